What follows belongs to an exercise in optimizing a design on an open flow for small area, a short achievable clock period and few clock cycles per item; a production flow would make more cautious choices. RTL that was checked went through simulation tests only; none was proved equivalent to the original. Runs are listed by start time; runs that overlapped did not see each other's results, and the first one shown may already differ from the original design. Not every run is shown, and edits may drop behaviour that the tests do not exercise. No functional check of the RTL was part of runs 3 to 10, 20, 24 to 26, 30 and 34 to 36.

==> design.v <==
module simple_generic_matrix_mult #(
    parameter integer M = 3,
    parameter integer N = 3,
    parameter integer P = 3,
    parameter integer DATA_WIDTH = 8
)(
    input  wire clk,
    input  wire rst,
    input  wire start,
    input  wire signed [DATA_WIDTH-1:0] a_in,
    input  wire [$clog2(M*N)-1:0] a_addr,
    input  wire a_wen,
    input  wire signed [DATA_WIDTH-1:0] b_in,
    input  wire [$clog2(N*P)-1:0] b_addr,
    input  wire b_wen,
    output reg [2*DATA_WIDTH-1:0] c_out,
    output reg c_valid,
    output reg done
);
    reg signed [DATA_WIDTH-1:0] A [0:M*N-1];
    reg signed [DATA_WIDTH-1:0] B [0:N*P-1];
    reg [$clog2(M):0] row;
    reg [$clog2(P):0] col;
    reg [$clog2(N):0] k_count;
    reg signed [2*DATA_WIDTH + $clog2(N):0] accumulator;
    localparam IDLE     = 0;
    localparam COMPUTE  = 1;
    localparam ACC_FINAL= 2;
    localparam OUTPUT   = 3;
    localparam DONE_ST  = 4;
    reg [2:0] state;
    wire signed [2*DATA_WIDTH-1:0] product;
    assign product = $signed(A[row*N + k_count]) * $signed(B[k_count*P + col]);
    always @(posedge clk) begin
        if (a_wen) A[a_addr] <= a_in;
        if (b_wen) B[b_addr] <= b_in;
    end
    always @(posedge clk or posedge rst) begin
        if (rst) begin
            state <= IDLE;
            row <= 0;
            col <= 0;
            k_count <= 0;
            accumulator <= 0;
            c_valid <= 0;
            done <= 0;
            c_out <= 0;
        end else begin
            c_valid <= 0;
            case (state)
                IDLE: begin
                    done <= 0;
                    if (start) begin
                        row <= 0;
                        col <= 0;
                        k_count <= 0;
                        accumulator <= 0;
                        state <= COMPUTE;
                    end
                end
                COMPUTE: begin
                    accumulator <= accumulator + product;
                    if (k_count == N-1) state <= ACC_FINAL;
                    else k_count <= k_count + 1;
                end
                ACC_FINAL: state <= OUTPUT;
                OUTPUT: begin
                    c_out <= accumulator[2*DATA_WIDTH-1:0];
                    c_valid <= 1;
                    accumulator <= 0;
                    k_count <= 0;
                    if (col == P-1) begin
                        col <= 0;
                        if (row == M-1) state <= DONE_ST;
                        else begin
                            row <= row + 1;
                            state <= COMPUTE;
                        end
                    end else begin
                        col <= col + 1;
                        state <= COMPUTE;
                    end
                end
                DONE_ST: begin
                    done <= 1;
                    if (!start) state <= IDLE;
                end
                default: state <= IDLE;
            endcase
        end
    end
endmodule
==> run.sh <==
#!/bin/bash
# synth_recipe.tcl (not shown) runs the flow's synth.tcl, then flattens the netlist and writes it again
# the make line also repeats each setting of config.mk as NAME=value (left out here)
make -C /OpenROAD-flow-scripts/flow DESIGN_CONFIG=/design/flow/config.mk WORK_HOME=/design/flow/orfs CLKGATE_MAP_FILE= SYNTH_SCRIPT=/design/flow/synth_recipe.tcl finish
==> config.mk <==
export PLATFORM = sky130hd
export DESIGN_NAME = simple_generic_matrix_mult
export DESIGN_NICKNAME = simple_generic_matrix_mult
export VERILOG_FILES = /design/flow/design.v
export SDC_FILE = /design/flow/constraint.sdc
export NUM_CORES = 4
export LEC_CHECK = 0
export CAP_MARGIN = 20
export CORE_MARGIN = 2
export CORE_UTILIZATION = 40
export SLEW_MARGIN = 20
==> constraint.sdc <==
create_clock -name core_clock -period 10.0 [get_ports {clk}]
set_input_delay 2.0000 -clock core_clock [delete_from_list [all_inputs] [get_ports {clk}]]
set_output_delay 2.0000 -clock core_clock [all_outputs]
set_load 0.01 [all_outputs]
==> impl_metrics.toml, run 1 <==
[synth]
syn_inst = 792
ys_seq_area_share_pct = 50.8
syn_area_um2 = 10800
async_flop_share_pct = 24.2
ys_seq_elements = 190
syn_avg_cell_area_um2 = 13.6
syn_nets = 943
yosysWarnings = 1
synth_ff_type = "edfxtp_1"
synth-edff-count = 144
synthDistinctLibCells = 51

[global_route]
grt_pass1_vias = 6160
grt_use_total_pct = 15.5
antenna_found_initial = 0
grt_max_degree = 47
grt_pass1_wl_um = 33600
grt.overflow.total = 0

[finish]
final_area_um2 = 12100
final_nets = 993
layout_commonest_cell = "edfxtp_1"
n_antenna_cell = 0
area_growth_pct = 12.8
layout-drive-gt1-share_pct = 9.84
final_cell_mix = "edfxtp_1, inv_1, fa_1"

[clocking]
cts_buffers = 17
cts.sinks = 190
ctsResizeCount = 0
insertion_delay_ns = 0.44
root_buffer = "clkbuf_16"
clockBufferDepth = 2
postCtsSetupRepairBufs = 0
cts_tree = "done"
h-tree-depth = 4
postCtsHoldBufs = 0
clk_transition_reported_paths_ns = 0.08

[floorplanning]
num_rows = 60
coreArea_um2 = 26700
die_h_um = 168
die-area_um2 = 28200
start_util_pct = 40.3
fp.dieW_um = 168
io_pins = 47

[job]
max-cap-violations = 0

[worst_setup_path]
worst-setup-path-type = "flop to flop"
worstPathArrival_ns = 7.77
crit_path_max_fanout = 8
reg2reg_depth = 26
end_kind = "flop"
critPathRequiredTime_ns = 10.35
start_kind = "flop"

[detailed_routing]
vias = 5969
routed_wl_um = 20500
via_per_inst = 4.99
ant_nets = 0
drc = 0
first_iter_violations = 461
wl_per_cell_um = 17.1
firstDrtPassIters = 4

[timing]
fmaxAchievable_ghz = 0.135
finalHoldViolCount = 0
tns_ns = 0
worst_pin_slew_ns = 1.01
period_share_pct = 74.2
skew_ns = 0.0144
setup_viol = 0
rsz0062_at_grt = "no"
slew_viol_final = 0
relSlewSlack_pct = 32.3
period_needed_ns = 7.42

[placement]
dp_hpwl_um = 14700
globalplace.congestion = 0.780
io_buffer_count = 46
place_area_um2 = 11600

[status]
status = "timing/DRC/antenna clean"

[worst_hold_path]
min_path_type = "flop to flop"
holdPathStages = 2
-- layout make-up --
type	instances	area [um^2]
Tap cell	341	427
Multi-Input combinational cell	480	4800
Fill cell	2386	14600
Clock buffer	17	425
Sequential cell	190	5480
Clock inverter	14	129
Inverter	102	383
Timing Repair Buffer	51	510
-- cell usage after synthesis, types with 12 or more instances --
master,count,area (um^2)
dfrtp_1,46,1150
edfxtp_1,144,4320
fa_1,78,1560
ha_1,44,551
inv_1,99,372
mux2i_1,16,160
mux4_2,23,518
nand2_1,74,278
nand2b_1,19,119
nor2_1,71,267
o21ai_0,28,140
xnor2_1,12,105
-- registers in the layout, indices dropped and copies added, names as in the netlist --
signal       cells
B               72
c_valid          1
c_out           16
k_count          3
A               72
done             1
col              3
accumulator     16
state            3
row              3
-- routing by layer --
layer  share of wire (%)  global-route usage [%]
met1                  50                    22.7
met2                  46                    24.5
met3                 3.3                    2.44
met4                 1.1                    4.05
met5                   0                       0
-- worst max-delay path, cell delays in order (launching register included) --
cell,delay [ns]
dfrtp_1,0.47
inv_1,0.11
fa_1,0.46
inv_1,0.07
ha_1,0.13
inv_1,0.05
fa_1,0.92
mux2i_1,0.40
nor2_1,0.12
a21oi_4,0.28
inv_2,0.06
nand2_1,0.07
fa_1,0.44
fa_1,0.55
inv_1,0.05
fa_1,0.50
fa_1,0.54
inv_1,0.05
fa_1,0.52
inv_1,0.04
ha_1,0.34
a21oi_1,0.17
o22ai_1,0.13
o21ai_0,0.36
a31oi_1,0.16
xnor2_1,0.15
o21ai_0,0.15
-- final timing paths --
check                                        from                           to  slack, ns
min in group asynchronous                     rst           col[0]$_DFFE_PP0P_       1.82
hold reg to reg              c_out[9]$_DFFE_PP0P_         c_out[9]$_DFFE_PP0P_       0.48
hold / removal               c_out[9]$_DFFE_PP0P_         c_out[9]$_DFFE_PP0P_       0.48
setup / recovery           k_count[0]$_DFFE_PP0P_  accumulator[15]$_DFFE_PP0P_       2.58
max in group asynchronous                     rst  accumulator[11]$_DFFE_PP0P_       7.70
setup reg to reg           k_count[0]$_DFFE_PP0P_  accumulator[15]$_DFFE_PP0P_       2.58
-- kinds of logic (layout without fill, tap and decap cells) --
family | Yosys count | count (layout) | synth area share, %
compound gates | 80 | 80 | 5.29
xor+xnor | 21 | 21 | 2.02
fa+ha+maj | 122 | 122 | 19.6
buf+inv | 122 | 184 | 4.88
flops | 190 | 190 | 50.8
mux | 49 | 49 | 8.60
simple gates | 208 | 208 | 8.75
-- through the flow --
step / hold WS [ns] / std cells / utilization (%) / setup WS [ns]
CTS: 0.486 / 1194 / 45.3 / 2.43
finish: 0.479 / 1195 / 45.4 / 2.58
global route: 0.526 / 1195 / 45.4 / 2.03
detailed placement: 0.466 / 1163 / 43.2 / 2.48
global placement: 0.457 / 1163 / 43.2 / 2.56
floorplan: 0.468 / 792 / - / 3.27
Testbench counts, summed over its fixed seeds: cycles 89,600, items 14,400.
Power of run 1 is not shown: default switching activity piles up to over one toggle a cycle in this logic, so the estimate is an artifact.
==> inputs of run 2 (changes only) <==
==> design.v (replaced) <==
module simple_generic_matrix_mult #(
    parameter integer M = 3,
    parameter integer N = 3,
    parameter integer P = 3,
    parameter integer DATA_WIDTH = 8
)(
    input  wire clk,
    input  wire rst,
    input  wire start,
    input  wire signed [DATA_WIDTH-1:0] a_in,
    input  wire [$clog2(M*N)-1:0] a_addr,
    input  wire a_wen,
    input  wire signed [DATA_WIDTH-1:0] b_in,
    input  wire [$clog2(N*P)-1:0] b_addr,
    input  wire b_wen,
    output reg [2*DATA_WIDTH-1:0] c_out,
    output reg c_valid,
    output reg done
);
    reg [7:0] A [0:8];
    reg [7:0] B [0:8];
    always @(posedge clk) begin
        if (a_wen) A[a_addr] <= a_in;
        if (b_wen) B[b_addr] <= b_in;
    end
    reg [3:0] t;
    reg [2:0] row, col;    
    wire adv = start | (t != 0);
    always @(posedge clk or posedge rst) begin
        if (rst) begin
            t <= 0;
            row <= 3'b001;
            col <= 3'b001;
            c_valid <= 0;
            done <= 0;
        end else begin
            c_valid <= adv;
            done <= (t == 8);
            t <= (t == 8) ? 4'd0 : adv ? t + 4'd1 : 4'd0;
            if (adv) begin
                col <= {col[1:0], col[2]};
                if (col[2]) row <= {row[1:0], row[2]};
            end
        end
    end
    wire [7:0] a0 = ({8{row[0]}} & A[0]) | ({8{row[1]}} & A[3]) | ({8{row[2]}} & A[6]);
    wire [7:0] a1 = ({8{row[0]}} & A[1]) | ({8{row[1]}} & A[4]) | ({8{row[2]}} & A[7]);
    wire [7:0] a2 = ({8{row[0]}} & A[2]) | ({8{row[1]}} & A[5]) | ({8{row[2]}} & A[8]);
    wire [7:0] b0 = ({8{col[0]}} & B[0]) | ({8{col[1]}} & B[1]) | ({8{col[2]}} & B[2]);
    wire [7:0] b1 = ({8{col[0]}} & B[3]) | ({8{col[1]}} & B[4]) | ({8{col[2]}} & B[5]);
    wire [7:0] b2 = ({8{col[0]}} & B[6]) | ({8{col[1]}} & B[7]) | ({8{col[2]}} & B[8]);
    wire signed [15:0] p0 = $signed(a0) * $signed(b0);
    wire signed [15:0] p1 = $signed(a1) * $signed(b1);
    wire signed [15:0] p2 = $signed(a2) * $signed(b2);
    always @(posedge clk) c_out <= p0 + p1 + p2;
endmodule
==> run 2 against run 1 <==
  * Die area grew 25%
  * Worst setup slack worse by 0.051 ns
  * Clock skew fell by 0.0019 ns
  * Final area rose by 26%
  * Still clean
  * Area after synthesis grew 25%
  * Clock-buffer cell count did not move
  * Global-route usage increased by 2.9 points
  * Critical endpoint is now c_out[15]$_DFF_P_
  * Register-to-register slack got worse by 0.05 ns
  * Critical path type unchanged
==> impl_metrics.toml, run 2 <==
[finish]
final_nets = 1550
final_area_um2 = 15300
layout_commonest_cell = "inv_1"
layout-drive-gt1-share_pct = 6.50
final_cell_mix = "inv_1, fa_1, edfxtp_1"
area_growth_pct = 13.4
largestRegisters = "A (72), B (72), c_out (16)"
n_antenna_cell = 0

[clocking]
clk_transition_reported_paths_ns = 0.07
cts.sinks = 172
cts_buffers = 17
cts_tree = "done"
postCtsHoldBufs = 0
insertion_delay_ns = 0.43
clockBufferDepth = 2
ctsResizeCount = 0
root_buffer = "clkbuf_16"
postCtsSetupRepairBufs = 0
h-tree-depth = 4

[global_route]
grt_max_degree = 27
grtUsageMet3_pct = 2.83
grt.overflow.total = 0
grt_use_met2_pct = 31.3
grt_use_met1_pct = 24.7
grt_pass1_vias = 9067
top_usage_layer = "met2"
antenna_found_initial = 0
grt_pass1_wl_um = 49400
grt_use_total_pct = 18.4

[timing]
slew_viol_final = 0
setup_ws_ns = 2.53
relSlewSlack_pct = 37.5
fmaxAchievable_ghz = 0.134
setup_viol = 0
rsz0062_at_grt = "no"
period_needed_ns = 7.47
tns_ns = 0
period_share_pct = 74.7
finalHoldViolCount = 0
skew_ns = 0.0125
worst_pin_slew_ns = 0.934

[worst_setup_path]
start_kind = "flop"
crit_top_cell = "fa_1"
critPathSlowestCell = "dfrtp_1"
critPathRequiredTime_ns = 10.30
ff2ff_setup_slack_ns = 2.53
max_stage_delay_ns = 0.95
path_depth = 21
crit_chain = "a222oi_1 -> buf_4 -> nor2_1 -> inv_1 -> fa_1 -> fa_1 -> inv_1 -> fa_1 -> fa_1 -> fa_1 -> fa_1 -> inv_1 -> fa_1 -> inv_1 -> ha_1 -> o21a_1 -> o31a_1 -> o41a_1 -> or3_1 -> a31oi_1 -> xnor2_1"
crit_path_max_fanout = 26
worstPathArrival_ns = 7.78
worst-setup-path-type = "flop to flop"
reg2reg_depth = 21
critPathBufInv = 5
end_kind = "flop"
path_delay_family = "adder cells"

[synth]
async_flop_share_pct = 6.98
synth_commonest_cells = "inv_1, fa_1, edfxtp_1"
yosys.area.top_type_share_pct = 32.1
synth_ff_type = "edfxtp_1"
syn_area_um2 = 13500
synth-edff-count = 144
yosysTopAreaCell = "edfxtp_1"
ys_top_cells_by_area = "edfxtp_1, fa_1, inv_1"
syn_inst = 1150
ys_seq_elements = 172
syn_nets = 1467
ys_seq_area_share_pct = 36.7
synth_most_common_cell = "inv_1"
yosysWarnings = 1
synthDistinctLibCells = 39
syn_avg_cell_area_um2 = 11.7

[floorplanning]
start_util_pct = 40.4
die-area_um2 = 35200
coreArea_um2 = 33400
fp.dieW_um = 188
io_pins = 47
die_h_um = 188
num_rows = 67

[detailed_routing]
ant_nets = 0
vias = 8219
wl_per_cell_um = 17.8
routed_wl_um = 30200
firstDrtPassIters = 6
via_per_inst = 4.85
first_iter_violations = 579
drc = 0

[worst_hold_path]
min_path_type = "flop to flop"
holdPathStages = 1

[placement]
place_ws_ns = 2.47
io_buffer_count = 46
globalplace.congestion = 0.883
place_area_um2 = 14700
dp_hpwl_um = 24400

[job]
max-cap-violations = 0

[status]
status = "timing/DRC/antenna clean"
==> run 2: cell types whose count changed after synthesis, sizes merged, moves of 15 or more <==
| cell | delta |
|---|---|
| a222oi | +31 |
| a22oi | +17 |
| dfrtp | -36 |
| dfxtp | +16 |
| fa | +135 |
| ha | +31 |
| inv | +158 |
| mux2i | -15 |
| mux4 | -32 |
| nand2 | +20 |
| nor2 | +40 |
| o21ai | -31 |
| or2 | +19 |
| xnor2 | +16 |
==> run 2: through the flow <==
step | util [%] | hold WS [ns] | cells
6_report | 45.8 | 0.497 | 1694
3_3_place_gp | 44.0 | 0.475 | 1657
5_1_grt | 45.8 | 0.506 | 1694
3_5_place_dp | 44.1 | 0.482 | 1659
2_1_floorplan | - | 0.448 | 1150
4_1_cts | 45.8 | 0.497 | 1691
==> run 2: worst register-to-register path, delay by kind of cell (launching register included) <==
family                     cells  cell delay [ns]
xor gates and xnor gates       1             0.09
AOI/OAI and AO/OA              5             1.04
DFF                            1             0.95
buffers and inverters          5             0.50
and+or+nand+nor                2             1.04
adders and majority gates      8             3.75
==> run 2: cell type report <==
type / instances / area (um^2)
Fill cell: 3127 / 18100
Timing Repair Buffer: 84 / 738
Tap cell: 448 / 561
Clock inverter: 15 / 145
Multi-Input combinational cell: 698 / 7500
Inverter: 260 / 976
Clock buffer: 17 / 425
Sequential cell: 172 / 4950
==> run 2: metal layers <==
metal	vias up	share of wire, %
met5	-	0
met4	0	1.8
met3	36	5.0
met2	223	49
met1	4158	44
li1	3802	-
==> run 2: kinds of logic after synthesis <==
logic type      Yosys count  share of synthesized area (%)
mux                       4                          0.325
buf+inv                 280                           7.79
xor+xnor                 33                           2.14
simple gates            299                           10.0
fa+ha+maj               288                           38.6
compound gates           74                           4.46
flops                   172                           36.7
==> run 2: path summary, 6_finish.rpt <==
| kind | from | to |
|---|---|---|
| hold / removal | t[0]$_DFF_PP0_ | t[0]$_DFF_PP0_ |
| min in group asynchronous | rst | c_valid$_DFF_PP0_ |
| setup / recovery | row[1]$_DFFE_PP0P_ | c_out[15]$_DFF_P_ |
| setup reg to reg | row[1]$_DFFE_PP0P_ | c_out[15]$_DFF_P_ |
| hold reg to reg | t[0]$_DFF_PP0_ | t[0]$_DFF_PP0_ |
| max in group asynchronous | rst | row[0]$_DFFE_PP1P_ |
Testbench counts for the RTL of run 2, summed over its fixed seeds: cycles 28,800, items 14,400.
Power of run 2 is not shown: the default activity estimate is doubtful for this run.
==> inputs of run 3 (changes only) <==
--- a/design.v
+++ b/design.v
@@ -17,6 +17,7 @@
     output reg c_valid,
     output reg done
 );
+    localparam integer E = 1;    
     reg [7:0] A [0:8];
     reg [7:0] B [0:8];
     always @(posedge clk) begin
@@ -34,10 +35,10 @@
             c_valid <= 0;
             done <= 0;
         end else begin
-            c_valid <= adv;
-            done <= (t == 8);
-            t <= (t == 8) ? 4'd0 : adv ? t + 4'd1 : 4'd0;
-            if (adv) begin
+            c_valid <= adv && (t >= E) && (t <= E + 8);
+            done <= (t == E + 8);
+            t <= (t == E + 8) ? 4'd0 : adv ? t + 4'd1 : 4'd0;
+            if (adv && t <= 8) begin
                 col <= {col[1:0], col[2]};
                 if (col[2]) row <= {row[1:0], row[2]};
             end
@@ -49,8 +50,417 @@
     wire [7:0] b0 = ({8{col[0]}} & B[0]) | ({8{col[1]}} & B[1]) | ({8{col[2]}} & B[2]);
     wire [7:0] b1 = ({8{col[0]}} & B[3]) | ({8{col[1]}} & B[4]) | ({8{col[2]}} & B[5]);
     wire [7:0] b2 = ({8{col[0]}} & B[6]) | ({8{col[1]}} & B[7]) | ({8{col[2]}} & B[8]);
-    wire signed [15:0] p0 = $signed(a0) * $signed(b0);
-    wire signed [15:0] p1 = $signed(a1) * $signed(b1);
-    wire signed [15:0] p2 = $signed(a2) * $signed(b2);
-    always @(posedge clk) c_out <= p0 + p1 + p2;
+    wire pp0_0_0, pp0_0_1, pp0_0_2, pp0_0_3, pp0_0_4, pp0_0_5, pp0_0_6, pp0_0_7, pp0_1_0, pp0_1_1, pp0_1_2, pp0_1_3, pp0_1_4, pp0_1_5, pp0_1_6, pp0_1_7, pp0_2_0, pp0_2_1, pp0_2_2, pp0_2_3, pp0_2_4, pp0_2_5, pp0_2_6, pp0_2_7, pp0_3_0, pp0_3_1, pp0_3_2, pp0_3_3, pp0_3_4, pp0_3_5, pp0_3_6, pp0_3_7, pp0_4_0, pp0_4_1, pp0_4_2, pp0_4_3, pp0_4_4, pp0_4_5, pp0_4_6, pp0_4_7, pp0_5_0, pp0_5_1, pp0_5_2, pp0_5_3, pp0_5_4, pp0_5_5, pp0_5_6, pp0_5_7, pp0_6_0, pp0_6_1, pp0_6_2, pp0_6_3, pp0_6_4, pp0_6_5, pp0_6_6, pp0_6_7, pp0_7_0, pp0_7_1, pp0_7_2, pp0_7_3, pp0_7_4, pp0_7_5, pp0_7_6, pp0_7_7, pp1_0_0, pp1_0_1, pp1_0_2, pp1_0_3, pp1_0_4, pp1_0_5, pp1_0_6, pp1_0_7, pp1_1_0, pp1_1_1, pp1_1_2, pp1_1_3, pp1_1_4, pp1_1_5, pp1_1_6, pp1_1_7, pp1_2_0, pp1_2_1, pp1_2_2, pp1_2_3, pp1_2_4, pp1_2_5, pp1_2_6, pp1_2_7, pp1_3_0, pp1_3_1, pp1_3_2, pp1_3_3, pp1_3_4, pp1_3_5, pp1_3_6, pp1_3_7, pp1_4_0, pp1_4_1, pp1_4_2, pp1_4_3, pp1_4_4, pp1_4_5, pp1_4_6, pp1_4_7, pp1_5_0, pp1_5_1, pp1_5_2, pp1_5_3, pp1_5_4, pp1_5_5, pp1_5_6, pp1_5_7, pp1_6_0, pp1_6_1, pp1_6_2, pp1_6_3, pp1_6_4, pp1_6_5, pp1_6_6, pp1_6_7, pp1_7_0, pp1_7_1, pp1_7_2, pp1_7_3, pp1_7_4, pp1_7_5, pp1_7_6, pp1_7_7, pp2_0_0, pp2_0_1, pp2_0_2, pp2_0_3, pp2_0_4, pp2_0_5, pp2_0_6, pp2_0_7, pp2_1_0, pp2_1_1, pp2_1_2, pp2_1_3, pp2_1_4, pp2_1_5, pp2_1_6, pp2_1_7, pp2_2_0, pp2_2_1, pp2_2_2, pp2_2_3, pp2_2_4, pp2_2_5, pp2_2_6, pp2_2_7, pp2_3_0, pp2_3_1, pp2_3_2, pp2_3_3, pp2_3_4, pp2_3_5, pp2_3_6, pp2_3_7, pp2_4_0, pp2_4_1, pp2_4_2, pp2_4_3, pp2_4_4, pp2_4_5, pp2_4_6, pp2_4_7, pp2_5_0, pp2_5_1, pp2_5_2, pp2_5_3, pp2_5_4, pp2_5_5, pp2_5_6, pp2_5_7, pp2_6_0, pp2_6_1, pp2_6_2, pp2_6_3, pp2_6_4, pp2_6_5, pp2_6_6, pp2_6_7, pp2_7_0, pp2_7_1, pp2_7_2, pp2_7_3, pp2_7_4, pp2_7_5, pp2_7_6, pp2_7_7, s1, c2, s3, c4, s5, c6, s7, c8, s9, c10, s11, c12, s13, c14, s15, c16, s17, c18, s19, c20, s21, c22, s23, c24, s25, c26, s27, c28, s29, c30, s31, c32, s33, c34, s35, c36, s37, c38, s39, c40, s41, c42, s43, c44, s45, c46, s47, c48, s49, c50, s51, c52, s53, c54, s55, c56, s57, c58, s59, c60, s61, c62, s63, c64, s65, c66, s67, c68, s69, c70, s71, c72, s73, c74, s75, c76, s77, c78, s79, c80, s81, c82, s83, c84, s85, c86, s87, c88, s89, c90, s91, c92, s93, c94, s95, c96, s97, c98, s99, c100, s101, c102, s103, c104, s105, c106, s107, c108, s109, c110, s111, c112, s113, c114, s115, c116, s117, c118, s119, c120, s121, c122, s123, c124, s125, c126, s127, c128, s129, c130, s131, c132, s133, c134, s135, c136, s137, c138, s139, c140, s141, c142, s143, c144, s145, c146, s147, c148, s149, c150, s151, c152, s153, c154, s155, c156, s157, c158, s159, c160, s161, c162, s163, c164, s165, c166, s167, c168, s169, c170, s171, c172, s173, c174, s175, c176, s177, c178, s179, c180, s181, c182, s183, c184, s185, c186, s187, c188, s189, c190, s191, c192, s193, c194, s195, c196, s197, c198, s199, c200, s201, c202, s203, c204, s205, c206, s207, c208, s209, c210, s211, c212, s213, c214, s215, c216, s217, c218, s219, c220, s221, c222, s223, c224, s225, c226, s227, c228, s229, c230, s231, c232, s233, c234, s235, c236, s237, c238, s239, c240, s241, c242, s243, c244, s245, c246, s247, c248, s249, c250, s251, c252, s253, c254, s255, c256, s257, c258, s259, c260, s261, c262, s263, c264, s265, c266, s267, c268, s269, c270, s271, c272, s273, c274, s275, c276, s277, c278, s279, c280, s281, c282, s283, c284, s285, c286, s287, c288, s289, c290, s291, c292, s293, c294, s295, c296, s297, c298, s299, c300, s301, c302, s303, c304, s305, c306, s307, c308, s309, c310, s311, s312, c313, s314, c315, s316, c317, s318, c319, s320, c321, s322, c323, s324, c325, s326, c327, s328, c329, s330, c331, s332, c333, s334, c335, s336, c337, s338, c339, s340, c341, s342;
+    assign pp0_0_0 = a0[0] & b0[0];
+    assign pp0_0_1 = a0[0] & b0[1];
+    assign pp0_0_2 = a0[0] & b0[2];
+    assign pp0_0_3 = a0[0] & b0[3];
+    assign pp0_0_4 = a0[0] & b0[4];
+    assign pp0_0_5 = a0[0] & b0[5];
+    assign pp0_0_6 = a0[0] & b0[6];
+    assign pp0_0_7 = ~(a0[0] & b0[7]);
+    assign pp0_1_0 = a0[1] & b0[0];
+    assign pp0_1_1 = a0[1] & b0[1];
+    assign pp0_1_2 = a0[1] & b0[2];
+    assign pp0_1_3 = a0[1] & b0[3];
+    assign pp0_1_4 = a0[1] & b0[4];
+    assign pp0_1_5 = a0[1] & b0[5];
+    assign pp0_1_6 = a0[1] & b0[6];
+    assign pp0_1_7 = ~(a0[1] & b0[7]);
+    assign pp0_2_0 = a0[2] & b0[0];
+    assign pp0_2_1 = a0[2] & b0[1];
+    assign pp0_2_2 = a0[2] & b0[2];
+    assign pp0_2_3 = a0[2] & b0[3];
+    assign pp0_2_4 = a0[2] & b0[4];
+    assign pp0_2_5 = a0[2] & b0[5];
+    assign pp0_2_6 = a0[2] & b0[6];
+    assign pp0_2_7 = ~(a0[2] & b0[7]);
+    assign pp0_3_0 = a0[3] & b0[0];
+    assign pp0_3_1 = a0[3] & b0[1];
+    assign pp0_3_2 = a0[3] & b0[2];
+    assign pp0_3_3 = a0[3] & b0[3];
+    assign pp0_3_4 = a0[3] & b0[4];
+    assign pp0_3_5 = a0[3] & b0[5];
+    assign pp0_3_6 = a0[3] & b0[6];
+    assign pp0_3_7 = ~(a0[3] & b0[7]);
+    assign pp0_4_0 = a0[4] & b0[0];
+    assign pp0_4_1 = a0[4] & b0[1];
+    assign pp0_4_2 = a0[4] & b0[2];
+    assign pp0_4_3 = a0[4] & b0[3];
+    assign pp0_4_4 = a0[4] & b0[4];
+    assign pp0_4_5 = a0[4] & b0[5];
+    assign pp0_4_6 = a0[4] & b0[6];
+    assign pp0_4_7 = ~(a0[4] & b0[7]);
+    assign pp0_5_0 = a0[5] & b0[0];
+    assign pp0_5_1 = a0[5] & b0[1];
+    assign pp0_5_2 = a0[5] & b0[2];
+    assign pp0_5_3 = a0[5] & b0[3];
+    assign pp0_5_4 = a0[5] & b0[4];
+    assign pp0_5_5 = a0[5] & b0[5];
+    assign pp0_5_6 = a0[5] & b0[6];
+    assign pp0_5_7 = ~(a0[5] & b0[7]);
+    assign pp0_6_0 = a0[6] & b0[0];
+    assign pp0_6_1 = a0[6] & b0[1];
+    assign pp0_6_2 = a0[6] & b0[2];
+    assign pp0_6_3 = a0[6] & b0[3];
+    assign pp0_6_4 = a0[6] & b0[4];
+    assign pp0_6_5 = a0[6] & b0[5];
+    assign pp0_6_6 = a0[6] & b0[6];
+    assign pp0_6_7 = ~(a0[6] & b0[7]);
+    assign pp0_7_0 = ~(a0[7] & b0[0]);
+    assign pp0_7_1 = ~(a0[7] & b0[1]);
+    assign pp0_7_2 = ~(a0[7] & b0[2]);
+    assign pp0_7_3 = ~(a0[7] & b0[3]);
+    assign pp0_7_4 = ~(a0[7] & b0[4]);
+    assign pp0_7_5 = ~(a0[7] & b0[5]);
+    assign pp0_7_6 = ~(a0[7] & b0[6]);
+    assign pp0_7_7 = a0[7] & b0[7];
+    assign pp1_0_0 = a1[0] & b1[0];
+    assign pp1_0_1 = a1[0] & b1[1];
+    assign pp1_0_2 = a1[0] & b1[2];
+    assign pp1_0_3 = a1[0] & b1[3];
+    assign pp1_0_4 = a1[0] & b1[4];
+    assign pp1_0_5 = a1[0] & b1[5];
+    assign pp1_0_6 = a1[0] & b1[6];
+    assign pp1_0_7 = ~(a1[0] & b1[7]);
+    assign pp1_1_0 = a1[1] & b1[0];
+    assign pp1_1_1 = a1[1] & b1[1];
+    assign pp1_1_2 = a1[1] & b1[2];
+    assign pp1_1_3 = a1[1] & b1[3];
+    assign pp1_1_4 = a1[1] & b1[4];
+    assign pp1_1_5 = a1[1] & b1[5];
+    assign pp1_1_6 = a1[1] & b1[6];
+    assign pp1_1_7 = ~(a1[1] & b1[7]);
+    assign pp1_2_0 = a1[2] & b1[0];
+    assign pp1_2_1 = a1[2] & b1[1];
+    assign pp1_2_2 = a1[2] & b1[2];
+    assign pp1_2_3 = a1[2] & b1[3];
+    assign pp1_2_4 = a1[2] & b1[4];
+    assign pp1_2_5 = a1[2] & b1[5];
+    assign pp1_2_6 = a1[2] & b1[6];
+    assign pp1_2_7 = ~(a1[2] & b1[7]);
+    assign pp1_3_0 = a1[3] & b1[0];
+    assign pp1_3_1 = a1[3] & b1[1];
+    assign pp1_3_2 = a1[3] & b1[2];
+    assign pp1_3_3 = a1[3] & b1[3];
+    assign pp1_3_4 = a1[3] & b1[4];
+    assign pp1_3_5 = a1[3] & b1[5];
+    assign pp1_3_6 = a1[3] & b1[6];
+    assign pp1_3_7 = ~(a1[3] & b1[7]);
+    assign pp1_4_0 = a1[4] & b1[0];
+    assign pp1_4_1 = a1[4] & b1[1];
+    assign pp1_4_2 = a1[4] & b1[2];
+    assign pp1_4_3 = a1[4] & b1[3];
+    assign pp1_4_4 = a1[4] & b1[4];
+    assign pp1_4_5 = a1[4] & b1[5];
+    assign pp1_4_6 = a1[4] & b1[6];
+    assign pp1_4_7 = ~(a1[4] & b1[7]);
+    assign pp1_5_0 = a1[5] & b1[0];
+    assign pp1_5_1 = a1[5] & b1[1];
+    assign pp1_5_2 = a1[5] & b1[2];
+    assign pp1_5_3 = a1[5] & b1[3];
+    assign pp1_5_4 = a1[5] & b1[4];
+    assign pp1_5_5 = a1[5] & b1[5];
+    assign pp1_5_6 = a1[5] & b1[6];
+    assign pp1_5_7 = ~(a1[5] & b1[7]);
+    assign pp1_6_0 = a1[6] & b1[0];
+    assign pp1_6_1 = a1[6] & b1[1];
+    assign pp1_6_2 = a1[6] & b1[2];
+    assign pp1_6_3 = a1[6] & b1[3];
+    assign pp1_6_4 = a1[6] & b1[4];
+    assign pp1_6_5 = a1[6] & b1[5];
+    assign pp1_6_6 = a1[6] & b1[6];
+    assign pp1_6_7 = ~(a1[6] & b1[7]);
+    assign pp1_7_0 = ~(a1[7] & b1[0]);
+    assign pp1_7_1 = ~(a1[7] & b1[1]);
+    assign pp1_7_2 = ~(a1[7] & b1[2]);
+    assign pp1_7_3 = ~(a1[7] & b1[3]);
+    assign pp1_7_4 = ~(a1[7] & b1[4]);
+    assign pp1_7_5 = ~(a1[7] & b1[5]);
+    assign pp1_7_6 = ~(a1[7] & b1[6]);
+    assign pp1_7_7 = a1[7] & b1[7];
+    assign pp2_0_0 = a2[0] & b2[0];
+    assign pp2_0_1 = a2[0] & b2[1];
+    assign pp2_0_2 = a2[0] & b2[2];
+    assign pp2_0_3 = a2[0] & b2[3];
+    assign pp2_0_4 = a2[0] & b2[4];
+    assign pp2_0_5 = a2[0] & b2[5];
+    assign pp2_0_6 = a2[0] & b2[6];
+    assign pp2_0_7 = ~(a2[0] & b2[7]);
+    assign pp2_1_0 = a2[1] & b2[0];
+    assign pp2_1_1 = a2[1] & b2[1];
+    assign pp2_1_2 = a2[1] & b2[2];
+    assign pp2_1_3 = a2[1] & b2[3];
+    assign pp2_1_4 = a2[1] & b2[4];
+    assign pp2_1_5 = a2[1] & b2[5];
+    assign pp2_1_6 = a2[1] & b2[6];
+    assign pp2_1_7 = ~(a2[1] & b2[7]);
+    assign pp2_2_0 = a2[2] & b2[0];
+    assign pp2_2_1 = a2[2] & b2[1];
+    assign pp2_2_2 = a2[2] & b2[2];
+    assign pp2_2_3 = a2[2] & b2[3];
+    assign pp2_2_4 = a2[2] & b2[4];
+    assign pp2_2_5 = a2[2] & b2[5];
+    assign pp2_2_6 = a2[2] & b2[6];
+    assign pp2_2_7 = ~(a2[2] & b2[7]);
+    assign pp2_3_0 = a2[3] & b2[0];
+    assign pp2_3_1 = a2[3] & b2[1];
+    assign pp2_3_2 = a2[3] & b2[2];
+    assign pp2_3_3 = a2[3] & b2[3];
+    assign pp2_3_4 = a2[3] & b2[4];
+    assign pp2_3_5 = a2[3] & b2[5];
+    assign pp2_3_6 = a2[3] & b2[6];
+    assign pp2_3_7 = ~(a2[3] & b2[7]);
+    assign pp2_4_0 = a2[4] & b2[0];
+    assign pp2_4_1 = a2[4] & b2[1];
+    assign pp2_4_2 = a2[4] & b2[2];
+    assign pp2_4_3 = a2[4] & b2[3];
+    assign pp2_4_4 = a2[4] & b2[4];
+    assign pp2_4_5 = a2[4] & b2[5];
+    assign pp2_4_6 = a2[4] & b2[6];
+    assign pp2_4_7 = ~(a2[4] & b2[7]);
+    assign pp2_5_0 = a2[5] & b2[0];
+    assign pp2_5_1 = a2[5] & b2[1];
+    assign pp2_5_2 = a2[5] & b2[2];
+    assign pp2_5_3 = a2[5] & b2[3];
+    assign pp2_5_4 = a2[5] & b2[4];
+    assign pp2_5_5 = a2[5] & b2[5];
+    assign pp2_5_6 = a2[5] & b2[6];
+    assign pp2_5_7 = ~(a2[5] & b2[7]);
+    assign pp2_6_0 = a2[6] & b2[0];
+    assign pp2_6_1 = a2[6] & b2[1];
+    assign pp2_6_2 = a2[6] & b2[2];
+    assign pp2_6_3 = a2[6] & b2[3];
+    assign pp2_6_4 = a2[6] & b2[4];
+    assign pp2_6_5 = a2[6] & b2[5];
+    assign pp2_6_6 = a2[6] & b2[6];
+    assign pp2_6_7 = ~(a2[6] & b2[7]);
+    assign pp2_7_0 = ~(a2[7] & b2[0]);
+    assign pp2_7_1 = ~(a2[7] & b2[1]);
+    assign pp2_7_2 = ~(a2[7] & b2[2]);
+    assign pp2_7_3 = ~(a2[7] & b2[3]);
+    assign pp2_7_4 = ~(a2[7] & b2[4]);
+    assign pp2_7_5 = ~(a2[7] & b2[5]);
+    assign pp2_7_6 = ~(a2[7] & b2[6]);
+    assign pp2_7_7 = a2[7] & b2[7];
+    mm_fa u_s1 (.a(pp0_0_6), .b(pp0_1_5), .c(pp0_2_4), .s(s1), .co(c2));
+    mm_fa u_s3 (.a(pp0_0_7), .b(pp0_1_6), .c(pp0_2_5), .s(s3), .co(c4));
+    mm_fa u_s5 (.a(pp0_3_4), .b(pp0_4_3), .c(pp0_5_2), .s(s5), .co(c6));
+    mm_fa u_s7 (.a(pp0_6_1), .b(pp0_7_0), .c(pp1_0_7), .s(s7), .co(c8));
+    mm_fa u_s9 (.a(pp0_1_7), .b(pp0_2_6), .c(pp0_3_5), .s(s9), .co(c10));
+    mm_fa u_s11 (.a(pp0_4_4), .b(pp0_5_3), .c(pp0_6_2), .s(s11), .co(c12));
+    mm_fa u_s13 (.a(pp0_7_1), .b(pp1_1_7), .c(pp1_2_6), .s(s13), .co(c14));
+    mm_fa u_s15 (.a(pp0_2_7), .b(pp0_3_6), .c(pp0_4_5), .s(s15), .co(c16));
+    mm_ha u_s17 (.a(pp0_5_4), .b(pp0_6_3), .s(s17), .co(c18));
+    mm_fa u_s19 (.a(pp0_0_4), .b(pp0_1_3), .c(pp0_2_2), .s(s19), .co(c20));
+    mm_fa u_s21 (.a(pp0_0_5), .b(pp0_1_4), .c(pp0_2_3), .s(s21), .co(c22));
+    mm_fa u_s23 (.a(pp0_3_2), .b(pp0_4_1), .c(pp0_5_0), .s(s23), .co(c24));
+    mm_fa u_s25 (.a(pp1_0_5), .b(pp1_1_4), .c(pp1_2_3), .s(s25), .co(c26));
+    mm_fa u_s27 (.a(s1), .b(pp0_3_3), .c(pp0_4_2), .s(s27), .co(c28));
+    mm_fa u_s29 (.a(pp0_5_1), .b(pp0_6_0), .c(pp1_0_6), .s(s29), .co(c30));
+    mm_fa u_s31 (.a(pp1_1_5), .b(pp1_2_4), .c(pp1_3_3), .s(s31), .co(c32));
+    mm_fa u_s33 (.a(pp1_4_2), .b(pp1_5_1), .c(pp1_6_0), .s(s33), .co(c34));
+    mm_ha u_s35 (.a(pp2_0_6), .b(pp2_1_5), .s(s35), .co(c36));
+    mm_fa u_s37 (.a(c2), .b(s3), .c(s5), .s(s37), .co(c38));
+    mm_fa u_s39 (.a(s7), .b(pp1_1_6), .c(pp1_2_5), .s(s39), .co(c40));
+    mm_fa u_s41 (.a(pp1_3_4), .b(pp1_4_3), .c(pp1_5_2), .s(s41), .co(c42));
+    mm_fa u_s43 (.a(pp1_6_1), .b(pp1_7_0), .c(pp2_0_7), .s(s43), .co(c44));
+    mm_fa u_s45 (.a(pp2_1_6), .b(pp2_2_5), .c(pp2_3_4), .s(s45), .co(c46));
+    mm_ha u_s47 (.a(pp2_4_3), .b(pp2_5_2), .s(s47), .co(c48));
+    mm_fa u_s49 (.a(c4), .b(c6), .c(c8), .s(s49), .co(c50));
+    mm_fa u_s51 (.a(s9), .b(s11), .c(s13), .s(s51), .co(c52));
+    mm_fa u_s53 (.a(pp1_3_5), .b(pp1_4_4), .c(pp1_5_3), .s(s53), .co(c54));
+    mm_fa u_s55 (.a(pp1_6_2), .b(pp1_7_1), .c(pp2_1_7), .s(s55), .co(c56));
+    mm_fa u_s57 (.a(pp2_2_6), .b(pp2_3_5), .c(pp2_4_4), .s(s57), .co(c58));
+    mm_fa u_s59 (.a(pp2_5_3), .b(pp2_6_2), .c(pp2_7_1), .s(s59), .co(c60));
+    mm_fa u_s61 (.a(c10), .b(c12), .c(c14), .s(s61), .co(c62));
+    mm_fa u_s63 (.a(s15), .b(s17), .c(pp0_7_2), .s(s63), .co(c64));
+    mm_fa u_s65 (.a(pp1_2_7), .b(pp1_3_6), .c(pp1_4_5), .s(s65), .co(c66));
+    mm_fa u_s67 (.a(pp1_5_4), .b(pp1_6_3), .c(pp1_7_2), .s(s67), .co(c68));
+    mm_fa u_s69 (.a(pp2_2_7), .b(pp2_3_6), .c(pp2_4_5), .s(s69), .co(c70));
+    mm_fa u_s71 (.a(pp2_5_4), .b(pp2_6_3), .c(pp2_7_2), .s(s71), .co(c72));
+    mm_fa u_s73 (.a(c16), .b(c18), .c(pp0_3_7), .s(s73), .co(c74));
+    mm_fa u_s75 (.a(pp0_4_6), .b(pp0_5_5), .c(pp0_6_4), .s(s75), .co(c76));
+    mm_fa u_s77 (.a(pp0_7_3), .b(pp1_3_7), .c(pp1_4_6), .s(s77), .co(c78));
+    mm_fa u_s79 (.a(pp1_5_5), .b(pp1_6_4), .c(pp1_7_3), .s(s79), .co(c80));
+    mm_fa u_s81 (.a(pp2_3_7), .b(pp2_4_6), .c(pp2_5_5), .s(s81), .co(c82));
+    mm_fa u_s83 (.a(pp0_4_7), .b(pp0_5_6), .c(pp0_6_5), .s(s83), .co(c84));
+    mm_fa u_s85 (.a(pp0_7_4), .b(pp1_4_7), .c(pp1_5_6), .s(s85), .co(c86));
+    mm_fa u_s87 (.a(pp0_0_3), .b(pp0_1_2), .c(pp0_2_1), .s(s87), .co(c88));
+    mm_ha u_s89 (.a(pp0_3_0), .b(pp1_0_3), .s(s89), .co(c90));
+    mm_fa u_s91 (.a(s19), .b(pp0_3_1), .c(pp0_4_0), .s(s91), .co(c92));
+    mm_fa u_s93 (.a(pp1_0_4), .b(pp1_1_3), .c(pp1_2_2), .s(s93), .co(c94));
+    mm_fa u_s95 (.a(pp1_3_1), .b(pp1_4_0), .c(pp2_0_4), .s(s95), .co(c96));
+    mm_fa u_s97 (.a(c20), .b(s21), .c(s23), .s(s97), .co(c98));
+    mm_fa u_s99 (.a(s25), .b(pp1_3_2), .c(pp1_4_1), .s(s99), .co(c100));
+    mm_fa u_s101 (.a(pp1_5_0), .b(pp2_0_5), .c(pp2_1_4), .s(s101), .co(c102));
+    mm_ha u_s103 (.a(pp2_2_3), .b(pp2_3_2), .s(s103), .co(c104));
+    mm_fa u_s105 (.a(c22), .b(c24), .c(c26), .s(s105), .co(c106));
+    mm_fa u_s107 (.a(s27), .b(s29), .c(s31), .s(s107), .co(c108));
+    mm_fa u_s109 (.a(s33), .b(s35), .c(pp2_2_4), .s(s109), .co(c110));
+    mm_fa u_s111 (.a(pp2_3_3), .b(pp2_4_2), .c(pp2_5_1), .s(s111), .co(c112));
+    mm_fa u_s113 (.a(c28), .b(c30), .c(c32), .s(s113), .co(c114));
+    mm_fa u_s115 (.a(c34), .b(c36), .c(s37), .s(s115), .co(c116));
+    mm_fa u_s117 (.a(s39), .b(s41), .c(s43), .s(s117), .co(c118));
+    mm_fa u_s119 (.a(s45), .b(s47), .c(pp2_6_1), .s(s119), .co(c120));
+    mm_fa u_s121 (.a(c38), .b(c40), .c(c42), .s(s121), .co(c122));
+    mm_fa u_s123 (.a(c44), .b(c46), .c(c48), .s(s123), .co(c124));
+    mm_fa u_s125 (.a(s49), .b(s51), .c(s53), .s(s125), .co(c126));
+    mm_fa u_s127 (.a(s55), .b(s57), .c(s59), .s(s127), .co(c128));
+    mm_fa u_s129 (.a(c50), .b(c52), .c(c54), .s(s129), .co(c130));
+    mm_fa u_s131 (.a(c56), .b(c58), .c(c60), .s(s131), .co(c132));
+    mm_fa u_s133 (.a(s61), .b(s63), .c(s65), .s(s133), .co(c134));
+    mm_fa u_s135 (.a(s67), .b(s69), .c(s71), .s(s135), .co(c136));
+    mm_fa u_s137 (.a(c62), .b(c64), .c(c66), .s(s137), .co(c138));
+    mm_fa u_s139 (.a(c68), .b(c70), .c(c72), .s(s139), .co(c140));
+    mm_fa u_s141 (.a(s73), .b(s75), .c(s77), .s(s141), .co(c142));
+    mm_fa u_s143 (.a(s79), .b(s81), .c(pp2_6_4), .s(s143), .co(c144));
+    mm_fa u_s145 (.a(c74), .b(c76), .c(c78), .s(s145), .co(c146));
+    mm_fa u_s147 (.a(c80), .b(c82), .c(s83), .s(s147), .co(c148));
+    mm_fa u_s149 (.a(s85), .b(pp1_6_5), .c(pp1_7_4), .s(s149), .co(c150));
+    mm_fa u_s151 (.a(pp2_4_7), .b(pp2_5_6), .c(pp2_6_5), .s(s151), .co(c152));
+    mm_fa u_s153 (.a(c84), .b(c86), .c(pp0_5_7), .s(s153), .co(c154));
+    mm_fa u_s155 (.a(pp0_6_6), .b(pp0_7_5), .c(pp1_5_7), .s(s155), .co(c156));
+    mm_fa u_s157 (.a(pp1_6_6), .b(pp1_7_5), .c(pp2_5_7), .s(s157), .co(c158));
+    mm_fa u_s159 (.a(pp0_0_2), .b(pp0_1_1), .c(pp0_2_0), .s(s159), .co(c160));
+    mm_ha u_s161 (.a(pp1_0_2), .b(pp1_1_1), .s(s161), .co(c162));
+    mm_fa u_s163 (.a(s87), .b(s89), .c(pp1_1_2), .s(s163), .co(c164));
+    mm_fa u_s165 (.a(pp1_2_1), .b(pp1_3_0), .c(pp2_0_3), .s(s165), .co(c166));
+    mm_ha u_s167 (.a(pp2_1_2), .b(pp2_2_1), .s(s167), .co(c168));
+    mm_fa u_s169 (.a(c88), .b(c90), .c(s91), .s(s169), .co(c170));
+    mm_fa u_s171 (.a(s93), .b(s95), .c(pp2_1_3), .s(s171), .co(c172));
+    mm_fa u_s173 (.a(pp2_2_2), .b(pp2_3_1), .c(pp2_4_0), .s(s173), .co(c174));
+    mm_fa u_s175 (.a(c92), .b(c94), .c(c96), .s(s175), .co(c176));
+    mm_fa u_s177 (.a(s97), .b(s99), .c(s101), .s(s177), .co(c178));
+    mm_fa u_s179 (.a(s103), .b(pp2_4_1), .c(pp2_5_0), .s(s179), .co(c180));
+    mm_fa u_s181 (.a(c98), .b(c100), .c(c102), .s(s181), .co(c182));
+    mm_fa u_s183 (.a(c104), .b(s105), .c(s107), .s(s183), .co(c184));
+    mm_fa u_s185 (.a(s109), .b(s111), .c(pp2_6_0), .s(s185), .co(c186));
+    mm_fa u_s187 (.a(c106), .b(c108), .c(c110), .s(s187), .co(c188));
+    mm_fa u_s189 (.a(c112), .b(s113), .c(s115), .s(s189), .co(c190));
+    mm_fa u_s191 (.a(s117), .b(s119), .c(pp2_7_0), .s(s191), .co(c192));
+    mm_fa u_s193 (.a(c114), .b(c116), .c(c118), .s(s193), .co(c194));
+    mm_fa u_s195 (.a(c120), .b(s121), .c(s123), .s(s195), .co(c196));
+    assign s197 = ~(s125 ^ s127);
+    assign c198 = s125 | s127;
+    mm_fa u_s199 (.a(c122), .b(c124), .c(c126), .s(s199), .co(c200));
+    mm_fa u_s201 (.a(c128), .b(s129), .c(s131), .s(s201), .co(c202));
+    assign s203 = ~(s133 ^ s135);
+    assign c204 = s133 | s135;
+    mm_fa u_s205 (.a(c130), .b(c132), .c(c134), .s(s205), .co(c206));
+    mm_fa u_s207 (.a(c136), .b(s137), .c(s139), .s(s207), .co(c208));
+    mm_fa u_s209 (.a(s141), .b(s143), .c(pp2_7_3), .s(s209), .co(c210));
+    mm_fa u_s211 (.a(c138), .b(c140), .c(c142), .s(s211), .co(c212));
+    mm_fa u_s213 (.a(c144), .b(s145), .c(s147), .s(s213), .co(c214));
+    mm_fa u_s215 (.a(s149), .b(s151), .c(pp2_7_4), .s(s215), .co(c216));
+    mm_fa u_s217 (.a(c146), .b(c148), .c(c150), .s(s217), .co(c218));
+    mm_fa u_s219 (.a(c152), .b(s153), .c(s155), .s(s219), .co(c220));
+    mm_fa u_s221 (.a(s157), .b(pp2_6_6), .c(pp2_7_5), .s(s221), .co(c222));
+    mm_fa u_s223 (.a(c154), .b(c156), .c(c158), .s(s223), .co(c224));
+    mm_fa u_s225 (.a(pp0_6_7), .b(pp0_7_6), .c(pp1_6_7), .s(s225), .co(c226));
+    mm_fa u_s227 (.a(pp1_7_6), .b(pp2_6_7), .c(pp2_7_6), .s(s227), .co(c228));
+    mm_fa u_s229 (.a(pp0_0_1), .b(pp0_1_0), .c(pp1_0_1), .s(s229), .co(c230));
+    mm_fa u_s231 (.a(s159), .b(s161), .c(pp1_2_0), .s(s231), .co(c232));
+    mm_ha u_s233 (.a(pp2_0_2), .b(pp2_1_1), .s(s233), .co(c234));
+    mm_fa u_s235 (.a(c160), .b(c162), .c(s163), .s(s235), .co(c236));
+    mm_fa u_s237 (.a(s165), .b(s167), .c(pp2_3_0), .s(s237), .co(c238));
+    mm_fa u_s239 (.a(c164), .b(c166), .c(c168), .s(s239), .co(c240));
+    mm_fa u_s241 (.a(s169), .b(s171), .c(s173), .s(s241), .co(c242));
+    mm_fa u_s243 (.a(c170), .b(c172), .c(c174), .s(s243), .co(c244));
+    mm_fa u_s245 (.a(s175), .b(s177), .c(s179), .s(s245), .co(c246));
+    mm_fa u_s247 (.a(c176), .b(c178), .c(c180), .s(s247), .co(c248));
+    mm_fa u_s249 (.a(s181), .b(s183), .c(s185), .s(s249), .co(c250));
+    mm_fa u_s251 (.a(c182), .b(c184), .c(c186), .s(s251), .co(c252));
+    mm_fa u_s253 (.a(s187), .b(s189), .c(s191), .s(s253), .co(c254));
+    mm_fa u_s255 (.a(c188), .b(c190), .c(c192), .s(s255), .co(c256));
+    mm_fa u_s257 (.a(s193), .b(s195), .c(s197), .s(s257), .co(c258));
+    mm_fa u_s259 (.a(c194), .b(c196), .c(c198), .s(s259), .co(c260));
+    mm_fa u_s261 (.a(s199), .b(s201), .c(s203), .s(s261), .co(c262));
+    mm_fa u_s263 (.a(c200), .b(c202), .c(c204), .s(s263), .co(c264));
+    mm_fa u_s265 (.a(s205), .b(s207), .c(s209), .s(s265), .co(c266));
+    mm_fa u_s267 (.a(c206), .b(c208), .c(c210), .s(s267), .co(c268));
+    mm_fa u_s269 (.a(s211), .b(s213), .c(s215), .s(s269), .co(c270));
+    mm_fa u_s271 (.a(c212), .b(c214), .c(c216), .s(s271), .co(c272));
+    mm_fa u_s273 (.a(s217), .b(s219), .c(s221), .s(s273), .co(c274));
+    mm_fa u_s275 (.a(c218), .b(c220), .c(c222), .s(s275), .co(c276));
+    mm_fa u_s277 (.a(s223), .b(s225), .c(s227), .s(s277), .co(c278));
+    mm_fa u_s279 (.a(c224), .b(c226), .c(c228), .s(s279), .co(c280));
+    mm_fa u_s281 (.a(pp0_7_7), .b(pp1_7_7), .c(pp2_7_7), .s(s281), .co(c282));
+    mm_ha u_s283 (.a(s229), .b(pp1_1_0), .s(s283), .co(c284));
+    mm_fa u_s285 (.a(c230), .b(s231), .c(s233), .s(s285), .co(c286));
+    mm_fa u_s287 (.a(c232), .b(c234), .c(s235), .s(s287), .co(c288));
+    mm_fa u_s289 (.a(c236), .b(c238), .c(s239), .s(s289), .co(c290));
+    mm_fa u_s291 (.a(c240), .b(c242), .c(s243), .s(s291), .co(c292));
+    mm_fa u_s293 (.a(c244), .b(c246), .c(s247), .s(s293), .co(c294));
+    mm_fa u_s295 (.a(c248), .b(c250), .c(s251), .s(s295), .co(c296));
+    mm_fa u_s297 (.a(c252), .b(c254), .c(s255), .s(s297), .co(c298));
+    mm_fa u_s299 (.a(c256), .b(c258), .c(s259), .s(s299), .co(c300));
+    mm_fa u_s301 (.a(c260), .b(c262), .c(s263), .s(s301), .co(c302));
+    mm_fa u_s303 (.a(c264), .b(c266), .c(s267), .s(s303), .co(c304));
+    mm_fa u_s305 (.a(c268), .b(c270), .c(s271), .s(s305), .co(c306));
+    mm_fa u_s307 (.a(c272), .b(c274), .c(s275), .s(s307), .co(c308));
+    mm_fa u_s309 (.a(c276), .b(c278), .c(s279), .s(s309), .co(c310));
+    assign s311 = c280 ^ c282;
+    mm_ha u_s312 (.a(pp0_0_0), .b(pp1_0_0), .s(s312), .co(c313));
+    mm_fa u_s314 (.a(s283), .b(pp2_0_1), .c(pp2_1_0), .s(s314), .co(c315));
+    mm_fa u_s316 (.a(c284), .b(s285), .c(pp2_2_0), .s(s316), .co(c317));
+    mm_fa u_s318 (.a(c286), .b(s287), .c(s237), .s(s318), .co(c319));
+    mm_fa u_s320 (.a(c288), .b(s289), .c(s241), .s(s320), .co(c321));
+    mm_fa u_s322 (.a(c290), .b(s291), .c(s245), .s(s322), .co(c323));
+    mm_fa u_s324 (.a(c292), .b(s293), .c(s249), .s(s324), .co(c325));
+    mm_fa u_s326 (.a(c294), .b(s295), .c(s253), .s(s326), .co(c327));
+    mm_fa u_s328 (.a(c296), .b(s297), .c(s257), .s(s328), .co(c329));
+    mm_fa u_s330 (.a(c298), .b(s299), .c(s261), .s(s330), .co(c331));
+    mm_fa u_s332 (.a(c300), .b(s301), .c(s265), .s(s332), .co(c333));
+    mm_fa u_s334 (.a(c302), .b(s303), .c(s269), .s(s334), .co(c335));
+    mm_fa u_s336 (.a(c304), .b(s305), .c(s273), .s(s336), .co(c337));
+    mm_fa u_s338 (.a(c306), .b(s307), .c(s277), .s(s338), .co(c339));
+    mm_fa u_s340 (.a(c308), .b(s309), .c(s281), .s(s340), .co(c341));
+    assign s342 = c310 ^ s311 ^ 1'b1;
+    reg ra_s312, ra_pp2_0_0, ra_c313, ra_s314, ra_c315, ra_s316, ra_c317, ra_s318, ra_c319, ra_s320, ra_c321, ra_s322, ra_c323, ra_s324, ra_c325, ra_s326, ra_c327, ra_s328, ra_c329, ra_s330, ra_c331, ra_s332, ra_c333, ra_s334, ra_c335, ra_s336, ra_c337, ra_s338, ra_c339, ra_s340, ra_c341, ra_s342;
+    always @(posedge clk) begin
+        ra_s312 <= s312;
+        ra_pp2_0_0 <= pp2_0_0;
+        ra_c313 <= c313;
+        ra_s314 <= s314;
+        ra_c315 <= c315;
+        ra_s316 <= s316;
+        ra_c317 <= c317;
+        ra_s318 <= s318;
+        ra_c319 <= c319;
+        ra_s320 <= s320;
+        ra_c321 <= c321;
+        ra_s322 <= s322;
+        ra_c323 <= c323;
+        ra_s324 <= s324;
+        ra_c325 <= c325;
+        ra_s326 <= s326;
+        ra_c327 <= c327;
+        ra_s328 <= s328;
+        ra_c329 <= c329;
+        ra_s330 <= s330;
+        ra_c331 <= c331;
+        ra_s332 <= s332;
+        ra_c333 <= c333;
+        ra_s334 <= s334;
+        ra_c335 <= c335;
+        ra_s336 <= s336;
+        ra_c337 <= c337;
+        ra_s338 <= s338;
+        ra_c339 <= c339;
+        ra_s340 <= s340;
+        ra_c341 <= c341;
+        ra_s342 <= s342;
+    end
+    wire [15:0] row1 = {ra_c341, ra_c339, ra_c337, ra_c335, ra_c333, ra_c331, ra_c329, ra_c327, ra_c325, ra_c323, ra_c321, ra_c319, ra_c317, ra_c315, ra_c313, ra_s312};
+    wire [15:0] row2 = {ra_s342, ra_s340, ra_s338, ra_s336, ra_s334, ra_s332, ra_s330, ra_s328, ra_s326, ra_s324, ra_s322, ra_s320, ra_s318, ra_s316, ra_s314, ra_pp2_0_0};
+    always @(posedge clk) c_out <= row1 + row2;
 endmodule
+module mm_fa (input wire a, input wire b, input wire c, output wire s, output wire co);
+    assign s = a ^ b ^ c;
+    assign co = (a & b) | (a & c) | (b & c);
+endmodule
+module mm_ha (input wire a, input wire b, output wire s, output wire co);
+    assign s = a ^ b;
+    assign co = a & b;
+endmodule
--- a/config.mk
+++ b/config.mk
@@ -9,3 +9,5 @@
 export CORE_MARGIN = 2
 export CORE_UTILIZATION = 40
 export SLEW_MARGIN = 20
+export SYNTH_HIERARCHICAL = 1
+export SYNTH_MINIMUM_KEEP_SIZE = 0
==> run 3 against run 2 <==
  * Still clean
  * Clock skew increased by 0.0032 ns
  * Fmax up 35%
  * Critical path depth shrank 12
  * Sequential share of layout area up 9.3 points
  * First-iteration DRC count up 24%
  * Register-to-register slack improved by 1.9 ns
  * Worst setup slack gained 1.9 ns
  * Synthesized cell count down 28%
  * Core utilization up 1.0 points
  * Non-clock buffer count up 9
  * Clock-buffer cell count increased by 14
  * Worst hold slack got worse by 0.060 ns
==> impl_metrics.toml, run 3 <==
[status]
status = "timing/DRC/antenna clean"

[synth]
ys_seq_area_share_pct = 48.1
yosys.area.top_type_share_pct = 37.2
synthXorXnorAreaFrac_pct = 0.980
yosysWarnings = 7
ys_seq_elements = 204
synth_commonest_cells = "nor2_1, fa_1, edfxtp_1"
synth-edff-count = 144
synth_top_family_by_area = "adder cells"
synthMuxAreaShare_pct = 0.754
yosysTopAreaCell = "edfxtp_1"
synth_most_common_cell = "nor2_1"
syn_avg_cell_area_um2 = 14.1
synthDistinctLibCells = 50
synth_ff_type = "edfxtp_1"
yosys.area_share.simple_pct = 10.5
yosys.area_share.adder_pct = 30.7
synth_compound_area_share_pct = 6.66
syn_area_um2 = 11600
async_flop_share_pct = 5.88
syn_nets = 1042
ys_top_cells_by_area = "edfxtp_1, fa_1, dfxtp_1"
syn_inst = 823

[finish]
largestRegisters = "A (72), B (72), c_out (16)"
n_antenna_cell = 0
layoutNonFillerInstCount = 1318
layout-drive-gt1-share_pct = 9.96
area_growth_pct = 15.5
final_nets = 1138
final_cell_mix = "nor2_1, fa_1, edfxtp_1"
nFillCells = 2521
layout_commonest_cell = "nor2_1"
final_area_um2 = 13400

[clocking]
postCtsSetupRepairBufs = 0
postCtsHoldBufs = 0
cts_buffers = 22
h-tree-depth = 1
root_buffer = "clkbuf_16"
insertion_delay_ns = 0.53
cts_tree = "done"
clk_transition_reported_paths_ns = 0.06
ctsResizeCount = 0
clockBufferDepth = 3
cts.sinks = 204

[timing]
period_share_pct = 55.3
rsz0062_at_grt = "no"
tns_ns = 0
relSlewSlack_pct = 25.2
period_needed_ns = 5.53
skew_ns = 0.0158
slew_viol_final = 0
setup_viol = 0
fmaxAchievable_ghz = 0.181
finalHoldViolCount = 0
setup_ws_ns = 4.47
worst_pin_slew_ns = 1.12

[floorplanning]
fp.dieW_um = 174
io_pins = 47
coreArea_um2 = 28600
num_rows = 62
start_util_pct = 40.6
die_h_um = 174
die-area_um2 = 30400

[detailed_routing]
first_iter_violations = 716
via_per_inst = 5.30
wl_per_cell_um = 20.1
drc = 0
vias = 6982
routed_wl_um = 26500
firstDrtPassIters = 6
ant_nets = 0

[placement]
io_buffer_count = 46
globalplace.congestion = 0.879
place_inst = 1279
dp_hpwl_um = 19300
place_ws_ns = 4.47
place_area_um2 = 12700

[global_route]
grt.overflow.total = 0
grt_max_degree = 27
antenna_found_initial = 0
grt_pass1_wl_um = 42500
grt_use_total_pct = 18.0
grt_pass1_vias = 7552

[job]
max-cap-violations = 0

[worst_setup_path]
start_kind = "flop"
worst-setup-path-type = "flop to flop"
end_kind = "flop"
worstPathArrival_ns = 5.93
crit_path_max_fanout = 26
critPathRequiredTime_ns = 10.40

[worst_hold_path]
min_path_type = "flop to flop"
[run 3: changes by cell type after synthesis, sizes merged, moves of 22 or more]
cell / previous run / this run
inv: 260 / 21
nand2: 94 / 33
dfxtp: 16 / 48
fa: 213 / 159
ha: 75 / 31
xnor2: 30 / 8
nor2: 111 / 167
or2: 27 / 0
nand2b: 18 / 42
[run 3: cell type report]
| cell class | count | area [um^2] | share of cell area (%) |
|---|---|---|---|
| multi-input combinational | 577 | 5770 | 43.0 |
| inverter | 21 | 78.8 | 0.588 |
| timing repair buffer | 93 | 808 | 6.03 |
| clock inverter | 8 | 88.8 | 0.662 |
| clock buffer | 31 | 594 | 4.43 |
| tap | 384 | 480 | 3.58 |
| sequential | 204 | 5590 | 41.7 |
[run 3: metrics by stage]
step	utilization, %	hold slack, ns
final	46.8	0.437
after global routing	46.8	0.459
after CTS	46.8	0.446
after detailed placement	44.5	0.434
after global placement	44.4	0.433
after floorplan	-	0.420
[run 3: final timing paths]
check | endpoint | cells past startpoint | slack [ns] | from
worst max register to register | ra_s328$_DFF_P_ | 9 | 4.47 | col[1]$_DFFE_PP0N_
worst min register to register | c_out[0]$_DFF_P_ | 1 | 0.44 | ra_pp2_0_0$_DFF_P_
min in group asynchronous | c_valid$_DFF_PP0_ | 2 | 1.79 | rst
worst max-delay path | ra_s328$_DFF_P_ | 9 | 4.47 | col[1]$_DFFE_PP0N_
max in group asynchronous | row[0]$_DFFE_PP1P_ | 2 | 7.87 | rst
worst min-delay path | c_out[0]$_DFF_P_ | 1 | 0.44 | ra_pp2_0_0$_DFF_P_
[run 3: cell families (layout without fill, tap and decap cells)]
kind of cell | count (synthesis) | in the layout
compound gates | 93 | 93
xor+xnor | 13 | 13
fa+ha+maj | 190 | 190
buf+inv | 42 | 153
flops | 204 | 204
mux | 8 | 8
simple gates | 273 | 273
[run 3: Yosys stat by module, one instance, submodules excluded]
module	flops+latches	copies in the design
simple_generic_matrix_mult	204	1
mm_ha	0	10
mm_fa	0	158
[run 3: metal layers]
layer / wire length (um) / GRT usage [%] / vias to the layer above
li1: - / - / 3110
met1: 11500 / 24.8 / 3553
met2: 12400 / 29.4 / 271
met3: 1900 / 3.28 / 48
met4: 688 / 4.87 / 0
met5: 0 / 0 / -
[run 3: worst max-delay path, stage by stage (launching register included)]
cell,delay (ns)
dfrtp_1,0.72
a222oi_1,1.04
nor2_1,0.18
fa_1,0.55
fa_1,0.53
fa_1,0.54
fa_1,0.52
fa_1,0.40
fa_1,0.54
fa_1,0.41
Power of run 3 is not shown: the default activity estimate is doubtful for this run.
==> inputs of run 4 (changes only) <==
--- a/config.mk
+++ b/config.mk
@@ -5,9 +5,11 @@
 export SDC_FILE = /design/flow/constraint.sdc
 export NUM_CORES = 4
 export LEC_CHECK = 0
+export ABC_CLOCK_PERIOD_IN_PS = 3000
 export CAP_MARGIN = 20
 export CORE_MARGIN = 2
 export CORE_UTILIZATION = 40
+export SETUP_SLACK_MARGIN = 5
 export SLEW_MARGIN = 20
 export SYNTH_HIERARCHICAL = 1
 export SYNTH_MINIMUM_KEEP_SIZE = 0
==> run 4 against run 3 <==
  * Flip-flop and latch count stayed put
  * Synthesized cell count stayed put
  * Register-to-register slack better by 0.68 ns
  * Clock-buffer cell count stayed put
  * Worst setup slack better by 0.68 ns
  * First-iteration DRC count is 7.4% higher
  * Critical path type unchanged
  * Worst hold slack hardly changed
==> impl_metrics.toml, run 4 <==
[synth]
synth_commonest_cells = "nor2_1, fa_1, edfxtp_1"
syn_nets = 1042
synthMuxAreaShare_pct = 0.754
yosys.area_share.adder_pct = 30.7
yosys.area_share.simple_pct = 10.5
synthDistinctLibCells = 50
async_flop_share_pct = 5.88
ys_top_cells_by_area = "edfxtp_1, fa_1, dfxtp_1"
synth_most_common_cell = "nor2_1"
synthXorXnorAreaFrac_pct = 0.980
syn_avg_cell_area_um2 = 14.1
synth_ff_type = "edfxtp_1"
yosysWarnings = 7
syn_inst = 823
yosys.area.top_type_share_pct = 37.2
syn_area_um2 = 11600
synth-edff-count = 144
synth_top_family_by_area = "adder cells"
yosysTopAreaCell = "edfxtp_1"
synth_compound_area_share_pct = 6.66
ys_seq_area_share_pct = 48.1
ys_seq_elements = 204

[detailed_routing]
firstDrtPassIters = 7
via_per_inst = 5.26
first_iter_violations = 769
drc = 0
ant_nets = 0
routed_wl_um = 26900
wl_per_cell_um = 20.2
vias = 7027

[clocking]
h-tree-depth = 1
insertion_delay_ns = 0.53
clockBufferDepth = 3
cts_tree = "done"
root_buffer = "clkbuf_16"
cts.sinks = 204
cts_buffers = 22
clk_transition_reported_paths_ns = 0.06

[timing]
tns_ns = 0
fmaxAchievable_ghz = 0.206
setup_viol = 0
slew_viol_final = 0
skew_ns = 0.0152
relSlewSlack_pct = 35.5
period_share_pct = 48.4
rsz0062_at_grt = "no"
period_needed_ns = 4.84
finalHoldViolCount = 0
worst_pin_slew_ns = 0.965

[global_route]
grt_pass1_wl_um = 42600
grt_pass1_vias = 7592
grt.overflow.total = 0
antenna_found_initial = 0
grt_max_degree = 27
grt_use_total_pct = 18.0

[worst_setup_path]
crit_path_max_fanout = 23
critPathRequiredTime_ns = 10.40
max_stage_delay_ns = 0.56
worstPathArrival_ns = 5.25
crit_chain = "buf_6 -> a222oi_1 -> buf_4 -> nor2_1 -> fa_1 -> fa_1 -> fa_1 -> fa_1 -> fa_1 -> fa_1 -> fa_1"
crit_top_cell = "fa_1"
critPathSlowestCell = "fa_1"
worst-setup-path-type = "flop to flop"
start_kind = "flop"
end_kind = "flop"

[floorplanning]
fp.dieW_um = 174
io_pins = 47
start_util_pct = 40.6
coreArea_um2 = 28600
num_rows = 62
die-area_um2 = 30400
die_h_um = 174

[finish]
n_antenna_cell = 0
largestRegisters = "A (72), B (72), c_out (16)"
area_growth_pct = 16.9
nFillCells = 2515
layout-drive-gt1-share_pct = 12.1
final_cell_mix = "nor2_1, fa_1, edfxtp_1"
final_nets = 1155
layout_commonest_cell = "nor2_1"

[placement]
io_buffer_count = 46
globalplace.congestion = 0.879
dp_hpwl_um = 19300

[status]
status = "timing/DRC/antenna clean"

[job]
max-cap-violations = 0

[worst_hold_path]
min_path_type = "flop to flop"
-- run 4: cell types whose count changed in the layout (fill, tap and decap cells not counted) --
cell | previous run | this run
buf_4 | 45 | 58
buf_6 | 0 | 4
nand2_1 | 33 | 30
nand2_2 | 0 | 3
dfrtp_1 | 10 | 8
dfstp_2 | 2 | 0
dfstp_4 | 0 | 2
dfrtp_2 | 0 | 1
dfrtp_4 | 0 | 1
-- run 4: timing repair --
| item | in CTS | in global routing |
|---|---|---|
| hold buffers | 0 | 0 |
| pin swaps | 4 | 4 |
| hold endpoints to repair | 0 | 0 |
| setup endpoints to repair | 20 | 13 |
| buffers inserted | 6 | 11 |
| resized for setup | 4 | 5 |
-- run 4: area by class of cell --
cell class	count	area (um^2)	share of cell area, %
well taps	384	480	3.54
clock inverters	8	88.8	0.654
clock buffers	31	594	4.38
repair buffers	110	951	7.01
inverters	21	78.8	0.581
multi-input cells	577	5780	42.6
flip-flops and latches	204	5600	41.3
-- run 4: worst paths after layout --
kind	start	end	slack, ns	cells past startpoint
max	row[1]$_DFFE_PP0P_	ra_s330$_DFF_P_	5.16	11
min	ra_pp2_0_0$_DFF_P_	c_out[0]$_DFF_P_	0.44	1
max reg2reg	row[1]$_DFFE_PP0P_	ra_s330$_DFF_P_	5.16	11
min reg2reg	ra_pp2_0_0$_DFF_P_	c_out[0]$_DFF_P_	0.44	1
max in group asynchronous	rst	col[1]$_DFFE_PP0N_	7.87	2
min in group asynchronous	rst	c_valid$_DFF_PP0_	1.78	2
-- run 4: per-stage QoR --
stage / worst slack, ns / cell area, um^2 / hold WS (ns) / instances / util (%)
6_report: 5.16 / 13600 / 0.437 / 1335 / 47.4
5_1_grt: 5.01 / 13600 / 0.459 / 1335 / 47.4
3_5_place_dp: 4.47 / 12700 / 0.434 / 1279 / 44.5
2_1_floorplan: 5.03 / 11600 / 0.420 / 823 / -
4_1_cts: 5.04 / 13500 / 0.446 / 1324 / 47.0
3_3_place_gp: 4.52 / 12700 / 0.433 / 1277 / 44.4
-- run 4: kinds of logic after synthesis --
family                   count (synthesis)
adder cells (fa/ha/maj)                190
AO/OA/AOI/OAI                           93
buffers and inverters                   42
AND/OR/NAND/NOR                        273
XOR/XNOR                                13
flip-flops                             204
multiplexers                             8
-- run 4: routing by layer --
layer / part of all wire, % / global-route usage [%]
met1: 43 / 24.9
met2: 47 / 29.5
met3: 6.8 / 3.35
met4: 2.5 / 4.90
met5: 0 / 0
-- run 4: critical path, delay by kind of cell (launching register included) --
family	cells	cell delay [ns]
AOI/OAI and AO/OA	1	0.33
buffers and inverters	2	0.44
adders and majority gates	7	3.46
DFF	1	0.42
and+or+nand+nor	1	0.07
-- run 4: per-module statistics from Yosys, one instance, submodules excluded --
| module | cells | area (um^2) |
|---|---|---|
| mm_fa | 1 | 20.0 |
| simple_generic_matrix_mult | 655 | 8330 |
| mm_ha | 1 | 12.5 |
Power of run 4 is not shown: the default activity estimate is doubtful for this run.
--- run 5: outline of the changes from run 4 ---
design.v: 466 -> 472 lines; modules unchanged: 2
  simple_generic_matrix_mult: edited, 458 -> 464 lines, shown in part
==> module simple_generic_matrix_mult as of run 5, first 51 of 464 lines <==
module simple_generic_matrix_mult #(
    parameter integer M = 3,
    parameter integer N = 3,
    parameter integer P = 3,
    parameter integer DATA_WIDTH = 8
)(
    input  wire clk,
    input  wire rst,
    input  wire start,
    input  wire signed [DATA_WIDTH-1:0] a_in,
    input  wire [$clog2(M*N)-1:0] a_addr,
    input  wire a_wen,
    input  wire signed [DATA_WIDTH-1:0] b_in,
    input  wire [$clog2(N*P)-1:0] b_addr,
    input  wire b_wen,
    output reg [2*DATA_WIDTH-1:0] c_out,
    output reg c_valid,
    output reg done
);
    localparam integer E = 1;    
    reg [7:0] A [0:8];
    reg [7:0] B [0:8];
    always @(posedge clk) begin
        if (a_wen) A[a_addr] <= a_in;
        if (b_wen) B[b_addr] <= b_in;
    end
    reg [3:0] t;
    reg [2:0] row, col;    
    wire adv = start | (t != 0);
    always @(posedge clk or posedge rst) begin
        if (rst) begin
            t <= 0;
            row <= 3'b001;
            col <= 3'b001;
            c_valid <= 0;
            done <= 0;
        end else begin
            c_valid <= adv && (t >= E) && (t <= E + 8);
            done <= (t == E + 8);
            t <= (t == E + 8) ? 4'd0 : adv ? t + 4'd1 : 4'd0;
            if (adv && t <= 8) begin
                col <= {col[1:0], col[2]};
                if (col[2]) row <= {row[1:0], row[2]};
            end
        end
    end
    wire [7:0] ma0 = ({8{row[0]}} & A[0]) | ({8{row[1]}} & A[3]) | ({8{row[2]}} & A[6]);
    wire [7:0] ma1 = ({8{row[0]}} & A[1]) | ({8{row[1]}} & A[4]) | ({8{row[2]}} & A[7]);
    wire [7:0] ma2 = ({8{row[0]}} & A[2]) | ({8{row[1]}} & A[5]) | ({8{row[2]}} & A[8]);
    wire [7:0] mb0 = ({8{col[0]}} & B[0]) | ({8{col[1]}} & B[1]) | ({8{col[2]}} & B[2]);
    wire [7:0] mb1 = ({8{col[0]}} & B[3]) | ({8{col[1]}} & B[4]) | ({8{col[2]}} & B[5]);
==> run 5 against run 4 <==
  * Worst hold slack lost 0.11 ns
  * Sequential share of layout area up 1.2 points
  * Die area shrank 0.62%
  * Highest routed layer unchanged
==> impl_metrics.toml, run 5 <==
[floorplanning]
coreArea_um2 = 28500
io_pins = 47
fp.dieW_um = 174
num_rows = 62
die_h_um = 174
die-area_um2 = 30200
start_util_pct = 40.4

[worst_setup_path]
end_kind = "flop"
crit_path_max_fanout = 14
worst-setup-path-type = "flop to flop"
start_kind = "flop"
critPathSlowestCell = "a222oi_1"
critPathBufInv = 1
worstPathArrival_ns = 5.06
path_delay_family = "adder cells"
crit_top_cell = "fa_1"
crit_chain = "buf_4 -> a222oi_1 -> nor2_1 -> fa_1 -> fa_1 -> fa_1 -> fa_1 -> fa_1"
max_stage_delay_ns = 0.96
critPathRequiredTime_ns = 10.40

[clocking]
root_buffer = "clkbuf_16"
postCtsSetupRepairBufs = 0
ctsResizeCount = 0
h-tree-depth = 1
clk_transition_reported_paths_ns = 0.06
insertion_delay_ns = 0.53
postCtsHoldBufs = 0
clockBufferDepth = 3
cts_tree = "done"
cts.sinks = 211
cts_buffers = 24

[timing]
setup_viol = 0
worst_pin_slew_ns = 1.12
fmaxAchievable_ghz = 0.215
finalHoldViolCount = 0
relSlewSlack_pct = 25.2
period_share_pct = 46.6
skew_ns = 0.0188
rsz0062_at_grt = "no"
period_needed_ns = 4.66
slew_viol_final = 0
tns_ns = 0
hold_ws_ns = 0.326

[global_route]
grt_pass1_vias = 7448
antenna_found_initial = 0
grt.overflow.total = 0
grt_pass1_wl_um = 41100
grt_use_total_pct = 17.5
grt_max_degree = 27

[finish]
final_cell_mix = "nor2_1, fa_1, edfxtp_1"
layout-drive-gt1-share_pct = 11.0
final_nets = 1111
seq_area_um2 = 5730
layout_commonest_cell = "nor2_1"
nFillCells = 2543
largestRegisters = "A (72), B (72), c_out (16)"
layoutNonFillerInstCount = 1300
area_growth_pct = 16.9
final_util_pct = 47.2
n_antenna_cell = 0
multi_input_area_um2 = 5580

[detailed_routing]
vias = 6744
first_iter_violations = 566
drc = 0
route.met3.wl_um = 1260
ant_nets = 0
firstDrtPassIters = 6
wl_per_cell_um = 19.5
wl_met1_um = 11100
top_layer_used = "met4"
via_per_inst = 5.19
routed_wl_um = 25400
wl_met2_um = 12300

[synth]
yosysTopAreaCell = "edfxtp_1"
ys_top_cells_by_area = "edfxtp_1, fa_1, dfxtp_1"
synth-edff-count = 144
yosys.area.top_type_share_pct = 37.5
syn_avg_cell_area_um2 = 14.4
ys_seq_area_share_pct = 49.6
syn_nets = 1014
ys_seq_elements = 211
yosysWarnings = 7
synth_commonest_cells = "nor2_1, fa_1, edfxtp_1"
synth_ff_type = "edfxtp_1"
async_flop_share_pct = 5.69
synth_most_common_cell = "nor2_1"
syn_inst = 801
syn_area_um2 = 11500
synthDistinctLibCells = 40

[status]
status = "timing/DRC/antenna clean"

[job]
max-cap-violations = 0

[placement]
dp_hpwl_um = 18800
globalplace.congestion = 0.870
io_buffer_count = 46
place_inst = 1253

[worst_hold_path]
min_path_type = "flop to flop"
run 5: routing by layer:
layer  up-vias  GRT usage (%)
met5         -              0
met1      3504           23.7
met4         0           4.76
met2       183           29.4
li1       3015              -
met3        42           2.74
run 5: path summary, 6_finish.rpt:
kind                            slack (ns)               start                 end  depth (start not counted)
worst min register to register        0.33       ra_s1$_DFF_P_    c_out[0]$_DFF_P_                          0
worst max-delay path                  5.34  col[1]$_DFFE_PP0P_     ra_s290$_DFF_P_                          8
min in group asynchronous             1.78                 rst  row[1]$_DFFE_PP0P_                          2
worst max register to register        5.34  col[1]$_DFFE_PP0P_     ra_s290$_DFF_P_                          8
worst min-delay path                  0.33       ra_s1$_DFF_P_    c_out[0]$_DFF_P_                          0
max in group asynchronous             7.87                 rst  col[0]$_DFFE_PP1P_                          2
run 5: final cells by class:
type	instances	share of cell area [%]
clock inverters	15	1.57
inverters	19	0.529
clock buffers	29	4.67
repair buffers	90	5.81
flip-flops and latches	211	42.5
well taps	384	3.56
multi-input cells	552	41.4
run 5: Yosys stat by module (local to each module, per instance):
module | cell area [um^2] | times used | flops+latches | cells inside
mm_ha | 12.5 | 4 | 0 | 1
simple_generic_matrix_mult | 8250 | 1 | 211 | 635
mm_fa | 20.0 | 162 | 0 | 1
run 5: cells by family after synthesis:
group / synth area share [%]
DFF: 49.6
AOI/OAI and AO/OA: 5.75
and+or+nand+nor: 10.3
adders and majority gates: 30.5
muxes: 0.770
buffers and inverters: 2.06
xor gates and xnor gates: 0.987
run 5: worst reg2reg max path: stages, from the launching register on:
cell and delay [ns]:
dfrtp_1 0.55, buf_4 0.28, a222oi_1 0.96, nor2_1 0.18
fa_1 0.55, fa_1 0.59, fa_1 0.46, fa_1 0.57
fa_1 0.40
run 5: metrics by stage:
stage                     cell area [um^2]  setup WS (ns)
after CTS                            13500           5.28
after floorplan                      11500           5.95
after detailed placement             12600           5.29
after global routing                 13500           5.14
final                                13500           5.34
after global placement               12600           5.20
Power of run 5 is not shown: the default activity estimate is doubtful for this run.
==> inputs of run 6 (changes only) <==
--- a/design.v
+++ b/design.v
@@ -387,79 +387,89 @@
     mm_fa u_s280 (.a(c244), .b(c246), .c(s247), .s(s280), .co(c281));
     mm_fa u_s282 (.a(c248), .b(c250), .c(s251), .s(s282), .co(c283));
     mm_fa u_s284 (.a(c252), .b(c202), .c(s203), .s(s284), .co(c285));
-    mm_fa u_s286 (.a(c255), .b(s256), .c(s141), .s(s286), .co(c287));
-    mm_fa u_s288 (.a(c257), .b(s258), .c(s39), .s(s288), .co(c289));
-    mm_fa u_s290 (.a(c259), .b(s260), .c(s262), .s(s290), .co(c291));
-    mm_fa u_s292 (.a(c261), .b(c263), .c(s264), .s(s292), .co(c293));
-    mm_fa u_s294 (.a(c265), .b(s266), .c(s268), .s(s294), .co(c295));
-    mm_fa u_s296 (.a(c267), .b(c269), .c(s270), .s(s296), .co(c297));
-    assign s298 = ~(s272 ^ s97);
-    assign c299 = s272 | s97;
-    mm_fa u_s300 (.a(c271), .b(c273), .c(s274), .s(s300), .co(c301));
-    mm_fa u_s302 (.a(c275), .b(c277), .c(s278), .s(s302), .co(c303));
-    mm_fa u_s304 (.a(c279), .b(s280), .c(s249), .s(s304), .co(c305));
-    mm_fa u_s306 (.a(c281), .b(s282), .c(s123), .s(s306), .co(c307));
-    mm_ha u_s308 (.a(ra_c291), .b(ra_s292), .s(s308), .co(c309));
-    mm_fa u_s310 (.a(ra_c293), .b(ra_s294), .c(ra_s175), .s(s310), .co(c311));
-    mm_ha u_s312 (.a(ra_c295), .b(ra_s296), .s(s312), .co(c313));
-    mm_fa u_s314 (.a(ra_c297), .b(ra_c299), .c(ra_s300), .s(s314), .co(c315));
-    mm_fa u_s316 (.a(ra_c301), .b(ra_s302), .c(ra_s243), .s(s316), .co(c317));
-    mm_ha u_s318 (.a(ra_c287), .b(ra_s288), .s(s318), .co(c319));
-    mm_ha u_s320 (.a(ra_c289), .b(ra_s290), .s(s320), .co(c321));
-    mm_fa u_s322 (.a(s308), .b(ra_s221), .c(ra_s223), .s(s322), .co(c323));
-    assign s324 = ~(c309 ^ s310);
-    assign c325 = c309 | s310;
-    mm_fa u_s326 (.a(c311), .b(s312), .c(ra_s298), .s(s326), .co(c327));
-    mm_fa u_s328 (.a(c313), .b(s314), .c(ra_s276), .s(s328), .co(c329));
-    mm_fa u_s330 (.a(c315), .b(s316), .c(ra_s245), .s(s330), .co(c331));
-    mm_fa u_s332 (.a(c317), .b(ra_c303), .c(ra_s304), .s(s332), .co(c333));
-    mm_fa u_s334 (.a(ra_c305), .b(ra_s306), .c(ra_s125), .s(s334), .co(c335));
-    mm_fa u_s336 (.a(ra_c307), .b(ra_c283), .c(ra_s284), .s(s336), .co(c337));
+    mm_ha u_s286 (.a(ra_c261), .b(ra_c263), .s(s286), .co(c287));
+    mm_fa u_s288 (.a(ra_c265), .b(ra_s266), .c(ra_s268), .s(s288), .co(c289));
+    mm_fa u_s290 (.a(ra_c267), .b(ra_c269), .c(ra_s270), .s(s290), .co(c291));
+    mm_ha u_s292 (.a(ra_s272), .b(ra_s97), .s(s292), .co(c293));
+    mm_fa u_s294 (.a(ra_c271), .b(ra_c273), .c(ra_s274), .s(s294), .co(c295));
+    mm_fa u_s296 (.a(ra_c275), .b(ra_c277), .c(ra_s278), .s(s296), .co(c297));
+    mm_ha u_s298 (.a(ra_c257), .b(ra_s258), .s(s298), .co(c299));
+    mm_ha u_s300 (.a(ra_c259), .b(ra_s260), .s(s300), .co(c301));
+    mm_fa u_s302 (.a(s286), .b(ra_s264), .c(ra_s221), .s(s302), .co(c303));
+    mm_fa u_s304 (.a(c287), .b(s288), .c(ra_s175), .s(s304), .co(c305));
+    mm_fa u_s306 (.a(c289), .b(s290), .c(s292), .s(s306), .co(c307));
+    mm_fa u_s308 (.a(c291), .b(c293), .c(s294), .s(s308), .co(c309));
+    mm_fa u_s310 (.a(c295), .b(s296), .c(ra_s243), .s(s310), .co(c311));
+    mm_fa u_s312 (.a(c297), .b(ra_c279), .c(ra_s280), .s(s312), .co(c313));
+    mm_fa u_s314 (.a(ra_c281), .b(ra_s282), .c(ra_s123), .s(s314), .co(c315));
+    mm_ha u_s316 (.a(ra_c255), .b(ra_s256), .s(s316), .co(c317));
+    mm_fa u_s318 (.a(s298), .b(ra_s39), .c(ra_s41), .s(s318), .co(c319));
+    mm_fa u_s320 (.a(c299), .b(s300), .c(ra_s262), .s(s320), .co(c321));
+    mm_fa u_s322 (.a(c301), .b(s302), .c(ra_s223), .s(s322), .co(c323));
+    assign s324 = ~(c303 ^ s304);
+    assign c325 = c303 | s304;
+    assign s326 = ~(c305 ^ s306);
+    assign c327 = c305 | s306;
+    mm_fa u_s328 (.a(c307), .b(s308), .c(ra_s276), .s(s328), .co(c329));
+    mm_fa u_s330 (.a(c309), .b(s310), .c(ra_s245), .s(s330), .co(c331));
+    mm_fa u_s332 (.a(c311), .b(s312), .c(ra_s249), .s(s332), .co(c333));
+    mm_fa u_s334 (.a(c313), .b(s314), .c(ra_s125), .s(s334), .co(c335));
+    mm_fa u_s336 (.a(c315), .b(ra_c283), .c(ra_s284), .s(s336), .co(c337));
     assign s338 = ra_c285 ^ ra_s253;
-    reg ra_s1, ra_s129, ra_s205, ra_s11, ra_s254, ra_s286, ra_c287, ra_s288, ra_s41, ra_c289, ra_s290, ra_c291, ra_s292, ra_s221, ra_s223, ra_c293, ra_s294, ra_s175, ra_c295, ra_s296, ra_s298, ra_c297, ra_c299, ra_s300, ra_s276, ra_c301, ra_s302, ra_s243, ra_s245, ra_c303, ra_s304, ra_c305, ra_s306, ra_s125, ra_c307, ra_c283, ra_s284, ra_c285, ra_s253;
+    reg ra_s1, ra_s129, ra_s205, ra_s11, ra_s254, ra_c255, ra_s256, ra_s141, ra_c257, ra_s258, ra_s39, ra_s41, ra_c259, ra_s260, ra_s262, ra_c261, ra_c263, ra_s264, ra_s221, ra_s223, ra_c265, ra_s266, ra_s268, ra_s175, ra_c267, ra_c269, ra_s270, ra_s272, ra_s97, ra_c271, ra_c273, ra_s274, ra_s276, ra_c275, ra_c277, ra_s278, ra_s243, ra_s245, ra_c279, ra_s280, ra_s249, ra_c281, ra_s282, ra_s123, ra_s125, ra_c283, ra_s284, ra_c285, ra_s253;
     always @(posedge clk) begin
         ra_s1 <= s1;
         ra_s129 <= s129;
         ra_s205 <= s205;
         ra_s11 <= s11;
         ra_s254 <= s254;
-        ra_s286 <= s286;
-        ra_c287 <= c287;
-        ra_s288 <= s288;
+        ra_c255 <= c255;
+        ra_s256 <= s256;
+        ra_s141 <= s141;
+        ra_c257 <= c257;
+        ra_s258 <= s258;
+        ra_s39 <= s39;
         ra_s41 <= s41;
-        ra_c289 <= c289;
-        ra_s290 <= s290;
-        ra_c291 <= c291;
-        ra_s292 <= s292;
+        ra_c259 <= c259;
+        ra_s260 <= s260;
+        ra_s262 <= s262;
+        ra_c261 <= c261;
+        ra_c263 <= c263;
+        ra_s264 <= s264;
         ra_s221 <= s221;
         ra_s223 <= s223;
-        ra_c293 <= c293;
-        ra_s294 <= s294;
+        ra_c265 <= c265;
+        ra_s266 <= s266;
+        ra_s268 <= s268;
         ra_s175 <= s175;
-        ra_c295 <= c295;
-        ra_s296 <= s296;
-        ra_s298 <= s298;
-        ra_c297 <= c297;
-        ra_c299 <= c299;
-        ra_s300 <= s300;
+        ra_c267 <= c267;
+        ra_c269 <= c269;
+        ra_s270 <= s270;
+        ra_s272 <= s272;
+        ra_s97 <= s97;
+        ra_c271 <= c271;
+        ra_c273 <= c273;
+        ra_s274 <= s274;
         ra_s276 <= s276;
-        ra_c301 <= c301;
-        ra_s302 <= s302;
+        ra_c275 <= c275;
+        ra_c277 <= c277;
+        ra_s278 <= s278;
         ra_s243 <= s243;
         ra_s245 <= s245;
-        ra_c303 <= c303;
-        ra_s304 <= s304;
-        ra_c305 <= c305;
-        ra_s306 <= s306;
+        ra_c279 <= c279;
+        ra_s280 <= s280;
+        ra_s249 <= s249;
+        ra_c281 <= c281;
+        ra_s282 <= s282;
+        ra_s123 <= s123;
         ra_s125 <= s125;
-        ra_c307 <= c307;
         ra_c283 <= c283;
         ra_s284 <= s284;
         ra_c285 <= c285;
         ra_s253 <= s253;
     end
-    wire [15:0] row1 = {c337, c335, c333, c331, c329, c327, c325, c323, c321, c319, s318, ra_s286, ra_s254, ra_s205, ra_s129, ra_s1};
-    wire [15:0] row2 = {s338, s336, s334, s332, s330, s328, s326, s324, s322, s320, ra_s41, 1'b0, 1'b0, ra_s11, 1'b0, 1'b0};
+    wire [15:0] row1 = {c337, c335, c333, c331, c329, c327, c325, c323, c321, c319, c317, s316, ra_s254, ra_s205, ra_s129, ra_s1};
+    wire [15:0] row2 = {s338, s336, s334, s332, s330, s328, s326, s324, s322, s320, s318, ra_s141, 1'b0, ra_s11, 1'b0, 1'b0};
     always @(posedge clk) c_out <= row1 + row2;
 endmodule
 module mm_fa (input wire a, input wire b, input wire c, output wire s, output wire co);
==> run 6 against run 5 <==
  * Still clean
  * Register-to-register slack improved by 0.64 ns
  * Clock skew decreased by 0.0063 ns
  * Synthesized cell count is 1.9% higher
  * Critical path type unchanged
  * Highest routed layer unchanged
==> impl_metrics.toml, run 6 <==
[timing]
setup_viol = 0
slew_viol_final = 0
relSlewSlack_pct = 36.4
rsz0062_at_grt = "no"
skew_ns = 0.0125
finalHoldViolCount = 0
tns_ns = 0
worst_pin_slew_ns = 0.951
period_share_pct = 40.2
fmaxAchievable_ghz = 0.249
period_needed_ns = 4.02

[worst_setup_path]
ff2ff_setup_slack_ns = 5.98
worst-setup-path-type = "flop to flop"
crit_path_max_fanout = 26
worstPathArrival_ns = 4.43
start_kind = "flop"
end_kind = "flop"
reg2reg_depth = 7
critPathRequiredTime_ns = 10.41
r2r_end = "ra_s276$_DFF_P_"
r2r-start = "row[1]$_DFFE_PP0P_"

[floorplanning]
die_h_um = 175
start_util_pct = 40.8
die-area_um2 = 30800
coreArea_um2 = 28800
io_pins = 47
num_rows = 62
fp.dieW_um = 175

[worst_hold_path]
min_from = "ra_s1$_DFF_P_"
min_path_type = "flop to flop"
holdPathStages = 0
whs_endpoint = "c_out[0]$_DFF_P_"

[synth]
yosysTopAreaCell = "edfxtp_1"
synth_ff_type = "edfxtp_1"
syn_nets = 1030
synth-edff-count = 144
ys_seq_area_share_pct = 50.4
syn_avg_cell_area_um2 = 14.4
yosys.area.top_type_share_pct = 36.8
synthDistinctLibCells = 40
ys_top_cells_by_area = "edfxtp_1, fa_1, dfxtp_1"
synth_most_common_cell = "nor2_1"
ys_seq_elements = 221
syn_inst = 816
async_flop_share_pct = 5.43
yosysWarnings = 7
synth_commonest_cells = "nor2_1, fa_1, edfxtp_1"
syn_area_um2 = 11800

[job]
max-cap-violations = 0

[clocking]
insertion_delay_ns = 0.55
cts.sinks = 221
clk_transition_reported_paths_ns = 0.06
ctsResizeCount = 0
postCtsHoldBufs = 0
cts_buffers = 25
root_buffer = "clkbuf_16"
h-tree-depth = 1
clockBufferDepth = 3
postCtsSetupRepairBufs = 0
cts_tree = "done"

[finish]
n_antenna_cell = 0
layout_commonest_cell = "nor2_1"
layout-drive-gt1-share_pct = 11.2
area_growth_pct = 17.1
final_cell_mix = "nor2_1, fa_1, edfxtp_1"
nFillCells = 2513
final_nets = 1132
largestRegisters = "A (72), B (72), c_out (16)"

[global_route]
antenna_found_initial = 0
grt_pass1_wl_um = 41600
grt.overflow.total = 0
grt_use_total_pct = 17.5
grt_max_degree = 27
grt_pass1_vias = 7478

[detailed_routing]
vias = 6881
first_iter_violations = 615
wl_per_cell_um = 19.6
ant_nets = 0
via_per_inst = 5.21
firstDrtPassIters = 7
routed_wl_um = 25900
drc = 0

[placement]
io_buffer_count = 46
globalplace.congestion = 0.833
dp_hpwl_um = 18900

[status]
status = "timing/DRC/antenna clean"
## run 6: kinds of logic (layout without fill, tap and decap cells)
group / count (synthesis) / in the layout / share of synthesized area [%]
XOR/XNOR: 14 / 14 / 1.04
adder cells (fa/ha/maj): 185 / 185 / 30.0
buffers and inverters: 41 / 161 / 2.12
AO/OA/AOI/OAI: 83 / 83 / 5.79
AND/OR/NAND/NOR: 266 / 266 / 10.1
flip-flops: 221 / 221 / 50.4
multiplexers: 6 / 6 / 0.575
## run 6: modules after synthesis, one instance, submodules excluded
module / area, um^2 / cells / copies in the design
simple_generic_matrix_mult: 8470 / 650 / 1
mm_fa: 20.0 / 1 / 161
mm_ha: 12.5 / 1 / 5
## run 6: how the worst max path moves through the flow
stage / from / endpoint / slack [ns] / cells after the start
floorplan: row[1]$_DFFE_PP0P_ / ra_s262$_DFF_P_ / 6.44 / 8
global placement: b_wen / B[0][7]$_DFFE_PP_ / 5.71 / 3
detailed placement: a_wen / A[0][0]$_DFFE_PP_ / 5.66 / 3
CTS: row[1]$_DFFE_PP0P_ / ra_s262$_DFF_P_ / 5.79 / 6
global route: row[1]$_DFFE_PP0P_ / ra_s276$_DFF_P_ / 5.80 / 7
finish: row[1]$_DFFE_PP0P_ / ra_s276$_DFF_P_ / 5.98 / 7
## run 6: layer usage
layer | part of all wire (%) | global-route usage [%]
met1 | 44 | 24.3
met2 | 48 | 28.7
met3 | 6.2 | 2.97
met4 | 2.5 | 4.92
met5 | 0 | 0
## run 6: layout make-up
cell class,instances,area (um^2),area share (%)
clock inverters,17,236,1.72
well taps,384,480,3.49
clock buffers,28,637,4.63
inverters,22,82.6,0.600
flip-flops and latches,221,5930,43.1
multi-input cells,554,5590,40.6
repair buffers,94,808,5.87
## run 6: stage by stage
step | instances | hold slack, ns | cell area [um^2] | utilization, % | worst slack [ns]
final | 1320 | 0.331 | 13800 | 47.8 | 5.98
after global routing | 1320 | 0.349 | 13800 | 47.8 | 5.80
after CTS | 1318 | 0.332 | 13700 | 47.8 | 5.79
after detailed placement | 1273 | 0.318 | 12900 | 44.7 | 5.66
after global placement | 1265 | 0.314 | 12800 | 44.6 | 5.71
after floorplan | 816 | 0.310 | 11800 | - | 6.44
## run 6: critical path, stage by stage (launching register included)
cell             delay [ns]
dfrtp_1                0.70
a222oi_1               0.73
clkdlybuf4s18_2        0.37
nor2_1                 0.07
fa_1                   0.49
fa_1                   0.53
fa_1                   0.57
fa_1                   0.42
Power of run 6 is not shown: the default activity estimate is doubtful for this run.
==> inputs of run 7 (changes only) <==
==> flow/run.sh (new file) <==
#!/bin/bash
set -euo pipefail
bash standard.sh SETUP_SLACK_MARGIN=7 finish > standard_flow.log 2>&1
==> standard.sh (new file) <==
#!/bin/bash
# synth_recipe.tcl (not shown) runs the flow's synth.tcl, then flattens the netlist and writes it again
# the make line also repeats each setting of config.mk as NAME=value (left out here)
make -C /OpenROAD-flow-scripts/flow DESIGN_CONFIG=/design/flow/config.mk WORK_HOME=/design/flow/orfs CLKGATE_MAP_FILE= SYNTH_SCRIPT=/design/flow/synth_recipe.tcl "${@:-finish}"
--- a/config.mk
+++ b/config.mk
@@ -9,7 +9,6 @@
 export CAP_MARGIN = 20
 export CORE_MARGIN = 2
 export CORE_UTILIZATION = 40
-export SETUP_SLACK_MARGIN = 5
 export SLEW_MARGIN = 20
 export SYNTH_HIERARCHICAL = 1
 export SYNTH_MINIMUM_KEEP_SIZE = 0
removed: run.sh
==> run 7 against run 6 <==
  * Synthesized cell count is the same
  * Critical path depth grew 1
  * Non-clock buffer count grew 71
  * Clock skew grew 0.0043 ns
  * Still clean on timing, DRC and antenna
  * First-iteration DRC count shrank 10%
  * Via count grew 5.8%
  * Flip-flop and latch count is the same
  * Core utilization grew 4.6 points
  * Die area is the same
  * Routed wire length grew 8.2%
  * Clock-buffer cell count grew 6
  * Register-to-register slack gained 0.45 ns
==> impl_metrics.toml, run 7 <==
[timing]
period_needed_ns = 3.57
relSlewSlack_pct = 66.6
fmaxAchievable_ghz = 0.280
finalHoldViolCount = 0
skew_ns = 0.0168
tns_ns = 0
worst_pin_slew_ns = 0.499
setup_viol = 0
slew_viol_final = 0
rsz0062_at_grt = "yes"
period_share_pct = 35.7

[floorplanning]
num_rows = 62
die-area_um2 = 30800
fp.dieW_um = 175
io_pins = 47
start_util_pct = 40.8
die_h_um = 175
coreArea_um2 = 28800

[clocking]
cts_buffers = 25
insertion_delay_ns = 0.54
clockBufferDepth = 3
root_buffer = "clkbuf_16"
cts.sinks = 221
h-tree-depth = 1
postCtsHoldBufs = 0
clk_transition_reported_paths_ns = 0.06
cts_tree = "done"

[worst_setup_path]
ff2ff_setup_slack_ns = 6.43
crit_path_max_fanout = 12
r2r_end = "ra_s254$_DFF_P_"
worst-setup-path-type = "flop to flop"
worstPathArrival_ns = 3.98
start_kind = "flop"
end_kind = "flop"
reg2reg_depth = 8
r2r-start = "row[0]$_DFFE_PP1P_"
critPathRequiredTime_ns = 10.42

[synth]
syn_area_um2 = 11800
syn_inst = 816
async_flop_share_pct = 5.43
ys_seq_area_share_pct = 50.4
synth_ff_type = "edfxtp_1"
synth_commonest_cells = "nor2_1, fa_1, edfxtp_1"
ys_top_cells_by_area = "edfxtp_1, fa_1, dfxtp_1"
ys_seq_elements = 221
yosysTopAreaCell = "edfxtp_1"
synthDistinctLibCells = 40
synth_most_common_cell = "nor2_1"
synth-edff-count = 144
yosys.area.top_type_share_pct = 36.8
syn_avg_cell_area_um2 = 14.4
syn_nets = 1030
yosysWarnings = 7

[detailed_routing]
routed_wl_um = 28000
vias = 7279
drc = 0
wl_per_cell_um = 20.1
wl_met2_um = 14000
route.met3.wl_um = 1650
wl_met1_um = 11800
ant_nets = 0
top_layer_used = "met4"
firstDrtPassIters = 5
first_iter_violations = 552
via_per_inst = 5.23

[job]
max-cap-violations = 0

[placement]
dp_hpwl_um = 19200
io_buffer_count = 46
globalplace.congestion = 0.837

[global_route]
grt.overflow.total = 0
grt_max_degree = 27
grt_pass1_vias = 7839
grt_pass1_wl_um = 44300
grt_use_total_pct = 18.8
antenna_found_initial = 0

[status]
status = "timing/DRC/antenna clean"

[finish]
multi_input_area_um2 = 6140
nFillCells = 2390
area_growth_pct = 28.3
final_cell_mix = "nor2_1, edfxtp_1, fa_2"
final_nets = 1203
layout-drive-gt1-share_pct = 34.0
largestRegisters = "A (72), B (72), c_out (16)"
layout_commonest_cell = "nor2_1"
seq_area_um2 = 5950
n_antenna_cell = 0

[worst_hold_path]
min_from = "ra_s129$_DFF_P_"
holdPathStages = 0
min_path_type = "flop to flop"
whs_endpoint = "c_out[1]$_DFF_P_"
-- run 7: area by class of cell --
| cell class | instances | area share (%) |
|---|---|---|
| multi-input combinational | 554 | 40.7 |
| sequential | 221 | 39.5 |
| timing repair buffer | 165 | 10.6 |
| clock buffer | 34 | 4.64 |
| tap | 384 | 3.19 |
| clock inverter | 12 | 0.813 |
| inverter | 22 | 0.548 |
-- run 7: logic make-up (layout without fill, tap and decap cells) --
logic type / count (synthesis) / count (layout) / synth area share, %
simple gates: 266 / 266 / 10.1
compound gates: 83 / 83 / 5.79
mux: 6 / 6 / 0.575
xor+xnor: 14 / 14 / 1.04
fa+ha+maj: 185 / 185 / 30.0
buf+inv: 41 / 233 / 2.12
flops: 221 / 221 / 50.4
-- run 7: what timing repair did --
item,in CTS,in global routing
cloned,1,0
setup endpoints to repair,207,179
pin swaps,70,52
gates resized for setup,182,71
buffers inserted,67,11
-- run 7: worst max-delay path: stages (launching register included) --
cell      delay (ns)
dfstp_4         0.51
buf_12          0.16
a222oi_1        0.44
buf_2           0.26
nor2_1          0.09
fa_2            0.56
fa_2            0.45
fa_2            0.55
fa_2            0.43
-- run 7: modules after synthesis (local to each module, per instance) --
module                      area, um^2  cells  copies in the design  flops+latches
mm_fa                             20.0      1                   161              0
mm_ha                             12.5      1                     5              0
simple_generic_matrix_mult        8470    650                     1            221
-- run 7: stage by stage --
step	util (%)	hold slack (ns)	setup slack, ns	cells	area, um^2
after floorplan	-	0.310	6.48	816	11900
final	52.4	0.327	6.43	1392	15100
after detailed placement	45.0	0.315	5.81	1267	13000
after CTS	51.1	0.329	6.53	1381	14700
after global routing	52.4	0.339	6.37	1392	15100
after global placement	44.8	0.311	5.62	1255	12900
-- run 7: worst max-delay path by stage --
stage | start | slack, ns | to | depth (start not counted)
3_5_place_dp | col[1]$_DFFE_PP0P_ | 5.81 | ra_s272$_DFF_P_ | 6
4_1_cts | row[1]$_DFFE_PP0P_ | 6.53 | ra_s254$_DFF_P_ | 8
3_3_place_gp | row[1]$_DFFE_PP0P_ | 5.62 | ra_s276$_DFF_P_ | 6
2_1_floorplan | row[0]$_DFFE_PP1P_ | 6.48 | ra_s254$_DFF_P_ | 8
5_1_grt | row[0]$_DFFE_PP1P_ | 6.37 | ra_s254$_DFF_P_ | 8
6_report | row[0]$_DFFE_PP1P_ | 6.43 | ra_s254$_DFF_P_ | 8
-- run 7: layer usage --
metal,global-route usage [%],vias up
met5,0,-
met4,4.27,0
met3,3.01,35
met2,32.1,226
met1,25.4,3787
li1,-,3231
Power of run 7 is not shown: the default activity estimate is doubtful for this run.
==> inputs of run 8 (changes only) <==
==> flow/run.sh (replaced) <==
#!/bin/bash
set -euo pipefail
bash standard.sh SETUP_SLACK_MARGIN=6 finish > standard_flow.log 2>&1
==> run 8 against run 7 <==
  * Clock-buffer cell count is 6 lower
  * Final area is 8.6% lower
  * Synthesized cell count stayed put
  * Worst hold slack better by 0.0031 ns
  * Routed wire length is 7.6% lower
  * Critical path depth is 1 lower
  * Cell count is 5.1% lower
  * Clock skew is 0.0055 ns lower
  * Still clean on timing, DRC and antenna
  * Area after synthesis stayed put
  * Worst setup slack worse by 0.28 ns
==> impl_metrics.toml, run 8 <==
[worst_hold_path]
min_from = "ra_s1$_DFF_P_"
holdPathStages = 0
whs_endpoint = "c_out[0]$_DFF_P_"
min_path_type = "flop to flop"

[job]
max-cap-violations = 0

[timing]
rsz0062_at_grt = "no"
period_share_pct = 38.4
worst_pin_slew_ns = 0.944
skew_ns = 0.0113
period_needed_ns = 3.84
tns_ns = 0
finalHoldViolCount = 0
setup_viol = 0
relSlewSlack_pct = 36.8
fmaxAchievable_ghz = 0.260
slew_viol_final = 0

[placement]
dp_hpwl_um = 18900
io_buffer_count = 46
globalplace.congestion = 0.833

[synth]
yosys.area.top_type_share_pct = 36.8
ys_top_cells_by_area = "edfxtp_1, fa_1, dfxtp_1"
ys_seq_area_share_pct = 50.4
synth_most_common_cell = "nor2_1"
synthDistinctLibCells = 40
ys_seq_elements = 221
async_flop_share_pct = 5.43
syn_avg_cell_area_um2 = 14.4
syn_nets = 1030
yosysWarnings = 7
synth-edff-count = 144
yosysTopAreaCell = "edfxtp_1"
synth_commonest_cells = "nor2_1, fa_1, edfxtp_1"
syn_area_um2 = 11800
syn_inst = 816
synth_ff_type = "edfxtp_1"

[finish]
layout-drive-gt1-share_pct = 11.4
multi_input_area_um2 = 5590
final_nets = 1133
n_antenna_cell = 0
largestRegisters = "A (72), B (72), c_out (16)"
area_growth_pct = 17.2
final_cell_mix = "nor2_1, fa_1, edfxtp_1"
seq_area_um2 = 5930
nFillCells = 2512
layout_commonest_cell = "nor2_1"

[global_route]
grt.overflow.total = 0
grt_max_degree = 27
grt_pass1_wl_um = 41700
grt_pass1_vias = 7497
grt_use_total_pct = 17.6
antenna_found_initial = 0

[worst_setup_path]
start_kind = "flop"
r2r_end = "ra_s262$_DFF_P_"
r2r-start = "col[2]$_DFFE_PP0P_"
critPathRequiredTime_ns = 10.42
worst-setup-path-type = "flop to flop"
end_kind = "flop"
worstPathArrival_ns = 4.26
reg2reg_depth = 7
ff2ff_setup_slack_ns = 6.16
crit_path_max_fanout = 13

[clocking]
insertion_delay_ns = 0.55
cts_buffers = 25
root_buffer = "clkbuf_16"
clk_transition_reported_paths_ns = 0.06
h-tree-depth = 1
clockBufferDepth = 3
cts.sinks = 221
cts_tree = "done"

[floorplanning]
io_pins = 47
die-area_um2 = 30800
die_h_um = 175
fp.dieW_um = 175
start_util_pct = 40.8
num_rows = 62
coreArea_um2 = 28800

[detailed_routing]
ant_nets = 0
routed_wl_um = 25900
firstDrtPassIters = 7
first_iter_violations = 617
via_per_inst = 5.24
drc = 0
vias = 6921
wl_per_cell_um = 19.6

[status]
status = "timing/DRC/antenna clean"
-- run 8: worst max-delay path, cell delays in order (launching register included) --
cell      delay, ns
dfrtp_1        0.58
a222oi_1       0.77
buf_2          0.30
nor2_1         0.09
fa_1           0.43
fa_1           0.58
fa_1           0.48
fa_1           0.48
-- run 8: worst max-delay path by stage --
stage	slack, ns	from	cells after the start	endpoint
finish	6.16	col[2]$_DFFE_PP0P_	7	ra_s262$_DFF_P_
global route	6.02	col[2]$_DFFE_PP0P_	7	ra_s262$_DFF_P_
CTS	6.13	col[2]$_DFFE_PP0P_	7	ra_s262$_DFF_P_
detailed placement	5.66	a_wen	3	A[0][0]$_DFFE_PP_
global placement	5.71	b_wen	3	B[0][7]$_DFFE_PP_
floorplan	6.44	row[1]$_DFFE_PP0P_	8	ra_s262$_DFF_P_
-- run 8: metrics by stage --
| step | utilization (%) | instance area, um^2 | std cells | setup WS (ns) | hold WS (ns) |
|---|---|---|---|---|---|
| 2_1_floorplan | - | 11800 | 816 | 6.44 | 0.310 |
| 6_report | 47.9 | 13800 | 1321 | 6.16 | 0.330 |
| 5_1_grt | 47.9 | 13800 | 1321 | 6.02 | 0.349 |
| 3_5_place_dp | 44.7 | 12900 | 1273 | 5.66 | 0.318 |
| 4_1_cts | 47.8 | 13800 | 1321 | 6.13 | 0.332 |
| 3_3_place_gp | 44.6 | 12800 | 1265 | 5.71 | 0.314 |
-- run 8: cells by family (layout without fill, tap and decap cells) --
logic type,Yosys count,count (layout),share of synthesized area (%)
xor+xnor,14,14,1.04
buf+inv,41,162,2.12
fa+ha+maj,185,185,30.0
simple gates,266,266,10.1
compound gates,83,83,5.79
mux,6,6,0.575
flops,221,221,50.4
-- run 8: per-module statistics from Yosys (local to each module, per instance) --
module | cells inside | area (um^2) | flops+latches
mm_fa | 1 | 20.0 | 0
simple_generic_matrix_mult | 650 | 8470 | 221
mm_ha | 1 | 12.5 | 0
-- run 8: what timing repair did --
item / in CTS / in global routing
pin swaps: 3 / 1
hold endpoints to repair: 0 / 0
setup buffers: 3 / 0
hold buffers: 0 / 0
gates resized for setup: 0 / 1
endpoints found under the setup margin: 27 / 2
-- run 8: area by class of cell --
cell class	count	share of cell area (%)
timing repair buffer	95	5.96
clock buffer	28	4.62
tap	384	3.49
sequential	221	43.0
inverter	22	0.599
clock inverter	17	1.72
multi-input combinational	554	40.6
-- run 8: layer usage --
| layer | vias up | GRT usage (%) | part of all wire [%] |
|---|---|---|---|
| met3 | 41 | 2.92 | 6.6 |
| met5 | - | 0 | 0 |
| met4 | 0 | 5.13 | 2.4 |
| met2 | 239 | 28.7 | 47 |
| li1 | 3081 | - | - |
| met1 | 3560 | 24.4 | 44 |
Power of run 8 is not shown: the default activity estimate is doubtful for this run.
==> inputs of run 9 (changes only) <==
--- a/design.v
+++ b/design.v
@@ -18,38 +18,34 @@
     output reg done
 );
     localparam integer E = 1;    
-    reg [7:0] A [0:8];
-    reg [7:0] B [0:8];
-    always @(posedge clk) begin
-        if (a_wen) A[a_addr] <= a_in;
-        if (b_wen) B[b_addr] <= b_in;
-    end
     reg [3:0] t;
-    reg [2:0] row, col;    
-    wire adv = start | (t != 0);
+    wire rd = start | ((t != 0) & (t <= 8));           
+    wire rot_b = rd;                                    
+    wire rot_a = rd & ((t == 2) | (t == 5) | (t == 8));  
     always @(posedge clk or posedge rst) begin
         if (rst) begin
             t <= 0;
-            row <= 3'b001;
-            col <= 3'b001;
             c_valid <= 0;
             done <= 0;
         end else begin
-            c_valid <= adv && (t >= E) && (t <= E + 8);
+            c_valid <= (t >= E) && (t <= E + 8) && (t != 0 || start);
             done <= (t == E + 8);
-            t <= (t == E + 8) ? 4'd0 : adv ? t + 4'd1 : 4'd0;
-            if (adv && t <= 8) begin
-                col <= {col[1:0], col[2]};
-                if (col[2]) row <= {row[1:0], row[2]};
-            end
+            t <= (t == E + 8) ? 4'd0 : (start || t != 0) ? t + 4'd1 : 4'd0;
+        end
+    end
+    reg [7:0] A [0:8];
+    reg [7:0] B [0:8];
+    integer x;
+    always @(posedge clk) begin
+        for (x = 0; x < 9; x = x + 1) begin
+            if (rot_a) A[x] <= A[(x + 3) % 9];
+            else if (a_wen && a_addr == x) A[x] <= a_in;
+            if (rot_b) B[x] <= B[(x % 3 == 2) ? x - 2 : x + 1];
+            else if (b_wen && b_addr == x) B[x] <= b_in;
         end
     end
-    wire [7:0] ma0 = ({8{row[0]}} & A[0]) | ({8{row[1]}} & A[3]) | ({8{row[2]}} & A[6]);
-    wire [7:0] ma1 = ({8{row[0]}} & A[1]) | ({8{row[1]}} & A[4]) | ({8{row[2]}} & A[7]);
-    wire [7:0] ma2 = ({8{row[0]}} & A[2]) | ({8{row[1]}} & A[5]) | ({8{row[2]}} & A[8]);
-    wire [7:0] mb0 = ({8{col[0]}} & B[0]) | ({8{col[1]}} & B[1]) | ({8{col[2]}} & B[2]);
-    wire [7:0] mb1 = ({8{col[0]}} & B[3]) | ({8{col[1]}} & B[4]) | ({8{col[2]}} & B[5]);
-    wire [7:0] mb2 = ({8{col[0]}} & B[6]) | ({8{col[1]}} & B[7]) | ({8{col[2]}} & B[8]);
+    wire [7:0] ma0 = A[0], ma1 = A[1], ma2 = A[2];
+    wire [7:0] mb0 = B[0], mb1 = B[3], mb2 = B[6];
     wire [7:0] a0 = ma0, a1 = ma1, a2 = ma2, b0 = mb0, b1 = mb1, b2 = mb2;
     wire pp0_0_0, pp0_0_1, pp0_0_2, pp0_0_3, pp0_0_4, pp0_0_5, pp0_0_6, pp0_0_7, pp0_1_0, pp0_1_1, pp0_1_2, pp0_1_3, pp0_1_4, pp0_1_5, pp0_1_6, pp0_1_7, pp0_2_0, pp0_2_1, pp0_2_2, pp0_2_3, pp0_2_4, pp0_2_5, pp0_2_6, pp0_2_7, pp0_3_0, pp0_3_1, pp0_3_2, pp0_3_3, pp0_3_4, pp0_3_5, pp0_3_6, pp0_3_7, pp0_4_0, pp0_4_1, pp0_4_2, pp0_4_3, pp0_4_4, pp0_4_5, pp0_4_6, pp0_4_7, pp0_5_0, pp0_5_1, pp0_5_2, pp0_5_3, pp0_5_4, pp0_5_5, pp0_5_6, pp0_5_7, pp0_6_0, pp0_6_1, pp0_6_2, pp0_6_3, pp0_6_4, pp0_6_5, pp0_6_6, pp0_6_7, pp0_7_0, pp0_7_1, pp0_7_2, pp0_7_3, pp0_7_4, pp0_7_5, pp0_7_6, pp0_7_7, pp1_0_0, pp1_0_1, pp1_0_2, pp1_0_3, pp1_0_4, pp1_0_5, pp1_0_6, pp1_0_7, pp1_1_0, pp1_1_1, pp1_1_2, pp1_1_3, pp1_1_4, pp1_1_5, pp1_1_6, pp1_1_7, pp1_2_0, pp1_2_1, pp1_2_2, pp1_2_3, pp1_2_4, pp1_2_5, pp1_2_6, pp1_2_7, pp1_3_0, pp1_3_1, pp1_3_2, pp1_3_3, pp1_3_4, pp1_3_5, pp1_3_6, pp1_3_7, pp1_4_0, pp1_4_1, pp1_4_2, pp1_4_3, pp1_4_4, pp1_4_5, pp1_4_6, pp1_4_7, pp1_5_0, pp1_5_1, pp1_5_2, pp1_5_3, pp1_5_4, pp1_5_5, pp1_5_6, pp1_5_7, pp1_6_0, pp1_6_1, pp1_6_2, pp1_6_3, pp1_6_4, pp1_6_5, pp1_6_6, pp1_6_7, pp1_7_0, pp1_7_1, pp1_7_2, pp1_7_3, pp1_7_4, pp1_7_5, pp1_7_6, pp1_7_7, pp2_0_0, pp2_0_1, pp2_0_2, pp2_0_3, pp2_0_4, pp2_0_5, pp2_0_6, pp2_0_7, pp2_1_0, pp2_1_1, pp2_1_2, pp2_1_3, pp2_1_4, pp2_1_5, pp2_1_6, pp2_1_7, pp2_2_0, pp2_2_1, pp2_2_2, pp2_2_3, pp2_2_4, pp2_2_5, pp2_2_6, pp2_2_7, pp2_3_0, pp2_3_1, pp2_3_2, pp2_3_3, pp2_3_4, pp2_3_5, pp2_3_6, pp2_3_7, pp2_4_0, pp2_4_1, pp2_4_2, pp2_4_3, pp2_4_4, pp2_4_5, pp2_4_6, pp2_4_7, pp2_5_0, pp2_5_1, pp2_5_2, pp2_5_3, pp2_5_4, pp2_5_5, pp2_5_6, pp2_5_7, pp2_6_0, pp2_6_1, pp2_6_2, pp2_6_3, pp2_6_4, pp2_6_5, pp2_6_6, pp2_6_7, pp2_7_0, pp2_7_1, pp2_7_2, pp2_7_3, pp2_7_4, pp2_7_5, pp2_7_6, pp2_7_7, s1, c2, s3, c4, s5, c6, s7, c8, s9, c10, s11, c12, s13, c14, s15, c16, s17, c18, s19, c20, s21, c22, s23, c24, s25, c26, s27, c28, s29, c30, s31, c32, s33, c34, s35, c36, s37, c38, s39, c40, s41, c42, s43, c44, s45, c46, s47, c48, s49, c50, s51, c52, s53, c54, s55, c56, s57, c58, s59, c60, s61, c62, s63, c64, s65, c66, s67, c68, s69, c70, s71, c72, s73, c74, s75, c76, s77, c78, s79, c80, s81, c82, s83, c84, s85, c86, s87, c88, s89, c90, s91, c92, s93, c94, s95, c96, s97, c98, s99, c100, s101, c102, s103, c104, s105, c106, s107, c108, s109, c110, s111, c112, s113, c114, s115, c116, s117, c118, s119, c120, s121, c122, s123, c124, s125, c126, s127, c128, s129, c130, s131, c132, s133, c134, s135, c136, s137, c138, s139, c140, s141, c142, s143, c144, s145, c146, s147, c148, s149, c150, s151, c152, s153, c154, s155, c156, s157, c158, s159, c160, s161, c162, s163, c164, s165, c166, s167, c168, s169, c170, s171, c172, s173, c174, s175, c176, s177, c178, s179, c180, s181, c182, s183, c184, s185, c186, s187, c188, s189, c190, s191, c192, s193, c194, s195, c196, s197, c198, s199, c200, s201, c202, s203, c204, s205, c206, s207, c208, s209, c210, s211, c212, s213, c214, s215, c216, s217, c218, s219, c220, s221, c222, s223, c224, s225, c226, s227, c228, s229, c230, s231, c232, s233, c234, s235, c236, s237, c238, s239, c240, s241, c242, s243, c244, s245, c246, s247, c248, s249, c250, s251, c252, s253, s254, c255, s256, c257, s258, c259, s260, c261, s262, c263, s264, c265, s266, c267, s268, c269, s270, c271, s272, c273, s274, c275, s276, c277, s278, c279, s280, c281, s282, c283, s284, c285, s286, c287, s288, c289, s290, c291, s292, c293, s294, c295, s296, c297, s298, c299, s300, c301, s302, c303, s304, c305, s306, c307, s308, c309, s310, c311, s312, c313, s314, c315, s316, c317, s318, c319, s320, c321, s322, c323, s324, c325, s326, c327, s328, c329, s330, c331, s332, c333, s334, c335, s336, c337, s338;
     assign pp0_0_0 = a0[0] & b0[0];
@@ -387,89 +383,79 @@
     mm_fa u_s280 (.a(c244), .b(c246), .c(s247), .s(s280), .co(c281));
     mm_fa u_s282 (.a(c248), .b(c250), .c(s251), .s(s282), .co(c283));
     mm_fa u_s284 (.a(c252), .b(c202), .c(s203), .s(s284), .co(c285));
-    mm_ha u_s286 (.a(ra_c261), .b(ra_c263), .s(s286), .co(c287));
-    mm_fa u_s288 (.a(ra_c265), .b(ra_s266), .c(ra_s268), .s(s288), .co(c289));
-    mm_fa u_s290 (.a(ra_c267), .b(ra_c269), .c(ra_s270), .s(s290), .co(c291));
-    mm_ha u_s292 (.a(ra_s272), .b(ra_s97), .s(s292), .co(c293));
-    mm_fa u_s294 (.a(ra_c271), .b(ra_c273), .c(ra_s274), .s(s294), .co(c295));
-    mm_fa u_s296 (.a(ra_c275), .b(ra_c277), .c(ra_s278), .s(s296), .co(c297));
-    mm_ha u_s298 (.a(ra_c257), .b(ra_s258), .s(s298), .co(c299));
-    mm_ha u_s300 (.a(ra_c259), .b(ra_s260), .s(s300), .co(c301));
-    mm_fa u_s302 (.a(s286), .b(ra_s264), .c(ra_s221), .s(s302), .co(c303));
-    mm_fa u_s304 (.a(c287), .b(s288), .c(ra_s175), .s(s304), .co(c305));
-    mm_fa u_s306 (.a(c289), .b(s290), .c(s292), .s(s306), .co(c307));
-    mm_fa u_s308 (.a(c291), .b(c293), .c(s294), .s(s308), .co(c309));
-    mm_fa u_s310 (.a(c295), .b(s296), .c(ra_s243), .s(s310), .co(c311));
-    mm_fa u_s312 (.a(c297), .b(ra_c279), .c(ra_s280), .s(s312), .co(c313));
-    mm_fa u_s314 (.a(ra_c281), .b(ra_s282), .c(ra_s123), .s(s314), .co(c315));
-    mm_ha u_s316 (.a(ra_c255), .b(ra_s256), .s(s316), .co(c317));
-    mm_fa u_s318 (.a(s298), .b(ra_s39), .c(ra_s41), .s(s318), .co(c319));
-    mm_fa u_s320 (.a(c299), .b(s300), .c(ra_s262), .s(s320), .co(c321));
-    mm_fa u_s322 (.a(c301), .b(s302), .c(ra_s223), .s(s322), .co(c323));
-    assign s324 = ~(c303 ^ s304);
-    assign c325 = c303 | s304;
-    assign s326 = ~(c305 ^ s306);
-    assign c327 = c305 | s306;
-    mm_fa u_s328 (.a(c307), .b(s308), .c(ra_s276), .s(s328), .co(c329));
-    mm_fa u_s330 (.a(c309), .b(s310), .c(ra_s245), .s(s330), .co(c331));
-    mm_fa u_s332 (.a(c311), .b(s312), .c(ra_s249), .s(s332), .co(c333));
-    mm_fa u_s334 (.a(c313), .b(s314), .c(ra_s125), .s(s334), .co(c335));
-    mm_fa u_s336 (.a(c315), .b(ra_c283), .c(ra_s284), .s(s336), .co(c337));
+    mm_fa u_s286 (.a(c255), .b(s256), .c(s141), .s(s286), .co(c287));
+    mm_fa u_s288 (.a(c257), .b(s258), .c(s39), .s(s288), .co(c289));
+    mm_fa u_s290 (.a(c259), .b(s260), .c(s262), .s(s290), .co(c291));
+    mm_fa u_s292 (.a(c261), .b(c263), .c(s264), .s(s292), .co(c293));
+    mm_fa u_s294 (.a(c265), .b(s266), .c(s268), .s(s294), .co(c295));
+    mm_fa u_s296 (.a(c267), .b(c269), .c(s270), .s(s296), .co(c297));
+    assign s298 = ~(s272 ^ s97);
+    assign c299 = s272 | s97;
+    mm_fa u_s300 (.a(c271), .b(c273), .c(s274), .s(s300), .co(c301));
+    mm_fa u_s302 (.a(c275), .b(c277), .c(s278), .s(s302), .co(c303));
+    mm_fa u_s304 (.a(c279), .b(s280), .c(s249), .s(s304), .co(c305));
+    mm_fa u_s306 (.a(c281), .b(s282), .c(s123), .s(s306), .co(c307));
+    mm_ha u_s308 (.a(ra_c291), .b(ra_s292), .s(s308), .co(c309));
+    mm_fa u_s310 (.a(ra_c293), .b(ra_s294), .c(ra_s175), .s(s310), .co(c311));
+    mm_ha u_s312 (.a(ra_c295), .b(ra_s296), .s(s312), .co(c313));
+    mm_fa u_s314 (.a(ra_c297), .b(ra_c299), .c(ra_s300), .s(s314), .co(c315));
+    mm_fa u_s316 (.a(ra_c301), .b(ra_s302), .c(ra_s243), .s(s316), .co(c317));
+    mm_ha u_s318 (.a(ra_c287), .b(ra_s288), .s(s318), .co(c319));
+    mm_ha u_s320 (.a(ra_c289), .b(ra_s290), .s(s320), .co(c321));
+    mm_fa u_s322 (.a(s308), .b(ra_s221), .c(ra_s223), .s(s322), .co(c323));
+    assign s324 = ~(c309 ^ s310);
+    assign c325 = c309 | s310;
+    mm_fa u_s326 (.a(c311), .b(s312), .c(ra_s298), .s(s326), .co(c327));
+    mm_fa u_s328 (.a(c313), .b(s314), .c(ra_s276), .s(s328), .co(c329));
+    mm_fa u_s330 (.a(c315), .b(s316), .c(ra_s245), .s(s330), .co(c331));
+    mm_fa u_s332 (.a(c317), .b(ra_c303), .c(ra_s304), .s(s332), .co(c333));
+    mm_fa u_s334 (.a(ra_c305), .b(ra_s306), .c(ra_s125), .s(s334), .co(c335));
+    mm_fa u_s336 (.a(ra_c307), .b(ra_c283), .c(ra_s284), .s(s336), .co(c337));
     assign s338 = ra_c285 ^ ra_s253;
-    reg ra_s1, ra_s129, ra_s205, ra_s11, ra_s254, ra_c255, ra_s256, ra_s141, ra_c257, ra_s258, ra_s39, ra_s41, ra_c259, ra_s260, ra_s262, ra_c261, ra_c263, ra_s264, ra_s221, ra_s223, ra_c265, ra_s266, ra_s268, ra_s175, ra_c267, ra_c269, ra_s270, ra_s272, ra_s97, ra_c271, ra_c273, ra_s274, ra_s276, ra_c275, ra_c277, ra_s278, ra_s243, ra_s245, ra_c279, ra_s280, ra_s249, ra_c281, ra_s282, ra_s123, ra_s125, ra_c283, ra_s284, ra_c285, ra_s253;
+    reg ra_s1, ra_s129, ra_s205, ra_s11, ra_s254, ra_s286, ra_c287, ra_s288, ra_s41, ra_c289, ra_s290, ra_c291, ra_s292, ra_s221, ra_s223, ra_c293, ra_s294, ra_s175, ra_c295, ra_s296, ra_s298, ra_c297, ra_c299, ra_s300, ra_s276, ra_c301, ra_s302, ra_s243, ra_s245, ra_c303, ra_s304, ra_c305, ra_s306, ra_s125, ra_c307, ra_c283, ra_s284, ra_c285, ra_s253;
     always @(posedge clk) begin
         ra_s1 <= s1;
         ra_s129 <= s129;
         ra_s205 <= s205;
         ra_s11 <= s11;
         ra_s254 <= s254;
-        ra_c255 <= c255;
-        ra_s256 <= s256;
-        ra_s141 <= s141;
-        ra_c257 <= c257;
-        ra_s258 <= s258;
-        ra_s39 <= s39;
+        ra_s286 <= s286;
+        ra_c287 <= c287;
+        ra_s288 <= s288;
         ra_s41 <= s41;
-        ra_c259 <= c259;
-        ra_s260 <= s260;
-        ra_s262 <= s262;
-        ra_c261 <= c261;
-        ra_c263 <= c263;
-        ra_s264 <= s264;
+        ra_c289 <= c289;
+        ra_s290 <= s290;
+        ra_c291 <= c291;
+        ra_s292 <= s292;
         ra_s221 <= s221;
         ra_s223 <= s223;
-        ra_c265 <= c265;
-        ra_s266 <= s266;
-        ra_s268 <= s268;
+        ra_c293 <= c293;
+        ra_s294 <= s294;
         ra_s175 <= s175;
-        ra_c267 <= c267;
-        ra_c269 <= c269;
-        ra_s270 <= s270;
-        ra_s272 <= s272;
-        ra_s97 <= s97;
-        ra_c271 <= c271;
-        ra_c273 <= c273;
-        ra_s274 <= s274;
+        ra_c295 <= c295;
+        ra_s296 <= s296;
+        ra_s298 <= s298;
+        ra_c297 <= c297;
+        ra_c299 <= c299;
+        ra_s300 <= s300;
         ra_s276 <= s276;
-        ra_c275 <= c275;
-        ra_c277 <= c277;
-        ra_s278 <= s278;
+        ra_c301 <= c301;
+        ra_s302 <= s302;
         ra_s243 <= s243;
         ra_s245 <= s245;
-        ra_c279 <= c279;
-        ra_s280 <= s280;
-        ra_s249 <= s249;
-        ra_c281 <= c281;
-        ra_s282 <= s282;
-        ra_s123 <= s123;
+        ra_c303 <= c303;
+        ra_s304 <= s304;
+        ra_c305 <= c305;
+        ra_s306 <= s306;
         ra_s125 <= s125;
+        ra_c307 <= c307;
         ra_c283 <= c283;
         ra_s284 <= s284;
         ra_c285 <= c285;
         ra_s253 <= s253;
     end
-    wire [15:0] row1 = {c337, c335, c333, c331, c329, c327, c325, c323, c321, c319, c317, s316, ra_s254, ra_s205, ra_s129, ra_s1};
-    wire [15:0] row2 = {s338, s336, s334, s332, s330, s328, s326, s324, s322, s320, s318, ra_s141, 1'b0, ra_s11, 1'b0, 1'b0};
+    wire [15:0] row1 = {c337, c335, c333, c331, c329, c327, c325, c323, c321, c319, s318, ra_s286, ra_s254, ra_s205, ra_s129, ra_s1};
+    wire [15:0] row2 = {s338, s336, s334, s332, s330, s328, s326, s324, s322, s320, ra_s41, 1'b0, 1'b0, ra_s11, 1'b0, 1'b0};
     always @(posedge clk) c_out <= row1 + row2;
 endmodule
 module mm_fa (input wire a, input wire b, input wire c, output wire s, output wire co);
==> flow/run.sh (replaced) <==
#!/bin/bash
set -euo pipefail
bash standard.sh SETUP_SLACK_MARGIN=7 finish > standard_flow.log 2>&1
==> run 9 against run 8 <==
  * Via count rose by 14%
  * Global-route usage rose by 1.4 points
  * Worst setup slack improved by 0.48 ns
  * Still clean on timing, DRC and antenna
  * Worst hold slack got worse by 0.0041 ns
  * Clock skew rose by 0.0051 ns
  * Flip-flop and latch count fell by 16
  * Non-clock buffer count rose by 98
  * Largest cell class is now multi-input gates
  * Die area rose by 5.4%
  * Highest routed layer unchanged
==> impl_metrics.toml, run 9 <==
[clocking]
cts_tree = "done"
root_buffer = "clkbuf_16"
clk_transition_reported_paths_ns = 0.06
clockBufferDepth = 3
insertion_delay_ns = 0.53
cts_buffers = 24
h-tree-depth = 1
cts.sinks = 205
postCtsHoldBufs = 0

[detailed_routing]
routed_wl_um = 31000
wl_per_cell_um = 20.5
via_per_inst = 5.21
first_iter_violations = 665
firstDrtPassIters = 5
vias = 7869
drc = 0
ant_nets = 0

[timing]
relSlewSlack_pct = 52.5
slew_viol_final = 0
worst_pin_slew_ns = 0.712
skew_ns = 0.0164
fmaxAchievable_ghz = 0.298
tns_ns = 0
period_needed_ns = 3.36
period_share_pct = 33.6
rsz0062_at_grt = "yes"
setup_viol = 0
finalHoldViolCount = 0

[synth]
synth_most_common_cell = "and2_1"
synth_commonest_cells = "and2_1, fa_1, a21o_1"
synth_ff_type = "edfxtp_1"
syn_avg_cell_area_um2 = 13.5
syn_nets = 1130
synth-edff-count = 144
yosysWarnings = 9
synthDistinctLibCells = 42
yosysTopAreaCell = "edfxtp_1"
syn_inst = 916
ys_seq_area_share_pct = 45.0
yosys.area.top_type_share_pct = 34.9
syn_area_um2 = 12400
async_flop_share_pct = 2.93
ys_top_cells_by_area = "edfxtp_1, fa_1, dfxtp_1"
ys_seq_elements = 205

[placement]
io_buffer_count = 46
dp_hpwl_um = 19800
globalplace.congestion = 0.800
place_area_um2 = 13500

[worst_setup_path]
start_kind = "flop"
path_delay_family = "adder cells"
end_kind = "flop"
crit_path_max_fanout = 7
crit_chain = "and2_4 -> fa_2 -> fa_1 -> fa_2 -> fa_2 -> fa_1"
crit_top_cell = "fa_2"
max_stage_delay_ns = 0.58
ff2ff_setup_slack_ns = 6.64
worst-setup-path-type = "flop to flop"
critPathRequiredTime_ns = 10.41
critPathSlowestCell = "fa_2"
worstPathArrival_ns = 3.77
critPathBufInv = 0

[floorplanning]
die-area_um2 = 32400
die_h_um = 180
start_util_pct = 40.5
fp.dieW_um = 180
io_pins = 47
num_rows = 64
coreArea_um2 = 30600

[global_route]
grt_max_degree = 73
grt_pass1_wl_um = 47800
grt_use_total_pct = 19.0
grt_pass1_vias = 8367
antenna_found_initial = 0
grt.overflow.total = 0

[finish]
final_cell_mix = "a21o_1, edfxtp_1, and2_1"
area_growth_pct = 28.4
layout_commonest_cell = "a21o_1"
final_area_um2 = 15900
largestRegisters = "A (72), B (72), c_out (16)"
final_nets = 1312
layout-drive-gt1-share_pct = 32.2
n_antenna_cell = 0

[job]
max-cap-violations = 0

[status]
status = "timing/DRC/antenna clean"

[worst_hold_path]
min_path_type = "flop to flop"
[run 9: cell types whose count changed in the layout (fill, tap and decap cells not counted), moves of 16 or more]
cell | previous run | this run
buf_12 | 0 | 16
nand2b_1 | 42 | 4
and2_1 | 5 | 122
clkdlybuf4s50_1 | 46 | 17
nand2_1 | 24 | 51
a21o_1 | 1 | 145
nor2_1 | 167 | 8
buf_4 | 42 | 100
and2_4 | 0 | 45
fa_1 | 161 | 90
buf_6 | 0 | 23
a222oi_1 | 42 | 0
fa_2 | 0 | 72
[run 9: Yosys stat by module (local to each module, per instance)]
module | flip-flops and latches | cells
mm_fa | 0 | 1
mm_ha | 0 | 1
simple_generic_matrix_mult | 205 | 750
[run 9: metrics by stage]
step / cells / worst slack (ns) / utilization, % / hold slack, ns
after global routing: 1509 / 6.57 / 52.1 / 0.345
final: 1509 / 6.64 / 52.1 / 0.326
after detailed placement: 1320 / 5.85 / 44.0 / 0.312
after global placement: 1320 / 5.90 / 44.0 / 0.315
after CTS: 1477 / 6.63 / 50.4 / 0.326
after floorplan: 916 / 6.80 / - / 0.310
[run 9: metal layers]
metal	GRT usage [%]	part of all wire, %
met4	5.19	2.4
met2	31.5	49
met3	2.79	4.8
met1	26.2	44
met5	0	0
[run 9: cell families after synthesis]
kind of cell,synth area share (%)
compound gates,11.4
xor+xnor,0.908
fa+ha+maj,28.5
buf+inv,2.12
flops,45.0
simple gates,12.1
[run 9: timing repair]
action | in CTS | in global routing
resized for setup | 154 | 55
cloned | 2 | 14
buffers inserted | 114 | 18
endpoints found under the setup margin | 329 | 247
pin swaps | 33 | 13
[run 9: path summary, 6_finish.rpt]
check / cells after the start / from / to
max reg2reg: 6 / B[0][6]$_DFFE_PP_ / ra_s294$_DFF_P_
min in group asynchronous: 2 / rst / t[1]$_DFF_PP0_
min reg2reg: 0 / ra_s1$_DFF_P_ / c_out[0]$_DFF_P_
max in group asynchronous: 2 / rst / t[3]$_DFF_PP0_
min: 0 / ra_s1$_DFF_P_ / c_out[0]$_DFF_P_
max: 6 / B[0][6]$_DFFE_PP_ / ra_s294$_DFF_P_
[run 9: final cells by class]
class | count | area (um^2)
timing repair buffer | 193 | 1830
inverter | 14 | 52.6
multi-input combinational | 660 | 7180
clock buffer | 28 | 616
fill | 2609 | 14700
tap | 396 | 495
sequential | 205 | 5580
clock inverter | 13 | 178
[run 9: worst reg2reg max path, stage by stage (launching register included)]
cell and delay (ns):
edfxtp_1 0.54, and2_4 0.24, fa_2 0.58, fa_1 0.45, fa_2 0.57, fa_2 0.44
fa_1 0.42
Power of run 9 is not shown: default switching activity piles up to over one toggle a cycle in this logic, so the estimate is an artifact.
==> inputs of run 10 (changes only) <==
--- a/design.v
+++ b/design.v
@@ -383,79 +383,89 @@
     mm_fa u_s280 (.a(c244), .b(c246), .c(s247), .s(s280), .co(c281));
     mm_fa u_s282 (.a(c248), .b(c250), .c(s251), .s(s282), .co(c283));
     mm_fa u_s284 (.a(c252), .b(c202), .c(s203), .s(s284), .co(c285));
-    mm_fa u_s286 (.a(c255), .b(s256), .c(s141), .s(s286), .co(c287));
-    mm_fa u_s288 (.a(c257), .b(s258), .c(s39), .s(s288), .co(c289));
-    mm_fa u_s290 (.a(c259), .b(s260), .c(s262), .s(s290), .co(c291));
-    mm_fa u_s292 (.a(c261), .b(c263), .c(s264), .s(s292), .co(c293));
-    mm_fa u_s294 (.a(c265), .b(s266), .c(s268), .s(s294), .co(c295));
-    mm_fa u_s296 (.a(c267), .b(c269), .c(s270), .s(s296), .co(c297));
-    assign s298 = ~(s272 ^ s97);
-    assign c299 = s272 | s97;
-    mm_fa u_s300 (.a(c271), .b(c273), .c(s274), .s(s300), .co(c301));
-    mm_fa u_s302 (.a(c275), .b(c277), .c(s278), .s(s302), .co(c303));
-    mm_fa u_s304 (.a(c279), .b(s280), .c(s249), .s(s304), .co(c305));
-    mm_fa u_s306 (.a(c281), .b(s282), .c(s123), .s(s306), .co(c307));
-    mm_ha u_s308 (.a(ra_c291), .b(ra_s292), .s(s308), .co(c309));
-    mm_fa u_s310 (.a(ra_c293), .b(ra_s294), .c(ra_s175), .s(s310), .co(c311));
-    mm_ha u_s312 (.a(ra_c295), .b(ra_s296), .s(s312), .co(c313));
-    mm_fa u_s314 (.a(ra_c297), .b(ra_c299), .c(ra_s300), .s(s314), .co(c315));
-    mm_fa u_s316 (.a(ra_c301), .b(ra_s302), .c(ra_s243), .s(s316), .co(c317));
-    mm_ha u_s318 (.a(ra_c287), .b(ra_s288), .s(s318), .co(c319));
-    mm_ha u_s320 (.a(ra_c289), .b(ra_s290), .s(s320), .co(c321));
-    mm_fa u_s322 (.a(s308), .b(ra_s221), .c(ra_s223), .s(s322), .co(c323));
-    assign s324 = ~(c309 ^ s310);
-    assign c325 = c309 | s310;
-    mm_fa u_s326 (.a(c311), .b(s312), .c(ra_s298), .s(s326), .co(c327));
-    mm_fa u_s328 (.a(c313), .b(s314), .c(ra_s276), .s(s328), .co(c329));
-    mm_fa u_s330 (.a(c315), .b(s316), .c(ra_s245), .s(s330), .co(c331));
-    mm_fa u_s332 (.a(c317), .b(ra_c303), .c(ra_s304), .s(s332), .co(c333));
-    mm_fa u_s334 (.a(ra_c305), .b(ra_s306), .c(ra_s125), .s(s334), .co(c335));
-    mm_fa u_s336 (.a(ra_c307), .b(ra_c283), .c(ra_s284), .s(s336), .co(c337));
+    mm_ha u_s286 (.a(ra_c261), .b(ra_c263), .s(s286), .co(c287));
+    mm_fa u_s288 (.a(ra_c265), .b(ra_s266), .c(ra_s268), .s(s288), .co(c289));
+    mm_fa u_s290 (.a(ra_c267), .b(ra_c269), .c(ra_s270), .s(s290), .co(c291));
+    mm_ha u_s292 (.a(ra_s272), .b(ra_s97), .s(s292), .co(c293));
+    mm_fa u_s294 (.a(ra_c271), .b(ra_c273), .c(ra_s274), .s(s294), .co(c295));
+    mm_fa u_s296 (.a(ra_c275), .b(ra_c277), .c(ra_s278), .s(s296), .co(c297));
+    mm_ha u_s298 (.a(ra_c257), .b(ra_s258), .s(s298), .co(c299));
+    mm_ha u_s300 (.a(ra_c259), .b(ra_s260), .s(s300), .co(c301));
+    mm_fa u_s302 (.a(s286), .b(ra_s264), .c(ra_s221), .s(s302), .co(c303));
+    mm_fa u_s304 (.a(c287), .b(s288), .c(ra_s175), .s(s304), .co(c305));
+    mm_fa u_s306 (.a(c289), .b(s290), .c(s292), .s(s306), .co(c307));
+    mm_fa u_s308 (.a(c291), .b(c293), .c(s294), .s(s308), .co(c309));
+    mm_fa u_s310 (.a(c295), .b(s296), .c(ra_s243), .s(s310), .co(c311));
+    mm_fa u_s312 (.a(c297), .b(ra_c279), .c(ra_s280), .s(s312), .co(c313));
+    mm_fa u_s314 (.a(ra_c281), .b(ra_s282), .c(ra_s123), .s(s314), .co(c315));
+    mm_ha u_s316 (.a(ra_c255), .b(ra_s256), .s(s316), .co(c317));
+    mm_fa u_s318 (.a(s298), .b(ra_s39), .c(ra_s41), .s(s318), .co(c319));
+    mm_fa u_s320 (.a(c299), .b(s300), .c(ra_s262), .s(s320), .co(c321));
+    mm_fa u_s322 (.a(c301), .b(s302), .c(ra_s223), .s(s322), .co(c323));
+    assign s324 = ~(c303 ^ s304);
+    assign c325 = c303 | s304;
+    assign s326 = ~(c305 ^ s306);
+    assign c327 = c305 | s306;
+    mm_fa u_s328 (.a(c307), .b(s308), .c(ra_s276), .s(s328), .co(c329));
+    mm_fa u_s330 (.a(c309), .b(s310), .c(ra_s245), .s(s330), .co(c331));
+    mm_fa u_s332 (.a(c311), .b(s312), .c(ra_s249), .s(s332), .co(c333));
+    mm_fa u_s334 (.a(c313), .b(s314), .c(ra_s125), .s(s334), .co(c335));
+    mm_fa u_s336 (.a(c315), .b(ra_c283), .c(ra_s284), .s(s336), .co(c337));
     assign s338 = ra_c285 ^ ra_s253;
-    reg ra_s1, ra_s129, ra_s205, ra_s11, ra_s254, ra_s286, ra_c287, ra_s288, ra_s41, ra_c289, ra_s290, ra_c291, ra_s292, ra_s221, ra_s223, ra_c293, ra_s294, ra_s175, ra_c295, ra_s296, ra_s298, ra_c297, ra_c299, ra_s300, ra_s276, ra_c301, ra_s302, ra_s243, ra_s245, ra_c303, ra_s304, ra_c305, ra_s306, ra_s125, ra_c307, ra_c283, ra_s284, ra_c285, ra_s253;
+    reg ra_s1, ra_s129, ra_s205, ra_s11, ra_s254, ra_c255, ra_s256, ra_s141, ra_c257, ra_s258, ra_s39, ra_s41, ra_c259, ra_s260, ra_s262, ra_c261, ra_c263, ra_s264, ra_s221, ra_s223, ra_c265, ra_s266, ra_s268, ra_s175, ra_c267, ra_c269, ra_s270, ra_s272, ra_s97, ra_c271, ra_c273, ra_s274, ra_s276, ra_c275, ra_c277, ra_s278, ra_s243, ra_s245, ra_c279, ra_s280, ra_s249, ra_c281, ra_s282, ra_s123, ra_s125, ra_c283, ra_s284, ra_c285, ra_s253;
     always @(posedge clk) begin
         ra_s1 <= s1;
         ra_s129 <= s129;
         ra_s205 <= s205;
         ra_s11 <= s11;
         ra_s254 <= s254;
-        ra_s286 <= s286;
-        ra_c287 <= c287;
-        ra_s288 <= s288;
+        ra_c255 <= c255;
+        ra_s256 <= s256;
+        ra_s141 <= s141;
+        ra_c257 <= c257;
+        ra_s258 <= s258;
+        ra_s39 <= s39;
         ra_s41 <= s41;
-        ra_c289 <= c289;
-        ra_s290 <= s290;
-        ra_c291 <= c291;
-        ra_s292 <= s292;
+        ra_c259 <= c259;
+        ra_s260 <= s260;
+        ra_s262 <= s262;
+        ra_c261 <= c261;
+        ra_c263 <= c263;
+        ra_s264 <= s264;
         ra_s221 <= s221;
         ra_s223 <= s223;
-        ra_c293 <= c293;
-        ra_s294 <= s294;
+        ra_c265 <= c265;
+        ra_s266 <= s266;
+        ra_s268 <= s268;
         ra_s175 <= s175;
-        ra_c295 <= c295;
-        ra_s296 <= s296;
-        ra_s298 <= s298;
-        ra_c297 <= c297;
-        ra_c299 <= c299;
-        ra_s300 <= s300;
+        ra_c267 <= c267;
+        ra_c269 <= c269;
+        ra_s270 <= s270;
+        ra_s272 <= s272;
+        ra_s97 <= s97;
+        ra_c271 <= c271;
+        ra_c273 <= c273;
+        ra_s274 <= s274;
         ra_s276 <= s276;
-        ra_c301 <= c301;
-        ra_s302 <= s302;
+        ra_c275 <= c275;
+        ra_c277 <= c277;
+        ra_s278 <= s278;
         ra_s243 <= s243;
         ra_s245 <= s245;
-        ra_c303 <= c303;
-        ra_s304 <= s304;
-        ra_c305 <= c305;
-        ra_s306 <= s306;
+        ra_c279 <= c279;
+        ra_s280 <= s280;
+        ra_s249 <= s249;
+        ra_c281 <= c281;
+        ra_s282 <= s282;
+        ra_s123 <= s123;
         ra_s125 <= s125;
-        ra_c307 <= c307;
         ra_c283 <= c283;
         ra_s284 <= s284;
         ra_c285 <= c285;
         ra_s253 <= s253;
     end
-    wire [15:0] row1 = {c337, c335, c333, c331, c329, c327, c325, c323, c321, c319, s318, ra_s286, ra_s254, ra_s205, ra_s129, ra_s1};
-    wire [15:0] row2 = {s338, s336, s334, s332, s330, s328, s326, s324, s322, s320, ra_s41, 1'b0, 1'b0, ra_s11, 1'b0, 1'b0};
+    wire [15:0] row1 = {c337, c335, c333, c331, c329, c327, c325, c323, c321, c319, c317, s316, ra_s254, ra_s205, ra_s129, ra_s1};
+    wire [15:0] row2 = {s338, s336, s334, s332, s330, s328, s326, s324, s322, s320, s318, ra_s141, 1'b0, ra_s11, 1'b0, 1'b0};
     always @(posedge clk) c_out <= row1 + row2;
 endmodule
 module mm_fa (input wire a, input wire b, input wire c, output wire s, output wire co);
==> run 10 against run 9 <==
  * Still clean on timing, DRC and antenna
  * Global-route usage shrank 0.30 points
  * Core utilization shrank 1.6 points
  * Area after synthesis grew 2.2%
==> impl_metrics.toml, run 10 <==
[synth]
synth_compound_area_share_pct = 11.3
ys_seq_elements = 215
ys_top_cells_by_area = "edfxtp_1, fa_1, dfxtp_1"
syn_area_um2 = 12700
yosysTopAreaCell = "edfxtp_1"
yosysWarnings = 9
yosys.area_share.adder_pct = 27.9
synthMuxAreaShare_pct = 0.0889
synth_commonest_cells = "and2_1, fa_1, a21o_1"
synthDistinctLibCells = 48
async_flop_share_pct = 2.79
synth_ff_type = "edfxtp_1"
syn_avg_cell_area_um2 = 13.6
syn_nets = 1147
ys_seq_area_share_pct = 45.6
syn_inst = 932
synth_most_common_cell = "and2_1"
synth_top_family_by_area = "adder cells"
synth-edff-count = 144
yosys.area_share.simple_pct = 11.9
synthXorXnorAreaFrac_pct = 1.07
yosys.area.top_type_share_pct = 34.1

[timing]
setup_viol = 0
relSlewSlack_pct = 51.2
worst_pin_slew_ns = 0.732
skew_ns = 0.0167
period_needed_ns = 3.14
rsz0062_at_grt = "yes"
hold_ws_ns = 0.328
tns_ns = 0
fmaxAchievable_ghz = 0.318
slew_viol_final = 0
period_share_pct = 31.4
finalHoldViolCount = 0

[floorplanning]
die_h_um = 182
io_pins = 47
start_util_pct = 40.4
fp.dieW_um = 182
die-area_um2 = 33100
coreArea_um2 = 31400
num_rows = 65

[detailed_routing]
vias = 7916
routed_wl_um = 31000
firstDrtPassIters = 5
via_per_inst = 5.28
wl_per_cell_um = 20.7
drc = 0
first_iter_violations = 547
ant_nets = 0

[finish]
final_util_pct = 50.5
nFillCells = 2670
n_antenna_cell = 0
largestRegisters = "A (72), B (72), c_out (16)"
layout_commonest_cell = "fa_1"
final_nets = 1295
area_growth_pct = 25.0
final_cell_mix = "fa_1, and2_1, a21o_1"
layout-drive-gt1-share_pct = 21.5

[global_route]
grt.overflow.total = 0
grt_use_total_pct = 18.7
grt_pass1_wl_um = 47400
grt_max_degree = 73
grt_pass1_vias = 8186
antenna_found_initial = 0

[worst_setup_path]
end_kind = "flop"
crit_path_max_fanout = 6
worstPathArrival_ns = 3.60
critPathRequiredTime_ns = 10.46
start_kind = "flop"
worst-setup-path-type = "flop to flop"

[clocking]
clockBufferDepth = 3
postCtsHoldBufs = 0
insertion_delay_ns = 0.54
clk_transition_reported_paths_ns = 0.06
h-tree-depth = 1
cts_buffers = 23
root_buffer = "clkbuf_16"
cts_tree = "done"
cts.sinks = 215

[job]
max-cap-violations = 0

[placement]
globalplace.congestion = 0.776
io_buffer_count = 46
dp_hpwl_um = 20100

[status]
status = "timing/DRC/antenna clean"

[worst_hold_path]
min_path_type = "flop to flop"
run 10: cell count changes after synthesis, sizes merged, moves of 3 or more:
| cell | change |
|---|---|
| dfxtp | +10 |
| o21ai | -4 |
| a211oi | -3 |
| clkbuf | +3 |
| nor2b | +3 |
run 10: path summary, 6_finish.rpt:
| check | slack, ns | cells after the start | end | from |
|---|---|---|---|---|
| worst max-delay path | 6.86 | 9 | c_out[15]$_DFF_P_ | ra_c271$_DFF_P_ |
| worst min-delay path | 0.33 | 0 | c_out[1]$_DFF_P_ | ra_s129$_DFF_P_ |
| worst max register to register | 6.86 | 9 | c_out[15]$_DFF_P_ | ra_c271$_DFF_P_ |
| worst min register to register | 0.33 | 0 | c_out[1]$_DFF_P_ | ra_s129$_DFF_P_ |
| max in group asynchronous | 8.12 | 2 | done$_DFF_PP0_ | rst |
| min in group asynchronous | 1.67 | 2 | t[1]$_DFF_PP0_ | rst |
run 10: cells by family (layout without fill, tap and decap cells):
group,Yosys count,after routing
and+or+nand+nor,263,263
DFF,215,215
AOI/OAI and AO/OA,197,199
adders and majority gates,186,186
buffers and inverters,57,220
xor gates and xnor gates,13,13
muxes,1,1
run 10: metal layers:
metal	wire length, um	up-vias	global-route usage (%)
met5	0	-	0
met4	852	0	5.35
met3	1340	50	2.09
met2	15500	204	32.5
met1	13300	4161	24.9
li1	-	3501	-
run 10: timing repair:
| item | 4_1_cts | 5_1_grt |
|---|---|---|
| endpoints found under the hold margin | 0 | 0 |
| pin swaps | 20 | 24 |
| gates cloned | 6 | 8 |
| buffers inserted | 51 | 52 |
| setup endpoints to repair | 311 | 139 |
| resized for setup | 132 | 19 |
run 10: critical path, cell delays in order (launching register included):
cell	delay, ns
dfxtp_1	0.32
fa_2	0.57
fa_1	0.43
fa_1	0.49
ha_4	0.33
and4_4	0.25
nand4_1	0.12
a2bb2oi_2	0.17
mux2_1	0.32
o211ai_1	0.08
run 10: metrics by stage:
step	worst slack (ns)	area [um^2]	std cells
floorplan	6.80	12800	932
global placement	5.86	13600	1340
detailed placement	5.85	13600	1340
CTS	6.84	15200	1439
global route	6.74	15800	1499
finish	6.86	15800	1499
run 10: per-module statistics from Yosys (local to each module, per instance):
module                      cells  area [um^2]  flip-flops and latches
mm_fa                           1         20.0                       0
simple_generic_matrix_mult    766         9390                     215
mm_ha                           1         12.5                       0
run 10: layout make-up:
class                   count  area, um^2  area share, %
well taps                 402         503           3.18
flip-flops and latches    215        5780           36.5
multi-input cells         662        7020           44.3
clock buffers              29         629           3.97
inverters                  14        52.6          0.332
repair buffers            164        1660           10.5
clock inverters            13         189           1.19
Power of run 10 is left out for the same reason.
## Run 11: large edit since run 10, in outline
design.v: 478 -> 488 lines; modules unchanged: 2
  simple_generic_matrix_mult: edited, 470 -> 480 lines, shown in part
==> module simple_generic_matrix_mult as of run 11, first 49 of 480 lines <==
module simple_generic_matrix_mult #(
    parameter integer M = 3,
    parameter integer N = 3,
    parameter integer P = 3,
    parameter integer DATA_WIDTH = 8
)(
    input  wire clk,
    input  wire rst,
    input  wire start,
    input  wire signed [DATA_WIDTH-1:0] a_in,
    input  wire [$clog2(M*N)-1:0] a_addr,
    input  wire a_wen,
    input  wire signed [DATA_WIDTH-1:0] b_in,
    input  wire [$clog2(N*P)-1:0] b_addr,
    input  wire b_wen,
    output reg [2*DATA_WIDTH-1:0] c_out,
    output reg c_valid,
    output reg done
);
    localparam integer E = 1;    
    reg [3:0] t;
    wire rd = start | ((t != 0) & (t <= 8));           
    wire rot_b = rd;                                    
    wire rot_a = rd & ((t == 2) | (t == 5) | (t == 8));  
    always @(posedge clk or posedge rst) begin
        if (rst) begin
            t <= 0;
            c_valid <= 0;
            done <= 0;
        end else begin
            c_valid <= (t >= E) && (t <= E + 8) && (t != 0 || start);
            done <= (t == E + 8);
            t <= (t == E + 8) ? 4'd0 : (start || t != 0) ? t + 4'd1 : 4'd0;
        end
    end
    reg [7:0] A [0:8];
    reg [7:0] B [0:8];
    integer x;
    always @(posedge clk) begin
        for (x = 0; x < 9; x = x + 1) begin
            if (rot_a) A[x] <= A[(x + 3) % 9];
            else if (a_wen && a_addr == x) A[x] <= a_in;
            if (rot_b) B[x] <= B[(x % 3 == 2) ? x - 2 : x + 1];
            else if (b_wen && b_addr == x) B[x] <= b_in;
        end
    end
    wire [7:0] ma0 = A[0], ma1 = A[1], ma2 = A[2];
    wire [7:0] mb0 = B[0], mb1 = B[3], mb2 = B[6];
    wire [7:0] a0 = ma0, a1 = ma1, a2 = ma2, b0 = mb0, b1 = mb1, b2 = mb2;
--- a/config.mk
+++ b/config.mk
@@ -9,6 +9,7 @@
 export CAP_MARGIN = 20
 export CORE_MARGIN = 2
 export CORE_UTILIZATION = 40
+export CTS_BUF_LIST = sky130_fd_sc_hd__clkbuf_4
 export SLEW_MARGIN = 20
 export SYNTH_HIERARCHICAL = 1
 export SYNTH_MINIMUM_KEEP_SIZE = 0
==> run 11 against run 10 <==
  * Still clean on timing, DRC and antenna
  * Synthesized cell count up 4.3%
  * Clock-buffer cell count up 53
  * Final area down 4.4%
  * Die area down 0.91%
  * First-iteration DRC count up 2.9%
  * Flip-flop and latch count down 1
  * Non-clock buffer count down 20
  * Register-to-register slack better by 0.12 ns
  * Routed wire length down 7.6%
  * Clock skew up 0.067 ns
==> impl_metrics.toml, run 11 <==
[status]
status = "timing/DRC/antenna clean"

[detailed_routing]
vias = 7843
routed_wl_um = 28700
wl_per_cell_um = 18.6
firstDrtPassIters = 5
ant_nets = 0
drc = 0
via_per_inst = 5.09
first_iter_violations = 563

[clocking]
clockBufferDepth = 3
cts.sinks = 214
root_buffer = "clkbuf_4"
h-tree-depth = 2
clk_transition_reported_paths_ns = 0.07
insertion_delay_ns = 0.69
cts_buffers = 55
postCtsHoldBufs = 0
cts_tree = "done"

[timing]
period_share_pct = 31.9
finalHoldViolCount = 0
skew_ns = 0.0837
fmaxAchievable_ghz = 0.314
setup_ws_ns = 6.81
relSlewSlack_pct = 52.9
hold_ws_ns = 0.356
setup_viol = 0
slew_viol_final = 0
tns_ns = 0
worst_pin_slew_ns = 0.707
period_needed_ns = 3.19
rsz0062_at_grt = "yes"

[finish]
area_growth_pct = 20.7
final_nets = 1318
largestRegisters = "A (72), B (72), c_out (16)"
layout_commonest_cell = "fa_1"
final_cell_mix = "fa_1, nand2_1, a21o_1"
nFillCells = 2718
layout-drive-gt1-share_pct = 23.6

[worst_setup_path]
critPathRequiredTime_ns = 8.00
critPathBufInv = 1
path_delay_family = "flip-flops"
critPathSlowestCell = "dfrtp_1"
start_kind = "flop"
crit_path_max_fanout = 1
max_stage_delay_ns = 0.37
worstPathArrival_ns = 1.19
end_kind = "output pin"
worst-setup-path-type = "flop to output pin"
crit_chain = "buf_2"

[floorplanning]
fp.dieW_um = 181
die_h_um = 181
coreArea_um2 = 30700
start_util_pct = 40.8
io_pins = 47
die-area_um2 = 32800
num_rows = 64

[synth]
yosysWarnings = 9
synth-edff-count = 144
synth_most_common_cell = "fa_1"
yosysTopAreaCell = "edfxtp_1"
ys_top_cells_by_area = "edfxtp_1, fa_1, dfxtp_1"
syn_avg_cell_area_um2 = 12.9
ys_seq_elements = 214
synthDistinctLibCells = 41
synth_commonest_cells = "fa_1, nand2_1, a21o_1"
syn_nets = 1192
syn_area_um2 = 12600
async_flop_share_pct = 2.80
synth_ff_type = "edfxtp_1"
yosys.area.top_type_share_pct = 34.4
ys_seq_area_share_pct = 45.8
syn_inst = 972

[global_route]
grt_pass1_vias = 8156
antenna_found_initial = 1
grt_use_total_pct = 17.5
grt_max_degree = 73
grt.overflow.total = 0
grt_pass1_wl_um = 44600

[placement]
dp_hpwl_um = 19500
place_ws_ns = 5.82
io_buffer_count = 46
globalplace.congestion = 0.851

[job]
max-cap-violations = 0

[worst_hold_path]
min_path_type = "flop to flop"
-- run 11: cell count changes after synthesis, sizes merged, moves of 3 or more --
cell and delta:
nor3 -3, and2 -108, nand2 +105, nor2b -3, nand4 -3, clkbuf +33, nor2 -6, inv +27
ha +3
-- run 11: path summary, 6_finish.rpt --
| path | start | to | slack, ns | depth (start not counted) |
|---|---|---|---|---|
| max reg2reg | ra_s278$_DFF_P_ | c_out[13]$_DFF_P_ | 6.98 | 9 |
| min reg2reg | ra_s264$_DFF_P_ | c_out[3]$_DFF_P_ | 0.36 | 1 |
| min | ra_s264$_DFF_P_ | c_out[3]$_DFF_P_ | 0.36 | 1 |
| max in group asynchronous | rst | t[0]$_DFF_PP0_ | 8.27 | 2 |
| min in group asynchronous | rst | c_valid$_DFF_PP0_ | 1.52 | 2 |
| max | c_valid$_DFF_PP0_ | c_valid | 6.81 | 1 |
-- run 11: cell families after synthesis --
logic type | after synthesis | synth area share, %
flops | 214 | 45.8
xor+xnor | 14 | 1.04
simple gates | 247 | 9.22
fa+ha+maj | 191 | 28.8
buf+inv | 117 | 4.26
compound gates | 189 | 10.9
-- run 11: final cells by class --
class / count / area, um^2 / area share, %
clock inverter: 21 / 118 / 0.776
clock buffer: 82 / 616 / 4.06
antenna: 1 / 2.50 / 0.0165
tap: 396 / 495 / 3.27
inverter: 41 / 154 / 1.02
multi-input combinational: 642 / 6690 / 44.1
sequential: 214 / 5760 / 38.0
timing repair buffer: 144 / 1310 / 8.67
-- run 11: through the flow --
stage                     instances  area, um^2  util [%]
after global routing           1541       15200      49.3
after floorplan                 972       12700         -
final                          1541       15200      49.3
after global placement         1341       13300      43.2
after CTS                      1487       14500      47.2
after detailed placement       1341       13300      43.2
-- run 11: Yosys stat by module, one instance, submodules excluded --
module / cells / copies in the design / area [um^2] / flops+latches
simple_generic_matrix_mult: 805 / 1 / 9250 / 214
mm_fa: 1 / 162 / 20.0 / 0
mm_ha: 1 / 5 / 12.5 / 0
-- run 11: routing by layer --
layer,GRT usage (%),up-vias,part of all wire [%]
li1,-,3522,-
met1,24.2,4032,46
met2,27.8,244,47
met3,3.59,45,5.8
met4,5.30,0,1.7
met5,0,-,0
-- run 11: what timing repair did --
action	CTS	global route
gates cloned	1	0
endpoints found under the setup margin	315	158
setup buffers	42	53
resized for setup	106	38
pin swaps	14	23
Testbench counts for the RTL of run 11, summed over its fixed seeds: cycles 30,400, items 14,400.
Power of run 11 is left out for the same reason.
==> inputs of run 12 (changes only) <==
--- a/config.mk
+++ b/config.mk
@@ -9,7 +9,7 @@
 export CAP_MARGIN = 20
 export CORE_MARGIN = 2
 export CORE_UTILIZATION = 40
-export CTS_BUF_LIST = sky130_fd_sc_hd__clkbuf_4
+export CTS_BUF_LIST = sky130_fd_sc_hd__clkbuf_8
 export SLEW_MARGIN = 20
 export SYNTH_HIERARCHICAL = 1
 export SYNTH_MINIMUM_KEEP_SIZE = 0
==> run 12 against run 11 <==
  * Still clean on timing, DRC and antenna
  * First-iteration DRC count rose by 20%
  * Synthesized cell count is the same
  * Via count shrank 1.5%
  * Core utilization rose by 0.35 points
  * Non-clock buffer count decreased by 2
  * Clock-buffer cell count fell by 42
  * Critical path depth unchanged
  * Final area up 0.70%
  * Critical path type unchanged
  * Critical endpoint unchanged
  * Highest routed layer unchanged
==> impl_metrics.toml, run 12 <==
[timing]
tns_ns = 0
setup_viol = 0
slew_viol_final = 0
period_needed_ns = 3.06
skew_ns = 0.0375
fmaxAchievable_ghz = 0.327
worst_pin_slew_ns = 0.712
relSlewSlack_pct = 52.6
rsz0062_at_grt = "yes"
period_share_pct = 30.6
finalHoldViolCount = 0

[synth]
yosysTopAreaCell = "edfxtp_1"
syn_avg_cell_area_um2 = 12.9
synth_ff_type = "edfxtp_1"
ys_seq_elements = 214
syn_nets = 1192
synth_commonest_cells = "fa_1, nand2_1, a21o_1"
syn_area_um2 = 12600
synthDistinctLibCells = 41
async_flop_share_pct = 2.80
yosys.area.top_type_share_pct = 34.4
syn_inst = 972
synth-edff-count = 144
ys_top_cells_by_area = "edfxtp_1, fa_1, dfxtp_1"
yosysWarnings = 9
synth_most_common_cell = "fa_1"
ys_seq_area_share_pct = 45.8

[detailed_routing]
first_iter_violations = 676
drc = 0
via_per_inst = 5.15
vias = 7726
ant_nets = 0
firstDrtPassIters = 6
routed_wl_um = 29200
wl_per_cell_um = 19.4

[worst_setup_path]
crit_path_max_fanout = 1
path_delay_family = "flip-flops"
critPathSlowestCell = "dfrtp_1"
crit_chain = "buf_2"
critPathBufInv = 1
start_kind = "flop"
end_kind = "output pin"
worst-setup-path-type = "flop to output pin"
max_stage_delay_ns = 0.37
worstPathArrival_ns = 1.06
critPathRequiredTime_ns = 8.00

[clocking]
clk_transition_reported_paths_ns = 0.06
cts.sinks = 214
postCtsHoldBufs = 0
insertion_delay_ns = 0.57
cts_tree = "done"
h-tree-depth = 2
clockBufferDepth = 3
cts_buffers = 38
root_buffer = "clkbuf_8"

[global_route]
grt_pass1_wl_um = 44600
grt_pass1_vias = 7953
grt.overflow.total = 0
grt_use_total_pct = 17.6
grt_max_degree = 73
antenna_found_initial = 0

[finish]
nFillCells = 2657
n_antenna_cell = 0
layout-drive-gt1-share_pct = 20.2
area_growth_pct = 21.5
final_nets = 1301
layout_commonest_cell = "fa_1"
largestRegisters = "A (72), B (72), c_out (16)"
layoutNonFillerInstCount = 1501
final_cell_mix = "fa_1, nand2_1, a21o_1"

[placement]
place_inst = 1341
io_buffer_count = 46
globalplace.congestion = 0.851
dp_hpwl_um = 19500

[floorplanning]
fp.dieW_um = 181
io_pins = 47
die-area_um2 = 32800
die_h_um = 181
coreArea_um2 = 30700
start_util_pct = 40.8
num_rows = 64

[status]
status = "timing/DRC/antenna clean"

[worst_hold_path]
min_path_type = "flop to flop"

[job]
max-cap-violations = 0
==> run 12: cell types whose count changed in the layout (fill, tap and decap cells not counted), moves of 4 or more <==
| cell | change |
|---|---|
| inv_1 | +10 |
| clkbuf_4 | -82 |
| clkbuf_8 | +40 |
| buf_6 | +5 |
| buf_4 | -14 |
| clkinv_1 | -10 |
| dlygate4sd2_1 | +6 |
| clkdlybuf4s50_1 | -9 |
| and2_4 | -6 |
| clkbuf_16 | +4 |
| and2_1 | +5 |
==> run 12: cells by family (layout without fill, tap and decap cells) <==
family          Yosys count  in the layout  share of synthesized area [%]
simple gates            247            248                           9.22
flops                   214            214                           45.8
fa+ha+maj               191            191                           28.8
compound gates          189            191                           10.9
buf+inv                 117            247                           4.26
xor+xnor                 14             14                           1.04
==> run 12: repair_timing <==
action / in CTS / in global routing
resized for setup: 122 / 32
pin swaps: 29 / 15
endpoints found under the setup margin: 314 / 216
gates cloned: 3 / 4
setup buffers: 47 / 42
hold endpoints to repair: 0 / 0
==> run 12: area by class of cell <==
type / count / area, um^2 / area share (%)
clock buffer: 40 / 551 / 3.61
clock inverter: 24 / 205 / 1.34
inverter: 41 / 154 / 1.01
multi-input combinational: 644 / 6700 / 43.9
sequential: 214 / 5760 / 37.8
tap: 396 / 495 / 3.25
timing repair buffer: 142 / 1400 / 9.14
==> run 12: per-module statistics from Yosys (local to each module, per instance) <==
module / copies in the design / flip-flops and latches / area (um^2) / cells inside
mm_fa: 162 / 0 / 20.0 / 1
mm_ha: 5 / 0 / 12.5 / 1
simple_generic_matrix_mult: 1 / 214 / 9250 / 805
==> run 12: per-layer routing <==
| metal | vias to the layer above | global-route usage [%] | part of all wire, % |
|---|---|---|---|
| met4 | 0 | 5.27 | 2.7 |
| met2 | 240 | 28.2 | 46 |
| met5 | - | 0 | 0 |
| li1 | 3450 | - | - |
| met1 | 3976 | 24.7 | 46 |
| met3 | 60 | 3.25 | 5.7 |
==> run 12: through the flow <==
stage / util, % / hold slack [ns] / setup slack [ns] / instance area (um^2)
2_1_floorplan: - / 0.338 / 6.80 / 12700
3_3_place_gp: 43.2 / 0.347 / 5.87 / 13300
3_5_place_dp: 43.2 / 0.341 / 5.82 / 13300
4_1_cts: 47.6 / 0.354 / 6.83 / 14600
5_1_grt: 49.6 / 0.363 / 6.88 / 15300
6_report: 49.6 / 0.353 / 6.94 / 15300
==> run 12: worst reg2reg max path: stages (launching register included) <==
cell	delay (ns)
dfxtp_2	0.32
fa_1	0.54
fa_1	0.43
fa_1	0.49
ha_4	0.32
nand3_2	0.07
o211ai_1	0.27
nand2b_4	0.22
a41oi_2	0.12
xnor2_1	0.14
==> run 12: final timing paths <==
check	to	start	cells after the start	slack (ns)
worst min-delay path	c_out[3]$_DFF_P_	ra_s264$_DFF_P_	1	0.35
worst min register to register	c_out[3]$_DFF_P_	ra_s264$_DFF_P_	1	0.35
worst max register to register	c_out[15]$_DFF_P_	ra_s278$_DFF_P_	9	6.98
worst max-delay path	c_valid	c_valid$_DFF_PP0_	1	6.94
max in group asynchronous	t[3]$_DFF_PP0_	rst	2	8.15
min in group asynchronous	c_valid$_DFF_PP0_	rst	2	1.65
Power of run 12 is left out for the same reason.
==> inputs of run 13 (changes only) <==
--- a/config.mk
+++ b/config.mk
@@ -10,6 +10,8 @@
 export CORE_MARGIN = 2
 export CORE_UTILIZATION = 40
 export CTS_BUF_LIST = sky130_fd_sc_hd__clkbuf_8
+export CTS_CLUSTER_DIAMETER = 60
+export CTS_CLUSTER_SIZE = 14
 export SLEW_MARGIN = 20
 export SYNTH_HIERARCHICAL = 1
 export SYNTH_MINIMUM_KEEP_SIZE = 0
==> run 13 against run 12 <==
  * Die area unchanged
  * Clock-buffer cell count decreased by 19
  * First-iteration DRC count increased by 7.2%
  * Fmax about the same
  * Register-to-register slack improved by 0.02 ns
  * Cell count decreased by 3.4%
  * Worst setup slack improved by 0.0025 ns
  * Sequential share of layout area increased by 1.6 points
  * Non-clock buffer count decreased by 23
  * Synthesized cell count unchanged
  * Flip-flop and latch count unchanged
  * Critical endpoint unchanged
==> impl_metrics.toml, run 13 <==
[timing]
hold_ws_ns = 0.360
tns_ns = 0
fmaxAchievable_ghz = 0.327
skew_ns = 0.0221
worst_pin_slew_ns = 0.704
slew_viol_final = 0
period_share_pct = 30.6
period_needed_ns = 3.06
relSlewSlack_pct = 53.0
finalHoldViolCount = 0
rsz0062_at_grt = "yes"
setup_viol = 0

[worst_setup_path]
ff2ff_setup_slack_ns = 7.00
start_kind = "flop"
reg2reg_depth = 9
r2r_end = "c_out[15]$_DFF_P_"
crit_chain = "buf_2"
critPathSlowestCell = "dfrtp_1"
end_kind = "output pin"
critPathBufInv = 1
crit_path_max_fanout = 1
r2r-start = "ra_s278$_DFF_P_"
worst-setup-path-type = "flop to output pin"
max_stage_delay_ns = 0.38
path_delay_family = "flip-flops"
critPathRequiredTime_ns = 8.00
worstPathArrival_ns = 1.06

[clocking]
cts.sinks = 214
clockBufferDepth = 3
postCtsHoldBufs = 0
clk_transition_reported_paths_ns = 0.09
cts_tree = "done"
insertion_delay_ns = 0.56
cts_buffers = 21
root_buffer = "clkbuf_8"
h-tree-depth = 1

[finish]
final_cell_mix = "fa_1, nand2_1, a21o_1"
layout_commonest_cell = "fa_1"
n_antenna_cell = 0
layout-drive-gt1-share_pct = 16.8
largestRegisters = "A (72), B (72), c_out (16)"
multi_input_area_um2 = 6650
nFillCells = 2686
final_util_pct = 47.7
area_growth_pct = 16.7
final_nets = 1261
seq_area_um2 = 5760

[synth]
syn_area_um2 = 12600
synth_ff_type = "edfxtp_1"
syn_inst = 972
yosysTopAreaCell = "edfxtp_1"
synth_commonest_cells = "fa_1, nand2_1, a21o_1"
synth_most_common_cell = "fa_1"
syn_avg_cell_area_um2 = 12.9
ys_top_cells_by_area = "edfxtp_1, fa_1, dfxtp_1"
synth-edff-count = 144
ys_seq_area_share_pct = 45.8
yosys.area.top_type_share_pct = 34.4
synthDistinctLibCells = 41
ys_seq_elements = 214
syn_nets = 1192
yosysWarnings = 9
async_flop_share_pct = 2.80

[detailed_routing]
vias = 7466
firstDrtPassIters = 7
wl_per_cell_um = 19.4
routed_wl_um = 28100
drc = 0
via_per_inst = 5.15
ant_nets = 0
first_iter_violations = 725

[global_route]
grt_use_met1_pct = 24.4
grt_pass1_wl_um = 43700
grtUsageMet3_pct = 2.72
grt_max_degree = 73
grt_use_met2_pct = 27.6
grt.overflow.total = 0
antenna_found_initial = 0
grt_pass1_vias = 7756
top_usage_layer = "met2"
grt_use_total_pct = 17.1

[worst_hold_path]
min_path_type = "flop to flop"
holdPathStages = 1
whs_endpoint = "c_out[3]$_DFF_P_"
min_from = "ra_s264$_DFF_P_"

[floorplanning]
fp.dieW_um = 181
coreArea_um2 = 30700
start_util_pct = 40.8
die-area_um2 = 32800
io_pins = 47
num_rows = 64
die_h_um = 181

[placement]
globalplace.congestion = 0.851
dp_hpwl_um = 19500
io_buffer_count = 46

[status]
status = "timing/DRC/antenna clean"

[job]
max-cap-violations = 0
run 13: layout make-up:
type	instances	area share [%]
multi-input cells	644	45.4
clock buffers	21	1.97
inverters	41	1.05
flip-flops and latches	214	39.3
clock inverters	15	0.572
well taps	396	3.38
repair buffers	119	8.29
run 13: worst max path at each step:
stage	start	to	cells after the start
after global routing	c_valid$_DFF_PP0_	c_valid	1
after detailed placement	start	A[7][2]$_DFFE_PP_	5
after floorplan	start	A[5][0]$_DFFE_PP_	5
after global placement	start	A[7][6]$_DFFE_PP_	5
after CTS	done$_DFF_PP0_	done	1
final	c_valid$_DFF_PP0_	c_valid	1
run 13: metrics by stage:
stage	std cells	setup WS, ns	area (um^2)
after CTS	1414	6.90	14300
after global placement	1341	5.87	13300
final	1450	6.94	14700
after floorplan	972	6.80	12700
after global routing	1450	6.88	14700
after detailed placement	1341	5.82	13300
run 13: repair_timing:
action | in CTS | in global routing
cloned | 2 | 2
pin swaps | 31 | 10
setup endpoints to repair | 312 | 241
buffers inserted | 35 | 34
gates resized for setup | 124 | 20
run 13: worst register-to-register path, cell delays in order (launching register included):
cell,delay [ns]
dfxtp_2,0.33
fa_1,0.54
fa_1,0.43
fa_1,0.49
ha_4,0.31
nand3_2,0.07
o211ai_1,0.25
nand2b_4,0.21
a41oi_2,0.12
xnor2_1,0.14
run 13: modules after synthesis (local to each module, per instance):
module | cells inside | flops+latches
mm_ha | 1 | 0
simple_generic_matrix_mult | 805 | 214
mm_fa | 1 | 0
run 13: metal layers:
layer / wire, um / vias up
met5: 0 / -
met3: 1520 / 43
met2: 13000 / 220
li1: - / 3363
met4: 609 / 0
met1: 13000 / 3840
run 13: kinds of logic after synthesis:
logic type / Yosys count / share of synthesized area [%]
xor+xnor: 14 / 1.04
fa+ha+maj: 191 / 28.8
simple gates: 247 / 9.22
flops: 214 / 45.8
buf+inv: 117 / 4.26
compound gates: 189 / 10.9
Power of run 13 is left out for the same reason.
==> inputs of run 14 (changes only) <==
==> flow/run.sh (replaced) <==
#!/bin/bash
set -euo pipefail
bash standard.sh SETUP_SLACK_MARGIN=6.7 finish > standard_flow.log 2>&1
--- a/config.mk
+++ b/config.mk
@@ -10,8 +10,6 @@
 export CORE_MARGIN = 2
 export CORE_UTILIZATION = 40
 export CTS_BUF_LIST = sky130_fd_sc_hd__clkbuf_8
-export CTS_CLUSTER_DIAMETER = 60
-export CTS_CLUSTER_SIZE = 14
 export SLEW_MARGIN = 20
 export SYNTH_HIERARCHICAL = 1
 export SYNTH_MINIMUM_KEEP_SIZE = 0
==> run 14 against run 13 <==
  * Still clean on timing, DRC and antenna
  * Flip-flop and latch count unchanged
  * Worst setup slack got worse by 0.24 ns
  * Sequential share of layout area up 1.3 points
  * Worst hold slack got worse by 0.0055 ns
==> impl_metrics.toml, run 14 <==
[clocking]
insertion_delay_ns = 0.55
cts_tree = "done"
cts_buffers = 37
h-tree-depth = 2
root_buffer = "clkbuf_8"
clockBufferDepth = 3
postCtsHoldBufs = 0
clk_transition_reported_paths_ns = 0.06
cts.sinks = 214

[detailed_routing]
wl_per_cell_um = 19.2
first_iter_violations = 582
firstDrtPassIters = 5
via_per_inst = 5.16
vias = 7340
drc = 0
ant_nets = 0
routed_wl_um = 27300

[synth]
synthXorXnorAreaFrac_pct = 1.04
synth_top_family_by_area = "adder cells"
ys_seq_area_share_pct = 45.8
yosysWarnings = 9
synth_commonest_cells = "fa_1, nand2_1, a21o_1"
syn_area_um2 = 12600
yosys.area_share.simple_pct = 9.22
syn_inst = 972
synthMuxAreaShare_pct = 0
synth_compound_area_share_pct = 10.9
yosysTopAreaCell = "edfxtp_1"
synth-edff-count = 144
yosys.area_share.adder_pct = 28.8
yosys.area.top_type_share_pct = 34.4
syn_avg_cell_area_um2 = 12.9
ys_seq_elements = 214
synth_most_common_cell = "fa_1"
async_flop_share_pct = 2.80
syn_nets = 1192
synthDistinctLibCells = 41
ys_top_cells_by_area = "edfxtp_1, fa_1, dfxtp_1"
synth_ff_type = "edfxtp_1"

[timing]
fmaxAchievable_ghz = 0.303
period_share_pct = 33.0
skew_ns = 0.0243
worst_pin_slew_ns = 0.845
relSlewSlack_pct = 43.6
slew_viol_final = 0
finalHoldViolCount = 0
tns_ns = 0
rsz0062_at_grt = "yes"
period_needed_ns = 3.30
setup_viol = 0

[placement]
dp_hpwl_um = 19700
place_inst = 1345
globalplace.congestion = 0.841
io_buffer_count = 46

[worst_hold_path]
min_path_type = "flop to flop"

[finish]
area_growth_pct = 12.9
final_nets = 1217
layout-drive-gt1-share_pct = 9.84
layout_commonest_cell = "fa_1"
final_cell_mix = "fa_1, nand2_1, a21o_1"
n_antenna_cell = 0
layoutNonFillerInstCount = 1422
largestRegisters = "A (72), B (72), c_out (16)"

[worst_setup_path]
worst-setup-path-type = "input port to flop"
crit_path_max_fanout = 8
worstPathArrival_ns = 3.49
start_kind = "input port"
critPathRequiredTime_ns = 10.19
end_kind = "flop"

[global_route]
grt_pass1_vias = 7785
grt_max_degree = 73
antenna_found_initial = 0
grt_pass1_wl_um = 43400
grt.overflow.total = 0
grt_use_total_pct = 17.0

[floorplanning]
die_h_um = 181
coreArea_um2 = 30700
start_util_pct = 40.8
fp.dieW_um = 181
io_pins = 47
die-area_um2 = 32800
num_rows = 64

[status]
status = "timing/DRC/antenna clean"

[job]
max-cap-violations = 0
==> run 14: cell count changes in the layout (fill, tap and decap cells not counted), moves of 7 or more <==
cell | previous run | this run
buf_2 | 14 | 0
dfxtp_2 | 7 | 0
dfxtp_1 | 57 | 64
buf_4 | 50 | 13
clkdlybuf4s50_1 | 17 | 27
o21ai_4 | 12 | 5
buf_12 | 20 | 1
clkbuf_8 | 21 | 41
dlygate4sd2_1 | 7 | 18
==> run 14: critical path, cell delays in order <==
cell             delay (ns)
clkdlybuf4s50_1        0.49
or3b_2                 0.58
o21ai_2                0.41
==> run 14: cell families after synthesis <==
| logic type | Yosys count |
|---|---|
| DFF | 214 |
| AOI/OAI and AO/OA | 189 |
| adders and majority gates | 191 |
| and+or+nand+nor | 247 |
| buffers and inverters | 117 |
| xor gates and xnor gates | 14 |
==> run 14: what timing repair did <==
| item | in CTS | in global routing |
|---|---|---|
| setup endpoints to repair | 202 | 236 |
| resized for setup | 38 | 16 |
| buffers inserted | 7 | 1 |
| pin swaps | 1 | 4 |
| hold endpoints to repair | 0 | 0 |
| cloned | 0 | 1 |
==> run 14: per-layer routing <==
metal	share of wire, %	routed length, um	up-vias	GRT usage [%]
met5	0	0	-	0
met4	2.5	689	0	5.17
met3	5.6	1530	50	3.53
met2	48	13000	206	26.9
met1	44	12100	3794	23.8
li1	-	-	3290	-
==> run 14: layout make-up <==
class / count / area [um^2]
clock inverters: 27 / 160
repair buffers: 61 / 573
inverters: 41 / 154
fillers: 2836 / 16600
clock buffers: 41 / 564
multi-input cells: 642 / 6470
well taps: 396 / 495
flip-flops and latches: 214 / 5760
==> run 14: worst paths after layout <==
| path | startpoint | depth (start not counted) | slack (ns) | end |
|---|---|---|---|---|
| max in group asynchronous | rst | 2 | 8.13 | t[3]$_DFF_PP0_ |
| min in group asynchronous | rst | 2 | 1.67 | done$_DFF_PP0_ |
| worst max register to register | ra_c283$_DFF_P_ | 8 | 6.80 | c_out[12]$_DFF_P_ |
| worst min register to register | ra_s264$_DFF_P_ | 1 | 0.35 | c_out[3]$_DFF_P_ |
| worst min-delay path | ra_s264$_DFF_P_ | 1 | 0.35 | c_out[3]$_DFF_P_ |
| worst max-delay path | b_wen | 3 | 6.70 | B[1][5]$_DFFE_PP_ |
==> run 14: modules after synthesis (local to each module, per instance) <==
module / cell area (um^2) / cells inside / flops+latches
mm_ha: 12.5 / 1 / 0
simple_generic_matrix_mult: 9250 / 805 / 214
mm_fa: 20.0 / 1 / 0
==> run 14: through the flow <==
stage	hold WS (ns)	utilization [%]	instance area, um^2	setup slack, ns
after floorplan	0.338	-	12600	6.65
after global placement	0.343	43.0	13200	5.85
after detailed placement	0.343	43.0	13200	5.82
after CTS	0.356	45.8	14100	6.62
after global routing	0.369	46.1	14200	6.66
final	0.354	46.1	14200	6.70
Power of run 14 is left out for the same reason.
==> inputs of run 15 (changes only) <==
==> flow/run.sh (replaced) <==
#!/bin/bash
set -euo pipefail
bash standard.sh SETUP_SLACK_MARGIN=7 finish > standard_flow.log 2>&1
--- a/config.mk
+++ b/config.mk
@@ -10,6 +10,8 @@
 export CORE_MARGIN = 2
 export CORE_UTILIZATION = 40
 export CTS_BUF_LIST = sky130_fd_sc_hd__clkbuf_8
+export CTS_CLUSTER_DIAMETER = 60
+export CTS_CLUSTER_SIZE = 18
 export SLEW_MARGIN = 20
 export SYNTH_HIERARCHICAL = 1
 export SYNTH_MINIMUM_KEEP_SIZE = 0
==> run 15 against run 14 <==
  * Still clean on timing, DRC and antenna
  * Routed wire length increased by 2.9%
  * Non-clock buffer count grew 59
  * Core utilization increased by 1.8 points
  * Synthesized cell count is the same
  * Worst hold slack improved by 0.0034 ns
  * Critical path depth decreased by 2
  * Worst setup slack gained 0.24 ns
  * Clock-buffer cell count fell by 22
  * Area after synthesis is the same
  * Critical endpoint is now c_valid
  * Largest cell class unchanged
  * Highest routed layer unchanged
==> impl_metrics.toml, run 15 <==
[global_route]
grt_use_total_pct = 17.0
grt_pass1_wl_um = 43400
grt_max_degree = 73
grt_pass1_vias = 7685
grt.overflow.total = 0
antenna_found_initial = 0

[worst_setup_path]
critPathSlowestCell = "dfrtp_1"
ff2ff_setup_slack_ns = 7.01
critPathRequiredTime_ns = 8.00
worstPathArrival_ns = 1.05
r2r-start = "B[0][7]$_DFFE_PP_"
end_kind = "output pin"
reg2reg_depth = 5
crit_chain = "buf_2"
max_stage_delay_ns = 0.38
start_kind = "flop"
worst-setup-path-type = "flop to output pin"
path_delay_family = "flip-flops"
crit_path_max_fanout = 1
r2r_end = "ra_s288$_DFF_P_"
critPathBufInv = 1

[detailed_routing]
wl_met1_um = 13000
routed_wl_um = 28100
wl_per_cell_um = 19.4
ant_nets = 0
first_iter_violations = 694
via_per_inst = 5.20
vias = 7518
top_layer_used = "met4"
route.met3.wl_um = 1450
firstDrtPassIters = 5
drc = 0
wl_met2_um = 13000

[floorplanning]
num_rows = 64
io_pins = 47
start_util_pct = 40.8
die-area_um2 = 32800
coreArea_um2 = 30700
fp.dieW_um = 181
die_h_um = 181

[synth]
synth_ff_type = "edfxtp_1"
synthDistinctLibCells = 41
synth-edff-count = 144
synth_commonest_cells = "fa_1, nand2_1, a21o_1"
syn_avg_cell_area_um2 = 12.9
synth_most_common_cell = "fa_1"
syn_nets = 1192
yosysWarnings = 9
yosysTopAreaCell = "edfxtp_1"
syn_inst = 972
ys_seq_elements = 214
yosys.area.top_type_share_pct = 34.4
syn_area_um2 = 12600
ys_seq_area_share_pct = 45.8
ys_top_cells_by_area = "edfxtp_1, fa_1, dfxtp_1"
async_flop_share_pct = 2.80

[clocking]
h-tree-depth = 1
cts_buffers = 19
clockBufferDepth = 3
clk_transition_reported_paths_ns = 0.09
insertion_delay_ns = 0.56
cts.sinks = 214
root_buffer = "clkbuf_8"
cts_tree = "done"

[timing]
rsz0062_at_grt = "yes"
finalHoldViolCount = 0
relSlewSlack_pct = 53.2
skew_ns = 0.0270
tns_ns = 0
slew_viol_final = 0
period_needed_ns = 3.05
period_share_pct = 30.5
worst_pin_slew_ns = 0.702
fmaxAchievable_ghz = 0.328
setup_viol = 0

[finish]
final_cell_mix = "fa_1, nand2_1, a21o_1"
n_antenna_cell = 0
area_growth_pct = 17.3
final_util_pct = 47.9
layout_commonest_cell = "fa_1"
final_nets = 1258
largestRegisters = "A (72), B (72), c_out (16)"
layout-drive-gt1-share_pct = 17.1

[worst_hold_path]
holdPathStages = 1
whs_endpoint = "c_out[3]$_DFF_P_"
min_from = "ra_s264$_DFF_P_"
min_path_type = "flop to flop"

[status]
status = "timing/DRC/antenna clean"

[job]
max-cap-violations = 0

[placement]
dp_hpwl_um = 19500
io_buffer_count = 46
globalplace.congestion = 0.851
run 15: metal layers:
metal  vias up  track usage (%)
met5         -                0
met4         0             4.07
met3        41             2.58
li1       3353                -
met2       223             27.3
met1      3901             24.4
run 15: Yosys stat by module (local to each module, per instance):
| module | area [um^2] | copies in the design |
|---|---|---|
| mm_ha | 12.5 | 5 |
| mm_fa | 20.0 | 162 |
| simple_generic_matrix_mult | 9250 | 1 |
run 15: layout make-up:
class / count / area [um^2]
flip-flops and latches: 214 / 5760
clock buffers: 19 / 262
repair buffers: 120 / 1240
inverters: 41 / 154
clock inverters: 13 / 159
fillers: 2683 / 16000
well taps: 396 / 495
multi-input cells: 642 / 6650
run 15: worst max path at each step:
stage	from	endpoint	cells past startpoint
finish	c_valid$_DFF_PP0_	c_valid	1
global route	ra_c275$_DFF_P_	c_out[14]$_DFF_P_	8
CTS	b_addr[0]	B[7][5]$_DFFE_PP_	3
detailed placement	start	A[7][2]$_DFFE_PP_	5
global placement	start	A[7][6]$_DFFE_PP_	5
floorplan	start	A[5][0]$_DFFE_PP_	5
run 15: timing repair:
| action | 4_1_cts | 5_1_grt |
|---|---|---|
| pin swaps | 25 | 14 |
| gates resized for setup | 122 | 26 |
| cloned | 2 | 2 |
| hold buffers | 0 | 0 |
| endpoints found under the setup margin | 312 | 198 |
| setup buffers | 32 | 36 |
run 15: cells by family (layout without fill, tap and decap cells):
| group | count (synthesis) | in the layout | synth area share, % |
|---|---|---|---|
| buf+inv | 117 | 193 | 4.26 |
| simple gates | 247 | 247 | 9.22 |
| fa+ha+maj | 191 | 191 | 28.8 |
| compound gates | 189 | 190 | 10.9 |
| flops | 214 | 214 | 45.8 |
| xor+xnor | 14 | 14 | 1.04 |
run 15: through the flow:
stage / cell area, um^2 / worst slack, ns / hold WS, ns / cells
final: 14700 / 6.95 / 0.358 / 1445
after global routing: 14700 / 6.88 / 0.364 / 1445
after CTS: 14200 / 6.82 / 0.362 / 1407
after detailed placement: 13300 / 5.82 / 0.341 / 1341
after global placement: 13300 / 5.87 / 0.347 / 1341
after floorplan: 12700 / 6.80 / 0.338 / 972
Power of run 15 is left out for the same reason.
==> inputs of run 16 (changes only) <==
--- a/config.mk
+++ b/config.mk
@@ -9,9 +9,9 @@
 export CAP_MARGIN = 20
 export CORE_MARGIN = 2
 export CORE_UTILIZATION = 40
-export CTS_BUF_LIST = sky130_fd_sc_hd__clkbuf_8
-export CTS_CLUSTER_DIAMETER = 60
-export CTS_CLUSTER_SIZE = 18
+export CTS_BUF_LIST = sky130_fd_sc_hd__clkbuf_16
+export CTS_CLUSTER_DIAMETER = 80
+export CTS_CLUSTER_SIZE = 28
 export SLEW_MARGIN = 20
 export SYNTH_HIERARCHICAL = 1
 export SYNTH_MINIMUM_KEEP_SIZE = 0
==> run 16 against run 15 <==
  * Core utilization up 0.89 points
  * Still clean
  * Register-to-register slack lost 0.05 ns
  * Flip-flop and latch count did not move
  * Fmax up 0.36%
  * Clock-buffer cell count decreased by 6
  * Area after synthesis did not move
  * Critical endpoint is now c_out[13]$_DFF_P_
  * Via count increased by 1.8%
  * Critical path depth is 8 higher
  * Non-clock buffer count up 29
  * Routed wire length increased by 3.4%
  * Cell count is 1.3% higher
  * Worst setup slack better by 0.011 ns
==> impl_metrics.toml, run 16 <==
[synth]
syn_inst = 972
async_flop_share_pct = 2.80
yosysTopAreaCell = "edfxtp_1"
syn_avg_cell_area_um2 = 12.9
yosysWarnings = 9
syn_nets = 1192
synthDistinctLibCells = 41
synth_most_common_cell = "fa_1"
ys_seq_area_share_pct = 45.8
yosys.area.top_type_share_pct = 34.4
synth-edff-count = 144
synth_commonest_cells = "fa_1, nand2_1, a21o_1"
syn_area_um2 = 12600
ys_seq_elements = 214
synth_ff_type = "edfxtp_1"
ys_top_cells_by_area = "edfxtp_1, fa_1, dfxtp_1"

[placement]
globalplace.congestion = 0.851
dp_hpwl_um = 19500
io_buffer_count = 46

[status]
status = "timing/DRC/antenna clean"

[floorplanning]
fp.dieW_um = 181
die-area_um2 = 32800
num_rows = 64
die_h_um = 181
coreArea_um2 = 30700
io_pins = 47
start_util_pct = 40.8

[global_route]
grt_pass1_vias = 7708
grt_max_degree = 73
grt.overflow.total = 0
grt_pass1_wl_um = 44300
antenna_found_initial = 0
grt_use_total_pct = 17.4

[detailed_routing]
via_per_inst = 5.23
routed_wl_um = 29000
ant_nets = 0
first_iter_violations = 670
firstDrtPassIters = 5
drc = 0
wl_met1_um = 13000
top_layer_used = "met4"
route.met3.wl_um = 1890
wl_met2_um = 13600
vias = 7653
wl_per_cell_um = 19.8

[finish]
largestRegisters = "A (72), B (72), c_out (16)"
n_antenna_cell = 0
final_nets = 1281
nFillCells = 2657
multi_input_area_um2 = 6650
final_cell_mix = "fa_1, nand2_1, a21o_1"
layout-drive-gt1-share_pct = 18.4
area_growth_pct = 19.5
layout_commonest_cell = "fa_1"
seq_area_um2 = 5760

[worst_setup_path]
crit_top_cell = "fa_1"
start_kind = "flop"
crit_path_max_fanout = 4
end_kind = "flop"
crit_chain = "fa_1 -> fa_1 -> fa_1 -> ha_4 -> nand3_2 -> o211ai_1 -> nand2b_4 -> a41oi_2 -> xor2_1"
critPathRequiredTime_ns = 10.37
max_stage_delay_ns = 0.54
worstPathArrival_ns = 3.41
worst-setup-path-type = "flop to flop"
critPathSlowestCell = "fa_1"

[timing]
period_needed_ns = 3.04
worst_pin_slew_ns = 0.696
period_share_pct = 30.4
finalHoldViolCount = 0
slew_viol_final = 0
skew_ns = 0.0350
rsz0062_at_grt = "yes"
relSlewSlack_pct = 53.5
setup_viol = 0
tns_ns = 0
fmaxAchievable_ghz = 0.329

[clocking]
insertion_delay_ns = 0.51
cts_tree = "done"
root_buffer = "clkbuf_16"
clockBufferDepth = 3
cts.sinks = 214
cts_buffers = 13
postCtsHoldBufs = 0
h-tree-depth = 1
clk_transition_reported_paths_ns = 0.08

[job]
max-cap-violations = 0

[worst_hold_path]
min_path_type = "flop to flop"
[run 16: cell counts after synthesis]
Identical to the previous run, type by type.
[run 16: area by class of cell]
| class | instances | share of cell area (%) |
|---|---|---|
| clock inverters | 9 | 0.626 |
| well taps | 396 | 3.30 |
| flip-flops and latches | 214 | 38.4 |
| inverters | 41 | 1.03 |
| clock buffers | 13 | 2.17 |
| repair buffers | 149 | 10.1 |
| multi-input cells | 642 | 44.4 |
[run 16: what timing repair did]
action                                  4_1_cts  5_1_grt
resized for setup                           139       12
gates cloned                                  6        8
setup buffers                                44       43
pin swaps                                    22       46
endpoints found under the setup margin      314      101
[run 16: Yosys stat by module, one instance, submodules excluded]
module                      cells  flops+latches  area [um^2]
simple_generic_matrix_mult    805            214         9250
mm_ha                           1              0         12.5
mm_fa                           1              0         20.0
[run 16: metal layers]
metal  up-vias  track usage [%]
li1       3398                -
met1      3941             25.7
met2       279             27.9
met3        35             2.14
met4         0             3.35
met5         -                0
[run 16: through the flow]
step | hold slack (ns) | cell area (um^2) | util [%] | std cells | setup WS [ns]
final | 0.358 | 15000 | 48.8 | 1464 | 6.96
after global routing | 0.370 | 15000 | 48.8 | 1464 | 6.89
after CTS | 0.360 | 14400 | 46.8 | 1413 | 6.94
after detailed placement | 0.341 | 13300 | 43.2 | 1341 | 5.82
after global placement | 0.347 | 13300 | 43.2 | 1341 | 5.87
after floorplan | 0.338 | 12700 | - | 972 | 6.80
[run 16: worst paths after layout]
path | startpoint | end | slack [ns] | cells past startpoint
worst max-delay path | ra_s278$_DFF_P_ | c_out[13]$_DFF_P_ | 6.96 | 9
min in group asynchronous | rst | c_valid$_DFF_PP0_ | 1.70 | 2
worst max register to register | ra_s278$_DFF_P_ | c_out[13]$_DFF_P_ | 6.96 | 9
max in group asynchronous | rst | t[2]$_DFF_PP0_ | 8.10 | 2
worst min-delay path | ra_s264$_DFF_P_ | c_out[3]$_DFF_P_ | 0.36 | 1
worst min register to register | ra_s264$_DFF_P_ | c_out[3]$_DFF_P_ | 0.36 | 1
[run 16: logic make-up (layout without fill, tap and decap cells)]
group | count (synthesis) | after routing | share of synthesized area, %
and+or+nand+nor | 247 | 247 | 9.22
DFF | 214 | 214 | 45.8
adders and majority gates | 191 | 191 | 28.8
AOI/OAI and AO/OA | 189 | 190 | 10.9
buffers and inverters | 117 | 212 | 4.26
xor gates and xnor gates | 14 | 14 | 1.04
[run 16: worst max-delay path: cells and delay by family, from the launching register on]
family	cells	cell delay, ns
adders and majority gates	4	1.77
AOI/OAI and AO/OA	2	0.38
DFF	1	0.33
and+or+nand+nor	2	0.28
xor gates and xnor gates	1	0.16
Power of run 16 is left out for the same reason.
==> inputs of run 17 (changes only) <==
--- a/design.v
+++ b/design.v
@@ -33,19 +33,36 @@
             t <= (t == E + 8) ? 4'd0 : (start || t != 0) ? t + 4'd1 : 4'd0;
         end
     end
-    reg [7:0] A [0:8];
-    reg [7:0] B [0:8];
-    integer x;
-    always @(posedge clk) begin
-        for (x = 0; x < 9; x = x + 1) begin
-            if (rot_a) A[x] <= A[(x + 3) % 9];
-            else if (a_wen && a_addr == x) A[x] <= a_in;
-            if (rot_b) B[x] <= B[(x % 3 == 2) ? x - 2 : x + 1];
-            else if (b_wen && b_addr == x) B[x] <= b_in;
+    reg [71:0] Am, Bm;
+    genvar x;
+    generate
+        for (x = 0; x < 9; x = x + 1) begin : st
+            wire wa = a_wen & (a_addr == x);
+            wire wb = b_wen & (b_addr == x);
+            wire ha = ~(wa | rot_a);
+            wire hb = ~(wb | rot_b);
+            if (x < 3) begin : ao
+                always @(posedge clk)
+                    Am[8*x +: 8] <= ({8{wa}} & a_in) | ({8{rot_a}} & Am[8*((x + 3) % 9) +: 8])
+                                  | ({8{ha}} & Am[8*x +: 8]);
+            end else begin : ae
+                always @(posedge clk)
+                    if (rot_a) Am[8*x +: 8] <= Am[8*((x + 3) % 9) +: 8];
+                    else if (wa) Am[8*x +: 8] <= a_in;
+            end
+            if (x % 3 == 0) begin : bo
+                always @(posedge clk)
+                    Bm[8*x +: 8] <= ({8{wb}} & b_in) | ({8{rot_b}} & Bm[8*(x + 1) +: 8])
+                                  | ({8{hb}} & Bm[8*x +: 8]);
+            end else begin : be
+                always @(posedge clk)
+                    if (rot_b) Bm[8*x +: 8] <= Bm[8*((x % 3 == 2) ? x - 2 : x + 1) +: 8];
+                    else if (wb) Bm[8*x +: 8] <= b_in;
+            end
         end
-    end
-    wire [7:0] ma0 = A[0], ma1 = A[1], ma2 = A[2];
-    wire [7:0] mb0 = B[0], mb1 = B[3], mb2 = B[6];
+    endgenerate
+    wire [7:0] ma0 = Am[7:0], ma1 = Am[15:8], ma2 = Am[23:16];
+    wire [7:0] mb0 = Bm[7:0], mb1 = Bm[31:24], mb2 = Bm[55:48];
     wire [7:0] a0 = ma0, a1 = ma1, a2 = ma2, b0 = mb0, b1 = mb1, b2 = mb2;
     wire pp0_0_0, pp0_0_1, pp0_0_2, pp0_0_3, pp0_0_4, pp0_0_5, pp0_0_6, pp0_0_7, pp0_1_0, pp0_1_1, pp0_1_2, pp0_1_3, pp0_1_4, pp0_1_5, pp0_1_6, pp0_1_7, pp0_2_0, pp0_2_1, pp0_2_2, pp0_2_3, pp0_2_4, pp0_2_5, pp0_2_6, pp0_2_7, pp0_3_0, pp0_3_1, pp0_3_2, pp0_3_3, pp0_3_4, pp0_3_5, pp0_3_6, pp0_3_7, pp0_4_0, pp0_4_1, pp0_4_2, pp0_4_3, pp0_4_4, pp0_4_5, pp0_4_6, pp0_4_7, pp0_5_0, pp0_5_1, pp0_5_2, pp0_5_3, pp0_5_4, pp0_5_5, pp0_5_6, pp0_5_7, pp0_6_0, pp0_6_1, pp0_6_2, pp0_6_3, pp0_6_4, pp0_6_5, pp0_6_6, pp0_6_7, pp0_7_0, pp0_7_1, pp0_7_2, pp0_7_3, pp0_7_4, pp0_7_5, pp0_7_6, pp0_7_7, pp1_0_0, pp1_0_1, pp1_0_2, pp1_0_3, pp1_0_4, pp1_0_5, pp1_0_6, pp1_0_7, pp1_1_0, pp1_1_1, pp1_1_2, pp1_1_3, pp1_1_4, pp1_1_5, pp1_1_6, pp1_1_7, pp1_2_0, pp1_2_1, pp1_2_2, pp1_2_3, pp1_2_4, pp1_2_5, pp1_2_6, pp1_2_7, pp1_3_0, pp1_3_1, pp1_3_2, pp1_3_3, pp1_3_4, pp1_3_5, pp1_3_6, pp1_3_7, pp1_4_0, pp1_4_1, pp1_4_2, pp1_4_3, pp1_4_4, pp1_4_5, pp1_4_6, pp1_4_7, pp1_5_0, pp1_5_1, pp1_5_2, pp1_5_3, pp1_5_4, pp1_5_5, pp1_5_6, pp1_5_7, pp1_6_0, pp1_6_1, pp1_6_2, pp1_6_3, pp1_6_4, pp1_6_5, pp1_6_6, pp1_6_7, pp1_7_0, pp1_7_1, pp1_7_2, pp1_7_3, pp1_7_4, pp1_7_5, pp1_7_6, pp1_7_7, pp2_0_0, pp2_0_1, pp2_0_2, pp2_0_3, pp2_0_4, pp2_0_5, pp2_0_6, pp2_0_7, pp2_1_0, pp2_1_1, pp2_1_2, pp2_1_3, pp2_1_4, pp2_1_5, pp2_1_6, pp2_1_7, pp2_2_0, pp2_2_1, pp2_2_2, pp2_2_3, pp2_2_4, pp2_2_5, pp2_2_6, pp2_2_7, pp2_3_0, pp2_3_1, pp2_3_2, pp2_3_3, pp2_3_4, pp2_3_5, pp2_3_6, pp2_3_7, pp2_4_0, pp2_4_1, pp2_4_2, pp2_4_3, pp2_4_4, pp2_4_5, pp2_4_6, pp2_4_7, pp2_5_0, pp2_5_1, pp2_5_2, pp2_5_3, pp2_5_4, pp2_5_5, pp2_5_6, pp2_5_7, pp2_6_0, pp2_6_1, pp2_6_2, pp2_6_3, pp2_6_4, pp2_6_5, pp2_6_6, pp2_6_7, pp2_7_0, pp2_7_1, pp2_7_2, pp2_7_3, pp2_7_4, pp2_7_5, pp2_7_6, pp2_7_7, s1, c2, s3, c4, s5, c6, s7, c8, s9, c10, s11, c12, s13, c14, s15, c16, s17, c18, s19, c20, s21, c22, s23, c24, s25, c26, s27, c28, s29, c30, s31, c32, s33, c34, s35, c36, s37, c38, s39, c40, s41, c42, s43, c44, s45, c46, s47, c48, s49, c50, s51, c52, s53, c54, s55, c56, s57, c58, s59, c60, s61, c62, s63, c64, s65, c66, s67, c68, s69, c70, s71, c72, s73, c74, s75, c76, s77, c78, s79, c80, s81, c82, s83, c84, s85, c86, s87, c88, s89, c90, s91, c92, s93, c94, s95, c96, s97, c98, s99, c100, s101, c102, s103, c104, s105, c106, s107, c108, s109, c110, s111, c112, s113, c114, s115, c116, s117, c118, s119, c120, s121, c122, s123, c124, s125, c126, s127, c128, s129, c130, s131, c132, s133, c134, s135, c136, s137, c138, s139, c140, s141, c142, s143, c144, s145, c146, s147, c148, s149, c150, s151, c152, s153, c154, s155, c156, s157, c158, s159, c160, s161, c162, s163, c164, s165, c166, s167, c168, s169, c170, s171, c172, s173, c174, s175, c176, s177, c178, s179, c180, s181, c182, s183, c184, s185, c186, s187, c188, s189, c190, s191, c192, s193, c194, s195, c196, s197, c198, s199, c200, s201, c202, s203, c204, s205, c206, s207, c208, s209, c210, s211, c212, s213, c214, s215, c216, s217, c218, s219, c220, s221, c222, s223, c224, s225, c226, s227, c228, s229, c230, s231, c232, s233, c234, s235, c236, s237, c238, s239, c240, s241, c242, s243, c244, s245, c246, s247, c248, s249, c250, s251, c252, s253, c254, s255, c256, s257, c258, s259, c260, s261, c262, s263, s264, c265, s266, c267, s268, c269, s270, c271, s272, c273, s274, c275, s276, c277, s278, c279, s280, c281, s282, c283, s284, c285, s286, c287, s288, c289, s290, c291, s292, c293, s294, c295, s296, c297, s298, c299, s300, c301, s302, c303, s304, c305, s306, c307, s308, c309, s310, c311, s312, c313, s314, c315, s316, c317, s318, c319, s320, c321, s322, c323, s324, c325, s326, c327, s328, c329, s330, c331, s332, c333, s334, c335, s336, c337, s338, c339, s340, c341, s342, c343, s344, c345, s346, c347, s348, c349, s350;
     assign pp0_0_0 = ~(a0[0] & b0[0]);
--- a/config.mk
+++ b/config.mk
@@ -9,9 +9,9 @@
 export CAP_MARGIN = 20
 export CORE_MARGIN = 2
 export CORE_UTILIZATION = 40
-export CTS_BUF_LIST = sky130_fd_sc_hd__clkbuf_16
-export CTS_CLUSTER_DIAMETER = 80
-export CTS_CLUSTER_SIZE = 28
+export CTS_BUF_LIST = sky130_fd_sc_hd__clkbuf_8
+export CTS_CLUSTER_DIAMETER = 60
+export CTS_CLUSTER_SIZE = 14
 export SLEW_MARGIN = 20
 export SYNTH_HIERARCHICAL = 1
 export SYNTH_MINIMUM_KEEP_SIZE = 0
==> run 17 against run 16 <==
  * Sequential share of layout area is 1.1 points lower
  * Routed wire length is 0.88% higher
  * Die area fell by 0.78%
  * Largest cell class unchanged
==> impl_metrics.toml, run 17 <==
[clocking]
root_buffer = "clkbuf_8"
clk_transition_reported_paths_ns = 0.08
cts_tree = "done"
clockBufferDepth = 3
cts.sinks = 214
postCtsHoldBufs = 0
cts_buffers = 23
h-tree-depth = 1
insertion_delay_ns = 0.57

[timing]
relSlewSlack_pct = 52.6
finalHoldViolCount = 0
period_needed_ns = 3.17
slew_viol_final = 0
rsz0062_at_grt = "yes"
worst_pin_slew_ns = 0.711
fmaxAchievable_ghz = 0.316
tns_ns = 0
skew_ns = 0.0395
period_share_pct = 31.7
setup_viol = 0

[synth]
yosysTopAreaCell = "fa_1"
syn_avg_cell_area_um2 = 10.9
syn_area_um2 = 12500
syn_inst = 1140
async_flop_share_pct = 2.80
ys_seq_elements = 214
synthDistinctLibCells = 49
ys_seq_area_share_pct = 42.4
syn_nets = 1360
synth_ff_type = "dfxtp_1"
synth_commonest_cells = "nand2_1, fa_1, dfxtp_1"
synth_most_common_cell = "nand2_1"
yosysWarnings = 7
ys_top_cells_by_area = "fa_1, edfxtp_1, dfxtp_1"
yosys.area.top_type_share_pct = 26.2
synth-edff-count = 96

[worst_setup_path]
max_stage_delay_ns = 0.54
crit_path_max_fanout = 5
path_delay_family = "adder cells"
crit_chain = "fa_1 -> fa_1 -> fa_1 -> ha_4 -> and3_4 -> a2111oi_4 -> a21oi_2 -> a41oi_2 -> xnor2_1"
worst-setup-path-type = "flop to flop"
critPathSlowestCell = "fa_1"
end_kind = "flop"
critPathBufInv = 0
worstPathArrival_ns = 3.61
start_kind = "flop"
crit_top_cell = "fa_1"
critPathRequiredTime_ns = 10.44
ff2ff_setup_slack_ns = 6.83

[detailed_routing]
first_iter_violations = 496
vias = 8171
routed_wl_um = 29300
firstDrtPassIters = 7
wl_per_cell_um = 18.4
ant_nets = 0
drc = 0
via_per_inst = 5.14

[global_route]
grt_pass1_vias = 8747
antenna_found_initial = 2
grt.overflow.total = 0
grt_max_degree = 76
grt_use_total_pct = 18.7
grt_pass1_wl_um = 47900

[finish]
final_nets = 1397
layout-drive-gt1-share_pct = 14.3
area_growth_pct = 14.5
layout_commonest_cell = "nand2_1"
n_antenna_cell = 0
final_cell_mix = "nand2_1, fa_1, edfxtp_1"
largestRegisters = "Am (72), Bm (72), c_out (16)"

[status]
status = "timing/DRC/antenna clean"

[job]
max-cap-violations = 0

[floorplanning]
start_util_pct = 40.7
io_pins = 47
fp.dieW_um = 180
num_rows = 64
coreArea_um2 = 30600
die_h_um = 180
die-area_um2 = 32600

[worst_hold_path]
min_path_type = "flop to flop"

[placement]
globalplace.congestion = 0.805
dp_hpwl_um = 21200
io_buffer_count = 46
[run 17: cell count changes after synthesis, sizes merged, moves of 10 or more]
cell / delta
buf: -10
and2: -15
a22o: +24
nand2: +255
a22oi: +25
edfxtp: -48
dfxtp: +48
a21o: -119
[run 17: final timing paths]
kind / from / end / cells past startpoint
setup reg to reg: ra_s278$_DFF_P_ / c_out[15]$_DFF_P_ / 9
hold reg to reg: ra_s1$_DFF_P_ / c_out[0]$_DFF_P_ / 1
setup / recovery: ra_s278$_DFF_P_ / c_out[15]$_DFF_P_ / 9
hold / removal: ra_s1$_DFF_P_ / c_out[0]$_DFF_P_ / 1
min in group asynchronous: rst / t[2]$_DFF_PP0_ / 2
max in group asynchronous: rst / t[1]$_DFF_PP0_ / 2
[run 17: cells by family after synthesis]
| kind of cell | share of synthesized area (%) |
|---|---|
| AO/OA/AOI/OAI | 6.90 |
| XOR/XNOR | 1.12 |
| adder cells (fa/ha/maj) | 29.0 |
| buffers and inverters | 3.57 |
| flip-flops | 42.4 |
| AND/OR/NAND/NOR | 17.0 |
[run 17: worst register-to-register path, delay by kind of cell, from the launching register on]
| family | cells | cell delay [ns] |
|---|---|---|
| DFF | 1 | 0.33 |
| and+or+nand+nor | 1 | 0.17 |
| AOI/OAI and AO/OA | 3 | 0.75 |
| adders and majority gates | 4 | 1.73 |
| xor gates and xnor gates | 1 | 0.09 |
[run 17: final cells by class]
cell class / count / area, um^2
Clock buffer: 24 / 330
Clock inverter: 18 / 140
Fill cell: 2860 / 16300
Inverter: 38 / 143
Multi-Input combinational cell: 822 / 7090
Sequential cell: 214 / 5320
Tap cell: 396 / 495
Timing Repair Buffer: 78 / 743
[run 17: modules after synthesis (local to each module, per instance)]
module	area, um^2	copies in the design	flops+latches	cells
mm_fa	20.0	162	0	1
mm_ha	12.5	5	0	1
simple_generic_matrix_mult	9150	1	214	973
[run 17: stage by stage]
| step | hold WS, ns | cells | setup slack, ns | util (%) | cell area (um^2) |
|---|---|---|---|---|---|
| floorplan | 0.338 | 1140 | 6.85 | - | 12700 |
| global placement | 0.341 | 1518 | 5.60 | 43.7 | 13400 |
| detailed placement | 0.344 | 1518 | 5.55 | 43.7 | 13400 |
| CTS | 0.364 | 1586 | 6.81 | 46.2 | 14100 |
| global route | 0.382 | 1590 | 6.63 | 46.6 | 14300 |
| finish | 0.360 | 1590 | 6.83 | 46.6 | 14300 |
[run 17: layer usage]
metal | track usage, % | up-vias | wire length, um | part of all wire [%]
met1 | 24.2 | 4082 | 12200 | 42
li1 | - | 3775 | - | -
met4 | 5.42 | 0 | 883 | 3.0
met3 | 3.11 | 57 | 1660 | 5.7
met5 | 0 | - | 0 | 0
met2 | 32.5 | 257 | 14500 | 50
[run 17: timing repair]
action,in CTS,in global routing
gates cloned,1,0
pin swaps,20,7
gates resized for setup,112,48
endpoints found under the setup margin,272,128
setup buffers,25,4
Testbench counts for the RTL of run 17, summed over its fixed seeds: cycles 30,400, items 14,400.
Power of run 17 is left out for the same reason.
==> inputs of run 18 (changes only) <==
--- a/config.mk
+++ b/config.mk
@@ -8,7 +8,7 @@
 export ABC_CLOCK_PERIOD_IN_PS = 3000
 export CAP_MARGIN = 20
 export CORE_MARGIN = 2
-export CORE_UTILIZATION = 40
+export CORE_UTILIZATION = 60
 export CTS_BUF_LIST = sky130_fd_sc_hd__clkbuf_8
 export CTS_CLUSTER_DIAMETER = 60
 export CTS_CLUSTER_SIZE = 14
==> run 18 against run 17 <==
  * Clock-buffer cell count decreased by 1
  * Global-route usage increased by 7.9 points
  * Critical path type unchanged
  * Synthesized cell count unchanged
  * Via count decreased by 0.97%
  * Still clean
  * Core utilization increased by 23 points
  * Sequential share of layout area increased by 0.43 points
  * Clock skew decreased by 0.012 ns
  * Register-to-register slack improved by 0.07 ns
  * First-iteration DRC count increased by 12%
  * Non-clock buffer count unchanged
  * Worst hold slack got worse by 0.0015 ns
  * Largest cell class unchanged
  * Routed wire length decreased by 4.8%
  * Highest routed layer unchanged
==> impl_metrics.toml, run 18 <==
[finish]
final_cell_mix = "nand2_1, fa_1, dfxtp_1, edfxtp_1, inv_1"
n_antenna_cell = 0
layout-drive-gt1-share_pct = 12.6
nFillCells = 1577
multi_input_area_um2 = 7120
final_nets = 1394
seq_area_um2 = 5300
layoutNonFillerInstCount = 1457
area_growth_pct = 12.7
layout_commonest_cell = "nand2_1"
largestRegisters = "Am (72), Bm (72), c_out (16)"

[clocking]
cts_buffers = 20
h-tree-depth = 1
postCtsHoldBufs = 0
clk_transition_reported_paths_ns = 0.09
clockBufferDepth = 3
insertion_delay_ns = 0.54
cts_tree = "done"
root_buffer = "clkbuf_8"
cts.sinks = 214

[synth]
synth_most_common_cell = "nand2_1"
ys_seq_elements = 214
synth_ff_type = "dfxtp_1"
yosysTopAreaCell = "fa_1"
synth-edff-count = 96
async_flop_share_pct = 2.80
synth_commonest_cells = "nand2_1, fa_1, dfxtp_1"
syn_inst = 1140
synthDistinctLibCells = 49
yosysWarnings = 7
ys_seq_area_share_pct = 42.4
syn_area_um2 = 12500
syn_nets = 1360
syn_avg_cell_area_um2 = 10.9
ys_top_cells_by_area = "fa_1, edfxtp_1, dfxtp_1"
yosys.area.top_type_share_pct = 26.2

[floorplanning]
io_pins = 47
start_util_pct = 61.4
fp.dieW_um = 148
coreArea_um2 = 20300
num_rows = 52
die_h_um = 148
die-area_um2 = 21900

[timing]
slew_viol_final = 0
rsz0062_at_grt = "yes"
finalHoldViolCount = 0
worst_pin_slew_ns = 0.568
fmaxAchievable_ghz = 0.323
hold_ws_ns = 0.359
period_needed_ns = 3.10
setup_viol = 0
setup_ws_ns = 6.90
skew_ns = 0.0272
relSlewSlack_pct = 61.9
period_share_pct = 31.0
tns_ns = 0

[job]
max-cap-violations = 0

[worst_hold_path]
min_path_type = "flop to flop"
min_from = "ra_s1$_DFF_P_"

[detailed_routing]
first_iter_violations = 556
firstDrtPassIters = 6
ant_nets = 0
drc = 0
routed_wl_um = 27900
vias = 8092
wl_per_cell_um = 19.1
via_per_inst = 5.55

[worst_setup_path]
worstPathArrival_ns = 3.56
cp-startpoint = "ra_s278$_DFF_P_"
r2r-start = "ra_s278$_DFF_P_"
start_kind = "flop"
max_stage_delay_ns = 0.54
end_kind = "flop"
critPathSlowestCell = "fa_1"
critPathRequiredTime_ns = 10.46
crit_top_cell = "fa_1"
worst-setup-path-type = "flop to flop"
crit_chain = "fa_1 -> fa_1 -> fa_1 -> ha_4 -> and3_4 -> a2111oi_4 -> a21oi_2 -> a41oi_2 -> xnor2_1"
crit_path_max_fanout = 5

[global_route]
grt_max_degree = 76
grt_pass1_wl_um = 45400
grt_use_total_pct = 26.7
antenna_found_initial = 0
grt_pass1_vias = 8529
grt.overflow.total = 0

[placement]
io_buffer_count = 46
globalplace.congestion = 0.875
place_ws_ns = 5.57
place_inst = 1393
dp_hpwl_um = 20900

[status]
status = "timing/DRC/antenna clean"
## run 18: cell families (layout without fill, tap and decap cells)
logic type,count (synthesis),count (layout),share of synthesized area [%]
xor+xnor,15,15,1.12
compound gates,115,116,6.90
simple gates,500,500,17.0
fa+ha+maj,191,191,29.0
buf+inv,105,151,3.57
flops,214,214,42.4
## run 18: repair_timing
| item | CTS | global route |
|---|---|---|
| endpoints found under the setup margin | 263 | 163 |
| resized for setup | 122 | 20 |
| gates cloned | 2 | 0 |
| pin swaps | 36 | 10 |
| buffers inserted | 23 | 4 |
## run 18: cell type report
cell class | instances | share of cell area [%]
Multi-Input combinational cell | 822 | 50.7
Clock inverter | 12 | 0.606
Inverter | 38 | 1.02
Clock buffer | 23 | 2.26
Sequential cell | 214 | 37.7
Timing Repair Buffer | 78 | 5.30
Tap cell | 270 | 2.41
## run 18: modules after synthesis, one instance, submodules excluded
module                      cell area [um^2]  cells  flip-flops and latches
simple_generic_matrix_mult              9150    973                     214
mm_fa                                   20.0      1                       0
mm_ha                                   12.5      1                       0
## run 18: final timing paths
path,slack (ns),cells after the start,to
hold / removal,0.36,1,c_out[0]$_DFF_P_
setup / recovery,6.90,9,c_out[15]$_DFF_P_
min in group asynchronous,1.67,2,t[1]$_DFF_PP0_
setup reg to reg,6.90,9,c_out[15]$_DFF_P_
max in group asynchronous,8.14,2,t[3]$_DFF_PP0_
hold reg to reg,0.36,1,c_out[0]$_DFF_P_
## run 18: worst max-delay path: cells and delay by family (launching register included)
family	cells	cell delay (ns)
AND/OR/NAND/NOR	1	0.17
flip-flops	1	0.33
AO/OA/AOI/OAI	3	0.68
XOR/XNOR	1	0.14
adder cells (fa/ha/maj)	4	1.71
## run 18: routing by layer
metal,global-route usage [%],vias up,share of wire (%)
li1,-,3745,-
met1,37.1,4032,43
met2,45.3,276,49
met3,4.17,39,6.5
met4,5.38,0,1.5
met5,0,-,0
## run 18: metrics by stage
| step | area [um^2] | utilization, % |
|---|---|---|
| 2_1_floorplan | 12700 | - |
| 3_3_place_gp | 13200 | 65.0 |
| 3_5_place_dp | 13200 | 65.0 |
| 4_1_cts | 14000 | 68.9 |
| 5_1_grt | 14000 | 69.2 |
| 6_report | 14000 | 69.2 |
Power of run 18 is left out for the same reason.
==> inputs of run 19 (changes only) <==
--- a/config.mk
+++ b/config.mk
@@ -5,10 +5,10 @@
 export SDC_FILE = /design/flow/constraint.sdc
 export NUM_CORES = 4
 export LEC_CHECK = 0
-export ABC_CLOCK_PERIOD_IN_PS = 3000
+export ABC_CLOCK_PERIOD_IN_PS = 1500
 export CAP_MARGIN = 20
 export CORE_MARGIN = 2
-export CORE_UTILIZATION = 60
+export CORE_UTILIZATION = 40
 export CTS_BUF_LIST = sky130_fd_sc_hd__clkbuf_8
 export CTS_CLUSTER_DIAMETER = 60
 export CTS_CLUSTER_SIZE = 14
==> run 19 against run 18 <==
  * Critical path depth unchanged
  * Global-route usage down 7.9 points
  * Clock skew is 0.012 ns higher
  * Routed wire length rose by 5.0%
  * Critical endpoint unchanged
  * Area after synthesis stayed put
==> impl_metrics.toml, run 19 <==
[status]
status = "timing/DRC/antenna clean"

[synth]
synthDistinctLibCells = 49
ys_seq_area_share_pct = 42.4
synth_most_common_cell = "nand2_1"
synth-edff-count = 96
syn_area_um2 = 12500
async_flop_share_pct = 2.80
syn_inst = 1140
syn_avg_cell_area_um2 = 10.9
ys_seq_elements = 214
ys_top_cells_by_area = "fa_1, edfxtp_1, dfxtp_1"
yosysWarnings = 7
yosys.area.top_type_share_pct = 26.2
syn_nets = 1360
yosysTopAreaCell = "fa_1"
synth_ff_type = "dfxtp_1"
synth_commonest_cells = "nand2_1, fa_1, dfxtp_1"

[timing]
fmaxAchievable_ghz = 0.316
relSlewSlack_pct = 52.6
worst_pin_slew_ns = 0.711
slew_viol_final = 0
skew_ns = 0.0395
hold_ws_ns = 0.360
period_needed_ns = 3.17
tns_ns = 0
finalHoldViolCount = 0
setup_viol = 0
rsz0062_at_grt = "yes"
period_share_pct = 31.7

[floorplanning]
num_rows = 64
io_pins = 47
fp.dieW_um = 180
start_util_pct = 40.7
coreArea_um2 = 30600
die_h_um = 180
die-area_um2 = 32600

[placement]
io_buffer_count = 46
dp_hpwl_um = 21200
globalplace.congestion = 0.805

[global_route]
grt_pass1_wl_um = 47900
grt.overflow.total = 0
grt_pass1_vias = 8747
grt_max_degree = 76
antenna_found_initial = 2
grt_use_total_pct = 18.7

[worst_setup_path]
ff2ff_setup_slack_ns = 6.83
end_kind = "flop"
start_kind = "flop"
worstPathArrival_ns = 3.61
r2r_end = "c_out[15]$_DFF_P_"
r2r-start = "ra_s278$_DFF_P_"
worst-setup-path-type = "flop to flop"
critPathRequiredTime_ns = 10.44
crit_path_max_fanout = 5
reg2reg_depth = 9

[worst_hold_path]
whs_endpoint = "c_out[0]$_DFF_P_"
min_path_type = "flop to flop"
min_from = "ra_s1$_DFF_P_"
holdPathStages = 1

[detailed_routing]
first_iter_violations = 496
routed_wl_um = 29300
via_per_inst = 5.14
vias = 8171
ant_nets = 0
drc = 0
firstDrtPassIters = 7
wl_per_cell_um = 18.4

[finish]
final_cell_mix = "nand2_1, fa_1, edfxtp_1"
layout_commonest_cell = "nand2_1"
layout-drive-gt1-share_pct = 14.3
n_antenna_cell = 0
largestRegisters = "Am (72), Bm (72), c_out (16)"
area_growth_pct = 14.5
final_nets = 1397

[clocking]
h-tree-depth = 1
cts_buffers = 23
insertion_delay_ns = 0.57
cts.sinks = 214
postCtsHoldBufs = 0
root_buffer = "clkbuf_8"
clockBufferDepth = 3
clk_transition_reported_paths_ns = 0.08
cts_tree = "done"

[job]
max-cap-violations = 0
==> run 19: layout make-up <==
cell class / instances / area [um^2]
flip-flops and latches: 214 / 5320
multi-input cells: 822 / 7090
clock buffers: 24 / 330
repair buffers: 78 / 743
fillers: 2860 / 16300
well taps: 396 / 495
inverters: 38 / 143
clock inverters: 18 / 140
==> run 19: cells by family (layout without fill, tap and decap cells) <==
family / after synthesis / count (layout) / synth area share (%)
buf+inv: 105 / 158 / 3.57
xor+xnor: 15 / 15 / 1.12
simple gates: 500 / 500 / 17.0
compound gates: 115 / 116 / 6.90
fa+ha+maj: 191 / 191 / 29.0
flops: 214 / 214 / 42.4
==> run 19: metal layers <==
| layer | wire, um | vias to the layer above | global-route usage, % |
|---|---|---|---|
| met5 | 0 | - | 0 |
| li1 | - | 3775 | - |
| met1 | 12200 | 4082 | 24.2 |
| met3 | 1660 | 57 | 3.11 |
| met2 | 14500 | 257 | 32.5 |
| met4 | 883 | 0 | 5.42 |
==> run 19: how the worst max path moves through the flow <==
stage	start	to	slack (ns)	cells past startpoint
2_1_floorplan	start	Am[24]$_DFFE_PP_	6.85	8
3_3_place_gp	start	Am[32]$_DFFE_PP_	5.60	5
3_5_place_dp	start	Am[34]$_DFFE_PP_	5.55	5
4_1_cts	ra_s278$_DFF_P_	c_out[15]$_DFF_P_	6.81	9
5_1_grt	ra_s278$_DFF_P_	c_out[15]$_DFF_P_	6.63	9
6_report	ra_s278$_DFF_P_	c_out[15]$_DFF_P_	6.83	9
==> run 19: through the flow <==
stage / cell area (um^2) / std cells / setup WS (ns) / utilization [%]
final: 14300 / 1590 / 6.83 / 46.6
after global routing: 14300 / 1590 / 6.63 / 46.6
after CTS: 14100 / 1586 / 6.81 / 46.2
after detailed placement: 13400 / 1518 / 5.55 / 43.7
after global placement: 13400 / 1518 / 5.60 / 43.7
after floorplan: 12700 / 1140 / 6.85 / -
==> run 19: critical path, cell delays in order, from the launching register on <==
cell and delay [ns]:
dfxtp_2 0.33, fa_1 0.54, fa_1 0.43, fa_1 0.54, ha_4 0.22, and3_4 0.17
a2111oi_4 0.40, a21oi_2 0.16, a41oi_2 0.19, xnor2_1 0.09
==> run 19: modules after synthesis (local to each module, per instance) <==
module,flip-flops and latches,cells inside,cell area (um^2),copies in the design
mm_fa,0,1,20.0,162
mm_ha,0,1,12.5,5
simple_generic_matrix_mult,214,973,9150,1
==> run 19: what timing repair did <==
action,CTS,global route
buffers inserted,25,4
resized for setup,112,48
pin swaps,20,7
setup endpoints to repair,272,128
gates cloned,1,0
Power of run 19 is left out for the same reason.
--- run 20: outline of the changes from run 19 ---
design.v: 505 -> 365 lines; modules unchanged: 2
  simple_generic_matrix_mult: edited, 497 -> 350 lines, shown in part
  mm_be: new, 4 lines
  mm_bs: new, 3 lines
==> module simple_generic_matrix_mult as of run 20, first 50 of 350 lines <==
module simple_generic_matrix_mult #(
    parameter integer M = 3,
    parameter integer N = 3,
    parameter integer P = 3,
    parameter integer DATA_WIDTH = 8
)(
    input  wire clk,
    input  wire rst,
    input  wire start,
    input  wire signed [DATA_WIDTH-1:0] a_in,
    input  wire [$clog2(M*N)-1:0] a_addr,
    input  wire a_wen,
    input  wire signed [DATA_WIDTH-1:0] b_in,
    input  wire [$clog2(N*P)-1:0] b_addr,
    input  wire b_wen,
    output reg [2*DATA_WIDTH-1:0] c_out,
    output reg c_valid,
    output reg done
);
    localparam integer E = 1;    
    reg [3:0] t;
    wire rd = start | ((t != 0) & (t <= 8));           
    wire rot_b = rd;                                    
    wire rot_a = rd & ((t == 2) | (t == 5) | (t == 8));  
    always @(posedge clk or posedge rst) begin
        if (rst) begin
            t <= 0;
            c_valid <= 0;
            done <= 0;
        end else begin
            c_valid <= (t >= E) && (t <= E + 8) && (t != 0 || start);
            done <= (t == E + 8);
            t <= (t == E + 8) ? 4'd0 : (start || t != 0) ? t + 4'd1 : 4'd0;
        end
    end
    reg [71:0] Am, Bm;
    genvar x;
    generate
        for (x = 0; x < 9; x = x + 1) begin : st
            wire wa = a_wen & (a_addr == x);
            wire wb = b_wen & (b_addr == x);
            wire ha = ~(wa | rot_a);
            wire hb = ~(wb | rot_b);
            if (x < 3) begin : ao
                always @(posedge clk)
                    Am[8*x +: 8] <= ({8{wa}} & a_in) | ({8{rot_a}} & Am[8*((x + 3) % 9) +: 8])
                                  | ({8{ha}} & Am[8*x +: 8]);
            end else begin : ae
                always @(posedge clk)
                    if (rot_a) Am[8*x +: 8] <= Am[8*((x + 3) % 9) +: 8];
==> module mm_be as of run 20 <==
module mm_be (input wire b2, input wire b1, input wire b0, output wire one, output wire two);
    assign one = b1 ^ b0;
    assign two = (b2 ^ b1) & ~(b1 ^ b0);
endmodule
==> module mm_bs as of run 20 <==
module mm_bs (input wire one, input wire two, input wire neg, input wire x, input wire y, output wire p);
    assign p = ((one & x) | (two & y)) ^ neg;
endmodule
--- a/config.mk
+++ b/config.mk
@@ -5,10 +5,10 @@
 export SDC_FILE = /design/flow/constraint.sdc
 export NUM_CORES = 4
 export LEC_CHECK = 0
-export ABC_CLOCK_PERIOD_IN_PS = 1500
+export ABC_CLOCK_PERIOD_IN_PS = 3000
 export CAP_MARGIN = 20
 export CORE_MARGIN = 2
-export CORE_UTILIZATION = 40
+export CORE_UTILIZATION = 60
 export CTS_BUF_LIST = sky130_fd_sc_hd__clkbuf_8
 export CTS_CLUSTER_DIAMETER = 60
 export CTS_CLUSTER_SIZE = 14
==> run 20 against run 19 <==
  * Still clean
  * Final area rose by 2.9%
  * Clock skew down 0.016 ns
  * Synthesized cell count decreased by 9.5%
  * Global-route usage is 9.3 points higher
  * Routed wire length is 0.63% higher
  * Register-to-register slack improved by 0.25 ns
  * Worst setup slack better by 0.10 ns
  * Via count rose by 3.0%
  * Non-clock buffer count is 37 higher
  * Clock-buffer cell count increased by 1
  * Die area down 33%
  * Flip-flop and latch count fell by 4
  * Largest cell class unchanged
  * Critical path type is now flop to output pin
==> impl_metrics.toml, run 20 <==
[finish]
layout_commonest_cell = "nand2_1"
n_antenna_cell = 0
final_cell_mix = "nand2_1, xnor2_1, edfxtp_1"
layoutNonFillerInstCount = 1426
largestRegisters = "Am (72), Bm (72), c_out (16)"
area_growth_pct = 19.0
final_nets = 1285
final_area_um2 = 14700
layout-drive-gt1-share_pct = 25.3
nFillCells = 1426

[timing]
skew_ns = 0.0237
period_needed_ns = 3.06
slew_viol_final = 0
setup_viol = 0
tns_ns = 0
fmaxAchievable_ghz = 0.326
period_share_pct = 30.6
worst_pin_slew_ns = 0.751
relSlewSlack_pct = 49.9
rsz0062_at_grt = "yes"
finalHoldViolCount = 0

[floorplanning]
die-area_um2 = 21700
coreArea_um2 = 20200
fp.dieW_um = 147
io_pins = 47
start_util_pct = 61.1
num_rows = 52
die_h_um = 147

[synth]
syn_nets = 1176
syn_area_um2 = 12300
synth-edff-count = 96
yosysTopAreaCell = "edfxtp_1"
syn_avg_cell_area_um2 = 11.9
yosys.area.top_type_share_pct = 23.4
synth_ff_type = "dfxtp_1"
yosysWarnings = 7
synth_commonest_cells = "nand2_1, xnor2_1, dfxtp_1"
synthDistinctLibCells = 54
ys_top_cells_by_area = "edfxtp_1, dfxtp_1, fa_1"
synth_most_common_cell = "nand2_1"
syn_inst = 1032
ys_seq_elements = 210
async_flop_share_pct = 2.86
ys_seq_area_share_pct = 42.2

[clocking]
clk_transition_reported_paths_ns = 0.09
insertion_delay_ns = 0.56
cts_tree = "done"
root_buffer = "clkbuf_8"
cts.sinks = 210
h-tree-depth = 1
cts_buffers = 22
clockBufferDepth = 3

[detailed_routing]
routed_wl_um = 29500
firstDrtPassIters = 4
vias = 8417
wl_per_cell_um = 20.7
drc = 0
ant_nets = 0
first_iter_violations = 588
via_per_inst = 5.90

[worst_setup_path]
critPathSlowestCell = "dfrtp_1"
crit_chain = "buf_2"
worstPathArrival_ns = 1.06
path_delay_family = "flip-flops"
r2r-start = "Bm[30]$_DFF_P_"
end_kind = "output pin"
worst-setup-path-type = "flop to output pin"
cp-startpoint = "c_valid$_DFF_PP0_"
start_kind = "flop"
max_stage_delay_ns = 0.37
critPathBufInv = 1
crit_path_max_fanout = 1
critPathRequiredTime_ns = 8.00

[global_route]
grt_pass1_vias = 8317
grt_pass1_wl_um = 47300
grt.overflow.total = 0
grt_max_degree = 61
grt_use_total_pct = 28.0
antenna_found_initial = 0

[worst_hold_path]
min_path_type = "flop to flop"
min_from = "ra_s3$_DFF_P_"

[job]
max-cap-violations = 0

[status]
status = "timing/DRC/antenna clean"

[placement]
io_buffer_count = 46
place_area_um2 = 13200
globalplace.congestion = 0.824
place_inst = 1324
dp_hpwl_um = 20800
-- run 20: cell types whose count changed after synthesis, moves of 10 or more --
cell	previous run	this run
o21ai_2	0	10
and2_1	44	8
nand2_1	413	177
xnor2_1	6	111
inv_1	38	14
a22oi_2	0	84
o21ai_0	12	25
fa_1	163	90
clkbuf_1	49	6
a21o_1	27	72
xor2_1	8	19
-- run 20: cells by family (layout without fill, tap and decap cells) --
logic type	after synthesis	count (layout)	synth area share, %
compound gates	275	276	19.9
fa+ha+maj	115	115	17.2
mux	3	3	0.274
simple gates	254	254	9.40
flops	210	210	42.2
buf+inv	45	168	1.91
xor+xnor	130	130	9.24
-- run 20: area by class of cell --
cell class / instances / area (um^2) / area share, %
Multi-Input combinational cell: 778 / 7480 / 51.0
Sequential cell: 210 / 5240 / 35.7
Timing Repair Buffer: 115 / 1120 / 7.62
Clock buffer: 25 / 344 / 2.35
Tap cell: 270 / 338 / 2.30
Clock inverter: 14 / 92.6 / 0.631
Inverter: 14 / 52.6 / 0.358
-- run 20: per-stage QoR --
stage               hold slack (ns)  utilization, %  worst slack, ns
floorplan                     0.420               -             6.67
global placement              0.442            65.7             5.54
detailed placement            0.463            65.7             5.46
CTS                           0.480            70.9             6.91
global route                  0.496            72.7             6.90
finish                        0.470            72.7             6.94
-- run 20: Yosys stat by module, one instance, submodules excluded --
module,cells inside,copies in the design,cell area [um^2],flip-flops and latches
mm_fa,1,90,20.0,0
simple_generic_matrix_mult,733,1,8390,210
mm_ha,1,5,12.5,0
mm_bs,2,84,21.3,0
mm_be,4,9,31.3,0
-- run 20: final timing paths --
check	endpoint	slack (ns)	cells past startpoint
worst max-delay path	c_valid	6.94	1
worst min-delay path	c_out[0]$_DFF_P_	0.47	1
worst max register to register	ra_s135$_DFF_P_	7.08	6
worst min register to register	c_out[0]$_DFF_P_	0.47	1
max in group asynchronous	done$_DFF_PP0_	8.14	2
min in group asynchronous	t[0]$_DFF_PP0_	1.65	2
-- run 20: layer usage --
layer | global-route usage, % | routed length [um] | share of wire, %
met5 | 0 | 0 | 0
met4 | 7.84 | 795 | 2.7
met3 | 3.79 | 1620 | 5.5
met2 | 45.4 | 14000 | 48
met1 | 40.0 | 13000 | 44
-- run 20: what timing repair did --
action                                  4_1_cts  5_1_grt
hold buffers                                  0        0
pin swaps                                    24        9
resized for setup                           146       36
setup buffers                                29       31
cloned                                        3        0
endpoints found under the setup margin      285      145
Power of run 20 is left out for the same reason.
==> inputs of run 21 (changes only) <==
==> design.v: back to that of run 17 <==
--- a/config.mk
+++ b/config.mk
@@ -8,7 +8,7 @@
 export ABC_CLOCK_PERIOD_IN_PS = 3000
 export CAP_MARGIN = 20
 export CORE_MARGIN = 2
-export CORE_UTILIZATION = 60
+export CORE_UTILIZATION = 70
 export CTS_BUF_LIST = sky130_fd_sc_hd__clkbuf_8
 export CTS_CLUSTER_DIAMETER = 60
 export CTS_CLUSTER_SIZE = 14
==> run 21 against run 20 <==
  * Die area decreased by 13%
  * Non-clock buffer count decreased by 37
  * Flip-flop and latch count increased by 4
  * First-iteration DRC count increased by 30%
  * Fmax decreased by 0.82%
  * Via count decreased by 1.0%
  * Cell count decreased by 1.2%
  * Area after synthesis increased by 1.1%
  * Worst hold slack got worse by 0.10 ns
  * Synthesized cell count increased by 10%
  * Global-route usage increased by 3.1 points
  * Sequential share of layout area increased by 2.3 points
==> impl_metrics.toml, run 21 <==
[status]
status = "timing/DRC/antenna clean"

[detailed_routing]
firstDrtPassIters = 5
vias = 8331
via_per_inst = 5.91
routed_wl_um = 27400
first_iter_violations = 766
wl_per_cell_um = 19.5
ant_nets = 0
drc = 0

[worst_setup_path]
critPathSlowestCell = "fa_1"
crit_top_cell = "fa_1"
critPathRequiredTime_ns = 10.47
crit_path_max_fanout = 5
end_kind = "flop"
ff2ff_setup_slack_ns = 6.91
worstPathArrival_ns = 3.56
max_stage_delay_ns = 0.55
worst-setup-path-type = "flop to flop"
crit_chain = "fa_1 -> fa_1 -> fa_1 -> ha_4 -> and3_4 -> a2111oi_4 -> a21oi_2 -> a41oi_2 -> xnor2_1"
start_kind = "flop"

[clocking]
cts_tree = "done"
clockBufferDepth = 3
cts.sinks = 214
insertion_delay_ns = 0.54
cts_buffers = 19
h-tree-depth = 1
root_buffer = "clkbuf_8"
clk_transition_reported_paths_ns = 0.09

[synth]
synth_commonest_cells = "nand2_1, fa_1, dfxtp_1"
yosysTopAreaCell = "fa_1"
yosys.area_share.adder_pct = 29.0
synthXorXnorAreaFrac_pct = 1.12
synth_compound_area_share_pct = 6.90
async_flop_share_pct = 2.80
synth_top_family_by_area = "adder cells"
yosysWarnings = 7
synth_most_common_cell = "nand2_1"
synth-edff-count = 96
ys_seq_area_share_pct = 42.4
synthDistinctLibCells = 49
syn_area_um2 = 12500
syn_nets = 1360
yosys.area_share.simple_pct = 17.0
syn_inst = 1140
synth_ff_type = "dfxtp_1"
ys_top_cells_by_area = "fa_1, edfxtp_1, dfxtp_1"
syn_avg_cell_area_um2 = 10.9
synthMuxAreaShare_pct = 0
yosys.area.top_type_share_pct = 26.2
ys_seq_elements = 214

[timing]
hold_ws_ns = 0.366
period_share_pct = 30.9
worst_pin_slew_ns = 0.705
setup_viol = 0
fmaxAchievable_ghz = 0.324
period_needed_ns = 3.09
skew_ns = 0.0146
rsz0062_at_grt = "yes"
slew_viol_final = 0
relSlewSlack_pct = 53.0
finalHoldViolCount = 0
tns_ns = 0

[placement]
dp_hpwl_um = 20100
io_buffer_count = 46
place_area_um2 = 13100
globalplace.congestion = 0.910

[finish]
n_antenna_cell = 0
largestRegisters = "Am (72), Bm (72), c_out (16)"
final_util_pct = 80.3
final_cell_mix = "nand2_1, fa_1, edfxtp_1"
area_growth_pct = 12.0
layout-drive-gt1-share_pct = 12.1
layout_commonest_cell = "nand2_1"
final_nets = 1393
final_area_um2 = 13900

[floorplanning]
fp.dieW_um = 137
coreArea_um2 = 17400
io_pins = 47
die_h_um = 137
num_rows = 48
die-area_um2 = 18900
start_util_pct = 71.8

[global_route]
grt_use_total_pct = 31.1
grt_max_degree = 73
antenna_found_initial = 0
grt.overflow.total = 0
grt_pass1_vias = 8555
grt_pass1_wl_um = 44400

[job]
max-cap-violations = 0

[worst_hold_path]
min_path_type = "flop to flop"
==> run 21: cell count changes in the layout (fill, tap and decap cells not counted), moves of 41 or more <==
cell / previous run / this run
fa_1: 90 / 163
nand2_1: 176 / 413
a22oi_2: 84 / 1
xnor2_1: 109 / 6
a21o_1: 72 / 27
and2_1: 3 / 44
==> run 21: Yosys stat by module (local to each module, per instance) <==
| module | flops+latches | copies in the design | cells inside |
|---|---|---|---|
| mm_ha | 0 | 5 | 1 |
| mm_fa | 0 | 162 | 1 |
| simple_generic_matrix_mult | 214 | 1 | 973 |
==> run 21: cells by family after synthesis <==
kind of cell	Yosys count
simple gates	500
fa+ha+maj	191
xor+xnor	15
flops	214
buf+inv	105
compound gates	115
==> run 21: final timing paths <==
kind / startpoint / end / cells past startpoint
worst min register to register: ra_s129$_DFF_P_ / c_out[1]$_DFF_P_ / 1
min in group asynchronous: rst / t[3]$_DFF_PP0_ / 2
worst min-delay path: ra_s129$_DFF_P_ / c_out[1]$_DFF_P_ / 1
worst max-delay path: ra_s278$_DFF_P_ / c_out[15]$_DFF_P_ / 9
worst max register to register: ra_s278$_DFF_P_ / c_out[15]$_DFF_P_ / 9
max in group asynchronous: rst / done$_DFF_PP0_ / 2
==> run 21: metal layers <==
layer	vias to the layer above	wire length [um]	share of wire, %	track usage, %
li1	3749	-	-	-
met1	4149	11100	41	43.0
met2	359	13200	48	50.4
met3	74	2180	8.0	5.92
met4	0	894	3.3	10.5
met5	-	0	0	0
==> run 21: area by class of cell <==
cell class | count | area [um^2]
clock buffer | 21 | 289
clock inverter | 11 | 47.5
fill | 1044 | 3410
inverter | 38 | 143
multi-input combinational | 822 | 7070
sequential | 214 | 5300
tap | 225 | 282
timing repair buffer | 78 | 813
==> run 21: worst max-delay path: cells and delay by family, from the launching register on <==
family          cells  cell delay, ns
xor+xnor            1            0.13
compound gates      3            0.66
simple gates        1            0.18
fa+ha+maj           4            1.74
flops               1            0.33
==> run 21: what timing repair did <==
item                       4_1_cts  5_1_grt
pin swaps                       23        9
setup endpoints to repair      263       84
buffers inserted                22        4
gates cloned                     4        0
hold buffers                     0        0
gates resized for setup        110       39
==> run 21: metrics by stage <==
stage / setup WS (ns) / cells
2_1_floorplan: 6.85 / 1140
3_3_place_gp: 5.63 / 1347
3_5_place_dp: 5.57 / 1347
4_1_cts: 6.89 / 1405
5_1_grt: 6.78 / 1409
6_report: 6.91 / 1409
Testbench counts for the RTL of run 21, summed over its fixed seeds: cycles 30,400, items 14,400.
Power of run 21 is left out for the same reason.
==> inputs of run 22 (changes only) <==
==> flow/run.sh (replaced) <==
#!/bin/bash
set -euo pipefail
bash standard.sh SETUP_SLACK_MARGIN=7.15 finish > standard_flow.log 2>&1
==> run 22 against run 21 <==
  * Register-to-register slack hardly changed
  * Area after synthesis did not move
  * Critical path depth unchanged
  * Die area stayed put
  * Clock-buffer cell count decreased by 1
  * Core utilization up 2.3 points
  * Synthesized cell count is the same
  * Worst hold slack worse by 0.0054 ns
  * Cell count increased by 1.2%
  * Sequential share of layout area fell by 0.74 points
==> impl_metrics.toml, run 22 <==
[status]
status = "timing/DRC/antenna clean"

[placement]
dp_hpwl_um = 20400
globalplace.congestion = 0.909
io_buffer_count = 46
place_inst = 1347
place_ws_ns = 5.62

[finish]
largestRegisters = "Am (72), Bm (72), c_out (16)"
area_growth_pct = 15.2
layout-drive-gt1-share_pct = 17.9
layout_commonest_cell = "nand2_1"
final_cell_mix = "nand2_1, fa_1, edfxtp_1"
n_antenna_cell = 0
layoutNonFillerInstCount = 1426
nFillCells = 947
final_nets = 1409

[synth]
async_flop_share_pct = 2.80
synth_commonest_cells = "nand2_1, fa_1, dfxtp_1"
synth-edff-count = 96
syn_nets = 1360
ys_seq_area_share_pct = 42.4
syn_inst = 1140
syn_area_um2 = 12500
synth_most_common_cell = "nand2_1"
synthDistinctLibCells = 49
syn_avg_cell_area_um2 = 10.9
ys_seq_elements = 214
yosysTopAreaCell = "fa_1"
yosys.area.top_type_share_pct = 26.2
synth_ff_type = "dfxtp_1"
ys_top_cells_by_area = "fa_1, edfxtp_1, dfxtp_1"
yosysWarnings = 7

[timing]
period_needed_ns = 3.10
rsz0062_at_grt = "yes"
setup_viol = 0
slew_viol_final = 0
relSlewSlack_pct = 60.1
fmaxAchievable_ghz = 0.322
skew_ns = 0.0347
setup_ws_ns = 6.90
finalHoldViolCount = 0
worst_pin_slew_ns = 0.598
tns_ns = 0
hold_ws_ns = 0.360
period_share_pct = 31.0

[clocking]
h-tree-depth = 1
insertion_delay_ns = 0.55
cts_tree = "done"
cts.sinks = 214
root_buffer = "clkbuf_8"
clockBufferDepth = 3
cts_buffers = 19
clk_transition_reported_paths_ns = 0.08

[global_route]
grt_use_total_pct = 31.6
grt_max_degree = 73
grt_pass1_wl_um = 45200
antenna_found_initial = 0
grt_pass1_vias = 8684
grt.overflow.total = 0

[detailed_routing]
ant_nets = 0
vias = 8746
firstDrtPassIters = 5
drc = 0
first_iter_violations = 761
via_per_inst = 6.13
routed_wl_um = 30200
wl_per_cell_um = 21.1

[worst_setup_path]
critPathRequiredTime_ns = 10.45
start_kind = "flop"
crit_path_max_fanout = 4
worstPathArrival_ns = 3.56
crit_chain = "fa_1 -> fa_1 -> fa_1 -> ha_4 -> and3_4 -> a2111oi_4 -> a21oi_2 -> a41oi_2 -> xnor2_1"
critPathSlowestCell = "fa_1"
worst-setup-path-type = "flop to flop"
end_kind = "flop"
max_stage_delay_ns = 0.54
crit_top_cell = "fa_1"

[floorplanning]
die-area_um2 = 18900
die_h_um = 137
coreArea_um2 = 17400
start_util_pct = 71.8
fp.dieW_um = 137
io_pins = 47
num_rows = 48

[worst_hold_path]
min_path_type = "flop to flop"

[job]
max-cap-violations = 0
[run 22: per-module statistics from Yosys, one instance, submodules excluded]
module | copies in the design | cell area (um^2) | flops+latches
simple_generic_matrix_mult | 1 | 9150 | 214
mm_fa | 162 | 20.0 | 0
mm_ha | 5 | 12.5 | 0
[run 22: what timing repair did]
item                       in CTS  in global routing
gates resized for setup       145                 81
pin swaps                      24                 46
setup buffers                  21                 12
cloned                          3                 10
hold buffers                    0                  0
setup endpoints to repair     275                193
[run 22: metrics by stage]
step | util (%) | cell area (um^2)
after floorplan | - | 12800
after global placement | 76.0 | 13200
after global routing | 82.7 | 14300
after detailed placement | 76.0 | 13200
final | 82.7 | 14300
after CTS | 80.2 | 13900
[run 22: path summary, 6_finish.rpt]
check	start	end	slack (ns)	depth (start not counted)
setup / recovery	ra_c275$_DFF_P_	c_out[15]$_DFF_P_	6.90	9
max in group asynchronous	rst	done$_DFF_PP0_	8.15	2
hold reg to reg	ra_s209$_DFF_P_	c_out[2]$_DFF_P_	0.36	1
min in group asynchronous	rst	t[0]$_DFF_PP0_	1.66	2
setup reg to reg	ra_c275$_DFF_P_	c_out[15]$_DFF_P_	6.90	9
hold / removal	ra_s209$_DFF_P_	c_out[2]$_DFF_P_	0.36	1
[run 22: critical path: cells and delay by family (launching register included)]
| kind | cells | cell delay [ns] |
|---|---|---|
| XOR/XNOR | 1 | 0.13 |
| flip-flops | 1 | 0.33 |
| AO/OA/AOI/OAI | 3 | 0.67 |
| adder cells (fa/ha/maj) | 4 | 1.73 |
| AND/OR/NAND/NOR | 1 | 0.17 |
[run 22: per-layer routing]
layer / share of wire (%) / up-vias / track usage, %
li1: - / 3787 / -
met4: 3.8 / 0 / 7.50
met1: 37 / 4337 / 42.3
met3: 9.8 / 105 / 5.89
met2: 49 / 517 / 54.2
met5: 0 / - / 0
[run 22: cells by family (layout without fill, tap and decap cells)]
logic type                 Yosys count  after routing  synth area share, %
adders and majority gates          191            191                 29.0
xor gates and xnor gates            15             15                 1.12
AOI/OAI and AO/OA                  115            117                 6.90
DFF                                214            214                 42.4
and+or+nand+nor                    500            500                 17.0
buffers and inverters              105            164                 3.57
[run 22: final cells by class]
class / count / area, um^2 / area share (%)
clock inverters: 13 / 78.8 / 0.549
well taps: 225 / 282 / 1.96
clock buffers: 20 / 275 / 1.92
multi-input cells: 823 / 7180 / 50.1
flip-flops and latches: 214 / 5350 / 37.3
repair buffers: 93 / 1040 / 7.22
inverters: 38 / 143 / 0.994
Power of run 22 is left out for the same reason.
==> inputs of run 23 (changes only) <==
==> flow/run.sh (replaced) <==
#!/bin/bash
set -euo pipefail
bash standard.sh SETUP_SLACK_MARGIN=7 "BUFFER_PORTS_ARGS=-buffer_cell sky130_fd_sc_hd__buf_2" finish > standard_flow.log 2>&1
==> run 23 against run 22 <==
  * Still clean on timing, DRC and antenna
  * Non-clock buffer count fell by 38
  * Routed wire length fell by 9.4%
  * Fmax is 0.99% lower
  * Flip-flop and latch count did not move
  * First-iteration DRC count is 4.6% lower
  * Worst hold slack gained 0.0081 ns
  * Synthesized cell count unchanged
  * Register-to-register slack worse by 0.03 ns
  * Via count decreased by 8.0%
  * Sequential share of layout area is 1.8 points higher
  * Largest cell class unchanged
==> impl_metrics.toml, run 23 <==
[status]
status = "timing/DRC/antenna clean"

[floorplanning]
coreArea_um2 = 17400
fp.dieW_um = 137
io_pins = 47
num_rows = 48
die-area_um2 = 18900
start_util_pct = 71.8
die_h_um = 137

[timing]
skew_ns = 0.0179
fmaxAchievable_ghz = 0.319
period_share_pct = 31.3
slew_viol_final = 0
relSlewSlack_pct = 52.1
rsz0062_at_grt = "yes"
tns_ns = 0
finalHoldViolCount = 0
setup_viol = 0
worst_pin_slew_ns = 0.719
period_needed_ns = 3.13

[worst_setup_path]
path_depth = 9
critPathSlowestCell = "fa_1"
path_delay_family = "adder cells"
worst-setup-path-type = "flop to flop"
end_kind = "flop"
crit_top_cell = "fa_1"
critPathRequiredTime_ns = 10.41
reg2reg_depth = 9
worstPathArrival_ns = 3.55
crit_chain = "fa_1 -> fa_1 -> fa_1 -> ha_4 -> and2_1 -> a2111oi_4 -> a21oi_2 -> a41oi_2 -> xnor2_1"
r2r_end = "c_out[15]$_DFF_P_"
start_kind = "flop"
max_stage_delay_ns = 0.55
worstSetupEndpoint = "c_out[15]$_DFF_P_"
crit_path_max_fanout = 5
r2r-start = "ra_s278$_DFF_P_"
cp-startpoint = "ra_s278$_DFF_P_"
ff2ff_setup_slack_ns = 6.87
critPathBufInv = 0

[synth]
async_flop_share_pct = 2.80
yosysWarnings = 7
yosysTopAreaCell = "fa_1"
syn_inst = 1140
yosys.area.top_type_share_pct = 26.2
syn_nets = 1360
synth-edff-count = 96
synth_ff_type = "dfxtp_1"
ys_top_cells_by_area = "fa_1, edfxtp_1, dfxtp_1"
synth_commonest_cells = "nand2_1, fa_1, dfxtp_1"
ys_seq_elements = 214
synth_most_common_cell = "nand2_1"
ys_seq_area_share_pct = 42.4
syn_area_um2 = 12500
syn_avg_cell_area_um2 = 10.9
synthDistinctLibCells = 49

[clocking]
h-tree-depth = 1
postCtsHoldBufs = 0
clockBufferDepth = 3
cts_tree = "done"
clk_transition_reported_paths_ns = 0.09
cts.sinks = 214
root_buffer = "clkbuf_8"
cts_buffers = 19
insertion_delay_ns = 0.53

[detailed_routing]
ant_nets = 0
via_per_inst = 5.81
vias = 8044
drc = 0
first_iter_violations = 726
routed_wl_um = 27300
wl_per_cell_um = 19.7
firstDrtPassIters = 5

[finish]
seq_area_um2 = 5300
n_antenna_cell = 0
layout-drive-gt1-share_pct = 13.3
nFillCells = 1102
largestRegisters = "Am (72), Bm (72), c_out (16)"
multi_input_area_um2 = 7140
layout_commonest_cell = "nand2_1"
final_cell_mix = "nand2_1, fa_1, edfxtp_1"
area_growth_pct = 9.05
final_nets = 1369

[global_route]
grt_use_total_pct = 30.2
grt_pass1_vias = 8335
grt_pass1_wl_um = 43000
antenna_found_initial = 0
grt_max_degree = 76
grt.overflow.total = 0

[placement]
dp_hpwl_um = 20300
io_buffer_count = 46
globalplace.congestion = 0.905

[worst_hold_path]
min_path_type = "flop to flop"

[job]
max-cap-violations = 0
## run 23: cell types whose count changed in the layout (fill, tap and decap cells not counted), sizes merged
cell           before  now
clkdlybuf4s50      17    0
clkbuf             31   19
buf                63   55
clkdlybuf4s15       2    0
inv                48   46
clkinv              1    2
o21a                3    2
o21ai              14   13
## run 23: metal layers
layer  routed length, um  share of wire (%)  global-route usage (%)
met5                   0                  0                       0
met4                 463                1.7                    6.76
met2               13600                 50                    51.5
met3                2180                8.0                    6.44
met1               11100                 41                    40.5
## run 23: cell families after synthesis
kind of cell | count (synthesis) | synth area share [%]
AND/OR/NAND/NOR | 500 | 17.0
flip-flops | 214 | 42.4
adder cells (fa/ha/maj) | 191 | 29.0
AO/OA/AOI/OAI | 115 | 6.90
buffers and inverters | 105 | 3.57
XOR/XNOR | 15 | 1.12
## run 23: repair_timing
item | 4_1_cts | 5_1_grt
setup endpoints to repair | 152 | 81
setup buffers | 2 | 4
pin swaps | 5 | 17
gates resized for setup | 14 | 53
## run 23: worst min path at each step
stage / from / end / slack (ns) / depth (start not counted)
after floorplan: ra_s1$_DFF_P_ / c_out[0]$_DFF_P_ / 0.34 / 1
after global placement: ra_s264$_DFF_P_ / c_out[3]$_DFF_P_ / 0.34 / 1
after detailed placement: ra_s209$_DFF_P_ / c_out[2]$_DFF_P_ / 0.35 / 1
after CTS: ra_s209$_DFF_P_ / c_out[2]$_DFF_P_ / 0.37 / 1
after global routing: ra_s264$_DFF_P_ / c_out[3]$_DFF_P_ / 0.39 / 1
final: ra_s209$_DFF_P_ / c_out[2]$_DFF_P_ / 0.37 / 1
## run 23: stage by stage
step	setup slack (ns)	cells	instance area (um^2)	hold slack, ns	util, %
after detailed placement	6.10	1347	12900	0.348	74.4
final	6.87	1384	13600	0.369	78.3
after floorplan	6.85	1140	12700	0.338	-
after CTS	6.83	1380	13300	0.369	76.9
after global routing	6.77	1384	13600	0.386	78.3
after global placement	6.14	1347	12900	0.338	74.4
## run 23: cell type report
class	instances	share of cell area, %
flip-flops and latches	214	39.1
well taps	225	2.07
multi-input cells	821	52.5
repair buffers	55	2.79
inverters	38	1.05
clock inverters	12	0.571
clock buffers	19	1.93
## run 23: Yosys stat by module, one instance, submodules excluded
module	cells inside	cell area [um^2]
simple_generic_matrix_mult	973	9150
mm_ha	1	12.5
mm_fa	1	20.0
Power of run 23 is left out for the same reason.
--- run 24: outline of the changes from run 23 ---
design.v: 505 -> 500 lines; modules unchanged: 2
  simple_generic_matrix_mult: edited, 497 -> 492 lines, shown in part
==> module simple_generic_matrix_mult as of run 24, first 50 of 492 lines <==
module simple_generic_matrix_mult #(
    parameter integer M = 3,
    parameter integer N = 3,
    parameter integer P = 3,
    parameter integer DATA_WIDTH = 8
)(
    input  wire clk,
    input  wire rst,
    input  wire start,
    input  wire signed [DATA_WIDTH-1:0] a_in,
    input  wire [$clog2(M*N)-1:0] a_addr,
    input  wire a_wen,
    input  wire signed [DATA_WIDTH-1:0] b_in,
    input  wire [$clog2(N*P)-1:0] b_addr,
    input  wire b_wen,
    output reg [2*DATA_WIDTH-1:0] c_out,
    output reg c_valid,
    output reg done
);
    localparam integer E = 1;    
    reg [3:0] t;
    wire rd = start | ((t != 0) & (t <= 8));           
    wire rot_b = rd;                                    
    wire rot_a = rd & ((t == 2) | (t == 5) | (t == 8));  
    always @(posedge clk or posedge rst) begin
        if (rst) begin
            t <= 0;
            c_valid <= 0;
            done <= 0;
        end else begin
            c_valid <= (t >= E) && (t <= E + 8) && (t != 0 || start);
            done <= (t == E + 8);
            t <= (t == E + 8) ? 4'd0 : (start || t != 0) ? t + 4'd1 : 4'd0;
        end
    end
    reg [71:0] Am, Bm;
    genvar x;
    generate
        for (x = 0; x < 9; x = x + 1) begin : st
            wire wa = a_wen & (a_addr == x);
            wire wb = b_wen & (b_addr == x);
            wire ha = ~(wa | rot_a);
            wire hb = ~(wb | rot_b);
            if (x < 3) begin : ao
                always @(posedge clk)
                    Am[8*x +: 8] <= ({8{wa}} & a_in) | ({8{rot_a}} & Am[8*((x + 3) % 9) +: 8])
                                  | ({8{ha}} & Am[8*x +: 8]);
            end else begin : ae
                always @(posedge clk)
                    if (rot_a) Am[8*x +: 8] <= Am[8*((x + 3) % 9) +: 8];
==> run 24 against run 23 <==
  * Non-clock buffer count increased by 51
  * Flip-flop and latch count fell by 5
  * Worst hold slack worse by 0.0068 ns
  * Die area decreased by 1.4%
  * Register-to-register slack improved by 0.10 ns
  * Clock-buffer cell count did not move
  * Fmax increased by 3.0%
==> impl_metrics.toml, run 24 <==
[worst_setup_path]
critPathSlowestCell = "dfrtp_1"
max_stage_delay_ns = 0.37
r2r-start = "Bm[25]$_DFF_P_"
crit_path_max_fanout = 1
reg2reg_depth = 6
path_delay_family = "flip-flops"
r2r_end = "ra_s253$_DFF_P_"
path_depth = 1
critPathRequiredTime_ns = 8.00
crit_chain = "buf_2"
start_kind = "flop"
end_kind = "output pin"
worst-setup-path-type = "flop to output pin"
ff2ff_setup_slack_ns = 6.97
worstPathArrival_ns = 1.04
critPathBufInv = 1

[finish]
final_nets = 1257
nFillCells = 1014
multi_input_area_um2 = 6990
area_growth_pct = 13.1
layout_commonest_cell = "nand2_1"
layout-drive-gt1-share_pct = 25.3
n_antenna_cell = 0
largestRegisters = "Am (72), Bm (72), c_out (16)"
final_util_pct = 80.5
seq_area_um2 = 5360
final_cell_mix = "nand2_1, fa_1, a21o_1"

[synth]
syn_inst = 998
async_flop_share_pct = 2.87
synth_commonest_cells = "fa_1, nand2_1, a21o_1"
syn_area_um2 = 12300
yosysTopAreaCell = "fa_1"
ys_seq_area_share_pct = 42.1
synth_top_family_by_area = "adder cells"
synth_most_common_cell = "fa_1"
ys_seq_elements = 209
yosysWarnings = 7
ys_top_cells_by_area = "fa_1, edfxtp_1, dfxtp_1"
synthDistinctLibCells = 48
syn_nets = 1213
synthMuxAreaShare_pct = 0.173
syn_avg_cell_area_um2 = 12.3
yosys.area.top_type_share_pct = 27.2
synth_compound_area_share_pct = 12.7
yosys.area_share.adder_pct = 29.2
synth-edff-count = 96
synth_ff_type = "dfxtp_1"
yosys.area_share.simple_pct = 11.0
synthXorXnorAreaFrac_pct = 0.642

[timing]
slew_viol_final = 0
rsz0062_at_grt = "yes"
hold_ws_ns = 0.362
tns_ns = 0
period_share_pct = 30.4
setup_viol = 0
relSlewSlack_pct = 29.5
finalHoldViolCount = 0
period_needed_ns = 3.04
skew_ns = 0.0325
fmaxAchievable_ghz = 0.329
worst_pin_slew_ns = 1.05

[clocking]
insertion_delay_ns = 0.54
clockBufferDepth = 3
h-tree-depth = 1
root_buffer = "clkbuf_8"
cts_tree = "done"
clk_transition_reported_paths_ns = 0.09
postCtsHoldBufs = 0
cts_buffers = 19
cts.sinks = 209

[placement]
io_buffer_count = 46
dp_hpwl_um = 20600
globalplace.congestion = 0.945

[floorplanning]
fp.dieW_um = 136
start_util_pct = 71.2
die_h_um = 136
coreArea_um2 = 17200
num_rows = 48
die-area_um2 = 18600
io_pins = 47

[worst_hold_path]
min_from = "ra_s19$_DFF_P_"
holdPathStages = 1
min_path_type = "flop to flop"
whs_endpoint = "c_out[2]$_DFF_P_"

[global_route]
grt_pass1_wl_um = 44400
grt_max_degree = 76
grt_pass1_vias = 8383
antenna_found_initial = 1
grt_use_total_pct = 31.9
grt.overflow.total = 0

[status]
status = "timing/DRC/antenna clean"

[detailed_routing]
ant_nets = 0
drc = 0
vias = 8140
via_per_inst = 6.36
first_iter_violations = 745
wl_per_cell_um = 22.8
firstDrtPassIters = 6
routed_wl_um = 29200

[job]
max-cap-violations = 0
run 24: cell types whose count changed after synthesis, moves of 14 or more:
cell and change:
nor3_1 +14, a221o_1 +24, a22oi_1 -25, and2_1 +20
nand2_1 -269, a21o_1 +93
run 24: final cells by class:
type	instances	area share [%]
Sequential cell	209	38.6
Tap cell	225	2.03
Inverter	38	1.03
Clock buffer	19	1.88
Clock inverter	14	0.478
Multi-Input combinational cell	668	50.3
Timing Repair Buffer	106	5.67
run 24: cell families after synthesis:
| logic type | count (synthesis) |
|---|---|
| flops | 209 |
| xor+xnor | 9 |
| fa+ha+maj | 186 |
| mux | 2 |
| simple gates | 271 |
| compound gates | 200 |
| buf+inv | 121 |
run 24: what timing repair did:
item	CTS	global route
pin swaps	5	27
endpoints found under the setup margin	231	55
setup buffers	23	35
resized for setup	114	59
run 24: per-stage QoR:
stage / instance area (um^2) / std cells / worst slack, ns
global placement: 12700 / 1188 / 6.19
CTS: 13400 / 1244 / 6.95
finish: 13900 / 1279 / 6.96
floorplan: 12600 / 998 / 6.83
global route: 13900 / 1279 / 6.92
detailed placement: 12700 / 1188 / 6.09
run 24: worst reg2reg max path, stage by stage (launching register included):
cell and delay, ns:
dfxtp_4 0.44, and2_1 0.19, fa_2 0.49, fa_2 0.41, fa_1 0.44, fa_1 0.52
fa_1 0.40
run 24: per-module statistics from Yosys, one instance, submodules excluded:
| module | flops+latches | cells | times used |
|---|---|---|---|
| mm_fa | 0 | 1 | 167 |
| simple_generic_matrix_mult | 209 | 831 | 1 |
run 24: worst max-delay path by stage:
| stage | from | endpoint | slack [ns] |
|---|---|---|---|
| final | done$_DFF_PP0_ | done | 6.96 |
| after global routing | Bm[25]$_DFF_P_ | ra_s253$_DFF_P_ | 6.92 |
| after CTS | done$_DFF_PP0_ | done | 6.95 |
| after detailed placement | start | Am[60]$_DFFE_PP_ | 6.09 |
| after global placement | start | Am[40]$_DFFE_PP_ | 6.19 |
| after floorplan | b_addr[1] | Bm[16]$_DFFE_PP_ | 6.83 |
run 24: metal layers:
| metal | GRT usage (%) | share of wire (%) | vias to the layer above |
|---|---|---|---|
| met1 | 42.1 | 38 | 4080 |
| met2 | 51.6 | 48 | 495 |
| met5 | 0 | 0.055 | - |
| met3 | 8.02 | 10 | 103 |
| li1 | - | - | 3460 |
| met4 | 12.1 | 3.6 | 2 |
Power of run 24 is left out for the same reason.
==> inputs of run 25 (changes only) <==
--- a/design.v
+++ b/design.v
@@ -359,7 +359,7 @@
     mm_fa u_s187 (.a(s175), .b(s177), .c(s179), .s(s187), .co(c188));
     mm_fa u_s189 (.a(s181), .b(c148), .c(c150), .s(s189), .co(c190));
     mm_fa u_s191 (.a(c152), .b(s183), .c(s185), .s(s191), .co(c192));
-    mm_fa u_s193 (.a(s187), .b(c154), .c(c156), .s(s193), .co(c194));
+    mm_fa u_s193 (.a(s187), .b(c154), .c(s189), .s(s193), .co(c194));
     assign s195 = ~(pp0_2_7 ^ pp0_3_6);
     assign c196 = pp0_2_7 | pp0_3_6;
     mm_fa u_s197 (.a(pp0_4_5), .b(pp0_5_4), .c(pp0_6_3), .s(s197), .co(c198));
@@ -390,7 +390,7 @@
     mm_fa u_s247 (.a(s237), .b(s239), .c(s241), .s(s247), .co(c248));
     mm_fa u_s249 (.a(c216), .b(c218), .c(c220), .s(s249), .co(c250));
     mm_fa u_s251 (.a(s243), .b(s245), .c(s247), .s(s251), .co(c252));
-    mm_fa u_s253 (.a(c222), .b(c224), .c(s249), .s(s253), .co(c254));
+    mm_fa u_s253 (.a(c222), .b(s249), .c(c224), .s(s253), .co(c254));
     mm_fa u_s255 (.a(pp0_4_7), .b(pp0_5_6), .c(pp0_6_5), .s(s255), .co(c256));
     mm_fa u_s257 (.a(pp0_7_4), .b(pp1_4_7), .c(pp1_5_6), .s(s257), .co(c258));
     mm_fa u_s259 (.a(pp1_6_5), .b(pp1_7_4), .c(pp2_4_7), .s(s259), .co(c260));
@@ -415,32 +415,32 @@
     mm_fa u_s297 (.a(c278), .b(c280), .c(c282), .s(s297), .co(c298));
     mm_fa u_s299 (.a(s293), .b(s295), .c(c284), .s(s299), .co(c300));
     mm_fa u_s301 (.a(c286), .b(s297), .c(c288), .s(s301), .co(c302));
-    mm_fa u_s303 (.a(s299), .b(c290), .c(c292), .s(s303), .co(c304));
+    mm_fa u_s303 (.a(s299), .b(c290), .c(s301), .s(s303), .co(c304));
     mm_fa u_s305 (.a(pp0_7_7), .b(pp1_7_7), .c(pp2_7_7), .s(s305), .co(c306));
     mm_fa u_s307 (.a(c294), .b(c296), .c(s305), .s(s307), .co(c308));
     mm_fa u_s309 (.a(c298), .b(s307), .c(c300), .s(s309), .co(c310));
     assign s311 = 1'b1 ^ c306 ^ c308;
     mm_fa u_s312 (.a(ra_s57), .b(ra_c38), .c(ra_s59), .s(s312), .co(c313));
     mm_fa u_s314 (.a(ra_s85), .b(ra_s87), .c(c313), .s(s314), .co(c315));
-    mm_fa u_s316 (.a(ra_c86), .b(ra_s117), .c(ra_s119), .s(s316), .co(c317));
+    mm_fa u_s316 (.a(ra_s117), .b(ra_c86), .c(ra_s119), .s(s316), .co(c317));
     mm_fa u_s318 (.a(ra_c88), .b(s316), .c(c315), .s(s318), .co(c319));
     mm_fa u_s320 (.a(ra_c120), .b(ra_s155), .c(ra_s157), .s(s320), .co(c321));
     mm_fa u_s322 (.a(c317), .b(s320), .c(c319), .s(s322), .co(c323));
-    mm_fa u_s324 (.a(ra_s189), .b(ra_s191), .c(ra_c158), .s(s324), .co(c325));
+    mm_fa u_s324 (.a(ra_c156), .b(ra_s191), .c(ra_c158), .s(s324), .co(c325));
     mm_fa u_s326 (.a(ra_s193), .b(c321), .c(s324), .s(s326), .co(c327));
-    mm_fa u_s328 (.a(ra_c192), .b(ra_s221), .c(ra_s223), .s(s328), .co(c329));
+    mm_fa u_s328 (.a(ra_s221), .b(ra_c192), .c(ra_s223), .s(s328), .co(c329));
     mm_fa u_s330 (.a(ra_c194), .b(ra_s225), .c(c325), .s(s330), .co(c331));
     mm_fa u_s332 (.a(s328), .b(c327), .c(s330), .s(s332), .co(c333));
-    mm_fa u_s334 (.a(ra_s251), .b(ra_c226), .c(ra_s253), .s(s334), .co(c335));
+    mm_fa u_s334 (.a(ra_c226), .b(ra_s251), .c(ra_s253), .s(s334), .co(c335));
     mm_fa u_s336 (.a(c329), .b(s334), .c(c331), .s(s336), .co(c337));
-    mm_fa u_s338 (.a(ra_c252), .b(ra_s273), .c(ra_c254), .s(s338), .co(c339));
-    mm_fa u_s340 (.a(ra_s275), .b(c335), .c(s338), .s(s340), .co(c341));
+    mm_fa u_s338 (.a(ra_c252), .b(ra_s273), .c(ra_s275), .s(s338), .co(c339));
+    mm_fa u_s340 (.a(ra_c254), .b(c335), .c(s338), .s(s340), .co(c341));
     mm_fa u_s342 (.a(ra_s289), .b(ra_c274), .c(ra_s291), .s(s342), .co(c343));
     mm_fa u_s344 (.a(ra_c276), .b(c339), .c(s342), .s(s344), .co(c345));
-    mm_fa u_s346 (.a(ra_s301), .b(ra_s303), .c(c343), .s(s346), .co(c347));
+    mm_fa u_s346 (.a(ra_c292), .b(ra_s303), .c(c343), .s(s346), .co(c347));
     mm_fa u_s348 (.a(ra_c302), .b(ra_s309), .c(ra_c304), .s(s348), .co(c349));
     assign s350 = ra_s311 ^ ra_c310 ^ c349;
-    reg ra_s1, ra_s7, ra_s19, ra_s37, ra_s57, ra_c38, ra_s59, ra_s85, ra_s87, ra_c86, ra_s117, ra_s119, ra_c88, ra_c120, ra_s155, ra_s157, ra_s189, ra_s191, ra_c158, ra_s193, ra_c192, ra_s221, ra_s223, ra_c194, ra_s225, ra_s251, ra_c226, ra_s253, ra_c252, ra_s273, ra_c254, ra_s275, ra_s289, ra_c274, ra_s291, ra_c276, ra_s301, ra_s303, ra_c302, ra_s309, ra_c304, ra_s311, ra_c310;
+    reg ra_s1, ra_s7, ra_s19, ra_s37, ra_s57, ra_c38, ra_s59, ra_s85, ra_s87, ra_s117, ra_c86, ra_s119, ra_c88, ra_c120, ra_s155, ra_s157, ra_c156, ra_s191, ra_c158, ra_s193, ra_s221, ra_c192, ra_s223, ra_c194, ra_s225, ra_c226, ra_s251, ra_s253, ra_c252, ra_s273, ra_s275, ra_c254, ra_s289, ra_c274, ra_s291, ra_c276, ra_c292, ra_s303, ra_c302, ra_s309, ra_c304, ra_s311, ra_c310;
     always @(posedge clk) begin
         ra_s1 <= s1;
         ra_s7 <= s7;
@@ -451,34 +451,34 @@
         ra_s59 <= s59;
         ra_s85 <= s85;
         ra_s87 <= s87;
-        ra_c86 <= c86;
         ra_s117 <= s117;
+        ra_c86 <= c86;
         ra_s119 <= s119;
         ra_c88 <= c88;
         ra_c120 <= c120;
         ra_s155 <= s155;
         ra_s157 <= s157;
-        ra_s189 <= s189;
+        ra_c156 <= c156;
         ra_s191 <= s191;
         ra_c158 <= c158;
         ra_s193 <= s193;
-        ra_c192 <= c192;
         ra_s221 <= s221;
+        ra_c192 <= c192;
         ra_s223 <= s223;
         ra_c194 <= c194;
         ra_s225 <= s225;
-        ra_s251 <= s251;
         ra_c226 <= c226;
+        ra_s251 <= s251;
         ra_s253 <= s253;
         ra_c252 <= c252;
         ra_s273 <= s273;
-        ra_c254 <= c254;
         ra_s275 <= s275;
+        ra_c254 <= c254;
         ra_s289 <= s289;
         ra_c274 <= c274;
         ra_s291 <= s291;
         ra_c276 <= c276;
-        ra_s301 <= s301;
+        ra_c292 <= c292;
         ra_s303 <= s303;
         ra_c302 <= c302;
         ra_s309 <= s309;
==> run 25 against run 24 <==
  * Still clean on timing, DRC and antenna
  * Core utilization is 1.2 points lower
  * First-iteration DRC count increased by 15%
  * Clock skew down 0.0087 ns
  * Cell count fell by 1.5%
  * Fmax is 0.70% lower
  * Critical path depth up 5
  * Critical endpoint is now ra_s157$_DFF_P_
  * Largest cell class unchanged
==> impl_metrics.toml, run 25 <==
[floorplanning]
fp.dieW_um = 136
num_rows = 48
coreArea_um2 = 17200
io_pins = 47
start_util_pct = 71.2
die_h_um = 136
die-area_um2 = 18600

[timing]
worst_pin_slew_ns = 0.936
period_share_pct = 30.6
setup_viol = 0
finalHoldViolCount = 0
relSlewSlack_pct = 37.1
fmaxAchievable_ghz = 0.326
rsz0062_at_grt = "yes"
tns_ns = 0
slew_viol_final = 0
skew_ns = 0.0238
period_needed_ns = 3.06

[synth]
syn_avg_cell_area_um2 = 12.3
synth_ff_type = "dfxtp_1"
synthXorXnorAreaFrac_pct = 0.642
synth_commonest_cells = "fa_1, nand2_1, a21o_1"
yosysTopAreaCell = "fa_1"
synthMuxAreaShare_pct = 0.173
ys_seq_area_share_pct = 42.1
synth_top_family_by_area = "adder cells"
synth_compound_area_share_pct = 12.7
syn_area_um2 = 12300
yosys.area_share.simple_pct = 11.0
yosysWarnings = 7
syn_inst = 998
yosys.area_share.adder_pct = 29.2
ys_top_cells_by_area = "fa_1, edfxtp_1, dfxtp_1"
yosys.area.top_type_share_pct = 27.2
synthDistinctLibCells = 48
ys_seq_elements = 209
synth-edff-count = 96
syn_nets = 1213
synth_most_common_cell = "fa_1"
async_flop_share_pct = 2.87

[global_route]
grt_use_met1_pct = 44.3
antenna_found_initial = 0
grtUsageMet3_pct = 6.26
grt_pass1_vias = 8306
grt_max_degree = 76
top_usage_layer = "met2"
grt_use_total_pct = 32.4
grt_use_met2_pct = 51.9
grt.overflow.total = 0
grt_pass1_wl_um = 45000

[status]
status = "timing/DRC/antenna clean"

[placement]
globalplace.congestion = 0.923
dp_hpwl_um = 20700
io_buffer_count = 46

[detailed_routing]
first_iter_violations = 855
drc = 0
routed_wl_um = 29300
vias = 8031
via_per_inst = 6.37
ant_nets = 0
firstDrtPassIters = 7
wl_per_cell_um = 23.2

[worst_setup_path]
critPathBufInv = 0
crit_path_max_fanout = 10
critPathRequiredTime_ns = 10.39
crit_top_cell = "fa_1"
r2r-start = "Am[12]$_DFF_P_"
path_depth = 6
worstPathArrival_ns = 3.45
crit_chain = "nand2_1 -> fa_1 -> fa_1 -> fa_1 -> fa_1 -> fa_1"
reg2reg_depth = 6
worstSetupEndpoint = "ra_s157$_DFF_P_"
max_stage_delay_ns = 0.55
path_delay_family = "adder cells"
end_kind = "flop"
start_kind = "flop"
cp-startpoint = "Am[12]$_DFF_P_"
worst-setup-path-type = "flop to flop"
critPathSlowestCell = "fa_1"
ff2ff_setup_slack_ns = 6.94
r2r_end = "ra_s157$_DFF_P_"

[finish]
layout-drive-gt1-share_pct = 22.7
nFillCells = 1033
final_nets = 1238
n_antenna_cell = 0
layout_commonest_cell = "nand2_1"
final_cell_mix = "nand2_1, fa_1, a21o_1"
area_growth_pct = 11.4
largestRegisters = "Am (72), Bm (72), c_out (16)"

[clocking]
cts_buffers = 19
cts.sinks = 209
h-tree-depth = 1
cts_tree = "done"
insertion_delay_ns = 0.53
clk_transition_reported_paths_ns = 0.10
root_buffer = "clkbuf_8"
postCtsHoldBufs = 0
clockBufferDepth = 3

[worst_hold_path]
min_path_type = "flop to flop"

[job]
max-cap-violations = 0
-- run 25: cell types whose count changed in the layout (fill, tap and decap cells not counted), sizes merged --
cell    change
buf        -19
clkbuf      +1
clkinv      -1
-- run 25: worst register-to-register path: stages (launching register included) --
cell and delay [ns]:
dfxtp_4 0.45, nand2_1 0.10, fa_1 0.50, fa_1 0.47, fa_1 0.41, fa_1 0.55, fa_1 0.44
-- run 25: layout make-up --
| class | count | area (um^2) | share of cell area (%) |
|---|---|---|---|
| timing repair buffer | 87 | 597 | 4.36 |
| sequential | 209 | 5360 | 39.2 |
| inverter | 38 | 143 | 1.04 |
| tap | 225 | 282 | 2.06 |
| clock inverter | 13 | 57.6 | 0.421 |
| clock buffer | 20 | 275 | 2.01 |
| multi-input combinational | 668 | 6970 | 50.9 |
-- run 25: logic make-up (layout without fill, tap and decap cells) --
group                      count (synthesis)  count (layout)
muxes                                      2               2
AOI/OAI and AO/OA                        200             200
DFF                                      209             209
adders and majority gates                186             186
and+or+nand+nor                          271             271
xor gates and xnor gates                   9               9
buffers and inverters                    121             158
-- run 25: per-stage QoR --
stage | setup WS, ns | util, % | cells | cell area, um^2 | hold slack, ns
3_5_place_dp | 6.04 | 73.4 | 1187 | 12700 | 0.341
6_report | 6.94 | 79.4 | 1260 | 13700 | 0.359
3_3_place_gp | 6.12 | 73.4 | 1187 | 12700 | 0.337
2_1_floorplan | 6.83 | - | 998 | 12600 | 0.338
5_1_grt | 6.89 | 79.4 | 1260 | 13700 | 0.372
4_1_cts | 6.96 | 78.1 | 1248 | 13500 | 0.361
-- run 25: per-module statistics from Yosys (local to each module, per instance) --
| module | times used | cells inside | flops+latches | cell area, um^2 |
|---|---|---|---|---|
| mm_fa | 167 | 1 | 0 | 20.0 |
| simple_generic_matrix_mult | 1 | 831 | 209 | 8940 |
-- run 25: timing repair --
item                                    CTS  global route
setup buffers                            28            12
pin swaps                                10             9
endpoints found under the setup margin  243            42
resized for setup                       123            35
gates cloned                              0             0
hold endpoints to repair                  0             0
-- run 25: worst min path at each step --
stage	start	to	slack, ns	cells after the start
final	ra_s19$_DFF_P_	c_out[2]$_DFF_P_	0.36	1
after global routing	ra_s1$_DFF_P_	c_out[0]$_DFF_P_	0.37	1
after CTS	ra_s19$_DFF_P_	c_out[2]$_DFF_P_	0.36	1
after detailed placement	ra_s19$_DFF_P_	c_out[2]$_DFF_P_	0.34	1
after global placement	ra_s7$_DFF_P_	c_out[1]$_DFF_P_	0.34	1
after floorplan	ra_s1$_DFF_P_	c_out[0]$_DFF_P_	0.34	1
-- run 25: routing by layer --
layer,wire [um],vias up
li1,-,3429
met1,11500,4075
met2,14000,423
met3,2680,104
met4,1080,0
met5,0,-
Power of run 25 is left out for the same reason.
==> run 26: too many edits to list; what changed since run 25 <==
design.v: 500 -> 505 lines; modules unchanged: 2
  simple_generic_matrix_mult: edited, 492 -> 497 lines, shown in part
==> module simple_generic_matrix_mult as of run 26, first 50 of 497 lines <==
module simple_generic_matrix_mult #(
    parameter integer M = 3,
    parameter integer N = 3,
    parameter integer P = 3,
    parameter integer DATA_WIDTH = 8
)(
    input  wire clk,
    input  wire rst,
    input  wire start,
    input  wire signed [DATA_WIDTH-1:0] a_in,
    input  wire [$clog2(M*N)-1:0] a_addr,
    input  wire a_wen,
    input  wire signed [DATA_WIDTH-1:0] b_in,
    input  wire [$clog2(N*P)-1:0] b_addr,
    input  wire b_wen,
    output reg [2*DATA_WIDTH-1:0] c_out,
    output reg c_valid,
    output reg done
);
    localparam integer E = 1;    
    reg [3:0] t;
    wire rd = start | ((t != 0) & (t <= 8));           
    wire rot_b = rd;                                    
    wire rot_a = rd & ((t == 2) | (t == 5) | (t == 8));  
    always @(posedge clk or posedge rst) begin
        if (rst) begin
            t <= 0;
            c_valid <= 0;
            done <= 0;
        end else begin
            c_valid <= (t >= E) && (t <= E + 8) && (t != 0 || start);
            done <= (t == E + 8);
            t <= (t == E + 8) ? 4'd0 : (start || t != 0) ? t + 4'd1 : 4'd0;
        end
    end
    reg [71:0] Am, Bm;
    genvar x;
    generate
        for (x = 0; x < 9; x = x + 1) begin : st
            wire wa = a_wen & (a_addr == x);
            wire wb = b_wen & (b_addr == x);
            wire ha = ~(wa | rot_a);
            wire hb = ~(wb | rot_b);
            if (x < 3) begin : ao
                always @(posedge clk)
                    Am[8*x +: 8] <= ({8{wa}} & a_in) | ({8{rot_a}} & Am[8*((x + 3) % 9) +: 8])
                                  | ({8{ha}} & Am[8*x +: 8]);
            end else begin : ae
                always @(posedge clk)
                    if (rot_a) Am[8*x +: 8] <= Am[8*((x + 3) % 9) +: 8];
==> run 26 against run 25 <==
  * Still clean
  * Clock skew up 0.0073 ns
  * Clock-buffer cell count shrank 1
  * Worst hold slack better by 0.0049 ns
  * Worst setup slack better by 0.047 ns
  * Via count fell by 0.96%
  * Non-clock buffer count decreased by 17
  * Core utilization fell by 0.17 points
  * Critical path depth shrank 5
  * Flip-flop and latch count rose by 5
  * First-iteration DRC count is 17% lower
  * Critical endpoint is now c_valid
  * Largest cell class unchanged
  * Highest routed layer unchanged
==> impl_metrics.toml, run 26 <==
[synth]
ys_top_cells_by_area = "fa_1, edfxtp_1, dfxtp_1"
yosysTopAreaCell = "fa_1"
yosysWarnings = 7
synth-edff-count = 96
syn_avg_cell_area_um2 = 12.3
syn_inst = 1003
synthDistinctLibCells = 48
synth_most_common_cell = "fa_1"
ys_seq_area_share_pct = 42.6
yosys.area.top_type_share_pct = 27.0
synth_ff_type = "dfxtp_1"
async_flop_share_pct = 2.80
syn_area_um2 = 12400
synth_commonest_cells = "fa_1, nand2_1, a21o_1"
ys_seq_elements = 214
syn_nets = 1218

[timing]
finalHoldViolCount = 0
rsz0062_at_grt = "yes"
period_needed_ns = 3.02
fmaxAchievable_ghz = 0.332
relSlewSlack_pct = 34.4
setup_viol = 0
tns_ns = 0
skew_ns = 0.0312
slew_viol_final = 0
worst_pin_slew_ns = 0.976
period_share_pct = 30.2

[worst_setup_path]
crit_path_max_fanout = 1
critPathRequiredTime_ns = 8.00
crit_chain = "buf_2"
reg2reg_depth = 10
cp-startpoint = "c_valid$_DFF_PP0_"
path_depth = 1
worstPathArrival_ns = 1.02
start_kind = "flop"
end_kind = "output pin"
path_delay_family = "flip-flops"
worst-setup-path-type = "flop to output pin"
r2r_end = "c_out[14]$_DFF_P_"
critPathSlowestCell = "dfrtp_1"
worstSetupEndpoint = "c_valid"
ff2ff_setup_slack_ns = 6.99
critPathBufInv = 1
max_stage_delay_ns = 0.36
r2r-start = "ra_c86$_DFF_P_"

[placement]
io_buffer_count = 46
dp_hpwl_um = 21000
globalplace.congestion = 0.958
place_inst = 1192

[finish]
layout-drive-gt1-share_pct = 20.2
layout_commonest_cell = "fa_1"
final_nets = 1226
final_cell_mix = "fa_1, nand2_1, a21o_1"
layoutNonFillerInstCount = 1249
nFillCells = 1025
area_growth_pct = 10.6
largestRegisters = "Am (72), Bm (72), c_out (16)"

[floorplanning]
num_rows = 48
io_pins = 47
die-area_um2 = 18800
die_h_um = 137
start_util_pct = 71.6
coreArea_um2 = 17300
fp.dieW_um = 137

[detailed_routing]
route.met3.wl_um = 2640
routed_wl_um = 29000
wl_met1_um = 11200
via_per_inst = 6.37
wl_met2_um = 14200
drc = 0
firstDrtPassIters = 5
ant_nets = 0
top_layer_used = "met4"
wl_per_cell_um = 23.2
first_iter_violations = 706
vias = 7954

[clocking]
clockBufferDepth = 3
cts_buffers = 19
cts.sinks = 214
insertion_delay_ns = 0.53
root_buffer = "clkbuf_8"
h-tree-depth = 1
clk_transition_reported_paths_ns = 0.09
cts_tree = "done"

[global_route]
grt_use_total_pct = 31.7
grt.overflow.total = 0
antenna_found_initial = 0
grt_max_degree = 76
grt_pass1_vias = 8368
grt_pass1_wl_um = 44400

[worst_hold_path]
min_path_type = "flop to flop"
holdPathStages = 1

[job]
max-cap-violations = 0

[status]
status = "timing/DRC/antenna clean"
## run 26: cell count changes in the layout (fill, tap and decap cells not counted), moves of 2 or more
cell and delta:
dfxtp_2 +15, buf_4 -15, buf_2 -9, fa_2 -18, ha_2 -2, dfxtp_4 -9
ha_4 +3, fa_1 +18, buf_6 +7, diode_2 +2
## run 26: per-stage QoR
stage / util, % / setup slack [ns] / instance area (um^2) / hold WS (ns)
2_1_floorplan: - / 6.83 / 12700 / 0.338
3_3_place_gp: 73.8 / 6.19 / 12800 / 0.340
3_5_place_dp: 73.8 / 6.09 / 12800 / 0.346
4_1_cts: 77.4 / 6.90 / 13400 / 0.365
5_1_grt: 79.2 / 6.92 / 13700 / 0.373
6_report: 79.2 / 6.98 / 13700 / 0.364
## run 26: metal layers
metal	global-route usage [%]	vias to the layer above
met5	0	-
met4	11.3	0
met3	7.59	94
met2	51.5	446
met1	42.1	4009
li1	-	3405
## run 26: how the worst min path moves through the flow
stage             startpoint          endpoint
3_3_place_gp   ra_s7$_DFF_P_  c_out[1]$_DFF_P_
3_5_place_dp   ra_s1$_DFF_P_  c_out[0]$_DFF_P_
5_1_grt        ra_s1$_DFF_P_  c_out[0]$_DFF_P_
4_1_cts        ra_s1$_DFF_P_  c_out[0]$_DFF_P_
2_1_floorplan  ra_s1$_DFF_P_  c_out[0]$_DFF_P_
6_report       ra_s1$_DFF_P_  c_out[0]$_DFF_P_
## run 26: layout make-up
| type | instances | area (um^2) | share of cell area (%) |
|---|---|---|---|
| Antenna cell | 2 | 5.00 | 0.0365 |
| Clock buffer | 19 | 262 | 1.91 |
| Clock inverter | 13 | 60.1 | 0.438 |
| Inverter | 38 | 143 | 1.04 |
| Multi-Input combinational cell | 668 | 6990 | 51.0 |
| Sequential cell | 214 | 5440 | 39.7 |
| Tap cell | 225 | 282 | 2.06 |
| Timing Repair Buffer | 70 | 518 | 3.78 |
## run 26: cells by family (layout without fill, tap and decap cells)
group	Yosys count	in the layout	share of synthesized area, %
other	0	2	0
XOR/XNOR	9	9	0.637
buffers and inverters	121	140	4.13
AO/OA/AOI/OAI	200	200	12.6
flip-flops	214	214	42.6
AND/OR/NAND/NOR	271	271	10.9
adder cells (fa/ha/maj)	186	186	28.9
multiplexers	2	2	0.172
## run 26: per-module statistics from Yosys, one instance, submodules excluded
module                      copies in the design  flip-flops and latches
simple_generic_matrix_mult                     1                     214
mm_fa                                        167                       0
## run 26: timing repair
action	in CTS	in global routing
endpoints found under the setup margin	238	81
setup buffers	7	16
resized for setup	103	42
pin swaps	17	9
hold buffers	0	0
Power of run 26 is left out for the same reason.
==> inputs of run 27 (changes only) <==
--- a/design.v
+++ b/design.v
@@ -64,7 +64,7 @@
     wire [7:0] ma0 = Am[7:0], ma1 = Am[15:8], ma2 = Am[23:16];
     wire [7:0] mb0 = Bm[7:0], mb1 = Bm[31:24], mb2 = Bm[55:48];
     wire [7:0] a0 = ma0, a1 = ma1, a2 = ma2, b0 = mb0, b1 = mb1, b2 = mb2;
-    wire pp0_0_0, pp0_0_1, pp0_0_2, pp0_0_3, pp0_0_4, pp0_0_5, pp0_0_6, pp0_0_7, pp0_1_0, pp0_1_1, pp0_1_2, pp0_1_3, pp0_1_4, pp0_1_5, pp0_1_6, pp0_1_7, pp0_2_0, pp0_2_1, pp0_2_2, pp0_2_3, pp0_2_4, pp0_2_5, pp0_2_6, pp0_2_7, pp0_3_0, pp0_3_1, pp0_3_2, pp0_3_3, pp0_3_4, pp0_3_5, pp0_3_6, pp0_3_7, pp0_4_0, pp0_4_1, pp0_4_2, pp0_4_3, pp0_4_4, pp0_4_5, pp0_4_6, pp0_4_7, pp0_5_0, pp0_5_1, pp0_5_2, pp0_5_3, pp0_5_4, pp0_5_5, pp0_5_6, pp0_5_7, pp0_6_0, pp0_6_1, pp0_6_2, pp0_6_3, pp0_6_4, pp0_6_5, pp0_6_6, pp0_6_7, pp0_7_0, pp0_7_1, pp0_7_2, pp0_7_3, pp0_7_4, pp0_7_5, pp0_7_6, pp0_7_7, pp1_0_0, pp1_0_1, pp1_0_2, pp1_0_3, pp1_0_4, pp1_0_5, pp1_0_6, pp1_0_7, pp1_1_0, pp1_1_1, pp1_1_2, pp1_1_3, pp1_1_4, pp1_1_5, pp1_1_6, pp1_1_7, pp1_2_0, pp1_2_1, pp1_2_2, pp1_2_3, pp1_2_4, pp1_2_5, pp1_2_6, pp1_2_7, pp1_3_0, pp1_3_1, pp1_3_2, pp1_3_3, pp1_3_4, pp1_3_5, pp1_3_6, pp1_3_7, pp1_4_0, pp1_4_1, pp1_4_2, pp1_4_3, pp1_4_4, pp1_4_5, pp1_4_6, pp1_4_7, pp1_5_0, pp1_5_1, pp1_5_2, pp1_5_3, pp1_5_4, pp1_5_5, pp1_5_6, pp1_5_7, pp1_6_0, pp1_6_1, pp1_6_2, pp1_6_3, pp1_6_4, pp1_6_5, pp1_6_6, pp1_6_7, pp1_7_0, pp1_7_1, pp1_7_2, pp1_7_3, pp1_7_4, pp1_7_5, pp1_7_6, pp1_7_7, pp2_0_0, pp2_0_1, pp2_0_2, pp2_0_3, pp2_0_4, pp2_0_5, pp2_0_6, pp2_0_7, pp2_1_0, pp2_1_1, pp2_1_2, pp2_1_3, pp2_1_4, pp2_1_5, pp2_1_6, pp2_1_7, pp2_2_0, pp2_2_1, pp2_2_2, pp2_2_3, pp2_2_4, pp2_2_5, pp2_2_6, pp2_2_7, pp2_3_0, pp2_3_1, pp2_3_2, pp2_3_3, pp2_3_4, pp2_3_5, pp2_3_6, pp2_3_7, pp2_4_0, pp2_4_1, pp2_4_2, pp2_4_3, pp2_4_4, pp2_4_5, pp2_4_6, pp2_4_7, pp2_5_0, pp2_5_1, pp2_5_2, pp2_5_3, pp2_5_4, pp2_5_5, pp2_5_6, pp2_5_7, pp2_6_0, pp2_6_1, pp2_6_2, pp2_6_3, pp2_6_4, pp2_6_5, pp2_6_6, pp2_6_7, pp2_7_0, pp2_7_1, pp2_7_2, pp2_7_3, pp2_7_4, pp2_7_5, pp2_7_6, pp2_7_7, s1, c2, s3, c4, s5, c6, s7, c8, s9, c10, s11, c12, s13, c14, s15, c16, s17, c18, s19, c20, s21, c22, s23, c24, s25, c26, s27, c28, s29, c30, s31, c32, s33, c34, s35, c36, s37, c38, s39, c40, s41, c42, s43, c44, s45, c46, s47, c48, s49, c50, s51, c52, s53, c54, s55, c56, s57, c58, s59, c60, s61, c62, s63, c64, s65, c66, s67, c68, s69, c70, s71, c72, s73, c74, s75, c76, s77, c78, s79, c80, s81, c82, s83, c84, s85, c86, s87, c88, s89, c90, s91, c92, s93, c94, s95, c96, s97, c98, s99, c100, s101, c102, s103, c104, s105, c106, s107, c108, s109, c110, s111, c112, s113, c114, s115, c116, s117, c118, s119, c120, s121, c122, s123, c124, s125, c126, s127, c128, s129, c130, s131, c132, s133, c134, s135, c136, s137, c138, s139, c140, s141, c142, s143, c144, s145, c146, s147, c148, s149, c150, s151, c152, s153, c154, s155, c156, s157, c158, s159, c160, s161, c162, s163, c164, s165, c166, s167, c168, s169, c170, s171, c172, s173, c174, s175, c176, s177, c178, s179, c180, s181, c182, s183, c184, s185, c186, s187, c188, s189, c190, s191, c192, s193, c194, s195, c196, s197, c198, s199, c200, s201, c202, s203, c204, s205, c206, s207, c208, s209, c210, s211, c212, s213, c214, s215, c216, s217, c218, s219, c220, s221, c222, s223, c224, s225, c226, s227, c228, s229, c230, s231, c232, s233, c234, s235, c236, s237, c238, s239, c240, s241, c242, s243, c244, s245, c246, s247, c248, s249, c250, s251, c252, s253, c254, s255, c256, s257, c258, s259, c260, s261, c262, s263, c264, s265, c266, s267, c268, s269, c270, s271, c272, s273, c274, s275, c276, s277, c278, s279, c280, s281, c282, s283, c284, s285, c286, s287, c288, s289, c290, s291, c292, s293, c294, s295, c296, s297, c298, s299, c300, s301, s302, c303, s304, c305, s306, c307, s308, c309, s310, c311, s312, c313, s314, c315, s316, c317, s318, c319, s320, c321, s322, c323, s324, c325, s326, c327, s328, c329, s330, c331, s332, c333, s334, c335, s336, c337, s338, c339, s340, c341, s342, c343, s344, c345, s346, c347, s348, c349, s350;
+    wire pp0_0_0, pp0_0_1, pp0_0_2, pp0_0_3, pp0_0_4, pp0_0_5, pp0_0_6, pp0_0_7, pp0_1_0, pp0_1_1, pp0_1_2, pp0_1_3, pp0_1_4, pp0_1_5, pp0_1_6, pp0_1_7, pp0_2_0, pp0_2_1, pp0_2_2, pp0_2_3, pp0_2_4, pp0_2_5, pp0_2_6, pp0_2_7, pp0_3_0, pp0_3_1, pp0_3_2, pp0_3_3, pp0_3_4, pp0_3_5, pp0_3_6, pp0_3_7, pp0_4_0, pp0_4_1, pp0_4_2, pp0_4_3, pp0_4_4, pp0_4_5, pp0_4_6, pp0_4_7, pp0_5_0, pp0_5_1, pp0_5_2, pp0_5_3, pp0_5_4, pp0_5_5, pp0_5_6, pp0_5_7, pp0_6_0, pp0_6_1, pp0_6_2, pp0_6_3, pp0_6_4, pp0_6_5, pp0_6_6, pp0_6_7, pp0_7_0, pp0_7_1, pp0_7_2, pp0_7_3, pp0_7_4, pp0_7_5, pp0_7_6, pp0_7_7, pp1_0_0, pp1_0_1, pp1_0_2, pp1_0_3, pp1_0_4, pp1_0_5, pp1_0_6, pp1_0_7, pp1_1_0, pp1_1_1, pp1_1_2, pp1_1_3, pp1_1_4, pp1_1_5, pp1_1_6, pp1_1_7, pp1_2_0, pp1_2_1, pp1_2_2, pp1_2_3, pp1_2_4, pp1_2_5, pp1_2_6, pp1_2_7, pp1_3_0, pp1_3_1, pp1_3_2, pp1_3_3, pp1_3_4, pp1_3_5, pp1_3_6, pp1_3_7, pp1_4_0, pp1_4_1, pp1_4_2, pp1_4_3, pp1_4_4, pp1_4_5, pp1_4_6, pp1_4_7, pp1_5_0, pp1_5_1, pp1_5_2, pp1_5_3, pp1_5_4, pp1_5_5, pp1_5_6, pp1_5_7, pp1_6_0, pp1_6_1, pp1_6_2, pp1_6_3, pp1_6_4, pp1_6_5, pp1_6_6, pp1_6_7, pp1_7_0, pp1_7_1, pp1_7_2, pp1_7_3, pp1_7_4, pp1_7_5, pp1_7_6, pp1_7_7, pp2_0_0, pp2_0_1, pp2_0_2, pp2_0_3, pp2_0_4, pp2_0_5, pp2_0_6, pp2_0_7, pp2_1_0, pp2_1_1, pp2_1_2, pp2_1_3, pp2_1_4, pp2_1_5, pp2_1_6, pp2_1_7, pp2_2_0, pp2_2_1, pp2_2_2, pp2_2_3, pp2_2_4, pp2_2_5, pp2_2_6, pp2_2_7, pp2_3_0, pp2_3_1, pp2_3_2, pp2_3_3, pp2_3_4, pp2_3_5, pp2_3_6, pp2_3_7, pp2_4_0, pp2_4_1, pp2_4_2, pp2_4_3, pp2_4_4, pp2_4_5, pp2_4_6, pp2_4_7, pp2_5_0, pp2_5_1, pp2_5_2, pp2_5_3, pp2_5_4, pp2_5_5, pp2_5_6, pp2_5_7, pp2_6_0, pp2_6_1, pp2_6_2, pp2_6_3, pp2_6_4, pp2_6_5, pp2_6_6, pp2_6_7, pp2_7_0, pp2_7_1, pp2_7_2, pp2_7_3, pp2_7_4, pp2_7_5, pp2_7_6, pp2_7_7, s1, c2, s3, c4, s5, c6, s7, c8, s9, c10, s11, c12, s13, c14, s15, c16, s17, c18, s19, c20, s21, c22, s23, c24, s25, c26, s27, c28, s29, c30, s31, c32, s33, c34, s35, c36, s37, c38, s39, c40, s41, c42, s43, c44, s45, c46, s47, c48, s49, c50, s51, c52, s53, c54, s55, c56, s57, c58, s59, c60, s61, c62, s63, c64, s65, c66, s67, c68, s69, c70, s71, c72, s73, c74, s75, c76, s77, c78, s79, c80, s81, c82, s83, c84, s85, c86, s87, c88, s89, c90, s91, c92, s93, c94, s95, c96, s97, c98, s99, c100, s101, c102, s103, c104, s105, c106, s107, c108, s109, c110, s111, c112, s113, c114, s115, c116, s117, c118, s119, c120, s121, c122, s123, c124, s125, c126, s127, c128, s129, c130, s131, c132, s133, c134, s135, c136, s137, c138, s139, c140, s141, c142, s143, c144, s145, c146, s147, c148, s149, c150, s151, c152, s153, c154, s155, c156, s157, c158, s159, c160, s161, c162, s163, c164, s165, c166, s167, c168, s169, c170, s171, c172, s173, c174, s175, c176, s177, c178, s179, c180, s181, c182, s183, c184, s185, c186, s187, c188, s189, c190, s191, c192, s193, c194, s195, c196, s197, c198, s199, c200, s201, c202, s203, c204, s205, c206, s207, c208, s209, c210, s211, c212, s213, c214, s215, c216, s217, c218, s219, c220, s221, c222, s223, c224, s225, c226, s227, c228, s229, c230, s231, c232, s233, c234, s235, c236, s237, c238, s239, c240, s241, c242, s243, c244, s245, c246, s247, c248, s249, c250, s251, c252, s253, c254, s255, c256, s257, c258, s259, c260, s261, c262, s263, c264, s265, c266, s267, c268, s269, c270, s271, c272, s273, c274, s275, c276, s277, c278, s279, c280, s281, c282, s283, c284, s285, c286, s287, c288, s289, c290, s291, c292, s293, c294, s295, c296, s297, s298, c299, s300, c301, s302, c303, s304, c305, s306, c307, s308, c309, s310, c311, s312, c313, s314, c315, s316, c317, s318, c319, s320, c321, s322, c323, s324, c325, s326, c327, s328, c329, s330, c331, s332, c333, s334, c335, s336, c337, s338, c339, s340, c341, s342, c343, s344, c345, s346, c347, s348, c349, s350;
     assign pp0_0_0 = ~(a0[0] & b0[0]);
     assign pp0_0_1 = ~(a0[0] & b0[1]);
     assign pp0_0_2 = ~(a0[0] & b0[2]);
@@ -373,74 +373,74 @@
     mm_fa u_s213 (.a(c178), .b(s201), .c(s203), .s(s213), .co(c214));
     mm_fa u_s215 (.a(s205), .b(s207), .c(c180), .s(s215), .co(c216));
     mm_fa u_s217 (.a(c182), .b(s209), .c(c184), .s(s217), .co(c218));
-    mm_fa u_s219 (.a(s211), .b(s213), .c(c186), .s(s219), .co(c220));
-    mm_fa u_s221 (.a(pp0_3_7), .b(pp0_4_6), .c(pp0_5_5), .s(s221), .co(c222));
-    mm_fa u_s223 (.a(pp0_6_4), .b(pp0_7_3), .c(pp1_3_7), .s(s223), .co(c224));
-    mm_fa u_s225 (.a(pp1_4_6), .b(pp1_5_5), .c(pp1_6_4), .s(s225), .co(c226));
-    mm_fa u_s227 (.a(pp1_7_3), .b(pp2_3_7), .c(pp2_4_6), .s(s227), .co(c228));
-    mm_fa u_s229 (.a(pp2_5_5), .b(pp2_6_4), .c(pp2_7_3), .s(s229), .co(c230));
-    mm_fa u_s231 (.a(c190), .b(c192), .c(c194), .s(s231), .co(c232));
-    mm_fa u_s233 (.a(c196), .b(c198), .c(c200), .s(s233), .co(c234));
-    mm_fa u_s235 (.a(s221), .b(s223), .c(s225), .s(s235), .co(c236));
-    mm_fa u_s237 (.a(s227), .b(s229), .c(c202), .s(s237), .co(c238));
-    mm_fa u_s239 (.a(c204), .b(c206), .c(c208), .s(s239), .co(c240));
-    mm_fa u_s241 (.a(s231), .b(s233), .c(s235), .s(s241), .co(c242));
-    mm_fa u_s243 (.a(c210), .b(c212), .c(c214), .s(s243), .co(c244));
-    mm_fa u_s245 (.a(s237), .b(s239), .c(s241), .s(s245), .co(c246));
-    mm_fa u_s247 (.a(pp0_4_7), .b(pp0_5_6), .c(pp0_6_5), .s(s247), .co(c248));
-    mm_fa u_s249 (.a(pp0_7_4), .b(pp1_4_7), .c(pp1_5_6), .s(s249), .co(c250));
-    mm_fa u_s251 (.a(pp1_6_5), .b(pp1_7_4), .c(pp2_4_7), .s(s251), .co(c252));
-    mm_fa u_s253 (.a(pp2_5_6), .b(pp2_6_5), .c(pp2_7_4), .s(s253), .co(c254));
-    mm_fa u_s255 (.a(c222), .b(c224), .c(c226), .s(s255), .co(c256));
-    mm_fa u_s257 (.a(c228), .b(c230), .c(s247), .s(s257), .co(c258));
-    mm_fa u_s259 (.a(s249), .b(s251), .c(s253), .s(s259), .co(c260));
-    mm_fa u_s261 (.a(c232), .b(c234), .c(c236), .s(s261), .co(c262));
-    mm_fa u_s263 (.a(s255), .b(s257), .c(s259), .s(s263), .co(c264));
-    mm_fa u_s265 (.a(c238), .b(c240), .c(c242), .s(s265), .co(c266));
-    mm_fa u_s267 (.a(s261), .b(s263), .c(c244), .s(s267), .co(c268));
-    mm_fa u_s269 (.a(pp0_5_7), .b(pp0_6_6), .c(pp0_7_5), .s(s269), .co(c270));
-    mm_fa u_s271 (.a(pp1_5_7), .b(pp1_6_6), .c(pp1_7_5), .s(s271), .co(c272));
-    mm_fa u_s273 (.a(pp2_5_7), .b(pp2_6_6), .c(pp2_7_5), .s(s273), .co(c274));
-    mm_fa u_s275 (.a(c248), .b(c250), .c(c252), .s(s275), .co(c276));
-    mm_fa u_s277 (.a(c254), .b(s269), .c(s271), .s(s277), .co(c278));
-    mm_fa u_s279 (.a(s273), .b(c256), .c(c258), .s(s279), .co(c280));
-    mm_fa u_s281 (.a(c260), .b(s275), .c(s277), .s(s281), .co(c282));
-    mm_fa u_s283 (.a(c262), .b(c264), .c(s279), .s(s283), .co(c284));
-    mm_fa u_s285 (.a(pp0_6_7), .b(pp0_7_6), .c(pp1_6_7), .s(s285), .co(c286));
-    mm_fa u_s287 (.a(pp1_7_6), .b(pp2_6_7), .c(pp2_7_6), .s(s287), .co(c288));
-    mm_fa u_s289 (.a(c270), .b(c272), .c(c274), .s(s289), .co(c290));
-    mm_fa u_s291 (.a(s285), .b(s287), .c(c276), .s(s291), .co(c292));
-    mm_fa u_s293 (.a(c278), .b(s289), .c(c280), .s(s293), .co(c294));
-    mm_fa u_s295 (.a(pp0_7_7), .b(pp1_7_7), .c(pp2_7_7), .s(s295), .co(c296));
-    mm_fa u_s297 (.a(c286), .b(c288), .c(s295), .s(s297), .co(c298));
-    mm_fa u_s299 (.a(c290), .b(s297), .c(c292), .s(s299), .co(c300));
-    assign s301 = 1'b1 ^ c296 ^ c298;
-    mm_fa u_s302 (.a(ra_s57), .b(ra_c38), .c(ra_s59), .s(s302), .co(c303));
-    mm_fa u_s304 (.a(ra_s81), .b(ra_s83), .c(ra_c60), .s(s304), .co(c305));
-    mm_fa u_s306 (.a(ra_s85), .b(c303), .c(s304), .s(s306), .co(c307));
-    mm_fa u_s308 (.a(ra_c86), .b(ra_s115), .c(ra_s117), .s(s308), .co(c309));
-    mm_fa u_s310 (.a(c305), .b(s308), .c(c307), .s(s310), .co(c311));
-    mm_fa u_s312 (.a(ra_s149), .b(ra_c116), .c(ra_s151), .s(s312), .co(c313));
-    mm_fa u_s314 (.a(ra_c118), .b(ra_s153), .c(c309), .s(s314), .co(c315));
-    mm_fa u_s316 (.a(s312), .b(s314), .c(c311), .s(s316), .co(c317));
-    mm_fa u_s318 (.a(ra_s183), .b(ra_c152), .c(ra_c154), .s(s318), .co(c319));
-    mm_fa u_s320 (.a(ra_s185), .b(ra_s187), .c(c313), .s(s320), .co(c321));
-    mm_fa u_s322 (.a(s318), .b(c315), .c(s320), .s(s322), .co(c323));
-    mm_fa u_s324 (.a(ra_c188), .b(ra_s215), .c(ra_s217), .s(s324), .co(c325));
-    mm_fa u_s326 (.a(ra_s219), .b(c319), .c(s324), .s(s326), .co(c327));
-    mm_fa u_s328 (.a(c321), .b(s326), .c(c323), .s(s328), .co(c329));
-    mm_fa u_s330 (.a(ra_c216), .b(ra_c218), .c(ra_s243), .s(s330), .co(c331));
-    mm_fa u_s332 (.a(ra_s245), .b(ra_c220), .c(c325), .s(s332), .co(c333));
-    mm_fa u_s334 (.a(s330), .b(c327), .c(s332), .s(s334), .co(c335));
-    mm_fa u_s336 (.a(ra_c246), .b(ra_s265), .c(ra_s267), .s(s336), .co(c337));
-    mm_fa u_s338 (.a(c331), .b(s336), .c(c333), .s(s338), .co(c339));
-    mm_fa u_s340 (.a(ra_s281), .b(ra_c266), .c(ra_s283), .s(s340), .co(c341));
-    mm_fa u_s342 (.a(ra_c268), .b(c337), .c(s340), .s(s342), .co(c343));
-    mm_fa u_s344 (.a(ra_s291), .b(ra_c282), .c(ra_c284), .s(s344), .co(c345));
-    mm_fa u_s346 (.a(ra_s293), .b(c341), .c(s344), .s(s346), .co(c347));
-    mm_fa u_s348 (.a(ra_c294), .b(ra_s299), .c(c345), .s(s348), .co(c349));
-    assign s350 = ra_s301 ^ ra_c300 ^ c349;
-    reg ra_s1, ra_s7, ra_s19, ra_s37, ra_s57, ra_c38, ra_s59, ra_s81, ra_s83, ra_c60, ra_s85, ra_c86, ra_s115, ra_s117, ra_s149, ra_c116, ra_s151, ra_c118, ra_s153, ra_s183, ra_c152, ra_c154, ra_s185, ra_s187, ra_c188, ra_s215, ra_s217, ra_s219, ra_c216, ra_c218, ra_s243, ra_s245, ra_c220, ra_c246, ra_s265, ra_s267, ra_s281, ra_c266, ra_s283, ra_c268, ra_s291, ra_c282, ra_c284, ra_s293, ra_c294, ra_s299, ra_s301, ra_c300;
+    mm_fa u_s219 (.a(pp0_3_7), .b(pp0_4_6), .c(pp0_5_5), .s(s219), .co(c220));
+    mm_fa u_s221 (.a(pp0_6_4), .b(pp0_7_3), .c(pp1_3_7), .s(s221), .co(c222));
+    mm_fa u_s223 (.a(pp1_4_6), .b(pp1_5_5), .c(pp1_6_4), .s(s223), .co(c224));
+    mm_fa u_s225 (.a(pp1_7_3), .b(pp2_3_7), .c(pp2_4_6), .s(s225), .co(c226));
+    mm_fa u_s227 (.a(pp2_5_5), .b(pp2_6_4), .c(pp2_7_3), .s(s227), .co(c228));
+    mm_fa u_s229 (.a(c190), .b(c192), .c(c194), .s(s229), .co(c230));
+    mm_fa u_s231 (.a(c196), .b(c198), .c(c200), .s(s231), .co(c232));
+    mm_fa u_s233 (.a(s219), .b(s221), .c(s223), .s(s233), .co(c234));
+    mm_fa u_s235 (.a(s225), .b(s227), .c(c202), .s(s235), .co(c236));
+    mm_fa u_s237 (.a(c204), .b(c206), .c(c208), .s(s237), .co(c238));
+    mm_fa u_s239 (.a(s229), .b(s231), .c(s233), .s(s239), .co(c240));
+    mm_fa u_s241 (.a(c210), .b(c212), .c(c214), .s(s241), .co(c242));
+    mm_fa u_s243 (.a(s235), .b(s237), .c(s239), .s(s243), .co(c244));
+    mm_fa u_s245 (.a(pp0_4_7), .b(pp0_5_6), .c(pp0_6_5), .s(s245), .co(c246));
+    mm_fa u_s247 (.a(pp0_7_4), .b(pp1_4_7), .c(pp1_5_6), .s(s247), .co(c248));
+    mm_fa u_s249 (.a(pp1_6_5), .b(pp1_7_4), .c(pp2_4_7), .s(s249), .co(c250));
+    mm_fa u_s251 (.a(pp2_5_6), .b(pp2_6_5), .c(pp2_7_4), .s(s251), .co(c252));
+    mm_fa u_s253 (.a(c220), .b(c222), .c(c224), .s(s253), .co(c254));
+    mm_fa u_s255 (.a(c226), .b(c228), .c(s245), .s(s255), .co(c256));
+    mm_fa u_s257 (.a(s247), .b(s249), .c(s251), .s(s257), .co(c258));
+    mm_fa u_s259 (.a(c230), .b(c232), .c(c234), .s(s259), .co(c260));
+    mm_fa u_s261 (.a(s253), .b(s255), .c(s257), .s(s261), .co(c262));
+    mm_fa u_s263 (.a(c236), .b(c238), .c(c240), .s(s263), .co(c264));
+    mm_fa u_s265 (.a(pp0_5_7), .b(pp0_6_6), .c(pp0_7_5), .s(s265), .co(c266));
+    mm_fa u_s267 (.a(pp1_5_7), .b(pp1_6_6), .c(pp1_7_5), .s(s267), .co(c268));
+    mm_fa u_s269 (.a(pp2_5_7), .b(pp2_6_6), .c(pp2_7_5), .s(s269), .co(c270));
+    mm_fa u_s271 (.a(c246), .b(c248), .c(c250), .s(s271), .co(c272));
+    mm_fa u_s273 (.a(c252), .b(s265), .c(s267), .s(s273), .co(c274));
+    mm_fa u_s275 (.a(s269), .b(c254), .c(c256), .s(s275), .co(c276));
+    mm_fa u_s277 (.a(c258), .b(s271), .c(s273), .s(s277), .co(c278));
+    mm_fa u_s279 (.a(c260), .b(c262), .c(s275), .s(s279), .co(c280));
+    mm_fa u_s281 (.a(pp0_6_7), .b(pp0_7_6), .c(pp1_6_7), .s(s281), .co(c282));
+    mm_fa u_s283 (.a(pp1_7_6), .b(pp2_6_7), .c(pp2_7_6), .s(s283), .co(c284));
+    mm_fa u_s285 (.a(c266), .b(c268), .c(c270), .s(s285), .co(c286));
+    mm_fa u_s287 (.a(s281), .b(s283), .c(c272), .s(s287), .co(c288));
+    mm_fa u_s289 (.a(c274), .b(s285), .c(c276), .s(s289), .co(c290));
+    mm_fa u_s291 (.a(pp0_7_7), .b(pp1_7_7), .c(pp2_7_7), .s(s291), .co(c292));
+    mm_fa u_s293 (.a(c282), .b(c284), .c(s291), .s(s293), .co(c294));
+    mm_fa u_s295 (.a(c286), .b(s293), .c(c288), .s(s295), .co(c296));
+    assign s297 = 1'b1 ^ c292 ^ c294;
+    mm_fa u_s298 (.a(ra_s57), .b(ra_c38), .c(ra_s59), .s(s298), .co(c299));
+    mm_fa u_s300 (.a(ra_s81), .b(ra_s83), .c(ra_c60), .s(s300), .co(c301));
+    mm_fa u_s302 (.a(ra_s85), .b(c299), .c(s300), .s(s302), .co(c303));
+    mm_fa u_s304 (.a(ra_c86), .b(ra_s115), .c(ra_s117), .s(s304), .co(c305));
+    mm_fa u_s306 (.a(c301), .b(s304), .c(c303), .s(s306), .co(c307));
+    mm_fa u_s308 (.a(ra_s149), .b(ra_c116), .c(ra_s151), .s(s308), .co(c309));
+    mm_fa u_s310 (.a(ra_c118), .b(ra_s153), .c(c305), .s(s310), .co(c311));
+    mm_fa u_s312 (.a(s308), .b(s310), .c(c307), .s(s312), .co(c313));
+    mm_fa u_s314 (.a(ra_s183), .b(ra_c152), .c(ra_c154), .s(s314), .co(c315));
+    mm_fa u_s316 (.a(ra_s185), .b(ra_s187), .c(c309), .s(s316), .co(c317));
+    mm_fa u_s318 (.a(s314), .b(c311), .c(s316), .s(s318), .co(c319));
+    mm_fa u_s320 (.a(ra_s211), .b(ra_s213), .c(ra_c186), .s(s320), .co(c321));
+    mm_fa u_s322 (.a(ra_c188), .b(ra_s215), .c(ra_s217), .s(s322), .co(c323));
+    mm_fa u_s324 (.a(c315), .b(s320), .c(s322), .s(s324), .co(c325));
+    mm_fa u_s326 (.a(c317), .b(s324), .c(c319), .s(s326), .co(c327));
+    mm_fa u_s328 (.a(ra_c216), .b(ra_c218), .c(ra_s241), .s(s328), .co(c329));
+    mm_fa u_s330 (.a(ra_s243), .b(c321), .c(c323), .s(s330), .co(c331));
+    mm_fa u_s332 (.a(s328), .b(c325), .c(s330), .s(s332), .co(c333));
+    mm_fa u_s334 (.a(ra_s259), .b(ra_s261), .c(ra_c242), .s(s334), .co(c335));
+    mm_fa u_s336 (.a(ra_c244), .b(ra_s263), .c(c329), .s(s336), .co(c337));
+    mm_fa u_s338 (.a(s334), .b(c331), .c(s336), .s(s338), .co(c339));
+    mm_fa u_s340 (.a(ra_s277), .b(ra_c264), .c(ra_s279), .s(s340), .co(c341));
+    mm_fa u_s342 (.a(c335), .b(s340), .c(c337), .s(s342), .co(c343));
+    mm_fa u_s344 (.a(ra_s287), .b(ra_c278), .c(ra_c280), .s(s344), .co(c345));
+    mm_fa u_s346 (.a(ra_s289), .b(c341), .c(s344), .s(s346), .co(c347));
+    mm_fa u_s348 (.a(ra_c290), .b(ra_s295), .c(c345), .s(s348), .co(c349));
+    assign s350 = ra_s297 ^ ra_c296 ^ c349;
+    reg ra_s1, ra_s7, ra_s19, ra_s37, ra_s57, ra_c38, ra_s59, ra_s81, ra_s83, ra_c60, ra_s85, ra_c86, ra_s115, ra_s117, ra_s149, ra_c116, ra_s151, ra_c118, ra_s153, ra_s183, ra_c152, ra_c154, ra_s185, ra_s187, ra_s211, ra_s213, ra_c186, ra_c188, ra_s215, ra_s217, ra_c216, ra_c218, ra_s241, ra_s243, ra_s259, ra_s261, ra_c242, ra_c244, ra_s263, ra_s277, ra_c264, ra_s279, ra_s287, ra_c278, ra_c280, ra_s289, ra_c290, ra_s295, ra_s297, ra_c296;
     always @(posedge clk) begin
         ra_s1 <= s1;
         ra_s7 <= s7;
@@ -466,33 +466,35 @@
         ra_c154 <= c154;
         ra_s185 <= s185;
         ra_s187 <= s187;
+        ra_s211 <= s211;
+        ra_s213 <= s213;
+        ra_c186 <= c186;
         ra_c188 <= c188;
         ra_s215 <= s215;
         ra_s217 <= s217;
-        ra_s219 <= s219;
         ra_c216 <= c216;
         ra_c218 <= c218;
+        ra_s241 <= s241;
         ra_s243 <= s243;
-        ra_s245 <= s245;
-        ra_c220 <= c220;
-        ra_c246 <= c246;
-        ra_s265 <= s265;
-        ra_s267 <= s267;
-        ra_s281 <= s281;
-        ra_c266 <= c266;
-        ra_s283 <= s283;
-        ra_c268 <= c268;
-        ra_s291 <= s291;
-        ra_c282 <= c282;
-        ra_c284 <= c284;
-        ra_s293 <= s293;
-        ra_c294 <= c294;
-        ra_s299 <= s299;
-        ra_s301 <= s301;
-        ra_c300 <= c300;
+        ra_s259 <= s259;
+        ra_s261 <= s261;
+        ra_c242 <= c242;
+        ra_c244 <= c244;
+        ra_s263 <= s263;
+        ra_s277 <= s277;
+        ra_c264 <= c264;
+        ra_s279 <= s279;
+        ra_s287 <= s287;
+        ra_c278 <= c278;
+        ra_c280 <= c280;
+        ra_s289 <= s289;
+        ra_c290 <= c290;
+        ra_s295 <= s295;
+        ra_s297 <= s297;
+        ra_c296 <= c296;
     end
-    wire [15:0] row1 = {s350, c347, c343, s342, c335, s334, s328, s322, s316, s310, s306, s302, ra_s37, ra_s19, ra_s7, ra_s1};
-    wire [15:0] row2 = {1'b0, s348, s346, c339, s338, c329, 1'b0, c317, 1'b0, 1'b0, 1'b0, 1'b0, 1'b0, 1'b0, 1'b0, 1'b0};
+    wire [15:0] row1 = {s350, c347, s346, c339, c333, s332, s326, s318, s312, s306, s302, s298, ra_s37, ra_s19, ra_s7, ra_s1};
+    wire [15:0] row2 = {1'b0, s348, c343, s342, s338, c327, 1'b0, c313, 1'b0, 1'b0, 1'b0, 1'b0, 1'b0, 1'b0, 1'b0, 1'b0};
     always @(posedge clk) c_out <= ~(row1 + row2);
 endmodule
 module mm_fa (input wire a, input wire b, input wire c, output wire s, output wire co);
==> run 27 against run 26 <==
  * Still clean on timing, DRC and antenna
  * Final area down 1.0%
  * Worst hold slack worse by 0.0037 ns
  * Core utilization shrank 0.82 points
  * Routed wire length about the same
  * Flip-flop and latch count increased by 2
  * Clock-buffer cell count grew 2
  * Synthesized cell count increased by 0.20%
  * Die area increased by 0.31%
  * Critical endpoint unchanged
==> impl_metrics.toml, run 27 <==
[status]
status = "timing/DRC/antenna clean"

[global_route]
grt_pass1_wl_um = 44700
grt_max_degree = 76
grt.overflow.total = 0
grt_pass1_vias = 8445
antenna_found_initial = 1
grt_use_total_pct = 32.0

[worst_setup_path]
r2r-start = "ra_s151$_DFF_P_"
worst-setup-path-type = "flop to output pin"
start_kind = "flop"
cp-startpoint = "c_valid$_DFF_PP0_"
crit_path_max_fanout = 1
ff2ff_setup_slack_ns = 7.00
critPathRequiredTime_ns = 8.00
critPathSlowestCell = "dfrtp_1"
path_delay_family = "flip-flops"
worstSetupEndpoint = "c_valid"
max_stage_delay_ns = 0.36
r2r_end = "c_out[14]$_DFF_P_"
end_kind = "output pin"
crit_chain = "buf_2"
path_depth = 1
worstPathArrival_ns = 1.03
critPathBufInv = 1
reg2reg_depth = 10

[finish]
layout-drive-gt1-share_pct = 15.2
nFillCells = 1045
layout_commonest_cell = "fa_1"
seq_area_um2 = 5340
multi_input_area_um2 = 6970
final_nets = 1218
largestRegisters = "Am (72), Bm (72), c_out (16)"
area_growth_pct = 9.15
final_cell_mix = "fa_1, nand2_1, a21o_1"

[synth]
syn_nets = 1220
yosysWarnings = 7
synth_ff_type = "dfxtp_1"
ys_top_cells_by_area = "fa_1, edfxtp_1, dfxtp_1"
syn_avg_cell_area_um2 = 12.4
ys_seq_area_share_pct = 42.8
yosys.area.top_type_share_pct = 26.9
synth_most_common_cell = "fa_1"
syn_inst = 1005
synth-edff-count = 96
synth_commonest_cells = "fa_1, nand2_1, a21o_1"
async_flop_share_pct = 2.78
ys_seq_elements = 216
yosysTopAreaCell = "fa_1"
synthDistinctLibCells = 48
syn_area_um2 = 12400

[timing]
setup_viol = 0
tns_ns = 0
relSlewSlack_pct = 32.0
worst_pin_slew_ns = 1.01
fmaxAchievable_ghz = 0.330
skew_ns = 0.0203
period_needed_ns = 3.03
period_share_pct = 30.3
slew_viol_final = 0
finalHoldViolCount = 0
rsz0062_at_grt = "yes"

[detailed_routing]
routed_wl_um = 29000
wl_met1_um = 10800
vias = 8036
wl_met2_um = 14200
route.met3.wl_um = 2930
ant_nets = 0
via_per_inst = 6.47
drc = 0
first_iter_violations = 689
wl_per_cell_um = 23.4
top_layer_used = "met4"
firstDrtPassIters = 5

[clocking]
clockBufferDepth = 3
postCtsHoldBufs = 0
cts_tree = "done"
cts.sinks = 216
h-tree-depth = 1
clk_transition_reported_paths_ns = 0.09
root_buffer = "clkbuf_8"
cts_buffers = 20
insertion_delay_ns = 0.54

[placement]
globalplace.congestion = 0.936
dp_hpwl_um = 21300
io_buffer_count = 46

[worst_hold_path]
min_path_type = "flop to flop"

[floorplanning]
io_pins = 47
coreArea_um2 = 17300
fp.dieW_um = 137
num_rows = 48
die-area_um2 = 18800
start_util_pct = 71.8
die_h_um = 137

[job]
max-cap-violations = 0
==> run 27: cell count changes after synthesis, sizes merged <==
cell / previous run / this run
dfxtp: 112 / 114
==> run 27: worst min-delay path by stage <==
stage / to / from / slack [ns] / cells after the start
global route: c_out[3]$_DFF_P_ / ra_s37$_DFF_P_ / 0.37 / 1
global placement: c_out[0]$_DFF_P_ / ra_s1$_DFF_P_ / 0.34 / 1
detailed placement: c_out[1]$_DFF_P_ / ra_s7$_DFF_P_ / 0.34 / 1
CTS: c_out[1]$_DFF_P_ / ra_s7$_DFF_P_ / 0.36 / 1
floorplan: c_out[0]$_DFF_P_ / ra_s1$_DFF_P_ / 0.34 / 1
finish: c_out[3]$_DFF_P_ / ra_s37$_DFF_P_ / 0.36 / 1
==> run 27: per-layer routing <==
layer / up-vias / GRT usage (%)
met3: 89 / 7.28
li1: 3386 / -
met1: 4069 / 42.2
met5: - / 0
met4: 0 / 12.2
met2: 492 / 52.3
==> run 27: logic make-up (layout without fill, tap and decap cells) <==
logic type,count (synthesis),after routing,share of synthesized area (%)
other cells,0,1,0
xor+xnor,9,9,0.635
fa+ha+maj,186,186,28.8
flops,216,216,42.8
compound gates,200,200,12.6
buf+inv,121,132,4.12
mux,2,2,0.171
simple gates,271,271,10.9
==> run 27: area by class of cell <==
class | instances | share of cell area [%]
Tap cell | 225 | 2.08
Multi-Input combinational cell | 668 | 51.4
Clock inverter | 14 | 0.701
Inverter | 38 | 1.05
Sequential cell | 216 | 39.4
Antenna cell | 1 | 0.0185
Timing Repair Buffer | 59 | 3.23
Clock buffer | 21 | 2.13
==> run 27: timing repair <==
| item | 4_1_cts | 5_1_grt |
|---|---|---|
| pin swaps | 17 | 12 |
| gates resized for setup | 23 | 33 |
| endpoints found under the setup margin | 197 | 73 |
| setup buffers | 4 | 7 |
==> run 27: through the flow <==
| step | instances | hold slack [ns] | instance area (um^2) | worst slack, ns | utilization (%) |
|---|---|---|---|---|---|
| floorplan | 1005 | 0.338 | 12700 | 6.83 | - |
| global placement | 1194 | 0.340 | 12800 | 6.19 | 74.0 |
| detailed placement | 1195 | 0.341 | 12800 | 6.10 | 74.2 |
| CTS | 1234 | 0.360 | 13400 | 6.82 | 77.2 |
| global route | 1242 | 0.372 | 13600 | 6.89 | 78.4 |
| finish | 1242 | 0.360 | 13600 | 6.97 | 78.4 |
==> run 27: per-module statistics from Yosys (local to each module, per instance) <==
module | cells inside | cell area (um^2) | flops+latches
mm_fa | 1 | 20.0 | 0
simple_generic_matrix_mult | 838 | 9080 | 216
==> run 27: worst reg2reg max path: cells and delay by family (launching register included) <==
| family | cells | cell delay (ns) |
|---|---|---|
| buf+inv | 1 | 0.16 |
| fa+ha+maj | 5 | 1.85 |
| compound gates | 3 | 0.42 |
| flops | 1 | 0.34 |
| xor+xnor | 1 | 0.18 |
Testbench counts for the RTL of run 27, summed over its fixed seeds: cycles 30,400, items 14,400.
Power of run 27 is left out for the same reason.
==> inputs of run 28 (changes only) <==
--- a/design.v
+++ b/design.v
@@ -41,23 +41,11 @@
             wire wb = b_wen & (b_addr == x);
             wire ha = ~(wa | rot_a);
             wire hb = ~(wb | rot_b);
-            if (x < 3) begin : ao
-                always @(posedge clk)
-                    Am[8*x +: 8] <= ({8{wa}} & a_in) | ({8{rot_a}} & Am[8*((x + 3) % 9) +: 8])
-                                  | ({8{ha}} & Am[8*x +: 8]);
-            end else begin : ae
-                always @(posedge clk)
-                    if (rot_a) Am[8*x +: 8] <= Am[8*((x + 3) % 9) +: 8];
-                    else if (wa) Am[8*x +: 8] <= a_in;
-            end
-            if (x % 3 == 0) begin : bo
-                always @(posedge clk)
-                    Bm[8*x +: 8] <= ({8{wb}} & b_in) | ({8{rot_b}} & Bm[8*(x + 1) +: 8])
-                                  | ({8{hb}} & Bm[8*x +: 8]);
-            end else begin : be
-                always @(posedge clk)
-                    if (rot_b) Bm[8*x +: 8] <= Bm[8*((x % 3 == 2) ? x - 2 : x + 1) +: 8];
-                    else if (wb) Bm[8*x +: 8] <= b_in;
+            always @(posedge clk) begin
+                Am[8*x +: 8] <= ({8{wa}} & a_in) | ({8{rot_a}} & Am[8*((x + 3) % 9) +: 8])
+                              | ({8{ha}} & Am[8*x +: 8]);
+                Bm[8*x +: 8] <= ({8{wb}} & b_in) | ({8{rot_b}} & Bm[8*((x % 3 == 2) ? x - 2 : x + 1) +: 8])
+                              | ({8{hb}} & Bm[8*x +: 8]);
             end
         end
     endgenerate
==> run 28 against run 27 <==
  * Die area shrank 0.88%
  * Critical path depth stayed put
  * Via count is 5.8% higher
  * Clock skew is 0.0081 ns lower
  * Global-route usage down 0.86 points
  * Sequential share of layout area fell by 6.1 points
  * Non-clock buffer count is 9 lower
  * Flip-flop and latch count is the same
==> impl_metrics.toml, run 28 <==
[detailed_routing]
drc = 0
firstDrtPassIters = 6
routed_wl_um = 28900
ant_nets = 0
vias = 8506
first_iter_violations = 904
wl_per_cell_um = 22.0
via_per_inst = 6.47

[finish]
layoutNonFillerInstCount = 1315
layout-drive-gt1-share_pct = 13.3
area_growth_pct = 6.73
nFillCells = 1132
final_area_um2 = 13100
layout_commonest_cell = "dfxtp_1"
final_nets = 1303
largestRegisters = "Am (72), Bm (72), c_out (16)"
n_antenna_cell = 0
final_cell_mix = "dfxtp_1, fa_1, nand2_1"

[synth]
ys_top_cells_by_area = "dfxtp_1, fa_1, a221o_1"
synth_commonest_cells = "dfxtp_1, fa_1, nand2_1"
synth-edff-count = 0
yosys.area.top_type_share_pct = 34.2
syn_area_um2 = 12300
ys_seq_elements = 216
async_flop_share_pct = 2.78
synth_ff_type = "dfxtp_1"
yosysTopAreaCell = "dfxtp_1"
syn_nets = 1323
yosysWarnings = 7
synth_most_common_cell = "dfxtp_1"
ys_seq_area_share_pct = 35.4
syn_inst = 1108
synthDistinctLibCells = 46
syn_avg_cell_area_um2 = 11.1

[global_route]
grt_pass1_vias = 8409
grt_use_total_pct = 31.1
grt.overflow.total = 0
grt_max_degree = 82
antenna_found_initial = 0
grt_pass1_wl_um = 44800

[clocking]
clockBufferDepth = 3
root_buffer = "clkbuf_8"
clk_transition_reported_paths_ns = 0.09
cts_tree = "done"
postCtsSetupRepairBufs = 0
h-tree-depth = 1
insertion_delay_ns = 0.55
cts.sinks = 216
cts_buffers = 19

[timing]
period_share_pct = 30.4
slew_viol_final = 0
rsz0062_at_grt = "yes"
fmaxAchievable_ghz = 0.329
finalHoldViolCount = 0
worst_pin_slew_ns = 0.812
skew_ns = 0.0122
tns_ns = 0
setup_ws_ns = 6.96
setup_viol = 0
period_needed_ns = 3.04
relSlewSlack_pct = 45.7

[worst_setup_path]
reg2reg_depth = 10
end_kind = "output pin"
critPathSlowestCell = "dfrtp_1"
worst-setup-path-type = "flop to output pin"
path_delay_family = "flip-flops"
crit_path_max_fanout = 1
worstPathArrival_ns = 1.04
r2r-start = "ra_s81$_DFF_P_"
max_stage_delay_ns = 0.36
crit_chain = "buf_2"
worstSetupEndpoint = "done"
critPathBufInv = 1
r2r_end = "c_out[14]$_DFF_P_"
start_kind = "flop"
critPathRequiredTime_ns = 8.00
cp-startpoint = "done$_DFF_PP0_"
path_depth = 1
ff2ff_setup_slack_ns = 7.01

[status]
status = "timing/DRC/antenna clean"

[floorplanning]
start_util_pct = 71.4
num_rows = 48
fp.dieW_um = 137
die-area_um2 = 18700
die_h_um = 137
coreArea_um2 = 17200
io_pins = 47

[job]
max-cap-violations = 0

[placement]
place_ws_ns = 6.14
place_area_um2 = 12600
dp_hpwl_um = 20400
io_buffer_count = 46
place_inst = 1290
globalplace.congestion = 0.910

[worst_hold_path]
min_from = "ra_s1$_DFF_P_"
min_path_type = "flop to flop"
run 28: cell types whose count changed after synthesis, moves of 35 or more:
cell,previous run,this run
dfxtp_1,114,210
nor3_1,16,51
edfxtp_1,96,0
a221o_1,24,70
a21o_1,120,72
a22o_1,24,72
run 28: worst min-delay path by stage:
stage	end	cells past startpoint	slack, ns
2_1_floorplan	c_out[0]$_DFF_P_	1	0.34
3_3_place_gp	c_out[0]$_DFF_P_	1	0.34
3_5_place_dp	c_out[0]$_DFF_P_	1	0.35
4_1_cts	c_out[0]$_DFF_P_	1	0.37
5_1_grt	c_out[2]$_DFF_P_	1	0.38
6_report	c_out[0]$_DFF_P_	1	0.37
run 28: worst reg2reg max path, cell delays in order (launching register included):
cell and delay, ns:
dfxtp_1 0.32, fa_1 0.50, fa_2 0.36, fa_2 0.36, fa_2 0.38, ha_4 0.19
ha_2 0.19, a21oi_2 0.19, o211ai_1 0.12, a21oi_1 0.17, xor2_1 0.15
run 28: routing by layer:
metal / track usage (%) / wire [um] / vias to the layer above
met4: 8.56 / 790 / 0
met3: 4.74 / 2120 / 69
met1: 44.5 / 12300 / 4249
li1: - / - / 3778
met2: 49.9 / 13700 / 410
met5: 0 / 0 / -
run 28: what timing repair did:
item                                    4_1_cts  5_1_grt
hold buffers                                  0        0
endpoints found under the hold margin         0        0
pin swaps                                     2        5
gates resized for setup                      24       38
cloned                                        0        2
endpoints found under the setup margin      143      141
run 28: per-stage QoR:
stage               util [%]  hold WS, ns
global route            76.2        0.382
CTS                     75.3        0.366
finish                  76.2        0.369
detailed placement      72.8        0.345
floorplan                  -        0.338
global placement        72.8        0.338
run 28: per-module statistics from Yosys, one instance, submodules excluded:
module | times used | cells inside | flip-flops and latches | area, um^2
simple_generic_matrix_mult | 1 | 941 | 216 | 8960
mm_fa | 167 | 1 | 0 | 20.0
run 28: cells by family after synthesis:
| family | after synthesis | share of synthesized area (%) |
|---|---|---|
| AO/OA/AOI/OAI | 234 | 16.4 |
| XOR/XNOR | 10 | 0.864 |
| adder cells (fa/ha/maj) | 186 | 29.1 |
| buffers and inverters | 130 | 4.99 |
| flip-flops | 216 | 35.4 |
| multiplexers | 1 | 0.0813 |
| AND/OR/NAND/NOR | 331 | 13.2 |
run 28: area by class of cell:
class | instances | area, um^2 | share of cell area, %
Multi-Input combinational cell | 763 | 7670 | 58.4
Sequential cell | 216 | 4370 | 33.3
Timing Repair Buffer | 50 | 349 | 2.66
Clock buffer | 21 | 289 | 2.20
Tap cell | 225 | 282 | 2.14
Inverter | 38 | 143 | 1.09
Clock inverter | 2 | 37.5 | 0.286
Testbench counts for the RTL of run 28, summed over its fixed seeds: cycles 30,400, items 14,400.
Power of run 28 is not shown: the default activity estimate is doubtful for this run.
==> inputs of run 29 (changes only) <==
--- a/config.mk
+++ b/config.mk
@@ -8,7 +8,7 @@
 export ABC_CLOCK_PERIOD_IN_PS = 3000
 export CAP_MARGIN = 20
 export CORE_MARGIN = 2
-export CORE_UTILIZATION = 70
+export CORE_UTILIZATION = 80
 export CTS_BUF_LIST = sky130_fd_sc_hd__clkbuf_8
 export CTS_CLUSTER_DIAMETER = 60
 export CTS_CLUSTER_SIZE = 14
==> run 29 against run 28 <==
  * Cell count down 2.6%
  * Worst hold slack better by 0.0018 ns
  * Core utilization up 11 points
  * Routed wire length up 9.9%
  * Fmax down 3.9%
  * Die area down 12%
  * Via count up 7.3%
  * Critical path depth up 8
  * Clock-buffer cell count down 2
==> impl_metrics.toml, run 29 <==
[status]
status = "timing/DRC/antenna clean"

[finish]
final_cell_mix = "dfxtp_1, fa_1, nand2_1"
layout-drive-gt1-share_pct = 13.8
largestRegisters = "Am (72), Bm (72), c_out (16)"
final_nets = 1305
layout_commonest_cell = "dfxtp_1"
n_antenna_cell = 0
area_growth_pct = 6.61

[worst_setup_path]
worstPathArrival_ns = 3.61
crit_top_cell = "fa_2"
max_stage_delay_ns = 0.63
crit_chain = "fa_2 -> fa_1 -> fa_2 -> fa_2 -> ha_4 -> a21oi_4 -> o211ai_1 -> a21oi_2 -> xor2_1"
critPathSlowestCell = "fa_2"
reg2reg_depth = 9
crit_path_max_fanout = 3
start_kind = "flop"
ff2ff_setup_slack_ns = 6.84
worst-setup-path-type = "flop to flop"
r2r_end = "c_out[14]$_DFF_P_"
critPathRequiredTime_ns = 10.45
end_kind = "flop"
path_delay_family = "adder cells"
r2r-start = "ra_s151$_DFF_P_"
critPathBufInv = 0

[clocking]
h-tree-depth = 1
cts_tree = "done"
root_buffer = "clkbuf_8"
insertion_delay_ns = 0.56
postCtsHoldBufs = 0
cts.sinks = 216
cts_buffers = 19
clockBufferDepth = 3
clk_transition_reported_paths_ns = 0.09

[synth]
yosysWarnings = 7
synth-edff-count = 0
synthDistinctLibCells = 46
syn_area_um2 = 12300
yosys.area.top_type_share_pct = 34.2
syn_avg_cell_area_um2 = 11.1
syn_nets = 1323
ys_seq_area_share_pct = 35.4
synth_commonest_cells = "dfxtp_1, fa_1, nand2_1"
ys_seq_elements = 216
async_flop_share_pct = 2.78
synth_most_common_cell = "dfxtp_1"
synth_ff_type = "dfxtp_1"
syn_inst = 1108
yosysTopAreaCell = "dfxtp_1"
ys_top_cells_by_area = "dfxtp_1, fa_1, a221o_1"

[floorplanning]
start_util_pct = 81.6
die-area_um2 = 16400
die_h_um = 128
num_rows = 45
coreArea_um2 = 15100
io_pins = 47
fp.dieW_um = 128

[detailed_routing]
vias = 9129
firstDrtPassIters = 8
first_iter_violations = 1150
via_per_inst = 7.13
drc = 0
wl_per_cell_um = 24.8
routed_wl_um = 31800
ant_nets = 0

[worst_hold_path]
min_path_type = "flop to flop"
holdPathStages = 1
whs_endpoint = "c_out[3]$_DFF_P_"
min_from = "ra_s37$_DFF_P_"

[global_route]
grt_max_degree = 82
grt_use_total_pct = 37.5
grt_pass1_vias = 9234
antenna_found_initial = 0
grt.overflow.total = 0
grt_pass1_wl_um = 47400

[placement]
dp_hpwl_um = 21600
io_buffer_count = 46
globalplace.congestion = 0.936

[timing]
worst_pin_slew_ns = 0.728
finalHoldViolCount = 0
skew_ns = 0.0189
rsz0062_at_grt = "yes"
relSlewSlack_pct = 51.3
period_needed_ns = 3.16
period_share_pct = 31.6
tns_ns = 0
setup_viol = 0
fmaxAchievable_ghz = 0.316
slew_viol_final = 0

[job]
max-cap-violations = 0
-- run 29: changes by cell type in the layout (fill, tap and decap cells not counted), moves of 2 or more --
| cell | change |
|---|---|
| nor3_4 | +2 |
| inv_1 | +3 |
| dfxtp_2 | +5 |
| dfxtp_1 | -5 |
| nor3_2 | -3 |
| clkbuf_4 | -2 |
| clkbuf_8 | -2 |
| fa_1 | -2 |
| buf_6 | +4 |
| fa_2 | +2 |
| buf_4 | +3 |
-- run 29: layout make-up --
class | count | area (um^2)
multi-input combinational | 763 | 7720
sequential | 216 | 4380
fill | 748 | 1970
timing repair buffer | 52 | 357
clock buffer | 19 | 262
tap | 188 | 235
inverter | 38 | 143
clock inverter | 5 | 27.5
-- run 29: per-stage QoR --
step                      worst slack [ns]  hold WS [ns]  utilization (%)  area, um^2  std cells
final                                 6.84         0.371             86.9       13100       1281
after CTS                             6.82         0.376             85.6       12900       1277
after global routing                  6.72         0.385             86.9       13100       1281
after global placement                6.16         0.338             82.9       12500       1253
after floorplan                       6.77         0.338                -       12600       1108
after detailed placement              6.08         0.356             82.9       12500       1253
-- run 29: logic make-up (layout without fill, tap and decap cells) --
family / count (synthesis) / count (layout) / synth area share, %
AND/OR/NAND/NOR: 331 / 332 / 13.2
multiplexers: 1 / 1 / 0.0813
AO/OA/AOI/OAI: 234 / 234 / 16.4
XOR/XNOR: 10 / 10 / 0.864
adder cells (fa/ha/maj): 186 / 186 / 29.1
buffers and inverters: 130 / 114 / 4.99
flip-flops: 216 / 216 / 35.4
-- run 29: per-layer routing --
| layer | global-route usage, % | part of all wire, % |
|---|---|---|
| met5 | 0 | 0 |
| met4 | 19.0 | 6.1 |
| met3 | 7.35 | 10 |
| met2 | 60.7 | 47 |
| met1 | 48.7 | 36 |
-- run 29: worst max-delay path by stage --
stage | to | slack [ns] | from | depth (start not counted)
after detailed placement | Bm[26]$_DFF_P_ | 6.08 | b_addr[0] | 5
final | c_out[14]$_DFF_P_ | 6.84 | ra_s151$_DFF_P_ | 9
after global placement | Am[0]$_DFF_P_ | 6.16 | start | 6
after CTS | c_out[14]$_DFF_P_ | 6.82 | ra_s81$_DFF_P_ | 10
after floorplan | Bm[0]$_DFF_P_ | 6.77 | b_addr[3] | 5
after global routing | c_out[14]$_DFF_P_ | 6.72 | ra_s151$_DFF_P_ | 9
-- run 29: per-module statistics from Yosys (local to each module, per instance) --
module,cells inside,flops+latches
mm_fa,1,0
simple_generic_matrix_mult,941,216
-- run 29: what timing repair did --
action | in CTS | in global routing
gates resized for setup | 28 | 42
cloned | 0 | 1
hold endpoints to repair | 0 | 0
buffers inserted | 0 | 3
pin swaps | 2 | 14
endpoints found under the setup margin | 146 | 154
Power of run 29 is not shown: the default activity estimate is doubtful for this run.
==> run 30: too many edits to list; what changed since run 29 <==
design.v: 495 -> 488 lines; modules unchanged: 2
  simple_generic_matrix_mult: edited, 487 -> 480 lines, shown in part
==> module simple_generic_matrix_mult as of run 30, first 51 of 480 lines <==
module simple_generic_matrix_mult #(
    parameter integer M = 3,
    parameter integer N = 3,
    parameter integer P = 3,
    parameter integer DATA_WIDTH = 8
)(
    input  wire clk,
    input  wire rst,
    input  wire start,
    input  wire signed [DATA_WIDTH-1:0] a_in,
    input  wire [$clog2(M*N)-1:0] a_addr,
    input  wire a_wen,
    input  wire signed [DATA_WIDTH-1:0] b_in,
    input  wire [$clog2(N*P)-1:0] b_addr,
    input  wire b_wen,
    output reg [2*DATA_WIDTH-1:0] c_out,
    output reg c_valid,
    output reg done
);
    localparam integer E = 1;    
    reg [3:0] t;
    wire rd = start | ((t != 0) & (t <= 8));           
    wire rot_b = rd;                                    
    wire rot_a = rd & ((t == 2) | (t == 5) | (t == 8));  
    always @(posedge clk or posedge rst) begin
        if (rst) begin
            t <= 0;
            c_valid <= 0;
            done <= 0;
        end else begin
            c_valid <= (t >= E) && (t <= E + 8) && (t != 0 || start);
            done <= (t == E + 8);
            t <= (t == E + 8) ? 4'd0 : (start || t != 0) ? t + 4'd1 : 4'd0;
        end
    end
    reg [71:0] Am, Bm;
    genvar x;
    generate
        for (x = 0; x < 9; x = x + 1) begin : st
            wire wa = a_wen & (a_addr == x);
            wire wb = b_wen & (b_addr == x);
            wire ha = ~(wa | rot_a);
            wire hb = ~(wb | rot_b);
            always @(posedge clk) begin
                Am[8*x +: 8] <= ({8{wa}} & a_in) | ({8{rot_a}} & Am[8*((x + 3) % 9) +: 8])
                              | ({8{ha}} & Am[8*x +: 8]);
                Bm[8*x +: 8] <= ({8{wb}} & b_in) | ({8{rot_b}} & Bm[8*((x % 3 == 2) ? x - 2 : x + 1) +: 8])
                              | ({8{hb}} & Bm[8*x +: 8]);
            end
        end
    endgenerate
--- a/config.mk
+++ b/config.mk
@@ -8,7 +8,7 @@
 export ABC_CLOCK_PERIOD_IN_PS = 3000
 export CAP_MARGIN = 20
 export CORE_MARGIN = 2
-export CORE_UTILIZATION = 80
+export CORE_UTILIZATION = 70
 export CTS_BUF_LIST = sky130_fd_sc_hd__clkbuf_8
 export CTS_CLUSTER_DIAMETER = 60
 export CTS_CLUSTER_SIZE = 14
==> run 30 against run 29 <==
  * Highest routed layer unchanged
  * Area after synthesis shrank 1.1%
  * Routed wire length is 6.7% lower
  * Worst setup slack improved by 0.092 ns
  * Worst hold slack got worse by 0.011 ns
  * Non-clock buffer count grew 42
  * Global-route usage is 5.7 points lower
  * Core utilization is 8.0 points lower
  * Clock skew up 0.0075 ns
  * Cell count rose by 5.7%
  * Critical path type unchanged
  * Sequential share of layout area down 0.89 points
==> impl_metrics.toml, run 30 <==
[floorplanning]
die_h_um = 136
start_util_pct = 71.1
io_pins = 47
coreArea_um2 = 17100
die-area_um2 = 18500
num_rows = 48
fp.dieW_um = 136

[synth]
yosysTopAreaCell = "dfxtp_1"
yosysWarnings = 7
yosys.area.top_type_share_pct = 33.4
ys_seq_area_share_pct = 34.6
syn_avg_cell_area_um2 = 11.1
synth_most_common_cell = "dfxtp_1"
syn_nets = 1316
ys_top_cells_by_area = "dfxtp_1, fa_1, a221o_1"
synth-edff-count = 0
async_flop_share_pct = 2.87
ys_seq_elements = 209
synth_commonest_cells = "dfxtp_1, fa_1, nand2_1"
synth_ff_type = "dfxtp_1"
synthDistinctLibCells = 46
syn_inst = 1101
syn_area_um2 = 12200

[finish]
n_antenna_cell = 0
final_nets = 1340
largestRegisters = "Am (72), Bm (72), c_out (16)"
layout_commonest_cell = "dfxtp_1"
nFillCells = 1073
layout-drive-gt1-share_pct = 21.9
final_cell_mix = "dfxtp_1, nand2_1, fa_1"
area_growth_pct = 11.0

[timing]
tns_ns = 0
skew_ns = 0.0264
fmaxAchievable_ghz = 0.326
period_needed_ns = 3.07
worst_pin_slew_ns = 0.716
period_share_pct = 30.7
relSlewSlack_pct = 52.2
setup_viol = 0
rsz0062_at_grt = "yes"
slew_viol_final = 0
finalHoldViolCount = 0

[clocking]
postCtsHoldBufs = 0
clk_transition_reported_paths_ns = 0.09
insertion_delay_ns = 0.53
cts_tree = "done"
cts_buffers = 19
root_buffer = "clkbuf_8"
cts.sinks = 209
h-tree-depth = 1
clockBufferDepth = 3

[worst_setup_path]
critPathRequiredTime_ns = 10.38
r2r-start = "Bm[3]$_DFF_P_"
start_kind = "flop"
worst-setup-path-type = "flop to flop"
ff2ff_setup_slack_ns = 6.93
crit_path_max_fanout = 10
r2r_end = "ra_s157$_DFF_P_"
worstPathArrival_ns = 3.45
end_kind = "flop"
reg2reg_depth = 6

[global_route]
grt_use_met2_pct = 51.4
top_usage_layer = "met2"
grt_pass1_vias = 8607
grt_pass1_wl_um = 45400
antenna_found_initial = 0
grt_max_degree = 82
grt_use_met1_pct = 44.5
grt_use_total_pct = 31.8
grtUsageMet3_pct = 5.93
grt.overflow.total = 0

[detailed_routing]
first_iter_violations = 1073
via_per_inst = 6.51
routed_wl_um = 29700
ant_nets = 0
vias = 8817
wl_per_cell_um = 21.9
drc = 0
firstDrtPassIters = 6

[worst_hold_path]
min_path_type = "flop to flop"
min_from = "ra_s37$_DFF_P_"
whs_endpoint = "c_out[3]$_DFF_P_"
holdPathStages = 1

[placement]
dp_hpwl_um = 20500
globalplace.congestion = 0.888
io_buffer_count = 46

[status]
status = "timing/DRC/antenna clean"

[job]
max-cap-violations = 0
-- run 30: changes by cell type after synthesis, sizes merged --
cell,change
dfxtp,-7
-- run 30: cell type report --
type,count,area [um^2],share of cell area (%)
repair buffers,94,671,4.97
clock buffers,21,289,2.14
flip-flops and latches,209,4380,32.5
inverters,38,143,1.06
well taps,225,282,2.08
clock inverters,4,45.0,0.333
multi-input cells,763,7690,57.0
-- run 30: repair_timing --
item,in CTS,in global routing
setup endpoints to repair,152,129
buffers inserted,13,29
pin swaps,3,14
cloned,1,2
resized for setup,111,50
-- run 30: logic make-up (layout without fill, tap and decap cells) --
kind of cell	Yosys count	count (layout)	share of synthesized area, %
and+or+nand+nor	331	332	13.4
AOI/OAI and AO/OA	234	234	16.6
DFF	209	209	34.6
adders and majority gates	186	186	29.4
buffers and inverters	130	157	5.05
xor gates and xnor gates	10	10	0.874
muxes	1	1	0.0823
-- run 30: per-stage QoR --
stage          utilization [%]  instance area [um^2]  hold slack (ns)  instances  setup slack (ns)
4_1_cts                   76.6                 13100            0.362       1323              6.96
6_report                  78.9                 13500            0.360       1354              6.93
2_1_floorplan                -                 12500            0.338       1101              6.77
3_5_place_dp              72.5                 12400            0.343       1284              6.10
3_3_place_gp              72.5                 12400            0.338       1284              6.16
5_1_grt                   78.9                 13500            0.376       1354              6.90
-- run 30: per-module statistics from Yosys, one instance, submodules excluded --
module / cells / copies in the design
mm_fa: 1 / 167
simple_generic_matrix_mult: 934 / 1
-- run 30: per-layer routing --
| metal | up-vias | share of wire, % |
|---|---|---|
| li1 | 3856 | - |
| met1 | 4396 | 40 |
| met2 | 499 | 48 |
| met3 | 66 | 9.6 |
| met4 | 0 | 2.4 |
| met5 | - | 0 |
-- run 30: worst max path at each step --
stage,startpoint,end,slack (ns)
final,Bm[3]$_DFF_P_,ra_s157$_DFF_P_,6.93
after floorplan,b_addr[3],Bm[0]$_DFF_P_,6.77
after CTS,c_valid$_DFF_PP0_,c_valid,6.96
after global routing,Bm[3]$_DFF_P_,ra_s157$_DFF_P_,6.90
after global placement,start,Am[0]$_DFF_P_,6.16
after detailed placement,b_addr[0],Bm[28]$_DFF_P_,6.10
-- run 30: worst max-delay path, cell delays in order, from the launching register on --
cell and delay, ns:
dfxtp_4 0.43, nand2_1 0.10, fa_1 0.52, fa_1 0.48, fa_2 0.43, fa_1 0.54, fa_1 0.43
Power of run 30 is not shown: the default activity estimate is doubtful for this run.
==> inputs of run 31 (changes only) <==
==> design.v: back to that of run 28 <==
==> flow/run.sh (replaced) <==
#!/bin/bash
set -euo pipefail
bash standard.sh SETUP_SLACK_MARGIN=7.1 "BUFFER_PORTS_ARGS=-buffer_cell sky130_fd_sc_hd__buf_2" finish > standard_flow.log 2>&1
==> run 31 against run 30 <==
  * Register-to-register slack improved by 0.07 ns
  * Cell count fell by 2.0%
  * Clock-buffer cell count did not move
  * Still clean
  * Critical path depth fell by 5
  * Synthesized cell count rose by 0.64%
  * First-iteration DRC count fell by 20%
  * Core utilization fell by 1.5 points
  * Fmax rose by 0.86%
  * Final area fell by 1.2%
  * Non-clock buffer count fell by 35
  * Worst hold slack improved by 0.019 ns
==> impl_metrics.toml, run 31 <==
[clocking]
cts_buffers = 20
clockBufferDepth = 3
root_buffer = "clkbuf_8"
cts.sinks = 216
cts_tree = "done"
insertion_delay_ns = 0.53
postCtsHoldBufs = 0
h-tree-depth = 1
clk_transition_reported_paths_ns = 0.10

[floorplanning]
num_rows = 48
die-area_um2 = 18700
fp.dieW_um = 137
die_h_um = 137
coreArea_um2 = 17200
start_util_pct = 71.4
io_pins = 47

[placement]
dp_hpwl_um = 20500
io_buffer_count = 46
globalplace.congestion = 0.889

[worst_setup_path]
reg2reg_depth = 9
critPathBufInv = 1
path_delay_family = "flip-flops"
r2r_end = "c_out[15]$_DFF_P_"
crit_path_max_fanout = 1
worstPathArrival_ns = 1.04
critPathRequiredTime_ns = 8.00
start_kind = "flop"
critPathSlowestCell = "dfrtp_1"
end_kind = "output pin"
max_stage_delay_ns = 0.37
worst-setup-path-type = "flop to output pin"
r2r-start = "ra_s151$_DFF_P_"
crit_chain = "buf_2"
ff2ff_setup_slack_ns = 7.00

[synth]
async_flop_share_pct = 2.78
yosysTopAreaCell = "dfxtp_1"
synth_ff_type = "dfxtp_1"
yosysWarnings = 7
ys_top_cells_by_area = "dfxtp_1, fa_1, a221o_1"
synth_commonest_cells = "dfxtp_1, fa_1, nand2_1"
ys_seq_area_share_pct = 35.4
ys_seq_elements = 216
syn_inst = 1108
synthDistinctLibCells = 46
synth-edff-count = 0
synth_most_common_cell = "dfxtp_1"
syn_nets = 1323
yosys.area.top_type_share_pct = 34.2
syn_area_um2 = 12300
syn_avg_cell_area_um2 = 11.1

[timing]
relSlewSlack_pct = 52.1
finalHoldViolCount = 0
skew_ns = 0.0241
tns_ns = 0
period_share_pct = 30.4
period_needed_ns = 3.04
worst_pin_slew_ns = 0.718
fmaxAchievable_ghz = 0.329
rsz0062_at_grt = "yes"
slew_viol_final = 0
setup_viol = 0

[detailed_routing]
routed_wl_um = 29700
wl_per_cell_um = 22.4
ant_nets = 0
via_per_inst = 6.50
vias = 8631
firstDrtPassIters = 5
drc = 0
first_iter_violations = 862

[worst_hold_path]
min_from = "ra_s37$_DFF_P_"
holdPathStages = 1
whs_endpoint = "c_out[3]$_DFF_P_"
min_path_type = "flop to flop"

[global_route]
antenna_found_initial = 0
grt_use_total_pct = 32.2
grt_max_degree = 73
grt_pass1_wl_um = 46100
grt.overflow.total = 0
grt_pass1_vias = 8627

[finish]
largestRegisters = "Am (72), Bm (72), c_out (16)"
nFillCells = 1150
layout-drive-gt1-share_pct = 17.7
final_cell_mix = "dfxtp_1, fa_1, nand2_1"
layout_commonest_cell = "dfxtp_1"
n_antenna_cell = 0
final_nets = 1313
area_growth_pct = 8.45

[status]
status = "timing/DRC/antenna clean"

[job]
max-cap-violations = 0
run 31: cell types whose count changed in the layout (fill, tap and decap cells not counted), sizes merged:
cell / delta
dfxtp: +7
buf: -31
clkbuf: -5
clkinvlp: +1
bufbuf: +1
run 31: Yosys stat by module (local to each module, per instance):
module                      flip-flops and latches  times used
mm_fa                                            0         167
simple_generic_matrix_mult                     216           1
run 31: kinds of logic after synthesis:
| family | share of synthesized area (%) |
|---|---|
| fa+ha+maj | 29.1 |
| simple gates | 13.2 |
| buf+inv | 4.99 |
| compound gates | 16.4 |
| mux | 0.0813 |
| xor+xnor | 0.864 |
| flops | 35.4 |
run 31: worst max path at each step:
stage | from | end | slack [ns] | depth (start not counted)
3_3_place_gp | b_addr[0] | Bm[29]$_DFF_P_ | 6.14 | 5
4_1_cts | done$_DFF_PP0_ | done | 6.93 | 1
3_5_place_dp | b_addr[0] | Bm[27]$_DFF_P_ | 6.07 | 5
6_report | done$_DFF_PP0_ | done | 6.96 | 1
2_1_floorplan | b_addr[3] | Bm[0]$_DFF_P_ | 6.77 | 5
5_1_grt | ra_s151$_DFF_P_ | c_out[15]$_DFF_P_ | 6.85 | 9
run 31: what timing repair did:
item / CTS / global route
resized for setup: 42 / 56
setup buffers: 7 / 2
pin swaps: 10 / 4
cloned: 2 / 0
endpoints found under the setup margin: 168 / 120
run 31: final cells by class:
cell class | instances | area [um^2] | area share (%)
inverter | 38 | 143 | 1.07
timing repair buffer | 59 | 443 | 3.32
clock buffer | 21 | 289 | 2.17
sequential | 216 | 4410 | 33.1
clock inverter | 5 | 57.6 | 0.431
tap | 225 | 282 | 2.11
multi-input combinational | 763 | 7720 | 57.8
run 31: through the flow:
step	hold slack [ns]	cell area (um^2)	cells	worst slack [ns]	util [%]
final	0.379	13300	1327	6.96	77.4
after global routing	0.383	13300	1327	6.85	77.4
after CTS	0.365	13200	1325	6.93	76.5
after detailed placement	0.345	12600	1290	6.07	73.0
after global placement	0.338	12600	1290	6.14	73.0
after floorplan	0.338	12600	1108	6.77	-
run 31: layer usage:
metal  vias to the layer above  global-route usage (%)  part of all wire [%]
li1                       3801                       -                     -
met4                         0                    10.4                   2.8
met2                       432                    52.1                    48
met3                        85                    6.00                   7.7
met1                      4313                    44.2                    41
met5                         -                       0                     0
Testbench counts for the RTL of run 31, summed over its fixed seeds: cycles 30,400, items 14,400.
Power of run 31 is not shown: the default activity estimate is doubtful for this run.
==> inputs of run 32 (changes only) <==
==> flow/run.sh (replaced) <==
#!/bin/bash
set -euo pipefail
bash standard.sh SETUP_SLACK_MARGIN=7 "BUFFER_PORTS_ARGS=-buffer_cell sky130_fd_sc_hd__buf_2" finish > standard_flow.log 2>&1
--- a/config.mk
+++ b/config.mk
@@ -9,9 +9,9 @@
 export CAP_MARGIN = 20
 export CORE_MARGIN = 2
 export CORE_UTILIZATION = 70
-export CTS_BUF_LIST = sky130_fd_sc_hd__clkbuf_8
-export CTS_CLUSTER_DIAMETER = 60
-export CTS_CLUSTER_SIZE = 14
+export CTS_BUF_LIST = sky130_fd_sc_hd__clkbuf_16
+export CTS_CLUSTER_DIAMETER = 80
+export CTS_CLUSTER_SIZE = 24
 export SLEW_MARGIN = 20
 export SYNTH_HIERARCHICAL = 1
 export SYNTH_MINIMUM_KEEP_SIZE = 0
==> run 32 against run 31 <==
  * Worst hold slack worse by 0.015 ns
  * Clock-buffer cell count is 8 lower
  * Via count is 0.75% lower
  * Sequential share of layout area is 0.20 points lower
  * Critical path depth is 5 higher
  * Still clean
  * Register-to-register slack hardly changed
  * Area after synthesis stayed put
==> impl_metrics.toml, run 32 <==
[status]
status = "timing/DRC/antenna clean"

[finish]
layout-drive-gt1-share_pct = 13.2
layout_commonest_cell = "dfxtp_1"
nFillCells = 1109
final_nets = 1307
area_growth_pct = 7.85
largestRegisters = "Am (72), Bm (72), c_out (16)"
final_cell_mix = "dfxtp_1, fa_1, nand2_1"

[job]
max-cap-violations = 0

[detailed_routing]
wl_per_cell_um = 22.2
routed_wl_um = 29300
via_per_inst = 6.48
firstDrtPassIters = 7
first_iter_violations = 922
vias = 8566
drc = 0
ant_nets = 0

[global_route]
grt.overflow.total = 0
grt_pass1_wl_um = 45300
antenna_found_initial = 0
grt_use_total_pct = 31.7
grt_max_degree = 82
grt_pass1_vias = 8426

[timing]
period_needed_ns = 3.01
finalHoldViolCount = 0
period_share_pct = 30.1
fmaxAchievable_ghz = 0.332
worst_pin_slew_ns = 0.675
skew_ns = 0.0210
tns_ns = 0
relSlewSlack_pct = 54.7
setup_viol = 0
slew_viol_final = 0
rsz0062_at_grt = "yes"

[worst_setup_path]
worst-setup-path-type = "input port to flop"
start_kind = "input port"
path_delay_family = "simple AND/OR/NAND/NOR gates"
critPathRequiredTime_ns = 10.44
critPathBufInv = 2
end_kind = "flop"
worstPathArrival_ns = 3.45
max_stage_delay_ns = 0.45
critPathSlowestCell = "nor3_2"
crit_chain = "buf_2 -> nand3b_1 -> buf_4 -> nor2_1 -> nor3_2 -> a221o_1"
crit_path_max_fanout = 32

[synth]
syn_inst = 1108
synth_top_family_by_area = "adder cells"
ys_seq_area_share_pct = 35.4
synthXorXnorAreaFrac_pct = 0.864
synth_compound_area_share_pct = 16.4
yosysTopAreaCell = "dfxtp_1"
synth_most_common_cell = "dfxtp_1"
synth-edff-count = 0
ys_top_cells_by_area = "dfxtp_1, fa_1, a221o_1"
synthDistinctLibCells = 46
synthMuxAreaShare_pct = 0.0813
yosysWarnings = 7
syn_avg_cell_area_um2 = 11.1
yosys.area_share.simple_pct = 13.2
synth_ff_type = "dfxtp_1"
yosys.area_share.adder_pct = 29.1
ys_seq_elements = 216
synth_commonest_cells = "dfxtp_1, fa_1, nand2_1"
async_flop_share_pct = 2.78
yosys.area.top_type_share_pct = 34.2
syn_area_um2 = 12300
syn_nets = 1323

[floorplanning]
num_rows = 48
coreArea_um2 = 17200
io_pins = 47
fp.dieW_um = 137
die-area_um2 = 18700
start_util_pct = 71.4
die_h_um = 137

[placement]
globalplace.congestion = 0.910
io_buffer_count = 46
dp_hpwl_um = 20400

[clocking]
cts_buffers = 13
postCtsHoldBufs = 0
cts.sinks = 216
clk_transition_reported_paths_ns = 0.09
clockBufferDepth = 3
root_buffer = "clkbuf_16"
insertion_delay_ns = 0.50
cts_tree = "done"
h-tree-depth = 1

[worst_hold_path]
min_path_type = "flop to flop"
==> run 32: cell counts after synthesis <==
Identical to the previous run, type by type.
==> run 32: per-stage QoR <==
stage	hold WS (ns)	area, um^2	utilization [%]	std cells	setup WS (ns)
global placement	0.338	12600	72.8	1290	6.13
global route	0.375	13300	77.0	1320	6.92
detailed placement	0.345	12600	72.8	1290	6.14
finish	0.363	13300	77.0	1321	6.99
CTS	0.365	13100	75.9	1310	6.92
floorplan	0.338	12600	-	1108	6.77
==> run 32: timing repair <==
item,4_1_cts,5_1_grt
resized for setup,27,26
cloned,1,4
pin swaps,4,5
endpoints found under the setup margin,148,154
setup buffers,1,6
==> run 32: path summary, 6_finish.rpt <==
| check | slack [ns] | end | cells past startpoint | from |
|---|---|---|---|---|
| setup / recovery | 6.99 | Bm[56]$_DFF_P_ | 6 | b_addr[3] |
| hold / removal | 0.36 | c_out[0]$_DFF_P_ | 1 | ra_s1$_DFF_P_ |
| setup reg to reg | 7.00 | c_out[14]$_DFF_P_ | 10 | ra_s81$_DFF_P_ |
| hold reg to reg | 0.36 | c_out[0]$_DFF_P_ | 1 | ra_s1$_DFF_P_ |
| max in group asynchronous | 8.42 | c_valid$_DFF_PP0_ | 2 | rst |
| min in group asynchronous | 1.40 | t[2]$_DFF_PP0_ | 2 | rst |
==> run 32: per-module statistics from Yosys (local to each module, per instance) <==
module,cell area [um^2],flops+latches,cells
simple_generic_matrix_mult,8960,216,941
mm_fa,20.0,0,1
==> run 32: cell families (layout without fill, tap and decap cells) <==
| group | count (synthesis) | after routing |
|---|---|---|
| multiplexers | 1 | 1 |
| AO/OA/AOI/OAI | 234 | 234 |
| other | 0 | 1 |
| adder cells (fa/ha/maj) | 186 | 186 |
| buffers and inverters | 130 | 115 |
| flip-flops | 216 | 216 |
| XOR/XNOR | 10 | 10 |
| AND/OR/NAND/NOR | 331 | 333 |
==> run 32: cell type report <==
type                            instances  area, um^2  area share, %
Timing Repair Buffer                   59         388           2.92
Tap cell                              225         282           2.12
Clock buffer                           13         325           2.45
Clock inverter                          5        65.1          0.490
Sequential cell                       216        4360           32.9
Antenna cell                            1        2.50         0.0189
Inverter                               38         143           1.07
Multi-Input combinational cell        764        7710           58.1
==> run 32: routing by layer <==
metal  wire, um  global-route usage (%)
met4        715                    8.91
met2      14100                    51.9
met1      12300                    44.2
met3       2170                    5.11
met5          0                       0
==> run 32: worst reg2reg max path: stages, from the launching register on <==
cell,delay [ns]
dfxtp_1,0.33
fa_1,0.49
fa_2,0.36
fa_2,0.36
fa_2,0.37
ha_4,0.20
ha_2,0.21
a21oi_4,0.19
o211ai_1,0.12
a21oi_1,0.16
xor2_1,0.17
Power of run 32 is not shown: the default activity estimate is doubtful for this run.
==> inputs of run 33 (changes only) <==
--- a/config.mk
+++ b/config.mk
@@ -9,9 +9,9 @@
 export CAP_MARGIN = 20
 export CORE_MARGIN = 2
 export CORE_UTILIZATION = 70
-export CTS_BUF_LIST = sky130_fd_sc_hd__clkbuf_16
-export CTS_CLUSTER_DIAMETER = 80
-export CTS_CLUSTER_SIZE = 24
+export CTS_BUF_LIST = sky130_fd_sc_hd__clkbuf_8 sky130_fd_sc_hd__clkbuf_16
+export CTS_CLUSTER_DIAMETER = 60
+export CTS_CLUSTER_SIZE = 14
 export SLEW_MARGIN = 20
 export SYNTH_HIERARCHICAL = 1
 export SYNTH_MINIMUM_KEEP_SIZE = 0
==> run 33 against run 32 <==
  * Cell count about the same
  * First-iteration DRC count increased by 12%
  * Via count decreased by 0.69%
  * Die area unchanged
  * Sequential share of layout area decreased by 0.23 points
  * Register-to-register slack improved by 0.03 ns
  * Critical endpoint is now Am[0]$_DFF_P_
  * Clock skew decreased by 0.012 ns
  * Clock-buffer cell count increased by 8
  * Routed wire length decreased by 0.98%
  * Worst hold slack got worse by 0.0043 ns
  * Final area increased by 0.69%
==> impl_metrics.toml, run 33 <==
[floorplanning]
io_pins = 47
num_rows = 48
die-area_um2 = 18700
coreArea_um2 = 17200
start_util_pct = 71.4
die_h_um = 137
fp.dieW_um = 137

[detailed_routing]
wl_met1_um = 12300
wl_per_cell_um = 22.0
top_layer_used = "met4"
firstDrtPassIters = 6
routed_wl_um = 29000
drc = 0
route.met3.wl_um = 2150
via_per_inst = 6.44
wl_met2_um = 14100
ant_nets = 0
first_iter_violations = 1036
vias = 8507

[worst_hold_path]
whs_endpoint = "c_out[3]$_DFF_P_"
min_path_type = "flop to flop"
min_from = "ra_s37$_DFF_P_"
holdPathStages = 1

[clocking]
insertion_delay_ns = 0.50
cts.sinks = 216
h-tree-depth = 1
cts_buffers = 19
root_buffer = "clkbuf_16"
cts_tree = "done"
postCtsHoldBufs = 0
clk_transition_reported_paths_ns = 0.06
clockBufferDepth = 3

[synth]
yosys.area_share.simple_pct = 13.2
synthDistinctLibCells = 46
syn_inst = 1108
syn_nets = 1323
synthXorXnorAreaFrac_pct = 0.864
yosysTopAreaCell = "dfxtp_1"
synth_compound_area_share_pct = 16.4
synth_ff_type = "dfxtp_1"
yosys.area_share.adder_pct = 29.1
async_flop_share_pct = 2.78
yosysWarnings = 7
yosys.area.top_type_share_pct = 34.2
synthMuxAreaShare_pct = 0.0813
syn_avg_cell_area_um2 = 11.1
synth_most_common_cell = "dfxtp_1"
ys_top_cells_by_area = "dfxtp_1, fa_1, a221o_1"
synth_top_family_by_area = "adder cells"
synth-edff-count = 0
ys_seq_elements = 216
synth_commonest_cells = "dfxtp_1, fa_1, nand2_1"
ys_seq_area_share_pct = 35.4
syn_area_um2 = 12300

[placement]
dp_hpwl_um = 20400
globalplace.congestion = 0.910
place_ws_ns = 6.14
io_buffer_count = 46
place_area_um2 = 12600

[finish]
layout_commonest_cell = "dfxtp_1"
largestRegisters = "Am (72), Bm (72), c_out (16)"
layout-drive-gt1-share_pct = 13.2
final_cell_mix = "dfxtp_1, fa_1, nand2_1"
multi_input_area_um2 = 7700
seq_area_um2 = 4360
area_growth_pct = 8.59
nFillCells = 1114
final_nets = 1308
final_area_um2 = 13400
n_antenna_cell = 0

[global_route]
grt.overflow.total = 0
antenna_found_initial = 0
grt_use_total_pct = 32.0
grt_pass1_vias = 8555
grt_pass1_wl_um = 46100
grt_max_degree = 64

[worst_setup_path]
crit_path_max_fanout = 41
critPathSlowestCell = "o31ai_4"
reg2reg_depth = 9
start_kind = "input port"
worst-setup-path-type = "input port to flop"
r2r-start = "ra_s151$_DFF_P_"
max_stage_delay_ns = 0.36
crit_chain = "buf_4 -> nor3b_4 -> o31ai_4 -> buf_12 -> nor2_4 -> a21o_1"
ff2ff_setup_slack_ns = 7.03
path_delay_family = "compound AO/OA/AOI/OAI gates"
r2r_end = "c_out[15]$_DFF_P_"
end_kind = "flop"
critPathBufInv = 2
critPathRequiredTime_ns = 10.39
worstPathArrival_ns = 3.38

[timing]
rsz0062_at_grt = "yes"
slew_viol_final = 0
setup_ws_ns = 7.01
relSlewSlack_pct = 55.6
worst_pin_slew_ns = 0.663
finalHoldViolCount = 0
period_needed_ns = 2.99
tns_ns = 0
skew_ns = 0.00936
setup_viol = 0
period_share_pct = 29.9
fmaxAchievable_ghz = 0.334

[status]
status = "timing/DRC/antenna clean"

[job]
max-cap-violations = 0
## run 33: cell counts after synthesis
Identical to the previous run, type by type.
## run 33: per-module statistics from Yosys (local to each module, per instance)
| module | flops+latches | cells | times used |
|---|---|---|---|
| simple_generic_matrix_mult | 216 | 941 | 1 |
| mm_fa | 0 | 1 | 167 |
## run 33: worst max path at each step
stage | startpoint | to | slack [ns] | cells after the start
after global routing | ra_s81$_DFF_P_ | c_out[14]$_DFF_P_ | 6.96 | 10
final | start | Am[0]$_DFF_P_ | 7.01 | 6
after global placement | start | Am[0]$_DFF_P_ | 6.13 | 6
after detailed placement | b_addr[0] | Bm[19]$_DFF_P_ | 6.14 | 5
after floorplan | b_addr[3] | Bm[0]$_DFF_P_ | 6.77 | 5
after CTS | ra_s151$_DFF_P_ | c_out[14]$_DFF_P_ | 6.97 | 9
## run 33: cell families (layout without fill, tap and decap cells)
| family | count (synthesis) | in the layout |
|---|---|---|
| muxes | 1 | 1 |
| adders and majority gates | 186 | 186 |
| and+or+nand+nor | 331 | 333 |
| xor gates and xnor gates | 10 | 10 |
| DFF | 216 | 216 |
| buffers and inverters | 130 | 115 |
| AOI/OAI and AO/OA | 234 | 234 |
## run 33: worst register-to-register path, stage by stage (launching register included)
cell and delay [ns]:
dfxtp_2 0.32, fa_2 0.38, fa_1 0.46, fa_2 0.38
fa_2 0.39, ha_4 0.29, a31oi_4 0.17, o21bai_2 0.11
o41ai_2 0.24, xnor2_1 0.11
## run 33: area by class of cell
type / count / share of cell area, %
clock buffer: 21 / 3.76
sequential: 216 / 32.6
tap: 225 / 2.11
inverter: 38 / 1.07
clock inverter: 2 / 0.290
timing repair buffer: 54 / 2.54
multi-input combinational: 764 / 57.6
## run 33: repair_timing
| action | in CTS | in global routing |
|---|---|---|
| buffers inserted | 1 | 3 |
| setup endpoints to repair | 148 | 73 |
| cloned | 2 | 1 |
| gates resized for setup | 31 | 16 |
| pin swaps | 10 | 5 |
## run 33: metal layers
metal  vias up  track usage [%]
met3        64             4.85
met4         0             7.00
met2       399             52.5
met5         -                0
li1       3784                -
met1      4260             45.6
## run 33: through the flow
stage,utilization [%],hold WS (ns),instances
2_1_floorplan,-,0.338,1108
3_3_place_gp,72.8,0.338,1290
3_5_place_dp,72.8,0.345,1290
4_1_cts,77.0,0.360,1316
5_1_grt,77.5,0.377,1320
6_report,77.5,0.359,1320
Power of run 33 is not shown: the default activity estimate is doubtful for this run.
==> inputs of run 34 (changes only) <==
--- a/design.v
+++ b/design.v
@@ -264,7 +264,7 @@
     mm_fa u_s29 (.a(pp2_3_0), .b(c10), .c(c12), .s(s29), .co(c30));
     mm_fa u_s31 (.a(c14), .b(s21), .c(s23), .s(s31), .co(c32));
     mm_fa u_s33 (.a(s25), .b(s27), .c(c16), .s(s33), .co(c34));
-    mm_fa u_s35 (.a(c18), .b(s29), .c(s31), .s(s35), .co(c36));
+    mm_fa u_s35 (.a(s29), .b(c18), .c(s31), .s(s35), .co(c36));
     mm_fa u_s37 (.a(s33), .b(c20), .c(s35), .s(s37), .co(c38));
     assign s39 = ~(pp0_0_4 ^ pp0_1_3);
     assign c40 = pp0_0_4 | pp0_1_3;
@@ -289,9 +289,9 @@
     mm_fa u_s75 (.a(c44), .b(c46), .c(c48), .s(s75), .co(c76));
     mm_fa u_s77 (.a(s61), .b(s63), .c(s65), .s(s77), .co(c78));
     mm_fa u_s79 (.a(s67), .b(s69), .c(s71), .s(s79), .co(c80));
-    mm_fa u_s81 (.a(c50), .b(c52), .c(c54), .s(s81), .co(c82));
-    mm_fa u_s83 (.a(s73), .b(s75), .c(s77), .s(s83), .co(c84));
-    mm_fa u_s85 (.a(s79), .b(c56), .c(c58), .s(s85), .co(c86));
+    mm_fa u_s81 (.a(c50), .b(c52), .c(s73), .s(s81), .co(c82));
+    mm_fa u_s83 (.a(c54), .b(s75), .c(s77), .s(s83), .co(c84));
+    mm_fa u_s85 (.a(s79), .b(c56), .c(s81), .s(s85), .co(c86));
     assign s87 = ~(pp0_0_6 ^ pp0_1_5);
     assign c88 = pp0_0_6 | pp0_1_5;
     mm_fa u_s89 (.a(pp0_2_4), .b(pp0_3_3), .c(pp0_4_2), .s(s89), .co(c90));
@@ -305,8 +305,8 @@
     mm_fa u_s105 (.a(c72), .b(s87), .c(s89), .s(s105), .co(c106));
     mm_fa u_s107 (.a(s91), .b(s93), .c(s95), .s(s107), .co(c108));
     mm_fa u_s109 (.a(s97), .b(s99), .c(c74), .s(s109), .co(c110));
-    mm_fa u_s111 (.a(c76), .b(c78), .c(c80), .s(s111), .co(c112));
-    mm_fa u_s113 (.a(s101), .b(s103), .c(s105), .s(s113), .co(c114));
+    mm_fa u_s111 (.a(c76), .b(s101), .c(c78), .s(s111), .co(c112));
+    mm_fa u_s113 (.a(c80), .b(s103), .c(s105), .s(s113), .co(c114));
     mm_fa u_s115 (.a(s107), .b(c82), .c(s109), .s(s115), .co(c116));
     mm_fa u_s117 (.a(c84), .b(s111), .c(s113), .s(s117), .co(c118));
     assign s119 = ~(pp0_0_7 ^ pp0_1_6);
@@ -324,7 +324,7 @@
     mm_fa u_s141 (.a(s121), .b(s123), .c(s125), .s(s141), .co(c142));
     mm_fa u_s143 (.a(s127), .b(s129), .c(s131), .s(s143), .co(c144));
     mm_fa u_s145 (.a(s133), .b(c102), .c(c104), .s(s145), .co(c146));
-    mm_fa u_s147 (.a(c106), .b(c108), .c(s135), .s(s147), .co(c148));
+    mm_fa u_s147 (.a(c106), .b(s135), .c(c108), .s(s147), .co(c148));
     mm_fa u_s149 (.a(s137), .b(s139), .c(s141), .s(s149), .co(c150));
     mm_fa u_s151 (.a(s143), .b(c110), .c(c112), .s(s151), .co(c152));
     mm_fa u_s153 (.a(s145), .b(c114), .c(s147), .s(s153), .co(c154));
@@ -341,10 +341,10 @@
     mm_fa u_s175 (.a(s157), .b(s159), .c(s161), .s(s175), .co(c176));
     mm_fa u_s177 (.a(s163), .b(s165), .c(s167), .s(s177), .co(c178));
     mm_fa u_s179 (.a(c136), .b(c138), .c(c140), .s(s179), .co(c180));
-    mm_fa u_s181 (.a(c142), .b(c144), .c(s169), .s(s181), .co(c182));
+    mm_fa u_s181 (.a(s169), .b(c142), .c(c144), .s(s181), .co(c182));
     mm_fa u_s183 (.a(s171), .b(s173), .c(s175), .s(s183), .co(c184));
     mm_fa u_s185 (.a(s177), .b(c146), .c(c148), .s(s185), .co(c186));
-    mm_fa u_s187 (.a(c150), .b(s179), .c(s181), .s(s187), .co(c188));
+    mm_fa u_s187 (.a(s179), .b(c150), .c(s181), .s(s187), .co(c188));
     assign s189 = ~(pp0_2_7 ^ pp0_3_6);
     assign c190 = pp0_2_7 | pp0_3_6;
     mm_fa u_s191 (.a(pp0_4_5), .b(pp0_5_4), .c(pp0_6_3), .s(s191), .co(c192));
@@ -357,10 +357,10 @@
     mm_fa u_s205 (.a(c166), .b(c168), .c(s189), .s(s205), .co(c206));
     mm_fa u_s207 (.a(s191), .b(s193), .c(s195), .s(s207), .co(c208));
     mm_fa u_s209 (.a(s197), .b(s199), .c(c170), .s(s209), .co(c210));
-    mm_fa u_s211 (.a(c172), .b(c174), .c(c176), .s(s211), .co(c212));
-    mm_fa u_s213 (.a(c178), .b(s201), .c(s203), .s(s213), .co(c214));
+    mm_fa u_s211 (.a(c172), .b(c174), .c(s201), .s(s211), .co(c212));
+    mm_fa u_s213 (.a(c176), .b(c178), .c(s203), .s(s213), .co(c214));
     mm_fa u_s215 (.a(s205), .b(s207), .c(c180), .s(s215), .co(c216));
-    mm_fa u_s217 (.a(c182), .b(s209), .c(c184), .s(s217), .co(c218));
+    mm_fa u_s217 (.a(s209), .b(c182), .c(s211), .s(s217), .co(c218));
     mm_fa u_s219 (.a(pp0_3_7), .b(pp0_4_6), .c(pp0_5_5), .s(s219), .co(c220));
     mm_fa u_s221 (.a(pp0_6_4), .b(pp0_7_3), .c(pp1_3_7), .s(s221), .co(c222));
     mm_fa u_s223 (.a(pp1_4_6), .b(pp1_5_5), .c(pp1_6_4), .s(s223), .co(c224));
@@ -370,10 +370,10 @@
     mm_fa u_s231 (.a(c196), .b(c198), .c(c200), .s(s231), .co(c232));
     mm_fa u_s233 (.a(s219), .b(s221), .c(s223), .s(s233), .co(c234));
     mm_fa u_s235 (.a(s225), .b(s227), .c(c202), .s(s235), .co(c236));
-    mm_fa u_s237 (.a(c204), .b(c206), .c(c208), .s(s237), .co(c238));
-    mm_fa u_s239 (.a(s229), .b(s231), .c(s233), .s(s239), .co(c240));
-    mm_fa u_s241 (.a(c210), .b(c212), .c(c214), .s(s241), .co(c242));
-    mm_fa u_s243 (.a(s235), .b(s237), .c(s239), .s(s243), .co(c244));
+    mm_fa u_s237 (.a(c204), .b(c206), .c(s229), .s(s237), .co(c238));
+    mm_fa u_s239 (.a(c208), .b(s231), .c(s233), .s(s239), .co(c240));
+    mm_fa u_s241 (.a(c210), .b(c212), .c(s235), .s(s241), .co(c242));
+    mm_fa u_s243 (.a(c214), .b(s237), .c(s239), .s(s243), .co(c244));
     mm_fa u_s245 (.a(pp0_4_7), .b(pp0_5_6), .c(pp0_6_5), .s(s245), .co(c246));
     mm_fa u_s247 (.a(pp0_7_4), .b(pp1_4_7), .c(pp1_5_6), .s(s247), .co(c248));
     mm_fa u_s249 (.a(pp1_6_5), .b(pp1_7_4), .c(pp2_4_7), .s(s249), .co(c250));
@@ -391,7 +391,7 @@
     mm_fa u_s273 (.a(c252), .b(s265), .c(s267), .s(s273), .co(c274));
     mm_fa u_s275 (.a(s269), .b(c254), .c(c256), .s(s275), .co(c276));
     mm_fa u_s277 (.a(c258), .b(s271), .c(s273), .s(s277), .co(c278));
-    mm_fa u_s279 (.a(c260), .b(c262), .c(s275), .s(s279), .co(c280));
+    mm_fa u_s279 (.a(c260), .b(s275), .c(c262), .s(s279), .co(c280));
     mm_fa u_s281 (.a(pp0_6_7), .b(pp0_7_6), .c(pp1_6_7), .s(s281), .co(c282));
     mm_fa u_s283 (.a(pp1_7_6), .b(pp2_6_7), .c(pp2_7_6), .s(s283), .co(c284));
     mm_fa u_s285 (.a(c266), .b(c268), .c(c270), .s(s285), .co(c286));
@@ -402,7 +402,7 @@
     mm_fa u_s295 (.a(c286), .b(s293), .c(c288), .s(s295), .co(c296));
     assign s297 = 1'b1 ^ c292 ^ c294;
     mm_fa u_s298 (.a(ra_s57), .b(ra_c38), .c(ra_s59), .s(s298), .co(c299));
-    mm_fa u_s300 (.a(ra_s81), .b(ra_s83), .c(ra_c60), .s(s300), .co(c301));
+    mm_fa u_s300 (.a(ra_c58), .b(ra_s83), .c(ra_c60), .s(s300), .co(c301));
     mm_fa u_s302 (.a(ra_s85), .b(c299), .c(s300), .s(s302), .co(c303));
     mm_fa u_s304 (.a(ra_c86), .b(ra_s115), .c(ra_s117), .s(s304), .co(c305));
     mm_fa u_s306 (.a(c301), .b(s304), .c(c303), .s(s306), .co(c307));
@@ -412,8 +412,8 @@
     mm_fa u_s314 (.a(ra_s183), .b(ra_c152), .c(ra_c154), .s(s314), .co(c315));
     mm_fa u_s316 (.a(ra_s185), .b(ra_s187), .c(c309), .s(s316), .co(c317));
     mm_fa u_s318 (.a(s314), .b(c311), .c(s316), .s(s318), .co(c319));
-    mm_fa u_s320 (.a(ra_s211), .b(ra_s213), .c(ra_c186), .s(s320), .co(c321));
-    mm_fa u_s322 (.a(ra_c188), .b(ra_s215), .c(ra_s217), .s(s322), .co(c323));
+    mm_fa u_s320 (.a(ra_c184), .b(ra_s213), .c(ra_c186), .s(s320), .co(c321));
+    mm_fa u_s322 (.a(ra_s215), .b(ra_c188), .c(ra_s217), .s(s322), .co(c323));
     mm_fa u_s324 (.a(c315), .b(s320), .c(s322), .s(s324), .co(c325));
     mm_fa u_s326 (.a(c317), .b(s324), .c(c319), .s(s326), .co(c327));
     mm_fa u_s328 (.a(ra_c216), .b(ra_c218), .c(ra_s241), .s(s328), .co(c329));
@@ -424,11 +424,11 @@
     mm_fa u_s338 (.a(s334), .b(c331), .c(s336), .s(s338), .co(c339));
     mm_fa u_s340 (.a(ra_s277), .b(ra_c264), .c(ra_s279), .s(s340), .co(c341));
     mm_fa u_s342 (.a(c335), .b(s340), .c(c337), .s(s342), .co(c343));
-    mm_fa u_s344 (.a(ra_s287), .b(ra_c278), .c(ra_c280), .s(s344), .co(c345));
-    mm_fa u_s346 (.a(ra_s289), .b(c341), .c(s344), .s(s346), .co(c347));
+    mm_fa u_s344 (.a(ra_s287), .b(ra_c278), .c(ra_s289), .s(s344), .co(c345));
+    mm_fa u_s346 (.a(ra_c280), .b(c341), .c(s344), .s(s346), .co(c347));
     mm_fa u_s348 (.a(ra_c290), .b(ra_s295), .c(c345), .s(s348), .co(c349));
     assign s350 = ra_s297 ^ ra_c296 ^ c349;
-    reg ra_s1, ra_s7, ra_s19, ra_s37, ra_s57, ra_c38, ra_s59, ra_s81, ra_s83, ra_c60, ra_s85, ra_c86, ra_s115, ra_s117, ra_s149, ra_c116, ra_s151, ra_c118, ra_s153, ra_s183, ra_c152, ra_c154, ra_s185, ra_s187, ra_s211, ra_s213, ra_c186, ra_c188, ra_s215, ra_s217, ra_c216, ra_c218, ra_s241, ra_s243, ra_s259, ra_s261, ra_c242, ra_c244, ra_s263, ra_s277, ra_c264, ra_s279, ra_s287, ra_c278, ra_c280, ra_s289, ra_c290, ra_s295, ra_s297, ra_c296;
+    reg ra_s1, ra_s7, ra_s19, ra_s37, ra_s57, ra_c38, ra_s59, ra_c58, ra_s83, ra_c60, ra_s85, ra_c86, ra_s115, ra_s117, ra_s149, ra_c116, ra_s151, ra_c118, ra_s153, ra_s183, ra_c152, ra_c154, ra_s185, ra_s187, ra_c184, ra_s213, ra_c186, ra_s215, ra_c188, ra_s217, ra_c216, ra_c218, ra_s241, ra_s243, ra_s259, ra_s261, ra_c242, ra_c244, ra_s263, ra_s277, ra_c264, ra_s279, ra_s287, ra_c278, ra_s289, ra_c280, ra_c290, ra_s295, ra_s297, ra_c296;
     always @(posedge clk) begin
         ra_s1 <= s1;
         ra_s7 <= s7;
@@ -437,7 +437,7 @@
         ra_s57 <= s57;
         ra_c38 <= c38;
         ra_s59 <= s59;
-        ra_s81 <= s81;
+        ra_c58 <= c58;
         ra_s83 <= s83;
         ra_c60 <= c60;
         ra_s85 <= s85;
@@ -454,11 +454,11 @@
         ra_c154 <= c154;
         ra_s185 <= s185;
         ra_s187 <= s187;
-        ra_s211 <= s211;
+        ra_c184 <= c184;
         ra_s213 <= s213;
         ra_c186 <= c186;
-        ra_c188 <= c188;
         ra_s215 <= s215;
+        ra_c188 <= c188;
         ra_s217 <= s217;
         ra_c216 <= c216;
         ra_c218 <= c218;
@@ -474,8 +474,8 @@
         ra_s279 <= s279;
         ra_s287 <= s287;
         ra_c278 <= c278;
-        ra_c280 <= c280;
         ra_s289 <= s289;
+        ra_c280 <= c280;
         ra_c290 <= c290;
         ra_s295 <= s295;
         ra_s297 <= s297;
--- a/config.mk
+++ b/config.mk
@@ -9,7 +9,7 @@
 export CAP_MARGIN = 20
 export CORE_MARGIN = 2
 export CORE_UTILIZATION = 70
-export CTS_BUF_LIST = sky130_fd_sc_hd__clkbuf_8 sky130_fd_sc_hd__clkbuf_16
+export CTS_BUF_LIST = sky130_fd_sc_hd__clkbuf_8
 export CTS_CLUSTER_DIAMETER = 60
 export CTS_CLUSTER_SIZE = 14
 export SLEW_MARGIN = 20
==> run 34 against run 33 <==
  * Critical path depth decreased by 5
  * Highest routed layer unchanged
  * Clock skew increased by 0.023 ns
  * Via count decreased by 0.29%
  * Still clean
  * Global-route usage down 1.7 points
==> impl_metrics.toml, run 34 <==
[status]
status = "timing/DRC/antenna clean"

[timing]
relSlewSlack_pct = 44.0
finalHoldViolCount = 0
period_needed_ns = 3.02
rsz0062_at_grt = "yes"
slew_viol_final = 0
worst_pin_slew_ns = 0.836
tns_ns = 0
setup_viol = 0
period_share_pct = 30.2
fmaxAchievable_ghz = 0.331
skew_ns = 0.0321

[detailed_routing]
via_per_inst = 6.44
wl_per_cell_um = 21.6
ant_nets = 0
drc = 0
routed_wl_um = 28500
firstDrtPassIters = 5
vias = 8482
first_iter_violations = 730

[synth]
syn_nets = 1323
synthDistinctLibCells = 46
syn_inst = 1108
yosys.area.top_type_share_pct = 34.2
ys_top_cells_by_area = "dfxtp_1, fa_1, a221o_1"
async_flop_share_pct = 2.78
synth_most_common_cell = "dfxtp_1"
synth_ff_type = "dfxtp_1"
synth-edff-count = 0
ys_seq_elements = 216
syn_avg_cell_area_um2 = 11.1
synth_commonest_cells = "dfxtp_1, fa_1, nand2_1"
yosysWarnings = 7
ys_seq_area_share_pct = 35.4
yosysTopAreaCell = "dfxtp_1"
syn_area_um2 = 12300

[finish]
seq_area_um2 = 4370
final_cell_mix = "dfxtp_1, fa_1, nand2_1"
final_nets = 1306
layout_commonest_cell = "dfxtp_1"
area_growth_pct = 7.08
layout-drive-gt1-share_pct = 13.4
nFillCells = 1151
n_antenna_cell = 0
multi_input_area_um2 = 7690
largestRegisters = "Am (72), Bm (72), c_out (16)"

[global_route]
grt.overflow.total = 0
grt_max_degree = 82
antenna_found_initial = 0
grtUsageMet3_pct = 5.63
grt_use_total_pct = 30.3
top_usage_layer = "met2"
grt_pass1_vias = 8450
grt_use_met1_pct = 42.9
grt_pass1_wl_um = 43900
grt_use_met2_pct = 48.8

[clocking]
cts_buffers = 19
cts_tree = "done"
clockBufferDepth = 3
root_buffer = "clkbuf_8"
cts.sinks = 216
postCtsHoldBufs = 0
h-tree-depth = 1
insertion_delay_ns = 0.54
clk_transition_reported_paths_ns = 0.09

[floorplanning]
coreArea_um2 = 17200
fp.dieW_um = 137
io_pins = 47
start_util_pct = 71.4
num_rows = 48
die_h_um = 137
die-area_um2 = 18700

[worst_setup_path]
critPathSlowestCell = "dfrtp_1"
crit_path_max_fanout = 1
worst-setup-path-type = "flop to output pin"
end_kind = "output pin"
crit_chain = "buf_2"
worstPathArrival_ns = 1.02
path_delay_family = "flip-flops"
max_stage_delay_ns = 0.37
critPathRequiredTime_ns = 8.00
critPathBufInv = 1
start_kind = "flop"

[placement]
globalplace.congestion = 0.909
dp_hpwl_um = 20400
io_buffer_count = 46

[job]
max-cap-violations = 0

[worst_hold_path]
min_path_type = "flop to flop"
## run 34: cell counts after synthesis
Identical to the previous run, type by type.
## run 34: final cells by class
type | instances | area share (%)
inverter | 38 | 1.08
clock inverter | 2 | 0.285
multi-input combinational | 763 | 58.4
tap | 225 | 2.14
sequential | 216 | 33.1
clock buffer | 21 | 2.19
timing repair buffer | 53 | 2.79
## run 34: Yosys stat by module, one instance, submodules excluded
module,flip-flops and latches,copies in the design,cell area (um^2),cells inside
mm_fa,0,167,20.0,1
simple_generic_matrix_mult,216,1,8960,941
## run 34: logic make-up after synthesis
kind of cell	synth area share, %
multiplexers	0.0813
buffers and inverters	4.99
AO/OA/AOI/OAI	16.4
XOR/XNOR	0.864
adder cells (fa/ha/maj)	29.1
flip-flops	35.4
AND/OR/NAND/NOR	13.2
## run 34: what timing repair did
item	CTS	global route
setup endpoints to repair	133	159
setup buffers	0	2
gates cloned	0	2
endpoints found under the hold margin	0	0
resized for setup	23	39
pin swaps	4	10
## run 34: final timing paths
kind,start,to,slack [ns],cells past startpoint
worst max-delay path,done$_DFF_PP0_,done,6.98,1
worst min register to register,ra_s19$_DFF_P_,c_out[2]$_DFF_P_,0.36,1
worst min-delay path,ra_s19$_DFF_P_,c_out[2]$_DFF_P_,0.36,1
worst max register to register,ra_c58$_DFF_P_,c_out[14]$_DFF_P_,7.05,10
min in group asynchronous,rst,t[2]$_DFF_PP0_,1.37,2
max in group asynchronous,rst,t[3]$_DFF_PP0_,8.43,2
## run 34: layer usage
| metal | share of wire [%] | up-vias |
|---|---|---|
| met1 | 42 | 4265 |
| li1 | - | 3772 |
| met2 | 48 | 382 |
| met3 | 7.8 | 63 |
| met4 | 2.4 | 0 |
| met5 | 0 | - |
## run 34: stage by stage
step	instances	utilization, %	setup slack [ns]	area, um^2	hold WS, ns
final	1318	76.5	6.98	13200	0.363
after global routing	1318	76.5	6.91	13200	0.381
after CTS	1314	75.3	6.83	13000	0.369
after detailed placement	1291	72.9	6.16	12600	0.341
after global placement	1291	72.9	6.15	12600	0.338
after floorplan	1108	-	6.77	12600	0.338
Power of run 34 is not shown: the default activity estimate is doubtful for this run.
--- run 35: outline of the changes from run 34 ---
design.v: 495 -> 353 lines; modules unchanged: 2
  simple_generic_matrix_mult: edited, 487 -> 338 lines, shown in part
  mm_be: new, 4 lines
  mm_bs: new, 3 lines
==> module simple_generic_matrix_mult as of run 35, first 51 of 338 lines <==
module simple_generic_matrix_mult #(
    parameter integer M = 3,
    parameter integer N = 3,
    parameter integer P = 3,
    parameter integer DATA_WIDTH = 8
)(
    input  wire clk,
    input  wire rst,
    input  wire start,
    input  wire signed [DATA_WIDTH-1:0] a_in,
    input  wire [$clog2(M*N)-1:0] a_addr,
    input  wire a_wen,
    input  wire signed [DATA_WIDTH-1:0] b_in,
    input  wire [$clog2(N*P)-1:0] b_addr,
    input  wire b_wen,
    output reg [2*DATA_WIDTH-1:0] c_out,
    output reg c_valid,
    output reg done
);
    localparam integer E = 1;    
    reg [3:0] t;
    wire rd = start | ((t != 0) & (t <= 8));           
    wire rot_b = rd;                                    
    wire rot_a = rd & ((t == 2) | (t == 5) | (t == 8));  
    always @(posedge clk or posedge rst) begin
        if (rst) begin
            t <= 0;
            c_valid <= 0;
            done <= 0;
        end else begin
            c_valid <= (t >= E) && (t <= E + 8) && (t != 0 || start);
            done <= (t == E + 8);
            t <= (t == E + 8) ? 4'd0 : (start || t != 0) ? t + 4'd1 : 4'd0;
        end
    end
    reg [71:0] Am, Bm;
    genvar x;
    generate
        for (x = 0; x < 9; x = x + 1) begin : st
            wire wa = a_wen & (a_addr == x);
            wire wb = b_wen & (b_addr == x);
            wire ha = ~(wa | rot_a);
            wire hb = ~(wb | rot_b);
            always @(posedge clk) begin
                Am[8*x +: 8] <= ({8{wa}} & a_in) | ({8{rot_a}} & Am[8*((x + 3) % 9) +: 8])
                              | ({8{ha}} & Am[8*x +: 8]);
                Bm[8*x +: 8] <= ({8{wb}} & b_in) | ({8{rot_b}} & Bm[8*((x % 3 == 2) ? x - 2 : x + 1) +: 8])
                              | ({8{hb}} & Bm[8*x +: 8]);
            end
        end
    endgenerate
==> module mm_be as of run 35 <==
module mm_be (input wire b2, input wire b1, input wire b0, output wire one, output wire two);
    assign one = b1 ^ b0;
    assign two = (b2 ^ b1) & ~(b1 ^ b0);
endmodule
==> module mm_bs as of run 35 <==
module mm_bs (input wire one, input wire two, input wire neg, input wire x, input wire y, output wire p);
    assign p = ((one & x) | (two & y)) ^ neg;
endmodule
==> run 35 against run 34 <==
  * Die area fell by 1.1%
  * Via count increased by 7.2%
  * Core utilization grew 4.8 points
  * Register-to-register slack worse by 0.22 ns
  * Worst setup slack got worse by 0.14 ns
  * Routed wire length increased by 5.7%
  * Highest routed layer unchanged
  * Cell count increased by 3.3%
  * Largest cell class unchanged
  * Synthesized cell count decreased by 5.7%
  * First-iteration DRC count down 23%
  * Area after synthesis decreased by 1.1%
==> impl_metrics.toml, run 35 <==
[detailed_routing]
drc = 0
route.met3.wl_um = 1960
firstDrtPassIters = 7
vias = 9089
via_per_inst = 6.67
wl_met2_um = 14800
wl_per_cell_um = 22.1
top_layer_used = "met4"
first_iter_violations = 560
ant_nets = 0
wl_met1_um = 12500
routed_wl_um = 30100

[synth]
syn_inst = 1045
synth_ff_type = "dfxtp_1"
synthMuxAreaShare_pct = 0.452
synth-edff-count = 0
synthXorXnorAreaFrac_pct = 9.13
ys_seq_area_share_pct = 34.8
syn_avg_cell_area_um2 = 11.6
yosys.area_share.adder_pct = 17.2
synth_commonest_cells = "dfxtp_1, a221o_1, xnor2_1"
synth_compound_area_share_pct = 23.5
synth_top_family_by_area = "compound AO/OA/AOI/OAI gates"
yosysWarnings = 7
ys_seq_elements = 210
syn_area_um2 = 12200
ys_top_cells_by_area = "dfxtp_1, fa_1, a221o_1"
synthDistinctLibCells = 49
yosys.area.top_type_share_pct = 33.6
async_flop_share_pct = 2.86
yosysTopAreaCell = "dfxtp_1"
syn_nets = 1184
yosys.area_share.simple_pct = 12.4
synth_most_common_cell = "dfxtp_1"

[clocking]
postCtsHoldBufs = 0
cts.sinks = 210
clockBufferDepth = 3
clk_transition_reported_paths_ns = 0.09
root_buffer = "clkbuf_8"
cts_buffers = 19
insertion_delay_ns = 0.54
h-tree-depth = 1
cts_tree = "done"

[global_route]
grt_pass1_vias = 8602
grt_use_total_pct = 31.2
antenna_found_initial = 0
grt_pass1_wl_um = 45300
grt_max_degree = 73
grt.overflow.total = 0

[timing]
worst_pin_slew_ns = 0.981
setup_viol = 0
finalHoldViolCount = 0
period_share_pct = 31.7
tns_ns = 0
skew_ns = 0.0189
slew_viol_final = 0
relSlewSlack_pct = 34.5
rsz0062_at_grt = "yes"
fmaxAchievable_ghz = 0.316
period_needed_ns = 3.17

[floorplanning]
num_rows = 48
start_util_pct = 71.1
coreArea_um2 = 17100
fp.dieW_um = 136
die-area_um2 = 18500
io_pins = 47
die_h_um = 136

[placement]
dp_hpwl_um = 20000
globalplace.congestion = 0.874
io_buffer_count = 46

[worst_setup_path]
end_kind = "flop"
path_delay_family = "adder cells"
worst-setup-path-type = "flop to flop"
critPathRequiredTime_ns = 10.43
worstPathArrival_ns = 3.59
critPathSlowestCell = "fa_2"
critPathBufInv = 0
crit_chain = "fa_2 -> fa_2 -> fa_2 -> fa_2 -> fa_2 -> ha_4 -> nand4_1 -> o21bai_2 -> a2111o_1 -> nand3_1"
start_kind = "flop"
crit_path_max_fanout = 4
crit_top_cell = "fa_2"
max_stage_delay_ns = 0.39

[finish]
layout-drive-gt1-share_pct = 27.9
n_antenna_cell = 0
final_cell_mix = "dfxtp_1, a221o_1, xnor2_1"
area_growth_pct = 14.3
largestRegisters = "Am (72), Bm (72), c_out (16)"
final_nets = 1273
layout_commonest_cell = "dfxtp_1"

[status]
status = "timing/DRC/antenna clean"

[job]
max-cap-violations = 0

[worst_hold_path]
min_path_type = "flop to flop"
## run 35: logic make-up (layout without fill, tap and decap cells)
| logic type | after synthesis | after routing |
|---|---|---|
| xor gates and xnor gates | 126 | 126 |
| and+or+nand+nor | 257 | 261 |
| adders and majority gates | 110 | 110 |
| DFF | 210 | 210 |
| muxes | 5 | 5 |
| buffers and inverters | 52 | 140 |
| AOI/OAI and AO/OA | 285 | 285 |
## run 35: Yosys stat by module, one instance, submodules excluded
module / flops+latches / cells / copies in the design / cell area, um^2
simple_generic_matrix_mult: 210 / 746 / 1 / 8200
mm_fa: 0 / 1 / 95 / 20.0
mm_bs: 0 / 2 / 84 / 21.3
mm_be: 0 / 4 / 9 / 31.3
## run 35: cell type report
cell class | instances | area (um^2)
multi-input cells | 787 | 8210
flip-flops and latches | 210 | 4300
fillers | 958 | 3200
repair buffers | 99 | 774
well taps | 225 | 282
clock buffers | 19 | 262
inverters | 17 | 63.8
clock inverters | 5 | 30.0
## run 35: stage by stage
step	utilization [%]	worst slack, ns	std cells	area, um^2	hold WS, ns
floorplan	-	6.85	1045	12400	0.420
global placement	74.0	6.00	1283	12700	0.435
detailed placement	74.0	5.91	1283	12700	0.445
CTS	77.6	6.77	1314	13300	0.466
global route	81.3	6.73	1362	13900	0.483
finish	81.3	6.83	1362	13900	0.460
## run 35: layer usage
metal / up-vias / track usage (%)
met5: - / 0
met4: 0 / 9.90
met3: 69 / 4.77
met2: 375 / 51.5
met1: 4501 / 42.6
li1: 4144 / -
## run 35: worst paths after layout
| path | cells past startpoint | slack [ns] | end | startpoint |
|---|---|---|---|---|
| max | 10 | 6.83 | c_out[14]$_DFF_P_ | ra_s23$_DFF_P_ |
| min | 1 | 0.46 | c_out[0]$_DFF_P_ | ra_s3$_DFF_P_ |
| max reg2reg | 10 | 6.83 | c_out[14]$_DFF_P_ | ra_s23$_DFF_P_ |
| min reg2reg | 1 | 0.46 | c_out[0]$_DFF_P_ | ra_s3$_DFF_P_ |
| max in group asynchronous | 2 | 8.45 | t[3]$_DFF_PP0_ | rst |
| min in group asynchronous | 2 | 1.37 | done$_DFF_PP0_ | rst |
## run 35: timing repair
action                                  4_1_cts  5_1_grt
gates cloned                                  2        2
resized for setup                            58       44
setup buffers                                 5       46
endpoints found under the setup margin      182      152
pin swaps                                     5       16
## run 35: worst reg2reg max path, delay by kind of cell (launching register included)
| family | cells | cell delay [ns] |
|---|---|---|
| AOI/OAI and AO/OA | 2 | 0.42 |
| and+or+nand+nor | 2 | 0.19 |
| adders and majority gates | 6 | 2.11 |
| DFF | 1 | 0.34 |
Power of run 35 is not shown: the default activity estimate is doubtful for this run.
## Run 36: large edit since run 35, in outline
design.v: 353 -> 495 lines; modules unchanged: 2
  simple_generic_matrix_mult: edited, 338 -> 487 lines, shown in part
  removed: mm_be, mm_bs
==> module simple_generic_matrix_mult as of run 36, first 50 of 487 lines <==
module simple_generic_matrix_mult #(
    parameter integer M = 3,
    parameter integer N = 3,
    parameter integer P = 3,
    parameter integer DATA_WIDTH = 8
)(
    input  wire clk,
    input  wire rst,
    input  wire start,
    input  wire signed [DATA_WIDTH-1:0] a_in,
    input  wire [$clog2(M*N)-1:0] a_addr,
    input  wire a_wen,
    input  wire signed [DATA_WIDTH-1:0] b_in,
    input  wire [$clog2(N*P)-1:0] b_addr,
    input  wire b_wen,
    output reg [2*DATA_WIDTH-1:0] c_out,
    output reg c_valid,
    output reg done
);
    localparam integer E = 1;    
    reg [3:0] t;
    wire rd = start | ((t != 0) & (t <= 8));           
    wire rot_b = rd;                                    
    wire rot_a = (t == 2) | (t == 5) | (t == 8);         
    always @(posedge clk or posedge rst) begin
        if (rst) begin
            t <= 0;
            c_valid <= 0;
            done <= 0;
        end else begin
            c_valid <= (E == 0) ? ((t <= 8) && (t != 0 || start)) : ((t >= E) && (t <= E + 8));
            done <= (t == E + 8);
            t <= (t == E + 8) ? 4'd0 : (start || t != 0) ? t + 4'd1 : 4'd0;
        end
    end
    reg [71:0] Am, Bm;
    genvar x;
    generate
        for (x = 0; x < 9; x = x + 1) begin : st
            wire wa = a_wen & (a_addr == x);
            wire wb = b_wen & (b_addr == x);
            wire ha = ~(wa | rot_a);
            wire hb = ~(wb | rot_b);
            always @(posedge clk) begin
                Am[8*x +: 8] <= ({8{wa}} & a_in) | ({8{rot_a}} & Am[8*((x + 3) % 9) +: 8])
                              | ({8{ha}} & Am[8*x +: 8]);
                Bm[8*x +: 8] <= ({8{wb}} & b_in) | ({8{rot_b}} & Bm[8*((x % 3 == 2) ? x - 2 : x + 1) +: 8])
                              | ({8{hb}} & Bm[8*x +: 8]);
            end
        end
==> run 36 against run 35 <==
  * Via count down 4.7%
  * Sequential share of layout area up 2.4 points
  * Core utilization down 4.7 points
  * Worst setup slack better by 0.13 ns
  * Register-to-register slack better by 0.13 ns
  * Critical path depth down 9
  * Flip-flop and latch count up 6
  * Worst hold slack worse by 0.092 ns
  * Die area up 0.31%
  * Critical path type is now flop to output pin
  * Largest cell class unchanged
==> impl_metrics.toml, run 36 <==
[placement]
io_buffer_count = 46
dp_hpwl_um = 20900
place_area_um2 = 12500
place_inst = 1284
globalplace.congestion = 0.896

[clocking]
cts_buffers = 20
cts_tree = "done"
postCtsHoldBufs = 0
h-tree-depth = 1
clockBufferDepth = 3
insertion_delay_ns = 0.53
cts.sinks = 216
root_buffer = "clkbuf_8"
clk_transition_reported_paths_ns = 0.09

[finish]
area_growth_pct = 7.74
final_area_um2 = 13200
layoutNonFillerInstCount = 1317
largestRegisters = "Am (72), Bm (72), c_out (16)"
seq_area_um2 = 4370
layout_commonest_cell = "dfxtp_1"
final_util_pct = 76.6
multi_input_area_um2 = 7650
nFillCells = 1129
final_nets = 1302
layout-drive-gt1-share_pct = 13.8
final_cell_mix = "dfxtp_1, fa_1, nand2_1"

[detailed_routing]
via_per_inst = 6.58
firstDrtPassIters = 7
routed_wl_um = 29900
first_iter_violations = 978
drc = 0
wl_per_cell_um = 22.7
ant_nets = 0
vias = 8665

[timing]
relSlewSlack_pct = 38.0
worst_pin_slew_ns = 0.929
rsz0062_at_grt = "yes"
period_share_pct = 30.4
period_needed_ns = 3.04
tns_ns = 0
skew_ns = 0.0232
finalHoldViolCount = 0
setup_viol = 0
fmaxAchievable_ghz = 0.329
slew_viol_final = 0

[global_route]
grt_use_total_pct = 33.1
grt_max_degree = 82
antenna_found_initial = 0
grt_pass1_wl_um = 46700
grt_pass1_vias = 8700
grt.overflow.total = 0

[floorplanning]
coreArea_um2 = 17200
io_pins = 47
die_h_um = 136
fp.dieW_um = 136
die-area_um2 = 18500
start_util_pct = 71.1
num_rows = 48

[synth]
syn_area_um2 = 12200
syn_inst = 1105
ys_seq_area_share_pct = 35.7
synth_commonest_cells = "dfxtp_1, fa_1, nand2_1"
yosysTopAreaCell = "dfxtp_1"
synth-edff-count = 0
synthDistinctLibCells = 44
yosys.area.top_type_share_pct = 34.4
ys_seq_elements = 216
async_flop_share_pct = 2.78
ys_top_cells_by_area = "dfxtp_1, fa_1, a221o_1"
syn_avg_cell_area_um2 = 11.0
synth_most_common_cell = "dfxtp_1"
yosysWarnings = 7
synth_ff_type = "dfxtp_1"
syn_nets = 1319

[worst_setup_path]
critPathBufInv = 1
critPathSlowestCell = "dfrtp_1"
crit_path_max_fanout = 1
crit_chain = "buf_2"
worst-setup-path-type = "flop to output pin"
max_stage_delay_ns = 0.38
path_delay_family = "flip-flops"
end_kind = "output pin"
worstPathArrival_ns = 1.04
start_kind = "flop"
critPathRequiredTime_ns = 8.00

[job]
max-cap-violations = 0

[status]
status = "timing/DRC/antenna clean"

[worst_hold_path]
min_path_type = "flop to flop"
-- run 36: cell types whose count changed in the layout (fill, tap and decap cells not counted), sizes merged, moves of 17 or more --
cell,delta
nand2,+124
xnor2,-96
a22oi,-83
a21o,+73
a221o,-72
a22o,+72
fa,+72
buf,-45
o21ai,-24
and2,-23
xor2,-20
inv,+18
nor2,+17
-- run 36: modules after synthesis, one instance, submodules excluded --
module / cell area [um^2] / flip-flops and latches / times used / cells
mm_fa: 20.0 / 0 / 167 / 1
simple_generic_matrix_mult: 8860 / 216 / 1 / 938
-- run 36: logic make-up after synthesis --
group,after synthesis,synth area share (%)
buffers and inverters,130,4.63
and+or+nand+nor,330,13.2
AOI/OAI and AO/OA,232,16.3
muxes,2,0.174
xor gates and xnor gates,10,0.779
DFF,216,35.7
adders and majority gates,185,29.2
-- run 36: path summary, 6_finish.rpt --
path	startpoint	slack, ns	depth (start not counted)	end
worst max-delay path	done$_DFF_PP0_	6.96	1	done
worst min-delay path	ra_s7$_DFF_P_	0.37	1	c_out[1]$_DFF_P_
worst max register to register	ra_s149$_DFF_P_	6.96	9	c_out[13]$_DFF_P_
worst min register to register	ra_s7$_DFF_P_	0.37	1	c_out[1]$_DFF_P_
max in group asynchronous	rst	8.40	2	c_valid$_DFF_PP0_
min in group asynchronous	rst	1.39	2	t[2]$_DFF_PP0_
-- run 36: repair_timing --
action / 4_1_cts / 5_1_grt
resized for setup: 32 / 32
gates cloned: 1 / 0
endpoints found under the setup margin: 63 / 68
pin swaps: 14 / 8
setup buffers: 6 / 0
-- run 36: area by class of cell --
| class | count | share of cell area [%] |
|---|---|---|
| Multi-Input combinational cell | 760 | 58.2 |
| Sequential cell | 216 | 33.3 |
| Timing Repair Buffer | 54 | 2.61 |
| Clock buffer | 21 | 2.20 |
| Tap cell | 225 | 2.14 |
| Inverter | 36 | 1.03 |
| Clock inverter | 4 | 0.590 |
| Antenna cell | 1 | 0.0190 |
-- run 36: routing by layer --
metal | GRT usage (%) | up-vias | share of wire [%]
li1 | - | 3766 | -
met1 | 45.5 | 4270 | 40
met2 | 51.9 | 524 | 47
met3 | 6.64 | 105 | 9.0
met4 | 13.7 | 0 | 3.6
met5 | 0 | - | 0
-- run 36: per-stage QoR --
step,setup slack [ns],hold WS [ns]
after CTS,6.88,0.366
after global placement,5.96,0.338
after floorplan,6.82,0.338
after detailed placement,5.87,0.345
after global routing,6.89,0.377
final,6.96,0.368
Power of run 36 is not shown: the default activity estimate is doubtful for this run.
==> inputs of run 37 (changes only) <==
--- a/design.v
+++ b/design.v
@@ -21,14 +21,14 @@
     reg [3:0] t;
     wire rd = start | ((t != 0) & (t <= 8));           
     wire rot_b = rd;                                    
-    wire rot_a = (t == 2) | (t == 5) | (t == 8);         
+    wire rot_a = rd & ((t == 2) | (t == 5) | (t == 8));  
     always @(posedge clk or posedge rst) begin
         if (rst) begin
             t <= 0;
             c_valid <= 0;
             done <= 0;
         end else begin
-            c_valid <= (E == 0) ? ((t <= 8) && (t != 0 || start)) : ((t >= E) && (t <= E + 8));
+            c_valid <= (t >= E) && (t <= E + 8) && (t != 0 || start);
             done <= (t == E + 8);
             t <= (t == E + 8) ? 4'd0 : (start || t != 0) ? t + 4'd1 : 4'd0;
         end
==> flow/run.sh (replaced) <==
#!/bin/bash
set -euo pipefail
bash standard.sh SETUP_SLACK_MARGIN=6.9 "BUFFER_PORTS_ARGS=-buffer_cell sky130_fd_sc_hd__buf_2" finish > standard_flow.log 2>&1
==> run 37 against run 36 <==
  * Register-to-register slack better by 0.03 ns
  * Synthesized cell count rose by 0.27%
  * Sequential share of layout area up 0.22 points
  * Clock skew fell by 0.011 ns
  * Die area increased by 0.80%
  * Via count down 1.1%
  * Highest routed layer unchanged
==> impl_metrics.toml, run 37 <==
[status]
status = "timing/DRC/antenna clean"

[clocking]
cts_buffers = 19
clockBufferDepth = 3
h-tree-depth = 1
cts_tree = "done"
insertion_delay_ns = 0.53
clk_transition_reported_paths_ns = 0.09
root_buffer = "clkbuf_8"
cts.sinks = 216
postCtsHoldBufs = 0

[floorplanning]
die_h_um = 137
start_util_pct = 71.4
fp.dieW_um = 137
num_rows = 48
coreArea_um2 = 17200
die-area_um2 = 18700
io_pins = 47

[global_route]
grt.overflow.total = 0
grt_pass1_vias = 8618
top_usage_layer = "met2"
grt_use_total_pct = 31.2
grt_max_degree = 73
antenna_found_initial = 0
grtUsageMet3_pct = 4.78
grt_use_met1_pct = 43.8
grt_use_met2_pct = 50.3
grt_pass1_wl_um = 45000

[detailed_routing]
drc = 0
via_per_inst = 6.50
wl_per_cell_um = 21.4
ant_nets = 0
firstDrtPassIters = 6
routed_wl_um = 28300
vias = 8569
first_iter_violations = 974

[worst_setup_path]
critPathRequiredTime_ns = 10.47
critPathBufInv = 1
worstPathArrival_ns = 3.57
max_stage_delay_ns = 0.45
critPathSlowestCell = "nor3_2"
start_kind = "input port"
crit_path_max_fanout = 20
path_delay_family = "simple AND/OR/NAND/NOR gates"
crit_chain = "buf_2 -> nand2b_4 -> nor2_1 -> nor3_2 -> a221o_1"
worst-setup-path-type = "input port to flop"
end_kind = "flop"

[finish]
layout_commonest_cell = "dfxtp_1"
final_cell_mix = "dfxtp_1, fa_1, nand2_1"
final_util_pct = 75.5
n_antenna_cell = 0
final_area_um2 = 13000
nFillCells = 1208
multi_input_area_um2 = 7610
largestRegisters = "Am (72), Bm (72), c_out (16)"
layout-drive-gt1-share_pct = 12.2
seq_area_um2 = 4350
final_nets = 1306
area_growth_pct = 5.70

[timing]
finalHoldViolCount = 0
slew_viol_final = 0
worst_pin_slew_ns = 0.732
relSlewSlack_pct = 51.2
tns_ns = 0
period_needed_ns = 3.10
fmaxAchievable_ghz = 0.323
rsz0062_at_grt = "yes"
skew_ns = 0.0124
period_share_pct = 31.0
setup_viol = 0

[synth]
syn_area_um2 = 12300
synth_most_common_cell = "dfxtp_1"
ys_top_cells_by_area = "dfxtp_1, fa_1, a221o_1"
ys_seq_area_share_pct = 35.4
syn_avg_cell_area_um2 = 11.1
synthDistinctLibCells = 46
yosysWarnings = 7
syn_inst = 1108
ys_seq_elements = 216
synth-edff-count = 0
yosys.area.top_type_share_pct = 34.2
syn_nets = 1323
synth_ff_type = "dfxtp_1"
yosysTopAreaCell = "dfxtp_1"
async_flop_share_pct = 2.78
synth_commonest_cells = "dfxtp_1, fa_1, nand2_1"

[job]
max-cap-violations = 0

[placement]
io_buffer_count = 46
dp_hpwl_um = 20300
place_area_um2 = 12500
globalplace.congestion = 0.881

[worst_hold_path]
min_path_type = "flop to flop"
==> run 37: cell types whose count changed after synthesis, sizes merged, moves of 2 or more <==
cell	previous run	this run
a21oi	4	7
nor2	36	33
buf	25	39
inv	29	31
clkbuf	69	53
==> run 37: cell type report <==
class	count	share of cell area (%)
Clock inverter	4	0.164
Sequential cell	216	33.5
Timing Repair Buffer	53	2.48
Clock buffer	20	2.12
Multi-Input combinational cell	763	58.5
Inverter	38	1.10
Tap cell	225	2.16
==> run 37: stage by stage <==
step	hold WS (ns)	setup slack [ns]	cells
after global routing	0.374	6.84	1319
final	0.364	6.90	1319
after global placement	0.338	5.91	1289
after CTS	0.366	6.91	1319
after floorplan	0.338	6.81	1108
after detailed placement	0.345	5.85	1289
==> run 37: kinds of logic after synthesis <==
group	after synthesis	share of synthesized area, %
XOR/XNOR	10	0.864
flip-flops	216	35.4
buffers and inverters	130	4.99
multiplexers	1	0.0813
adder cells (fa/ha/maj)	186	29.1
AND/OR/NAND/NOR	331	13.2
AO/OA/AOI/OAI	234	16.4
==> run 37: what timing repair did <==
item	CTS	global route
endpoints found under the hold margin	0	0
pin swaps	4	3
endpoints found under the setup margin	123	50
gates resized for setup	23	2
gates cloned	2	0
setup buffers	4	0
==> run 37: worst paths after layout <==
path	startpoint	to	slack, ns	depth (start not counted)
min in group asynchronous	rst	t[2]$_DFF_PP0_	1.37	2
setup reg to reg	ra_s81$_DFF_P_	c_out[14]$_DFF_P_	6.99	10
hold / removal	ra_s37$_DFF_P_	c_out[3]$_DFF_P_	0.36	1
setup / recovery	b_addr[1]	Bm[46]$_DFF_P_	6.90	5
hold reg to reg	ra_s37$_DFF_P_	c_out[3]$_DFF_P_	0.36	1
max in group asynchronous	rst	t[1]$_DFF_PP0_	8.44	2
==> run 37: metal layers <==
metal | routed length [um] | up-vias
met5 | 0 | -
met1 | 12200 | 4353
met3 | 1920 | 70
met2 | 13300 | 372
li1 | - | 3774
met4 | 843 | 0
==> run 37: modules after synthesis, one instance, submodules excluded <==
module	cells inside	cell area [um^2]	flops+latches
mm_fa	1	20.0	0
simple_generic_matrix_mult	941	8960	216
Testbench counts for the RTL of run 37, summed over its fixed seeds: cycles 30,400, items 14,400.
Power of run 37 is not shown: the default activity estimate is doubtful for this run.
==> inputs of run 38 (changes only) <==
==> flow/run.sh (replaced) <==
#!/bin/bash
set -euo pipefail
bash standard.sh SETUP_SLACK_MARGIN=6.8 "BUFFER_PORTS_ARGS=-buffer_cell sky130_fd_sc_hd__buf_2" finish > standard_flow.log 2>&1
==> run 38 against run 37 <==
  * Still clean on timing, DRC and antenna
  * Worst setup slack lost 0.068 ns
  * Die area did not move
  * Clock skew grew 0.0073 ns
  * Critical path depth up 1
  * Core utilization fell by 0.62 points
  * Fmax fell by 2.1%
  * Flip-flop and latch count unchanged
  * Routed wire length decreased by 1.6%
  * Worst hold slack lost 0.0045 ns
  * Cell count is essentially flat
  * Area after synthesis unchanged
  * Critical endpoint is now Am[0]$_DFF_P_
==> impl_metrics.toml, run 38 <==
[status]
status = "timing/DRC/antenna clean"

[detailed_routing]
drc = 0
routed_wl_um = 27800
via_per_inst = 6.29
wl_per_cell_um = 21.1
firstDrtPassIters = 5
first_iter_violations = 882
vias = 8302
ant_nets = 0

[timing]
relSlewSlack_pct = 53.4
skew_ns = 0.0197
tns_ns = 0
setup_viol = 0
fmaxAchievable_ghz = 0.316
period_share_pct = 31.7
rsz0062_at_grt = "yes"
period_needed_ns = 3.17
finalHoldViolCount = 0
slew_viol_final = 0
worst_pin_slew_ns = 0.697

[synth]
synth-edff-count = 0
yosysWarnings = 7
syn_nets = 1323
syn_area_um2 = 12300
ys_top_cells_by_area = "dfxtp_1, fa_1, a221o_1"
async_flop_share_pct = 2.78
synth_most_common_cell = "dfxtp_1"
synthDistinctLibCells = 46
syn_inst = 1108
ys_seq_area_share_pct = 35.4
synth_commonest_cells = "dfxtp_1, fa_1, nand2_1"
syn_avg_cell_area_um2 = 11.1
yosysTopAreaCell = "dfxtp_1"
ys_seq_elements = 216
synth_ff_type = "dfxtp_1"
yosys.area.top_type_share_pct = 34.2

[worst_hold_path]
min_path_type = "flop to flop"
holdPathStages = 1
min_from = "ra_s19$_DFF_P_"
whs_endpoint = "c_out[2]$_DFF_P_"

[floorplanning]
coreArea_um2 = 17200
die_h_um = 137
die-area_um2 = 18700
start_util_pct = 71.4
fp.dieW_um = 137
io_pins = 47
num_rows = 48

[clocking]
clockBufferDepth = 3
h-tree-depth = 1
cts.sinks = 216
cts_tree = "done"
insertion_delay_ns = 0.53
cts_buffers = 20
root_buffer = "clkbuf_8"
clk_transition_reported_paths_ns = 0.08

[finish]
n_antenna_cell = 0
layout-drive-gt1-share_pct = 11.1
final_nets = 1305
layout_commonest_cell = "dfxtp_1"
final_cell_mix = "dfxtp_1, fa_1, nand2_1"
largestRegisters = "Am (72), Bm (72), c_out (16)"
area_growth_pct = 4.84

[global_route]
grt_max_degree = 82
grtUsageMet3_pct = 5.56
top_usage_layer = "met2"
antenna_found_initial = 0
grt_pass1_vias = 8549
grt_use_met1_pct = 43.3
grt_use_met2_pct = 48.8
grt_pass1_wl_um = 44300
grt_use_total_pct = 30.8
grt.overflow.total = 0

[worst_setup_path]
critPathRequiredTime_ns = 10.43
crit_path_max_fanout = 81
r2r_end = "c_out[15]$_DFF_P_"
ff2ff_setup_slack_ns = 6.92
end_kind = "flop"
worst-setup-path-type = "input port to flop"
start_kind = "input port"
critPathSlowestCell = "buf_2"
crit_chain = "buf_2 -> nor3b_2 -> o31ai_4 -> clkbuf_16 -> nor2_1 -> a21o_1"
max_stage_delay_ns = 0.36
reg2reg_depth = 9
worstPathArrival_ns = 3.59
r2r-start = "ra_s149$_DFF_P_"

[placement]
dp_hpwl_um = 20300
globalplace.congestion = 0.861
io_buffer_count = 46

[job]
max-cap-violations = 0
-- run 38: cell type report --
class	count	area, um^2
clock inverter	6	36.3
multi-input combinational	763	7510
inverter	38	143
sequential	216	4350
clock buffer	21	289
fill	1211	4330
timing repair buffer	51	285
tap	225	282
-- run 38: critical path, delay by kind of cell --
family | cells | cell delay, ns
buffers and inverters | 2 | 0.71
AOI/OAI and AO/OA | 2 | 0.49
and+or+nand+nor | 2 | 0.34
-- run 38: modules after synthesis, one instance, submodules excluded --
| module | flops+latches | cell area [um^2] | times used | cells inside |
|---|---|---|---|---|
| simple_generic_matrix_mult | 216 | 8960 | 1 | 941 |
| mm_fa | 0 | 20.0 | 167 | 1 |
-- run 38: cells by family (layout without fill, tap and decap cells) --
family          count (synthesis)  in the layout  synth area share (%)
buf+inv                       130            116                  4.99
xor+xnor                       10             10                 0.864
flops                         216            216                  35.4
compound gates                234            234                  16.4
simple gates                  331            332                  13.2
mux                             1              1                0.0813
fa+ha+maj                     186            186                  29.1
-- run 38: what timing repair did --
action / in CTS / in global routing
endpoints found under the hold margin: 0 / 0
hold buffers: 0 / 0
pin swaps: 2 / 3
setup endpoints to repair: 138 / 122
gates resized for setup: 14 / 18
cloned: 1 / 0
setup buffers: 0 / 2
-- run 38: how the worst max path moves through the flow --
stage / endpoint / from / cells after the start
after floorplan: Am[32]$_DFF_P_ / a_addr[0] / 5
after global placement: Bm[63]$_DFF_P_ / b_addr[2] / 5
after detailed placement: Bm[33]$_DFF_P_ / b_addr[2] / 5
after CTS: Bm[33]$_DFF_P_ / b_addr[3] / 5
after global routing: Am[1]$_DFF_P_ / start / 6
final: Am[0]$_DFF_P_ / start / 6
-- run 38: metrics by stage --
step | setup slack (ns) | std cells | util, % | hold slack, ns | cell area (um^2)
after floorplan | 6.66 | 1108 | - | 0.338 | 12400
after global placement | 5.93 | 1290 | 72.0 | 0.338 | 12400
after detailed placement | 5.82 | 1290 | 72.0 | 0.341 | 12400
after CTS | 6.69 | 1318 | 74.3 | 0.360 | 12800
after global routing | 6.77 | 1320 | 74.9 | 0.381 | 12900
final | 6.83 | 1320 | 74.9 | 0.360 | 12900
-- run 38: per-layer routing --
layer  wire length, um  vias up
met5                 0        -
met4               697        0
met3              1930       65
met2             13000      311
met1             12200     4151
li1                  -     3775
Power of run 38 is not shown: the default activity estimate is doubtful for this run.

-- separate check: timing with driven ports --
In the flow no input, the clock included, has a driving cell. The finished layouts below were timed again as built, in two steps. Step 1 sets driving cells, clkbuf_16 on the clock port and buf_2 on the other inputs (assumed; they add their load-dependent delay and slew). Step 2 moves the port delays by t, midway between the first and last clock arrival at a register: inputs arrive t later, outputs are due t later. That takes back most of the time a late clock gives input paths. a / b / c = ideal ports / drivers / drivers and shift; a / b = the first two.
run	t (ns)	setup WS [ns]	clock arrival spread, ns	slew at the worst register clock pin (ns)
run 1	0.477	2.580 / 2.580 / 2.580	0.015 / 0.015	0.08 / 0.08
run 2	0.478	2.529 / 2.529 / 2.529	0.014 / 0.014	0.07 / 0.07
run 3	0.569	4.473 / 4.473 / 4.473	0.017 / 0.017	0.06 / 0.06
run 4	0.569	5.155 / 5.155 / 5.155	0.016 / 0.016	0.07 / 0.07
run 5	0.571	5.340 / 5.340 / 5.340	0.019 / 0.019	0.06 / 0.06
run 6	0.588	5.983 / 5.983 / 5.869	0.012 / 0.012	0.07 / 0.07
run 7	0.579	6.434 / 6.434 / 6.434	0.017 / 0.018	0.06 / 0.06
run 8	0.587	6.158 / 6.158 / 5.860	0.011 / 0.011	0.07 / 0.07
run 9	0.570	6.639 / 6.639 / 6.457	0.017 / 0.017	0.06 / 0.06
run 10	0.579	6.857 / 6.857 / 6.442	0.018 / 0.017	0.07 / 0.07
run 11	0.693	6.813 / 6.771 / 6.277	0.084 / 0.084	0.08 / 0.08
run 12	0.595	6.940 / 6.893 / 6.484	0.038 / 0.039	0.07 / 0.07
run 13	0.593	6.943 / 6.896 / 6.488	0.025 / 0.025	0.09 / 0.09
run 14	0.579	6.702 / 6.723 / 6.144	0.024 / 0.025	0.06 / 0.06
run 15	0.595	6.947 / 6.900 / 6.451	0.028 / 0.029	0.12 / 0.12
run 16	0.537	6.958 / 6.928 / 6.473	0.038 / 0.038	0.11 / 0.11
run 17	0.597	6.831 / 6.831 / 6.486	0.040 / 0.039	0.10 / 0.10
run 18	0.570	6.900 / 6.900 / 6.459	0.028 / 0.028	0.10 / 0.10
run 19	0.597	6.831 / 6.831 / 6.486	0.040 / 0.039	0.10 / 0.10
run 20	0.595	6.936 / 6.892 / 6.428	0.024 / 0.023	0.09 / 0.09
run 21	0.571	6.910 / 6.910 / 6.461	0.015 / 0.015	0.10 / 0.10
run 22	0.569	6.898 / 6.898 / 6.430	0.041 / 0.041	0.10 / 0.10
run 23	0.564	6.867 / 6.867 / 6.498	0.018 / 0.018	0.09 / 0.09
run 24	0.564	6.958 / 6.918 / 6.499	0.034 / 0.034	0.09 / 0.09
run 25	0.559	6.937 / 6.931 / 6.476	0.025 / 0.025	0.10 / 0.10
run 26	0.565	6.984 / 6.938 / 6.467	0.031 / 0.031	0.10 / 0.10
run 27	0.570	6.974 / 6.930 / 6.473	0.021 / 0.020	0.10 / 0.10
run 28	0.589	6.962 / 6.919 / 6.440	0.013 / 0.013	0.10 / 0.10
run 29	0.591	6.839 / 6.839 / 6.479	0.019 / 0.019	0.10 / 0.10
run 30	0.556	6.931 / 6.931 / 6.481	0.028 / 0.027	0.09 / 0.09
run 31	0.565	6.957 / 6.914 / 6.575	0.025 / 0.024	0.10 / 0.10
run 32	0.533	6.990 / 6.969 / 6.482	0.021 / 0.022	0.10 / 0.10
run 33	0.540	7.009 / 6.970 / 6.488	0.010 / 0.009	0.07 / 0.07
run 34	0.563	6.976 / 6.937 / 6.481	0.032 / 0.032	0.09 / 0.09
run 35	0.570	6.832 / 6.832 / 6.437	0.019 / 0.019	0.09 / 0.09
run 36	0.564	6.962 / 6.918 / 6.475	0.026 / 0.026	0.09 / 0.09
run 37	0.563	6.902 / 6.923 / 6.360	0.012 / 0.012	0.09 / 0.09
run 38	0.565	6.834 / 6.856 / 6.292	0.023 / 0.023	0.09 / 0.09
After both steps setup and hold are still met in every run listed. The setup slack of run 14, which loses most, moves by +0.021 ns with the drivers and by -0.558 ns with both steps.
